From an optimization exercise on the open Yosys and OpenROAD flow, aimed at small area, a short achievable clock period and few clock cycles; shortcuts taken in it are not production practice. RTL that was checked went through simulation tests only; none was proved equivalent to the original. Order is by start time. A run may have started before the one above it ended, and the first run may already hold edits. Some runs may be left out. An edit can pass the tests and still lose a function that they never use. Only the layout flow was run in runs 2 to 4, 10 to 12, 16 to 19, 21, 23 to 25, 28 to 33, 35, 36, 40, 42 to 44 and 50; the RTL was not checked for function there. Power figures rest on the tool's default switching activity, not on a simulated workload.

<file path="flow/run.sh">
#!/bin/bash
# synth_recipe.tcl (not shown) runs the flow's synth.tcl, then flattens the netlist and writes it again
# the make line also repeats each setting of config.mk as NAME=value (left out here)
make -C /OpenROAD-flow-scripts/flow DESIGN_CONFIG=/design/flow/config.mk WORK_HOME=/design/flow/orfs CLKGATE_MAP_FILE= SYNTH_SCRIPT=/design/flow/synth_recipe.tcl finish
</file>
<file path="flow/config.mk">
export PLATFORM = sky130hd
export DESIGN_NAME = FFT16_stream
export DESIGN_NICKNAME = FFT16_stream
export VERILOG_FILES = /design/flow/design.v
export SDC_FILE = /design/flow/constraint.sdc
export NUM_CORES = 8
export LEC_CHECK = 0
export CAP_MARGIN = 20
export CORE_MARGIN = 2
export CORE_UTILIZATION = 20
export PLACE_DENSITY = 0.3
export SLEW_MARGIN = 20
</file>
<file path="flow/constraint.sdc">
create_clock -name core_clock -period 10.0 [get_ports {i_clk}]
set_input_delay 2.0000 -clock core_clock [delete_from_list [all_inputs] [get_ports {i_clk}]]
set_output_delay 2.0000 -clock core_clock [all_outputs]
set_load 0.01 [all_outputs]
</file>
<file path="flow/design.v">
module get_negative #(parameter WORD_SIZE = 16)
(
	input 	[WORD_SIZE-1:0] in,
	output 	[WORD_SIZE-1:0] out
);
	assign out = ~in + 1'b1;
endmodule
module mux2in1 #( parameter WORD_SIZE = 16)
(
    input       [WORD_SIZE-1:0]    a,
    input       [WORD_SIZE-1:0]    b,
	 input 		 				sel,
    output reg  [WORD_SIZE-1:0]    out
);
	always @ (*) begin
		case (sel)
		1'b0    :   out = a;
		1'b1    :   out = b;
		default :   out = 0;
		endcase
	end
endmodule
module mux4in1 #(parameter WORD_SIZE = 16)
(
    input       [WORD_SIZE-1:0]    a,
    input       [WORD_SIZE-1:0]    b,
	 input       [WORD_SIZE-1:0]    c,
	 input       [WORD_SIZE-1:0]    d,
	 input 		 [1:0]		sel,
    output reg  [WORD_SIZE-1:0]    out
);
	always @ (*) begin
		case (sel)
		2'b00    :   out = a;
		2'b01    :   out = b;
		2'b10    :   out = c;
		2'b11    :   out = d;
		default  :   out = 0;
		endcase
	end
endmodule
module adder3 #(parameter WORD_SIZE = 16)
(
    input                   i_clk,
    input                   i_rst,
    input       [WORD_SIZE-1:0]     i_A,
    input       [WORD_SIZE-1:0]     i_B,
    input       [WORD_SIZE-1:0]     i_C,
    output reg  [WORD_SIZE-1:0]     o_sum
);
    always @(posedge i_clk or posedge i_rst) begin
        if(i_rst) begin
            o_sum <= 0;
        end
        else begin
				o_sum <= i_A + i_B + i_C;
        end
    end
endmodule
module multiplier #(parameter WORD_SIZE = 16, FRACTION = 8)
(
	input 						i_clk,
	input 						i_rst,
	input 		[WORD_SIZE-1:0] 		i_A,
	input 		[WORD_SIZE-1:0] 		i_B,
	output 		[WORD_SIZE-1:0] 		out
);
	reg [2*WORD_SIZE-1:0] 	P;
	reg [WORD_SIZE-1:0]		temp1;
	reg [WORD_SIZE-1:0]		temp2;
	reg [WORD_SIZE-1:0]    temp3;
	reg 						sign1;
	reg 						sign2;
	always @(posedge i_clk or posedge i_rst) begin
		if(i_rst) begin
			temp1 <= 0;
			temp2 <= 0;
			temp3 <= 0;
			P 		<= 0;
			sign1 <= 0;
			sign2 <= 0;
		end
		else begin
			temp1 <= i_A[WORD_SIZE-1] ? ~i_A + 1'b1 : i_A;
			temp2 <= i_B[WORD_SIZE-1] ? ~i_B + 1'b1 : i_B;
			sign1 <= i_A[WORD_SIZE-1] ^ i_B[WORD_SIZE-1];
			P <= temp1 * temp2;
			sign2 <= sign1;
			if(sign2)
				temp3 <= ~(P[WORD_SIZE - 1 + FRACTION:FRACTION]) + 1'b1;
			else
				temp3 <= P[WORD_SIZE - 1 + FRACTION:FRACTION];
		end
	end
	assign out = temp3;
endmodule
module flash #(parameter WORD_SIZE = 16)
(
	input 						i_clk,
	input 						i_we,
	input 			[WORD_SIZE-1:0] 	i_word,
	input				[1:0]		address,
	output 	reg 	[WORD_SIZE-1:0]	o_word0,
	output 	reg 	[WORD_SIZE-1:0]	o_word1,
	output 	reg 	[WORD_SIZE-1:0]	o_word2,
	output 	reg 	[WORD_SIZE-1:0]	o_word3
);
	always @(posedge i_clk) begin
		if(i_we) begin
			case(address)
			2'd0: o_word0 <= i_word;
			2'd1: o_word1 <= i_word;
			2'd2: o_word2 <= i_word;
			2'd3: o_word3 <= i_word;
			endcase
		end
	end
endmodule
module butterfly2 #(parameter WORD_SIZE = 16, FRACTION = 8) 
(
	input 					i_clk,
	input 					i_rst,
	input 					i_start,
	input 	[WORD_SIZE-1:0] 		i_in0_re,
	input 	[WORD_SIZE-1:0] 		i_in0_im,
	input 	[WORD_SIZE-1:0] 		i_in1_re,
	input 	[WORD_SIZE-1:0] 		i_in1_im,
	input 	[WORD_SIZE-1:0] 		i_twiddle_re,
	input 	[WORD_SIZE-1:0] 		i_twiddle_im,
	output 	[WORD_SIZE-1:0]			o_out0_re,
	output 	[WORD_SIZE-1:0]			o_out0_im,
	output 	[WORD_SIZE-1:0]			o_out1_re,
	output 	[WORD_SIZE-1:0]			o_out1_im,
	output 					o_butterfly_done
);
	wire 		[WORD_SIZE-1:0] 		current_factor1;
	wire 		[WORD_SIZE-1:0] 		current_factor2;
	wire		[WORD_SIZE-1:0]     	out_multiplier;
	wire		[WORD_SIZE-1:0]     	out_multiplier_negative;
	wire		[WORD_SIZE-1:0]			w_out_re0, w_out_re1, w_out_im0, w_out_im1;
	wire		[WORD_SIZE-1:0]			w_out_re0_neg, w_out_re1_neg, w_out_im0_neg, w_out_im1_neg;
	reg  						r_butterfly_done;
	reg 						r_busy;
	reg			[2:0]		counter;
	wire		[2:0]		w_flash_counter = counter - 3'd3;
	wire 						w_flash_we = r_busy && (counter >= 3) && (counter <= 6);
	assign o_butterfly_done = r_butterfly_done; 
	always @(posedge i_clk or posedge i_rst) begin
		if(i_rst) begin
			r_butterfly_done <= 0;
			r_busy <= 0;
			counter <= 0;
		end
		else begin
			r_butterfly_done <= 0;
			if(i_start) begin
				r_busy <= 1;
				counter <= 0;
			end
			else if(r_busy) begin
				counter <= counter + 1'b1;
				if(counter == 7) begin
					r_busy <= 0;
					r_butterfly_done <= 1;
				end
			end
		end
	end
	 flash #(.WORD_SIZE(WORD_SIZE)) flash1
	 ( 
		.i_clk(i_clk),
		.i_we(w_flash_we),
		.i_word(out_multiplier),
		.address(w_flash_counter[1:0]),
		.o_word0(w_out_re0),
		.o_word1(w_out_im0),
		.o_word2(w_out_im1),
		.o_word3(w_out_re1)
	 );
	 flash #(.WORD_SIZE(WORD_SIZE)) flash2
	 ( 
		.i_clk(i_clk),
		.i_we(w_flash_we),
		.i_word(out_multiplier_negative),
		.address(w_flash_counter[1:0]),
		.o_word0(w_out_re0_neg),
		.o_word1(w_out_im0_neg),
		.o_word2(w_out_im1_neg),
		.o_word3(w_out_re1_neg)
	 );
	  mux2in1 #(.WORD_SIZE(WORD_SIZE)) mux1
	 (
		  .a(i_in1_re),
		  .b(i_in1_im),
		  .sel(counter[0]),
		  .out(current_factor1)
	  );
     mux2in1 #(.WORD_SIZE(WORD_SIZE)) mux2
	 (
		  .a(i_twiddle_re),
		  .b(i_twiddle_im),
		  .sel(counter[1]),
		  .out(current_factor2)
	  );  
	  multiplier #(.WORD_SIZE(WORD_SIZE), .FRACTION(FRACTION)) M1
    (
        .i_clk(i_clk),
        .i_rst(i_rst),
        .i_A(current_factor1),
        .i_B(current_factor2),
        .out(out_multiplier)
    );
    get_negative #(.WORD_SIZE(WORD_SIZE)) neg1
    (
        .in(out_multiplier),
        .out(out_multiplier_negative)
    );
	 adder3 #(.WORD_SIZE(WORD_SIZE)) Add1
	 (
		.i_clk(i_clk),
		.i_rst(i_rst),
		.i_A(i_in0_re),
		.i_B(w_out_re0),
		.i_C(w_out_re1_neg),
		.o_sum(o_out0_re)
	 );
	 adder3 #(.WORD_SIZE(WORD_SIZE)) Add2
	 (
		.i_clk(i_clk),
		.i_rst(i_rst),
		.i_A(i_in0_im),
		.i_B(w_out_im0),
		.i_C(w_out_im1),
		.o_sum(o_out0_im)
	 );
	 adder3 #(.WORD_SIZE(WORD_SIZE)) Add3
	 (
		.i_clk(i_clk),
		.i_rst(i_rst),
		.i_A(i_in0_re),
		.i_B(w_out_re0_neg),
		.i_C(w_out_re1),
		.o_sum(o_out1_re)
	 );
	 adder3 #(.WORD_SIZE(WORD_SIZE)) Add4
	 (
		.i_clk(i_clk),
		.i_rst(i_rst),
		.i_A(i_in0_im),
		.i_B(w_out_im0_neg),
		.i_C(w_out_im1_neg),
		.o_sum(o_out1_im)
	 );
endmodule
module rom_twiddle #(parameter WORD_SIZE = 16)
(
	input 					i_clk,
	input						i_rst,
	input		  [1:0]		choose_twiddle,
	output reg [WORD_SIZE-1:0]	reg0_re,
	output reg [WORD_SIZE-1:0]	reg0_im,	
	output reg [WORD_SIZE-1:0]	reg1_re,
	output reg [WORD_SIZE-1:0]	reg1_im,
	output reg [WORD_SIZE-1:0]	reg2_re,
	output reg [WORD_SIZE-1:0]	reg2_im,
	output reg [WORD_SIZE-1:0]	reg3_re,
	output reg [WORD_SIZE-1:0]	reg3_im,
	output reg [WORD_SIZE-1:0]	reg4_re,
	output reg [WORD_SIZE-1:0]	reg4_im,
	output reg [WORD_SIZE-1:0]	reg5_re,
	output reg [WORD_SIZE-1:0]	reg5_im,
	output reg [WORD_SIZE-1:0]	reg6_re,
	output reg [WORD_SIZE-1:0]	reg6_im,
	output reg [WORD_SIZE-1:0]	reg7_re,
	output reg [WORD_SIZE-1:0]	reg7_im
);
	always @ (posedge i_clk or posedge i_rst) begin
		if(i_rst) begin
			reg0_re  <= 0;
			reg0_im  <= 0;
			reg1_re  <= 0;
			reg1_im  <= 0;
			reg2_re  <= 0;
			reg2_im  <= 0;
			reg3_re  <= 0;
			reg3_im  <= 0;
			reg4_re  <= 0;
			reg4_im  <= 0;
			reg5_re  <= 0;
			reg5_im  <= 0;
			reg6_re  <= 0;
			reg6_im  <= 0;
			reg7_re  <= 0;
			reg7_im  <= 0;
		end
		else begin
			if(choose_twiddle == 0 || choose_twiddle == 1) begin
				reg0_re  <= 16'b0000000100000000;  
				reg0_im  <= 16'b0000000000000000;  
				reg1_re  <= 16'b0000000011101101;  
				reg1_im  <= 16'b0000000001100010;  
				reg2_re  <= 16'b0000000010110101;  
				reg2_im  <= 16'b0000000010110101;  
				reg3_re  <= 16'b0000000001100010;  
				reg3_im  <= 16'b0000000011101101;  
				reg4_re  <= 16'b0000000000000000;  
				reg4_im  <= 16'b0000000100000000;  
				reg5_re  <= 16'b1111111110011110;  
				reg5_im  <= 16'b0000000011101101;  
				reg6_re  <= 16'b1111111101001011;  
				reg6_im  <= 16'b0000000010110101;  
				reg7_re  <= 16'b1111111100010011;  
				reg7_im  <= 16'b0000000001100010;  
			end
			else if(choose_twiddle == 2) begin
				reg0_re  <= 16'b0000000100000000;  
				reg0_im  <= 16'b0000000000000000;  
				reg1_re  <= 16'b0000000011111011;  
				reg1_im  <= 16'b0000000000110010;  
				reg2_re  <= 16'b0000000011101101;  
				reg2_im  <= 16'b0000000001100010;  
				reg3_re  <= 16'b0000000011010101;  
				reg3_im  <= 16'b0000000010001110;  
				reg4_re  <= 16'b0000000010110101;  
				reg4_im  <= 16'b0000000010110101;  
				reg5_re  <= 16'b0000000010001110;  
				reg5_im  <= 16'b0000000011010101;  
				reg6_re  <= 16'b0000000001100010;  
				reg6_im  <= 16'b0000000011101101;  
				reg7_re  <= 16'b0000000000110010;  
				reg7_im  <= 16'b0000000011111011;  
			end
			else begin
				reg0_re  <= 16'b0000000000000000;  
				reg0_im  <= 16'b0000000100000000;  
				reg1_re  <= 16'b1111111111001110;  
				reg1_im  <= 16'b0000000011111011;  
				reg2_re  <= 16'b1111111110011110;  
				reg2_im  <= 16'b0000000011101101;  
				reg3_re  <= 16'b1111111101110010;  
				reg3_im  <= 16'b0000000011010101;  
				reg4_re  <= 16'b1111111101001011;  
				reg4_im  <= 16'b0000000010110101;  
				reg5_re  <= 16'b1111111100101011;  
				reg5_im  <= 16'b0000000010001110;  
				reg6_re  <= 16'b1111111100010011;  
				reg6_im  <= 16'b0000000001100010;  
				reg7_re  <= 16'b1111111100000101;  
				reg7_im  <= 16'b0000000000110010;  
			end
		end
	end
endmodule
module control_unit
(
	input            i_clk, 
	input            i_rst,
	input            i_start,
	input            i_stage_done,
	input		[2:0]	  STAGES,
	output   [1:0]   o_mux_sel,
	output           o_next_stage,
	output 	        o_cycle_done
);
	reg [4:0] counter;
	reg 				  r_cycle_done;
	reg 				  r_next_stage;
	always @ (posedge i_clk or posedge i_rst) begin
		if(i_rst) begin
			counter <= 0;
			r_cycle_done <= 0;
			r_next_stage <= 0;
		end
		else begin
			r_cycle_done <= 1'b0;
			r_next_stage <= 1'b0;
			if(i_start)
				counter <= 0;
			else if(i_stage_done) begin
				counter <= counter + 1'b1;
				r_next_stage <= 1'b1;
				if(counter == STAGES - 1) begin
					counter <= 0;
					r_cycle_done <= 1'b1;
					r_next_stage <= 1'b0;
				end
			end
		end
	end
	assign o_mux_sel = counter [1:0];
	assign o_next_stage = r_next_stage;
	assign o_cycle_done = r_cycle_done;
endmodule
module ram_16_byte #(parameter WORD_SIZE = 16)
(
	input						i_clk,
	input						we,
	input				[WORD_SIZE-1:0]	in0_re,
	input				[WORD_SIZE-1:0]	in0_im,
	input				[WORD_SIZE-1:0]	in1_re,
	input				[WORD_SIZE-1:0]	in1_im,
	input				[WORD_SIZE-1:0]	in2_re,
	input				[WORD_SIZE-1:0]	in2_im,
	input				[WORD_SIZE-1:0]	in3_re,
	input				[WORD_SIZE-1:0]	in3_im,
	input				[WORD_SIZE-1:0]	in4_re,
	input				[WORD_SIZE-1:0]	in4_im,
	input				[WORD_SIZE-1:0]	in5_re,
	input				[WORD_SIZE-1:0]	in5_im,
	input				[WORD_SIZE-1:0]	in6_re,
	input				[WORD_SIZE-1:0]	in6_im,
	input				[WORD_SIZE-1:0]	in7_re,
	input				[WORD_SIZE-1:0]	in7_im,
	input				[WORD_SIZE-1:0]	in8_re,
	input				[WORD_SIZE-1:0]	in8_im,
	input				[WORD_SIZE-1:0]	in9_re,
	input				[WORD_SIZE-1:0]	in9_im,
	input				[WORD_SIZE-1:0]	in10_re,
	input				[WORD_SIZE-1:0]	in10_im,
	input				[WORD_SIZE-1:0]	in11_re,
	input				[WORD_SIZE-1:0]	in11_im,
	input				[WORD_SIZE-1:0]	in12_re,
	input				[WORD_SIZE-1:0]	in12_im,
	input				[WORD_SIZE-1:0]	in13_re,
	input				[WORD_SIZE-1:0]	in13_im,
	input				[WORD_SIZE-1:0]	in14_re,
	input				[WORD_SIZE-1:0]	in14_im,
	input				[WORD_SIZE-1:0]	in15_re,
	input				[WORD_SIZE-1:0]	in15_im,
	output		reg 	[WORD_SIZE-1:0]	out0_re,
	output		reg 	[WORD_SIZE-1:0]	out0_im,
	output		reg 	[WORD_SIZE-1:0]	out1_re,
	output		reg 	[WORD_SIZE-1:0]	out1_im,
	output		reg 	[WORD_SIZE-1:0]	out2_re,
	output		reg 	[WORD_SIZE-1:0]	out2_im,
	output		reg 	[WORD_SIZE-1:0]	out3_re,
	output		reg 	[WORD_SIZE-1:0]	out3_im,
	output		reg 	[WORD_SIZE-1:0]	out4_re,
	output		reg 	[WORD_SIZE-1:0]	out4_im,
	output		reg 	[WORD_SIZE-1:0]	out5_re,
	output		reg 	[WORD_SIZE-1:0]	out5_im,
	output		reg 	[WORD_SIZE-1:0]	out6_re,
	output		reg 	[WORD_SIZE-1:0]	out6_im,
	output		reg 	[WORD_SIZE-1:0]	out7_re,
	output		reg 	[WORD_SIZE-1:0]	out7_im,
	output		reg 	[WORD_SIZE-1:0]	out8_re,
	output		reg 	[WORD_SIZE-1:0]	out8_im,
	output		reg 	[WORD_SIZE-1:0]	out9_re,
	output		reg 	[WORD_SIZE-1:0]	out9_im,
	output		reg 	[WORD_SIZE-1:0]	out10_re,
	output		reg 	[WORD_SIZE-1:0]	out10_im,
	output		reg 	[WORD_SIZE-1:0]	out11_re,
	output		reg 	[WORD_SIZE-1:0]	out11_im,
	output		reg 	[WORD_SIZE-1:0]	out12_re,
	output		reg 	[WORD_SIZE-1:0]	out12_im,
	output		reg 	[WORD_SIZE-1:0]	out13_re,
	output		reg 	[WORD_SIZE-1:0]	out13_im,
	output		reg 	[WORD_SIZE-1:0]	out14_re,
	output		reg 	[WORD_SIZE-1:0]	out14_im,
	output		reg 	[WORD_SIZE-1:0]	out15_re,
	output		reg 	[WORD_SIZE-1:0]	out15_im
);
	always @(posedge i_clk) if(we) begin
		out0_re 	<= in0_re;
		out0_im 	<= in0_im;
		out1_re 	<= in1_re;
		out1_im 	<= in1_im;
		out2_re 	<= in2_re;
		out2_im 	<= in2_im;
		out3_re 	<= in3_re;
		out3_im 	<= in3_im;
		out4_re 	<= in4_re;
		out4_im 	<= in4_im;
		out5_re 	<= in5_re;
		out5_im 	<= in5_im;
		out6_re 	<= in6_re;
		out6_im 	<= in6_im;
		out7_re 	<= in7_re;
		out7_im 	<= in7_im;
		out8_re 	<= in8_re;
		out8_im 	<= in8_im;
		out9_re 	<= in9_re;
		out9_im 	<= in9_im;
		out10_re 	<= in10_re;
		out10_im 	<= in10_im;
		out11_re 	<= in11_re;
		out11_im 	<= in11_im;
		out12_re 	<= in12_re;
		out12_im 	<= in12_im;
		out13_re 	<= in13_re;
		out13_im 	<= in13_im;
		out14_re 	<= in14_re;
		out14_im 	<= in14_im;
		out15_re 	<= in15_re;
		out15_im 	<= in15_im;
	end
endmodule
module FFT16_top #(parameter WORD_SIZE = 16, parameter FRACTION = 8)
(
	input										  i_clk,
	input 									  i_rst,
	input 									  i_start,
	input				[2:0]					  STAGES,
	input				[1:0]					  choose_twiddle,
	input       	[WORD_SIZE-1:0]     in0_re,
	input       	[WORD_SIZE-1:0]     in0_im,
	input       	[WORD_SIZE-1:0]     in1_re,
	input       	[WORD_SIZE-1:0]     in1_im,
	input       	[WORD_SIZE-1:0]     in2_re,
	input       	[WORD_SIZE-1:0]     in2_im,
	input       	[WORD_SIZE-1:0]     in3_re,
	input       	[WORD_SIZE-1:0]     in3_im,
	input       	[WORD_SIZE-1:0]     in4_re,
	input       	[WORD_SIZE-1:0]     in4_im,
	input       	[WORD_SIZE-1:0]     in5_re,
	input       	[WORD_SIZE-1:0]     in5_im,
	input       	[WORD_SIZE-1:0]     in6_re,
	input       	[WORD_SIZE-1:0]     in6_im,
	input       	[WORD_SIZE-1:0]     in7_re,
	input       	[WORD_SIZE-1:0]     in7_im,
	input       	[WORD_SIZE-1:0]     in8_re,
	input       	[WORD_SIZE-1:0]     in8_im,
	input       	[WORD_SIZE-1:0]     in9_re,
	input       	[WORD_SIZE-1:0]     in9_im,
	input       	[WORD_SIZE-1:0]     in10_re,
	input       	[WORD_SIZE-1:0]     in10_im,
	input       	[WORD_SIZE-1:0]     in11_re,
	input       	[WORD_SIZE-1:0]     in11_im,
	input       	[WORD_SIZE-1:0]     in12_re,
	input       	[WORD_SIZE-1:0]     in12_im,
	input       	[WORD_SIZE-1:0]     in13_re,
	input       	[WORD_SIZE-1:0]     in13_im,
	input       	[WORD_SIZE-1:0]     in14_re,
	input       	[WORD_SIZE-1:0]     in14_im,
	input       	[WORD_SIZE-1:0]     in15_re,
	input       	[WORD_SIZE-1:0]     in15_im,
	output       	[WORD_SIZE-1:0]     out0_re,
	output       	[WORD_SIZE-1:0]     out0_im,
	output       	[WORD_SIZE-1:0]     out1_re,
	output       	[WORD_SIZE-1:0]     out1_im,
	output       	[WORD_SIZE-1:0]     out2_re,
	output       	[WORD_SIZE-1:0]     out2_im,
	output       	[WORD_SIZE-1:0]     out3_re,
	output       	[WORD_SIZE-1:0]     out3_im,
	output       	[WORD_SIZE-1:0]     out4_re,
	output       	[WORD_SIZE-1:0]     out4_im,
	output       	[WORD_SIZE-1:0]     out5_re,
	output       	[WORD_SIZE-1:0]     out5_im,
	output       	[WORD_SIZE-1:0]     out6_re,
	output       	[WORD_SIZE-1:0]     out6_im,
	output       	[WORD_SIZE-1:0]     out7_re,
	output       	[WORD_SIZE-1:0]     out7_im,
	output       	[WORD_SIZE-1:0]     out8_re,
	output       	[WORD_SIZE-1:0]     out8_im,
	output       	[WORD_SIZE-1:0]     out9_re,
	output       	[WORD_SIZE-1:0]     out9_im,
	output       	[WORD_SIZE-1:0]     out10_re,
	output       	[WORD_SIZE-1:0]     out10_im,
	output       	[WORD_SIZE-1:0]     out11_re,
	output       	[WORD_SIZE-1:0]     out11_im,
	output       	[WORD_SIZE-1:0]     out12_re,
	output       	[WORD_SIZE-1:0]     out12_im,
	output       	[WORD_SIZE-1:0]     out13_re,
	output       	[WORD_SIZE-1:0]     out13_im,
	output       	[WORD_SIZE-1:0]     out14_re,
	output       	[WORD_SIZE-1:0]     out14_im,
	output       	[WORD_SIZE-1:0]     out15_re,
	output       	[WORD_SIZE-1:0]     out15_im,
	output 									  o_FFT_cycle_done,
	output 									  o_butterfly_done
);	   
	wire        [WORD_SIZE-1:0]     w_twiddle0_re;
	wire        [WORD_SIZE-1:0]     w_twiddle0_im;
	wire        [WORD_SIZE-1:0]     w_twiddle1_re;
	wire        [WORD_SIZE-1:0]     w_twiddle1_im;
	wire        [WORD_SIZE-1:0]     w_twiddle2_re;
	wire        [WORD_SIZE-1:0]     w_twiddle2_im;
	wire        [WORD_SIZE-1:0]     w_twiddle3_re;
	wire        [WORD_SIZE-1:0]     w_twiddle3_im;
	wire        [WORD_SIZE-1:0]     w_twiddle4_re;
	wire        [WORD_SIZE-1:0]     w_twiddle4_im;
	wire        [WORD_SIZE-1:0]     w_twiddle5_re;
	wire        [WORD_SIZE-1:0]     w_twiddle5_im;
	wire        [WORD_SIZE-1:0]     w_twiddle6_re;
	wire        [WORD_SIZE-1:0]     w_twiddle6_im;
	wire        [WORD_SIZE-1:0]     w_twiddle7_re;
	wire        [WORD_SIZE-1:0]     w_twiddle7_im;
	wire       		[WORD_SIZE-1:0]     	w_Mux0_out0_re_butterfly_in;
	wire       		[WORD_SIZE-1:0]     	w_Mux0_out0_im_butterfly_in;
	wire       		[WORD_SIZE-1:0]     	w_Mux0_out1_re_butterfly_in;
	wire       		[WORD_SIZE-1:0]     	w_Mux0_out1_im_butterfly_in;
	wire       		[WORD_SIZE-1:0]     	w_Mux1_out0_re_butterfly_in;
	wire       		[WORD_SIZE-1:0]     	w_Mux1_out0_im_butterfly_in;
	wire       		[WORD_SIZE-1:0]     	w_Mux1_out1_re_butterfly_in;
	wire       		[WORD_SIZE-1:0]     	w_Mux1_out1_im_butterfly_in;
	wire       		[WORD_SIZE-1:0]     	w_Mux2_out0_re_butterfly_in;
	wire       		[WORD_SIZE-1:0]     	w_Mux2_out0_im_butterfly_in;
	wire       		[WORD_SIZE-1:0]     	w_Mux2_out1_re_butterfly_in;
	wire       		[WORD_SIZE-1:0]     	w_Mux2_out1_im_butterfly_in;
	wire       		[WORD_SIZE-1:0]     	w_Mux3_out0_re_butterfly_in;
	wire       		[WORD_SIZE-1:0]     	w_Mux3_out0_im_butterfly_in;
	wire       		[WORD_SIZE-1:0]     	w_Mux3_out1_re_butterfly_in;
	wire       		[WORD_SIZE-1:0]     	w_Mux3_out1_im_butterfly_in;
	wire       		[WORD_SIZE-1:0]     	w_Mux4_out0_re_butterfly_in;
	wire       		[WORD_SIZE-1:0]     	w_Mux4_out0_im_butterfly_in;
	wire       		[WORD_SIZE-1:0]     	w_Mux4_out1_re_butterfly_in;
	wire       		[WORD_SIZE-1:0]     	w_Mux4_out1_im_butterfly_in;
	wire       		[WORD_SIZE-1:0]     	w_Mux5_out0_re_butterfly_in;
	wire       		[WORD_SIZE-1:0]     	w_Mux5_out0_im_butterfly_in;
	wire       		[WORD_SIZE-1:0]     	w_Mux5_out1_re_butterfly_in;
	wire       		[WORD_SIZE-1:0]     	w_Mux5_out1_im_butterfly_in;
	wire       		[WORD_SIZE-1:0]     	w_Mux6_out0_re_butterfly_in;
	wire       		[WORD_SIZE-1:0]     	w_Mux6_out0_im_butterfly_in;
	wire       		[WORD_SIZE-1:0]     	w_Mux6_out1_re_butterfly_in;
	wire       		[WORD_SIZE-1:0]     	w_Mux6_out1_im_butterfly_in;
	wire       		[WORD_SIZE-1:0]     	w_Mux7_out0_re_butterfly_in;
	wire       		[WORD_SIZE-1:0]     	w_Mux7_out0_im_butterfly_in;
	wire       		[WORD_SIZE-1:0]     	w_Mux7_out1_re_butterfly_in;
	wire       		[WORD_SIZE-1:0]     	w_Mux7_out1_im_butterfly_in;
	wire        	[WORD_SIZE-1:0]     	w_out0_re_butterfly;
	wire        	[WORD_SIZE-1:0]     	w_out0_im_butterfly;
	wire        	[WORD_SIZE-1:0]     	w_out1_re_butterfly;
	wire        	[WORD_SIZE-1:0]     	w_out1_im_butterfly;
	wire        	[WORD_SIZE-1:0]     	w_out2_re_butterfly;
	wire        	[WORD_SIZE-1:0]     	w_out2_im_butterfly;
	wire        	[WORD_SIZE-1:0]     	w_out3_re_butterfly;
	wire        	[WORD_SIZE-1:0]     	w_out3_im_butterfly;
	wire        	[WORD_SIZE-1:0]     	w_out4_re_butterfly;
	wire        	[WORD_SIZE-1:0]     	w_out4_im_butterfly;
	wire        	[WORD_SIZE-1:0]     	w_out5_re_butterfly;
	wire        	[WORD_SIZE-1:0]     	w_out5_im_butterfly;
	wire        	[WORD_SIZE-1:0]     	w_out6_re_butterfly;
	wire        	[WORD_SIZE-1:0]     	w_out6_im_butterfly;
	wire        	[WORD_SIZE-1:0]     	w_out7_re_butterfly;
	wire        	[WORD_SIZE-1:0]     	w_out7_im_butterfly;
	wire        	[WORD_SIZE-1:0]     	w_out8_re_butterfly;
	wire        	[WORD_SIZE-1:0]     	w_out8_im_butterfly;
	wire        	[WORD_SIZE-1:0]     	w_out9_re_butterfly;
	wire        	[WORD_SIZE-1:0]     	w_out9_im_butterfly;
	wire        	[WORD_SIZE-1:0]     	w_out10_re_butterfly;
	wire        	[WORD_SIZE-1:0]     	w_out10_im_butterfly;
	wire        	[WORD_SIZE-1:0]     	w_out11_re_butterfly;
	wire        	[WORD_SIZE-1:0]     	w_out11_im_butterfly;
	wire        	[WORD_SIZE-1:0]     	w_out12_re_butterfly;
	wire        	[WORD_SIZE-1:0]     	w_out12_im_butterfly;
	wire        	[WORD_SIZE-1:0]     	w_out13_re_butterfly;
	wire        	[WORD_SIZE-1:0]     	w_out13_im_butterfly;
	wire        	[WORD_SIZE-1:0]     	w_out14_re_butterfly;
	wire        	[WORD_SIZE-1:0]     	w_out14_im_butterfly;
	wire        	[WORD_SIZE-1:0]     	w_out15_re_butterfly;
	wire        	[WORD_SIZE-1:0]     	w_out15_im_butterfly;
	wire    		[WORD_SIZE-1:0] 		w_Mux0_out_twiddle_re;
	wire    		[WORD_SIZE-1:0] 		w_Mux0_out_twiddle_im;
	wire    		[WORD_SIZE-1:0] 		w_Mux1_out_twiddle_re;
	wire    		[WORD_SIZE-1:0] 		w_Mux1_out_twiddle_im;
	wire    		[WORD_SIZE-1:0] 		w_Mux2_out_twiddle_re;
	wire    		[WORD_SIZE-1:0] 		w_Mux2_out_twiddle_im;
	wire    		[WORD_SIZE-1:0] 		w_Mux3_out_twiddle_re;
	wire    		[WORD_SIZE-1:0] 		w_Mux3_out_twiddle_im;
	wire    		[WORD_SIZE-1:0] 		w_Mux4_out_twiddle_re;
	wire    		[WORD_SIZE-1:0] 		w_Mux4_out_twiddle_im;
	wire    		[WORD_SIZE-1:0] 		w_Mux5_out_twiddle_re;
	wire    		[WORD_SIZE-1:0] 		w_Mux5_out_twiddle_im;
	wire    		[WORD_SIZE-1:0] 		w_Mux6_out_twiddle_re;
	wire    		[WORD_SIZE-1:0] 		w_Mux6_out_twiddle_im;
	wire    		[WORD_SIZE-1:0] 		w_Mux7_out_twiddle_re;
	wire    		[WORD_SIZE-1:0] 		w_Mux7_out_twiddle_im;
	wire 			[1:0]			Mux_switcher_butterfly;
	reg 							buffer;
	wire 							w_FFT_cycle_done;
	assign 						o_FFT_cycle_done = buffer;
	wire w_change_twiddle;
	assign w_change_twiddle = (STAGES == 1 ? 1'b1 : 1'b0);
	always @(posedge i_clk or posedge i_rst)
		if(i_rst)
			buffer <= 1'b0;
		else
			buffer <= w_FFT_cycle_done;
	wire 							w_next_stage;
	wire 							w_butterfly_start = i_start | w_next_stage;
	control_unit my_control_unit 
	(
		.i_clk(i_clk),    
		.i_rst(i_rst),
		.i_start(i_start),
		.i_stage_done(o_butterfly_done),
		.o_next_stage(w_next_stage),
		.STAGES(STAGES),
		.o_mux_sel(Mux_switcher_butterfly),
		.o_cycle_done(w_FFT_cycle_done)
	);
	rom_twiddle #(.WORD_SIZE(WORD_SIZE)) twiddle_rom 
	(
		.i_clk(i_clk),
		.i_rst(i_rst),
		.choose_twiddle(choose_twiddle),
		.reg0_re(w_twiddle0_re),
		.reg0_im(w_twiddle0_im),	
		.reg1_re(w_twiddle1_re),
		.reg1_im(w_twiddle1_im),
		.reg2_re(w_twiddle2_re),
		.reg2_im(w_twiddle2_im),
		.reg3_re(w_twiddle3_re),
		.reg3_im(w_twiddle3_im),
		.reg4_re(w_twiddle4_re),
		.reg4_im(w_twiddle4_im),
		.reg5_re(w_twiddle5_re),
		.reg5_im(w_twiddle5_im),
		.reg6_re(w_twiddle6_re),
		.reg6_im(w_twiddle6_im),
		.reg7_re(w_twiddle7_re),
		.reg7_im(w_twiddle7_im)
	);
	 mux4in1 #(.WORD_SIZE(WORD_SIZE)) mux_butterfly0_in0_re 
	(
		.a(in0_re),
		.b(out0_re),
		.c(out0_re),
		.d(out0_re),
		.sel(Mux_switcher_butterfly),
		.out(w_Mux0_out0_re_butterfly_in)
	);
	mux4in1 #(.WORD_SIZE(WORD_SIZE)) mux_butterfly0_in0_im
	(
		.a(in0_im),
		.b(out0_im),
		.c(out0_im),
		.d(out0_im),
		.sel(Mux_switcher_butterfly),
		.out(w_Mux0_out0_im_butterfly_in)
	);
	mux4in1 #(.WORD_SIZE(WORD_SIZE)) mux_butterfly0_in1_re
	(
		.a(in8_re),
		.b(out2_re),
		.c(out4_re),
		.d(out8_re),
		.sel(Mux_switcher_butterfly),
		.out(w_Mux0_out1_re_butterfly_in)
	);
	mux4in1 #(.WORD_SIZE(WORD_SIZE)) mux_butterfly0_in1_im
	(
		.a(in8_im),
		.b(out2_im),
		.c(out4_im),
		.d(out8_im),
		.sel(Mux_switcher_butterfly),
		.out(w_Mux0_out1_im_butterfly_in)
	);
	mux4in1 #(.WORD_SIZE(WORD_SIZE)) mux_butterfly0_twi_re 
	(
		.a((w_change_twiddle == 1 ? w_twiddle0_re: w_twiddle0_re)),
		.b(w_twiddle0_re),
		.c(w_twiddle0_re),
		.d(w_twiddle0_re),
		.sel(Mux_switcher_butterfly),
		.out(w_Mux0_out_twiddle_re)
	);
	mux4in1 #(.WORD_SIZE(WORD_SIZE)) mux_butterfly0_twi_im
	(
		.a((w_change_twiddle == 1 ? w_twiddle0_im: w_twiddle0_im)),
		.b(w_twiddle0_im),
		.c(w_twiddle0_im),
		.d(w_twiddle0_im),
		.sel(Mux_switcher_butterfly),
		.out(w_Mux0_out_twiddle_im)
	);
	butterfly2 #(.WORD_SIZE(WORD_SIZE), .FRACTION(FRACTION)) butterfly0
	(
		.i_clk(i_clk),
		.i_rst(i_rst),
		.i_start(w_butterfly_start),
		.i_in0_re(w_Mux0_out0_re_butterfly_in),
		.i_in0_im(w_Mux0_out0_im_butterfly_in),
		.i_in1_re(w_Mux0_out1_re_butterfly_in),
		.i_in1_im(w_Mux0_out1_im_butterfly_in),
		.i_twiddle_re(w_Mux0_out_twiddle_re),
		.i_twiddle_im(w_Mux0_out_twiddle_im),
		.o_out0_re(w_out0_re_butterfly),
		.o_out0_im(w_out0_im_butterfly),
		.o_out1_re(w_out1_re_butterfly),
		.o_out1_im(w_out1_im_butterfly),
		.o_butterfly_done(o_butterfly_done)
	);
	 mux4in1 #(.WORD_SIZE(WORD_SIZE)) mux_butterfly1_in0_re 
	(
		.a(in4_re),
		.b(out1_re),
		.c(out2_re),
		.d(out2_re),
		.sel(Mux_switcher_butterfly),
		.out(w_Mux1_out0_re_butterfly_in)
	);
	mux4in1 #(.WORD_SIZE(WORD_SIZE)) mux_butterfly1_in0_im
	(
		.a(in4_im),
		.b(out1_im),
		.c(out2_im),
		.d(out2_im),
		.sel(Mux_switcher_butterfly),
		.out(w_Mux1_out0_im_butterfly_in)
	);
	mux4in1 #(.WORD_SIZE(WORD_SIZE)) mux_butterfly1_in1_re
	(
		.a(in12_re),
		.b(out3_re),
		.c(out6_re),
		.d(out10_re),
		.sel(Mux_switcher_butterfly),
		.out(w_Mux1_out1_re_butterfly_in)
	);
	mux4in1 #(.WORD_SIZE(WORD_SIZE)) mux_butterfly1_in1_im
	(
		.a(in12_im),
		.b(out3_im),
		.c(out6_im),
		.d(out10_im),
		.sel(Mux_switcher_butterfly),
		.out(w_Mux1_out1_im_butterfly_in)
	);
	mux4in1 #(.WORD_SIZE(WORD_SIZE)) mux_butterfly1_twi_re 
	(
		.a((w_change_twiddle == 1 ? w_twiddle1_re: w_twiddle0_re)),
		.b(w_twiddle4_re),
		.c(w_twiddle2_re),
		.d(w_twiddle1_re),
		.sel(Mux_switcher_butterfly),
		.out(w_Mux1_out_twiddle_re)
	);
	mux4in1 #(.WORD_SIZE(WORD_SIZE)) mux_butterfly1_twi_im
	(
		.a((w_change_twiddle == 1 ? w_twiddle1_im: w_twiddle0_im)),
		.b(w_twiddle4_im),
		.c(w_twiddle2_im),
		.d(w_twiddle1_im),
		.sel(Mux_switcher_butterfly),
		.out(w_Mux1_out_twiddle_im)
	);
	butterfly2 #(.WORD_SIZE(WORD_SIZE), .FRACTION(FRACTION)) butterfly1
	(
		.i_clk(i_clk),
		.i_rst(i_rst),
		.i_start(w_butterfly_start),
		.i_in0_re(w_Mux1_out0_re_butterfly_in),
		.i_in0_im(w_Mux1_out0_im_butterfly_in),
		.i_in1_re(w_Mux1_out1_re_butterfly_in),
		.i_in1_im(w_Mux1_out1_im_butterfly_in),
		.i_twiddle_re(w_Mux1_out_twiddle_re),
		.i_twiddle_im(w_Mux1_out_twiddle_im),
		.o_out0_re(w_out2_re_butterfly),
		.o_out0_im(w_out2_im_butterfly),
		.o_out1_re(w_out3_re_butterfly),
		.o_out1_im(w_out3_im_butterfly)
	);
	 mux4in1 #(.WORD_SIZE(WORD_SIZE)) mux_butterfly2_in0_re 
	(
		.a(in2_re),
		.b(out4_re),
		.c(out1_re),
		.d(out4_re),
		.sel(Mux_switcher_butterfly),
		.out(w_Mux2_out0_re_butterfly_in)
	);
	mux4in1 #(.WORD_SIZE(WORD_SIZE)) mux_butterfly2_in0_im
	(
		.a(in2_im),
		.b(out4_im),
		.c(out1_im),
		.d(out4_im),
		.sel(Mux_switcher_butterfly),
		.out(w_Mux2_out0_im_butterfly_in)
	);
	mux4in1 #(.WORD_SIZE(WORD_SIZE)) mux_butterfly2_in1_re
	(
		.a(in10_re),
		.b(out6_re),
		.c(out5_re),
		.d(out12_re),
		.sel(Mux_switcher_butterfly),
		.out(w_Mux2_out1_re_butterfly_in)
	);
	mux4in1 #(.WORD_SIZE(WORD_SIZE)) mux_butterfly2_in1_im
	(
		.a(in10_im),
		.b(out6_im),
		.c(out5_im),
		.d(out12_im),
		.sel(Mux_switcher_butterfly),
		.out(w_Mux2_out1_im_butterfly_in)
	);
	mux4in1 #(.WORD_SIZE(WORD_SIZE)) mux_butterfly2_twi_re 
	(
		.a((w_change_twiddle == 1 ? w_twiddle2_re: w_twiddle0_re)),
		.b(w_twiddle0_re),
		.c(w_twiddle4_re),
		.d(w_twiddle2_re),
		.sel(Mux_switcher_butterfly),
		.out(w_Mux2_out_twiddle_re)
	);
	mux4in1 #(.WORD_SIZE(WORD_SIZE)) mux_butterfly2_twi_im
	(
		.a((w_change_twiddle == 1 ? w_twiddle2_im: w_twiddle0_im)),
		.b(w_twiddle0_im),
		.c(w_twiddle4_im),
		.d(w_twiddle2_im),
		.sel(Mux_switcher_butterfly),
		.out(w_Mux2_out_twiddle_im)
	);
	butterfly2 #(.WORD_SIZE(WORD_SIZE), .FRACTION(FRACTION)) butterfly2
	(
		.i_clk(i_clk),
		.i_rst(i_rst),
		.i_start(w_butterfly_start),
		.i_in0_re(w_Mux2_out0_re_butterfly_in),
		.i_in0_im(w_Mux2_out0_im_butterfly_in),
		.i_in1_re(w_Mux2_out1_re_butterfly_in),
		.i_in1_im(w_Mux2_out1_im_butterfly_in),
		.i_twiddle_re(w_Mux2_out_twiddle_re),
		.i_twiddle_im(w_Mux2_out_twiddle_im),
		.o_out0_re(w_out4_re_butterfly),
		.o_out0_im(w_out4_im_butterfly),
		.o_out1_re(w_out5_re_butterfly),
		.o_out1_im(w_out5_im_butterfly)
	);
	 mux4in1 #(.WORD_SIZE(WORD_SIZE)) mux_butterfly3_in0_re 
	(
		.a(in6_re),
		.b(out5_re),
		.c(out3_re),
		.d(out6_re),
		.sel(Mux_switcher_butterfly),
		.out(w_Mux3_out0_re_butterfly_in)
	);
	mux4in1 #(.WORD_SIZE(WORD_SIZE)) mux_butterfly3_in0_im
	(
		.a(in6_im),
		.b(out5_im),
		.c(out3_im),
		.d(out6_im),
		.sel(Mux_switcher_butterfly),
		.out(w_Mux3_out0_im_butterfly_in)
	);
	mux4in1 #(.WORD_SIZE(WORD_SIZE)) mux_butterfly3_in1_re
	(
		.a(in14_re),
		.b(out7_re),
		.c(out7_re),
		.d(out14_re),
		.sel(Mux_switcher_butterfly),
		.out(w_Mux3_out1_re_butterfly_in)
	);
	mux4in1 #(.WORD_SIZE(WORD_SIZE)) mux_butterfly3_in1_im
	(
		.a(in14_im),
		.b(out7_im),
		.c(out7_im),
		.d(out14_im),
		.sel(Mux_switcher_butterfly),
		.out(w_Mux3_out1_im_butterfly_in)
	);
	mux4in1 #(.WORD_SIZE(WORD_SIZE)) mux_butterfly3_twi_re 
	(
		.a((w_change_twiddle == 1 ? w_twiddle3_re: w_twiddle0_re)),
		.b(w_twiddle4_re),
		.c(w_twiddle6_re),
		.d(w_twiddle3_re),
		.sel(Mux_switcher_butterfly),
		.out(w_Mux3_out_twiddle_re)
	);
	mux4in1 #(.WORD_SIZE(WORD_SIZE)) mux_butterfly3_twi_im
	(
		.a((w_change_twiddle == 1 ? w_twiddle3_im: w_twiddle0_im)),
		.b(w_twiddle4_im),
		.c(w_twiddle6_im),
		.d(w_twiddle3_im),
		.sel(Mux_switcher_butterfly),
		.out(w_Mux3_out_twiddle_im)
	);
	butterfly2 #(.WORD_SIZE(WORD_SIZE), .FRACTION(FRACTION)) butterfly3
	(
		.i_clk(i_clk),
		.i_rst(i_rst),
		.i_start(w_butterfly_start),
		.i_in0_re(w_Mux3_out0_re_butterfly_in),
		.i_in0_im(w_Mux3_out0_im_butterfly_in),
		.i_in1_re(w_Mux3_out1_re_butterfly_in),
		.i_in1_im(w_Mux3_out1_im_butterfly_in),
		.i_twiddle_re(w_Mux3_out_twiddle_re),
		.i_twiddle_im(w_Mux3_out_twiddle_im),
		.o_out0_re(w_out6_re_butterfly),
		.o_out0_im(w_out6_im_butterfly),
		.o_out1_re(w_out7_re_butterfly),
		.o_out1_im(w_out7_im_butterfly)
	);
	 mux4in1 #(.WORD_SIZE(WORD_SIZE)) mux_butterfly4_in0_re 
	(
		.a(in1_re),
		.b(out8_re),
		.c(out8_re),
		.d(out1_re),
		.sel(Mux_switcher_butterfly),
		.out(w_Mux4_out0_re_butterfly_in)
	);
	mux4in1 #(.WORD_SIZE(WORD_SIZE)) mux_butterfly4_in0_im
	(
		.a(in1_im),
		.b(out8_im),
		.c(out8_im),
		.d(out1_im),
		.sel(Mux_switcher_butterfly),
		.out(w_Mux4_out0_im_butterfly_in)
	);
	mux4in1 #(.WORD_SIZE(WORD_SIZE)) mux_butterfly4_in1_re
	(
		.a(in9_re),
		.b(out10_re),
		.c(out12_re),
		.d(out9_re),
		.sel(Mux_switcher_butterfly),
		.out(w_Mux4_out1_re_butterfly_in)
	);
	mux4in1 #(.WORD_SIZE(WORD_SIZE)) mux_butterfly4_in1_im
	(
		.a(in9_im),
		.b(out10_im),
		.c(out12_im),
		.d(out9_im),
		.sel(Mux_switcher_butterfly),
		.out(w_Mux4_out1_im_butterfly_in)
	);
	mux4in1 #(.WORD_SIZE(WORD_SIZE)) mux_butterfly4_twi_re 
	(
		.a((w_change_twiddle == 1 ? w_twiddle4_re: w_twiddle0_re)),
		.b(w_twiddle0_re),
		.c(w_twiddle0_re),
		.d(w_twiddle4_re),
		.sel(Mux_switcher_butterfly),
		.out(w_Mux4_out_twiddle_re)
	);
	mux4in1 #(.WORD_SIZE(WORD_SIZE)) mux_butterfly4_twi_im
	(
		.a((w_change_twiddle == 1 ? w_twiddle4_im: w_twiddle0_im)),
		.b(w_twiddle0_im),
		.c(w_twiddle0_im),
		.d(w_twiddle4_im),
		.sel(Mux_switcher_butterfly),
		.out(w_Mux4_out_twiddle_im)
	);
	butterfly2 #(.WORD_SIZE(WORD_SIZE), .FRACTION(FRACTION)) butterfly4
	(
		.i_clk(i_clk),
		.i_rst(i_rst),
		.i_start(w_butterfly_start),
		.i_in0_re(w_Mux4_out0_re_butterfly_in),
		.i_in0_im(w_Mux4_out0_im_butterfly_in),
		.i_in1_re(w_Mux4_out1_re_butterfly_in),
		.i_in1_im(w_Mux4_out1_im_butterfly_in),
		.i_twiddle_re(w_Mux4_out_twiddle_re),
		.i_twiddle_im(w_Mux4_out_twiddle_im),
		.o_out0_re(w_out8_re_butterfly),
		.o_out0_im(w_out8_im_butterfly),
		.o_out1_re(w_out9_re_butterfly),
		.o_out1_im(w_out9_im_butterfly)
	);
	 mux4in1 #(.WORD_SIZE(WORD_SIZE)) mux_butterfly5_in0_re 
	(
		.a(in5_re),
		.b(out9_re),
		.c(out10_re),
		.d(out3_re),
		.sel(Mux_switcher_butterfly),
		.out(w_Mux5_out0_re_butterfly_in)
	);
	mux4in1 #(.WORD_SIZE(WORD_SIZE)) mux_butterfly5_in0_im
	(
		.a(in5_im),
		.b(out9_im),
		.c(out10_im),
		.d(out3_im),
		.sel(Mux_switcher_butterfly),
		.out(w_Mux5_out0_im_butterfly_in)
	);
	mux4in1 #(.WORD_SIZE(WORD_SIZE)) mux_butterfly5_in1_re
	(
		.a(in13_re),
		.b(out11_re),
		.c(out14_re),
		.d(out11_re),
		.sel(Mux_switcher_butterfly),
		.out(w_Mux5_out1_re_butterfly_in)
	);
	mux4in1 #(.WORD_SIZE(WORD_SIZE)) mux_butterfly5_in1_im
	(
		.a(in13_im),
		.b(out11_im),
		.c(out14_im),
		.d(out11_im),
		.sel(Mux_switcher_butterfly),
		.out(w_Mux5_out1_im_butterfly_in)
	);
	mux4in1 #(.WORD_SIZE(WORD_SIZE)) mux_butterfly5_twi_re 
	(
		.a((w_change_twiddle == 1 ? w_twiddle5_re: w_twiddle0_re)),
		.b(w_twiddle4_re),
		.c(w_twiddle2_re),
		.d(w_twiddle5_re),
		.sel(Mux_switcher_butterfly),
		.out(w_Mux5_out_twiddle_re)
	);
	mux4in1 #(.WORD_SIZE(WORD_SIZE)) mux_butterfly5_twi_im
	(
		.a((w_change_twiddle == 1 ? w_twiddle5_im: w_twiddle0_im)),
		.b(w_twiddle4_im),
		.c(w_twiddle2_im),
		.d(w_twiddle5_im),
		.sel(Mux_switcher_butterfly),
		.out(w_Mux5_out_twiddle_im)
	);
	butterfly2 #(.WORD_SIZE(WORD_SIZE), .FRACTION(FRACTION)) butterfly5
	(
		.i_clk(i_clk),
		.i_rst(i_rst),
		.i_start(w_butterfly_start),
		.i_in0_re(w_Mux5_out0_re_butterfly_in),
		.i_in0_im(w_Mux5_out0_im_butterfly_in),
		.i_in1_re(w_Mux5_out1_re_butterfly_in),
		.i_in1_im(w_Mux5_out1_im_butterfly_in),
		.i_twiddle_re(w_Mux5_out_twiddle_re),
		.i_twiddle_im(w_Mux5_out_twiddle_im),
		.o_out0_re(w_out10_re_butterfly),
		.o_out0_im(w_out10_im_butterfly),
		.o_out1_re(w_out11_re_butterfly),
		.o_out1_im(w_out11_im_butterfly)
	);
	 mux4in1 #(.WORD_SIZE(WORD_SIZE)) mux_butterfly6_in0_re 
	(
		.a(in3_re),
		.b(out12_re),
		.c(out9_re),
		.d(out5_re),
		.sel(Mux_switcher_butterfly),
		.out(w_Mux6_out0_re_butterfly_in)
	);
	mux4in1 #(.WORD_SIZE(WORD_SIZE)) mux_butterfly6_in0_im
	(
		.a(in3_im),
		.b(out12_im),
		.c(out9_im),
		.d(out5_im),
		.sel(Mux_switcher_butterfly),
		.out(w_Mux6_out0_im_butterfly_in)
	);
	mux4in1 #(.WORD_SIZE(WORD_SIZE)) mux_butterfly6_in1_re
	(
		.a(in11_re),
		.b(out14_re),
		.c(out13_re),
		.d(out13_re),
		.sel(Mux_switcher_butterfly),
		.out(w_Mux6_out1_re_butterfly_in)
	);
	mux4in1 #(.WORD_SIZE(WORD_SIZE)) mux_butterfly6_in1_im
	(
		.a(in11_im),
		.b(out14_im),
		.c(out13_im),
		.d(out13_im),
		.sel(Mux_switcher_butterfly),
		.out(w_Mux6_out1_im_butterfly_in)
	);
	mux4in1 #(.WORD_SIZE(WORD_SIZE)) mux_butterfly6_twi_re 
	(
		.a((w_change_twiddle == 1 ? w_twiddle6_re: w_twiddle0_re)),
		.b(w_twiddle0_re),
		.c(w_twiddle4_re),
		.d(w_twiddle6_re),
		.sel(Mux_switcher_butterfly),
		.out(w_Mux6_out_twiddle_re)
	);
	mux4in1 #(.WORD_SIZE(WORD_SIZE)) mux_butterfly6_twi_im
	(
		.a((w_change_twiddle == 1 ? w_twiddle6_im: w_twiddle0_im)),
		.b(w_twiddle0_im),
		.c(w_twiddle4_im),
		.d(w_twiddle6_im),
		.sel(Mux_switcher_butterfly),
		.out(w_Mux6_out_twiddle_im)
	);
	butterfly2 #(.WORD_SIZE(WORD_SIZE), .FRACTION(FRACTION)) butterfly6
	(
		.i_clk(i_clk),
		.i_rst(i_rst),
		.i_start(w_butterfly_start),
		.i_in0_re(w_Mux6_out0_re_butterfly_in),
		.i_in0_im(w_Mux6_out0_im_butterfly_in),
		.i_in1_re(w_Mux6_out1_re_butterfly_in),
		.i_in1_im(w_Mux6_out1_im_butterfly_in),
		.i_twiddle_re(w_Mux6_out_twiddle_re),
		.i_twiddle_im(w_Mux6_out_twiddle_im),
		.o_out0_re(w_out12_re_butterfly),
		.o_out0_im(w_out12_im_butterfly),
		.o_out1_re(w_out13_re_butterfly),
		.o_out1_im(w_out13_im_butterfly)
	);
	 mux4in1 #(.WORD_SIZE(WORD_SIZE)) mux_butterfly7_in0_re 
	(
		.a(in7_re),
		.b(out13_re),
		.c(out11_re),
		.d(out7_re),
		.sel(Mux_switcher_butterfly),
		.out(w_Mux7_out0_re_butterfly_in)
	);
	mux4in1 #(.WORD_SIZE(WORD_SIZE)) mux_butterfly7_in0_im
	(
		.a(in7_im),
		.b(out13_im),
		.c(out11_im),
		.d(out7_im),
		.sel(Mux_switcher_butterfly),
		.out(w_Mux7_out0_im_butterfly_in)
	);
	mux4in1 #(.WORD_SIZE(WORD_SIZE)) mux_butterfly7_in1_re
	(
		.a(in15_re),
		.b(out15_re),
		.c(out15_re),
		.d(out15_re),
		.sel(Mux_switcher_butterfly),
		.out(w_Mux7_out1_re_butterfly_in)
	);
	mux4in1 #(.WORD_SIZE(WORD_SIZE)) mux_butterfly7_in1_im
	(
		.a(in15_im),
		.b(out15_im),
		.c(out15_im),
		.d(out15_im),
		.sel(Mux_switcher_butterfly),
		.out(w_Mux7_out1_im_butterfly_in)
	);
	mux4in1 #(.WORD_SIZE(WORD_SIZE)) mux_butterfly7_twi_re 
	(
		.a((w_change_twiddle == 1 ? w_twiddle7_re: w_twiddle0_re)),
		.b(w_twiddle4_re),
		.c(w_twiddle6_re),
		.d(w_twiddle7_re),
		.sel(Mux_switcher_butterfly),
		.out(w_Mux7_out_twiddle_re)
	);
	mux4in1 #(.WORD_SIZE(WORD_SIZE)) mux_butterfly7_twi_im
	(
		.a((w_change_twiddle == 1 ? w_twiddle7_im: w_twiddle0_im)),
		.b(w_twiddle4_im),
		.c(w_twiddle6_im),
		.d(w_twiddle7_im),
		.sel(Mux_switcher_butterfly),
		.out(w_Mux7_out_twiddle_im)
	);
	butterfly2 #(.WORD_SIZE(WORD_SIZE), .FRACTION(FRACTION)) butterfly7
	(
		.i_clk(i_clk),
		.i_rst(i_rst),
		.i_start(w_butterfly_start),
		.i_in0_re(w_Mux7_out0_re_butterfly_in),
		.i_in0_im(w_Mux7_out0_im_butterfly_in),
		.i_in1_re(w_Mux7_out1_re_butterfly_in),
		.i_in1_im(w_Mux7_out1_im_butterfly_in),
		.i_twiddle_re(w_Mux7_out_twiddle_re),
		.i_twiddle_im(w_Mux7_out_twiddle_im),
		.o_out0_re(w_out14_re_butterfly),
		.o_out0_im(w_out14_im_butterfly),
		.o_out1_re(w_out15_re_butterfly),
		.o_out1_im(w_out15_im_butterfly)
	);
	ram_16_byte #( .WORD_SIZE(WORD_SIZE)) ram_out
	(
		.i_clk(i_clk),
		.we(o_butterfly_done),
		.in0_re(w_out0_re_butterfly),
		.in0_im(w_out0_im_butterfly),
		.in1_re(w_out1_re_butterfly),
		.in1_im(w_out1_im_butterfly),
		.in2_re(w_out2_re_butterfly),
		.in2_im(w_out2_im_butterfly),
		.in3_re(w_out3_re_butterfly),
		.in3_im(w_out3_im_butterfly),
		.in4_re(w_out4_re_butterfly),
		.in4_im(w_out4_im_butterfly),
		.in5_re(w_out5_re_butterfly),
		.in5_im(w_out5_im_butterfly),
		.in6_re(w_out6_re_butterfly),
		.in6_im(w_out6_im_butterfly),
		.in7_re(w_out7_re_butterfly),
		.in7_im(w_out7_im_butterfly),
		.in8_re(w_out8_re_butterfly),
		.in8_im(w_out8_im_butterfly),
		.in9_re(w_out9_re_butterfly),
		.in9_im(w_out9_im_butterfly),
		.in10_re(w_out10_re_butterfly),
		.in10_im(w_out10_im_butterfly),
		.in11_re(w_out11_re_butterfly),
		.in11_im(w_out11_im_butterfly),
		.in12_re(w_out12_re_butterfly),
		.in12_im(w_out12_im_butterfly),
		.in13_re(w_out13_re_butterfly),
		.in13_im(w_out13_im_butterfly),
		.in14_re(w_out14_re_butterfly),
		.in14_im(w_out14_im_butterfly),
		.in15_re(w_out15_re_butterfly),
		.in15_im(w_out15_im_butterfly),
		.out0_re(out0_re),
		.out0_im(out0_im),
		.out1_re(out1_re),
		.out1_im(out1_im),
		.out2_re(out2_re),
		.out2_im(out2_im),
		.out3_re(out3_re),
		.out3_im(out3_im),
		.out4_re(out4_re),
		.out4_im(out4_im),
		.out5_re(out5_re),
		.out5_im(out5_im),
		.out6_re(out6_re),
		.out6_im(out6_im),
		.out7_re(out7_re),
		.out7_im(out7_im),
		.out8_re(out8_re),
		.out8_im(out8_im),
		.out9_re(out9_re),
		.out9_im(out9_im),
		.out10_re(out10_re),
		.out10_im(out10_im),
		.out11_re(out11_re),
		.out11_im(out11_im),
		.out12_re(out12_re),
		.out12_im(out12_im),
		.out13_re(out13_re),
		.out13_im(out13_im),
		.out14_re(out14_re),
		.out14_im(out14_im),
		.out15_re(out15_re),
		.out15_im(out15_im)
	);
endmodule
module FFT16_stream #(parameter WORD_SIZE = 16, FRACTION = 8)
(
	input 							i_clk,
	input 							i_rst,
	input 							i_valid,
	input 		[WORD_SIZE-1:0] 	i_re,
	input 		[WORD_SIZE-1:0] 	i_im,
	output 							o_ready,
	output reg 						o_valid,
	output reg 	[WORD_SIZE-1:0] 	o_re,
	output reg 	[WORD_SIZE-1:0] 	o_im
);
	localparam S_LOAD = 2'd0, S_FFT = 2'd1, S_OUT = 2'd2;
	reg 		[1:0] 			r_state;
	reg 		[3:0] 			r_index;
	reg 							r_start;
	wire 							w_FFT_cycle_done;
	reg 		[WORD_SIZE-1:0] 	r_in_re [0:15];
	reg 		[WORD_SIZE-1:0] 	r_in_im [0:15];
	wire 		[WORD_SIZE-1:0] 	w_out_re [0:15];
	wire 		[WORD_SIZE-1:0] 	w_out_im [0:15];
	assign o_ready = (r_state == S_LOAD);
	always @(posedge i_clk) begin
		if(o_ready && i_valid) begin
			r_in_re[r_index] <= i_re;
			r_in_im[r_index] <= i_im;
		end
	end
	wire 		[3:0] 			w_out_sel = {r_index[2:0], r_index[3]};
	always @(posedge i_clk or posedge i_rst) begin
		if(i_rst) begin
			r_state <= S_LOAD;
			r_index <= 0;
			r_start <= 0;
			o_valid <= 0;
		end
		else begin
			r_start <= 0;
			o_valid <= 0;
			case(r_state)
			S_LOAD: begin
				if(i_valid) begin
					r_index <= r_index + 1'b1;
					if(r_index == 15) begin
						r_start <= 1;
						r_state <= S_FFT;
					end
				end
			end
			S_FFT: begin
				if(w_FFT_cycle_done)
					r_state <= S_OUT;
			end
			default: begin
				o_valid <= 1;
				r_index <= r_index + 1'b1;
				if(r_index == 15)
					r_state <= S_LOAD;
			end
			endcase
		end
	end
	always @(posedge i_clk) begin
		o_re <= w_out_re[w_out_sel];
		o_im <= w_out_im[w_out_sel];
	end
	FFT16_top #(.WORD_SIZE(WORD_SIZE), .FRACTION(FRACTION)) my_FFT16_top
	(
		.i_clk(i_clk),
		.i_rst(i_rst),
		.i_start(r_start),
		.STAGES(3'd4),
		.choose_twiddle(2'd0),
		.in0_re(r_in_re[0]),
		.in0_im(r_in_im[0]),
		.in1_re(r_in_re[1]),
		.in1_im(r_in_im[1]),
		.in2_re(r_in_re[2]),
		.in2_im(r_in_im[2]),
		.in3_re(r_in_re[3]),
		.in3_im(r_in_im[3]),
		.in4_re(r_in_re[4]),
		.in4_im(r_in_im[4]),
		.in5_re(r_in_re[5]),
		.in5_im(r_in_im[5]),
		.in6_re(r_in_re[6]),
		.in6_im(r_in_im[6]),
		.in7_re(r_in_re[7]),
		.in7_im(r_in_im[7]),
		.in8_re(r_in_re[8]),
		.in8_im(r_in_im[8]),
		.in9_re(r_in_re[9]),
		.in9_im(r_in_im[9]),
		.in10_re(r_in_re[10]),
		.in10_im(r_in_im[10]),
		.in11_re(r_in_re[11]),
		.in11_im(r_in_im[11]),
		.in12_re(r_in_re[12]),
		.in12_im(r_in_im[12]),
		.in13_re(r_in_re[13]),
		.in13_im(r_in_im[13]),
		.in14_re(r_in_re[14]),
		.in14_im(r_in_im[14]),
		.in15_re(r_in_re[15]),
		.in15_im(r_in_im[15]),
		.out0_re(w_out_re[0]),
		.out0_im(w_out_im[0]),
		.out1_re(w_out_re[1]),
		.out1_im(w_out_im[1]),
		.out2_re(w_out_re[2]),
		.out2_im(w_out_im[2]),
		.out3_re(w_out_re[3]),
		.out3_im(w_out_im[3]),
		.out4_re(w_out_re[4]),
		.out4_im(w_out_im[4]),
		.out5_re(w_out_re[5]),
		.out5_im(w_out_im[5]),
		.out6_re(w_out_re[6]),
		.out6_im(w_out_im[6]),
		.out7_re(w_out_re[7]),
		.out7_im(w_out_im[7]),
		.out8_re(w_out_re[8]),
		.out8_im(w_out_im[8]),
		.out9_re(w_out_re[9]),
		.out9_im(w_out_im[9]),
		.out10_re(w_out_re[10]),
		.out10_im(w_out_im[10]),
		.out11_re(w_out_re[11]),
		.out11_im(w_out_im[11]),
		.out12_re(w_out_re[12]),
		.out12_im(w_out_im[12]),
		.out13_re(w_out_re[13]),
		.out13_im(w_out_im[13]),
		.out14_re(w_out_re[14]),
		.out14_im(w_out_im[14]),
		.out15_re(w_out_re[15]),
		.out15_im(w_out_im[15]),
		.o_FFT_cycle_done(w_FFT_cycle_done),
		.o_butterfly_done()
	);
endmodule
</file>
==> results of run 1 <==
==> power groups by stage <==
stage          sequential, W  clock (W)  combinational, W
5_1_grt               0.0146     0.0153           0.00313
6_report              0.0145     0.0144           0.00275
4_1_cts               0.0146     0.0148           0.00288
2_1_floorplan         0.0144          0           0.00171
3_3_place_gp          0.0148          0           0.00288
3_5_place_dp          0.0148          0           0.00285
==> Yosys cell counts (120+ instances only) <==
cell type / instances / area, µm²
or3_1: 132 / 826
nand2_1: 921 / 3460
and2_1: 575 / 3600
inv_1: 3070 / 11500
fa_1: 1304 / 26100
ha_1: 1020 / 12800
nand3_1: 120 / 601
dfrtp_1: 1008 / 25200
a21oi_1: 303 / 1520
a22oi_1: 167 / 1250
xnor2_1: 707 / 6190
a222oi_1: 263 / 2630
clkbuf_1: 287 / 1080
edfxtp_1: 2000 / 60100
xor2_1: 211 / 1850
nor3_1: 210 / 1050
nor2_1: 512 / 1920
o21ai_0: 476 / 2380
==> routing by layer <==
metal / GRT usage (%) / vias to the layer above / share of wire (%)
met5: 0 / - / 0.017
met4: 7.26 / 20 / 4.9
met3: 2.85 / 1077 / 6.0
met2: 27.6 / 3980 / 45
met1: 24.1 / 61800 / 44
li1: - / 51600 / -
==> stage by stage <==
stage	std cells	area, µm²
4_1_cts	27600	208000
2_1_floorplan	15100	179000
6_report	27800	209000
3_5_place_dp	26900	196000
3_3_place_gp	26900	196000
5_1_grt	27600	209000
==> final cells by class <==
| cell class | instances | area (µm²) | area share, % |
|---|---|---|---|
| Timing Repair Buffer | 348 | 2910 | 1.39 |
| Multi-Input combinational cell | 8549 | 80500 | 38.6 |
| Sequential cell | 3040 | 85900 | 41.1 |
| Tap cell | 11900 | 14800 | 7.11 |
| Inverter | 3073 | 11500 | 5.53 |
| Clock inverter | 167 | 1740 | 0.835 |
| Antenna cell | 172 | 430 | 0.206 |
| Clock buffer | 550 | 11000 | 5.25 |
==> final timing paths <==
check / from / end / slack [ps] / cells past startpoint
max in group asynchronous: i_rst / my_FFT16_top.butterfly1.Add2.o_sum[13]$_DFF_PP0_ / 6480 / 4
max reg2reg: my_FFT16_top.my_control_unit.counter[0]$_DFFE_PP0P_ / my_FFT16_top.butterfly5.Add4.o_sum[13]$_DFF_PP0_ / 3220 / 18
min reg2reg: my_FFT16_top.butterfly3.Add1.o_sum[5]$_DFF_PP0_ / my_FFT16_top.ram_out.out6_re[5]$_DFFE_PP_ / 320 / 0
min: my_FFT16_top.butterfly3.Add1.o_sum[5]$_DFF_PP0_ / my_FFT16_top.ram_out.out6_re[5]$_DFFE_PP_ / 320 / 0
max: my_FFT16_top.my_control_unit.counter[0]$_DFFE_PP0P_ / my_FFT16_top.butterfly5.Add4.o_sum[13]$_DFF_PP0_ / 3220 / 18
min in group asynchronous: i_rst / my_FFT16_top.butterfly3.M1.P[13]$_DFF_PP0_ / 1490 / 2
==> cells by family (layout without fill, tap and decap cells) <==
| family | count (synthesis) | count (layout) | share of synthesized area (%) |
|---|---|---|---|
| AO/OA/AOI/OAI | 2084 | 2084 | 8.41 |
| XOR/XNOR | 918 | 918 | 4.48 |
| adder cells (fa/ha/maj) | 2324 | 2324 | 21.7 |
| buffers and inverters | 3510 | 4138 | 7.49 |
| flip-flops | 3040 | 3040 | 47.9 |
| multiplexers | 189 | 189 | 1.65 |
| other | 2 | 198 | 0.00419 |
| AND/OR/NAND/NOR | 3008 | 3008 | 8.38 |
==> worst reg2reg max path, delay by kind of cell (launching register included) <==
family | cells | cell delay [ps]
compound gates | 7 | 2360
flops | 1 | 490
buf+inv | 4 | 1680
fa+ha+maj | 3 | 1430
xor+xnor | 1 | 180
simple gates | 3 | 420
==> run_results.csv, run 1 <==
group,metric,value,unit
synthesis,seq_area_frac_synth,47.9,%
sta,min_period,6780,ps
final_layout,area_delta_synth_final,16.5,%
place,dp_slack,3360,ps
grt,grt_pass1_vias,121000,
cts,cts_hold_buffers,0,
power_and_ir_drop,power_density,152,mW/mm²
critical_path,crit_chain,"inv_1 > ha_4 > buf_4 > buf_4 > a222oi_1 > nand2_1 > o21ai_0 > fa_1 > inv_1 > ha_1 > nor2b_1 > o21ai_0 > a21boi_0 > o21ai_0 > a21oi_1 > a2111oi_0 > nor2_1 > xor2_1",
sta,finalCritPeriodShare,67.8,%
route,drc,0,
cts,max-clock-path-buffers,4,
cts,cts_setup_buffers,0,
final_layout,reg_top3,"r_in_im (256), r_in_re (256)",
critical_path,cp_max_fo,52,
floorplanning,num_io_pins,69,
floorplanning,start_util,20.1,%
route,firstDrtPassIters,15,
cts,clk_latency,1140,ps
route,wl,809000,µm
sta,fmaxAchievable,148,MHz
cts,cts_tree,"done",
grt,track_usage,17.6,%
critical_path,worstPathRequired,10900,ps
synthesis,synth_area,0.179,mm²
final_layout,finalNetCount,17800,
power_and_ir_drop,intPower,0.0232,W
cts,cts.sinks,3040,
floorplanning,chipWidth,951,µm
route,num_vias,119000,
synthesis,ys_warn_count,11,
critical_path,worst-path-buf-inv,4,
power_and_ir_drop,vdd_ir_drop_max,0.144,mV
grt,globalRouteOverflowTotal,0,
place,port_buffers,68,
sta,slew_viol_final,0,
floorplanning,dieArea,0.904,mm²
critical_path,crit_arrival,7680,ps
final_layout,fillers,95000,
cts,path_clk_slew,70,ps
sta,hold_violations,0,
power_and_ir_drop,seq_power_share,45.9,%
final_layout,final_common_cell,"inv_1",
place,gp_congestion,0.901,
power_and_ir_drop,power,0.0317,W
synthesis,synth_enable_flop_cells,2000,
route,vias_per_cell,4.27,
floorplanning,coreArea,0.893,mm²
sta,rsz0062_at_grt,"false",
grt,antenna_found_initial,139,
final_layout,final_util,23.4,%
place,hpwlAfterDp,622000,µm
sta,clock_skew,136,ps
critical_path,slowest_stage,"a2111oi_0",
sta,finalSetupViolCount,0,
sta,postLayoutSetupSlackWorst,3220,ps
cts,cts_resized,0,
synthesis,synth_flop_cell,"edfxtp_1",
route,wl_per_cell,29.1,µm
critical_path,crit_path_max_incr_delay,690,ps
sta,slew_headroom,9.84,%
critical_path,path_class,"flop to flop",
critical_path,critPathCaptureType,"flop",
final_layout,final_layout_size_suffix_gt1_share,7.70,%
power_and_ir_drop,p_sw,0.00844,W
cts,cts_buffers,381,
synthesis,async_reset_ff_share,33.2,%
sta,timing.setup.tns,0,ps
worst_hold_path,worstHoldPathType,"flop to flop",
route,ant_nets,0,
critical_path,crit_path_frequent_cell,"o21ai_0",
synthesis,ys_types,92,
critical_path,worstSetupStartpointType,"flop",
final_layout,final_cell_mix,"inv_1, edfxtp_1, fa_1",
synthesis,avgSynthCellArea,11.9,µm²
grt,grt_pass1_wl,1090000,µm
power_and_ir_drop,comb_power_share,8.7,%
floorplanning,die_h,951,µm
power_and_ir_drop,clkPwrFrac,45.4,%
synthesis,synth_cells,15100,
sta,worstMarginPinSlew,1350,ps
floorplanning,rows,347,
cts,h-tree-depth,5,
job,maxCapViolations,0,
power_and_ir_drop,swShare,26.7,%
route,drtIter0Drc,13200,
critical_path,crit_family,"compound AO/OA/AOI/OAI gates",
sta,whs,318,ps
power_and_ir_drop,power.leakage,85.4,nW
cts,cts_root_buffer,"clkbuf_16",
outcome,status,"complete, no violations",
synthesis,ys_ff_latch,3040,
grt,grt_max_degree,142,
Testbench counts, summed over its fixed seeds: cycles 14,216.
==> run 2: too many edits to list; what changed since run 1 <==
flow/design.v: 1485 -> 310 lines; modules unchanged: 0
  FFT16_stream: edited, 141 -> 84 lines, shown in part
  sdf_stage: new, 51 lines, not shown
  cmul3: new, 16 lines, not shown
  cmul_b5: new, 10 lines
  tw2: new, 45 lines, not shown
  tw3: new, 66 lines, not shown
  bit_exchange: new, 38 lines, not shown
  removed: get_negative, mux2in1, mux4in1, adder3, multiplier, flash, butterfly2, rom_twiddle, control_unit, ram_16_byte, FFT16_top
==> module FFT16_stream, changes in run 2, first 15 of 218 lines <==
@@ -1,141 +1,84 @@
-module FFT16_stream #(parameter WORD_SIZE = 16, FRACTION = 8)
-(
-	input 							i_clk,
-	input 							i_rst,
-	input 							i_valid,
-	input 		[WORD_SIZE-1:0] 	i_re,
-	input 		[WORD_SIZE-1:0] 	i_im,
-	output 							o_ready,
-	output reg 						o_valid,
-	output reg 	[WORD_SIZE-1:0] 	o_re,
-	output reg 	[WORD_SIZE-1:0] 	o_im
+module FFT16_stream (
+	input             i_clk,
+	input             i_rst,
==> module cmul_b5 as of run 2 <==
module cmul_b5 (
	input  [15:0] a,
	output [15:0] p
);
	wire signed [24:0] x  = {{9{a[15]}}, a};
	wire signed [24:0] x3 = (x <<< 1) + x;
	wire [24:0] bias = {17'd0, {8{a[15]}}};
	wire [24:0] f = (x3 <<< 6) - (x <<< 3) - x3 + bias;
	assign p = f[23:8];
endmodule
==> run_results.csv, run 2 <==
group,metric,value,unit
outcome,status,"complete, no violations",
critical_path,worstPathRequired,10700,ps
critical_path,crit_path_max_incr_delay,560,ps
final_layout,final_layout_size_suffix_gt1_share,6.77,%
synthesis,seq_area_frac_synth,38.7,%
sta,slew_viol_final,0,
place,port_buffers,68,
sta,worstMarginPinSlew,985,ps
cts,cts_root_buffer,"clkbuf_16",
sta,finalCritPeriodShare,92.6,%
sta,fmaxAchievable,108,MHz
grt,grt_pass1_vias,42600,
critical_path,cp_max_fo,8,
grt,globalRouteOverflowTotal,0,
synthesis,synth_top_area_share,34.4,%
critical_path,critPathCaptureType,"flop",
floorplanning,die_h,542,µm
cts,cts.sinks,1089,
final_layout,reg_top3,"st0.dl_im (128), st0.dl_re (128)",
grt,grt_util_met2,20.4,%
route,drtIter0Drc,2123,
floorplanning,coreArea,0.288,mm²
grt,grt_pass1_wl,265000,µm
grt,met3_usage,1.49,%
route,wl_per_cell,17.2,µm
critical_path,crit_family,"compound AO/OA/AOI/OAI gates",
sta,clock_skew,48.6,ps
cts,clk_latency,800,ps
critical_path,crit_arrival,9950,ps
sta,whs,299,ps
final_layout,fillers,31100,
synthesis,netlist_top_cells_area,"dfxtp_1, ha_1, xnor2_1",
route,vias_per_cell,4.13,
route,drt-met1-wl,81000,µm
synthesis,synth_enable_flop_cells,32,
cts,path_clk_slew,60,ps
cts,max-clock-path-buffers,4,
floorplanning,dieArea,0.294,mm²
critical_path,worst-path-buf-inv,1,
place,hpwlAfterDp,134000,µm
synthesis,synth_area,0.0579,mm²
critical_path,worstSetupStartpointType,"flop",
grt,top_usage_layer,"met2",
cts,cts_buffers,140,
synthesis,synth_top_cell_by_area,"dfxtp_1",
sta,rsz0062_at_grt,"false",
critical_path,slowest_stage,"o41a_1",
final_layout,area_delta_synth_final,17.4,%
floorplanning,start_util,20.1,%
synthesis,yosysMostFrequentCell,"dfxtp_1",
synthesis,async_reset_ff_share,5.79,%
route,wl,174000,µm
worst_hold_path,worstHoldPathType,"flop to flop",
synthesis,ys_warn_count,21,
synthesis,ys_types,99,
route,ant_nets,0,
sta,slew_headroom,33.7,%
grt,track_usage,11.7,%
critical_path,path_class,"flop to flop",
final_layout,ff_latch_area,0.0224,mm²
grt,grt_max_degree,85,
cts,cts_hold_buffers,0,
route,drc,0,
sta,min_period,9260,ps
cts,cts_tree,"done",
final_layout,final_common_cell,"dfxtp_1",
final_layout,finalNetCount,7068,
floorplanning,chipWidth,542,µm
grt,antenna_found_initial,14,
sta,hold_violations,0,
route,top_layer,"met4",
synthesis,synth_flop_cell,"dfxtp_1",
route,num_vias,41800,
synthesis,yosys-top-cells-count,"dfxtp_1, ha_1, inv_1, a21oi_1, nand2_1",
final_layout,final_cell_mix,"dfxtp_1, ha_1, inv_1",
route,firstDrtPassIters,5,
grt,met1_usage,15.0,%
final_layout,multi_input_area,0.0325,mm²
sta,timing.setup.tns,0,ps
floorplanning,num_io_pins,69,
synthesis,ys_ff_latch,1089,
floorplanning,rows,197,
route,wl_met2,83300,µm
sta,finalSetupViolCount,0,
cts,h-tree-depth,4,
route,dr_wl_met3,4950,µm
synthesis,synth_cells,6168,
job,maxCapViolations,0,
synthesis,avgSynthCellArea,9.39,µm²
place,gp_congestion,0.810,
## run 2: cell types whose count changed after synthesis, sizes merged, moves of 555 or more
cell and delta:
dfrtp -946, fa -1183, dfxtp +962, edfxtp -1968, and2 -555, inv -2469
## run 2: final cells by class
| class | instances | share of cell area, % |
|---|---|---|
| flip-flops and latches | 1089 | 33.0 |
| well taps | 3781 | 6.95 |
| repair buffers | 130 | 1.68 |
| clock inverters | 46 | 0.905 |
| inverters | 603 | 3.33 |
| diodes | 1 | 0.00368 |
| clock buffers | 204 | 6.31 |
| multi-input cells | 4277 | 47.8 |
## run 2: stage by stage
stage / setup slack, ps / cells / area (µm²) / utilization [%]
after floorplan: 1880 / 6168 / 57900 / -
after global placement: 704 / 9880 / 63100 / 21.9
after detailed placement: 684 / 9880 / 63100 / 21.9
after CTS: 644 / 10100 / 68000 / 23.6
after global routing: 41.7 / 10100 / 68000 / 23.6
final: 743 / 10100 / 68000 / 23.6
## run 2: final timing paths
path                                          start                        to  slack [ps]  depth (start not counted)
hold reg to reg            st2.dl_re[0][14]$_DFF_P_  st2.dl_re[1][14]$_DFF_P_         300                          0
setup / recovery                st2.o_im[2]$_DFF_P_    u_tw3.o_im[15]$_DFF_P_         740                         37
hold / removal             st2.dl_re[0][14]$_DFF_P_  st2.dl_re[1][14]$_DFF_P_         300                          0
max in group asynchronous                     i_rst       u_tw3.o_v$_DFF_PP0_        7270                          3
min in group asynchronous                     i_rst         wcnt[0]$_DFF_PP0_        1470                          2
setup reg to reg                st2.o_im[2]$_DFF_P_    u_tw3.o_im[15]$_DFF_P_         740                         37
## run 2: what timing repair did
item,in CTS,in global routing
buffers inserted,0,0
endpoints found under the setup margin,0,2
resized for setup,0,1
## run 2: cell families after synthesis
family	after synthesis	share of synthesized area, %
muxes	168	3.07
AOI/OAI and AO/OA	1557	16.9
buffers and inverters	802	5.20
and+or+nand+nor	1316	10.7
xor gates and xnor gates	444	6.74
DFF	1089	38.7
adders and majority gates	792	18.7
## run 2: worst reg2reg max path: cells and delay by family (launching register included)
family                     cells  cell delay [ps]
adders and majority gates      5             1520
buffers and inverters          1              100
and+or+nand+nor                7             1460
AOI/OAI and AO/OA             19             4320
DFF                            1              530
xor gates and xnor gates       4              980
muxes                          1              310
Power of run 2 is not shown: default switching activity piles up to over one toggle a cycle in this logic, so the estimate is an artifact.
--- run 3: outline of the changes from run 2 ---
flow/design.v: 310 -> 308 lines; modules unchanged: 2
  FFT16_stream: edited, 84 -> 85 lines, not shown
  cmul_ed: new, 5 lines, not shown
  cmul_62: new, 5 lines
  cmul_b5: edited, 10 -> 5 lines, not shown
  tw2: edited, 45 -> 47 lines, not shown
  tw3: edited, 66 -> 72 lines, not shown
  removed: cmul3
==> module cmul_62 as of run 3 <==
module cmul_62 (input [15:0] a, output [15:0] p);
	wire [24:0] x = {{9{a[15]}}, a};
	wire [24:0] f = (x << 6) + (x << 5) + (x << 1) + {17'd0, {8{a[15]}}};
	assign p = f[23:8];
endmodule
--- a/flow/config.mk
+++ b/flow/config.mk
@@ -7,6 +7,7 @@
 export LEC_CHECK = 0
 export CAP_MARGIN = 20
 export CORE_MARGIN = 2
-export CORE_UTILIZATION = 20
-export PLACE_DENSITY = 0.3
+export CORE_UTILIZATION = 50
+export PLACE_DENSITY = 0.6
+export SETUP_SLACK_MARGIN = 5
 export SLEW_MARGIN = 20
==> run_results.csv, run 3 <==
group,metric,value,unit
outcome,status,"complete, no violations",
final_layout,fin_cells,8021,
final_layout,area_delta_synth_final,10.6,%
critical_path,crit_family,"adder cells",
route,wl_met2,62900,µm
final_layout,fillers,10700,
synthesis,ys_warn_count,21,
critical_path,slowest_stage,"fa_1",
cts,path_clk_slew,60,ps
route,drt-met1-wl,62000,µm
route,vias_per_cell,5.19,
synthesis,avgSynthCellArea,9.83,µm²
synthesis,yosys-top-cells-count,"dfxtp_1, inv_1, ha_1, nand2_1, a21oi_1",
grt,track_usage,21.4,%
sta,hold_violations,0,
sta,worstMarginPinSlew,1080,ps
grt,grt_util_met2,36.0,%
grt,grt_max_degree,102,
floorplanning,dieArea,0.126,mm²
synthesis,ys_types,85,
cts,clk_latency,760,ps
final_layout,n_antenna_cell,0,
critical_path,worst-path-buf-inv,2,
route,firstDrtPassIters,5,
critical_path,crit_arrival,5280,ps
cts,cts.sinks,1193,
route,wl,134000,µm
synthesis,synth_area,0.0618,mm²
grt,met1_usage,28.4,%
grt,top_usage_layer,"met2",
sta,slew_headroom,28.0,%
cts,cts_buffers,119,
synthesis,yosysMostFrequentCell,"dfxtp_1",
floorplanning,start_util,50.5,%
floorplanning,rows,128,
job,maxCapViolations,0,
sta,clock_skew,88.8,ps
critical_path,path_class,"flop to flop",
sta,finalCritPeriodShare,47.8,%
place,dp_slack,4770,ps
grt,grt_pass1_wl,219000,µm
cts,cts_hold_buffers,0,
critical_path,critPathCaptureType,"flop",
worst_hold_path,worstHoldPathType,"flop to flop",
route,dr_wl_met3,4580,µm
final_layout,final_common_cell,"dfxtp_1",
critical_path,worstPathRequired,10500,ps
cts,cts_tree,"done",
sta,slew_viol_final,0,
cts,max-clock-path-buffers,3,
synthesis,netlist_top_cells_area,"dfxtp_1, ha_1, fa_1",
critical_path,crit_chain,"clkinvlp_4 > fa_1 > inv_1 > fa_1 > fa_1 > ha_1 > a2111o_1 > a31oi_1 > a21oi_2 > o2111ai_2 > a21o_1 > a21oi_1 > o2111a_1 > or3_1 > a21oi_2 > a221oi_1",
sta,whs,255,ps
critical_path,worstSetupStartpointType,"flop",
place,dp_cells,7793,
final_layout,final_layout_size_suffix_gt1_share,6.77,%
route,top_layer,"met4",
sta,postLayoutSetupSlackWorst,5220,ps
synthesis,synth_cells,6286,
sta,fmaxAchievable,209,MHz
place,hpwlAfterDp,101000,µm
synthesis,async_reset_ff_share,5.45,%
synthesis,synth_enable_flop_cells,32,
critical_path,cp_max_fo,6,
final_layout,reg_top3,"st0.dl_im (128), st0.dl_re (128)",
grt,met3_usage,3.02,%
synthesis,synth_flop_cell,"dfxtp_1",
route,wl_per_cell,16.7,µm
floorplanning,die_h,355,µm
critical_path,crit_path_max_incr_delay,610,ps
final_layout,final_cell_mix,"dfxtp_1, inv_1, ha_1",
cts,h-tree-depth,3,
route,drc,0,
synthesis,seq_area_frac_synth,39.7,%
cts,cts_root_buffer,"clkbuf_16",
grt,grt_pass1_vias,41400,
final_layout,finalNetCount,7216,
route,num_vias,41600,
grt,antenna_found_initial,3,
sta,min_period,4780,ps
route,drtIter0Drc,2367,
floorplanning,chipWidth,355,µm
floorplanning,coreArea,0.122,mm²
place,port_buffers,68,
sta,timing.setup.tns,0,ps
grt,globalRouteOverflowTotal,0,
synthesis,ys_ff_latch,1193,
route,ant_nets,0,
synthesis,synth_top_area_share,35.5,%
floorplanning,num_io_pins,69,
sta,finalSetupViolCount,0,
critical_path,crit_path_frequent_cell,"fa_1",
synthesis,synth_top_cell_by_area,"dfxtp_1",
place,gp_congestion,0.903,
sta,rsz0062_at_grt,"true",
-- run 3: cell types whose count changed after synthesis, moves of 27 or more --
| cell | previous run | this run |
|---|---|---|
| fa_1 | 121 | 294 |
| inv_1 | 600 | 725 |
| dfxtp_1 | 994 | 1096 |
| ha_1 | 671 | 593 |
| o21ai_0 | 417 | 361 |
| a21oi_1 | 450 | 397 |
| nand2_1 | 419 | 460 |
| o21bai_1 | 91 | 55 |
| or3_1 | 37 | 66 |
| a22oi_1 | 42 | 15 |
-- run 3: cell families after synthesis --
family | share of synthesized area, %
AO/OA/AOI/OAI | 13.0
buffers and inverters | 5.76
flip-flops | 39.7
XOR/XNOR | 6.20
AND/OR/NAND/NOR | 10.1
adder cells (fa/ha/maj) | 21.5
multiplexers | 3.69
-- run 3: final timing paths --
path                                         from                      to  slack (ps)  cells after the start
max reg2reg                   st2.o_re[0]$_DFF_P_  u_tw3.a_ya[15]$_DFF_P_        5220                     16
min reg2reg                ex0.b_im[2][0]$_DFF_P_  ex0.b_im[3][0]$_DFF_P_         250                      0
max in group asynchronous                   i_rst     ex0.vd[2]$_DFF_PP0_        7750                      4
max                           st2.o_re[0]$_DFF_P_  u_tw3.a_ya[15]$_DFF_P_        5220                     16
min in group asynchronous                   i_rst     u_tw2.a_v$_DFF_PP0_        1650                      3
min                        ex0.b_im[2][0]$_DFF_P_  ex0.b_im[3][0]$_DFF_P_         250                      0
-- run 3: timing repair --
| item | in CTS | in global routing |
|---|---|---|
| pin swaps | 0 | 2 |
| gates resized for setup | 11 | 19 |
| setup endpoints to repair | 11 | 29 |
| setup buffers | 2 | 2 |
-- run 3: final cells by class --
| cell class | instances | area (µm²) | area share [%] |
|---|---|---|---|
| Multi-Input combinational cell | 4149 | 33700 | 49.4 |
| Sequential cell | 1193 | 24600 | 36.0 |
| Clock buffer | 171 | 3550 | 5.20 |
| Inverter | 730 | 2750 | 4.03 |
| Tap cell | 1625 | 2030 | 2.98 |
| Timing Repair Buffer | 101 | 948 | 1.39 |
| Clock inverter | 52 | 712 | 1.04 |
-- run 3: metrics by stage --
step                instance area, µm²  utilization, %
finish                           68300            55.9
CTS                              68200            55.8
detailed placement               63900            52.3
global route                     68300            55.9
floorplan                        61800               -
global placement                 63900            52.3
Power of run 3 is left out for the same reason.
==> inputs of run 4 (changes only) <==
--- a/flow/config.mk
+++ b/flow/config.mk
@@ -7,7 +7,7 @@
 export LEC_CHECK = 0
 export CAP_MARGIN = 20
 export CORE_MARGIN = 2
-export CORE_UTILIZATION = 50
-export PLACE_DENSITY = 0.6
+export CORE_UTILIZATION = 20
+export PLACE_DENSITY = 0.3
 export SETUP_SLACK_MARGIN = 5
 export SLEW_MARGIN = 20
==> run_results.csv, run 4 <==
group,metric,value,unit
outcome,status,"complete, no violations",
route,vias_per_cell,3.94,
synthesis,yosys-top-cells-count,"dfxtp_1, inv_1, ha_1, nand2_1, a21oi_1",
final_layout,postLayoutCellArea,0.0724,mm²
sta,clock_skew,63.5,ps
synthesis,yosys.area_share.adder,21.5,%
route,num_vias,41700,
route,firstDrtPassIters,5,
grt,met3_usage,1.42,%
place,gp_congestion,0.775,
cts,max-clock-path-buffers,4,
final_layout,final_cell_mix,"dfxtp_1, inv_1, ha_1",
grt,grt_pass1_vias,43900,
synthesis,seq_area_frac_synth,39.7,%
synthesis,async_reset_ff_share,5.45,%
sta,finalCritPeriodShare,47.7,%
grt,grt_pass1_wl,269000,µm
cts,path_clk_slew,60,ps
critical_path,crit_chain,"clkinvlp_4 > fa_2 > inv_1 > fa_1 > fa_1 > ha_1 > a2111o_1 > a31oi_2 > a21oi_1 > o2111ai_2 > a21o_1 > a21oi_1 > o2111a_1 > or3_1 > a21oi_2 > a221oi_1",
critical_path,critPathCaptureType,"flop",
cts,clk_latency,810,ps
floorplanning,num_io_pins,69,
cts,cts.sinks,1193,
route,ant_nets,0,
floorplanning,die_h,560,µm
critical_path,path_class,"flop to flop",
synthesis,ys_types,85,
grt,globalRouteOverflowTotal,0,
final_layout,nClkBuffers,211,
place,placed_cell_area,0.0671,mm²
final_layout,bufAreaShareNonClock,1.51,%
sta,slew_viol_final,0,
final_layout,ff_latch_area,0.0246,mm²
cts,h-tree-depth,4,
cts,cts_hold_buffers,0,
route,drc,0,
final_layout,n_all_buffers,122,
final_layout,flops_and_latches,1193,
synthesis,yosysMostFrequentCell,"dfxtp_1",
synthesis,synth_cells,6286,
final_layout,clk_share,6.95,%
sta,worstMarginPinSlew,1050,ps
final_layout,dominant_cells,"multi-input gates",
synthesis,synth_top_cell_by_area,"dfxtp_1",
synthesis,synth_top_area_share,35.5,%
critical_path,worstPathRequired,10570,ps
synthesis,ys_ff_latch,1193,
worst_hold_path,worstHoldPathType,"flop to flop",
final_layout,multi_input_area,0.0338,mm²
job,maxCapViolations,0,
final_layout,n_all_inverters,730,
synthesis,synth_flop_cell,"dfxtp_1",
cts,cts_tree,"done",
final_layout,reg_top3,"st0.dl_im (128), st0.dl_re (128)",
grt,antenna_found_initial,15,
grt,met1_usage,14.8,%
sta,fmaxAchievable,209,MHz
route,wl,173000,µm
place,hpwlAfterDp,131000,µm
route,wl_per_cell,16.3,µm
critical_path,crit_arrival,5340,ps
final_layout,seq_share,33.9,%
synthesis,synth-simple-area-share,10.1,%
floorplanning,rows,204,
final_layout,finalNetCount,7271,
final_layout,final_common_cell,"dfxtp_1",
final_layout,final_layout_size_suffix_gt1_share,7.80,%
floorplanning,nWellTaps,4120,
synthesis,synth_top_family_by_area,"adder cells",
critical_path,crit_family,"compound AO/OA/AOI/OAI gates",
final_layout,final_util,23.5,%
synthesis,synth_enable_flop_cells,32,
synthesis,netlist_top_cells_area,"dfxtp_1, ha_1, fa_1",
sta,min_period,4770,ps
place,port_buffers,68,
floorplanning,chipWidth,560,µm
critical_path,worstSetupStartpointType,"flop",
critical_path,slowest_stage,"fa_2",
critical_path,cp_max_fo,6,
final_layout,area_delta_synth_final,17.2,%
grt,track_usage,11.0,%
synthesis,synth_area,0.0618,mm²
sta,finalSetupViolCount,0,
floorplanning,start_util,20.0,%
synthesis,synth_xor_area_share,6.20,%
cts,cts_root_buffer,"clkbuf_16",
floorplanning,dieArea,0.313,mm²
synthesis,avgSynthCellArea,9.83,µm²
critical_path,worst-path-buf-inv,2,
grt,grt_max_degree,79,
sta,timing.setup.tns,0,ps
synthesis,synth_mux_area_share,3.69,%
final_layout,fillers,33200,
sta,rsz0062_at_grt,"true",
critical_path,crit_path_max_incr_delay,620,ps
final_layout,nMultiInputCombCells,4149,
cts,cts_buffers,153,
grt,top_usage_layer,"met2",
synthesis,ys_warn_count,21,
sta,hold_violations,0,
synthesis,synth_compound_area_share,13.0,%
final_layout,n_antenna_cell,1,
final_layout,multi_input_area_share,46.7,%
grt,grt_util_met2,18.6,%
sta,slew_headroom,29.5,%
floorplanning,coreArea,0.308,mm²
route,drtIter0Drc,1711,
-- run 4: cell counts after synthesis --
Identical to the previous run, type by type.
-- run 4: cells by family (layout without fill, tap and decap cells) --
family | after synthesis | in the layout
and+or+nand+nor | 1344 | 1344
AOI/OAI and AO/OA | 1293 | 1293
DFF | 1193 | 1193
buffers and inverters | 944 | 1119
adders and majority gates | 887 | 887
xor gates and xnor gates | 437 | 437
muxes | 188 | 188
other | 0 | 1
-- run 4: final timing paths --
kind	from	cells past startpoint	end	slack [ps]
min in group asynchronous	i_rst	2	ex1.vd[0]$_DFF_PP0_	1440
max in group asynchronous	i_rst	3	st2.q[1]$_DFFE_PP0P_	7450
worst min-delay path	st1.dl_im[2][2]$_DFF_P_	0	st1.dl_im[3][2]$_DFF_P_	290
worst max-delay path	st2.o_re[0]$_DFF_P_	16	u_tw3.a_ya[15]$_DFF_P_	5230
worst max register to register	st2.o_re[0]$_DFF_P_	16	u_tw3.a_ya[15]$_DFF_P_	5230
worst min register to register	st1.dl_im[2][2]$_DFF_P_	0	st1.dl_im[3][2]$_DFF_P_	290
-- run 4: worst register-to-register path: stages, from the launching register on --
cell        delay, ps
dfxtp_4           410
clkinvlp_4        130
fa_2              620
inv_1             100
fa_1              510
fa_1              410
ha_1              210
a2111o_1          370
a31oi_2           180
a21oi_1           130
o2111ai_2         260
a21o_1            210
a21oi_1           120
o2111a_1          270
or3_1             390
a21oi_2           200
a221oi_1           80
-- run 4: through the flow --
| step | setup slack (ps) | std cells | hold WS [ps] |
|---|---|---|---|
| CTS | 4980 | 10600 | 282 |
| finish | 5230 | 10600 | 288 |
| global route | 4920 | 10600 | 299 |
| floorplan | 5050 | 6286 | 310 |
| detailed placement | 4580 | 10300 | 312 |
| global placement | 4690 | 10300 | 310 |
-- run 4: timing repair --
item | in CTS | in global routing
gates resized for setup | 22 | 23
pin swaps | 0 | 2
setup buffers | 6 | 6
endpoints found under the setup margin | 27 | 32
-- run 4: per-layer routing --
layer	vias up	part of all wire (%)
li1	21200	-
met1	19900	49
met2	417	47
met3	188	2.5
met4	0	1.9
met5	-	0
Power of run 4 is left out for the same reason.
--- run 5: outline of the changes from run 4 ---
flow/design.v: 308 -> 339 lines; modules unchanged: 1
  FFT16_stream: edited, 85 -> 81 lines, not shown
  sdf_stage: edited, 51 -> 72 lines, not shown
  cmul_b5: edited, 5 -> 5 lines, not shown
  cmul_ed_b5: new, 6 lines, not shown
  cmul_62: edited, 5 -> 5 lines, not shown
  tw2: edited, 47 -> 47 lines, not shown
  tw3: edited, 72 -> 85 lines, not shown
  removed: cmul_ed
--- a/flow/config.mk
+++ b/flow/config.mk
@@ -5,9 +5,10 @@
 export SDC_FILE = /design/flow/constraint.sdc
 export NUM_CORES = 8
 export LEC_CHECK = 0
+export ABC_CLOCK_PERIOD_IN_PS = 3500
 export CAP_MARGIN = 20
 export CORE_MARGIN = 2
-export CORE_UTILIZATION = 20
-export PLACE_DENSITY = 0.3
+export CORE_UTILIZATION = 50
+export PLACE_DENSITY = 0.6
 export SETUP_SLACK_MARGIN = 5
 export SLEW_MARGIN = 20
==> run_results.csv, run 5 <==
group,metric,value,unit
outcome,status,"complete, no violations",
synthesis,avgSynthCellArea,9.91,µm²
sta,min_period,4810,ps
cts,cts_buffers,133,
cts,cts_root_buffer,"clkbuf_16",
floorplanning,chipWidth,342,µm
final_layout,ff_latch_area,0.0257,mm²
grt,grt_util_met2,34.5,%
sta,clock_skew,45.1,ps
cts,path_clk_slew,70,ps
grt,grt_max_degree,83,
worst_hold_path,worstHoldPathType,"flop to flop",
sta,rsz0062_at_grt,"true",
final_layout,area_delta_synth_final,11.6,%
critical_path,r2r-end,"u_tw3.o_re[15]$_DFF_P_",
synthesis,synth_top_area_share,40.4,%
place,hpwlAfterDp,87500,µm
synthesis,ys_ff_latch,1249,
critical_path,crit_arrival,5390,ps
route,drtIter0Drc,2035,
cts,h-tree-depth,4,
critical_path,regToRegSetupSlack,5190,ps
route,drt-met1-wl,56600,µm
route,wl_per_cell,16.1,µm
place,gp_congestion,0.874,
route,vias_per_cell,5.08,
sta,finalSetupViolCount,0,
worst_hold_path,worstHoldPathCells,0,
final_layout,final_common_cell,"dfxtp_1",
final_layout,final_layout_size_suffix_gt1_share,6.64,%
cts,cts_hold_buffers,0,
place,port_buffers,68,
sta,slew_headroom,34.8,%
synthesis,async_reset_ff_share,5.20,%
floorplanning,die_h,342,µm
critical_path,r2r-start,"u_tw3.b_k[1]$_DFF_P_",
critical_path,worstPathRequired,10580,ps
grt,antenna_found_initial,0,
synthesis,synth_top_cell_by_area,"dfxtp_1",
final_layout,n_antenna_cell,0,
worst_hold_path,min_to,"st1.dl_re[3][10]$_DFF_P_",
route,wl_met2,55800,µm
final_layout,multi_input_area,0.0283,mm²
floorplanning,start_util,50.5,%
grt,top_usage_layer,"met2",
critical_path,reg2regPathDepth,16,
sta,finalCritPeriodShare,48.1,%
synthesis,netlist_top_cells_area,"dfxtp_1, ha_1, fa_1",
floorplanning,rows,123,
grt,met3_usage,2.46,%
synthesis,ys_types,86,
cts,cts.sinks,1249,
critical_path,slowest_stage,"mux4_2",
grt,globalRouteOverflowTotal,0,
critical_path,critPathCaptureType,"flop",
route,top_layer,"met4",
synthesis,ys_warn_count,21,
cts,clk_latency,730,ps
synthesis,synth_cells,5750,
synthesis,yosysMostFrequentCell,"dfxtp_1",
synthesis,synth_enable_flop_cells,33,
sta,worstMarginPinSlew,978,ps
cts,max-clock-path-buffers,3,
synthesis,yosys-top-cells-count,"dfxtp_1, inv_1, ha_1, nor2_1, nand2_1",
final_layout,reg_top3,"st0.dl_im (128), st0.dl_re (128)",
critical_path,crit_chain,"and2b_2 > buf_6 > mux2i_1 > ha_1 > o21ai_0 > ha_1 > nor2b_1 > o31ai_1 > a21oi_1 > a211oi_1 > nor2_1 > a211o_1 > a21oi_1 > xnor2_1 > mux4_2 > xnor2_1",
floorplanning,coreArea,0.113,mm²
synthesis,seq_area_frac_synth,45.0,%
critical_path,path_class,"flop to flop",
floorplanning,dieArea,0.117,mm²
grt,met1_usage,27.3,%
sta,slew_viol_final,0,
synthesis,synth_flop_cell,"dfxtp_1",
route,num_vias,37400,
worst_hold_path,min_from,"st1.dl_re[2][10]$_DFF_P_",
sta,timing.setup.tns,0,ps
grt,track_usage,20.4,%
critical_path,crit_family,"compound AO/OA/AOI/OAI gates",
sta,fmaxAchievable,208,MHz
route,firstDrtPassIters,5,
critical_path,worst-path-buf-inv,1,
critical_path,cp_max_fo,50,
sta,hold_violations,0,
grt,grt_pass1_wl,192000,µm
final_layout,finalNetCount,6458,
final_layout,final_cell_mix,"dfxtp_1, inv_1, ha_1",
job,maxCapViolations,0,
route,drc,0,
critical_path,worstSetupStartpointType,"flop",
final_layout,fillers,9843,
route,ant_nets,0,
route,wl,118000,µm
cts,cts_tree,"done",
route,dr_wl_met3,3440,µm
synthesis,synth_area,0.0570,mm²
critical_path,crit_path_max_incr_delay,500,ps
floorplanning,num_io_pins,69,
grt,grt_pass1_vias,36600,
==> run 5: cell count changes in the layout (fill, tap and decap cells not counted), sizes merged, moves of 40 or more <==
cell	previous run	this run
a21o	83	43
dfxtp	1096	1151
fa	294	184
ha	593	469
inv	725	604
mux2i	85	173
nand2	460	419
nor2	350	441
o21ai	366	320
xor2	140	86
==> run 5: logic make-up (layout without fill, tap and decap cells) <==
logic type	after synthesis	in the layout	synth area share, %
AOI/OAI and AO/OA	1119	1119	12.0
xor gates and xnor gates	372	372	5.72
adders and majority gates	653	653	16.8
buffers and inverters	805	930	5.33
DFF	1249	1249	45.0
muxes	248	248	4.84
and+or+nand+nor	1304	1304	10.3
==> run 5: through the flow <==
step	hold slack, ps	instances	cell area, µm²	setup WS (ps)	util [%]
after global routing	312	7375	63600	4950	56.3
after global placement	309	7126	58900	5070	52.2
after CTS	301	7372	63500	5130	56.3
final	296	7375	63600	5190	56.3
after detailed placement	312	7126	58900	5060	52.2
after floorplan	310	5750	57000	5070	-
==> run 5: repair_timing <==
item                                    CTS  global route
setup buffers                             6             2
gates resized for setup                   0             5
hold endpoints to repair                  0             0
endpoints found under the setup margin    1            10
==> run 5: how the worst max path moves through the flow <==
stage	startpoint	end	slack, ps	depth (start not counted)
after floorplan	u_tw3.b_k[1]$_DFF_P_	u_tw3.o_re[15]$_DFF_P_	5070	20
after global placement	u_tw3.e_b5$_DFFE_PP_	u_tw3.eo_a[15]$_DFF_P_	5070	16
after detailed placement	u_tw3.e_b5$_DFFE_PP_	u_tw3.eo_a[15]$_DFF_P_	5060	16
after CTS	u_tw3.b_k[1]$_DFF_P_	u_tw3.o_re[15]$_DFF_P_	5130	16
after global routing	u_tw3.b_k[1]$_DFF_P_	u_tw3.o_re[15]$_DFF_P_	4950	16
final	u_tw3.b_k[1]$_DFF_P_	u_tw3.o_re[15]$_DFF_P_	5190	16
==> run 5: layout make-up <==
type,instances,share of cell area (%)
Clock inverter,65,1.26
Inverter,587,3.47
Timing Repair Buffer,103,1.50
Multi-Input combinational cell,3696,44.5
Tap cell,1500,2.95
Sequential cell,1249,40.4
Clock buffer,175,5.90
Testbench counts for the RTL of run 5, summed over its fixed seeds: cycles 3,344.
Power of run 5 is left out for the same reason.
==> inputs of run 6 (changes only) <==
--- a/flow/config.mk
+++ b/flow/config.mk
@@ -5,7 +5,6 @@
 export SDC_FILE = /design/flow/constraint.sdc
 export NUM_CORES = 8
 export LEC_CHECK = 0
-export ABC_CLOCK_PERIOD_IN_PS = 3500
 export CAP_MARGIN = 20
 export CORE_MARGIN = 2
 export CORE_UTILIZATION = 50
==> run_results.csv, run 6 <==
group,metric,value,unit
outcome,status,"complete, no violations",
worst_hold_path,worstHoldPathType,"flop to flop",
sta,clock_skew,45.1,ps
floorplanning,chipWidth,342,µm
critical_path,crit_family,"compound AO/OA/AOI/OAI gates",
critical_path,slowest_stage,"mux4_2",
cts,cts.sinks,1249,
sta,worstMarginPinSlew,978,ps
sta,finalSetupViolCount,0,
sta,slew_viol_final,0,
grt,antenna_found_initial,0,
synthesis,synth_area,0.0570,mm²
synthesis,synth_flop_cell,"dfxtp_1",
synthesis,netlist_top_cells_area,"dfxtp_1, ha_1, fa_1",
cts,clk_latency,730,ps
grt,grt_max_degree,83,
sta,min_period,4810,ps
final_layout,ff_latch_area,0.0257,mm²
floorplanning,coreArea,0.113,mm²
sta,rsz0062_at_grt,"true",
final_layout,final_common_cell,"dfxtp_1",
synthesis,yosysMostFrequentCell,"dfxtp_1",
route,wl_per_cell,16.1,µm
floorplanning,rows,123,
critical_path,crit_arrival,5390,ps
route,vias_per_cell,5.08,
final_layout,n_antenna_cell,0,
grt,grt_pass1_wl,192000,µm
floorplanning,dieArea,0.117,mm²
synthesis,ys_types,86,
critical_path,worstSetupStartpointType,"flop",
grt,grt_pass1_vias,36600,
route,num_vias,37400,
cts,cts_root_buffer,"clkbuf_16",
route,drtIter0Drc,2035,
final_layout,reg_top3,"st0.dl_im (128), st0.dl_re (128)",
place,port_buffers,68,
synthesis,ys_ff_latch,1249,
grt,track_usage,20.4,%
grt,globalRouteOverflowTotal,0,
final_layout,multi_input_area,0.0283,mm²
floorplanning,die_h,342,µm
cts,cts_tree,"done",
route,wl,118000,µm
critical_path,path_class,"flop to flop",
job,maxCapViolations,0,
cts,cts_resized,0,
cts,path_clk_slew,70,ps
sta,fmaxAchievable,208,MHz
final_layout,fillers,9843,
final_layout,final_layout_size_suffix_gt1_share,6.64,%
critical_path,worstPathRequired,10580,ps
cts,cts_setup_buffers,6,
place,hpwlAfterDp,87500,µm
synthesis,yosys-top-cells-count,"dfxtp_1, inv_1, ha_1, nor2_1, nand2_1",
place,gp_congestion,0.874,
final_layout,final_cell_mix,"dfxtp_1, inv_1, ha_1",
synthesis,avgSynthCellArea,9.91,µm²
sta,timing.setup.tns,0,ps
synthesis,seq_area_frac_synth,45.0,%
critical_path,crit_path_max_incr_delay,500,ps
sta,slew_headroom,34.8,%
sta,finalCritPeriodShare,48.1,%
critical_path,critPathCaptureType,"flop",
route,ant_nets,0,
cts,cts_buffers,133,
route,drc,0,
sta,postLayoutSetupSlackWorst,5190,ps
sta,hold_violations,0,
synthesis,synth_top_area_share,40.4,%
synthesis,synth_enable_flop_cells,33,
cts,h-tree-depth,4,
floorplanning,num_io_pins,69,
critical_path,worst-path-buf-inv,1,
floorplanning,start_util,50.5,%
final_layout,area_delta_synth_final,11.6,%
place,dp_slack,5060,ps
cts,cts_hold_buffers,0,
critical_path,cp_max_fo,50,
final_layout,finalNetCount,6458,
route,firstDrtPassIters,5,
synthesis,async_reset_ff_share,5.20,%
cts,max-clock-path-buffers,3,
synthesis,synth_cells,5750,
synthesis,ys_warn_count,21,
critical_path,crit_chain,"and2b_2 > buf_6 > mux2i_1 > ha_1 > o21ai_0 > ha_1 > nor2b_1 > o31ai_1 > a21oi_1 > a211oi_1 > nor2_1 > a211o_1 > a21oi_1 > xnor2_1 > mux4_2 > xnor2_1",
synthesis,synth_top_cell_by_area,"dfxtp_1",
run 6: cell counts after synthesis:
Identical to the previous run, type by type.
run 6: area by class of cell:
| class | count | share of cell area, % |
|---|---|---|
| well taps | 1500 | 2.95 |
| multi-input cells | 3696 | 44.5 |
| inverters | 587 | 3.47 |
| clock buffers | 175 | 5.90 |
| clock inverters | 65 | 1.26 |
| flip-flops and latches | 1249 | 40.4 |
| repair buffers | 103 | 1.50 |
run 6: per-layer routing:
metal | vias to the layer above | GRT usage [%] | share of wire (%)
met3 | 167 | 2.46 | 2.9
met5 | - | 0 | 0
met2 | 485 | 34.5 | 47
met1 | 17600 | 27.3 | 48
li1 | 19200 | - | -
met4 | 0 | 6.01 | 2.2
run 6: final timing paths:
path	from	end	slack, ps	cells past startpoint
hold / removal	st1.dl_re[2][10]$_DFF_P_	st1.dl_re[3][10]$_DFF_P_	300	0
setup / recovery	u_tw3.b_k[1]$_DFF_P_	u_tw3.o_re[15]$_DFF_P_	5190	16
hold reg to reg	st1.dl_re[2][10]$_DFF_P_	st1.dl_re[3][10]$_DFF_P_	300	0
max in group asynchronous	i_rst	st0.q[3]$_DFFE_PP0P_	7410	3
min in group asynchronous	i_rst	ph[0]$_DFF_PP0_	1910	3
setup reg to reg	u_tw3.b_k[1]$_DFF_P_	u_tw3.o_re[15]$_DFF_P_	5190	16
run 6: logic make-up (layout without fill, tap and decap cells):
| logic type | count (synthesis) | in the layout | synth area share, % |
|---|---|---|---|
| AND/OR/NAND/NOR | 1304 | 1304 | 10.3 |
| flip-flops | 1249 | 1249 | 45.0 |
| AO/OA/AOI/OAI | 1119 | 1119 | 12.0 |
| buffers and inverters | 805 | 930 | 5.33 |
| adder cells (fa/ha/maj) | 653 | 653 | 16.8 |
| XOR/XNOR | 372 | 372 | 5.72 |
| multiplexers | 248 | 248 | 4.84 |
run 6: stage by stage:
| stage | hold slack (ps) | std cells | area, µm² | util, % |
|---|---|---|---|---|
| floorplan | 310 | 5750 | 57000 | - |
| global placement | 309 | 7126 | 58900 | 52.2 |
| detailed placement | 312 | 7126 | 58900 | 52.2 |
| CTS | 301 | 7372 | 63500 | 56.3 |
| global route | 312 | 7375 | 63600 | 56.3 |
| finish | 296 | 7375 | 63600 | 56.3 |
Power of run 6 is left out for the same reason.
==> inputs of run 7 (changes only) <==
==> flow/flow/run.sh (new file) <==
#!/bin/bash
# standard flow with a larger setup-slack margin for timing repair
sed 's/SETUP_SLACK_MARGIN=5 /SETUP_SLACK_MARGIN=6.5 /' standard.sh > standard_m.sh
bash standard_m.sh > flow.log 2>&1
==> flow/standard.sh (new file) <==
#!/bin/bash
# synth_recipe.tcl (not shown) runs the flow's synth.tcl, then flattens the netlist and writes it again
# the make line also repeats each setting of config.mk as NAME=value (left out here)
make -C /OpenROAD-flow-scripts/flow DESIGN_CONFIG=/design/flow/config.mk WORK_HOME=/design/flow/orfs CLKGATE_MAP_FILE= SYNTH_SCRIPT=/design/flow/synth_recipe.tcl "${@:-finish}"
removed: flow/run.sh
==> run_results.csv, run 7 <==
group,metric,value,unit
final_layout,finalNetCount,6560,
final_layout,fin_cells,7480,
critical_path,cp_max_fo,6,
floorplanning,start_util,50.5,%
route,firstDrtPassIters,5,
cts,max-clock-path-buffers,3,
sta,finalCritPeriodShare,44.3,%
synthesis,ys_types,86,
synthesis,avgSynthCellArea,9.91,µm²
grt,grt_pass1_wl,197000,µm
sta,slew_headroom,31.2,%
floorplanning,coreArea,0.113,mm²
synthesis,async_reset_ff_share,5.20,%
floorplanning,dieArea,0.117,mm²
synthesis,yosys-top-cells-count,"dfxtp_1, inv_1, ha_1, nor2_1, nand2_1",
worst_hold_path,min_from,"st2.dl_im[0][1]$_DFF_P_",
route,ant_nets,0,
final_layout,postLayoutCellArea,0.0661,mm²
worst_hold_path,worstHoldPathType,"flop to flop",
critical_path,crit_chain,"buf_6 > buf_4 > ha_4 > fa_1 > inv_1 > fa_1 > inv_1 > fa_1 > inv_1 > ha_4 > a21o_1 > nand2_1 > nand2_1 > a41o_1 > o41a_1 > nand4_1 > and4_4 > a21oi_1 > xnor2_1",
critical_path,worstPathRequired,10630,ps
place,dp_slack,5200,ps
synthesis,seq_area_frac_synth,45.0,%
route,vias_per_cell,5.10,
final_layout,ff_latch_area,0.0258,mm²
sta,rsz0062_at_grt,"true",
route,drc,0,
critical_path,r2r-start,"u_tw3.e_b5$_DFFE_PP_",
place,dp_cells,7131,
critical_path,worstSetupStartpointType,"flop",
sta,hold_violations,0,
final_layout,final_cell_mix,"dfxtp_1, inv_1, ha_1",
final_layout,reg_top3,"st0.dl_im (128), st0.dl_re (128)",
cts,clk_latency,750,ps
final_layout,n_antenna_cell,0,
critical_path,reg2regPathDepth,19,
critical_path,path_class,"flop to flop",
route,drt-met1-wl,57400,µm
place,hpwlAfterDp,87800,µm
sta,timing.setup.tns,0,ps
place,placed_cell_area,0.0593,mm²
outcome,status,"complete, no violations",
synthesis,ys_ff_latch,1249,
final_layout,fillers,9576,
route,dr_wl_met3,3770,µm
floorplanning,num_io_pins,69,
sta,clock_skew,45.1,ps
critical_path,regToRegSetupSlack,5570,ps
sta,finalSetupViolCount,0,
final_layout,final_common_cell,"dfxtp_1",
cts,cts_hold_buffers,0,
sta,slew_viol_final,0,
grt,antenna_found_initial,1,
place,gp_congestion,0.868,
synthesis,synth_flop_cell,"dfxtp_1",
sta,worstMarginPinSlew,1030,ps
floorplanning,chipWidth,342,µm
synthesis,synth_top_area_share,40.4,%
route,top_layer,"met4",
final_layout,multi_input_area,0.0298,mm²
place,port_buffers,68,
cts,path_clk_slew,60,ps
final_layout,area_delta_synth_final,16.0,%
floorplanning,rows,123,
critical_path,critPathCaptureType,"flop",
route,wl_met2,57900,µm
grt,grt_max_degree,66,
cts,cts_tree,"done",
synthesis,netlist_top_cells_area,"dfxtp_1, ha_1, fa_1",
critical_path,worst-path-buf-inv,5,
sta,min_period,4430,ps
critical_path,crit_arrival,5060,ps
synthesis,synth_area,0.0570,mm²
worst_hold_path,min_to,"st2.dl_im[1][1]$_DFF_P_",
critical_path,slowest_stage,"fa_1",
cts,cts_root_buffer,"clkbuf_16",
route,wl,122000,µm
critical_path,crit_path_max_incr_delay,500,ps
route,wl_per_cell,16.3,µm
grt,grt_pass1_vias,37300,
cts,cts.sinks,1249,
job,maxCapViolations,0,
synthesis,synth_enable_flop_cells,33,
cts,h-tree-depth,4,
cts,cts_buffers,130,
synthesis,ys_warn_count,21,
floorplanning,die_h,342,µm
critical_path,r2r-end,"u_tw3.eo_a[15]$_DFF_P_",
synthesis,synth_top_cell_by_area,"dfxtp_1",
grt,track_usage,20.9,%
synthesis,synth_cells,5750,
route,drtIter0Drc,2077,
grt,globalRouteOverflowTotal,0,
sta,fmaxAchievable,226,MHz
worst_hold_path,worstHoldPathCells,0,
sta,postLayoutSetupSlackWorst,5570,ps
final_layout,final_layout_size_suffix_gt1_share,12.5,%
route,num_vias,38100,
critical_path,crit_family,"adder cells",
synthesis,yosysMostFrequentCell,"dfxtp_1",
==> run 7: per-layer routing <==
metal,track usage [%],vias to the layer above
met5,0,-
met4,6.03,0
met3,2.78,183
met2,35.4,555
met1,27.9,18000
li1,-,19400
==> run 7: cells by family after synthesis <==
kind of cell               count (synthesis)  share of synthesized area (%)
and+or+nand+nor                         1304                           10.3
xor gates and xnor gates                 372                           5.72
DFF                                     1249                           45.0
adders and majority gates                653                           16.8
AOI/OAI and AO/OA                       1119                           12.0
muxes                                    248                           4.84
buffers and inverters                    805                           5.33
==> run 7: what timing repair did <==
| item | CTS | global route |
|---|---|---|
| setup endpoints to repair | 140 | 113 |
| resized for setup | 192 | 166 |
| pin swaps | 80 | 103 |
| cloned | 3 | 0 |
| setup buffers | 59 | 47 |
==> run 7: worst max path at each step <==
stage	start	endpoint	slack (ps)	depth (start not counted)
6_report	u_tw3.e_b5$_DFFE_PP_	u_tw3.eo_a[15]$_DFF_P_	5570	19
5_1_grt	u_tw3.e_b5$_DFFE_PP_	u_tw3.eo_a[15]$_DFF_P_	5450	19
4_1_cts	u_tw3.e_b5$_DFFE_PP_	u_tw3.eo_a[15]$_DFF_P_	5600	17
3_5_place_dp	u_tw3.e_b5$_DFFE_PP_	u_tw3.eo_a[15]$_DFF_P_	5200	17
3_3_place_gp	u_tw3.e_b5$_DFFE_PP_	u_tw3.eo_a[15]$_DFF_P_	5260	17
2_1_floorplan	u_tw3.e_b5$_DFFE_PP_	u_tw3.eo_a[15]$_DFF_P_	5610	16
==> run 7: final cells by class <==
type                            instances  area share, %
Multi-Input combinational cell       3696           45.1
Sequential cell                      1249           39.0
Clock buffer                          177           5.64
Inverter                              587           3.37
Tap cell                             1500           2.84
Timing Repair Buffer                  208           2.83
Clock inverter                         63           1.26
==> run 7: through the flow <==
step	util (%)	hold WS, ps
2_1_floorplan	-	310
3_3_place_gp	52.6	310
3_5_place_dp	52.6	312
4_1_cts	57.6	277
5_1_grt	58.6	281
6_report	58.6	286
Power of run 7 is left out for the same reason.
==> inputs of run 8 (changes only) <==
==> flow/run.sh (new file) <==
#!/bin/bash
# synth_recipe.tcl (not shown) runs the flow's synth.tcl, then flattens the netlist and writes it again
# the make line also repeats each setting of config.mk as NAME=value (left out here)
make -C /OpenROAD-flow-scripts/flow DESIGN_CONFIG=/design/flow/config.mk WORK_HOME=/design/flow/orfs CLKGATE_MAP_FILE= SYNTH_SCRIPT=/design/flow/synth_recipe.tcl finish
--- a/flow/config.mk
+++ b/flow/config.mk
@@ -7,7 +7,7 @@
 export LEC_CHECK = 0
 export CAP_MARGIN = 20
 export CORE_MARGIN = 2
-export CORE_UTILIZATION = 50
-export PLACE_DENSITY = 0.6
+export CORE_UTILIZATION = 65
+export PLACE_DENSITY = 0.75
 export SETUP_SLACK_MARGIN = 5
 export SLEW_MARGIN = 20
removed: flow/flow/run.sh
removed: flow/standard.sh
==> run_results.csv, run 8 <==
group,metric,value,unit
grt,grt_pass1_vias,37400,
final_layout,postLayoutCellArea,0.0628,mm²
grt,antenna_found_initial,0,
sta,timing.setup.tns,0,ps
final_layout,final_layout_size_suffix_gt1_share,6.35,%
synthesis,synth_top_family_by_area,"adder cells",
sta,slew_headroom,32.2,%
synthesis,synth_top_cell_by_area,"dfxtp_1",
sta,min_period,4760,ps
synthesis,synth_cells,5750,
sta,hold_violations,0,
critical_path,crit_arrival,5320,ps
critical_path,path_class,"flop to flop",
sta,fmaxAchievable,210,MHz
synthesis,ys_warn_count,21,
floorplanning,rows,108,
final_layout,reg_top3,"st0.dl_im (128), st0.dl_re (128)",
floorplanning,chipWidth,300,µm
synthesis,yosys-top-cells-count,"dfxtp_1, inv_1, ha_1, nor2_1, nand2_1",
floorplanning,die_h,300,µm
synthesis,ys_types,86,
worst_hold_path,worstHoldPathType,"flop to flop",
synthesis,yosys.area_share.adder,16.8,%
final_layout,final_cell_mix,"dfxtp_1, inv_1, ha_1",
final_layout,final_util,72.4,%
synthesis,synth_flop_cell,"dfxtp_1",
sta,finalSetupViolCount,0,
final_layout,n_antenna_cell,0,
grt,grt_pass1_wl,191000,µm
synthesis,synth_xor_area_share,5.72,%
synthesis,ys_ff_latch,1249,
place,dp_cells,6780,
synthesis,yosysMostFrequentCell,"dfxtp_1",
route,wl,117000,µm
cts,cts_buffers,117,
synthesis,synth_mux_area_share,4.84,%
cts,cts_tree,"done",
critical_path,worstSetupStartpointType,"flop",
grt,grt_max_degree,89,
sta,whs,282,ps
place,placed_cell_area,0.0585,mm²
critical_path,worstPathRequired,10570,ps
place,dp_slack,4950,ps
sta,finalCritPeriodShare,47.6,%
synthesis,seq_area_frac_synth,45.0,%
route,num_vias,38100,
route,drtIter0Drc,2185,
cts,cts.sinks,1249,
cts,path_clk_slew,70,ps
route,ant_nets,0,
synthesis,synth_enable_flop_cells,33,
floorplanning,coreArea,0.0868,mm²
route,firstDrtPassIters,8,
place,gp_congestion,0.925,
synthesis,avgSynthCellArea,9.91,µm²
outcome,status,"complete, no violations",
final_layout,final_common_cell,"dfxtp_1",
synthesis,netlist_top_cells_area,"dfxtp_1, ha_1, fa_1",
synthesis,synth_top_area_share,40.4,%
place,port_buffers,68,
floorplanning,start_util,65.7,%
critical_path,regToRegSetupSlack,5240,ps
synthesis,synth-simple-area-share,10.3,%
sta,rsz0062_at_grt,"true",
cts,max-clock-path-buffers,3,
final_layout,fin_cells,7010,
synthesis,synth_compound_area_share,12.0,%
cts,clk_latency,700,ps
route,drc,0,
grt,track_usage,26.1,%
sta,worstMarginPinSlew,1020,ps
floorplanning,num_io_pins,69,
cts,h-tree-depth,3,
sta,slew_viol_final,0,
cts,cts_root_buffer,"clkbuf_16",
cts,cts_hold_buffers,0,
grt,globalRouteOverflowTotal,0,
synthesis,synth_area,0.0570,mm²
final_layout,area_delta_synth_final,10.2,%
place,hpwlAfterDp,84800,µm
critical_path,critPathCaptureType,"flop",
route,vias_per_cell,5.44,
synthesis,async_reset_ff_share,5.20,%
sta,postLayoutSetupSlackWorst,5240,ps
critical_path,cp_max_fo,6,
job,maxCapViolations,0,
route,wl_per_cell,16.7,µm
sta,clock_skew,53.5,ps
final_layout,fillers,6220,
floorplanning,dieArea,0.0900,mm²
final_layout,finalNetCount,6440,
[run 8: cell counts after synthesis]
No cell type changed its count.
[run 8: critical path, stage by stage (launching register included)]
cell and delay, ps:
edfxtp_1 500, ha_1 370, fa_1 500, inv_1 50, fa_1 490, fa_1 420
ha_1 320, a21oi_1 180, nand3_1 100, o2111ai_1 290, a31oi_2 200, a41o_1 310
o41a_1 350, nand4_1 100, and4_1 220, a21oi_1 90, xnor2_1 130
[run 8: area by class of cell]
type | instances | area (µm²) | area share (%)
repair buffers | 100 | 921 | 1.47
inverters | 587 | 2210 | 3.52
clock inverters | 60 | 797 | 1.27
well taps | 1155 | 1450 | 2.30
flip-flops and latches | 1249 | 25700 | 40.9
clock buffers | 162 | 3410 | 5.44
multi-input cells | 3697 | 28300 | 45.1
[run 8: routing by layer]
layer	vias up	part of all wire, %	global-route usage, %
met3	182	3.2	3.08
met2	624	50	46.3
met5	-	0	0
met1	18100	45	33.6
met4	0	2.5	7.19
li1	19200	-	-
[run 8: cell families (layout without fill, tap and decap cells)]
group	count (synthesis)	after routing
and+or+nand+nor	1304	1305
DFF	1249	1249
AOI/OAI and AO/OA	1119	1119
buffers and inverters	805	909
adders and majority gates	653	653
xor gates and xnor gates	372	372
muxes	248	248
[run 8: repair_timing]
item / 4_1_cts / 5_1_grt
setup endpoints to repair: 2 / 11
pin swaps: 0 / 0
buffers inserted: 4 / 3
cloned: 0 / 1
resized for setup: 1 / 9
[run 8: path summary, 6_finish.rpt]
kind | from | depth (start not counted) | endpoint
worst max-delay path | u_tw3.e_b5$_DFFE_PP_ | 16 | u_tw3.eo_a[15]$_DFF_P_
worst min-delay path | st1.dl_re[1][3]$_DFF_P_ | 0 | st1.dl_re[2][3]$_DFF_P_
worst max register to register | u_tw3.e_b5$_DFFE_PP_ | 16 | u_tw3.eo_a[15]$_DFF_P_
worst min register to register | st1.dl_re[1][3]$_DFF_P_ | 0 | st1.dl_re[2][3]$_DFF_P_
max in group asynchronous | i_rst | 3 | st1.q[2]$_DFFE_PP0P_
min in group asynchronous | i_rst | 2 | x_v$_DFF_PP0_
Power of run 8 is left out for the same reason.
==> inputs of run 9 (changes only) <==
--- a/flow/config.mk
+++ b/flow/config.mk
@@ -7,7 +7,8 @@
 export LEC_CHECK = 0
 export CAP_MARGIN = 20
 export CORE_MARGIN = 2
-export CORE_UTILIZATION = 65
-export PLACE_DENSITY = 0.75
+export CORE_UTILIZATION = 50
+export CTS_BUF_LIST = sky130_fd_sc_hd__clkbuf_8
+export PLACE_DENSITY = 0.6
 export SETUP_SLACK_MARGIN = 5
 export SLEW_MARGIN = 20
==> run_results.csv, run 9 <==
group,metric,value,unit
cts,path_clk_slew,60,ps
cts,cts_buffers,195,
cts,h-tree-depth,4,
worst_hold_path,worstHoldPathType,"flop to flop",
place,placed_cell_area,0.0589,mm²
critical_path,cp_max_fo,50,
synthesis,synth_cells,5750,
synthesis,yosys-top-cells-count,"dfxtp_1, inv_1, ha_1, nor2_1, nand2_1",
final_layout,area_delta_synth_final,11.1,%
route,num_vias,37800,
synthesis,synth_enable_flop_cells,33,
synthesis,ys_warn_count,21,
critical_path,path_class,"flop to flop",
critical_path,worstSetupStartpointType,"flop",
floorplanning,start_util,50.5,%
cts,cts_hold_buffers,0,
floorplanning,chipWidth,342,µm
critical_path,crit_arrival,5520,ps
critical_path,critPathCaptureType,"flop",
place,gp_congestion,0.874,
final_layout,final_layout_size_suffix_gt1_share,7.77,%
final_layout,final_util,56.1,%
cts,cts_tree,"done",
cts,max-clock-path-buffers,3,
floorplanning,rows,123,
synthesis,synth_area,0.0570,mm²
grt,antenna_found_initial,1,
route,ant_nets,0,
grt,grt_pass1_vias,37100,
grt,track_usage,20.5,%
sta,whs,309,ps
sta,min_period,4800,ps
route,drc,0,
route,wl,119000,µm
floorplanning,dieArea,0.117,mm²
sta,clock_skew,40.8,ps
final_layout,final_common_cell,"dfxtp_1",
sta,slew_headroom,29.1,%
route,vias_per_cell,5.04,
synthesis,ys_ff_latch,1249,
sta,rsz0062_at_grt,"true",
cts,cts_root_buffer,"clkbuf_8",
final_layout,postLayoutCellArea,0.0633,mm²
outcome,status,"complete, no violations",
synthesis,avgSynthCellArea,9.91,µm²
synthesis,yosysMostFrequentCell,"dfxtp_1",
sta,timing.setup.tns,0,ps
synthesis,ys_types,86,
sta,finalSetupViolCount,0,
cts,cts.sinks,1249,
sta,slew_viol_final,0,
synthesis,seq_area_frac_synth,45.0,%
sta,hold_violations,0,
grt,grt_pass1_wl,192000,µm
synthesis,synth_top_area_share,40.4,%
critical_path,worstPathRequired,10730,ps
synthesis,synth_flop_cell,"dfxtp_1",
job,maxCapViolations,0,
final_layout,final_cell_mix,"dfxtp_1, inv_1, ha_1",
cts,clk_latency,880,ps
synthesis,synth_top_cell_by_area,"dfxtp_1",
sta,worstMarginPinSlew,1060,ps
grt,grt_max_degree,83,
place,port_buffers,68,
synthesis,netlist_top_cells_area,"dfxtp_1, ha_1, fa_1",
floorplanning,num_io_pins,69,
floorplanning,die_h,342,µm
synthesis,async_reset_ff_share,5.20,%
place,hpwlAfterDp,87500,µm
final_layout,finalNetCount,6519,
route,drtIter0Drc,1999,
route,firstDrtPassIters,6,
route,wl_per_cell,15.8,µm
sta,finalCritPeriodShare,48.0,%
floorplanning,coreArea,0.113,mm²
sta,fmaxAchievable,209,MHz
grt,globalRouteOverflowTotal,0,
final_layout,reg_top3,"st0.dl_im (128), st0.dl_re (128)",
-- run 9: final timing paths --
path                            cells after the start                      from  slack [ps]                       end
max in group asynchronous                           3                     i_rst        7560       u_tw2.o_v$_DFF_PP0_
worst max register to register                     16      u_tw3.b_k[1]$_DFF_P_        5200    u_tw3.o_re[15]$_DFF_P_
worst min-delay path                                0  st2.dl_im[0][15]$_DFF_P_         310  st2.dl_im[1][15]$_DFF_P_
worst min register to register                      0  st2.dl_im[0][15]$_DFF_P_         310  st2.dl_im[1][15]$_DFF_P_
min in group asynchronous                           3                     i_rst        1730      st3.q[0]$_DFFE_PP0P_
worst max-delay path                               16      u_tw3.b_k[1]$_DFF_P_        5200    u_tw3.o_re[15]$_DFF_P_
-- run 9: repair_timing --
item | 4_1_cts | 5_1_grt
buffers inserted | 6 | 2
endpoints found under the setup margin | 1 | 10
resized for setup | 0 | 6
-- run 9: through the flow --
stage	setup slack, ps	std cells
2_1_floorplan	5070	5750
3_3_place_gp	5070	7126
3_5_place_dp	5060	7126
4_1_cts	5100	7492
5_1_grt	4930	7495
6_report	5200	7496
-- run 9: critical path, cell delays in order, from the launching register on --
cell	delay, ps
dfxtp_1	430
and2b_2	190
buf_6	380
mux2i_1	320
ha_1	270
o21ai_0	280
ha_1	280
nor2b_1	140
o31ai_1	430
a21oi_1	220
a211oi_1	360
nor2_1	130
a211o_1	270
a21oi_1	170
xnor2_1	130
mux4_2	500
xnor2_1	140
-- run 9: cells by family after synthesis --
logic type / share of synthesized area, %
AND/OR/NAND/NOR: 10.3
flip-flops: 45.0
buffers and inverters: 5.33
multiplexers: 4.84
adder cells (fa/ha/maj): 16.8
AO/OA/AOI/OAI: 12.0
XOR/XNOR: 5.72
-- run 9: area by class of cell --
class                           count  area [µm²]
Antenna cell                        2        5.00
Multi-Input combinational cell   3696       28300
Tap cell                         1500        1880
Inverter                          587        2210
Sequential cell                  1249       25700
Fill cell                        9984       49500
Timing Repair Buffer              102         940
Clock buffer                      241        3320
Clock inverter                    119         966
-- run 9: metal layers --
metal / routed length (µm) / up-vias / global-route usage, % / share of wire (%)
li1: - / 19400 / - / -
met1: 56400 / 17700 / 27.2 / 48
met2: 55800 / 563 / 34.3 / 47
met3: 3830 / 167 / 3.08 / 3.2
met4: 2600 / 0 / 6.46 / 2.2
met5: 0 / - / 0 / 0
Power of run 9 is left out for the same reason.
--- run 10: outline of the changes from run 9 ---
flow/design.v: 339 -> 339 lines; modules unchanged: 2
  FFT16_stream: edited, 81 -> 80 lines, not shown
  cmul_a: new, 9 lines, not shown
  cmul_b: new, 6 lines
  tw2: edited, 47 -> 57 lines, not shown
  tw3: edited, 85 -> 77 lines, shown in part
  removed: cmul_b5, cmul_ed_b5, cmul_62
==> module cmul_b as of run 10 <==
module cmul_b (input [15:0] a, input [17:0] a3, input en, output [15:0] p);
	wire [23:0] x  = {{8{a[15]}}, a};
	wire [23:0] x3 = {{6{a3[17]}}, a3};
	wire [23:0] f  = ((x3 << 5) + (x << 1) + {16'd0, {8{a[15]}}}) & {24{en}};
	assign p = f[23:8];
endmodule
==> module tw3, changes in run 10, first 12 of 102 lines <==
@@ -4,8 +4,6 @@
 	input             i_v,
 	input      [15:0] i_re,
 	input      [15:0] i_im,
-	input             i_vn,      
-	input      [15:0] i_ren,
 	output reg        o_v,
 	output reg [15:0] o_re,
 	output reg [15:0] o_im,
@@ -26,39 +24,14 @@
 			o_v <= b_v;
 		end
--- a/flow/config.mk
+++ b/flow/config.mk
@@ -8,7 +8,6 @@
 export CAP_MARGIN = 20
 export CORE_MARGIN = 2
 export CORE_UTILIZATION = 50
-export CTS_BUF_LIST = sky130_fd_sc_hd__clkbuf_8
 export PLACE_DENSITY = 0.6
 export SETUP_SLACK_MARGIN = 5
 export SLEW_MARGIN = 20
==> run_results.csv, run 10 <==
group,metric,value,unit
grt,globalRouteOverflowTotal,0,
synthesis,async_reset_ff_share,5.08,%
worst_hold_path,worstHoldPathCells,0,
critical_path,regToRegSetupSlack,5330,ps
final_layout,ff_latch_area,0.0267,mm²
sta,finalCritPeriodShare,46.7,%
final_layout,multi_input_area,0.0316,mm²
sta,worstMarginPinSlew,1060,ps
floorplanning,start_util,50.5,%
critical_path,crit_family,"compound AO/OA/AOI/OAI gates",
synthesis,ys_types,83,
synthesis,synth_compound_area_share,14.2,%
critical_path,critPathCaptureType,"flop",
sta,finalSetupViolCount,0,
grt,track_usage,20.8,%
sta,rsz0062_at_grt,"true",
critical_path,worstPathRequired,10670,ps
cts,path_clk_slew,60,ps
place,placed_cell_area,0.0629,mm²
final_layout,n_antenna_cell,0,
floorplanning,num_io_pins,69,
floorplanning,dieArea,0.124,mm²
critical_path,slowest_stage,"fa_1",
critical_path,cp_max_fo,39,
final_layout,final_common_cell,"dfxtp_1",
synthesis,yosys.area_share.adder,16.1,%
cts,cts_buffers,136,
place,gp_congestion,0.877,
synthesis,synth-simple-area-share,12.2,%
sta,min_period,4670,ps
synthesis,synth_mux_area_share,3.76,%
synthesis,ys_warn_count,21,
synthesis,synth_xor_area_share,5.70,%
cts,h-tree-depth,4,
synthesis,synth_area,0.0608,mm²
synthesis,yosys-top-cells-count,"dfxtp_1, ha_1, nand2_1, nor2_1, inv_1",
synthesis,synth_top_area_share,39.6,%
worst_hold_path,min_to,"ex0.b_re[1][14]$_DFF_P_",
floorplanning,rows,127,
sta,whs,315,ps
sta,fmaxAchievable,214,MHz
final_layout,postLayoutCellArea,0.0675,mm²
route,drc,0,
synthesis,synth_cells,6235,
grt,antenna_found_initial,4,
critical_path,crit_path_frequent_cell,"a21oi_1",
critical_path,worst-path-buf-inv,2,
critical_path,worstSetupStartpointType,"flop",
final_layout,final_layout_size_suffix_gt1_share,6.22,%
grt,grt_pass1_vias,40200,
sta,slew_headroom,29.2,%
sta,timing.setup.tns,0,ps
critical_path,crit_path_max_incr_delay,520,ps
critical_path,reg2regPathDepth,16,
cts,cts_root_buffer,"clkbuf_16",
cts,cts_tree,"done",
route,wl,131000,µm
synthesis,avgSynthCellArea,9.75,µm²
critical_path,crit_chain,"buf_6 > nor2b_4 > buf_4 > a22oi_1 > fa_1 > fa_1 > ha_1 > a21o_1 > a21o_1 > a21oi_1 > a21boi_0 > o311ai_1 > a21oi_1 > or3_1 > a21oi_1 > xnor2_1",
worst_hold_path,min_from,"ex0.b_re[0][14]$_DFF_P_",
grt,grt_pass1_wl,211000,µm
cts,cts.sinks,1300,
synthesis,synth_enable_flop_cells,32,
route,ant_nets,0,
synthesis,synth_flop_cell,"dfxtp_1",
route,num_vias,41900,
floorplanning,die_h,353,µm
synthesis,synth_top_family_by_area,"adder cells",
final_layout,fin_cells,7978,
sta,slew_viol_final,0,
cts,clk_latency,760,ps
route,firstDrtPassIters,6,
route,wl_per_cell,16.5,µm
route,drtIter0Drc,2499,
critical_path,r2r-start,"u_tw3.a_b5$_DFF_P_",
synthesis,yosysMostFrequentCell,"dfxtp_1",
critical_path,path_class,"flop to flop",
critical_path,r2r-end,"u_tw3.b_ra[14]$_DFF_P_",
floorplanning,coreArea,0.120,mm²
grt,grt_max_degree,113,
critical_path,crit_arrival,5340,ps
cts,max-clock-path-buffers,3,
route,vias_per_cell,5.26,
worst_hold_path,worstHoldPathType,"flop to flop",
final_layout,final_cell_mix,"dfxtp_1, ha_1, nand2_1",
job,maxCapViolations,0,
synthesis,netlist_top_cells_area,"dfxtp_1, ha_1, xnor2_1",
final_layout,reg_top3,"st0.dl_im (128), st0.dl_re (128)",
sta,hold_violations,0,
critical_path,crit_cells,16,
place,hpwlAfterDp,96800,µm
floorplanning,chipWidth,353,µm
place,dp_cells,7719,
final_layout,fillers,10600,
sta,clock_skew,25.4,ps
synthesis,ys_ff_latch,1300,
synthesis,seq_area_frac_synth,43.9,%
synthesis,synth_top_cell_by_area,"dfxtp_1",
outcome,status,"complete, no violations",
final_layout,finalNetCount,7003,
final_layout,area_delta_synth_final,11.1,%
place,port_buffers,68,
## run 10: cells by family after synthesis
kind of cell,count (synthesis)
flops,1300
xor+xnor,396
buf+inv,667
fa+ha+maj,716
simple gates,1588
compound gates,1359
mux,209
## run 10: metal layers
layer	part of all wire, %	global-route usage [%]
met2	46	33.9
met1	48	28.2
met5	0.018	0
met4	3.2	7.53
met3	3.4	2.98
## run 10: worst register-to-register path: stages, from the launching register on
cell and delay, ps:
dfxtp_2 320, buf_6 330, nor2b_4 270, buf_4 230, a22oi_1 120, fa_1 520, fa_1 410, ha_1 300
a21o_1 160, a21o_1 180, a21oi_1 180, a21boi_0 200, o311ai_1 430, a21oi_1 190, or3_1 410, a21oi_1 190
xnor2_1 150
## run 10: area by class of cell
type                            count  share of cell area (%)
Multi-Input combinational cell   4269                    46.9
Sequential cell                  1300                    39.5
Clock buffer                      190                    5.65
Tap cell                         1612                    2.99
Inverter                          443                    2.47
Timing Repair Buffer              101                    1.41
Clock inverter                     62                    1.08
Timing Repair inverter              1                 0.00741
## run 10: worst max-delay path by stage
| stage | from | endpoint | slack, ps |
|---|---|---|---|
| 2_1_floorplan | u_tw3.b_b5$_DFF_P_ | u_tw3.o_re[15]$_DFF_P_ | 5280 |
| 3_3_place_gp | u_tw3.a_b5$_DFF_P_ | u_tw3.b_ra[14]$_DFF_P_ | 4480 |
| 3_5_place_dp | u_tw3.a_b5$_DFF_P_ | u_tw3.b_ra[14]$_DFF_P_ | 4430 |
| 4_1_cts | u_tw3.a_b5$_DFF_P_ | u_tw3.b_ra[14]$_DFF_P_ | 5030 |
| 5_1_grt | u_tw3.a_b5$_DFF_P_ | u_tw3.b_ra[14]$_DFF_P_ | 4970 |
| 6_report | u_tw3.a_b5$_DFF_P_ | u_tw3.b_ra[14]$_DFF_P_ | 5330 |
## run 10: per-stage QoR
| stage | setup slack [ps] | util [%] |
|---|---|---|
| floorplan | 5280 | - |
| global placement | 4480 | 52.3 |
| detailed placement | 4430 | 52.3 |
| CTS | 5030 | 56.1 |
| global route | 4970 | 56.1 |
| finish | 5330 | 56.1 |
## run 10: what timing repair did
item                                    4_1_cts  5_1_grt
hold endpoints to repair                      0        0
gates resized for setup                       3        5
endpoints found under the setup margin        9       10
pin swaps                                     1        0
buffers inserted                              1        4
hold buffers                                  0        0
gates cloned                                  2        0
Power of run 10 is left out for the same reason.
==> inputs of run 11 (changes only) <==
==> flow/flow/run.sh (new file) <==
#!/bin/bash
# standard flow with a larger setup-slack margin for timing repair
sed 's/SETUP_SLACK_MARGIN=5 /SETUP_SLACK_MARGIN=6.7 /' standard.sh > standard_m.sh
bash standard_m.sh > flow.log 2>&1
==> flow/standard.sh (new file) <==
#!/bin/bash
# synth_recipe.tcl (not shown) runs the flow's synth.tcl, then flattens the netlist and writes it again
# the make line also repeats each setting of config.mk as NAME=value (left out here)
make -C /OpenROAD-flow-scripts/flow DESIGN_CONFIG=/design/flow/config.mk WORK_HOME=/design/flow/orfs CLKGATE_MAP_FILE= SYNTH_SCRIPT=/design/flow/synth_recipe.tcl "${@:-finish}"
removed: flow/run.sh
==> run_results.csv, run 11 <==
group,metric,value,unit
floorplanning,dieArea,0.124,mm²
floorplanning,rows,127,
critical_path,crit_path_frequent_cell,"fa_1",
worst_hold_path,worstHoldPathType,"flop to flop",
job,maxCapViolations,0,
synthesis,synth_flop_cell,"dfxtp_1",
critical_path,startpoint,"u_tw2.a_k[0]$_SDFF_PN0_",
sta,min_period,4100,ps
final_layout,final_cell_mix,"dfxtp_1, ha_1, nand2_1",
grt,globalRouteOverflowTotal,0,
grt,grt_pass1_vias,41500,
synthesis,synth_top_cell_by_area,"dfxtp_1",
floorplanning,coreArea,0.120,mm²
cts,cts.sinks,1300,
route,num_vias,42800,
synthesis,ys_ff_latch,1300,
final_layout,final_common_cell,"dfxtp_1",
synthesis,ys_types,83,
synthesis,ys_warn_count,21,
final_layout,reg_top3,"st0.dl_im (128), st0.dl_re (128)",
place,port_buffers,68,
critical_path,path_class,"flop to flop",
grt,track_usage,21.4,%
final_layout,final_layout_size_suffix_gt1_share,13.5,%
cts,cts_buffers,135,
critical_path,crit_arrival,4790,ps
critical_path,crit_path_max_incr_delay,530,ps
critical_path,regToRegSetupSlack,5900,ps
critical_path,worstPathRequired,10690,ps
critical_path,critPathCaptureType,"flop",
synthesis,async_reset_ff_share,5.08,%
critical_path,r2r-start,"u_tw2.a_k[0]$_SDFF_PN0_",
floorplanning,start_util,50.5,%
grt,grt_max_degree,113,
route,drtIter0Drc,2486,
critical_path,reg2regPathDepth,16,
synthesis,synth_area,0.0608,mm²
cts,cts_tree,"done",
cts,max-clock-path-buffers,3,
place,hpwlAfterDp,95500,µm
critical_path,slowest_stage,"fa_1",
sta,timing.setup.tns,0,ps
route,wl_per_cell,16.7,µm
final_layout,fillers,10300,
grt,antenna_found_initial,1,
sta,fmaxAchievable,244,MHz
critical_path,crit_chain,"buf_12 > and2_4 > fa_1 > inv_1 > fa_1 > inv_2 > ha_4 > a21o_1 > a211oi_2 > o21ai_2 > a311oi_4 > nor3_2 > o31a_1 > o41a_1 > or4_1 > nand3_1",
place,gp_congestion,0.859,
synthesis,synth_enable_flop_cells,32,
floorplanning,die_h,353,µm
critical_path,cp-endpoint,"u_tw2.b_re[15]$_DFF_P_",
synthesis,seq_area_frac_synth,43.9,%
route,wl,135000,µm
cts,clk_latency,760,ps
worst_hold_path,min_from,"ex0.b_re[3][14]$_DFF_P_",
critical_path,cp_max_fo,10,
synthesis,yosysMostFrequentCell,"dfxtp_1",
sta,hold_violations,0,
route,firstDrtPassIters,5,
synthesis,synth_top_area_share,39.6,%
sta,finalSetupViolCount,0,
outcome,status,"complete, no violations",
synthesis,avgSynthCellArea,9.75,µm²
critical_path,worstSetupStartpointType,"flop",
floorplanning,num_io_pins,69,
floorplanning,chipWidth,353,µm
cts,h-tree-depth,4,
sta,worstMarginPinSlew,1010,ps
sta,slew_viol_final,0,
route,drc,0,
sta,rsz0062_at_grt,"true",
synthesis,yosys-top-cells-count,"dfxtp_1, ha_1, nand2_1, nor2_1, inv_1",
synthesis,synth_cells,6235,
worst_hold_path,worstHoldPathCells,0,
route,vias_per_cell,5.28,
final_layout,finalNetCount,7142,
final_layout,n_antenna_cell,0,
grt,grt_pass1_wl,218000,µm
cts,cts_root_buffer,"clkbuf_16",
synthesis,netlist_top_cells_area,"dfxtp_1, ha_1, xnor2_1",
cts,cts_hold_buffers,0,
route,ant_nets,0,
worst_hold_path,min_to,"ex0.b_re[4][14]$_DFF_P_",
cts,path_clk_slew,70,ps
sta,clock_skew,22.9,ps
final_layout,area_delta_synth_final,17.0,%
sta,finalCritPeriodShare,41.0,%
critical_path,r2r-end,"u_tw2.b_re[15]$_DFF_P_",
sta,slew_headroom,32.1,%
==> run 11: per-stage QoR <==
stage	setup WS (ps)	hold WS, ps	utilization (%)	instance area, µm²	cells
floorplan	5830	310	-	61200	6235
global placement	4980	310	52.5	63200	7721
detailed placement	4940	312	52.5	63200	7721
CTS	5850	314	58.0	69700	8065
global route	5750	323	59.1	71100	8109
finish	5900	315	59.1	71100	8109
==> run 11: area by class of cell <==
class,count,area [µm²],area share [%]
Multi-Input combinational cell,4269,33600,47.3
Sequential cell,1300,26700,37.6
Clock buffer,187,3970,5.59
Timing Repair Buffer,241,2270,3.20
Tap cell,1612,2020,2.84
Inverter,443,1680,2.36
Clock inverter,56,786,1.11
Timing Repair inverter,1,7.51,0.0106
==> run 11: worst max-delay path: cells and delay by family (launching register included) <==
family / cells / cell delay, ps
AOI/OAI and AO/OA: 6 / 1470
and+or+nand+nor: 4 / 720
buffers and inverters: 3 / 240
adders and majority gates: 3 / 1250
DFF: 1 / 350
==> run 11: timing repair <==
action                                  4_1_cts  5_1_grt
gates resized for setup                     351      216
endpoints found under the setup margin      169      133
setup buffers                                89       40
pin swaps                                   111      127
gates cloned                                 12        4
==> run 11: kinds of logic after synthesis <==
logic type	share of synthesized area, %
XOR/XNOR	5.70
AO/OA/AOI/OAI	14.2
AND/OR/NAND/NOR	12.2
flip-flops	43.9
multiplexers	3.76
buffers and inverters	4.12
adder cells (fa/ha/maj)	16.1
==> run 11: per-layer routing <==
metal,vias to the layer above,part of all wire (%),GRT usage (%)
met4,0,2.1,5.74
li1,21800,-,-
met5,-,0,0
met1,20200,48,28.7
met2,604,47,36.0
met3,189,3.1,2.99
Power of run 11 is left out for the same reason.
==> inputs of run 12 (changes only) <==
==> flow/flow/run.sh (replaced) <==
#!/bin/bash
# standard flow; timing repair aims at a larger setup-slack margin and may resize cells freely
sed 's/SETUP_SLACK_MARGIN=5 /SETUP_SLACK_MARGIN=6.7 MATCH_CELL_FOOTPRINT=0 /' standard.sh > standard_m.sh
bash standard_m.sh > flow.log 2>&1
==> run_results.csv, run 12 <==
group,metric,value,unit
grt,met1_usage,28.3,%
critical_path,worstSetupStartpointType,"flop",
synthesis,yosys-top-cells-count,"dfxtp_1, ha_1, nand2_1, nor2_1, inv_1",
synthesis,avgSynthCellArea,9.75,µm²
route,drtIter0Drc,2223,
final_layout,area_delta_synth_final,15.7,%
route,dr_wl_met3,5250,µm
critical_path,regToRegSetupSlack,5920,ps
grt,antenna_found_initial,2,
synthesis,synth_area,0.0608,mm²
route,num_vias,42900,
worst_hold_path,worstHoldPathType,"flop to flop",
sta,clock_skew,28.3,ps
grt,grt_max_degree,99,
route,ant_nets,0,
grt,grt_util_met2,35.4,%
floorplanning,coreArea,0.120,mm²
synthesis,ys_types,83,
sta,slew_viol_final,0,
sta,finalSetupViolCount,0,
route,top_layer,"met4",
job,maxCapViolations,0,
place,hpwlAfterDp,95900,µm
synthesis,async_reset_ff_share,5.08,%
floorplanning,start_util,50.5,%
route,wl_per_cell,16.6,µm
final_layout,reg_top3,"st0.dl_im (128), st0.dl_re (128)",
route,firstDrtPassIters,5,
grt,globalRouteOverflowTotal,0,
floorplanning,rows,127,
place,port_buffers,68,
route,wl_met2,62400,µm
synthesis,synth_top_area_share,39.6,%
cts,cts_root_buffer,"clkbuf_16",
final_layout,fillers,10400,
cts,max-clock-path-buffers,3,
grt,met3_usage,3.55,%
grt,track_usage,21.4,%
synthesis,netlist_top_cells_area,"dfxtp_1, ha_1, xnor2_1",
cts,path_clk_slew,60,ps
sta,worstMarginPinSlew,943,ps
cts,cts_hold_buffers,0,
sta,rsz0062_at_grt,"true",
outcome,status,"complete, no violations",
sta,timing.setup.tns,0,ps
synthesis,synth_cells,6235,
sta,hold_violations,0,
grt,grt_pass1_wl,217000,µm
route,drt-met1-wl,63000,µm
critical_path,path_class,"flop to flop",
route,wl,135000,µm
sta,finalCritPeriodShare,40.8,%
final_layout,finalNetCount,7140,
synthesis,ys_warn_count,21,
floorplanning,die_h,353,µm
critical_path,critPathCaptureType,"flop",
final_layout,final_layout_size_suffix_gt1_share,12.1,%
critical_path,worstPathRequired,10690,ps
cts,cts_tree,"done",
grt,grt_pass1_vias,41500,
final_layout,n_antenna_cell,0,
route,vias_per_cell,5.30,
synthesis,ys_ff_latch,1300,
final_layout,final_cell_mix,"dfxtp_1, ha_1, nand2_1",
floorplanning,num_io_pins,69,
synthesis,synth_top_cell_by_area,"dfxtp_1",
grt,top_usage_layer,"met2",
cts,cts_buffers,133,
sta,min_period,4080,ps
critical_path,crit_arrival,4770,ps
synthesis,synth_flop_cell,"dfxtp_1",
synthesis,yosysMostFrequentCell,"dfxtp_1",
critical_path,cp_max_fo,12,
route,drc,0,
floorplanning,dieArea,0.124,mm²
cts,h-tree-depth,4,
floorplanning,chipWidth,353,µm
cts,cts.sinks,1300,
sta,fmaxAchievable,245,MHz
sta,slew_headroom,37.0,%
place,gp_congestion,0.857,
synthesis,synth_enable_flop_cells,32,
final_layout,final_common_cell,"dfxtp_1",
synthesis,seq_area_frac_synth,43.9,%
cts,clk_latency,760,ps
## run 12: area by class of cell
cell class / count / area, µm² / area share, %
Multi-Input combinational cell: 4270 / 33200 / 47.2
Sequential cell: 1300 / 26700 / 38.0
Clock buffer: 179 / 3710 / 5.28
Timing Repair Buffer: 240 / 2300 / 3.27
Tap cell: 1612 / 2020 / 2.87
Inverter: 443 / 1670 / 2.38
Clock inverter: 58 / 694 / 0.987
Timing Repair inverter: 1 / 7.51 / 0.0107
## run 12: cells by family after synthesis
logic type      Yosys count  share of synthesized area (%)
fa+ha+maj               716                           16.1
buf+inv                 667                           4.12
compound gates         1359                           14.2
mux                     209                           3.76
flops                  1300                           43.9
xor+xnor                396                           5.70
simple gates           1588                           12.2
## run 12: path summary, 6_finish.rpt
| check | startpoint | end | cells past startpoint |
|---|---|---|---|
| max | u_tw2.a_k[0]$_SDFF_PN0_ | u_tw2.b_re[15]$_DFF_P_ | 16 |
| min | ex0.b_re[1][14]$_DFF_P_ | ex0.b_re[2][14]$_DFF_P_ | 0 |
| max reg2reg | u_tw2.a_k[0]$_SDFF_PN0_ | u_tw2.b_re[15]$_DFF_P_ | 16 |
| min reg2reg | ex0.b_re[1][14]$_DFF_P_ | ex0.b_re[2][14]$_DFF_P_ | 0 |
| max in group asynchronous | i_rst | x_v$_DFF_PP0_ | 3 |
| min in group asynchronous | i_rst | st2.q[1]$_DFFE_PP0P_ | 2 |
## run 12: repair_timing
action	CTS	global route
setup endpoints to repair	152	127
buffers inserted	79	52
gates cloned	11	1
pin swaps	83	101
resized for setup	230	181
## run 12: critical path, stage by stage, from the launching register on
cell and delay (ps):
dfxtp_4 350, buf_12 140, and2_4 140, fa_1 520
inv_1 50, fa_1 490, inv_2 40, ha_4 210
a21o_1 190, a211oi_2 200, o21ai_2 120, a311oi_4 340
nor3_2 90, o31a_1 270, o41a_1 340, or4_1 410
nand3_1 90
## run 12: stage by stage
step / cell area (µm²) / util (%) / setup WS [ps] / cells / hold slack [ps]
final: 70300 / 58.5 / 5920 / 8103 / 313
after global routing: 70300 / 58.5 / 5750 / 8103 / 323
after CTS: 69200 / 57.5 / 5890 / 8049 / 311
after detailed placement: 63200 / 52.5 / 4920 / 7722 / 312
after global placement: 63200 / 52.5 / 4980 / 7722 / 310
after floorplan: 61200 / - / 5870 / 6235 / 310
Power of run 12 is left out for the same reason.
==> inputs of run 13 (changes only) <==
==> flow/design.v: back to that of run 5 <==
==> run_results.csv, run 13 <==
group,metric,value,unit
outcome,status,"complete, no violations",
critical_path,crit_chain,"buf_6 > buf_4 > ha_4 > fa_1 > inv_1 > fa_1 > fa_1 > ha_4 > or3_4 > o21ai_4 > a31oi_4 > a41o_1 > o41a_1 > nand4_1 > and4_4 > a21oi_2 > xnor2_1",
critical_path,regToRegSetupSlack,5600,ps
critical_path,crit_path_frequent_cell,"fa_1",
grt,grt_util_met2,36.0,%
place,dp_cells,7127,
sta,hold_violations,0,
job,maxCapViolations,0,
route,drt-met1-wl,58000,µm
cts,max-clock-path-buffers,3,
grt,met1_usage,28.0,%
sta,slew_viol_final,0,
worst_hold_path,min_from,"st1.dl_im[0][14]$_DFF_P_",
critical_path,worstPathRequired,10590,ps
sta,rsz0062_at_grt,"true",
grt,antenna_found_initial,4,
synthesis,ys_ff_latch,1249,
final_layout,finalNetCount,6601,
cts,path_clk_slew,60,ps
synthesis,synth_area,0.0570,mm²
critical_path,crit_path_max_incr_delay,510,ps
sta,timing.setup.tns,0,ps
critical_path,r2r-start,"u_tw3.e_b5$_DFFE_PP_",
route,dr_wl_met3,3480,µm
sta,finalCritPeriodShare,44.0,%
route,ant_nets,0,
synthesis,yosys-top-cells-count,"dfxtp_1, inv_1, ha_1, nor2_1, nand2_1",
route,top_layer,"met4",
synthesis,ys_warn_count,21,
floorplanning,die_h,342,µm
floorplanning,dieArea,0.117,mm²
critical_path,r2r-end,"u_tw3.eo_a[15]$_DFF_P_",
route,firstDrtPassIters,5,
critical_path,reg2regPathDepth,17,
grt,grt_pass1_wl,200000,µm
grt,track_usage,21.3,%
place,hpwlAfterDp,89300,µm
final_layout,reg_top3,"st0.dl_im (128), st0.dl_re (128)",
synthesis,synth_xor_area_share,5.72,%
sta,finalSetupViolCount,0,
sta,clock_skew,53.3,ps
grt,top_usage_layer,"met2",
grt,met3_usage,2.67,%
final_layout,fillers,9557,
route,drc,0,
sta,slew_headroom,28.7,%
worst_hold_path,worstHoldPathType,"flop to flop",
synthesis,synth_top_cell_by_area,"dfxtp_1",
final_layout,final_layout_size_suffix_gt1_share,14.1,%
final_layout,final_cell_mix,"dfxtp_1, inv_1, ha_1",
place,port_buffers,68,
route,drtIter0Drc,1755,
synthesis,seq_area_frac_synth,45.0,%
sta,fmaxAchievable,227,MHz
critical_path,critPathCaptureType,"flop",
synthesis,synth_cells,5750,
sta,worstMarginPinSlew,1070,ps
route,wl_met2,58900,µm
floorplanning,coreArea,0.113,mm²
synthesis,async_reset_ff_share,5.20,%
worst_hold_path,worstHoldPathCells,0,
route,num_vias,38300,
critical_path,crit_arrival,4990,ps
cts,cts_tree,"done",
synthesis,synth_enable_flop_cells,33,
floorplanning,rows,123,
critical_path,path_class,"flop to flop",
route,vias_per_cell,5.09,
synthesis,ys_types,86,
grt,grt_max_degree,71,
final_layout,final_common_cell,"dfxtp_1",
cts,cts_root_buffer,"clkbuf_16",
route,wl,124000,µm
floorplanning,start_util,50.5,%
synthesis,synth-simple-area-share,10.3,%
synthesis,synth_top_family_by_area,"adder cells",
final_layout,multi_input_area,0.0302,mm²
final_layout,fin_cells,7521,
floorplanning,num_io_pins,69,
critical_path,worstSetupStartpointType,"flop",
grt,globalRouteOverflowTotal,0,
final_layout,area_delta_synth_final,17.6,%
final_layout,n_antenna_cell,0,
worst_hold_path,min_to,"st1.dl_im[1][14]$_DFF_P_",
final_layout,ff_latch_area,0.0258,mm²
floorplanning,chipWidth,342,µm
synthesis,avgSynthCellArea,9.91,µm²
synthesis,yosys.area_share.adder,16.8,%
cts,h-tree-depth,4,
route,wl_per_cell,16.5,µm
synthesis,synth_mux_area_share,4.84,%
critical_path,slowest_stage,"fa_1",
synthesis,synth_compound_area_share,12.0,%
synthesis,yosysMostFrequentCell,"dfxtp_1",
cts,cts.sinks,1249,
cts,clk_latency,750,ps
place,gp_congestion,0.852,
synthesis,synth_top_area_share,40.4,%
critical_path,cp_max_fo,8,
synthesis,synth_flop_cell,"dfxtp_1",
grt,grt_pass1_vias,38000,
sta,min_period,4400,ps
cts,cts_buffers,132,
synthesis,netlist_top_cells_area,"dfxtp_1, ha_1, fa_1",
[run 13: cell types whose count changed after synthesis, sizes merged, moves of 32 or more]
cell | previous run | this run
a21o | 93 | 43
a22oi | 35 | 3
and2 | 57 | 14
dfxtp | 1202 | 1151
fa | 114 | 184
ha | 602 | 469
inv | 438 | 586
mux2i | 135 | 173
nand2 | 482 | 419
nor2 | 473 | 441
nor3 | 150 | 110
[run 13: cell type report]
type	instances	share of cell area, %
multi-input combinational	3696	45.0
sequential	1249	38.5
clock buffer	189	5.77
timing repair buffer	247	3.40
inverter	587	3.32
tap	1500	2.80
clock inverter	53	1.23
[run 13: repair_timing]
| action | 4_1_cts | 5_1_grt |
|---|---|---|
| setup endpoints to repair | 189 | 160 |
| cloned | 2 | 0 |
| gates resized for setup | 258 | 197 |
| pin swaps | 118 | 125 |
| buffers inserted | 93 | 57 |
| hold endpoints to repair | 0 | 0 |
| hold buffers | 0 | 0 |
[run 13: critical path, delay by kind of cell, from the launching register on]
| kind | cells | cell delay, ps |
|---|---|---|
| compound gates | 5 | 790 |
| xor+xnor | 1 | 120 |
| fa+ha+maj | 5 | 1920 |
| buf+inv | 3 | 370 |
| flops | 1 | 370 |
| simple gates | 3 | 710 |
[run 13: how the worst max path moves through the flow]
stage,from,to,slack [ps],cells past startpoint
floorplan,u_tw3.e_b5$_DFFE_PP_,u_tw3.eo_a[15]$_DFF_P_,5610,16
global placement,u_tw3.e_b5$_DFFE_PP_,u_tw3.eo_a[15]$_DFF_P_,5250,16
detailed placement,u_tw3.e_b5$_DFFE_PP_,u_tw3.eo_a[15]$_DFF_P_,5180,16
CTS,u_tw3.e_b5$_DFFE_PP_,u_tw3.eo_a[15]$_DFF_P_,5500,17
global route,u_tw3.e_b5$_DFFE_PP_,u_tw3.eo_a[15]$_DFF_P_,5430,20
finish,u_tw3.e_b5$_DFFE_PP_,u_tw3.eo_a[15]$_DFF_P_,5600,17
[run 13: metrics by stage]
stage          area [µm²]  hold slack (ps)  setup slack (ps)  util, %
6_report            67000              305              5600     59.4
2_1_floorplan       57400              310              5610        -
5_1_grt             67000              313              5430     59.4
3_3_place_gp        59300              309              5250     52.6
3_5_place_dp        59300              312              5180     52.6
4_1_cts             65700              307              5500     58.2
Testbench counts for the RTL of run 13, summed over its fixed seeds: cycles 3,344.
Power of run 13 is left out for the same reason.
--- run 14: outline of the changes from run 13 ---
flow/design.v: 339 -> 382 lines; modules unchanged: 1
  FFT16_stream: edited, 81 -> 80 lines, not shown
  sdf_stage: edited, 72 -> 74 lines, not shown
  cmul_lo: new, 15 lines, not shown
  cmul_a_hi: new, 8 lines, not shown
  cmul_b_hi: new, 6 lines, not shown
  times3: new, 3 lines
  tw2: edited, 47 -> 68 lines, not shown
  tw3: edited, 85 -> 90 lines, shown in part
  removed: cmul_b5, cmul_ed_b5, cmul_62
==> module times3 as of run 14 <==
module times3 (input [15:0] a, output [17:0] a3);
	assign a3 = {{2{a[15]}}, a} + {a[15], a, 1'b0};
endmodule
==> module tw3, changes in run 14, first 12 of 116 lines <==
@@ -4,8 +4,6 @@
 	input             i_v,
 	input      [15:0] i_re,
 	input      [15:0] i_im,
-	input             i_vn,      
-	input      [15:0] i_ren,
 	output reg        o_v,
 	output reg [15:0] o_re,
 	output reg [15:0] o_im,
@@ -26,39 +24,13 @@
 			o_v <= b_v;
 		end
removed: flow/flow/run.sh
removed: flow/standard.sh
==> flow/run.sh (new file) <==
#!/bin/bash
# synth_recipe.tcl (not shown) runs the flow's synth.tcl, then flattens the netlist and writes it again
# the make line also repeats each setting of config.mk as NAME=value (left out here)
make -C /OpenROAD-flow-scripts/flow DESIGN_CONFIG=/design/flow/config.mk WORK_HOME=/design/flow/orfs CLKGATE_MAP_FILE= SYNTH_SCRIPT=/design/flow/synth_recipe.tcl finish
==> run_results.csv, run 14 <==
group,metric,value,unit
cts,cts.sinks,1308,
synthesis,synth_xor_area_share,6.86,%
cts,h-tree-depth,4,
final_layout,final_layout_size_suffix_gt1_share,6.36,%
sta,timing.setup.tns,0,ps
critical_path,cp_max_fo,42,
critical_path,path_class,"flop to flop",
final_layout,fillers,10300,
place,dp_cells,7461,
sta,slew_viol_final,0,
floorplanning,rows,126,
critical_path,worstPathRequired,10680,ps
synthesis,yosysMostFrequentCell,"dfxtp_1",
place,hpwlAfterDp,97600,µm
route,drtIter0Drc,2227,
sta,whs,305,ps
grt,track_usage,21.2,%
final_layout,postLayoutCellArea,0.0664,mm²
critical_path,slowest_stage,"fa_1",
grt,grt_max_degree,81,
sta,hold_violations,0,
cts,clk_latency,780,ps
sta,clock_skew,43.0,ps
cts,cts_root_buffer,"clkbuf_16",
job,maxCapViolations,0,
cts,max-clock-path-buffers,3,
place,placed_cell_area,0.0617,mm²
sta,rsz0062_at_grt,"false",
final_layout,fin_cells,7703,
synthesis,synth_mux_area_share,3.06,%
route,num_vias,39700,
cts,cts_tree,"done",
grt,globalRouteOverflowTotal,0,
synthesis,ys_ff_latch,1308,
final_layout,area_delta_synth_final,11.5,%
synthesis,synth_top_cell_by_area,"dfxtp_1",
final_layout,final_util,56.2,%
floorplanning,dieArea,0.122,mm²
synthesis,yosys.area_share.adder,17.8,%
critical_path,crit_chain,"buf_6 > nor2_1 > buf_4 > or2_2 > fa_1 > fa_1 > inv_1 > ha_1 > fa_1 > a21oi_1 > o21bai_1 > a21oi_1 > o21ai_0 > a41oi_1 > a211oi_1 > a21o_1 > a21oi_1 > xnor2_1",
route,vias_per_cell,5.15,
sta,min_period,4650,ps
synthesis,seq_area_frac_synth,44.5,%
synthesis,synth_cells,6018,
critical_path,worstSetupStartpointType,"flop",
place,dp_slack,4860,ps
final_layout,reg_top3,"st0.dl_im (128), st0.dl_re (128)",
grt,grt_pass1_vias,39300,
synthesis,netlist_top_cells_area,"dfxtp_1, ha_1, xnor2_1",
floorplanning,num_io_pins,69,
synthesis,synth_top_family_by_area,"adder cells",
synthesis,synth_flop_cell,"dfxtp_1",
floorplanning,die_h,349,µm
critical_path,reg2regPathDepth,18,
floorplanning,coreArea,0.118,mm²
critical_path,regToRegSetupSlack,5350,ps
route,firstDrtPassIters,5,
synthesis,synth-simple-area-share,11.0,%
synthesis,synth_area,0.0596,mm²
final_layout,n_antenna_cell,0,
outcome,status,"complete, no violations",
synthesis,synth_top_area_share,41.7,%
worst_hold_path,min_from,"st0.dl_im[6][12]$_DFF_P_",
critical_path,crit_path_max_incr_delay,510,ps
route,ant_nets,0,
sta,fmaxAchievable,215,MHz
final_layout,final_common_cell,"dfxtp_1",
cts,path_clk_slew,70,ps
synthesis,ys_types,92,
synthesis,async_reset_ff_share,5.05,%
sta,slew_headroom,30.3,%
critical_path,crit_arrival,5320,ps
synthesis,synth_compound_area_share,12.4,%
place,gp_congestion,0.876,
cts,cts_buffers,136,
place,port_buffers,68,
critical_path,r2r-start,"u_tw3.a_b5$_DFF_P_",
worst_hold_path,min_to,"st0.dl_im[7][12]$_DFF_P_",
cts,cts_hold_buffers,0,
synthesis,avgSynthCellArea,9.90,µm²
worst_hold_path,worstHoldPathCells,0,
final_layout,finalNetCount,6868,
route,wl_per_cell,16.5,µm
sta,finalCritPeriodShare,46.5,%
worst_hold_path,worstHoldPathType,"flop to flop",
final_layout,final_cell_mix,"dfxtp_1, ha_1, inv_1",
sta,finalSetupViolCount,0,
floorplanning,start_util,50.4,%
synthesis,ys_warn_count,21,
grt,grt_pass1_wl,207000,µm
critical_path,r2r-end,"u_tw3.b_ia[15]$_DFF_P_",
route,drc,0,
floorplanning,chipWidth,349,µm
sta,postLayoutSetupSlackWorst,5350,ps
critical_path,critPathCaptureType,"flop",
synthesis,synth_enable_flop_cells,0,
synthesis,yosys-top-cells-count,"dfxtp_1, ha_1, inv_1, nor2_1, nand2_1",
route,wl,127000,µm
sta,worstMarginPinSlew,1040,ps
grt,antenna_found_initial,4,
-- run 14: cell count changes after synthesis, moves of 36 or more --
cell and delta:
mux2i_1 -66, xnor2_1 +40, xor2_1 +53, dfxtp_1 +91, nand2b_1 +36, nand2_1 +40
fa_1 -54, ha_1 +170, clkbuf_1 -43, nor2b_1 +36, a21oi_1 +79, a31oi_1 -36
o21ai_0 -67, inv_1 -87
-- run 14: kinds of logic after synthesis --
| group | count (synthesis) |
|---|---|
| simple gates | 1433 |
| mux | 172 |
| fa+ha+maj | 769 |
| compound gates | 1180 |
| flops | 1308 |
| buf+inv | 690 |
| xor+xnor | 466 |
-- run 14: timing repair --
action                                  4_1_cts  5_1_grt
gates resized for setup                       1        3
setup buffers                                 0        0
endpoints found under the setup margin        3        3
-- run 14: metal layers --
| metal | share of wire [%] | track usage [%] |
|---|---|---|
| met1 | 48 | 28.4 |
| met4 | 2.5 | 6.68 |
| met5 | 0.010 | 0 |
| met2 | 46 | 35.3 |
| met3 | 3.2 | 3.11 |
-- run 14: final cells by class --
class | instances | area, µm² | share of cell area, %
flip-flops and latches | 1308 | 26500 | 39.9
clock inverters | 69 | 953 | 1.44
inverters | 502 | 1890 | 2.84
well taps | 1536 | 1920 | 2.89
multi-input cells | 4020 | 30500 | 45.9
clock buffers | 172 | 3750 | 5.65
repair buffers | 96 | 911 | 1.37
-- run 14: critical path: cells and delay by family (launching register included) --
kind | cells | cell delay, ps
adder cells (fa/ha/maj) | 4 | 1640
XOR/XNOR | 1 | 130
buffers and inverters | 3 | 610
AND/OR/NAND/NOR | 2 | 410
flip-flops | 1 | 320
AO/OA/AOI/OAI | 8 | 1450
-- run 14: how the worst max path moves through the flow --
stage,startpoint,end,depth (start not counted)
after global routing,u_tw3.a_b5$_DFF_P_,u_tw3.b_ra[15]$_DFF_P_,19
after floorplan,u_tw2.a_k[0]$_DFF_P_,u_tw2.b_re[15]$_DFF_P_,17
after detailed placement,u_tw3.a_b5$_DFF_P_,u_tw3.b_ra[15]$_DFF_P_,19
after global placement,u_tw3.a_b5$_DFF_P_,u_tw3.b_ra[15]$_DFF_P_,19
after CTS,u_tw3.a_b5$_DFF_P_,u_tw3.b_ia[15]$_DFF_P_,17
final,u_tw3.a_b5$_DFF_P_,u_tw3.b_ia[15]$_DFF_P_,18
Testbench counts for the RTL of run 14, summed over its fixed seeds: cycles 3,352.
Power of run 14 is left out for the same reason.
==> inputs of run 15 (changes only) <==
==> flow/flow/run.sh (new file) <==
#!/bin/bash
# standard flow with a larger setup-slack margin for timing repair
sed 's/SETUP_SLACK_MARGIN=5 /SETUP_SLACK_MARGIN=6.7 /' standard.sh > standard_m.sh
bash standard_m.sh > flow.log 2>&1
==> flow/standard.sh (new file) <==
#!/bin/bash
# synth_recipe.tcl (not shown) runs the flow's synth.tcl, then flattens the netlist and writes it again
# the make line also repeats each setting of config.mk as NAME=value (left out here)
make -C /OpenROAD-flow-scripts/flow DESIGN_CONFIG=/design/flow/config.mk WORK_HOME=/design/flow/orfs CLKGATE_MAP_FILE= SYNTH_SCRIPT=/design/flow/synth_recipe.tcl "${@:-finish}"
removed: flow/run.sh
==> run_results.csv, run 15 <==
group,metric,value,unit
critical_path,r2r-start,"u_tw3.a_ed$_DFF_P_",
synthesis,synth_top_family_by_area,"adder cells",
critical_path,crit_chain,"clkinvlp_4 > buf_12 > buf_12 > o22a_1 > fa_2 > fa_1 > inv_2 > ha_4 > fa_2 > a21oi_2 > o21bai_2 > a21oi_2 > o21ai_2 > a41oi_2 > a211oi_2 > a21o_1 > a21oi_2 > xnor2_1",
final_layout,final_cell_mix,"dfxtp_1, ha_1, inv_1",
place,placed_cell_area,0.0619,mm²
place,gp_congestion,0.891,
grt,grt_max_degree,81,
final_layout,final_common_cell,"dfxtp_1",
cts,h-tree-depth,4,
final_layout,postLayoutCellArea,0.0706,mm²
route,wl,137000,µm
floorplanning,start_util,50.4,%
sta,slew_viol_final,0,
floorplanning,rows,126,
grt,grt_pass1_wl,214000,µm
synthesis,synth-simple-area-share,11.0,%
synthesis,netlist_top_cells_area,"dfxtp_1, ha_1, xnor2_1",
route,drc,0,
cts,cts_root_buffer,"clkbuf_16",
sta,fmaxAchievable,255,MHz
final_layout,area_delta_synth_final,18.5,%
sta,worstMarginPinSlew,882,ps
cts,path_clk_slew,70,ps
critical_path,r2r-end,"u_tw3.b_ia[15]$_DFF_P_",
sta,slew_headroom,41.1,%
synthesis,synth_compound_area_share,12.4,%
final_layout,finalNetCount,7056,
grt,antenna_found_initial,3,
cts,max-clock-path-buffers,3,
sta,rsz0062_at_grt,"true",
route,ant_nets,0,
sta,finalSetupViolCount,0,
synthesis,async_reset_ff_share,5.05,%
job,maxCapViolations,0,
critical_path,crit_path_frequent_cell,"a21oi_2",
critical_path,reg2regPathDepth,18,
floorplanning,die_h,349,µm
synthesis,synth_top_cell_by_area,"dfxtp_1",
critical_path,regToRegSetupSlack,6070,ps
route,num_vias,40800,
synthesis,synth_cells,6018,
floorplanning,chipWidth,349,µm
grt,globalRouteOverflowTotal,0,
critical_path,startpoint,"u_tw3.a_ed$_DFF_P_",
sta,min_period,3930,ps
synthesis,synth_flop_cell,"dfxtp_1",
worst_hold_path,min_from,"st1.dl_re[2][7]$_DFF_P_",
floorplanning,dieArea,0.122,mm²
outcome,status,"complete, no violations",
synthesis,synth_enable_flop_cells,0,
critical_path,slowest_stage,"fa_1",
synthesis,yosys-top-cells-count,"dfxtp_1, ha_1, inv_1, nor2_1, nand2_1",
route,vias_per_cell,5.16,
synthesis,ys_warn_count,21,
sta,timing.setup.tns,0,ps
place,hpwlAfterDp,97800,µm
synthesis,synth_xor_area_share,6.86,%
synthesis,ys_ff_latch,1308,
critical_path,crit_path_max_incr_delay,530,ps
route,firstDrtPassIters,5,
critical_path,crit_arrival,4610,ps
grt,grt_pass1_vias,40000,
synthesis,seq_area_frac_synth,44.5,%
cts,clk_latency,780,ps
critical_path,critPathCaptureType,"flop",
route,wl_per_cell,17.3,µm
cts,cts_buffers,136,
synthesis,yosysMostFrequentCell,"dfxtp_1",
worst_hold_path,worstHoldPathCells,0,
synthesis,ys_types,92,
synthesis,synth_top_area_share,41.7,%
place,port_buffers,68,
worst_hold_path,worstHoldPathType,"flop to flop",
final_layout,final_layout_size_suffix_gt1_share,16.1,%
grt,track_usage,22.1,%
sta,finalCritPeriodShare,39.3,%
synthesis,yosys.area_share.adder,17.8,%
synthesis,synth_area,0.0596,mm²
final_layout,reg_top3,"st0.dl_im (128), st0.dl_re (128)",
floorplanning,num_io_pins,69,
floorplanning,coreArea,0.118,mm²
worst_hold_path,min_to,"st1.dl_re[3][7]$_DFF_P_",
synthesis,avgSynthCellArea,9.90,µm²
cts,cts_hold_buffers,0,
sta,hold_violations,0,
critical_path,cp_max_fo,4,
cts,cts_tree,"done",
critical_path,worstPathRequired,10680,ps
cts,cts.sinks,1308,
route,drtIter0Drc,2130,
critical_path,worstSetupStartpointType,"flop",
critical_path,path_class,"flop to flop",
synthesis,synth_mux_area_share,3.06,%
sta,clock_skew,32.3,ps
[run 15: cell counts after synthesis]
No cell type changed its count.
[run 15: worst max path at each step]
stage | endpoint | depth (start not counted)
finish | u_tw3.b_ia[15]$_DFF_P_ | 18
floorplan | u_tw3.b_ra[15]$_DFF_P_ | 19
global route | u_tw3.b_ia[15]$_DFF_P_ | 18
detailed placement | u_tw3.b_ra[15]$_DFF_P_ | 19
global placement | u_tw3.b_ra[15]$_DFF_P_ | 19
CTS | u_tw2.b_re[15]$_DFF_P_ | 16
[run 15: critical path, delay by kind of cell (launching register included)]
family | cells | cell delay (ps)
AO/OA/AOI/OAI | 9 | 1380
adder cells (fa/ha/maj) | 4 | 1420
buffers and inverters | 4 | 540
flip-flops | 1 | 370
XOR/XNOR | 1 | 130
[run 15: layer usage]
layer	global-route usage [%]	share of wire [%]	wire length (µm)
met5	0	0	0
met4	6.98	2.5	3390
met3	2.93	3.3	4520
met2	36.7	46	63200
met1	29.9	48	65500
[run 15: layout make-up]
class	count	area, µm²
multi-input combinational	4022	32800
inverter	502	1900
antenna	2	5.00
timing repair buffer	282	2770
sequential	1308	26600
fill	9975	47500
clock buffer	190	3930
tap	1536	1920
clock inverter	58	674
[run 15: per-stage QoR]
stage	utilization [%]	worst slack, ps	hold WS (ps)	cells
after global routing	59.8	5910	305	7899
after floorplan	-	6200	310	6018
after global placement	52.4	5050	310	7461
final	59.8	6070	304	7900
after detailed placement	52.4	4960	312	7461
after CTS	58.1	6050	308	7828
[run 15: cell families after synthesis]
| logic type | after synthesis |
|---|---|
| XOR/XNOR | 466 |
| AO/OA/AOI/OAI | 1180 |
| adder cells (fa/ha/maj) | 769 |
| AND/OR/NAND/NOR | 1433 |
| multiplexers | 172 |
| flip-flops | 1308 |
| buffers and inverters | 690 |
[run 15: repair_timing]
action	4_1_cts	5_1_grt
resized for setup	385	295
setup endpoints to repair	234	142
pin swaps	128	211
setup buffers	104	67
cloned	15	2
Power of run 15 is left out for the same reason.
==> inputs of run 16 (changes only) <==
--- a/flow/design.v
+++ b/flow/design.v
@@ -58,6 +58,7 @@
 	wire        t3_v, t3_nr;
 	wire [15:0] t3_re, t3_im;
 	tw3 u_tw3 (.i_clk(i_clk), .i_rst(i_rst), .i_v(s2_v), .i_re(s2_re), .i_im(s2_im),
+		.i_vn(s2_vn), .i_ren(s2_ren),
 		.o_v(t3_v), .o_re(t3_re), .o_im(t3_im), .o_nr(t3_nr));
 	wire        s3_v;
 	wire [15:0] s3_re, s3_im;
@@ -258,33 +259,82 @@
 	input             i_v,
 	input      [15:0] i_re,
 	input      [15:0] i_im,
+	input             i_vn,      
+	input      [15:0] i_ren,
 	output reg        o_v,
 	output reg [15:0] o_re,
 	output reg [15:0] o_im,
 	output reg        o_nr
 );
 	reg  [3:0] q;
-	reg        a_v, b_v;
+	reg        a_v, b_v, c_v;
 	always @(posedge i_clk or posedge i_rst) begin
 		if (i_rst) begin
 			q   <= 4'd0;
 			a_v <= 1'b0;
 			b_v <= 1'b0;
+			c_v <= 1'b0;
 			o_v <= 1'b0;
 		end else begin
 			if (i_v) q <= q + 4'd1;
 			a_v <= i_v;
 			b_v <= a_v;
-			o_v <= b_v;
+			c_v <= b_v;
+			o_v <= c_v;
 		end
 	end
-	wire [2:0] k  = {q[1], q[2], q[3]};
-	wire       x1 = q[0];
-	wire       ed = x1 & k[0];
-	wire       b5 = x1 & (k[1:0] == 2'd2);
-	reg        xs, ys, swp, nr;
+	wire [3:0] qn  = i_v ? q + 4'd1 : q;
+	wire [2:0] kn  = {qn[1], qn[2], qn[3]};
+	wire       ntn = i_vn & qn[0] & (kn[1:0] != 2'd0);    
+	wire [2:0] k   = {q[1], q[2], q[3]};
+	wire       x1  = q[0];
+	wire       nt  = i_v & x1 & (k[1:0] != 2'd0);
+	reg  [15:0] e_op;
+	reg         e_ed, e_b5;
+	always @(posedge i_clk) begin
+		e_op <= ntn ? i_ren : i_im;
+		e_ed <= ntn ? kn[0] : e_ed & nt;
+		e_b5 <= ntn ? (kn[1:0] == 2'd2) : e_b5 & nt;
+	end
+	wire [17:0] e3;
+	wire [1:0]  c_ed, c_b5, c_62;
+	times3  u_3 (.a(e_op), .a3(e3));
+	cmul_lo u_l (.a(e_op), .a3(e3), .c_ed(c_ed), .c_b5(c_b5), .c_62(c_62));
+	reg  [15:0] f_op;
+	reg  [17:0] f_3;
+	reg  [1:0]  f_ca, f_cb;
+	reg         f_ed, f_b5;
+	always @(posedge i_clk) begin
+		f_op <= e_op;
+		f_3  <= e3;
+		f_ca <= e_ed ? c_ed : (e_b5 ? c_b5 : 2'd0);
+		f_cb <= c_62;
+		f_ed <= e_ed;
+		f_b5 <= e_b5;
+	end
+	wire [15:0] pa, pb;
+	cmul_a_hi u_a (.a(f_op), .a3(f_3), .ed(f_ed), .b5(f_b5), .c(f_ca), .p(pa));
+	cmul_b_hi u_b (.a(f_op), .a3(f_3), .en(f_ed), .c(f_cb), .p(pb));
+	reg  [15:0] g_a, g_b, h_a, h_b;
+	always @(posedge i_clk) begin
+		g_a <= pa;  g_b <= pb;
+		h_a <= g_a; h_b <= g_b;
+	end
+	reg  [15:0] p1_re, p1_im, p2_re, p2_im, p3_re, p3_im;
+	reg  [2:0]  a_k, b_k, c_k;
+	reg         a_nt, b_nt, c_nt, a_x1, b_x1, c_x1;
+	always @(posedge i_clk) begin
+		p1_re <= i_re;  p1_im <= i_im;
+		p2_re <= p1_re; p2_im <= p1_im;
+		p3_re <= p2_re; p3_im <= p2_im;
+		a_k <= k;   a_nt <= nt;   a_x1 <= x1;
+		b_k <= a_k; b_nt <= a_nt; b_x1 <= a_x1;
+		c_k <= b_k; c_nt <= b_nt; c_x1 <= b_x1;
+	end
+	wire        b5 = (c_k[1:0] == 2'd2);
+	reg         xs, ys, swp, nr;
 	always @(*) begin
-		case (k)
+		case (c_k)
 			3'd1: begin xs = 1; ys = 0; swp = 0; nr = 0; end
 			3'd2: begin xs = 1; ys = 0; swp = 0; nr = 0; end
 			3'd3: begin xs = 0; ys = 1; swp = 1; nr = 0; end
@@ -295,51 +345,18 @@
 			default: begin xs = 0; ys = 0; swp = 0; nr = 0; end
 		endcase
 	end
-	wire [17:0] re3, im3;
-	wire [1:0]  r_ed, r_b5, r_62, i_ed, i_b5, i_62;
-	times3  u_r3 (.a(i_re), .a3(re3));
-	times3  u_i3 (.a(i_im), .a3(im3));
-	cmul_lo u_rl (.a(i_re), .a3(re3), .c_ed(r_ed), .c_b5(r_b5), .c_62(r_62));
-	cmul_lo u_il (.a(i_im), .a3(im3), .c_ed(i_ed), .c_b5(i_b5), .c_62(i_62));
-	reg  [15:0] a_re, a_im;
-	reg  [17:0] a_re3, a_im3;
-	reg  [1:0]  a_rca, a_rcb, a_ica, a_icb;
-	reg         a_ed, a_b5, a_xs, a_ys, a_sw, a_nr;
-	always @(posedge i_clk) begin
-		a_re  <= i_re;
-		a_im  <= i_im;
-		a_re3 <= re3;
-		a_im3 <= im3;
-		a_rca <= ed ? r_ed : (b5 ? r_b5 : 2'd0);
-		a_ica <= ed ? i_ed : (b5 ? i_b5 : 2'd0);
-		a_rcb <= r_62;
-		a_icb <= i_62;
-		a_ed  <= ed;
-		a_b5  <= b5;
-		a_xs  <= x1 & xs;
-		a_ys  <= x1 & ys;
-		a_sw  <= x1 & swp;
-		a_nr  <= x1 & nr;
-	end
-	wire [15:0] ra, rb, ia, ib;
-	cmul_a_hi u_ra (.a(a_re), .a3(a_re3), .ed(a_ed), .b5(a_b5), .c(a_rca), .p(ra));
-	cmul_b_hi u_rb (.a(a_re), .a3(a_re3), .en(a_ed), .c(a_rcb), .p(rb));
-	cmul_a_hi u_ia (.a(a_im), .a3(a_im3), .ed(a_ed), .b5(a_b5), .c(a_ica), .p(ia));
-	cmul_b_hi u_ib (.a(a_im), .a3(a_im3), .en(a_ed), .c(a_icb), .p(ib));
-	reg  [15:0] b_ra, b_rb, b_ia, b_ib;
-	reg         b_b5, b_xs, b_ys, b_sw, b_nr;
-	always @(posedge i_clk) begin
-		b_ra <= ra; b_rb <= rb; b_ia <= ia; b_ib <= ib;
-		b_b5 <= a_b5; b_xs <= a_xs; b_ys <= a_ys; b_sw <= a_sw; b_nr <= a_nr;
-	end
-	wire [15:0] xb = b_b5 ? b_ia : b_ib;
-	wire [15:0] ya = b_b5 ? b_ra : b_rb;
-	wire [15:0] X  = b_xs ? b_ra - xb : b_ra + xb;
-	wire [15:0] Y  = b_ys ? ya - b_ia : ya + b_ia;
+	wire [15:0] xb = b5 ? g_a : g_b;
+	wire [15:0] ya = b5 ? h_a : h_b;
+	wire [15:0] X  = xs ? h_a - xb : h_a + xb;
+	wire [15:0] Y  = ys ? ya - g_a : ya + g_a;
+	wire [15:0] ar = c_nt ? X : p3_re;
+	wire [15:0] ai = c_nt ? Y : p3_im;
+	wire        sw = c_x1 & swp;
+	wire        ng = c_x1 & nr;
 	always @(posedge i_clk) begin
-		o_re <= (b_sw ? Y : X) ^ {16{b_nr}};
-		o_im <= b_sw ? X : Y;
-		o_nr <= b_nr;
+		o_re <= (sw ? ai : ar) ^ {16{ng}};
+		o_im <= sw ? ar : ai;
+		o_nr <= ng;
 	end
 endmodule
 module bit_exchange #(parameter BI = 0, BJ = 3) (
==> run_results.csv, run 16 <==
group,metric,value,unit
place,gp_congestion,0.843,
place,port_buffers,68,
synthesis,synth_cells,5779,
outcome,status,"complete, no violations",
sta,clock_skew,38.7,ps
floorplanning,die_h,346,µm
critical_path,regToRegSetupSlack,6240,ps
synthesis,synth_top_cell_by_area,"dfxtp_1",
final_layout,final_cell_mix,"dfxtp_1, ha_1, inv_1",
cts,h-tree-depth,4,
worst_hold_path,worstHoldPathType,"flop to flop",
grt,track_usage,20.9,%
route,vias_per_cell,5.15,
synthesis,synth_top_family_by_area,"adder cells",
sta,fmaxAchievable,266,MHz
cts,cts_root_buffer,"clkbuf_16",
final_layout,finalNetCount,6727,
floorplanning,dieArea,0.119,mm²
floorplanning,coreArea,0.116,mm²
synthesis,avgSynthCellArea,10.1,µm²
cts,path_clk_slew,60,ps
sta,rsz0062_at_grt,"true",
grt,antenna_found_initial,3,
sta,min_period,3760,ps
cts,cts_hold_buffers,0,
synthesis,netlist_top_cells_area,"dfxtp_1, ha_1, xnor2_1",
final_layout,area_delta_synth_final,19.1,%
critical_path,crit_arrival,4450,ps
cts,cts_tree,"done",
synthesis,ys_types,86,
route,firstDrtPassIters,5,
route,drtIter0Drc,2248,
synthesis,synth_mux_area_share,3.47,%
floorplanning,rows,125,
sta,slew_headroom,26.5,%
route,ant_nets,0,
synthesis,seq_area_frac_synth,48.4,%
route,wl,130000,µm
sta,timing.setup.tns,0,ps
synthesis,yosys.area_share.adder,14.8,%
critical_path,path_class,"flop to flop",
synthesis,synth_compound_area_share,11.9,%
route,num_vias,39700,
critical_path,worstPathRequired,10680,ps
synthesis,synth_flop_cell,"dfxtp_1",
final_layout,final_common_cell,"dfxtp_1",
grt,grt_max_degree,77,
grt,globalRouteOverflowTotal,0,
synthesis,synth_xor_area_share,5.50,%
synthesis,synth_top_area_share,45.5,%
sta,worstMarginPinSlew,1100,ps
grt,grt_pass1_vias,38300,
floorplanning,chipWidth,346,µm
synthesis,async_reset_ff_share,4.81,%
cts,cts.sinks,1394,
cts,max-clock-path-buffers,3,
sta,finalCritPeriodShare,37.6,%
floorplanning,num_io_pins,69,
synthesis,ys_warn_count,21,
sta,whs,311,ps
route,wl_per_cell,16.8,µm
sta,hold_violations,0,
synthesis,synth_area,0.0583,mm²
sta,finalSetupViolCount,0,
sta,slew_viol_final,0,
synthesis,yosys-top-cells-count,"dfxtp_1, ha_1, inv_1, nor2_1, nand2_1",
final_layout,final_layout_size_suffix_gt1_share,17.0,%
cts,clk_latency,760,ps
critical_path,critPathCaptureType,"flop",
synthesis,ys_ff_latch,1394,
final_layout,reg_top3,"st0.dl_im (128), st0.dl_re (128)",
grt,grt_pass1_wl,201000,µm
critical_path,worstSetupStartpointType,"flop",
route,drc,0,
job,maxCapViolations,0,
synthesis,synth-simple-area-share,11.7,%
place,hpwlAfterDp,90500,µm
floorplanning,start_util,50.3,%
synthesis,synth_enable_flop_cells,0,
synthesis,yosysMostFrequentCell,"dfxtp_1",
critical_path,cp_max_fo,3,
cts,cts_buffers,141,
[run 16: layout make-up]
class | count | area (µm²)
antenna | 2 | 5.00
fill | 9628 | 46400
inverter | 463 | 1750
timing repair buffer | 319 | 2860
tap | 1524 | 1910
clock inverter | 62 | 788
sequential | 1394 | 28300
clock buffer | 191 | 4050
multi-input combinational | 3742 | 29800
[run 16: timing repair]
| item | in CTS | in global routing |
|---|---|---|
| setup buffers | 152 | 70 |
| pin swaps | 128 | 173 |
| gates resized for setup | 384 | 276 |
| setup endpoints to repair | 236 | 144 |
| cloned | 7 | 2 |
[run 16: metrics by stage]
step	cells	worst slack, ps	area, µm²	utilization [%]
2_1_floorplan	5779	6160	58700	-
3_3_place_gp	7211	5380	60700	52.4
3_5_place_dp	7211	5380	60700	52.4
4_1_cts	7623	6290	67700	58.4
5_1_grt	7695	6020	69500	59.9
6_report	7697	6240	69500	60.0
[run 16: final timing paths]
path | depth (start not counted) | to | startpoint
setup / recovery | 17 | u_tw2.b_im[15]$_DFF_P_ | u_tw2.a_k[0]$_DFF_P_
hold / removal | 0 | st1.dl_im[3][7]$_DFF_P_ | st1.dl_im[2][7]$_DFF_P_
setup reg to reg | 17 | u_tw2.b_im[15]$_DFF_P_ | u_tw2.a_k[0]$_DFF_P_
hold reg to reg | 0 | st1.dl_im[3][7]$_DFF_P_ | st1.dl_im[2][7]$_DFF_P_
max in group asynchronous | 3 | st0.g_oreg.r_v$_DFF_PP0_ | i_rst
min in group asynchronous | 2 | ex1.vd[0]$_DFF_PP0_ | i_rst
[run 16: layer usage]
metal	part of all wire (%)	global-route usage [%]	vias to the layer above
li1	-	-	20100
met1	51	31.2	18700
met2	43	30.9	673
met3	4.4	3.40	184
met4	2.1	6.36	0
met5	0	0	-
[run 16: critical path: stages (launching register included)]
cell       delay, ps
dfxtp_4          360
buf_12           130
mux2_4           300
fa_1             450
fa_1             490
ha_2             180
inv_2             40
fa_2             360
nor2b_2          130
o21ai_2           70
a21boi_2         190
o21ai_2           90
a21boi_2         170
o2111ai_2        170
a31oi_2          280
buf_4            150
nand4_1           80
nand3_1           80
Power of run 16 is left out for the same reason.
--- run 17: outline of the changes from run 16 ---
flow/design.v: 399 -> 397 lines; modules unchanged: 4
  cmul_lo: edited, 15 -> 15 lines, not shown
  cmul_a_terms: new, 8 lines
  tw2: edited, 68 -> 64 lines, not shown
  tw3: edited, 106 -> 114 lines, not shown
  removed: cmul_a_hi, cmul_b_hi
==> module cmul_a_terms as of run 17 <==
module cmul_a_terms (input [15:0] a, input [17:0] a3, input b5, input id,
	output [15:0] r1, output [15:0] r2, output [15:0] r3);
	wire [23:0] x  = {{8{a[15]}}, a};
	wire [23:0] x3 = {{6{a3[17]}}, a3};
	assign r1 = b5 ? x3[17:2] : a;
	assign r2 = id ? 16'd0 : (b5 ? ~x[20:5] : ~x[19:4]);
	assign r3 = id ? 16'd0 : ~x3[23:8];
endmodule
==> run_results.csv, run 17 <==
group,metric,value,unit
outcome,status,"complete, no violations",
final_layout,postLayoutCellArea,0.0669,mm²
cts,max-clock-path-buffers,3,
floorplanning,chipWidth,344,µm
sta,postLayoutSetupSlackWorst,6470,ps
critical_path,r2r-start,"u_tw3.e_op[1]$_DFF_P_",
floorplanning,start_util,50.5,%
grt,top_usage_layer,"met1",
route,wl,124000,µm
route,ant_nets,0,
route,num_vias,37900,
critical_path,reg2regPathDepth,16,
cts,clk_latency,750,ps
critical_path,critPathCaptureType,"flop",
synthesis,synth_xor_area_share,6.54,%
grt,grt_pass1_vias,36200,
synthesis,synth_top_cell_by_area,"dfxtp_1",
worst_hold_path,worstHoldPathType,"flop to flop",
critical_path,path_class,"flop to flop",
critical_path,worst-path-buf-inv,3,
synthesis,synth-simple-area-share,10.4,%
critical_path,startpoint,"u_tw3.e_op[1]$_DFF_P_",
critical_path,crit_path_frequent_cell,"inv_2",
grt,grt_pass1_wl,194000,µm
final_layout,area_delta_synth_final,15.5,%
grt,met3_usage,4.83,%
sta,worstMarginPinSlew,934,ps
critical_path,cp_max_fo,5,
route,drc,0,
grt,antenna_found_initial,2,
cts,path_clk_slew,60,ps
final_layout,fin_cells,7461,
final_layout,fillers,9733,
critical_path,crit_arrival,4160,ps
cts,cts_root_buffer,"clkbuf_16",
sta,slew_viol_final,0,
floorplanning,dieArea,0.118,mm²
sta,finalSetupViolCount,0,
synthesis,ys_types,101,
synthesis,async_reset_ff_share,4.85,%
grt,track_usage,20.6,%
final_layout,final_util,58.4,%
sta,finalCritPeriodShare,35.3,%
synthesis,seq_area_frac_synth,48.4,%
worst_hold_path,min_from,"st2.dl_im[0][3]$_DFF_P_",
synthesis,synth_top_family_by_area,"adder cells",
critical_path,crit_chain,"ha_4 > inv_2 > fa_2 > inv_2 > a21oi_2 > o21ai_2 > a21o_1 > a21o_4 > xor2_4 > fa_1 > fa_1 > inv_2 > ha_4 > a21oi_4 > xor2_1 > a21oi_1",
cts,cts_tree,"done",
place,port_buffers,68,
grt,grt_max_degree,87,
synthesis,avgSynthCellArea,10.2,µm²
floorplanning,coreArea,0.115,mm²
sta,hold_violations,0,
critical_path,worstPathRequired,10630,ps
critical_path,slowest_stage,"fa_1",
sta,clock_skew,28.3,ps
synthesis,synth_top_area_share,45.4,%
worst_hold_path,worstHoldPathCells,0,
final_layout,final_layout_size_suffix_gt1_share,13.8,%
sta,min_period,3530,ps
final_layout,reg_top3,"st0.dl_im (128), st0.dl_re (128)",
synthesis,synth_cells,5676,
synthesis,yosys-top-cells-count,"dfxtp_1, ha_1, nor2_1, inv_1, nand2_1",
synthesis,netlist_top_cells_area,"dfxtp_1, ha_1, xnor2_1",
synthesis,synth_enable_flop_cells,1,
grt,grt_util_met2,30.2,%
cts,cts.sinks,1381,
sta,timing.setup.tns,0,ps
route,vias_per_cell,5.08,
synthesis,ys_ff_latch,1381,
place,dp_slack,6110,ps
critical_path,crit_path_max_incr_delay,530,ps
synthesis,synth_compound_area_share,11.7,%
cts,h-tree-depth,4,
synthesis,synth_mux_area_share,3.82,%
route,firstDrtPassIters,6,
critical_path,crit_family,"adder cells",
synthesis,synth_area,0.0579,mm²
critical_path,r2r-end,"u_tw3.f_ca[0]$_DFF_P_",
final_layout,final_common_cell,"dfxtp_1",
place,hpwlAfterDp,89400,µm
final_layout,multi_input_area,0.0286,mm²
sta,rsz0062_at_grt,"true",
sta,whs,311,ps
job,maxCapViolations,0,
floorplanning,die_h,344,µm
grt,globalRouteOverflowTotal,0,
synthesis,synth_flop_cell,"dfxtp_1",
cts,cts_buffers,143,
route,drtIter0Drc,2266,
floorplanning,num_io_pins,69,
synthesis,yosys.area_share.adder,14.9,%
sta,fmaxAchievable,283,MHz
sta,slew_headroom,37.8,%
floorplanning,rows,124,
final_layout,finalNetCount,6497,
place,gp_congestion,0.844,
critical_path,worstSetupStartpointType,"flop",
cts,cts_hold_buffers,0,
grt,met1_usage,30.5,%
synthesis,yosysMostFrequentCell,"dfxtp_1",
critical_path,regToRegSetupSlack,6470,ps
final_layout,ff_latch_area,0.0281,mm²
place,placed_cell_area,0.0601,mm²
synthesis,ys_warn_count,21,
final_layout,final_cell_mix,"dfxtp_1, ha_1, nor2_1",
worst_hold_path,min_to,"st2.dl_im[1][3]$_DFF_P_",
place,dp_cells,7103,
route,wl_per_cell,16.6,µm
[run 17: cell types whose count changed in the layout (fill, tap and decap cells not counted), moves of 23 or more]
cell,delta
a21oi_1,+49
nor3_1,-39
o21ai_1,-26
o21ai_0,+35
xor2_1,+37
nor2_1,+55
xnor2_1,+38
nand2_1,-27
nor2b_1,-23
buf_4,-71
buf_6,-41
[run 17: what timing repair did]
action	4_1_cts	5_1_grt
pin swaps	63	134
setup buffers	38	56
gates resized for setup	283	188
cloned	0	2
endpoints found under the setup margin	179	120
[run 17: worst register-to-register path, stage by stage, from the launching register on]
cell	delay, ps
dfxtp_4	380
ha_4	140
inv_2	40
fa_2	410
inv_2	80
a21oi_2	50
o21ai_2	190
a21o_1	150
a21o_4	140
xor2_4	190
fa_1	470
fa_1	530
inv_2	50
ha_4	220
a21oi_4	160
xor2_1	150
a21oi_1	80
[run 17: final cells by class]
| class | count | share of cell area [%] |
|---|---|---|
| clock inverters | 67 | 1.42 |
| flip-flops and latches | 1381 | 42.0 |
| multi-input cells | 3640 | 42.7 |
| diodes | 1 | 0.00374 |
| repair buffers | 195 | 2.44 |
| inverters | 471 | 2.65 |
| well taps | 1512 | 2.83 |
| clock buffers | 194 | 5.96 |
[run 17: per-layer routing]
| metal | vias up | part of all wire [%] |
|---|---|---|
| met5 | - | 0 |
| met4 | 0 | 1.6 |
| met3 | 150 | 5.3 |
| met2 | 611 | 42 |
| met1 | 17800 | 51 |
| li1 | 19300 | - |
[run 17: worst max-delay path by stage]
stage	to	slack (ps)	cells after the start
3_5_place_dp	u_tw3.o_re[14]$_DFF_P_	6110	13
2_1_floorplan	u_tw3.f_ca[1]$_DFF_P_	6450	17
5_1_grt	u_tw3.f_ca[1]$_DFF_P_	6260	17
3_3_place_gp	u_tw3.f_ca[1]$_DFF_P_	6190	17
6_report	u_tw3.f_ca[0]$_DFF_P_	6470	16
4_1_cts	u_tw3.f_ca[0]$_DFF_P_	6430	16
[run 17: kinds of logic (layout without fill, tap and decap cells)]
kind of cell / after synthesis / count (layout)
and+or+nand+nor: 1332 / 1332
AOI/OAI and AO/OA: 1055 / 1055
DFF: 1381 / 1381
muxes: 191 / 191
other: 0 / 1
buffers and inverters: 655 / 927
adders and majority gates: 630 / 630
xor gates and xnor gates: 432 / 432
Power of run 17 is left out for the same reason.
==> run 18: too many edits to list; what changed since run 17 <==
flow/design.v: 397 -> 906 lines; modules unchanged: 7
  cmul_lo: edited, 15 -> 524 lines, not shown
==> run_results.csv, run 18 <==
group,metric,value,unit
outcome,status,"complete, no violations",
synthesis,seq_area_frac_synth,47.4,%
place,hpwlAfterDp,90500,µm
final_layout,finalNetCount,6869,
sta,slew_viol_final,0,
grt,track_usage,21.4,%
synthesis,async_reset_ff_share,4.83,%
floorplanning,dieArea,0.121,mm²
critical_path,cp-endpoint,"u_tw3.c_b5[0]$_DFF_P_",
sta,fmaxAchievable,264,MHz
sta,postLayoutSetupSlackWorst,6210,ps
sta,finalCritPeriodShare,37.9,%
critical_path,cp_max_fo,5,
route,vias_per_cell,5.23,
synthesis,synth_cells,6065,
sta,min_period,3790,ps
cts,cts_hold_buffers,0,
sta,clock_skew,26.2,ps
cts,h-tree-depth,4,
synthesis,synth-simple-area-share,11.7,%
critical_path,crit_arrival,4410,ps
critical_path,r2r-start,"st2.q[1]$_DFFE_PP0P_",
grt,grt_pass1_wl,210000,µm
synthesis,synth_mux_area_share,4.07,%
critical_path,worstPathRequired,10630,ps
final_layout,area_delta_synth_final,18.2,%
sta,worstMarginPinSlew,956,ps
place,gp_congestion,0.881,
floorplanning,coreArea,0.118,mm²
cts,cts_root_buffer,"clkbuf_16",
critical_path,startpoint,"st2.q[1]$_DFFE_PP0P_",
synthesis,synth_top_area_share,44.5,%
synthesis,synth_compound_area_share,13.7,%
route,drtIter0Drc,2180,
final_layout,postLayoutCellArea,0.0701,mm²
synthesis,ys_warn_count,22,
synthesis,avgSynthCellArea,9.78,µm²
synthesis,synth_area,0.0593,mm²
sta,slew_headroom,36.2,%
place,placed_cell_area,0.0615,mm²
floorplanning,start_util,50.3,%
synthesis,yosys-top-cells-count,"dfxtp_1, nor2_1, nand2_1, ha_1, inv_1",
cts,path_clk_slew,60,ps
worst_hold_path,worstHoldPathType,"flop to flop",
critical_path,reg2regPathDepth,18,
route,num_vias,41500,
final_layout,final_common_cell,"dfxtp_1",
grt,antenna_found_initial,1,
cts,cts_setup_buffers,112,
cts,max-clock-path-buffers,3,
final_layout,fin_cells,7926,
grt,globalRouteOverflowTotal,0,
route,wl_per_cell,16.6,µm
place,dp_slack,5320,ps
critical_path,critPathCaptureType,"flop",
sta,whs,312,ps
job,maxCapViolations,0,
critical_path,regToRegSetupSlack,6210,ps
final_layout,final_util,59.5,%
route,drc,0,
route,ant_nets,0,
grt,grt_max_degree,95,
synthesis,synth_top_family_by_area,"compound AO/OA/AOI/OAI gates",
worst_hold_path,worstHoldPathCells,0,
critical_path,path_class,"flop to flop",
route,firstDrtPassIters,7,
route,wl,132000,µm
critical_path,worstSetupStartpointType,"flop",
place,dp_cells,7466,
final_layout,final_layout_size_suffix_gt1_share,16.5,%
sta,rsz0062_at_grt,"true",
critical_path,r2r-end,"u_tw3.c_b5[0]$_DFF_P_",
cts,cts.sinks,1387,
synthesis,synth_enable_flop_cells,1,
synthesis,synth_top_cell_by_area,"dfxtp_1",
floorplanning,num_io_pins,69,
sta,finalSetupViolCount,0,
synthesis,netlist_top_cells_area,"dfxtp_1, ha_1, xnor2_1",
synthesis,ys_types,107,
sta,timing.setup.tns,0,ps
final_layout,n_antenna_cell,0,
floorplanning,die_h,348,µm
cts,cts_tree,"done",
floorplanning,chipWidth,348,µm
cts,cts_resized,334,
synthesis,yosysMostFrequentCell,"dfxtp_1",
cts,cts_buffers,143,
final_layout,final_cell_mix,"dfxtp_1, nor2_1, nand2_1",
grt,grt_pass1_vias,40600,
synthesis,yosys.area_share.adder,12.7,%
synthesis,ys_ff_latch,1387,
cts,clk_latency,760,ps
synthesis,synth_xor_area_share,5.88,%
synthesis,synth_flop_cell,"dfxtp_1",
place,port_buffers,68,
final_layout,reg_top3,"st0.dl_im (128), st0.dl_re (128)",
sta,hold_violations,0,
floorplanning,rows,126,
run 18: changes by cell type in the layout (fill, tap and decap cells not counted), moves of 25 or more:
| cell | change |
|---|---|
| nand2_1 | +80 |
| buf_4 | +79 |
| o211ai_1 | +31 |
| xor2_1 | -37 |
| a21oi_2 | +41 |
| nand3_1 | +26 |
| ha_1 | -61 |
| nor3_1 | +38 |
| nor2_1 | +32 |
| a21o_1 | -25 |
| a211oi_1 | +30 |
run 18: critical path, stage by stage, from the launching register on:
cell and delay, ps:
dfrtp_2 350, and2_4 170, buf_12 130, nand2_8 50, fa_2 400, inv_2 60, fa_2 470, mux2i_4 220
buf_6 150, inv_6 30, ha_4 170, nand2_2 60, nor3_2 40, a311o_1 340, a221o_1 340, a311oi_2 260
a211oi_2 90, nor3_2 240, nor4_2 80
run 18: cells by family (layout without fill, tap and decap cells):
family	after synthesis	count (layout)
mux	205	205
buf+inv	710	1035
flops	1387	1387
fa+ha+maj	556	556
xor+xnor	397	397
compound gates	1270	1270
simple gates	1540	1540
run 18: cell type report:
type | instances | area [µm²]
clock inverters | 63 | 867
flip-flops and latches | 1387 | 28200
well taps | 1536 | 1920
clock buffers | 194 | 4120
inverters | 471 | 1820
multi-input cells | 3968 | 30500
fillers | 9976 | 47700
repair buffers | 307 | 2750
run 18: metal layers:
| metal | routed length (µm) | vias to the layer above | global-route usage, % |
|---|---|---|---|
| li1 | - | 21100 | - |
| met1 | 60500 | 19500 | 27.8 |
| met2 | 62200 | 662 | 35.7 |
| met3 | 5150 | 217 | 3.72 |
| met4 | 3760 | 0 | 7.89 |
| met5 | 0 | - | 0 |
run 18: worst min-delay path by stage:
stage                              endpoint                     from
CTS                 st2.dl_re[1][5]$_DFF_P_  st2.dl_re[0][5]$_DFF_P_
global route         ex0.b_re[3][5]$_DFF_P_   ex0.b_re[2][5]$_DFF_P_
detailed placement   ex0.b_im[3][0]$_DFF_P_   ex0.b_im[2][0]$_DFF_P_
finish                 u_tw2.b_k[0]$_DFF_P_     u_tw2.a_k[0]$_DFF_P_
global placement     ex0.b_im[1][9]$_DFF_P_   ex0.b_im[0][9]$_DFF_P_
floorplan            ex0.b_im[1][0]$_DFF_P_   ex0.b_im[0][0]$_DFF_P_
Power of run 18 is left out for the same reason.
==> inputs of run 19 (changes only) <==
--- a/flow/config.mk
+++ b/flow/config.mk
@@ -7,7 +7,9 @@
 export LEC_CHECK = 0
 export CAP_MARGIN = 20
 export CORE_MARGIN = 2
-export CORE_UTILIZATION = 50
-export PLACE_DENSITY = 0.6
+export CORE_UTILIZATION = 70
+export CTS_CLUSTER_DIAMETER = 80
+export CTS_CLUSTER_SIZE = 25
+export PLACE_DENSITY = 0.8
 export SETUP_SLACK_MARGIN = 5
 export SLEW_MARGIN = 20
==> run_results.csv, run 19 <==
group,metric,value,unit
outcome,status,"complete, no violations",
synthesis,synth_flop_cell,"dfxtp_1",
critical_path,worstPathRequired,10590,ps
synthesis,yosys-top-cells-count,"dfxtp_1, nor2_1, nand2_1, ha_1, inv_1",
synthesis,ys_ff_latch,1387,
critical_path,cp_max_fo,6,
grt,track_usage,29.4,%
synthesis,synth_top_area_share,44.5,%
synthesis,async_reset_ff_share,4.83,%
route,wl_per_cell,18.2,µm
critical_path,crit_path_max_incr_delay,390,ps
route,drc,0,
final_layout,finalNetCount,6799,
synthesis,synth_enable_flop_cells,1,
route,vias_per_cell,5.76,
critical_path,regToRegSetupSlack,6270,ps
floorplanning,num_io_pins,69,
job,maxCapViolations,0,
route,firstDrtPassIters,7,
final_layout,final_layout_size_suffix_gt1_share,13.3,%
floorplanning,start_util,70.7,%
cts,cts_tree,"done",
critical_path,critPathCaptureType,"flop",
critical_path,reg2regPathDepth,17,
synthesis,synth_top_family_by_area,"compound AO/OA/AOI/OAI gates",
sta,finalCritPeriodShare,37.3,%
critical_path,worst-path-buf-inv,4,
sta,rsz0062_at_grt,"true",
route,num_vias,42500,
synthesis,synth_compound_area_share,13.7,%
route,drtIter0Drc,2787,
floorplanning,dieArea,0.0870,mm²
critical_path,crit_cells,17,
place,hpwlAfterDp,90000,µm
sta,worstMarginPinSlew,1140,ps
synthesis,seq_area_frac_synth,47.4,%
sta,slew_viol_final,0,
synthesis,yosysMostFrequentCell,"dfxtp_1",
cts,cts_root_buffer,"clkbuf_16",
cts,h-tree-depth,3,
synthesis,synth_xor_area_share,5.88,%
worst_hold_path,min_from,"ex0.b_re[4][13]$_DFF_P_",
route,ant_nets,0,
final_layout,final_cell_mix,"dfxtp_1, nor2_1, nand2_1",
synthesis,ys_warn_count,22,
place,placed_cell_area,0.0610,mm²
synthesis,avgSynthCellArea,9.78,µm²
floorplanning,rows,106,
cts,clk_latency,670,ps
place,gp_congestion,0.912,
cts,cts.sinks,1387,
sta,slew_headroom,24.2,%
floorplanning,die_h,295,µm
sta,finalSetupViolCount,0,
synthesis,netlist_top_cells_area,"dfxtp_1, ha_1, xnor2_1",
critical_path,r2r-end,"u_tw3.c_ed[1]$_DFF_P_",
critical_path,startpoint,"st2.q[1]$_DFFE_PP0P_",
cts,max-clock-path-buffers,3,
synthesis,yosys.area_share.adder,12.7,%
final_layout,area_delta_synth_final,12.4,%
cts,cts_hold_buffers,0,
critical_path,slowest_stage,"fa_2",
route,wl,134000,µm
worst_hold_path,worstHoldPathType,"flop to flop",
critical_path,worstSetupStartpointType,"flop",
grt,grt_pass1_wl,208000,µm
critical_path,crit_family,"compound AO/OA/AOI/OAI gates",
final_layout,postLayoutCellArea,0.0667,mm²
cts,cts_buffers,69,
grt,grt_max_degree,103,
final_layout,final_common_cell,"dfxtp_1",
synthesis,synth_cells,6065,
final_layout,n_antenna_cell,0,
critical_path,crit_chain,"and2_4 > buf_12 > nand2_8 > fa_2 > buf_4 > or2_4 > a21oi_4 > xnor2_2 > buf_4 > mux2i_4 > buf_6 > mux2_4 > a221oi_2 > nor3_1 > o31a_1 > a311oi_2 > mux2_4",
critical_path,r2r-start,"st2.q[1]$_DFFE_PP0P_",
synthesis,synth_area,0.0593,mm²
sta,timing.setup.tns,0,ps
grt,grt_pass1_vias,41000,
floorplanning,chipWidth,295,µm
critical_path,crit_arrival,4320,ps
sta,min_period,3730,ps
floorplanning,coreArea,0.0838,mm²
synthesis,synth_top_cell_by_area,"dfxtp_1",
critical_path,path_class,"flop to flop",
cts,path_clk_slew,100,ps
sta,clock_skew,38.6,ps
grt,antenna_found_initial,0,
synthesis,synth-simple-area-share,11.7,%
place,port_buffers,68,
final_layout,reg_top3,"st0.dl_im (128), st0.dl_re (128)",
synthesis,synth_mux_area_share,4.07,%
synthesis,ys_types,107,
sta,fmaxAchievable,268,MHz
final_layout,fillers,5329,
sta,hold_violations,0,
critical_path,cp-endpoint,"u_tw3.c_ed[1]$_DFF_P_",
grt,globalRouteOverflowTotal,0,
run 19: cell counts after synthesis:
Identical to the previous run, type by type.
run 19: logic make-up after synthesis:
group | Yosys count
xor+xnor | 397
simple gates | 1540
fa+ha+maj | 556
mux | 205
flops | 1387
compound gates | 1270
buf+inv | 710
run 19: worst min path at each step:
stage,endpoint,depth (start not counted)
after detailed placement,ex0.b_im[6][3]$_DFF_P_,0
after global placement,st2.dl_im[1][14]$_DFF_P_,0
after global routing,ex0.b_re[1][0]$_DFF_P_,0
after floorplan,ex0.b_im[1][0]$_DFF_P_,0
after CTS,ex1.b_re[1][12]$_DFF_P_,0
final,ex0.b_re[5][13]$_DFF_P_,0
run 19: cell type report:
| cell class | count | area (µm²) | area share (%) |
|---|---|---|---|
| Multi-Input combinational cell | 3968 | 30300 | 45.4 |
| Sequential cell | 1387 | 28200 | 42.2 |
| Timing Repair Buffer | 310 | 2870 | 4.30 |
| Clock buffer | 86 | 1850 | 2.78 |
| Inverter | 471 | 1840 | 2.76 |
| Tap cell | 1134 | 1420 | 2.13 |
| Clock inverter | 18 | 264 | 0.396 |
| Timing Repair inverter | 1 | 8.76 | 0.0131 |
run 19: layer usage:
layer	vias up	wire, µm	track usage, %
met3	290	5330	3.06
met1	20300	57800	38.3
met5	-	0	0
li1	20800	-	-
met4	0	4840	9.30
met2	1048	66400	51.6
run 19: metrics by stage:
step | hold slack, ps | std cells | utilization (%) | setup slack (ps)
floorplan | 310 | 6065 | - | 6230
global placement | 310 | 7061 | 72.7 | 5530
detailed placement | 312 | 7061 | 72.7 | 5470
CTS | 317 | 7293 | 77.6 | 6310
global route | 319 | 7375 | 79.5 | 6110
finish | 313 | 7375 | 79.5 | 6270
run 19: timing repair:
action / CTS / global route
cloned: 7 / 2
endpoints found under the setup margin: 224 / 147
setup buffers: 121 / 80
hold endpoints to repair: 0 / 0
resized for setup: 280 / 256
pin swaps: 91 / 183
Power of run 19 is left out for the same reason.
--- run 20: outline of the changes from run 19 ---
flow/design.v: 906 -> 399 lines; modules unchanged: 7
  cmul_lo: edited, 524 -> 17 lines, shown in part
==> module cmul_lo as of run 20, first 9 of 17 lines <==
module cmul_lo (
	input  [15:0] a,
	output [1:0]  c_ed,
	output [1:0]  c_b5,
	output [1:0]  c_62
);
	wire [8:0] i = {a[15], a[7:0]};
	wire [511:0] c_ed0 = 512'hfff8ffc0ff00f800e00007fcffe0ff80fc00f000803efff0ffc0fe00f800c0000007003f00ff07ff1ffff803001f007f03ff0fff7fc1000f003f01ff07ff3ffe;
	wire [511:0] c_ed1 = 512'h0007003f00ff07ff1ffff803001f007f03ff0fff7fc1000f003f01ff07ff3fff0000000000000000000000000000000000000000000000000000000000000001;
--- a/flow/config.mk
+++ b/flow/config.mk
@@ -7,9 +7,7 @@
 export LEC_CHECK = 0
 export CAP_MARGIN = 20
 export CORE_MARGIN = 2
-export CORE_UTILIZATION = 70
-export CTS_CLUSTER_DIAMETER = 80
-export CTS_CLUSTER_SIZE = 25
-export PLACE_DENSITY = 0.8
+export CORE_UTILIZATION = 50
+export PLACE_DENSITY = 0.6
 export SETUP_SLACK_MARGIN = 5
 export SLEW_MARGIN = 20
==> run_results.csv, run 20 <==
group,metric,value,unit
outcome,status,"complete, no violations",
sta,slew_viol_final,0,
place,gp_congestion,0.861,
floorplanning,dieArea,0.121,mm²
sta,worstMarginPinSlew,971,ps
synthesis,synth_compound_area_share,13.3,%
critical_path,critPathCaptureType,"flop",
critical_path,cp_max_fo,2,
place,port_buffers,68,
grt,track_usage,21.2,%
sta,finalCritPeriodShare,34.7,%
final_layout,final_cell_mix,"dfxtp_1, nor2_1, nand2_1",
critical_path,worst-path-buf-inv,2,
critical_path,reg2regPathDepth,15,
sta,rsz0062_at_grt,"true",
synthesis,yosys-top-cells-count,"dfxtp_1, nor2_1, nand2_1, ha_1, inv_1",
critical_path,crit_family,"adder cells",
synthesis,ys_types,88,
critical_path,regToRegSetupSlack,6530,ps
route,wl_per_cell,16.7,µm
critical_path,crit_chain,"inv_2 > fa_1 > inv_1 > fa_2 > ha_4 > fa_2 > a21o_1 > a21oi_2 > o21bai_2 > a211o_1 > a31oi_4 > a21oi_2 > a21o_1 > a21oi_2 > xnor2_1",
synthesis,synth_enable_flop_cells,1,
worst_hold_path,min_to,"ex0.b_im[3][6]$_DFF_P_",
synthesis,avgSynthCellArea,9.73,µm²
sta,fmaxAchievable,288,MHz
final_layout,ff_latch_area,0.0281,mm²
synthesis,seq_area_frac_synth,47.2,%
final_layout,reg_top3,"st0.dl_im (128), st0.dl_re (128)",
final_layout,fillers,10100,
critical_path,crit_arrival,4150,ps
route,num_vias,40900,
route,drc,0,
critical_path,crit_path_frequent_cell,"a21oi_2",
synthesis,yosys.area_share.adder,13.0,%
final_layout,multi_input_area,0.0296,mm²
synthesis,synth_flop_cell,"dfxtp_1",
sta,clock_skew,28.5,ps
synthesis,ys_warn_count,21,
synthesis,synth_top_area_share,44.4,%
critical_path,crit_path_max_incr_delay,520,ps
floorplanning,die_h,348,µm
cts,cts_buffers,142,
cts,path_clk_slew,60,ps
sta,hold_violations,0,
route,ant_nets,0,
job,maxCapViolations,0,
worst_hold_path,worstHoldPathType,"flop to flop",
grt,antenna_found_initial,7,
synthesis,synth_cells,6092,
grt,globalRouteOverflowTotal,0,
sta,finalSetupViolCount,0,
route,vias_per_cell,5.20,
sta,slew_headroom,35.1,%
cts,cts.sinks,1381,
synthesis,netlist_top_cells_area,"dfxtp_1, ha_1, xnor2_1",
final_layout,area_delta_synth_final,15.4,%
final_layout,final_common_cell,"dfxtp_1",
cts,h-tree-depth,4,
worst_hold_path,min_from,"ex0.b_im[2][6]$_DFF_P_",
grt,grt_max_degree,82,
synthesis,synth_area,0.0592,mm²
sta,min_period,3470,ps
grt,grt_pass1_vias,38600,
synthesis,ys_ff_latch,1381,
floorplanning,chipWidth,348,µm
route,drtIter0Drc,2760,
floorplanning,coreArea,0.118,mm²
synthesis,yosysMostFrequentCell,"dfxtp_1",
cts,cts_tree,"done",
cts,cts_root_buffer,"clkbuf_16",
route,dr_wl_met3,4920,µm
critical_path,worstSetupStartpointType,"flop",
critical_path,worstPathRequired,10680,ps
synthesis,synth_top_cell_by_area,"dfxtp_1",
grt,grt_pass1_wl,207000,µm
route,drt-met1-wl,68300,µm
synthesis,synth-simple-area-share,11.6,%
critical_path,r2r-end,"u_tw2.b_re[15]$_DFF_P_",
route,wl_met2,55300,µm
place,hpwlAfterDp,93700,µm
cts,clk_latency,770,ps
synthesis,async_reset_ff_share,4.85,%
critical_path,path_class,"flop to flop",
synthesis,synth_xor_area_share,6.34,%
floorplanning,rows,126,
route,wl,131000,µm
critical_path,slowest_stage,"fa_1",
critical_path,r2r-start,"u_tw2.a_rc[1]$_SDFF_PN0_",
final_layout,finalNetCount,6817,
final_layout,final_layout_size_suffix_gt1_share,12.6,%
route,firstDrtPassIters,6,
sta,timing.setup.tns,0,ps
synthesis,synth_mux_area_share,3.90,%
route,top_layer,"met4",
worst_hold_path,worstHoldPathCells,0,
floorplanning,num_io_pins,69,
cts,max-clock-path-buffers,3,
synthesis,synth_top_family_by_area,"compound AO/OA/AOI/OAI gates",
floorplanning,start_util,50.3,%
-- run 20: layout make-up --
type / instances / share of cell area, %
antenna: 3 / 0.0110
clock buffer: 188 / 5.95
clock inverter: 70 / 1.53
inverter: 469 / 2.60
multi-input combinational: 4003 / 43.3
sequential: 1381 / 41.1
tap: 1536 / 2.81
timing repair buffer: 212 / 2.75
-- run 20: per-stage QoR --
stage               cells  hold WS (ps)  util (%)  setup slack (ps)  area, µm²
finish               7862           313      58.0              6530      68400
global route         7859           321      58.0              6370      68300
CTS                  7809           311      57.1              6510      67200
detailed placement   7488           312      52.0              5750      61300
global placement     7488           310      52.0              5860      61300
floorplan            6092           310         -              6530      59300
-- run 20: timing repair --
item,CTS,global route
endpoints found under the setup margin,222,122
hold buffers,0,0
gates cloned,2,3
pin swaps,47,106
resized for setup,280,188
buffers inserted,61,47
-- run 20: logic make-up after synthesis --
| logic type | count (synthesis) |
|---|---|
| AO/OA/AOI/OAI | 1251 |
| flip-flops | 1381 |
| multiplexers | 197 |
| adder cells (fa/ha/maj) | 574 |
| buffers and inverters | 710 |
| XOR/XNOR | 429 |
| AND/OR/NAND/NOR | 1550 |
-- run 20: worst max path at each step --
stage,startpoint,endpoint,slack [ps],cells past startpoint
final,u_tw2.a_rc[1]$_SDFF_PN0_,u_tw2.b_re[15]$_DFF_P_,6530,15
after global placement,st3.q[0]$_DFFE_PP0P_,o_re[12]$_DFF_P_,5860,14
after CTS,u_tw2.a_rc[1]$_SDFF_PN0_,u_tw2.b_re[15]$_DFF_P_,6510,15
after global routing,u_tw2.a_rc[1]$_SDFF_PN0_,u_tw2.b_re[15]$_DFF_P_,6370,15
after floorplan,st0.q[3]$_DFFE_PP0P_,st0.dl_re[0][14]$_DFF_P_,6530,15
after detailed placement,st3.q[0]$_DFFE_PP0P_,o_re[12]$_DFF_P_,5750,14
-- run 20: metal layers --
| metal | up-vias | GRT usage [%] |
|---|---|---|
| li1 | 20800 | - |
| met1 | 19200 | 32.3 |
| met2 | 705 | 31.1 |
| met3 | 187 | 2.71 |
| met4 | 0 | 5.98 |
| met5 | - | 0 |
Testbench counts for the RTL of run 20, summed over its fixed seeds: cycles 3,360.
Power of run 20 is not shown: the default activity estimate is doubtful for this run.
==> inputs of run 21 (changes only) <==
--- a/flow/design.v
+++ b/flow/design.v
@@ -1,3 +1,47 @@
+module add16 (
+	input  [15:0] a,
+	input  [15:0] b,
+	input         ci,
+	output [15:0] s
+);
+	wire [15:0] p = a ^ b;
+	wire [15:0] g = a & b;
+	wire [7:0] g1, p1;
+	genvar i;
+	generate for (i = 0; i < 8; i = i + 1) begin : l1
+		if (i == 0) begin : z
+			assign g1[0] = g[1] | (p[1] & (g[0] | (p[0] & ci)));
+			assign p1[0] = 1'b0;
+		end else begin : n
+			assign g1[i] = g[2*i+1] | (p[2*i+1] & g[2*i]);
+			assign p1[i] = p[2*i+1] & p[2*i];
+		end
+	end endgenerate
+	wire [3:0] g2, p2;
+	generate for (i = 0; i < 4; i = i + 1) begin : l2
+		assign g2[i] = g1[2*i+1] | (p1[2*i+1] & g1[2*i]);
+		assign p2[i] = p1[2*i+1] & p1[2*i];
+	end endgenerate
+	wire [1:0] g3, p3;
+	generate for (i = 0; i < 2; i = i + 1) begin : l3
+		assign g3[i] = g2[2*i+1] | (p2[2*i+1] & g2[2*i]);
+		assign p3[i] = p2[2*i+1] & p2[2*i];
+	end endgenerate
+	wire [15:0] c;
+	assign c[0]  = ci;
+	assign c[1]  = g[0] | (p[0] & ci);
+	assign c[2]  = g1[0];
+	assign c[4]  = g2[0];
+	assign c[8]  = g3[0];
+	assign c[6]  = g1[2] | (p1[2] & c[4]);
+	assign c[12] = g2[2] | (p2[2] & c[8]);
+	assign c[10] = g1[4] | (p1[4] & c[8]);
+	assign c[14] = g1[6] | (p1[6] & c[12]);
+	generate for (i = 1; i < 8; i = i + 1) begin : odd
+		assign c[2*i+1] = g[2*i] | (p[2*i] & c[2*i]);
+	end endgenerate
+	assign s = p ^ c;
+endmodule
 module cmul_lo (
 	input  [15:0] a,
 	output [1:0]  c_ed,
@@ -136,10 +180,11 @@
 	wire [15:0] t_re  = i_re & {16{comb}};
 	wire [15:0] t_im  = i_im & {16{comb}};
 	wire        t_nr  = i_nr & comb;
-	wire [15:0] u_re  = x0_re + t_re + {15'd0, t_nr};
-	wire [15:0] y1_re = x0_re + ~t_re + {15'd0, ~t_nr};
-	wire [15:0] u_im  = x0_im + t_im;
-	wire [15:0] y1_im = x0_im - t_im;
+	wire [15:0] u_re, y1_re, u_im, y1_im;
+	add16 a0 (.a(x0_re), .b(t_re),  .ci(t_nr),  .s(u_re));
+	add16 a1 (.a(x0_re), .b(~t_re), .ci(~t_nr), .s(y1_re));
+	add16 a2 (.a(x0_im), .b(t_im),  .ci(1'b0),  .s(u_im));
+	add16 a3 (.a(x0_im), .b(~t_im), .ci(1'b1),  .s(y1_im));
 	wire        load  = i_v & ~comb;
 	integer j;
 	always @(posedge i_clk) begin
--- a/flow/config.mk
+++ b/flow/config.mk
@@ -7,7 +7,9 @@
 export LEC_CHECK = 0
 export CAP_MARGIN = 20
 export CORE_MARGIN = 2
-export CORE_UTILIZATION = 50
-export PLACE_DENSITY = 0.6
+export CORE_UTILIZATION = 70
+export CTS_CLUSTER_DIAMETER = 80
+export CTS_CLUSTER_SIZE = 25
+export PLACE_DENSITY = 0.8
 export SETUP_SLACK_MARGIN = 5
 export SLEW_MARGIN = 20
==> run_results.csv, run 21 <==
group,metric,value,unit
outcome,status,"complete, no violations",
place,placed_cell_area,0.0591,mm²
synthesis,netlist_top_cells_area,"dfxtp_1, ha_1, fa_1",
route,ant_nets,0,
critical_path,worstSetupStartpointType,"flop",
synthesis,synth_flop_cell,"dfxtp_1",
cts,h-tree-depth,3,
final_layout,clk_share,3.15,%
cts,cts_buffers,67,
route,wl_per_cell,19.1,µm
final_layout,final_cell_mix,"dfxtp_1, ha_1, nor2_1",
critical_path,slowest_stage,"dfrtp_2",
worst_hold_path,worstHoldPathType,"flop to flop",
cts,clk_latency,660,ps
synthesis,avgSynthCellArea,10.3,µm²
critical_path,cp_max_fo,5,
sta,timing.setup.tns,0,ps
synthesis,synth_cells,5532,
final_layout,seq_share,42.8,%
final_layout,multi_input_area_share,44.1,%
cts,cts_tree,"done",
final_layout,multi_input_area,0.0289,mm²
sta,slew_viol_final,0,
synthesis,synth_top_area_share,45.9,%
critical_path,crit_path_max_incr_delay,430,ps
final_layout,nMultiInputCombCells,3492,
final_layout,fillers,4543,
grt,grt_max_degree,119,
final_layout,final_layout_size_suffix_gt1_share,16.8,%
final_layout,bufAreaShareNonClock,5.32,%
critical_path,worstPathRequired,10550,ps
synthesis,ys_ff_latch,1381,
floorplanning,rows,104,
final_layout,postLayoutCellArea,0.0655,mm²
sta,slew_headroom,24.6,%
synthesis,seq_area_frac_synth,48.9,%
sta,min_period,4010,ps
place,port_buffers,68,
critical_path,critPathCaptureType,"flop",
sta,fmaxAchievable,249,MHz
cts,cts_resized,290,
route,num_vias,39600,
worst_hold_path,min_from,"st0.dl_re[2][9]$_DFF_P_",
grt,grt_pass1_vias,38800,
critical_path,worst-path-buf-inv,2,
critical_path,path_class,"flop to flop",
final_layout,reg_top3,"st0.dl_im (128), st0.dl_re (128)",
critical_path,crit_chain,"and2_4 > nand2_4 > inv_2 > fa_2 > fa_2 > inv_2 > a21oi_2 > o21bai_1 > a21oi_1 > o21bai_1 > a21o_1 > a41o_1 > nor4_2 > o41a_1 > fa_2 > xor2_2 > nand3_1 > o21ai_1 > a21oi_1",
place,hpwlAfterDp,81800,µm
critical_path,r2r-start,"st0.g_oreg.r_v$_DFF_PP0_",
final_layout,n_all_inverters,442,
critical_path,startpoint,"st0.g_oreg.r_v$_DFF_PP0_",
critical_path,crit_family,"compound AO/OA/AOI/OAI gates",
sta,whs,312,ps
final_layout,finalNetCount,6450,
grt,globalRouteOverflowTotal,0,
route,vias_per_cell,5.76,
critical_path,crit_path_frequent_cell,"fa_2",
final_layout,dominant_cells,"multi-input gates",
cts,path_clk_slew,90,ps
synthesis,yosysMostFrequentCell,"dfxtp_1",
cts,max-clock-path-buffers,3,
sta,finalCritPeriodShare,40.1,%
synthesis,synth_top_cell_by_area,"dfxtp_1",
sta,clock_skew,34.5,ps
floorplanning,start_util,70.8,%
cts,cts_setup_buffers,209,
synthesis,synth_area,0.0572,mm²
final_layout,n_antenna_cell,0,
route,drc,0,
synthesis,ys_warn_count,21,
sta,worstMarginPinSlew,1130,ps
final_layout,final_common_cell,"dfxtp_1",
cts,cts_root_buffer,"clkbuf_16",
job,maxCapViolations,0,
floorplanning,die_h,290,µm
synthesis,synth_enable_flop_cells,1,
route,wl,131000,µm
sta,rsz0062_at_grt,"true",
cts,cts.sinks,1381,
grt,grt_pass1_wl,198000,µm
final_layout,flops_and_latches,1381,
grt,antenna_found_initial,2,
final_layout,nClkBuffers,96,
cts,cts_hold_buffers,0,
synthesis,async_reset_ff_share,4.85,%
grt,track_usage,28.8,%
synthesis,ys_types,80,
floorplanning,num_io_pins,69,
final_layout,n_all_buffers,378,
sta,hold_violations,0,
final_layout,area_delta_synth_final,14.3,%
sta,finalSetupViolCount,0,
floorplanning,dieArea,0.0841,mm²
route,drtIter0Drc,2943,
route,firstDrtPassIters,8,
floorplanning,nWellTaps,1060,
synthesis,yosys-top-cells-count,"dfxtp_1, ha_1, nor2_1, a21oi_1, nand2_1",
place,gp_congestion,0.909,
final_layout,ff_latch_area,0.0280,mm²
critical_path,crit_arrival,4560,ps
floorplanning,coreArea,0.0808,mm²
floorplanning,chipWidth,290,µm
run 21: cell types whose count changed after synthesis, moves of 18 or more:
cell / delta
nor2_1: -107
nor3_1: -26
fa_1: +112
ha_1: -32
xnor2_1: -100
nand2b_1: -26
inv_1: -26
clkbuf_1: -20
nand2_1: -64
o21ai_0: -82
o21a_1: -18
o31ai_1: -35
run 21: metal layers:
metal | vias up | GRT usage [%] | share of wire, %
li1 | 18800 | - | -
met1 | 19100 | 36.6 | 41
met2 | 1283 | 50.6 | 50
met3 | 381 | 3.26 | 4.7
met4 | 2 | 10.6 | 4.5
met5 | - | 0 | 0.0061
run 21: path summary, 6_finish.rpt:
path | to | slack, ps | cells after the start
min reg2reg | st0.dl_re[3][9]$_DFF_P_ | 310 | 0
max | st1.dl_re[0][15]$_DFF_P_ | 5990 | 19
min | st0.dl_re[3][9]$_DFF_P_ | 310 | 0
max in group asynchronous | u_tw2.o_v$_DFF_PP0_ | 7570 | 4
max reg2reg | st1.dl_re[0][15]$_DFF_P_ | 5990 | 19
min in group asynchronous | o_valid$_DFF_PP0_ | 1780 | 3
run 21: metrics by stage:
stage / utilization, % / setup WS (ps) / instances
floorplan: - / 6210 / 5532
global placement: 73.2 / 5830 / 6469
detailed placement: 73.2 / 5700 / 6469
CTS: 78.8 / 6160 / 6792
global route: 81.0 / 5880 / 6863
finish: 81.0 / 5990 / 6863
run 21: cells by family (layout without fill, tap and decap cells):
kind of cell,count (synthesis),in the layout,synth area share [%]
flip-flops,1381,1381,48.9
AND/OR/NAND/NOR,1255,1258,9.57
AO/OA/AOI/OAI,1041,1041,11.1
buffers and inverters,662,930,4.40
adder cells (fa/ha/maj),653,653,16.7
XOR/XNOR,342,342,5.23
multiplexers,198,198,4.07
run 21: worst reg2reg max path, cell delays in order (launching register included):
cell and delay [ps]:
dfrtp_2 430, and2_4 200, nand2_4 80, inv_2 40, fa_2 360, fa_2 370
inv_2 90, a21oi_2 50, o21bai_1 230, a21oi_1 130, o21bai_1 210, a21o_1 210
a41o_1 270, nor4_2 70, o41a_1 340, fa_2 390, xor2_2 160, nand3_1 90
o21ai_1 100, a21oi_1 80
Power of run 21 is left out: the tool's default activity adds up to more than one toggle a clock period on the data nets, which glitch-free logic cannot reach.
==> inputs of run 22 (changes only) <==
--- a/flow/design.v
+++ b/flow/design.v
@@ -1,47 +1,3 @@
-module add16 (
-	input  [15:0] a,
-	input  [15:0] b,
-	input         ci,
-	output [15:0] s
-);
-	wire [15:0] p = a ^ b;
-	wire [15:0] g = a & b;
-	wire [7:0] g1, p1;
-	genvar i;
-	generate for (i = 0; i < 8; i = i + 1) begin : l1
-		if (i == 0) begin : z
-			assign g1[0] = g[1] | (p[1] & (g[0] | (p[0] & ci)));
-			assign p1[0] = 1'b0;
-		end else begin : n
-			assign g1[i] = g[2*i+1] | (p[2*i+1] & g[2*i]);
-			assign p1[i] = p[2*i+1] & p[2*i];
-		end
-	end endgenerate
-	wire [3:0] g2, p2;
-	generate for (i = 0; i < 4; i = i + 1) begin : l2
-		assign g2[i] = g1[2*i+1] | (p1[2*i+1] & g1[2*i]);
-		assign p2[i] = p1[2*i+1] & p1[2*i];
-	end endgenerate
-	wire [1:0] g3, p3;
-	generate for (i = 0; i < 2; i = i + 1) begin : l3
-		assign g3[i] = g2[2*i+1] | (p2[2*i+1] & g2[2*i]);
-		assign p3[i] = p2[2*i+1] & p2[2*i];
-	end endgenerate
-	wire [15:0] c;
-	assign c[0]  = ci;
-	assign c[1]  = g[0] | (p[0] & ci);
-	assign c[2]  = g1[0];
-	assign c[4]  = g2[0];
-	assign c[8]  = g3[0];
-	assign c[6]  = g1[2] | (p1[2] & c[4]);
-	assign c[12] = g2[2] | (p2[2] & c[8]);
-	assign c[10] = g1[4] | (p1[4] & c[8]);
-	assign c[14] = g1[6] | (p1[6] & c[12]);
-	generate for (i = 1; i < 8; i = i + 1) begin : odd
-		assign c[2*i+1] = g[2*i] | (p[2*i] & c[2*i]);
-	end endgenerate
-	assign s = p ^ c;
-endmodule
 module cmul_lo (
 	input  [15:0] a,
 	output [1:0]  c_ed,
@@ -180,11 +136,10 @@
 	wire [15:0] t_re  = i_re & {16{comb}};
 	wire [15:0] t_im  = i_im & {16{comb}};
 	wire        t_nr  = i_nr & comb;
-	wire [15:0] u_re, y1_re, u_im, y1_im;
-	add16 a0 (.a(x0_re), .b(t_re),  .ci(t_nr),  .s(u_re));
-	add16 a1 (.a(x0_re), .b(~t_re), .ci(~t_nr), .s(y1_re));
-	add16 a2 (.a(x0_im), .b(t_im),  .ci(1'b0),  .s(u_im));
-	add16 a3 (.a(x0_im), .b(~t_im), .ci(1'b1),  .s(y1_im));
+	wire [15:0] u_re  = x0_re + t_re + {15'd0, t_nr};
+	wire [15:0] y1_re = x0_re + ~t_re + {15'd0, ~t_nr};
+	wire [15:0] u_im  = x0_im + t_im;
+	wire [15:0] y1_im = x0_im - t_im;
 	wire        load  = i_v & ~comb;
 	integer j;
 	always @(posedge i_clk) begin
==> run_results.csv, run 22 <==
group,metric,value,unit
critical_path,worstPathRequired,10540,ps
route,num_vias,41600,
route,drc,0,
final_layout,n_antenna_cell,0,
synthesis,netlist_top_cells_area,"dfxtp_1, ha_1, xnor2_1",
sta,postLayoutSetupSlackWorst,6510,ps
synthesis,synth_flop_cell,"dfxtp_1",
floorplanning,coreArea,0.0837,mm²
critical_path,r2r-start,"u_tw3.f_b1[6]$_DFF_P_",
sta,min_period,3490,ps
synthesis,synth_top_cell_by_area,"dfxtp_1",
critical_path,crit_path_max_incr_delay,530,ps
sta,slew_headroom,30.4,%
sta,timing.setup.tns,0,ps
critical_path,slowest_stage,"fa_1",
sta,slew_viol_final,0,
synthesis,ys_ff_latch,1381,
sta,fmaxAchievable,287,MHz
worst_hold_path,min_from,"ex1.b_re[0][7]$_DFF_P_",
critical_path,cp_max_fo,2,
floorplanning,num_io_pins,69,
worst_hold_path,min_to,"ex1.b_re[1][7]$_DFF_P_",
synthesis,synth_cells,6092,
floorplanning,chipWidth,295,µm
synthesis,ys_types,88,
critical_path,critPathCaptureType,"flop",
worst_hold_path,worstHoldPathCells,0,
cts,cts_buffers,69,
route,wl,131000,µm
critical_path,reg2regPathDepth,14,
place,dp_slack,5960,ps
route,drtIter0Drc,3125,
floorplanning,dieArea,0.0870,mm²
final_layout,final_common_cell,"dfxtp_1",
grt,grt_pass1_vias,39100,
grt,globalRouteOverflowTotal,0,
place,gp_congestion,0.922,
critical_path,startpoint,"u_tw3.f_b1[6]$_DFF_P_",
sta,whs,313,ps
final_layout,final_layout_size_suffix_gt1_share,9.86,%
route,vias_per_cell,5.72,
route,ant_nets,0,
cts,cts_tree,"done",
synthesis,synth_area,0.0592,mm²
synthesis,seq_area_frac_synth,47.2,%
sta,hold_violations,0,
grt,track_usage,29.1,%
critical_path,crit_path_frequent_cell,"fa_2",
final_layout,final_cell_mix,"dfxtp_1, nor2_1, nand2_1",
final_layout,area_delta_synth_final,9.13,%
route,firstDrtPassIters,6,
critical_path,r2r-end,"u_tw3.g_a[15]$_DFF_P_",
cts,clk_latency,670,ps
floorplanning,rows,106,
job,maxCapViolations,0,
place,hpwlAfterDp,91700,µm
floorplanning,die_h,295,µm
final_layout,finalNetCount,6709,
sta,clock_skew,38.9,ps
critical_path,crit_arrival,4030,ps
grt,grt_max_degree,93,
cts,cts.sinks,1381,
synthesis,yosys-top-cells-count,"dfxtp_1, nor2_1, nand2_1, ha_1, inv_1",
place,port_buffers,68,
synthesis,synth_top_area_share,44.4,%
grt,grt_pass1_wl,204000,µm
critical_path,crit_family,"adder cells",
grt,antenna_found_initial,5,
cts,h-tree-depth,3,
floorplanning,start_util,70.8,%
cts,max-clock-path-buffers,3,
cts,cts_hold_buffers,0,
sta,rsz0062_at_grt,"true",
synthesis,yosysMostFrequentCell,"dfxtp_1",
cts,cts_root_buffer,"clkbuf_16",
sta,worstMarginPinSlew,1040,ps
critical_path,crit_chain,"inv_2 > fa_1 > fa_2 > ha_4 > fa_2 > a21o_1 > a21oi_2 > o21bai_2 > a211o_1 > nand2_2 > o2111ai_2 > a41oi_2 > o21bai_1 > xnor2_1",
cts,path_clk_slew,100,ps
outcome,status,"complete, no violations",
sta,finalCritPeriodShare,34.9,%
critical_path,regToRegSetupSlack,6510,ps
synthesis,ys_warn_count,21,
worst_hold_path,worstHoldPathType,"flop to flop",
sta,finalSetupViolCount,0,
final_layout,reg_top3,"st0.dl_im (128), st0.dl_re (128)",
synthesis,avgSynthCellArea,9.73,µm²
synthesis,async_reset_ff_share,4.85,%
critical_path,worst-path-buf-inv,1,
critical_path,path_class,"flop to flop",
synthesis,synth_enable_flop_cells,1,
critical_path,worstSetupStartpointType,"flop",
route,wl_per_cell,18.0,µm
==> run 22: cell types whose count changed after synthesis, sizes merged, moves of 18 or more <==
cell    delta
clkbuf    +20
fa       -112
ha        +32
inv       +26
nand2     +64
nand2b    +26
nor2     +105
nor3      +27
o21a      +18
o21ai     +83
o31ai     +34
xnor2    +100
==> run 22: repair_timing <==
| item | CTS | global route |
|---|---|---|
| endpoints found under the setup margin | 205 | 123 |
| resized for setup | 166 | 219 |
| pin swaps | 34 | 101 |
| cloned | 2 | 1 |
| buffers inserted | 36 | 44 |
==> run 22: routing by layer <==
layer  up-vias  share of wire (%)  global-route usage (%)
met2      1118                 45                    46.1
met4         2                2.1                    6.61
met5         -             0.0099                       0
met3       206                5.3                    3.59
met1     19800                 47                    42.7
li1      20500                  -                       -
==> run 22: area by class of cell <==
cell class	instances	area [µm²]
well taps	1134	1420
multi-input cells	4002	29700
repair buffers	178	1620
flip-flops and latches	1381	28100
fillers	5602	19000
clock buffers	89	1930
inverters	469	1780
clock inverters	14	186
==> run 22: cell families after synthesis <==
family                   after synthesis  share of synthesized area, %
flip-flops                          1381                          47.2
buffers and inverters                710                          4.53
multiplexers                         197                          3.90
AO/OA/AOI/OAI                       1251                          13.3
adder cells (fa/ha/maj)              574                          13.0
AND/OR/NAND/NOR                     1550                          11.6
XOR/XNOR                             429                          6.34
==> run 22: worst max-delay path by stage <==
stage                                     to  slack [ps]  cells after the start
floorplan           st0.dl_re[0][14]$_DFF_P_        6530                     15
global placement     ex1.b_re[0][15]$_DFF_P_        6090                     13
detailed placement   ex1.b_re[0][15]$_DFF_P_        5960                     13
CTS                   u_tw2.b_re[15]$_DFF_P_        6500                     15
global route          u_tw2.b_im[14]$_DFF_P_        6390                     14
finish                 u_tw3.g_a[15]$_DFF_P_        6510                     14
==> run 22: stage by stage <==
step | area (µm²) | utilization (%) | cells
6_report | 64700 | 77.3 | 7267
5_1_grt | 64700 | 77.3 | 7267
4_1_cts | 63400 | 75.8 | 7222
3_5_place_dp | 60700 | 72.6 | 7081
3_3_place_gp | 60700 | 72.6 | 7081
2_1_floorplan | 59300 | - | 6092
Testbench counts for the RTL of run 22, summed over its fixed seeds: cycles 3,360.
Power of run 22 is left out for the same reason.
--- run 23: outline of the changes from run 22 ---
flow/design.v: 399 -> 385 lines; modules unchanged: 2
  FFT16_stream: edited, 81 -> 82 lines, not shown
  cmul_p: new, 8 lines, not shown
  cmul_q: new, 5 lines
  cmul_62: new, 6 lines, not shown
  tw2: edited, 64 -> 62 lines, not shown
  tw3: edited, 114 -> 110 lines, not shown
  removed: cmul_lo, times3, cmul_a_terms
==> module cmul_q as of run 23 <==
module cmul_q (input [23:0] p, input [17:0] a3, input id, output [15:0] q);
	wire [23:0] t = id ? 24'd0 : {{6{a3[17]}}, a3};
	wire [23:0] f = p - t;
	assign q = f[23:8];
endmodule
==> run_results.csv, run 23 <==
group,metric,value,unit
outcome,status,"complete, no violations",
critical_path,worst-path-buf-inv,4,
worst_hold_path,min_from,"u_tw3.a_k[1]$_DFF_P_",
grt,grt_pass1_wl,198000,µm
route,drc,0,
worst_hold_path,worstHoldPathCells,0,
sta,hold_violations,0,
synthesis,yosysMostFrequentCell,"dfxtp_1",
final_layout,reg_top3,"st0.dl_im (128), st0.dl_re (128)",
synthesis,ys_warn_count,21,
critical_path,crit_arrival,4050,ps
synthesis,synth_enable_flop_cells,1,
sta,finalSetupViolCount,0,
route,num_vias,39900,
final_layout,postLayoutCellArea,0.0645,mm²
job,maxCapViolations,0,
cts,cts_buffers,68,
place,gp_congestion,0.904,
floorplanning,num_io_pins,69,
final_layout,fin_cells,7051,
route,ant_nets,0,
synthesis,synth_flop_cell,"dfxtp_1",
final_layout,final_common_cell,"dfxtp_1",
synthesis,netlist_top_cells_area,"dfxtp_1, ha_1, xnor2_1",
sta,postLayoutSetupSlackWorst,6520,ps
cts,path_clk_slew,100,ps
cts,max-clock-path-buffers,3,
critical_path,crit_chain,"and2_4 > buf_12 > inv_16 > buf_12 > nor2_4 > fa_1 > inv_2 > ha_4 > a21o_1 > a21o_1 > and2_4 > nor4_4 > a221oi_2 > o21ai_2 > a21boi_2 > o41a_1 > a21oi_2 > xnor2_1",
grt,track_usage,28.7,%
cts,cts.sinks,1393,
critical_path,r2r-start,"u_tw2.q[1]$_DFFE_PP0P_",
cts,cts_root_buffer,"clkbuf_16",
critical_path,crit_family,"compound AO/OA/AOI/OAI gates",
sta,rsz0062_at_grt,"true",
critical_path,reg2regPathDepth,18,
floorplanning,rows,105,
grt,grt_max_degree,89,
route,wl,128000,µm
worst_hold_path,min_to,"u_tw3.b_k[1]$_DFF_P_",
critical_path,regToRegSetupSlack,6520,ps
sta,min_period,3480,ps
floorplanning,dieArea,0.0856,mm²
final_layout,final_util,78.4,%
grt,globalRouteOverflowTotal,0,
grt,antenna_found_initial,5,
critical_path,worstPathRequired,10580,ps
sta,finalCritPeriodShare,34.8,%
synthesis,ys_types,81,
synthesis,synth_top_cell_by_area,"dfxtp_1",
route,drtIter0Drc,2656,
critical_path,cp_max_fo,8,
synthesis,avgSynthCellArea,10.0,µm²
grt,grt_pass1_vias,38000,
synthesis,synth_top_area_share,45.5,%
final_layout,fillers,5386,
critical_path,critPathCaptureType,"flop",
cts,cts_tree,"done",
critical_path,path_class,"flop to flop",
cts,h-tree-depth,3,
synthesis,async_reset_ff_share,4.81,%
cts,cts_hold_buffers,0,
final_layout,final_layout_size_suffix_gt1_share,10.7,%
sta,slew_headroom,30.7,%
synthesis,synth_area,0.0583,mm²
critical_path,crit_path_max_incr_delay,510,ps
final_layout,finalNetCount,6596,
floorplanning,chipWidth,293,µm
place,dp_slack,5630,ps
synthesis,synth_cells,5829,
critical_path,r2r-end,"u_tw2.a_rp[23]$_DFF_P_",
final_layout,area_delta_synth_final,10.6,%
sta,timing.setup.tns,0,ps
worst_hold_path,worstHoldPathType,"flop to flop",
route,firstDrtPassIters,5,
place,dp_cells,6811,
sta,clock_skew,24.5,ps
synthesis,ys_ff_latch,1393,
critical_path,slowest_stage,"fa_1",
synthesis,yosys-top-cells-count,"dfxtp_1, ha_1, nor2_1, inv_1, a21oi_1",
synthesis,seq_area_frac_synth,48.4,%
route,wl_per_cell,18.1,µm
sta,worstMarginPinSlew,1040,ps
final_layout,final_cell_mix,"dfxtp_1, ha_1, nor2_1",
cts,clk_latency,650,ps
floorplanning,start_util,70.9,%
sta,slew_viol_final,0,
sta,whs,315,ps
floorplanning,coreArea,0.0822,mm²
place,placed_cell_area,0.0600,mm²
place,port_buffers,68,
critical_path,worstSetupStartpointType,"flop",
floorplanning,die_h,293,µm
place,hpwlAfterDp,90700,µm
sta,fmaxAchievable,287,MHz
route,vias_per_cell,5.65,
[run 23: cell count changes after synthesis, moves of 43 or more]
| cell | before | now |
|---|---|---|
| o21ai_0 | 295 | 203 |
| nand2_1 | 501 | 410 |
| nor2_1 | 558 | 495 |
| xnor2_1 | 292 | 341 |
| clkbuf_1 | 200 | 154 |
| a211oi_1 | 57 | 14 |
[run 23: what timing repair did]
action | 4_1_cts | 5_1_grt
cloned | 6 | 1
buffers inserted | 63 | 70
gates resized for setup | 204 | 218
pin swaps | 63 | 117
endpoints found under the setup margin | 234 | 136
[run 23: logic make-up after synthesis]
kind of cell             synth area share [%]
buffers and inverters                    4.29
XOR/XNOR                                 7.26
adder cells (fa/ha/maj)                  14.0
AND/OR/NAND/NOR                          10.7
multiplexers                             3.18
AO/OA/AOI/OAI                            12.2
flip-flops                               48.4
[run 23: how the worst max path moves through the flow]
stage | start | to | slack [ps] | cells past startpoint
6_report | u_tw2.q[1]$_DFFE_PP0P_ | u_tw2.a_rp[23]$_DFF_P_ | 6520 | 18
2_1_floorplan | u_tw2.q[3]$_DFFE_PP0P_ | u_tw2.a_rp[23]$_DFF_P_ | 6450 | 18
5_1_grt | u_tw2.q[1]$_DFFE_PP0P_ | u_tw2.a_rp[23]$_DFF_P_ | 6380 | 17
4_1_cts | u_tw2.q[1]$_DFFE_PP0P_ | u_tw2.a_ip[22]$_DFF_P_ | 6560 | 17
3_5_place_dp | u_tw2.q[1]$_DFFE_PP0P_ | u_tw2.a_rp[23]$_DFF_P_ | 5630 | 16
3_3_place_gp | u_tw2.q[1]$_DFFE_PP0P_ | u_tw2.a_ip[22]$_DFF_P_ | 5720 | 15
[run 23: per-layer routing]
layer  vias up  wire length, µm  global-route usage, %
li1      19700                -                      -
met5         -               20                      0
met1     19100            60700                   42.2
met4         2             2670                   6.58
met2       858            58300                   45.9
met3       179             6200                   2.83
[run 23: final cells by class]
cell class	count	area (µm²)	share of cell area, %
tap	1070	1340	2.08
clock inverter	13	151	0.235
clock buffer	86	1830	2.84
timing repair inverter	2	13.8	0.0213
antenna	1	2.50	0.00388
sequential	1393	28300	43.8
timing repair buffer	225	1980	3.06
multi-input combinational	3775	29100	45.0
inverter	486	1860	2.88
Power of run 23 is left out for the same reason.
==> inputs of run 24 (changes only) <==
--- a/flow/design.v
+++ b/flow/design.v
@@ -59,7 +59,6 @@
 	wire        t3_v, t3_nr;
 	wire [15:0] t3_re, t3_im;
 	tw3 u_tw3 (.i_clk(i_clk), .i_rst(i_rst), .i_v(s2_v), .i_re(s2_re), .i_im(s2_im),
-		.i_vn(s2_vn), .i_ren(s2_ren),
 		.o_v(t3_v), .o_re(t3_re), .o_im(t3_im), .o_nr(t3_nr));
 	wire        s3_v;
 	wire [15:0] s3_re, s3_im;
@@ -241,8 +240,6 @@
 	input             i_v,
 	input      [15:0] i_re,
 	input      [15:0] i_im,
-	input             i_vn,      
-	input      [15:0] i_ren,
 	output reg        o_v,
 	output reg [15:0] o_re,
 	output reg [15:0] o_im,
@@ -265,18 +262,20 @@
 			o_v <= c_v;
 		end
 	end
-	wire [3:0] qn  = i_v ? q + 4'd1 : q;
-	wire [2:0] kn  = {qn[1], qn[2], qn[3]};
-	wire       ntn = i_vn & qn[0] & (kn[1:0] != 2'd0);    
 	wire [2:0] k   = {q[1], q[2], q[3]};
 	wire       x1  = q[0];
-	wire       nt  = i_v & x1 & (k[1:0] != 2'd0);
-	reg  [15:0] e_op;
-	reg         e_b5;
+	wire       nt  = i_v & x1 & (k[1:0] != 2'd0);    
+	reg  [15:0] p1_re, p1_im, p2_re, p2_im;
+	reg  [2:0]  a_k, b_k;
+	reg         a_nt, b_nt, a_x1, b_x1;
 	always @(posedge i_clk) begin
-		e_op <= ntn ? i_ren : i_im;
-		e_b5 <= ntn ? (kn[1:0] == 2'd2) : e_b5;
+		p1_re <= i_re;  p1_im <= i_im;
+		p2_re <= p1_re; p2_im <= p1_im;
+		a_k <= k;   a_nt <= nt;   a_x1 <= x1;
+		b_k <= a_k; b_nt <= a_nt; b_x1 <= a_x1;
 	end
+	wire [15:0] e_op = a_nt ? p1_im : i_re;
+	wire        e_b5 = a_nt ? (a_k[1:0] == 2'd2) : (k[1:0] == 2'd2);
 	wire [23:0] ep;
 	wire [17:0] e3;
 	cmul_p u_p (.a(e_op), .b5(e_b5), .id(1'b0), .p(ep), .a3(e3));
@@ -296,15 +295,6 @@
 		g_a <= qa;
 		g_b <= qb;
 	end
-	reg  [15:0] p1_re, p1_im, p2_re, p2_im;
-	reg  [2:0]  a_k, b_k;
-	reg         a_nt, b_nt, a_x1, b_x1;
-	always @(posedge i_clk) begin
-		p1_re <= i_re;  p1_im <= i_im;
-		p2_re <= p1_re; p2_im <= p1_im;
-		a_k <= k;   a_nt <= nt;   a_x1 <= x1;
-		b_k <= a_k; b_nt <= a_nt; b_x1 <= a_x1;
-	end
 	reg         xs, ys, swp, nr;
 	always @(*) begin
 		case (b_k)
==> run_results.csv, run 24 <==
group,metric,value,unit
outcome,status,"complete, no violations",
cts,cts_hold_buffers,0,
grt,track_usage,29.6,%
route,drc,0,
final_layout,reg_top3,"st0.dl_im (128), st0.dl_re (128)",
sta,min_period,3710,ps
critical_path,r2r-start,"u_tw3.a_nt$_DFF_P_",
job,maxCapViolations,0,
floorplanning,die_h,292,µm
critical_path,crit_arrival,4300,ps
synthesis,synth_enable_flop_cells,0,
place,hpwlAfterDp,90100,µm
synthesis,avgSynthCellArea,10.0,µm²
critical_path,startpoint,"u_tw3.a_nt$_DFF_P_",
critical_path,reg2regPathDepth,18,
sta,slew_viol_final,0,
synthesis,ys_types,86,
place,port_buffers,68,
cts,cts.sinks,1376,
synthesis,yosys-top-cells-count,"dfxtp_1, ha_1, nor2_1, a21oi_1, nand2_1",
cts,clk_latency,670,ps
synthesis,async_reset_ff_share,4.87,%
critical_path,crit_path_frequent_cell,"buf_12",
route,num_vias,40500,
sta,hold_violations,0,
synthesis,synth_top_cell_by_area,"dfxtp_1",
grt,grt_max_degree,92,
floorplanning,coreArea,0.0820,mm²
synthesis,netlist_top_cells_area,"dfxtp_1, ha_1, xnor2_1",
floorplanning,rows,105,
sta,rsz0062_at_grt,"true",
grt,grt_pass1_vias,38500,
route,wl_per_cell,18.6,µm
sta,clock_skew,32.1,ps
synthesis,ys_ff_latch,1376,
worst_hold_path,worstHoldPathCells,0,
critical_path,crit_path_max_incr_delay,450,ps
synthesis,synth_flop_cell,"dfxtp_1",
final_layout,final_layout_size_suffix_gt1_share,11.9,%
critical_path,crit_family,"compound AO/OA/AOI/OAI gates",
synthesis,ys_warn_count,21,
final_layout,area_delta_synth_final,12.1,%
route,ant_nets,0,
floorplanning,start_util,70.6,%
critical_path,critPathCaptureType,"flop",
synthesis,seq_area_frac_synth,48.2,%
critical_path,worstPathRequired,10590,ps
critical_path,cp_max_fo,6,
sta,fmaxAchievable,269,MHz
route,vias_per_cell,5.76,
cts,path_clk_slew,100,ps
grt,globalRouteOverflowTotal,0,
grt,grt_pass1_wl,202000,µm
synthesis,yosysMostFrequentCell,"dfxtp_1",
route,drtIter0Drc,2840,
route,firstDrtPassIters,6,
final_layout,final_cell_mix,"dfxtp_1, nor2_1, ha_1",
cts,cts_buffers,69,
synthesis,synth_cells,5791,
cts,max-clock-path-buffers,3,
sta,worstMarginPinSlew,1080,ps
critical_path,path_class,"flop to flop",
synthesis,synth_area,0.0579,mm²
final_layout,n_antenna_cell,0,
floorplanning,dieArea,0.0850,mm²
critical_path,crit_chain,"buf_12 > nor2_4 > a32oi_4 > buf_12 > buf_12 > mux2i_4 > fa_1 > inv_2 > ha_4 > a21oi_4 > o21a_1 > o31a_1 > o21bai_2 > a21boi_2 > o31ai_4 > o41a_1 > a21oi_2 > xor2_1",
sta,finalSetupViolCount,0,
cts,cts_tree,"done",
critical_path,slowest_stage,"fa_1",
place,gp_congestion,0.902,
synthesis,synth_top_area_share,45.3,%
final_layout,finalNetCount,6588,
critical_path,crit_cells,18,
critical_path,worstSetupStartpointType,"flop",
final_layout,final_common_cell,"dfxtp_1",
floorplanning,num_io_pins,69,
sta,slew_headroom,27.5,%
grt,antenna_found_initial,6,
cts,cts_root_buffer,"clkbuf_16",
route,wl,131000,µm
cts,h-tree-depth,3,
sta,timing.setup.tns,0,ps
worst_hold_path,min_from,"ex0.b_re[5][6]$_DFF_P_",
floorplanning,chipWidth,292,µm
sta,finalCritPeriodShare,37.1,%
critical_path,worst-path-buf-inv,4,
worst_hold_path,worstHoldPathType,"flop to flop",
run 24: changes by cell type in the layout (fill, tap and decap cells not counted), moves of 15 or more:
cell,before,now
a21o_1,91,62
buf_4,133,153
dfxtp_1,1307,1287
inv_1,468,385
inv_2,11,26
mux2i_1,91,111
nand2_1,386,401
nor2_1,482,515
o21ai_0,178,126
o21ai_1,44,97
xnor2_1,337,312
xor2_1,142,161
run 24: layer usage:
layer  wire (µm)  share of wire (%)  global-route usage [%]
met2       59100                 45                    46.6
met5           0                  0                       0
met4        3680                2.8                    9.15
met3        7770                5.9                    3.60
met1       60500                 46                    42.9
run 24: worst paths after layout:
path	end	slack (ps)
worst min register to register	ex0.b_re[6][6]$_DFF_P_	320
min in group asynchronous	u_tw3.o_v$_DFF_PP0_	1990
worst max-delay path	u_tw3.f_p[23]$_DFF_P_	6290
worst min-delay path	ex0.b_re[6][6]$_DFF_P_	320
worst max register to register	u_tw3.f_p[23]$_DFF_P_	6290
max in group asynchronous	st2.q[1]$_DFFE_PP0P_	7270
run 24: stage by stage:
stage	instances	worst slack [ps]	area [µm²]	utilization (%)	hold WS (ps)
2_1_floorplan	5791	6420	58300	-	310
3_3_place_gp	6777	5540	59700	72.8	309
3_5_place_dp	6777	5510	59700	72.8	312
4_1_cts	6988	6390	63600	77.6	319
5_1_grt	7042	6150	64900	79.2	326
6_report	7042	6290	64900	79.2	323
run 24: cell families after synthesis:
family | Yosys count | share of synthesized area (%)
flops | 1376 | 48.2
fa+ha+maj | 613 | 14.2
mux | 188 | 3.68
buf+inv | 599 | 3.90
xor+xnor | 480 | 7.26
compound gates | 1116 | 11.7
simple gates | 1419 | 11.0
run 24: layout make-up:
| class | count | area, µm² |
|---|---|---|
| flip-flops and latches | 1376 | 27900 |
| multi-input cells | 3819 | 29600 |
| well taps | 1070 | 1340 |
| clock inverters | 20 | 277 |
| inverters | 422 | 1600 |
| fillers | 5272 | 17100 |
| repair buffers | 253 | 2410 |
| clock buffers | 82 | 1800 |
run 24: what timing repair did:
item,CTS,global route
resized for setup,243,208
buffers inserted,100,54
cloned,9,0
pin swaps,66,123
setup endpoints to repair,224,128
Power of run 24 is left out for the same reason.
==> inputs of run 25 (changes only) <==
--- a/flow/design.v
+++ b/flow/design.v
@@ -199,29 +199,27 @@
 		end
 	end
 	wire [1:0]  k = q[1] ? {q[2], q[3]} : 2'd0;    
-	wire        b5 = k[0];
 	wire [23:0] rp, ip;
 	wire [17:0] r3, i3;
-	cmul_p u_rp (.a(i_re), .b5(1'b1), .id(~b5), .p(rp), .a3(r3));
-	cmul_p u_ip (.a(i_im), .b5(1'b1), .id(~b5), .p(ip), .a3(i3));
+	cmul_p u_rp (.a(i_re), .b5(1'b1), .id(1'b0), .p(rp), .a3(r3));
+	cmul_p u_ip (.a(i_im), .b5(1'b1), .id(1'b0), .p(ip), .a3(i3));
 	reg  [1:0]  a_k, b_k;
 	reg  [23:0] a_rp, a_ip;
 	reg  [17:0] a_r3, a_i3;
-	reg         a_id;
+	reg  [15:0] a_re, a_im;
 	always @(posedge i_clk) begin
 		a_k  <= k;
-		a_id <= ~b5;
-		a_rp <= rp;  a_r3 <= r3;
-		a_ip <= ip;  a_i3 <= i3;
+		a_rp <= rp;  a_r3 <= r3;  a_re <= i_re;
+		a_ip <= ip;  a_i3 <= i3;  a_im <= i_im;
 	end
 	wire [15:0] mr, mi;
-	cmul_q u_rq (.p(a_rp), .a3(a_r3), .id(a_id), .q(mr));
-	cmul_q u_iq (.p(a_ip), .a3(a_i3), .id(a_id), .q(mi));
+	cmul_q u_rq (.p(a_rp), .a3(a_r3), .id(1'b0), .q(mr));
+	cmul_q u_iq (.p(a_ip), .a3(a_i3), .id(1'b0), .q(mi));
 	reg  [15:0] b_re, b_im;
 	always @(posedge i_clk) begin
 		b_k  <= a_k;
-		b_re <= mr;
-		b_im <= mi;
+		b_re <= a_k[0] ? mr : a_re;
+		b_im <= a_k[0] ? mi : a_im;
 	end
 	wire [15:0] msum = b_re + b_im;
 	wire [15:0] mdif = b_re - b_im;
==> run_results.csv, run 25 <==
group,metric,value,unit
grt,track_usage,29.0,%
route,ant_nets,0,
critical_path,r2r-start,"u_tw3.a_nt$_DFF_P_",
critical_path,worst-path-buf-inv,6,
grt,met1_usage,43.2,%
sta,finalSetupViolCount,0,
floorplanning,die_h,293,µm
outcome,status,"complete, no violations",
floorplanning,nWellTaps,1080,
grt,globalRouteOverflowTotal,0,
grt,top_usage_layer,"met2",
grt,grt_max_degree,73,
sta,clock_skew,29.4,ps
cts,max-clock-path-buffers,3,
synthesis,avgSynthCellArea,10.0,µm²
final_layout,multi_input_area,0.0298,mm²
synthesis,yosysMostFrequentCell,"dfxtp_1",
synthesis,yosys-top-cells-count,"dfxtp_1, ha_1, nor2_1, inv_1, a21oi_1",
final_layout,final_cell_mix,"dfxtp_1, nor2_1, ha_1",
final_layout,reg_top3,"st0.dl_im (128), st0.dl_re (128)",
cts,path_clk_slew,100,ps
critical_path,critPathCaptureType,"flop",
floorplanning,rows,106,
final_layout,n_all_buffers,317,
final_layout,fillers,5178,
critical_path,r2r-end,"u_tw3.f_p[22]$_DFF_P_",
synthesis,synth_top_cell_by_area,"dfxtp_1",
critical_path,startpoint,"u_tw3.a_nt$_DFF_P_",
critical_path,worstSetupStartpointType,"flop",
synthesis,synth_flop_cell,"dfxtp_1",
floorplanning,coreArea,0.0833,mm²
critical_path,slowest_stage,"dfxtp_4",
critical_path,regToRegSetupSlack,6350,ps
place,hpwlAfterDp,91100,µm
floorplanning,dieArea,0.0860,mm²
final_layout,ff_latch_area,0.0285,mm²
final_layout,finalNetCount,6710,
final_layout,bufAreaShareNonClock,4.40,%
sta,fmaxAchievable,274,MHz
cts,clk_latency,650,ps
floorplanning,start_util,70.3,%
final_layout,area_delta_synth_final,13.3,%
critical_path,crit_cells,20,
synthesis,netlist_top_cells_area,"dfxtp_1, ha_1, xnor2_1",
job,maxCapViolations,0,
critical_path,path_class,"flop to flop",
critical_path,crit_path_max_incr_delay,440,ps
synthesis,ys_types,87,
cts,cts.sinks,1401,
final_layout,final_layout_size_suffix_gt1_share,14.4,%
cts,cts_buffers,68,
synthesis,seq_area_frac_synth,48.4,%
sta,finalCritPeriodShare,36.5,%
sta,slew_headroom,26.9,%
cts,cts_tree,"done",
final_layout,nMultiInputCombCells,3762,
critical_path,crit_family,"compound AO/OA/AOI/OAI gates",
worst_hold_path,worstHoldPathType,"flop to flop",
final_layout,n_all_inverters,509,
final_layout,flops_and_latches,1401,
place,gp_congestion,0.940,
route,firstDrtPassIters,5,
grt,grt_util_met2,45.5,%
critical_path,reg2regPathDepth,20,
synthesis,synth_cells,5847,
critical_path,crit_arrival,4230,ps
sta,timing.setup.tns,0,ps
route,num_vias,40400,
critical_path,crit_chain,"buf_12 > buf_12 > mux2i_4 > inv_2 > nand2b_4 > inv_1 > ha_1 > inv_1 > ha_4 > a21o_1 > a21oi_2 > o21ai_2 > a211o_1 > o211ai_1 > buf_4 > a211o_1 > nand3b_1 > a31o_2 > a21oi_2 > xnor2_1",
synthesis,synth_area,0.0586,mm²
final_layout,clk_share,2.94,%
sta,slew_viol_final,0,
route,drtIter0Drc,2586,
route,wl,131000,µm
route,wl_per_cell,18.3,µm
final_layout,nClkBuffers,86,
synthesis,async_reset_ff_share,4.78,%
grt,grt_pass1_vias,37900,
final_layout,final_common_cell,"dfxtp_1",
sta,hold_violations,0,
synthesis,synth_enable_flop_cells,0,
final_layout,n_antenna_cell,0,
sta,min_period,3650,ps
critical_path,cp-endpoint,"u_tw3.f_p[22]$_DFF_P_",
synthesis,synth_top_area_share,45.6,%
cts,cts_root_buffer,"clkbuf_16",
floorplanning,chipWidth,293,µm
grt,grt_pass1_wl,199000,µm
final_layout,dominant_cells,"multi-input gates",
route,drc,0,
sta,worstMarginPinSlew,1090,ps
critical_path,worstPathRequired,10590,ps
final_layout,seq_share,42.9,%
grt,antenna_found_initial,7,
critical_path,cp_max_fo,5,
sta,rsz0062_at_grt,"true",
cts,cts_hold_buffers,0,
synthesis,ys_warn_count,21,
final_layout,multi_input_area_share,44.8,%
route,vias_per_cell,5.63,
floorplanning,num_io_pins,69,
synthesis,ys_ff_latch,1401,
cts,h-tree-depth,3,
grt,met3_usage,3.89,%
place,port_buffers,68,
run 25: worst reg2reg max path, cell delays in order, from the launching register on:
cell	delay [ps]
dfxtp_4	440
buf_12	130
buf_12	100
mux2i_4	290
inv_2	120
nand2b_4	100
inv_1	40
ha_1	190
inv_1	100
ha_4	220
a21o_1	170
a21oi_2	220
o21ai_2	110
a211o_1	270
o211ai_1	160
buf_4	180
a211o_1	130
nand3b_1	110
a31o_2	270
a21oi_2	130
xnor2_1	120
run 25: worst min path at each step:
stage | from | endpoint | slack (ps) | depth (start not counted)
floorplan | ex0.b_im[0][0]$_DFF_P_ | ex0.b_im[1][0]$_DFF_P_ | 310 | 0
global placement | ex1.b_re[0][1]$_DFF_P_ | ex1.b_re[1][1]$_DFF_P_ | 310 | 0
detailed placement | ex0.b_re[5][12]$_DFF_P_ | ex0.b_re[6][12]$_DFF_P_ | 310 | 0
CTS | st0.dl_im[5][2]$_DFF_P_ | st0.dl_im[6][2]$_DFF_P_ | 310 | 0
global route | st1.dl_im[1][1]$_DFF_P_ | st1.dl_im[2][1]$_DFF_P_ | 310 | 0
finish | st0.dl_im[5][2]$_DFF_P_ | st0.dl_im[6][2]$_DFF_P_ | 310 | 0
run 25: layer usage:
layer	vias to the layer above	routed length [µm]
met3	147	7610
met2	957	59100
li1	19900	-
met5	-	13
met1	19400	62600
met4	2	2110
run 25: logic make-up after synthesis:
group | count (synthesis) | share of synthesized area (%)
and+or+nand+nor | 1338 | 10.1
muxes | 205 | 4.02
xor gates and xnor gates | 465 | 6.95
AOI/OAI and AO/OA | 1134 | 11.9
buffers and inverters | 685 | 4.40
adders and majority gates | 619 | 14.2
DFF | 1401 | 48.4
run 25: what timing repair did:
action	CTS	global route
cloned	4	0
buffers inserted	143	76
gates resized for setup	268	375
pin swaps	107	176
setup endpoints to repair	246	159
run 25: per-stage QoR:
stage	worst slack, ps	utilization, %	cell area, µm²	hold WS, ps	cells
after floorplan	6460	-	59000	310	5847
after global placement	5670	72.6	60500	310	6846
after detailed placement	5600	72.6	60500	312	6846
after CTS	6410	77.2	64300	312	7093
after global routing	6190	79.7	66400	314	7169
final	6350	79.7	66400	308	7169
Power of run 25 is left out for the same reason.
==> inputs of run 26 (changes only) <==
--- a/flow/design.v
+++ b/flow/design.v
@@ -59,6 +59,7 @@
 	wire        t3_v, t3_nr;
 	wire [15:0] t3_re, t3_im;
 	tw3 u_tw3 (.i_clk(i_clk), .i_rst(i_rst), .i_v(s2_v), .i_re(s2_re), .i_im(s2_im),
+		.i_vn(s2_vn), .i_ren(s2_ren),
 		.o_v(t3_v), .o_re(t3_re), .o_im(t3_im), .o_nr(t3_nr));
 	wire        s3_v;
 	wire [15:0] s3_re, s3_im;
@@ -238,6 +239,8 @@
 	input             i_v,
 	input      [15:0] i_re,
 	input      [15:0] i_im,
+	input             i_vn,      
+	input      [15:0] i_ren,
 	output reg        o_v,
 	output reg [15:0] o_re,
 	output reg [15:0] o_im,
@@ -260,20 +263,18 @@
 			o_v <= c_v;
 		end
 	end
+	wire [3:0] qn  = i_v ? q + 4'd1 : q;
+	wire [2:0] kn  = {qn[1], qn[2], qn[3]};
+	wire       ntn = i_vn & qn[0] & (kn[1:0] != 2'd0);    
 	wire [2:0] k   = {q[1], q[2], q[3]};
 	wire       x1  = q[0];
-	wire       nt  = i_v & x1 & (k[1:0] != 2'd0);    
-	reg  [15:0] p1_re, p1_im, p2_re, p2_im;
-	reg  [2:0]  a_k, b_k;
-	reg         a_nt, b_nt, a_x1, b_x1;
+	wire       nt  = i_v & x1 & (k[1:0] != 2'd0);
+	reg  [15:0] e_op;
+	reg         e_b5;
 	always @(posedge i_clk) begin
-		p1_re <= i_re;  p1_im <= i_im;
-		p2_re <= p1_re; p2_im <= p1_im;
-		a_k <= k;   a_nt <= nt;   a_x1 <= x1;
-		b_k <= a_k; b_nt <= a_nt; b_x1 <= a_x1;
+		e_op <= ntn ? i_ren : i_im;
+		e_b5 <= ntn ? (kn[1:0] == 2'd2) : e_b5;
 	end
-	wire [15:0] e_op = a_nt ? p1_im : i_re;
-	wire        e_b5 = a_nt ? (a_k[1:0] == 2'd2) : (k[1:0] == 2'd2);
 	wire [23:0] ep;
 	wire [17:0] e3;
 	cmul_p u_p (.a(e_op), .b5(e_b5), .id(1'b0), .p(ep), .a3(e3));
@@ -293,6 +294,15 @@
 		g_a <= qa;
 		g_b <= qb;
 	end
+	reg  [15:0] p1_re, p1_im, p2_re, p2_im;
+	reg  [2:0]  a_k, b_k;
+	reg         a_nt, b_nt, a_x1, b_x1;
+	always @(posedge i_clk) begin
+		p1_re <= i_re;  p1_im <= i_im;
+		p2_re <= p1_re; p2_im <= p1_im;
+		a_k <= k;   a_nt <= nt;   a_x1 <= x1;
+		b_k <= a_k; b_nt <= a_nt; b_x1 <= a_x1;
+	end
 	reg         xs, ys, swp, nr;
 	always @(*) begin
 		case (b_k)
--- a/flow/config.mk
+++ b/flow/config.mk
@@ -7,9 +7,9 @@
 export LEC_CHECK = 0
 export CAP_MARGIN = 20
 export CORE_MARGIN = 2
-export CORE_UTILIZATION = 70
-export CTS_CLUSTER_DIAMETER = 80
-export CTS_CLUSTER_SIZE = 25
-export PLACE_DENSITY = 0.8
+export CORE_UTILIZATION = 80
+export CTS_CLUSTER_DIAMETER = 100
+export CTS_CLUSTER_SIZE = 30
+export PLACE_DENSITY = 0.85
 export SETUP_SLACK_MARGIN = 5
 export SLEW_MARGIN = 20
==> run_results.csv, run 26 <==
group,metric,value,unit
floorplanning,start_util,80.8,%
cts,clk_latency,690,ps
cts,cts_buffers,53,
final_layout,ff_latch_area,0.0288,mm²
grt,grt_pass1_wl,220000,µm
synthesis,synth_top_cell_by_area,"dfxtp_1",
final_layout,final_layout_size_suffix_gt1_share,9.59,%
final_layout,bufAreaShareNonClock,2.75,%
final_layout,flops_and_latches,1418,
floorplanning,die_h,278,µm
worst_hold_path,worstHoldPathType,"flop to flop",
route,wl,145000,µm
final_layout,n_all_buffers,199,
cts,cts_hold_buffers,0,
critical_path,critPathCaptureType,"flop",
sta,clock_skew,30.9,ps
grt,track_usage,35.4,%
sta,finalSetupViolCount,0,
critical_path,worstSetupStartpointType,"flop",
floorplanning,coreArea,0.0743,mm²
synthesis,ys_warn_count,21,
critical_path,startpoint,"u_tw3.e_b5$_DFFE_PP_",
cts,h-tree-depth,2,
critical_path,r2r-start,"u_tw3.e_b5$_DFFE_PP_",
synthesis,avgSynthCellArea,10.0,µm²
synthesis,synth_cells,5997,
synthesis,yosys-top-cells-count,"dfxtp_1, ha_1, nor2_1, inv_1, nand2_1",
grt,grt_max_degree,75,
final_layout,clk_share,2.25,%
synthesis,synth_compound_area_share,12.2,%
critical_path,r2r-end,"u_tw3.f_p[23]$_DFF_P_",
cts,cts_root_buffer,"clkbuf_16",
final_layout,nClkBuffers,71,
grt,grt_pass1_vias,42000,
sta,fmaxAchievable,293,MHz
grt,globalRouteOverflowTotal,0,
place,hpwlAfterDp,102000,µm
sta,timing.setup.tns,0,ps
synthesis,synth_xor_area_share,6.64,%
final_layout,final_common_cell,"dfxtp_1",
final_layout,n_all_inverters,491,
synthesis,seq_area_frac_synth,47.9,%
route,num_vias,43300,
floorplanning,nWellTaps,969,
critical_path,crit_arrival,4030,ps
final_layout,final_cell_mix,"dfxtp_1, ha_1, nor2_1",
final_layout,fillers,3699,
synthesis,yosysMostFrequentCell,"dfxtp_1",
place,gp_congestion,0.958,
floorplanning,dieArea,0.0773,mm²
sta,slew_viol_final,0,
cts,path_clk_slew,110,ps
final_layout,dominant_cells,"multi-input gates",
route,firstDrtPassIters,6,
synthesis,synth_enable_flop_cells,1,
route,drtIter0Drc,4111,
sta,worstMarginPinSlew,1060,ps
sta,slew_headroom,29.1,%
synthesis,synth_flop_cell,"dfxtp_1",
grt,antenna_found_initial,3,
synthesis,synth-simple-area-share,11.4,%
synthesis,synth_top_family_by_area,"adder cells",
floorplanning,chipWidth,278,µm
final_layout,finalNetCount,6748,
synthesis,synth_top_area_share,45.0,%
synthesis,ys_types,80,
route,ant_nets,0,
synthesis,ys_ff_latch,1418,
final_layout,n_antenna_cell,0,
final_layout,seq_share,44.3,%
sta,rsz0062_at_grt,"true",
cts,cts_tree,"done",
sta,finalCritPeriodShare,34.2,%
synthesis,synth_mux_area_share,3.77,%
cts,max-clock-path-buffers,3,
final_layout,area_delta_synth_final,8.25,%
floorplanning,rows,100,
critical_path,cp_max_fo,8,
final_layout,nMultiInputCombCells,3926,
cts,cts.sinks,1418,
synthesis,netlist_top_cells_area,"dfxtp_1, ha_1, xnor2_1",
critical_path,worstPathRequired,10620,ps
critical_path,path_class,"flop to flop",
route,drc,0,
job,maxCapViolations,0,
final_layout,multi_input_area_share,46.0,%
sta,hold_violations,0,
critical_path,regToRegSetupSlack,6580,ps
sta,min_period,3420,ps
critical_path,reg2regPathDepth,15,
final_layout,reg_top3,"st0.dl_im (128), st0.dl_re (128)",
synthesis,synth_area,0.0600,mm²
synthesis,async_reset_ff_share,4.72,%
critical_path,cp-endpoint,"u_tw3.f_p[23]$_DFF_P_",
floorplanning,num_io_pins,69,
route,wl_per_cell,20.4,µm
outcome,status,"complete, no violations",
final_layout,multi_input_area,0.0299,mm²
route,vias_per_cell,6.12,
place,port_buffers,68,
synthesis,yosys.area_share.adder,14.0,%
[run 26: changes by cell type in the layout (fill, tap and decap cells not counted), sizes merged, moves of 17 or more]
cell | previous run | this run
buf | 249 | 137
nor2 | 524 | 501
nand3 | 54 | 90
xor2 | 154 | 131
inv | 512 | 488
nand2 | 402 | 435
a21oi | 452 | 383
nor3 | 90 | 145
o211ai | 9 | 29
mux2i | 124 | 100
dlygate4sd2 | 18 | 1
o21a | 33 | 60
[run 26: repair_timing]
action,CTS,global route
resized for setup,199,198
pin swaps,27,94
gates cloned,1,3
hold endpoints to repair,0,0
buffers inserted,49,51
endpoints found under the setup margin,253,130
[run 26: worst min-delay path by stage]
| stage | startpoint | to | slack, ps | cells past startpoint |
|---|---|---|---|---|
| floorplan | ex0.b_im[0][0]$_DFF_P_ | ex0.b_im[1][0]$_DFF_P_ | 310 | 0 |
| finish | st0.dl_re[6][15]$_DFF_P_ | st0.dl_re[7][15]$_DFF_P_ | 310 | 0 |
| global route | st0.dl_re[6][10]$_DFF_P_ | st0.dl_re[7][10]$_DFF_P_ | 330 | 0 |
| detailed placement | ex0.b_im[1][15]$_DFF_P_ | ex0.b_im[2][15]$_DFF_P_ | 310 | 0 |
| global placement | st1.dl_im[1][11]$_DFF_P_ | st1.dl_im[2][11]$_DFF_P_ | 310 | 0 |
| CTS | u_tw3.p1_re[11]$_DFF_P_ | u_tw3.p2_re[11]$_DFF_P_ | 310 | 0 |
[run 26: per-layer routing]
layer,track usage [%],vias up,routed length (µm)
met2,59.4,1738,68300
met4,12.6,6,5990
met1,47.5,20800,60700
met5,0,-,34
met3,4.38,451,9650
li1,-,20400,-
[run 26: stage by stage]
stage                     instance area (µm²)  worst slack, ps  hold WS, ps  cells  utilization (%)
after CTS                               63700             6490          315   7023             85.8
after global placement                  61600             6050          309   6898             82.9
final                                   65000             6580          313   7078             87.4
after detailed placement                61600             5910          312   6898             82.9
after floorplan                         60100             6700          310   5997                -
after global routing                    65000             6460          328   7078             87.4
[run 26: worst max-delay path: stages, from the launching register on]
cell and delay, ps:
edfxtp_1 530, buf_6 200, nand2_1 140, o21ai_1 140
fa_1 530, inv_1 40, ha_1 200, a21o_1 210
a221oi_4 290, a21oi_2 120, o21ai_2 150, o211ai_1 150
nand3_1 150, nand3b_1 180, a21oi_2 190, xnor2_1 130
Testbench counts for the RTL of run 26, summed over its fixed seeds: cycles 3,360.
Power of run 26 is left out for the same reason.
==> inputs of run 27 (changes only) <==
--- a/flow/config.mk
+++ b/flow/config.mk
@@ -7,9 +7,9 @@
 export LEC_CHECK = 0
 export CAP_MARGIN = 20
 export CORE_MARGIN = 2
-export CORE_UTILIZATION = 80
-export CTS_CLUSTER_DIAMETER = 100
-export CTS_CLUSTER_SIZE = 30
-export PLACE_DENSITY = 0.85
+export CORE_UTILIZATION = 70
+export CTS_CLUSTER_DIAMETER = 80
+export CTS_CLUSTER_SIZE = 25
+export PLACE_DENSITY = 0.8
 export SETUP_SLACK_MARGIN = 5
 export SLEW_MARGIN = 20
==> run_results.csv, run 27 <==
group,metric,value,unit
outcome,status,"complete, no violations",
cts,cts_buffers,71,
route,wl_per_cell,18.0,µm
job,maxCapViolations,0,
sta,slew_headroom,27.6,%
route,num_vias,41300,
final_layout,reg_top3,"st0.dl_im (128), st0.dl_re (128)",
grt,antenna_found_initial,7,
worst_hold_path,min_to,"ex0.b_re[1][6]$_DFF_P_",
route,drc,0,
critical_path,slowest_stage,"or4b_4",
synthesis,synth_cells,5997,
critical_path,crit_cells,13,
synthesis,avgSynthCellArea,10.0,µm²
final_layout,multi_input_area,0.0297,mm²
synthesis,synth_enable_flop_cells,1,
cts,cts_root_buffer,"clkbuf_16",
synthesis,seq_area_frac_synth,47.9,%
final_layout,final_layout_size_suffix_gt1_share,9.06,%
synthesis,netlist_top_cells_area,"dfxtp_1, ha_1, xnor2_1",
synthesis,async_reset_ff_share,4.72,%
critical_path,path_class,"flop to flop",
cts,max-clock-path-buffers,3,
sta,worstMarginPinSlew,1080,ps
critical_path,critPathCaptureType,"flop",
floorplanning,chipWidth,297,µm
worst_hold_path,worstHoldPathCells,0,
critical_path,regToRegSetupSlack,6660,ps
cts,h-tree-depth,3,
floorplanning,die_h,297,µm
critical_path,crit_chain,"mux2i_4 > nor2_2 > mux2_4 > fa_2 > a21o_1 > a21oi_2 > o21bai_1 > a21o_1 > a21oi_2 > o21ai_2 > o41ai_2 > or4b_4 > o211ai_1",
synthesis,synth_area,0.0600,mm²
grt,track_usage,28.9,%
floorplanning,dieArea,0.0881,mm²
place,port_buffers,68,
critical_path,crit_family,"compound AO/OA/AOI/OAI gates",
final_layout,fillers,5571,
synthesis,ys_ff_latch,1418,
critical_path,r2r-start,"u_tw3.h_selr$_DFF_P_",
critical_path,reg2regPathDepth,13,
final_layout,final_common_cell,"dfxtp_1",
grt,grt_pass1_vias,39500,
synthesis,synth_top_cell_by_area,"dfxtp_1",
synthesis,ys_types,80,
route,firstDrtPassIters,6,
route,wl,131000,µm
floorplanning,start_util,70.6,%
grt,globalRouteOverflowTotal,0,
sta,clock_skew,26.4,ps
route,vias_per_cell,5.68,
floorplanning,coreArea,0.0850,mm²
route,drtIter0Drc,3214,
final_layout,ff_latch_area,0.0288,mm²
critical_path,crit_arrival,3920,ps
sta,whs,313,ps
cts,cts.sinks,1418,
sta,slew_viol_final,0,
cts,path_clk_slew,90,ps
sta,hold_violations,0,
sta,timing.setup.tns,0,ps
place,hpwlAfterDp,95600,µm
sta,rsz0062_at_grt,"true",
grt,grt_max_degree,78,
synthesis,yosys-top-cells-count,"dfxtp_1, ha_1, nor2_1, inv_1, nand2_1",
final_layout,area_delta_synth_final,9.08,%
synthesis,synth_flop_cell,"dfxtp_1",
critical_path,cp_max_fo,3,
sta,finalCritPeriodShare,33.4,%
worst_hold_path,worstHoldPathType,"flop to flop",
floorplanning,num_io_pins,69,
synthesis,ys_warn_count,21,
cts,cts_hold_buffers,0,
critical_path,startpoint,"u_tw3.h_selr$_DFF_P_",
sta,finalSetupViolCount,0,
final_layout,final_cell_mix,"dfxtp_1, ha_1, nor2_1",
critical_path,worst-path-buf-inv,0,
final_layout,postLayoutCellArea,0.0655,mm²
cts,clk_latency,650,ps
final_layout,finalNetCount,6749,
critical_path,worstSetupStartpointType,"flop",
route,ant_nets,0,
floorplanning,rows,107,
sta,min_period,3340,ps
place,placed_cell_area,0.0618,mm²
final_layout,n_antenna_cell,0,
place,gp_congestion,0.935,
sta,fmaxAchievable,299,MHz
synthesis,synth_top_area_share,45.0,%
critical_path,worstPathRequired,10580,ps
critical_path,r2r-end,"u_tw3.o_re[14]$_DFF_P_",
critical_path,crit_path_max_incr_delay,490,ps
worst_hold_path,min_from,"ex0.b_re[0][6]$_DFF_P_",
grt,grt_pass1_wl,207000,µm
synthesis,yosysMostFrequentCell,"dfxtp_1",
cts,cts_tree,"done",
[run 27: cell counts after synthesis]
No cell type changed its count.
[run 27: routing by layer]
metal	share of wire, %	GRT usage (%)	vias up
met5	0.020	0	-
met4	1.7	5.89	4
met3	5.4	3.34	176
met2	45	45.7	985
met1	48	42.9	19800
li1	-	-	20400
[run 27: how the worst max path moves through the flow]
| stage | endpoint | slack, ps |
|---|---|---|
| final | u_tw3.o_re[14]$_DFF_P_ | 6660 |
| after detailed placement | u_tw3.o_re[14]$_DFF_P_ | 5920 |
| after floorplan | u_tw3.f_p[23]$_DFF_P_ | 6700 |
| after global routing | u_tw3.o_re[14]$_DFF_P_ | 6520 |
| after global placement | u_tw3.o_re[14]$_DFF_P_ | 6040 |
| after CTS | st1.dl_im[0][15]$_DFF_P_ | 6650 |
[run 27: kinds of logic (layout without fill, tap and decap cells)]
group,after synthesis,count (layout),share of synthesized area (%)
fa+ha+maj,624,624,14.0
buf+inv,653,780,4.12
xor+xnor,455,455,6.64
mux,192,192,3.77
compound gates,1150,1150,12.2
flops,1418,1418,47.9
simple gates,1505,1505,11.4
[run 27: cell type report]
cell class	instances	share of cell area, %
multi-input combinational	3926	45.3
clock inverter	16	0.300
sequential	1418	44.0
inverter	491	2.85
tap	1144	2.19
timing repair buffer	182	2.48
clock buffer	91	2.89
[run 27: what timing repair did]
item,CTS,global route
gates cloned,2,1
setup endpoints to repair,206,135
pin swaps,21,87
buffers inserted,39,47
gates resized for setup,168,163
[run 27: through the flow]
stage / setup WS (ps) / utilization [%] / instances
floorplan: 6700 / - / 5997
global placement: 6040 / 72.7 / 7072
detailed placement: 5920 / 72.7 / 7072
CTS: 6650 / 75.9 / 7220
global route: 6520 / 77.0 / 7268
finish: 6660 / 77.0 / 7268
Power of run 27 is left out for the same reason.
==> inputs of run 28 (changes only) <==
--- a/flow/design.v
+++ b/flow/design.v
@@ -185,18 +185,16 @@
 	output reg        o_nr
 );
 	reg [3:0] q;
-	reg       a_v, b_v;
+	reg       a_v;
 	always @(posedge i_clk or posedge i_rst) begin
 		if (i_rst) begin
 			q   <= 4'd0;
 			a_v <= 1'b0;
-			b_v <= 1'b0;
 			o_v <= 1'b0;
 		end else begin
 			if (i_v) q <= q + 4'd1;
 			a_v <= i_v;
-			b_v <= a_v;
-			o_v <= b_v;
+			o_v <= a_v;
 		end
 	end
 	wire [1:0]  k = q[1] ? {q[2], q[3]} : 2'd0;    
@@ -204,32 +202,25 @@
 	wire [17:0] r3, i3;
 	cmul_p u_rp (.a(i_re), .b5(1'b1), .id(1'b0), .p(rp), .a3(r3));
 	cmul_p u_ip (.a(i_im), .b5(1'b1), .id(1'b0), .p(ip), .a3(i3));
-	reg  [1:0]  a_k, b_k;
-	reg  [23:0] a_rp, a_ip;
-	reg  [17:0] a_r3, a_i3;
-	reg  [15:0] a_re, a_im;
+	reg  [1:0]  a_k;
+	reg  [15:0] a_rp, a_ip, a_re, a_im;
+	reg  [9:0]  a_r3, a_i3;
+	reg         a_rb, a_ib;
 	always @(posedge i_clk) begin
 		a_k  <= k;
-		a_rp <= rp;  a_r3 <= r3;  a_re <= i_re;
-		a_ip <= ip;  a_i3 <= i3;  a_im <= i_im;
+		a_rp <= rp[23:8];  a_r3 <= r3[17:8];  a_rb <= (rp[7:0] < r3[7:0]);  a_re <= i_re;
+		a_ip <= ip[23:8];  a_i3 <= i3[17:8];  a_ib <= (ip[7:0] < i3[7:0]);  a_im <= i_im;
 	end
-	wire [15:0] mr, mi;
-	cmul_q u_rq (.p(a_rp), .a3(a_r3), .id(1'b0), .q(mr));
-	cmul_q u_iq (.p(a_ip), .a3(a_i3), .id(1'b0), .q(mi));
-	reg  [15:0] b_re, b_im;
+	wire [15:0] rt = {{6{a_r3[9]}}, a_r3};
+	wire [15:0] it = {{6{a_i3[9]}}, a_i3};
+	wire [15:0] msum = a_rp + a_ip + ~rt + ~it + {15'd0, ~a_rb} + {15'd0, ~a_ib};
+	wire [15:0] mdif = a_rp + ~a_ip + ~rt + it + {15'd0, ~a_rb} + {15'd0, a_ib} + 16'd1;
 	always @(posedge i_clk) begin
-		b_k  <= a_k;
-		b_re <= a_k[0] ? mr : a_re;
-		b_im <= a_k[0] ? mi : a_im;
-	end
-	wire [15:0] msum = b_re + b_im;
-	wire [15:0] mdif = b_re - b_im;
-	always @(posedge i_clk) begin
-		case (b_k)
+		case (a_k)
 			2'd1: begin o_re <= mdif;  o_im <= msum; o_nr <= 1'b0; end
-			2'd2: begin o_re <= ~b_im; o_im <= b_re; o_nr <= 1'b1; end
+			2'd2: begin o_re <= ~a_im; o_im <= a_re; o_nr <= 1'b1; end
 			2'd3: begin o_re <= ~msum; o_im <= mdif; o_nr <= 1'b1; end
-			default: begin o_re <= b_re; o_im <= b_im; o_nr <= 1'b0; end
+			default: begin o_re <= a_re; o_im <= a_im; o_nr <= 1'b0; end
 		endcase
 	end
 endmodule
==> run_results.csv, run 28 <==
group,metric,value,unit
synthesis,synth_xor_area_share,6.56,%
worst_hold_path,worstHoldPathType,"flop to flop",
worst_hold_path,worstHoldPathCells,0,
floorplanning,die_h,292,µm
place,port_buffers,68,
sta,min_period,3770,ps
sta,slew_viol_final,0,
final_layout,fillers,5377,
grt,antenna_found_initial,4,
synthesis,synth_top_area_share,44.6,%
route,num_vias,39100,
place,gp_congestion,0.906,
job,maxCapViolations,0,
critical_path,worstSetupStartpointType,"flop",
worst_hold_path,min_from,"st2.dl_im[0][0]$_DFF_P_",
route,wl_per_cell,18.0,µm
sta,postLayoutSetupSlackWorst,6230,ps
synthesis,synth_cells,5745,
critical_path,cp_max_fo,2,
outcome,status,"complete, no violations",
route,drt-met1-wl,58500,µm
cts,cts.sinks,1361,
floorplanning,rows,105,
grt,globalRouteOverflowTotal,0,
grt,grt_max_degree,80,
sta,worstMarginPinSlew,1030,ps
floorplanning,chipWidth,292,µm
synthesis,ys_warn_count,21,
final_layout,final_cell_mix,"dfxtp_1, ha_1, inv_1",
final_layout,ff_latch_area,0.0277,mm²
final_layout,finalNetCount,6483,
critical_path,worst-path-buf-inv,3,
sta,rsz0062_at_grt,"true",
synthesis,ys_ff_latch,1361,
sta,fmaxAchievable,265,MHz
cts,path_clk_slew,100,ps
synthesis,synth_top_family_by_area,"adder cells",
sta,hold_violations,0,
grt,grt_pass1_wl,197000,µm
floorplanning,dieArea,0.0853,mm²
synthesis,synth_mux_area_share,3.43,%
sta,finalSetupViolCount,0,
critical_path,critPathCaptureType,"flop",
grt,track_usage,28.8,%
cts,cts_buffers,67,
cts,clk_latency,660,ps
critical_path,r2r-end,"u_tw2.o_re[14]$_DFF_P_",
place,dp_slack,5910,ps
synthesis,async_reset_ff_share,4.85,%
synthesis,yosysMostFrequentCell,"dfxtp_1",
route,dr_wl_met3,6250,µm
sta,slew_headroom,31.3,%
final_layout,fin_cells,6908,
critical_path,crit_arrival,4300,ps
critical_path,crit_path_max_incr_delay,490,ps
synthesis,synth_compound_area_share,11.6,%
critical_path,slowest_stage,"fa_1",
synthesis,seq_area_frac_synth,47.5,%
synthesis,ys_types,89,
critical_path,reg2regPathDepth,15,
cts,cts_root_buffer,"clkbuf_16",
critical_path,crit_chain,"inv_2 > fa_2 > buf_4 > fa_1 > inv_2 > fa_2 > a21o_1 > a21o_1 > a2111oi_4 > nor3_2 > o31ai_2 > o21ai_1 > xor2_1 > nand2_1 > o2bb2ai_1",
route,wl_met2,55900,µm
final_layout,final_common_cell,"dfxtp_1",
cts,max-clock-path-buffers,3,
final_layout,area_delta_synth_final,8.91,%
route,top_layer,"met4",
sta,whs,317,ps
route,ant_nets,0,
route,vias_per_cell,5.66,
synthesis,synth_area,0.0581,mm²
critical_path,crit_family,"adder cells",
synthesis,synth_flop_cell,"dfxtp_1",
route,drtIter0Drc,2970,
floorplanning,coreArea,0.0821,mm²
synthesis,avgSynthCellArea,10.1,µm²
synthesis,synth_top_cell_by_area,"dfxtp_1",
place,hpwlAfterDp,91300,µm
critical_path,path_class,"flop to flop",
floorplanning,start_util,70.8,%
route,drc,0,
place,dp_cells,6725,
critical_path,worstPathRequired,10530,ps
synthesis,yosys.area_share.adder,15.7,%
route,firstDrtPassIters,7,
floorplanning,num_io_pins,69,
synthesis,yosys-top-cells-count,"dfxtp_1, ha_1, inv_1, nor2_1, a21oi_1",
worst_hold_path,min_to,"st2.dl_im[1][0]$_DFF_P_",
sta,timing.setup.tns,0,ps
cts,cts_tree,"done",
final_layout,multi_input_area,0.0288,mm²
critical_path,r2r-start,"u_tw2.a_i3[1]$_DFF_P_",
place,placed_cell_area,0.0598,mm²
route,wl,125000,µm
synthesis,synth_enable_flop_cells,1,
critical_path,regToRegSetupSlack,6230,ps
sta,finalCritPeriodShare,37.7,%
final_layout,final_layout_size_suffix_gt1_share,9.05,%
sta,clock_skew,27.5,ps
cts,h-tree-depth,3,
final_layout,final_util,77.1,%
final_layout,postLayoutCellArea,0.0633,mm²
synthesis,netlist_top_cells_area,"dfxtp_1, ha_1, fa_1",
final_layout,reg_top3,"st0.dl_im (128), st0.dl_re (128)",
synthesis,synth-simple-area-share,10.7,%
grt,grt_pass1_vias,37700,
==> run 28: cell types whose count changed after synthesis, sizes merged, moves of 37 or more <==
cell | previous run | this run
ha | 547 | 509
fa | 77 | 137
o21ai | 245 | 197
a21oi | 383 | 441
nand2 | 435 | 398
dfxtp | 1350 | 1294
==> run 28: layout make-up <==
| class | count | area share (%) |
|---|---|---|
| Antenna cell | 4 | 0.0158 |
| Clock inverter | 16 | 0.364 |
| Inverter | 505 | 3.02 |
| Tap cell | 1070 | 2.12 |
| Sequential cell | 1361 | 43.7 |
| Clock buffer | 85 | 2.77 |
| Multi-Input combinational cell | 3697 | 45.5 |
| Timing Repair Buffer | 170 | 2.46 |
==> run 28: timing repair <==
action | CTS | global route
setup endpoints to repair | 181 | 103
gates cloned | 3 | 1
resized for setup | 174 | 137
buffers inserted | 39 | 34
pin swaps | 35 | 75
hold buffers | 0 | 0
==> run 28: worst register-to-register path, stage by stage (launching register included) <==
cell and delay, ps:
dfxtp_2 330, inv_2 50, fa_2 460, buf_4 160
fa_1 490, inv_2 60, fa_2 390, a21o_1 160
a21o_1 210, a2111oi_4 340, nor3_2 100, o31ai_2 290
o21ai_1 130, xor2_1 240, nand2_1 90, o2bb2ai_1 150
==> run 28: how the worst max path moves through the flow <==
stage / from / to / slack (ps) / cells after the start
3_5_place_dp: u_tw3.e_b5$_DFFE_PP_ / u_tw3.f_p[23]$_DFF_P_ / 5910 / 13
2_1_floorplan: u_tw2.a_i3[1]$_DFF_P_ / u_tw2.o_im[15]$_DFF_P_ / 6540 / 14
4_1_cts: u_tw2.a_r3[0]$_DFF_P_ / u_tw2.o_im[14]$_DFF_P_ / 6270 / 14
3_3_place_gp: i_valid / rdy_n$_DFF_PP0_ / 5990 / 5
5_1_grt: u_tw2.a_i3[1]$_DFF_P_ / u_tw2.o_re[15]$_DFF_P_ / 6090 / 14
6_report: u_tw2.a_i3[1]$_DFF_P_ / u_tw2.o_re[14]$_DFF_P_ / 6230 / 15
==> run 28: metal layers <==
| layer | GRT usage (%) | vias up |
|---|---|---|
| met2 | 45.4 | 968 |
| li1 | - | 19300 |
| met3 | 2.80 | 218 |
| met4 | 9.59 | 0 |
| met1 | 41.7 | 18600 |
| met5 | 0 | - |
Power of run 28 is left out for the same reason.
==> inputs of run 29 (changes only) <==
--- a/flow/design.v
+++ b/flow/design.v
@@ -269,21 +269,26 @@
 	wire [23:0] ep;
 	wire [17:0] e3;
 	cmul_p u_p (.a(e_op), .b5(e_b5), .id(1'b0), .p(ep), .a3(e3));
-	reg  [23:0] f_p;
-	reg  [17:0] f_3;
-	reg  [15:0] f_op;
+	wire [9:0]  l62 = {2'b0, e3[2:0], 5'd0} + {2'b0, e_op[6:0], 1'b0} + {2'b0, {8{e_op[15]}}};
+	reg  [15:0] f_p;
+	reg  [14:0] f_3;      
+	reg  [8:0]  f_a;      
+	reg         f_b;
+	reg  [1:0]  f_c;
 	always @(posedge i_clk) begin
-		f_p  <= ep;
-		f_3  <= e3;
-		f_op <= e_op;
+		f_p <= ep[23:8];
+		f_3 <= e3[17:3];
+		f_a <= e_op[15:7];
+		f_b <= (ep[7:0] < e3[7:0]);
+		f_c <= l62[9:8];
 	end
-	wire [15:0] qa, qb;
-	cmul_q  u_q  (.p(f_p), .a3(f_3), .id(1'b0), .q(qa));
-	cmul_62 u_62 (.a(f_op), .a3(f_3), .q(qb));
+	wire [15:0] t_hi = {{6{f_3[14]}}, f_3[14:5]};      
+	wire [15:0] t_62 = {f_3[14], f_3};                  
+	wire [15:0] a_62 = {{7{f_a[8]}}, f_a};              
 	reg  [15:0] g_a, g_b;
 	always @(posedge i_clk) begin
-		g_a <= qa;
-		g_b <= qb;
+		g_a <= f_p + ~t_hi + {15'd0, ~f_b};
+		g_b <= t_62 + a_62 + {14'd0, f_c};
 	end
 	reg  [15:0] p1_re, p1_im, p2_re, p2_im;
 	reg  [2:0]  a_k, b_k;
==> run_results.csv, run 29 <==
group,metric,value,unit
sta,slew_viol_final,0,
synthesis,synth_top_area_share,44.3,%
sta,min_period,3830,ps
critical_path,crit_path_max_incr_delay,600,ps
cts,cts_tree,"done",
sta,finalSetupViolCount,0,
critical_path,slowest_stage,"fa_2",
floorplanning,num_io_pins,69,
route,wl_met2,57400,µm
route,ant_nets,0,
floorplanning,start_util,70.7,%
grt,top_usage_layer,"met2",
worst_hold_path,min_from,"ex0.b_im[3][4]$_DFF_P_",
route,wl,131000,µm
sta,hold_violations,0,
critical_path,r2r-end,"u_tw2.o_im[13]$_DFF_P_",
cts,max-clock-path-buffers,3,
final_layout,final_layout_size_suffix_gt1_share,11.8,%
final_layout,finalNetCount,6566,
place,hpwlAfterDp,93400,µm
critical_path,startpoint,"u_tw2.a_ip[1]$_DFF_P_",
synthesis,async_reset_ff_share,4.89,%
final_layout,reg_top3,"st0.dl_im (128), st0.dl_re (128)",
cts,h-tree-depth,3,
route,wl_per_cell,18.7,µm
synthesis,synth_cells,5754,
synthesis,avgSynthCellArea,10.1,µm²
critical_path,reg2regPathDepth,12,
place,gp_congestion,0.934,
critical_path,r2r-start,"u_tw2.a_ip[1]$_DFF_P_",
route,firstDrtPassIters,8,
synthesis,ys_ff_latch,1350,
sta,finalCritPeriodShare,38.3,%
synthesis,synth_top_cell_by_area,"dfxtp_1",
sta,rsz0062_at_grt,"true",
synthesis,ys_types,77,
synthesis,yosysMostFrequentCell,"dfxtp_1",
critical_path,worst-path-buf-inv,2,
grt,grt_util_met2,44.9,%
critical_path,critPathCaptureType,"flop",
floorplanning,chipWidth,292,µm
route,drtIter0Drc,3304,
final_layout,final_cell_mix,"dfxtp_1, nor2_1, inv_1",
critical_path,cp-endpoint,"u_tw2.o_im[13]$_DFF_P_",
grt,antenna_found_initial,9,
sta,clock_skew,29.8,ps
grt,globalRouteOverflowTotal,0,
synthesis,synth_area,0.0580,mm²
route,num_vias,40000,
critical_path,regToRegSetupSlack,6170,ps
critical_path,worstSetupStartpointType,"flop",
critical_path,crit_cells,12,
worst_hold_path,worstHoldPathType,"flop to flop",
synthesis,yosys-top-cells-count,"dfxtp_1, nor2_1, ha_1, inv_1, nand2_1",
grt,grt_max_degree,81,
critical_path,cp_max_fo,2,
grt,grt_pass1_vias,38000,
critical_path,crit_path_frequent_cell,"a211oi_2",
job,maxCapViolations,0,
outcome,status,"complete, no violations",
synthesis,synth_enable_flop_cells,1,
sta,fmaxAchievable,261,MHz
place,port_buffers,68,
synthesis,seq_area_frac_synth,47.2,%
synthesis,ys_warn_count,21,
cts,cts_hold_buffers,0,
critical_path,worstPathRequired,10550,ps
cts,path_clk_slew,100,ps
cts,cts_buffers,67,
sta,timing.setup.tns,0,ps
sta,worstMarginPinSlew,1270,ps
floorplanning,coreArea,0.0820,mm²
synthesis,netlist_top_cells_area,"dfxtp_1, ha_1, fa_1",
sta,postLayoutSetupSlackWorst,6170,ps
route,top_layer,"met5",
critical_path,crit_family,"adder cells",
critical_path,crit_arrival,4380,ps
route,drt-met1-wl,60800,µm
sta,slew_headroom,14.8,%
route,vias_per_cell,5.74,
floorplanning,rows,105,
floorplanning,dieArea,0.0851,mm²
grt,track_usage,29.5,%
cts,clk_latency,670,ps
grt,met1_usage,43.7,%
cts,cts_root_buffer,"clkbuf_16",
final_layout,area_delta_synth_final,11.0,%
synthesis,synth_flop_cell,"dfxtp_1",
place,dp_slack,6080,ps
grt,grt_pass1_wl,201000,µm
floorplanning,die_h,292,µm
route,drc,0,
critical_path,crit_chain,"fa_2 > fa_1 > inv_2 > ha_4 > a211oi_2 > nor2_2 > o211a_1 > o41a_1 > a211oi_2 > buf_4 > xnor2_2 > mux4_2",
critical_path,path_class,"flop to flop",
cts,cts.sinks,1350,
final_layout,final_common_cell,"dfxtp_1",
grt,met3_usage,5.37,%
route,dr_wl_met3,9590,µm
==> run 29: cell types whose count changed after synthesis, sizes merged, moves of 17 or more <==
cell,previous run,this run
a21oi,441,407
nor2,472,510
o211ai,15,32
o21ai,197,226
or3,58,31
xor2,129,146
==> run 29: final cells by class <==
type	count	area (µm²)
Antenna cell	1	2.50
Clock buffer	77	1760
Clock inverter	19	231
Fill cell	5324	17600
Inverter	506	1920
Multi-Input combinational cell	3741	29600
Sequential cell	1350	27500
Tap cell	1070	1340
Timing Repair Buffer	216	1980
==> run 29: worst min path at each step <==
stage	slack [ps]	endpoint	depth (start not counted)
detailed placement	310	ex0.b_im[1][11]$_DFF_P_	0
floorplan	310	ex0.b_im[1][0]$_DFF_P_	0
finish	320	ex0.b_im[4][4]$_DFF_P_	0
global route	330	st0.dl_re[7][14]$_DFF_P_	0
global placement	310	st0.dl_im[1][5]$_DFF_P_	0
CTS	310	st1.dl_im[2][8]$_DFF_P_	0
==> run 29: worst register-to-register path: cells and delay by family (launching register included) <==
family / cells / cell delay [ps]
XOR/XNOR: 1 / 70
multiplexers: 1 / 460
buffers and inverters: 2 / 270
flip-flops: 1 / 340
adder cells (fa/ha/maj): 3 / 1270
AND/OR/NAND/NOR: 1 / 80
AO/OA/AOI/OAI: 4 / 1220
==> run 29: per-stage QoR <==
stage	std cells	cell area, µm²	hold WS [ps]	utilization, %
final	6980	64300	324	78.5
after global routing	6979	64300	327	78.5
after CTS	6927	62800	312	76.7
after detailed placement	6760	59700	312	72.9
after global placement	6760	59700	310	72.9
after floorplan	5754	58100	310	-
==> run 29: repair_timing <==
| item | 4_1_cts | 5_1_grt |
|---|---|---|
| setup endpoints to repair | 202 | 146 |
| buffers inserted | 68 | 50 |
| pin swaps | 67 | 109 |
| resized for setup | 232 | 255 |
| cloned | 3 | 2 |
==> run 29: cells by family (layout without fill, tap and decap cells) <==
logic type	after synthesis	count (layout)	synth area share [%]
muxes	167	167	3.40
buffers and inverters	663	818	4.31
xor gates and xnor gates	436	436	6.59
AOI/OAI and AO/OA	1070	1070	11.6
other	0	1	0
adders and majority gates	649	649	15.9
and+or+nand+nor	1419	1419	11.0
DFF	1350	1350	47.2
Power of run 29 is left out for the same reason.
==> inputs of run 30 (changes only) <==
--- a/flow/design.v
+++ b/flow/design.v
@@ -1,3 +1,45 @@
+module add16 (
+	input  [15:0] a,
+	input  [15:0] b,
+	input         ci,
+	output [15:0] s
+);
+	wire [15:0] p = a ^ b;
+	wire [15:0] g0 = a & b;
+	wire [15:0] gl0 = {g0[15:1], g0[0] | (p[0] & ci)};
+	wire [15:0] pl0 = {p[15:1], 1'b0};
+	wire [15:0] gl1, pl1, gl2, pl2, gl3, pl3, gl4;
+	genvar i;
+	generate for (i = 0; i < 16; i = i + 1) begin : lv
+		if (i % 2 == 1) begin : a1
+			assign gl1[i] = gl0[i] | (pl0[i] & gl0[i-1]);
+			assign pl1[i] = pl0[i] & pl0[i-1];
+		end else begin : b1
+			assign gl1[i] = gl0[i];
+			assign pl1[i] = pl0[i];
+		end
+		if (i % 4 >= 2) begin : a2
+			assign gl2[i] = gl1[i] | (pl1[i] & gl1[(i/4)*4+1]);
+			assign pl2[i] = pl1[i] & pl1[(i/4)*4+1];
+		end else begin : b2
+			assign gl2[i] = gl1[i];
+			assign pl2[i] = pl1[i];
+		end
+		if (i % 8 >= 4) begin : a3
+			assign gl3[i] = gl2[i] | (pl2[i] & gl2[(i/8)*8+3]);
+			assign pl3[i] = pl2[i] & pl2[(i/8)*8+3];
+		end else begin : b3
+			assign gl3[i] = gl2[i];
+			assign pl3[i] = pl2[i];
+		end
+		if (i >= 8) begin : a4
+			assign gl4[i] = gl3[i] | (pl3[i] & gl3[7]);
+		end else begin : b4
+			assign gl4[i] = gl3[i];
+		end
+	end endgenerate
+	assign s = p ^ {gl4[14:0], ci};
+endmodule
 module FFT16_stream (
 	input             i_clk,
 	input             i_rst,
@@ -120,10 +162,11 @@
 	wire [15:0] t_re  = i_re & {16{comb}};
 	wire [15:0] t_im  = i_im & {16{comb}};
 	wire        t_nr  = i_nr & comb;
-	wire [15:0] u_re  = x0_re + t_re + {15'd0, t_nr};
-	wire [15:0] y1_re = x0_re + ~t_re + {15'd0, ~t_nr};
-	wire [15:0] u_im  = x0_im + t_im;
-	wire [15:0] y1_im = x0_im - t_im;
+	wire [15:0] u_re, y1_re, u_im, y1_im;
+	add16 a0 (.a(x0_re), .b(t_re),  .ci(t_nr),  .s(u_re));
+	add16 a1 (.a(x0_re), .b(~t_re), .ci(~t_nr), .s(y1_re));
+	add16 a2 (.a(x0_im), .b(t_im),  .ci(1'b0),  .s(u_im));
+	add16 a3 (.a(x0_im), .b(~t_im), .ci(1'b1),  .s(y1_im));
 	wire        load  = i_v & ~comb;
 	integer j;
 	always @(posedge i_clk) begin
==> run_results.csv, run 30 <==
group,metric,value,unit
synthesis,synth_top_area_share,45.5,%
grt,track_usage,28.8,%
cts,clk_latency,640,ps
synthesis,yosysMostFrequentCell,"dfxtp_1",
cts,path_clk_slew,100,ps
grt,top_usage_layer,"met2",
synthesis,synth_mux_area_share,3.34,%
floorplanning,coreArea,0.0802,mm²
route,dr_wl_met3,7300,µm
route,firstDrtPassIters,8,
final_layout,reg_top3,"st0.dl_im (128), st0.dl_re (128)",
route,wl_per_cell,18.6,µm
critical_path,path_class,"flop to flop",
route,vias_per_cell,5.59,
route,wl_met2,54100,µm
sta,slew_headroom,29.8,%
final_layout,final_cell_mix,"dfxtp_1, ha_1, inv_1",
place,gp_congestion,0.944,
sta,slew_viol_final,0,
final_layout,final_common_cell,"dfxtp_1",
synthesis,yosys-top-cells-count,"dfxtp_1, ha_1, inv_1, nor2_1, nand2_1",
synthesis,yosys.area_share.adder,17.9,%
sta,hold_violations,0,
final_layout,area_delta_synth_final,10.6,%
grt,globalRouteOverflowTotal,0,
cts,cts_tree,"done",
floorplanning,rows,104,
floorplanning,chipWidth,288,µm
sta,finalCritPeriodShare,35.1,%
synthesis,async_reset_ff_share,4.89,%
route,top_layer,"met5",
outcome,status,"complete, no violations",
route,wl,122000,µm
grt,grt_pass1_wl,189000,µm
route,drtIter0Drc,2450,
grt,grt_pass1_vias,35500,
sta,worstMarginPinSlew,1050,ps
job,maxCapViolations,0,
sta,timing.setup.tns,0,ps
route,drt-met1-wl,58000,µm
sta,min_period,3510,ps
floorplanning,die_h,288,µm
floorplanning,dieArea,0.0830,mm²
floorplanning,num_io_pins,69,
critical_path,crit_arrival,4030,ps
sta,finalSetupViolCount,0,
route,num_vias,36800,
sta,fmaxAchievable,285,MHz
synthesis,synth_xor_area_share,6.40,%
critical_path,cp_max_fo,6,
grt,met3_usage,3.77,%
worst_hold_path,worstHoldPathType,"flop to flop",
place,hpwlAfterDp,87600,µm
grt,grt_max_degree,108,
synthesis,netlist_top_cells_area,"dfxtp_1, ha_1, fa_1",
synthesis,synth_compound_area_share,11.1,%
grt,met1_usage,43.0,%
final_layout,finalNetCount,6219,
final_layout,final_util,77.9,%
cts,max-clock-path-buffers,3,
sta,rsz0062_at_grt,"true",
cts,h-tree-depth,3,
synthesis,synth_area,0.0565,mm²
synthesis,synth_enable_flop_cells,1,
route,ant_nets,0,
critical_path,worstPathRequired,10520,ps
synthesis,synth_top_family_by_area,"adder cells",
synthesis,avgSynthCellArea,10.6,µm²
floorplanning,start_util,70.5,%
synthesis,synth_top_cell_by_area,"dfxtp_1",
synthesis,synth_cells,5335,
synthesis,ys_warn_count,21,
route,drc,0,
critical_path,worstSetupStartpointType,"flop",
synthesis,synth-simple-area-share,8.76,%
cts,cts_hold_buffers,0,
synthesis,ys_ff_latch,1350,
synthesis,synth_flop_cell,"dfxtp_1",
sta,clock_skew,29.2,ps
grt,antenna_found_initial,3,
cts,cts_root_buffer,"clkbuf_16",
final_layout,final_layout_size_suffix_gt1_share,10.7,%
synthesis,seq_area_frac_synth,48.4,%
critical_path,critPathCaptureType,"flop",
grt,grt_util_met2,44.5,%
cts,cts_buffers,67,
synthesis,ys_types,86,
cts,cts.sinks,1350,
place,port_buffers,68,
## run 30: changes by cell type after synthesis, moves of 39 or more
cell     delta
nor2_1     -66
o21ai_0    -59
inv_1      -39
a21oi_1    -49
nand3_1    -49
nor3_1     -83
fa_1       +48
## run 30: metrics by stage
stage                     hold slack [ps]  cell area [µm²]  setup WS [ps]  cells
after floorplan                       310            56600           6540   5335
after global placement                309            58300           6010   6361
after detailed placement              312            58300           5900   6361
after CTS                             325            61100           6560   6516
after global routing                  321            62500           6380   6579
final                                 322            62500           6490   6582
## run 30: final timing paths
path                                             to  cells after the start                     start  slack, ps
max                          u_tw2.o_re[12]$_DFF_P_                     11     u_tw2.a_i3[7]$_DFF_P_       6490
min                        st2.dl_im[1][13]$_DFF_P_                      0  st2.dl_im[0][13]$_DFF_P_        320
max reg2reg                  u_tw2.o_re[12]$_DFF_P_                     11     u_tw2.a_i3[7]$_DFF_P_       6490
min reg2reg                st2.dl_im[1][13]$_DFF_P_                      0  st2.dl_im[0][13]$_DFF_P_        320
max in group asynchronous       u_tw2.o_v$_DFF_PP0_                      3                     i_rst       7300
min in group asynchronous       wcnt[1]$_DFFE_PP0P_                      3                     i_rst       2000
## run 30: critical path: stages (launching register included)
cell and delay [ps]:
dfxtp_2 360, inv_1 50, fa_1 550, fa_1 450, inv_1 130, ha_2 330
and3_1 230, a221o_1 350, a31oi_4 210, o21bai_1 120, xor2_1 160, mux4_2 460
## run 30: kinds of logic after synthesis
kind of cell,Yosys count
AO/OA/AOI/OAI,992
XOR/XNOR,413
adder cells (fa/ha/maj),695
buffers and inverters,596
flip-flops,1350
multiplexers,162
AND/OR/NAND/NOR,1127
## run 30: what timing repair did
item,CTS,global route
hold endpoints to repair,0,0
gates cloned,1,3
gates resized for setup,196,181
setup buffers,55,60
pin swaps,64,88
setup endpoints to repair,216,124
## run 30: area by class of cell
cell class                 instances  area, µm²
antenna                            3       7.51
clock buffer                      83       1750
clock inverter                    16        211
fill                            5156      17700
inverter                         469       1780
multi-input combinational       3389      28100
sequential                      1350      27500
tap                             1060       1330
timing repair buffer             212       1890
Power of run 30 is left out for the same reason.
--- run 31: outline of the changes from run 30 ---
flow/design.v: 422 -> 432 lines; modules unchanged: 5
  addsk: new, 28 lines, not shown
  add16: edited, 42 -> 3 lines
  cmul_p: edited, 8 -> 11 lines, not shown
  tw2: edited, 51 -> 61 lines, not shown
  tw3: edited, 115 -> 123 lines, not shown
==> module add16 as of run 31 <==
module add16 (input [15:0] a, input [15:0] b, input ci, output [15:0] s);
	addsk #(.W(16)) u (.a(a), .b(b), .ci(ci), .s(s));
endmodule
==> run_results.csv, run 31 <==
group,metric,value,unit
outcome,status,"complete, no violations",
sta,fmaxAchievable,293,MHz
critical_path,crit_arrival,3950,ps
route,wl_per_cell,17.9,µm
critical_path,cp_max_fo,7,
critical_path,worst-path-buf-inv,3,
synthesis,ys_types,77,
critical_path,slowest_stage,"dfrtp_2",
critical_path,reg2regPathDepth,15,
floorplanning,die_h,287,µm
synthesis,seq_area_frac_synth,50.1,%
critical_path,r2r-start,"u_tw2.o_v$_DFF_PP0_",
route,drt-met1-wl,54200,µm
final_layout,multi_input_area,0.0270,mm²
grt,globalRouteOverflowTotal,0,
critical_path,regToRegSetupSlack,6590,ps
synthesis,ys_ff_latch,1385,
synthesis,synth_flop_cell,"dfxtp_1",
final_layout,final_cell_mix,"dfxtp_1, ha_1, inv_1",
final_layout,reg_top3,"st0.dl_im (128), st0.dl_re (128)",
critical_path,path_class,"flop to flop",
route,drc,0,
route,num_vias,35100,
sta,slew_viol_final,0,
synthesis,async_reset_ff_share,4.84,%
sta,slew_headroom,26.8,%
critical_path,startpoint,"u_tw2.o_v$_DFF_PP0_",
grt,grt_pass1_wl,179000,µm
floorplanning,rows,103,
synthesis,netlist_top_cells_area,"dfxtp_1, ha_1, fa_1",
cts,cts_tree,"done",
cts,max-clock-path-buffers,3,
grt,grt_max_degree,73,
cts,path_clk_slew,100,ps
route,top_layer,"met5",
grt,antenna_found_initial,8,
final_layout,ff_latch_area,0.0282,mm²
critical_path,crit_chain,"buf_6 > buf_4 > buf_4 > and3_4 > ha_4 > fa_2 > nor2b_2 > o211ai_1 > and3_4 > o31ai_4 > a41o_1 > o41ai_4 > xnor2_2 > nand2b_4 > a31o_2",
cts,cts.sinks,1385,
floorplanning,chipWidth,287,µm
critical_path,crit_family,"compound AO/OA/AOI/OAI gates",
route,ant_nets,0,
synthesis,ys_warn_count,24,
floorplanning,dieArea,0.0824,mm²
sta,finalSetupViolCount,0,
final_layout,final_layout_size_suffix_gt1_share,11.6,%
synthesis,yosysMostFrequentCell,"dfxtp_1",
synthesis,yosys-top-cells-count,"dfxtp_1, ha_1, inv_1, nor2_1, nand2_1",
synthesis,synth_top_area_share,47.0,%
cts,cts_buffers,67,
job,maxCapViolations,0,
place,hpwlAfterDp,81300,µm
cts,clk_latency,640,ps
sta,worstMarginPinSlew,1100,ps
place,port_buffers,68,
synthesis,synth_area,0.0561,mm²
cts,cts_root_buffer,"clkbuf_16",
final_layout,fillers,4950,
route,vias_per_cell,5.48,
synthesis,synth_top_cell_by_area,"dfxtp_1",
critical_path,worstPathRequired,10540,ps
worst_hold_path,worstHoldPathCells,0,
route,wl_met2,51700,µm
route,firstDrtPassIters,5,
final_layout,area_delta_synth_final,10.4,%
route,drtIter0Drc,2046,
sta,rsz0062_at_grt,"true",
critical_path,crit_cells,15,
worst_hold_path,worstHoldPathType,"flop to flop",
final_layout,finalNetCount,6037,
sta,timing.setup.tns,0,ps
floorplanning,start_util,70.9,%
grt,track_usage,27.2,%
synthesis,avgSynthCellArea,10.8,µm²
critical_path,worstSetupStartpointType,"flop",
route,wl,114000,µm
sta,clock_skew,33.5,ps
synthesis,synth_enable_flop_cells,1,
critical_path,crit_path_max_incr_delay,430,ps
sta,finalCritPeriodShare,34.1,%
worst_hold_path,min_from,"st1.dl_im[2][3]$_DFF_P_",
critical_path,critPathCaptureType,"flop",
synthesis,synth_cells,5182,
sta,hold_violations,0,
grt,grt_pass1_vias,34400,
floorplanning,coreArea,0.0791,mm²
place,gp_congestion,0.852,
route,dr_wl_met3,6410,µm
floorplanning,num_io_pins,69,
sta,min_period,3410,ps
final_layout,final_common_cell,"dfxtp_1",
cts,h-tree-depth,3,
run 31: cell count changes after synthesis, moves of 30 or more:
cell     previous run  this run
a21oi_1           358       314
nor3_1             47        83
a21o_1             77        42
dfxtp_1          1283      1317
o21a_1             84        51
nor2_1            444       412
mux2_2             43        73
o21ai_1            36         6
run 31: worst paths after layout:
path / to
setup / recovery: st2.dl_im[0][15]$_DFF_P_
hold / removal: st1.dl_im[3][3]$_DFF_P_
setup reg to reg: st2.dl_im[0][15]$_DFF_P_
hold reg to reg: st1.dl_im[3][3]$_DFF_P_
max in group asynchronous: u_tw3.o_v$_DFF_PP0_
min in group asynchronous: wcnt[1]$_DFFE_PP0P_
run 31: routing by layer:
| metal | GRT usage [%] | vias up |
|---|---|---|
| li1 | - | 17300 |
| met1 | 39.9 | 16900 |
| met2 | 42.2 | 737 |
| met3 | 4.80 | 168 |
| met4 | 6.39 | 4 |
| met5 | 0 | - |
run 31: timing repair:
action | in CTS | in global routing
buffers inserted | 52 | 50
gates cloned | 3 | 1
hold buffers | 0 | 0
gates resized for setup | 182 | 202
hold endpoints to repair | 0 | 0
pin swaps | 48 | 106
setup endpoints to repair | 198 | 120
run 31: final cells by class:
| type | count | share of cell area (%) |
|---|---|---|
| multi-input cells | 3210 | 43.6 |
| flip-flops and latches | 1385 | 45.5 |
| repair buffers | 202 | 2.95 |
| clock inverters | 13 | 0.239 |
| well taps | 1050 | 2.12 |
| diodes | 1 | 0.00404 |
| clock buffers | 87 | 2.88 |
| inverters | 450 | 2.76 |
run 31: cells by family after synthesis:
group / count (synthesis) / synth area share, %
compound gates: 786 / 8.69
mux: 196 / 4.36
other cells: 2 / 0.0134
fa+ha+maj: 686 / 17.7
flops: 1385 / 50.1
simple gates: 1151 / 9.22
xor+xnor: 387 / 6.04
buf+inv: 589 / 3.95
run 31: metrics by stage:
step / cells / worst slack [ps] / cell area (µm²) / hold WS [ps] / utilization, %
2_1_floorplan: 5183 / 6520 / 56200 / 310 / -
3_3_place_gp: 6191 / 6030 / 57800 / 310 / 73.1
3_5_place_dp: 6191 / 5990 / 57800 / 312 / 73.1
4_1_cts: 6346 / 6580 / 60600 / 310 / 76.6
5_1_grt: 6397 / 6440 / 61900 / 325 / 78.2
6_report: 6398 / 6590 / 61900 / 305 / 78.2
Power of run 31 is left out for the same reason.
==> inputs of run 32 (changes only) <==
--- a/flow/config.mk
+++ b/flow/config.mk
@@ -7,9 +7,9 @@
 export LEC_CHECK = 0
 export CAP_MARGIN = 20
 export CORE_MARGIN = 2
-export CORE_UTILIZATION = 70
+export CORE_UTILIZATION = 75
 export CTS_CLUSTER_DIAMETER = 80
 export CTS_CLUSTER_SIZE = 25
-export PLACE_DENSITY = 0.8
+export PLACE_DENSITY = 0.85
 export SETUP_SLACK_MARGIN = 5
 export SLEW_MARGIN = 20
==> run_results.csv, run 32 <==
group,metric,value,unit
route,drtIter0Drc,2889,
final_layout,seq_share,45.4,%
cts,h-tree-depth,3,
synthesis,netlist_top_cells_area,"dfxtp_1, ha_1, fa_1",
cts,path_clk_slew,100,ps
final_layout,final_cell_mix,"dfxtp_1, ha_1, inv_1",
cts,clk_latency,650,ps
cts,max-clock-path-buffers,3,
critical_path,path_class,"flop to flop",
sta,timing.setup.tns,0,ps
floorplanning,num_io_pins,69,
cts,cts_buffers,66,
synthesis,synth_area,0.0561,mm²
final_layout,clk_share,3.10,%
cts,cts_tree,"done",
floorplanning,die_h,277,µm
final_layout,n_antenna_cell,3,
final_layout,multi_input_area_share,43.5,%
final_layout,dominant_cells,"registers",
critical_path,crit_arrival,4020,ps
synthesis,synth_top_cell_by_area,"dfxtp_1",
place,port_buffers,68,
critical_path,crit_path_max_incr_delay,530,ps
grt,antenna_found_initial,3,
grt,globalRouteOverflowTotal,0,
grt,grt_pass1_vias,36400,
synthesis,avgSynthCellArea,10.8,µm²
synthesis,yosysMostFrequentCell,"dfxtp_1",
critical_path,r2r-start,"u_tw3.e_b5$_DFFE_PP_",
critical_path,worst-path-buf-inv,2,
floorplanning,rows,100,
worst_hold_path,min_to,"ex0.b_im[1][5]$_DFF_P_",
final_layout,finalNetCount,6048,
synthesis,synth_top_area_share,47.0,%
final_layout,ff_latch_area,0.0282,mm²
route,vias_per_cell,5.77,
sta,hold_violations,0,
final_layout,nMultiInputCombCells,3210,
job,maxCapViolations,0,
place,dp_cells,6102,
sta,min_period,3450,ps
critical_path,crit_chain,"buf_12 > and2_4 > fa_1 > inv_2 > ha_4 > o211ai_1 > a21o_1 > a31oi_4 > a211oi_2 > o21ai_2 > or3_4 > a21oi_4 > o21ba_2 > xnor2_1",
place,hpwlAfterDp,83200,µm
final_layout,flops_and_latches,1385,
route,num_vias,36500,
cts,cts_hold_buffers,0,
sta,finalCritPeriodShare,34.5,%
sta,finalSetupViolCount,0,
sta,fmaxAchievable,290,MHz
critical_path,slowest_stage,"fa_1",
critical_path,cp_max_fo,5,
sta,clock_skew,33.7,ps
final_layout,n_all_buffers,214,
final_layout,final_common_cell,"dfxtp_1",
grt,grt_pass1_wl,189000,µm
worst_hold_path,worstHoldPathType,"flop to flop",
final_layout,fillers,3913,
place,gp_congestion,0.892,
sta,rsz0062_at_grt,"true",
floorplanning,nWellTaps,969,
critical_path,worstSetupStartpointType,"flop",
route,wl,124000,µm
sta,slew_headroom,29.3,%
synthesis,synth_cells,5182,
worst_hold_path,worstHoldPathCells,0,
final_layout,n_all_inverters,450,
synthesis,yosys-top-cells-count,"dfxtp_1, ha_1, inv_1, nor2_1, nand2_1",
floorplanning,chipWidth,277,µm
worst_hold_path,min_from,"ex0.b_im[0][5]$_DFF_P_",
synthesis,async_reset_ff_share,4.84,%
critical_path,regToRegSetupSlack,6550,ps
floorplanning,dieArea,0.0770,mm²
floorplanning,coreArea,0.0742,mm²
grt,grt_max_degree,87,
synthesis,seq_area_frac_synth,50.1,%
cts,cts.sinks,1385,
critical_path,crit_family,"compound AO/OA/AOI/OAI gates",
final_layout,fin_cells,6328,
final_layout,area_delta_synth_final,10.5,%
synthesis,synth_enable_flop_cells,1,
sta,worstMarginPinSlew,1060,ps
final_layout,multi_input_area,0.0270,mm²
outcome,status,"complete, no violations",
critical_path,r2r-end,"u_tw3.f_p[15]$_DFF_P_",
route,ant_nets,0,
final_layout,nClkBuffers,87,
sta,slew_viol_final,0,
final_layout,bufAreaShareNonClock,3.19,%
cts,cts_root_buffer,"clkbuf_16",
critical_path,reg2regPathDepth,14,
synthesis,ys_ff_latch,1385,
floorplanning,start_util,75.6,%
synthesis,ys_types,77,
route,wl_per_cell,19.5,µm
final_layout,final_layout_size_suffix_gt1_share,11.8,%
final_layout,reg_top3,"st0.dl_im (128), st0.dl_re (128)",
route,firstDrtPassIters,5,
synthesis,ys_warn_count,24,
critical_path,critPathCaptureType,"flop",
critical_path,worstPathRequired,10580,ps
synthesis,synth_flop_cell,"dfxtp_1",
grt,track_usage,30.8,%
route,drc,0,
run 32: cell types whose count changed in the layout (fill, tap and decap cells not counted), sizes merged, moves of 2 or more:
cell	change
clkinvlp	+3
buf	+14
clkdlybuf4s15	-4
inv	-6
diode	+2
run 32: kinds of logic after synthesis:
family | after synthesis | synth area share, %
fa+ha+maj | 686 | 17.7
other cells | 2 | 0.0134
buf+inv | 589 | 3.95
flops | 1385 | 50.1
simple gates | 1151 | 9.22
compound gates | 786 | 8.69
xor+xnor | 387 | 6.04
mux | 196 | 4.36
run 32: stage by stage:
step / util (%) / hold WS [ps] / setup slack (ps) / instance area [µm²]
3_3_place_gp: 77.7 / 310 / 6010 / 57700
2_1_floorplan: - / 310 / 6520 / 56200
3_5_place_dp: 77.7 / 312 / 5840 / 57700
6_report: 83.5 / 315 / 6550 / 62000
4_1_cts: 81.7 / 314 / 6550 / 60600
5_1_grt: 83.5 / 311 / 6430 / 62000
run 32: worst max path at each step:
| stage | start | end | slack (ps) | depth (start not counted) |
|---|---|---|---|---|
| after floorplan | st0.g_oreg.r_v$_DFF_PP0_ | st1.dl_re[0][15]$_DFF_P_ | 6520 | 17 |
| after global routing | u_tw3.e_b5$_DFFE_PP_ | u_tw3.f_p[15]$_DFF_P_ | 6430 | 15 |
| after CTS | st0.g_oreg.r_v$_DFF_PP0_ | st1.dl_re[0][15]$_DFF_P_ | 6550 | 14 |
| after detailed placement | u_tw3.e_b5$_DFFE_PP_ | u_tw3.f_p[15]$_DFF_P_ | 5840 | 14 |
| after global placement | u_tw3.e_b5$_DFFE_PP_ | u_tw3.f_p[15]$_DFF_P_ | 6010 | 14 |
| final | u_tw3.e_b5$_DFFE_PP_ | u_tw3.f_p[15]$_DFF_P_ | 6550 | 14 |
run 32: what timing repair did:
item	CTS	global route
pin swaps	50	77
setup buffers	60	60
resized for setup	192	195
gates cloned	4	1
endpoints found under the hold margin	0	0
endpoints found under the setup margin	210	129
run 32: metal layers:
| layer | up-vias | GRT usage, % | part of all wire (%) |
|---|---|---|---|
| li1 | 17300 | - | - |
| met1 | 17900 | 44.1 | 44 |
| met2 | 1111 | 50.1 | 47 |
| met3 | 276 | 3.39 | 5.8 |
| met4 | 0 | 8.24 | 2.7 |
| met5 | - | 0 | 0 |
Power of run 32 is left out for the same reason.
==> inputs of run 33 (changes only) <==
==> flow/flow/run.sh (replaced) <==
#!/bin/bash
# standard flow with a larger setup-slack margin for timing repair
sed 's/SETUP_SLACK_MARGIN=5 /SETUP_SLACK_MARGIN=7.0 /' standard.sh > standard_m.sh
bash standard_m.sh > flow.log 2>&1
--- a/flow/config.mk
+++ b/flow/config.mk
@@ -7,9 +7,9 @@
 export LEC_CHECK = 0
 export CAP_MARGIN = 20
 export CORE_MARGIN = 2
-export CORE_UTILIZATION = 75
-export CTS_CLUSTER_DIAMETER = 80
-export CTS_CLUSTER_SIZE = 25
-export PLACE_DENSITY = 0.85
+export CORE_UTILIZATION = 70
+export CTS_CLUSTER_DIAMETER = 70
+export CTS_CLUSTER_SIZE = 30
+export PLACE_DENSITY = 0.8
 export SETUP_SLACK_MARGIN = 5
 export SLEW_MARGIN = 20
==> run_results.csv, run 33 <==
group,metric,value,unit
outcome,status,"complete, no violations",
final_layout,n_antenna_cell,0,
sta,timing.setup.tns,0,ps
synthesis,synth-simple-area-share,9.22,%
grt,grt_pass1_vias,35200,
cts,max-clock-path-buffers,3,
floorplanning,die_h,287,µm
synthesis,yosysMostFrequentCell,"dfxtp_1",
critical_path,regToRegSetupSlack,6640,ps
synthesis,synth_flop_cell,"dfxtp_1",
critical_path,cp_max_fo,8,
sta,clock_skew,41.6,ps
synthesis,yosys-top-cells-count,"dfxtp_1, ha_1, inv_1, nor2_1, nand2_1",
floorplanning,rows,103,
worst_hold_path,worstHoldPathType,"flop to flop",
cts,cts_buffers,59,
floorplanning,num_io_pins,69,
critical_path,reg2regPathDepth,14,
route,firstDrtPassIters,6,
cts,clk_latency,700,ps
synthesis,yosys.area_share.adder,17.7,%
job,maxCapViolations,0,
route,wl_per_cell,18.7,µm
synthesis,synth_area,0.0561,mm²
synthesis,async_reset_ff_share,4.84,%
place,port_buffers,68,
cts,cts_hold_buffers,0,
floorplanning,coreArea,0.0791,mm²
place,hpwlAfterDp,81200,µm
sta,rsz0062_at_grt,"true",
synthesis,synth_xor_area_share,6.04,%
critical_path,cp-endpoint,"o_re[15]$_DFF_P_",
synthesis,synth_top_cell_by_area,"dfxtp_1",
critical_path,critPathCaptureType,"flop",
grt,grt_pass1_wl,182000,µm
synthesis,ys_ff_latch,1385,
cts,path_clk_slew,110,ps
final_layout,fillers,4349,
final_layout,finalNetCount,6134,
grt,grt_max_degree,87,
route,num_vias,36300,
synthesis,avgSynthCellArea,10.8,µm²
route,vias_per_cell,5.58,
critical_path,worstPathRequired,10590,ps
cts,cts_root_buffer,"clkbuf_16",
synthesis,synth_mux_area_share,4.36,%
cts,h-tree-depth,2,
route,drc,0,
critical_path,path_class,"flop to flop",
grt,track_usage,27.6,%
floorplanning,dieArea,0.0824,mm²
cts,cts.sinks,1385,
sta,finalSetupViolCount,0,
synthesis,synth_compound_area_share,8.69,%
sta,finalCritPeriodShare,33.6,%
route,drtIter0Drc,2465,
place,gp_congestion,0.857,
synthesis,netlist_top_cells_area,"dfxtp_1, ha_1, fa_1",
sta,worstMarginPinSlew,1130,ps
sta,slew_viol_final,0,
synthesis,synth_top_area_share,47.0,%
critical_path,crit_arrival,3950,ps
route,ant_nets,0,
synthesis,synth_top_family_by_area,"adder cells",
final_layout,final_common_cell,"dfxtp_1",
grt,globalRouteOverflowTotal,0,
sta,hold_violations,0,
synthesis,ys_warn_count,24,
critical_path,r2r-end,"o_re[15]$_DFF_P_",
critical_path,worstSetupStartpointType,"flop",
critical_path,startpoint,"u_tw3.o_v$_DFF_PP0_",
synthesis,synth_cells,5182,
grt,antenna_found_initial,10,
cts,cts_resized,497,
critical_path,r2r-start,"u_tw3.o_v$_DFF_PP0_",
sta,slew_headroom,24.9,%
synthesis,synth_enable_flop_cells,1,
cts,cts_tree,"done",
cts,cts_setup_buffers,130,
final_layout,final_cell_mix,"dfxtp_1, ha_1, inv_1",
sta,min_period,3360,ps
sta,fmaxAchievable,297,MHz
synthesis,seq_area_frac_synth,50.1,%
final_layout,area_delta_synth_final,14.9,%
floorplanning,start_util,70.9,%
final_layout,reg_top3,"st0.dl_im (128), st0.dl_re (128)",
floorplanning,chipWidth,287,µm
route,wl,121000,µm
synthesis,ys_types,77,
final_layout,final_layout_size_suffix_gt1_share,18.8,%
-- run 33: cell counts after synthesis --
Identical to the previous run, type by type.
-- run 33: per-layer routing --
layer	vias to the layer above	part of all wire, %	GRT usage, %
li1	17500	-	-
met1	17800	47	40.7
met2	831	47	43.6
met3	154	5.1	4.00
met4	2	1.6	5.43
met5	-	0.011	0
-- run 33: area by class of cell --
cell class	instances	area [µm²]	area share, %
clock buffer	76	1560	2.42
clock inverter	23	360	0.559
inverter	450	1730	2.69
multi-input combinational	3211	28500	44.2
sequential	1385	28200	43.8
tap	1050	1310	2.04
timing repair buffer	306	2740	4.26
-- run 33: worst min-delay path by stage --
stage / from / slack (ps) / cells past startpoint / end
after CTS: ex0.b_im[1][2]$_DFF_P_ / 310 / 0 / ex0.b_im[2][2]$_DFF_P_
after global placement: st0.dl_im[1][0]$_DFF_P_ / 310 / 0 / st0.dl_im[2][0]$_DFF_P_
final: ex0.b_im[1][2]$_DFF_P_ / 310 / 0 / ex0.b_im[2][2]$_DFF_P_
after floorplan: ex0.b_im[0][0]$_DFF_P_ / 310 / 0 / ex0.b_im[1][0]$_DFF_P_
after detailed placement: st0.dl_im[0][4]$_DFF_P_ / 310 / 0 / st0.dl_im[1][4]$_DFF_P_
after global routing: ex0.b_im[1][2]$_DFF_P_ / 310 / 0 / ex0.b_im[2][2]$_DFF_P_
-- run 33: through the flow --
stage	utilization [%]	cell area, µm²	hold WS (ps)	setup slack, ps	cells
floorplan	-	56400	310	6620	5183
global placement	73.2	57900	310	6150	6180
detailed placement	73.2	57900	312	6100	6180
CTS	78.5	62100	311	6680	6411
global route	81.4	64400	312	6520	6501
finish	81.4	64400	313	6640	6501
-- run 33: cells by family (layout without fill, tap and decap cells) --
group                      Yosys count  in the layout
and+or+nand+nor                   1151           1153
AOI/OAI and AO/OA                  786            786
xor gates and xnor gates           387            387
buffers and inverters              589            855
muxes                              196            196
DFF                               1385           1385
other                                2              3
adders and majority gates          686            686
-- run 33: worst max-delay path, cell delays in order (launching register included) --
cell and delay [ps]:
dfrtp_2 430, and2_4 220, buf_4 120, buf_4 110, buf_4 160, nand2_1 120
ha_4 370, inv_1 100, a21oi_2 320, o21ai_4 100, a211o_1 350, a311oi_2 280
xnor2_1 140, and2_4 190, o31ai_1 220
Power of run 33 is left out for the same reason.
==> inputs of run 34 (changes only) <==
--- a/flow/design.v
+++ b/flow/design.v
@@ -1,33 +1,44 @@
-module addsk #(parameter W = 16) (
-	input  [W-1:0] a,
-	input  [W-1:0] b,
-	input          ci,
-	output [W-1:0] s
+module add16 (
+	input  [15:0] a,
+	input  [15:0] b,
+	input         ci,
+	output [15:0] s
 );
-	localparam L = $clog2(W);
-	wire [W-1:0] p = a ^ b;
-	wire [W-1:0] g = a & b;
-	wire [W-1:0] gg [0:L];
-	wire [W-1:0] pp [0:L];
-	assign gg[0] = {g[W-1:1], g[0] | (p[0] & ci)};
-	assign pp[0] = {p[W-1:1], 1'b0};
-	genvar l, i;
-	generate for (l = 1; l <= L; l = l + 1) begin : lv
-		for (i = 0; i < W; i = i + 1) begin : bt
-			if ((i % (1 << l)) >= (1 << (l - 1))) begin : cmb
-				localparam integer J = (i / (1 << l)) * (1 << l) + (1 << (l - 1)) - 1;
-				assign gg[l][i] = gg[l-1][i] | (pp[l-1][i] & gg[l-1][J]);
-				assign pp[l][i] = pp[l-1][i] & pp[l-1][J];
-			end else begin : pas
-				assign gg[l][i] = gg[l-1][i];
-				assign pp[l][i] = pp[l-1][i];
-			end
+	wire [15:0] p = a ^ b;
+	wire [15:0] g0 = a & b;
+	wire [15:0] gl0 = {g0[15:1], g0[0] | (p[0] & ci)};
+	wire [15:0] pl0 = {p[15:1], 1'b0};
+	wire [15:0] gl1, pl1, gl2, pl2, gl3, pl3, gl4;
+	genvar i;
+	generate for (i = 0; i < 16; i = i + 1) begin : lv
+		if (i % 2 == 1) begin : a1
+			assign gl1[i] = gl0[i] | (pl0[i] & gl0[i-1]);
+			assign pl1[i] = pl0[i] & pl0[i-1];
+		end else begin : b1
+			assign gl1[i] = gl0[i];
+			assign pl1[i] = pl0[i];
+		end
+		if (i % 4 >= 2) begin : a2
+			assign gl2[i] = gl1[i] | (pl1[i] & gl1[(i/4)*4+1]);
+			assign pl2[i] = pl1[i] & pl1[(i/4)*4+1];
+		end else begin : b2
+			assign gl2[i] = gl1[i];
+			assign pl2[i] = pl1[i];
+		end
+		if (i % 8 >= 4) begin : a3
+			assign gl3[i] = gl2[i] | (pl2[i] & gl2[(i/8)*8+3]);
+			assign pl3[i] = pl2[i] & pl2[(i/8)*8+3];
+		end else begin : b3
+			assign gl3[i] = gl2[i];
+			assign pl3[i] = pl2[i];
+		end
+		if (i >= 8) begin : a4
+			assign gl4[i] = gl3[i] | (pl3[i] & gl3[7]);
+		end else begin : b4
+			assign gl4[i] = gl3[i];
 		end
 	end endgenerate
-	assign s = p ^ {gg[L][W-2:0], ci};
-endmodule
-module add16 (input [15:0] a, input [15:0] b, input ci, output [15:0] s);
-	addsk #(.W(16)) u (.a(a), .b(b), .ci(ci), .s(s));
+	assign s = p ^ {gl4[14:0], ci};
 endmodule
 module FFT16_stream (
 	input             i_clk,
@@ -191,11 +202,8 @@
 	wire [23:0] m1 = id ? 24'd0 : (b5 ? (x << 6) : (x << 4));
 	wire [23:0] m2 = (b5 & ~id) ? (x << 3) : 24'd0;
 	wire [7:0]  bias = {8{a[15] & ~id}};
-	wire [23:0] r0 = {a, bias};
-	wire [23:0] cs = r0 ^ ~m1 ^ ~m2;
-	wire [23:0] cc = (r0 & ~m1) | (r0 & ~m2) | (~m1 & ~m2);
-	addsk #(.W(24)) u_p (.a(cs), .b({cc[22:0], 1'b1}), .ci(1'b1), .s(p));
-	addsk #(.W(18)) u_3 (.a({{2{a[15]}}, a}), .b({a[15], a, 1'b0}), .ci(1'b0), .s(a3));
+	assign p  = {a, bias} - m1 - m2;
+	assign a3 = {{2{a[15]}}, a} + {a[15], a, 1'b0};
 endmodule
 module cmul_q (input [23:0] p, input [17:0] a3, input id, output [15:0] q);
 	wire [23:0] t = id ? 24'd0 : {{6{a3[17]}}, a3};
@@ -248,18 +256,16 @@
 		a_rp <= rp[23:8];  a_r3 <= r3[17:8];  a_rb <= (rp[7:0] < r3[7:0]);  a_re <= i_re;
 		a_ip <= ip[23:8];  a_i3 <= i3[17:8];  a_ib <= (ip[7:0] < i3[7:0]);  a_im <= i_im;
 	end
-	wire [15:0] mr, mi;
-	add16 u_mr (.a(a_rp), .b(~{{6{a_r3[9]}}, a_r3}), .ci(~a_rb), .s(mr));
-	add16 u_mi (.a(a_ip), .b(~{{6{a_i3[9]}}, a_i3}), .ci(~a_ib), .s(mi));
+	wire [15:0] mr = a_rp + ~{{6{a_r3[9]}}, a_r3} + {15'd0, ~a_rb};
+	wire [15:0] mi = a_ip + ~{{6{a_i3[9]}}, a_i3} + {15'd0, ~a_ib};
 	reg  [15:0] b_re, b_im;
 	always @(posedge i_clk) begin
 		b_k  <= a_k;
 		b_re <= a_k[0] ? mr : a_re;
 		b_im <= a_k[0] ? mi : a_im;
 	end
-	wire [15:0] msum, mdif;
-	add16 u_ms (.a(b_re), .b(b_im),  .ci(1'b0), .s(msum));
-	add16 u_md (.a(b_re), .b(~b_im), .ci(1'b1), .s(mdif));
+	wire [15:0] msum = b_re + b_im;
+	wire [15:0] mdif = b_re - b_im;
 	always @(posedge i_clk) begin
 		case (b_k)
 			2'd1: begin o_re <= mdif;  o_im <= msum; o_nr <= 1'b0; end
@@ -331,14 +337,9 @@
 	wire [15:0] t_62 = {f_3[14], f_3};                  
 	wire [15:0] a_62 = {{7{f_a[8]}}, f_a};              
 	reg  [15:0] g_a, g_b;
-	wire [15:0] qa, qb;
-	wire [15:0] bs = t_62 ^ a_62 ^ {14'd0, f_c};
-	wire [15:0] bc = (t_62 & a_62) | (t_62 & {14'd0, f_c}) | (a_62 & {14'd0, f_c});
-	addsk #(.W(16)) u_qb (.a(bs), .b({bc[14:0], 1'b0}), .ci(1'b0), .s(qb));
-	add16 u_qa (.a(f_p), .b(~t_hi), .ci(~f_b), .s(qa));
 	always @(posedge i_clk) begin
-		g_a <= qa;
-		g_b <= qb;
+		g_a <= f_p + ~t_hi + {15'd0, ~f_b};
+		g_b <= t_62 + a_62 + {14'd0, f_c};
 	end
 	reg  [15:0] p1_re, p1_im, p2_re, p2_im;
 	reg  [2:0]  a_k, b_k;
@@ -383,12 +384,9 @@
 	end
 	wire [15:0] br = (h_selr ? g_a : g_b) & {16{~h_zr}};
 	wire [15:0] bi = (h_seli ? g_a : g_b) & {16{~h_zi}};
-	wire [15:0] sr, si;
-	add16 u_sr (.a(h_re), .b(br ^ {16{h_cr}}), .ci(h_cr), .s(sr));
-	add16 u_si (.a(h_im), .b(bi ^ {16{h_ci}}), .ci(h_ci), .s(si));
 	always @(posedge i_clk) begin
-		o_re <= sr;
-		o_im <= si;
+		o_re <= h_re + (br ^ {16{h_cr}}) + {15'd0, h_cr};
+		o_im <= h_im + (bi ^ {16{h_ci}}) + {15'd0, h_ci};
 		o_nr <= ng_d;
 	end
 endmodule
==> flow/flow/run.sh (replaced) <==
#!/bin/bash
# standard flow with a larger setup-slack margin for timing repair
sed 's/SETUP_SLACK_MARGIN=5 /SETUP_SLACK_MARGIN=6.7 /' standard.sh > standard_m.sh
bash standard_m.sh > flow.log 2>&1
--- a/flow/config.mk
+++ b/flow/config.mk
@@ -8,8 +8,8 @@
 export CAP_MARGIN = 20
 export CORE_MARGIN = 2
 export CORE_UTILIZATION = 70
-export CTS_CLUSTER_DIAMETER = 70
-export CTS_CLUSTER_SIZE = 30
+export CTS_CLUSTER_DIAMETER = 80
+export CTS_CLUSTER_SIZE = 25
 export PLACE_DENSITY = 0.8
 export SETUP_SLACK_MARGIN = 5
 export SLEW_MARGIN = 20
==> run_results.csv, run 34 <==
group,metric,value,unit
outcome,status,"complete, no violations",
critical_path,regToRegSetupSlack,6670,ps
sta,hold_violations,0,
route,drc,0,
synthesis,yosys-top-cells-count,"dfxtp_1, ha_1, inv_1, nor2_1, nand2_1",
place,hpwlAfterDp,81000,µm
route,num_vias,37200,
floorplanning,start_util,70.4,%
sta,min_period,3330,ps
synthesis,ys_types,76,
place,dp_slack,6100,ps
critical_path,slowest_stage,"dfxtp_1",
grt,globalRouteOverflowTotal,0,
route,firstDrtPassIters,8,
route,ant_nets,0,
sta,clock_skew,28.9,ps
synthesis,ys_warn_count,21,
cts,max-clock-path-buffers,3,
worst_hold_path,worstHoldPathType,"flop to flop",
cts,path_clk_slew,100,ps
floorplanning,chipWidth,291,µm
cts,cts_hold_buffers,0,
final_layout,n_antenna_cell,0,
critical_path,cp_max_fo,5,
place,gp_congestion,0.877,
final_layout,fillers,5455,
critical_path,worstPathRequired,10520,ps
sta,postLayoutSetupSlackWorst,6670,ps
sta,whs,318,ps
critical_path,r2r-start,"u_tw3.e_op[7]$_DFF_P_",
place,port_buffers,68,
place,placed_cell_area,0.0592,mm²
sta,finalCritPeriodShare,33.3,%
final_layout,reg_top3,"st0.dl_im (128), st0.dl_re (128)",
cts,clk_latency,640,ps
critical_path,startpoint,"u_tw3.e_op[7]$_DFF_P_",
final_layout,final_cell_mix,"dfxtp_1, ha_1, inv_1",
sta,timing.setup.tns,0,ps
floorplanning,die_h,291,µm
grt,track_usage,26.2,%
grt,grt_pass1_vias,37400,
sta,worstMarginPinSlew,1040,ps
sta,rsz0062_at_grt,"true",
synthesis,avgSynthCellArea,10.3,µm²
worst_hold_path,worstHoldPathCells,0,
synthesis,synth_cells,5583,
cts,cts_buffers,68,
sta,slew_viol_final,0,
synthesis,synth_enable_flop_cells,1,
final_layout,final_common_cell,"dfxtp_1",
floorplanning,num_io_pins,69,
floorplanning,rows,105,
sta,slew_headroom,30.4,%
synthesis,synth_top_area_share,45.8,%
final_layout,postLayoutCellArea,0.0625,mm²
cts,cts_tree,"done",
worst_hold_path,min_to,"u_tw3.b_x1$_DFF_P_",
critical_path,path_class,"flop to flop",
route,wl,113000,µm
critical_path,critPathCaptureType,"flop",
synthesis,synth_area,0.0575,mm²
grt,grt_pass1_wl,182000,µm
sta,finalSetupViolCount,0,
floorplanning,coreArea,0.0817,mm²
route,wl_per_cell,16.7,µm
final_layout,final_layout_size_suffix_gt1_share,8.69,%
critical_path,crit_arrival,3850,ps
synthesis,synth_flop_cell,"dfxtp_1",
synthesis,ys_ff_latch,1385,
cts,cts.sinks,1385,
critical_path,r2r-end,"u_tw3.f_p[14]$_DFF_P_",
route,drtIter0Drc,2099,
grt,antenna_found_initial,0,
cts,h-tree-depth,3,
synthesis,netlist_top_cells_area,"dfxtp_1, ha_1, fa_1",
critical_path,worstSetupStartpointType,"flop",
floorplanning,dieArea,0.0845,mm²
cts,cts_root_buffer,"clkbuf_16",
route,vias_per_cell,5.50,
synthesis,synth_top_cell_by_area,"dfxtp_1",
worst_hold_path,min_from,"u_tw3.a_x1$_DFF_P_",
synthesis,seq_area_frac_synth,48.8,%
synthesis,async_reset_ff_share,4.84,%
grt,grt_max_degree,94,
critical_path,crit_chain,"inv_1 > nor2_1 > a21oi_2 > fa_1 > ha_4 > and3_4 > nand3_2 > a21oi_2 > nor2_1 > a211o_1 > o21ai_2 > o21ai_2 > xnor2_1",
sta,fmaxAchievable,300,MHz
critical_path,reg2regPathDepth,13,
critical_path,crit_path_max_incr_delay,580,ps
job,maxCapViolations,0,
synthesis,yosysMostFrequentCell,"dfxtp_1",
final_layout,finalNetCount,6351,
final_layout,area_delta_synth_final,8.74,%
==> run 34: logic make-up (layout without fill, tap and decap cells) <==
| group | count (synthesis) | count (layout) | synth area share, % |
|---|---|---|---|
| AND/OR/NAND/NOR | 1376 | 1377 | 10.8 |
| AO/OA/AOI/OAI | 936 | 936 | 10.1 |
| flip-flops | 1385 | 1385 | 48.8 |
| adder cells (fa/ha/maj) | 654 | 654 | 16.0 |
| buffers and inverters | 617 | 729 | 4.07 |
| XOR/XNOR | 424 | 424 | 6.46 |
| multiplexers | 191 | 191 | 3.88 |
==> run 34: final cells by class <==
class	instances	area, µm²	area share (%)
Tap cell	1070	1340	2.14
Clock buffer	89	1800	2.88
Inverter	468	1780	2.84
Multi-Input combinational cell	3582	27900	44.6
Timing Repair inverter	1	7.51	0.0120
Timing Repair Buffer	156	1400	2.24
Clock inverter	15	170	0.272
Sequential cell	1385	28100	45.0
==> run 34: critical path: cells and delay by family (launching register included) <==
kind | cells | cell delay, ps
simple gates | 4 | 580
flops | 1 | 580
compound gates | 5 | 910
buf+inv | 1 | 170
xor+xnor | 1 | 120
fa+ha+maj | 2 | 860
==> run 34: timing repair <==
item	4_1_cts	5_1_grt
gates cloned	2	1
buffers inserted	41	26
endpoints found under the setup margin	188	116
pin swaps	18	66
gates resized for setup	113	187
==> run 34: worst max path at each step <==
| stage | to | slack, ps | cells past startpoint |
|---|---|---|---|
| 6_report | u_tw3.f_p[14]$_DFF_P_ | 6670 | 13 |
| 5_1_grt | u_tw3.f_p[14]$_DFF_P_ | 6560 | 13 |
| 4_1_cts | u_tw3.o_re[14]$_DFF_P_ | 6650 | 13 |
| 3_5_place_dp | u_tw3.f_p[14]$_DFF_P_ | 6100 | 14 |
| 3_3_place_gp | u_tw3.f_p[14]$_DFF_P_ | 6230 | 14 |
| 2_1_floorplan | ex1.b_re[0][15]$_DFF_P_ | 6700 | 16 |
==> run 34: through the flow <==
stage	std cells	utilization, %
after floorplan	5583	-
after global placement	6592	72.4
after detailed placement	6592	72.4
after CTS	6739	75.4
after global routing	6766	76.5
final	6766	76.5
==> run 34: layer usage <==
layer,vias up,global-route usage (%),part of all wire [%]
li1,18600,-,-
met1,17600,32.7,43
met2,705,47.0,50
met3,245,2.92,3.4
met4,0,9.48,3.7
met5,-,0,0
Testbench counts for the RTL of run 34, summed over its fixed seeds: cycles 3,360.
Power of run 34 is left out for the same reason.
==> inputs of run 35 (changes only) <==
--- a/flow/design.v
+++ b/flow/design.v
@@ -1,44 +1,33 @@
-module add16 (
-	input  [15:0] a,
-	input  [15:0] b,
-	input         ci,
-	output [15:0] s
+module addsk #(parameter W = 16) (
+	input  [W-1:0] a,
+	input  [W-1:0] b,
+	input          ci,
+	output [W-1:0] s
 );
-	wire [15:0] p = a ^ b;
-	wire [15:0] g0 = a & b;
-	wire [15:0] gl0 = {g0[15:1], g0[0] | (p[0] & ci)};
-	wire [15:0] pl0 = {p[15:1], 1'b0};
-	wire [15:0] gl1, pl1, gl2, pl2, gl3, pl3, gl4;
-	genvar i;
-	generate for (i = 0; i < 16; i = i + 1) begin : lv
-		if (i % 2 == 1) begin : a1
-			assign gl1[i] = gl0[i] | (pl0[i] & gl0[i-1]);
-			assign pl1[i] = pl0[i] & pl0[i-1];
-		end else begin : b1
-			assign gl1[i] = gl0[i];
-			assign pl1[i] = pl0[i];
-		end
-		if (i % 4 >= 2) begin : a2
-			assign gl2[i] = gl1[i] | (pl1[i] & gl1[(i/4)*4+1]);
-			assign pl2[i] = pl1[i] & pl1[(i/4)*4+1];
-		end else begin : b2
-			assign gl2[i] = gl1[i];
-			assign pl2[i] = pl1[i];
-		end
-		if (i % 8 >= 4) begin : a3
-			assign gl3[i] = gl2[i] | (pl2[i] & gl2[(i/8)*8+3]);
-			assign pl3[i] = pl2[i] & pl2[(i/8)*8+3];
-		end else begin : b3
-			assign gl3[i] = gl2[i];
-			assign pl3[i] = pl2[i];
-		end
-		if (i >= 8) begin : a4
-			assign gl4[i] = gl3[i] | (pl3[i] & gl3[7]);
-		end else begin : b4
-			assign gl4[i] = gl3[i];
+	localparam L = $clog2(W);
+	wire [W-1:0] p = a ^ b;
+	wire [W-1:0] g = a & b;
+	wire [W-1:0] gg [0:L];
+	wire [W-1:0] pp [0:L];
+	assign gg[0] = {g[W-1:1], g[0] | (p[0] & ci)};
+	assign pp[0] = {p[W-1:1], 1'b0};
+	genvar l, i;
+	generate for (l = 1; l <= L; l = l + 1) begin : lv
+		for (i = 0; i < W; i = i + 1) begin : bt
+			if ((i % (1 << l)) >= (1 << (l - 1))) begin : cmb
+				localparam integer J = (i / (1 << l)) * (1 << l) + (1 << (l - 1)) - 1;
+				assign gg[l][i] = gg[l-1][i] | (pp[l-1][i] & gg[l-1][J]);
+				assign pp[l][i] = pp[l-1][i] & pp[l-1][J];
+			end else begin : pas
+				assign gg[l][i] = gg[l-1][i];
+				assign pp[l][i] = pp[l-1][i];
+			end
 		end
 	end endgenerate
-	assign s = p ^ {gl4[14:0], ci};
+	assign s = p ^ {gg[L][W-2:0], ci};
+endmodule
+module add16 (input [15:0] a, input [15:0] b, input ci, output [15:0] s);
+	addsk #(.W(16)) u (.a(a), .b(b), .ci(ci), .s(s));
 endmodule
 module FFT16_stream (
 	input             i_clk,
@@ -202,19 +191,11 @@
 	wire [23:0] m1 = id ? 24'd0 : (b5 ? (x << 6) : (x << 4));
 	wire [23:0] m2 = (b5 & ~id) ? (x << 3) : 24'd0;
 	wire [7:0]  bias = {8{a[15] & ~id}};
-	assign p  = {a, bias} - m1 - m2;
-	assign a3 = {{2{a[15]}}, a} + {a[15], a, 1'b0};
-endmodule
-module cmul_q (input [23:0] p, input [17:0] a3, input id, output [15:0] q);
-	wire [23:0] t = id ? 24'd0 : {{6{a3[17]}}, a3};
-	wire [23:0] f = p - t;
-	assign q = f[23:8];
-endmodule
-module cmul_62 (input [15:0] a, input [17:0] a3, output [15:0] q);
-	wire [23:0] x  = {{8{a[15]}}, a};
-	wire [23:0] x3 = {{6{a3[17]}}, a3};
-	wire [23:0] f  = (x3 << 5) + (x << 1) + {16'd0, {8{a[15]}}};
-	assign q = f[23:8];
+	wire [23:0] r0 = {a, bias};
+	wire [23:0] cs = r0 ^ ~m1 ^ ~m2;
+	wire [23:0] cc = (r0 & ~m1) | (r0 & ~m2) | (~m1 & ~m2);
+	addsk #(.W(24)) u_p (.a(cs), .b({cc[22:0], 1'b1}), .ci(1'b1), .s(p));
+	addsk #(.W(18)) u_3 (.a({{2{a[15]}}, a}), .b({a[15], a, 1'b0}), .ci(1'b0), .s(a3));
 endmodule
 module tw2 (
 	input             i_clk,
@@ -256,16 +237,18 @@
 		a_rp <= rp[23:8];  a_r3 <= r3[17:8];  a_rb <= (rp[7:0] < r3[7:0]);  a_re <= i_re;
 		a_ip <= ip[23:8];  a_i3 <= i3[17:8];  a_ib <= (ip[7:0] < i3[7:0]);  a_im <= i_im;
 	end
-	wire [15:0] mr = a_rp + ~{{6{a_r3[9]}}, a_r3} + {15'd0, ~a_rb};
-	wire [15:0] mi = a_ip + ~{{6{a_i3[9]}}, a_i3} + {15'd0, ~a_ib};
+	wire [15:0] mr, mi;
+	add16 u_mr (.a(a_rp), .b(~{{6{a_r3[9]}}, a_r3}), .ci(~a_rb), .s(mr));
+	add16 u_mi (.a(a_ip), .b(~{{6{a_i3[9]}}, a_i3}), .ci(~a_ib), .s(mi));
 	reg  [15:0] b_re, b_im;
 	always @(posedge i_clk) begin
 		b_k  <= a_k;
 		b_re <= a_k[0] ? mr : a_re;
 		b_im <= a_k[0] ? mi : a_im;
 	end
-	wire [15:0] msum = b_re + b_im;
-	wire [15:0] mdif = b_re - b_im;
+	wire [15:0] msum, mdif;
+	add16 u_ms (.a(b_re), .b(b_im),  .ci(1'b0), .s(msum));
+	add16 u_md (.a(b_re), .b(~b_im), .ci(1'b1), .s(mdif));
 	always @(posedge i_clk) begin
 		case (b_k)
 			2'd1: begin o_re <= mdif;  o_im <= msum; o_nr <= 1'b0; end
@@ -315,7 +298,7 @@
 	reg         e_b5;
 	always @(posedge i_clk) begin
 		e_op <= ntn ? i_ren : i_im;
-		e_b5 <= ntn ? (kn[1:0] == 2'd2) : e_b5;
+		e_b5 <= ntn ? (kn[1:0] == 2'd2) : (k[1:0] == 2'd2);
 	end
 	wire [23:0] ep;
 	wire [17:0] e3;
@@ -337,9 +320,14 @@
 	wire [15:0] t_62 = {f_3[14], f_3};                  
 	wire [15:0] a_62 = {{7{f_a[8]}}, f_a};              
 	reg  [15:0] g_a, g_b;
+	wire [15:0] qa, qb;
+	wire [15:0] bs = t_62 ^ a_62 ^ {14'd0, f_c};
+	wire [15:0] bc = (t_62 & a_62) | (t_62 & {14'd0, f_c}) | (a_62 & {14'd0, f_c});
+	addsk #(.W(16)) u_qb (.a(bs), .b({bc[14:0], 1'b0}), .ci(1'b0), .s(qb));
+	add16 u_qa (.a(f_p), .b(~t_hi), .ci(~f_b), .s(qa));
 	always @(posedge i_clk) begin
-		g_a <= f_p + ~t_hi + {15'd0, ~f_b};
-		g_b <= t_62 + a_62 + {14'd0, f_c};
+		g_a <= qa;
+		g_b <= qb;
 	end
 	reg  [15:0] p1_re, p1_im, p2_re, p2_im;
 	reg  [2:0]  a_k, b_k;
@@ -384,9 +372,12 @@
 	end
 	wire [15:0] br = (h_selr ? g_a : g_b) & {16{~h_zr}};
 	wire [15:0] bi = (h_seli ? g_a : g_b) & {16{~h_zi}};
+	wire [15:0] sr, si;
+	add16 u_sr (.a(h_re), .b(br ^ {16{h_cr}}), .ci(h_cr), .s(sr));
+	add16 u_si (.a(h_im), .b(bi ^ {16{h_ci}}), .ci(h_ci), .s(si));
 	always @(posedge i_clk) begin
-		o_re <= h_re + (br ^ {16{h_cr}}) + {15'd0, h_cr};
-		o_im <= h_im + (bi ^ {16{h_ci}}) + {15'd0, h_ci};
+		o_re <= sr;
+		o_im <= si;
 		o_nr <= ng_d;
 	end
 endmodule
==> run_results.csv, run 35 <==
group,metric,value,unit
outcome,status,"complete, no violations",
synthesis,synth-simple-area-share,9.52,%
cts,cts_buffers,68,
critical_path,cp_max_fo,1,
place,hpwlAfterDp,83300,µm
synthesis,avgSynthCellArea,10.8,µm²
cts,cts_tree,"done",
critical_path,crit_family,"flip-flops",
grt,grt_max_degree,80,
synthesis,yosys.area_share.adder,17.5,%
critical_path,reg2regPathDepth,12,
sta,finalCritPeriodShare,32.9,%
job,maxCapViolations,0,
synthesis,synth_flop_cell,"dfxtp_1",
synthesis,synth_mux_area_share,3.82,%
floorplanning,die_h,288,µm
synthesis,synth_top_cell_by_area,"dfxtp_1",
route,wl_per_cell,17.8,µm
sta,worstMarginPinSlew,1100,ps
route,wl,115000,µm
synthesis,synth_top_area_share,46.6,%
sta,finalSetupViolCount,0,
final_layout,multi_input_area,0.0270,mm²
synthesis,synth_compound_area_share,9.80,%
critical_path,r2r-start,"u_tw3.e_op[0]$_DFF_P_",
sta,timing.setup.tns,0,ps
critical_path,r2r-end,"u_tw3.f_p[15]$_DFF_P_",
critical_path,worstPathRequired,8000,ps
final_layout,area_delta_synth_final,8.81,%
place,gp_congestion,0.884,
critical_path,path_class,"flop to output port",
sta,hold_violations,0,
final_layout,final_layout_size_suffix_gt1_share,8.71,%
critical_path,crit_chain,"clkdlybuf4s15_2",
place,port_buffers,68,
synthesis,yosys-top-cells-count,"dfxtp_1, ha_1, inv_1, nand2_1, nor2_1",
synthesis,yosysMostFrequentCell,"dfxtp_1",
floorplanning,rows,104,
synthesis,ys_ff_latch,1385,
final_layout,final_cell_mix,"dfxtp_1, ha_1, inv_1",
critical_path,crit_cells,1,
synthesis,synth_xor_area_share,5.91,%
cts,clk_latency,650,ps
synthesis,seq_area_frac_synth,49.6,%
route,firstDrtPassIters,8,
grt,antenna_found_initial,6,
cts,h-tree-depth,3,
cts,cts_hold_buffers,0,
grt,grt_pass1_vias,34600,
floorplanning,chipWidth,288,µm
critical_path,slowest_stage,"dfxtp_2",
route,num_vias,35500,
floorplanning,coreArea,0.0803,mm²
sta,min_period,3290,ps
grt,track_usage,27.3,%
synthesis,synth_enable_flop_cells,0,
sta,slew_headroom,26.5,%
critical_path,crit_arrival,1290,ps
critical_path,regToRegSetupSlack,6720,ps
synthesis,ys_types,91,
worst_hold_path,worstHoldPathType,"flop to flop",
final_layout,final_common_cell,"dfxtp_1",
cts,max-clock-path-buffers,3,
sta,fmaxAchievable,304,MHz
final_layout,ff_latch_area,0.0281,mm²
route,drc,0,
sta,rsz0062_at_grt,"true",
critical_path,worstSetupStartpointType,"flop",
synthesis,synth_top_family_by_area,"adder cells",
cts,cts.sinks,1385,
cts,cts_root_buffer,"clkbuf_16",
sta,clock_skew,32.1,ps
synthesis,netlist_top_cells_area,"dfxtp_1, ha_1, fa_1",
route,drtIter0Drc,2226,
sta,slew_viol_final,0,
synthesis,async_reset_ff_share,4.84,%
synthesis,synth_cells,5261,
synthesis,ys_warn_count,24,
floorplanning,num_io_pins,69,
route,ant_nets,0,
final_layout,reg_top3,"st0.dl_im (128), st0.dl_re (128)",
floorplanning,start_util,70.5,%
critical_path,crit_path_max_incr_delay,390,ps
critical_path,critPathCaptureType,"output port",
worst_hold_path,min_to,"ex0.b_re[6][9]$_DFF_P_",
cts,path_clk_slew,90,ps
grt,globalRouteOverflowTotal,0,
floorplanning,dieArea,0.0831,mm²
route,vias_per_cell,5.50,
critical_path,startpoint,"o_re[9]$_DFF_P_",
critical_path,worst-path-buf-inv,1,
final_layout,fillers,5180,
grt,grt_pass1_wl,181000,µm
worst_hold_path,worstHoldPathCells,0,
synthesis,synth_area,0.0566,mm²
final_layout,finalNetCount,6075,
worst_hold_path,min_from,"ex0.b_re[5][9]$_DFF_P_",
-- run 35: cell types whose count changed after synthesis, sizes merged, moves of 21 or more --
cell / previous run / this run
a21oi: 348 / 285
xnor2: 274 / 215
nor2: 447 / 395
nor3: 119 / 73
fa: 134 / 176
nand3: 76 / 35
inv: 467 / 433
o21ai: 212 / 183
nand2: 442 / 420
o21a: 52 / 73
-- run 35: metrics by stage --
stage | setup WS, ps | cells | cell area (µm²) | utilization, % | hold WS [ps]
after floorplan | 6670 | 5262 | 56700 | - | 310
after global placement | 6060 | 6278 | 58300 | 72.7 | 310
after detailed placement | 5940 | 6278 | 58300 | 72.7 | 312
after CTS | 6680 | 6411 | 60800 | 75.8 | 325
after global routing | 6550 | 6445 | 61500 | 76.7 | 328
final | 6710 | 6449 | 61600 | 76.7 | 318
-- run 35: area by class of cell --
| cell class | count | area share (%) |
|---|---|---|
| repair buffers | 158 | 2.21 |
| flip-flops and latches | 1385 | 45.7 |
| clock buffers | 84 | 2.93 |
| multi-input cells | 3308 | 43.9 |
| diodes | 4 | 0.0163 |
| clock inverters | 17 | 0.445 |
| well taps | 1060 | 2.15 |
| inverters | 433 | 2.68 |
-- run 35: worst max-delay path by stage --
stage,slack [ps],endpoint
floorplan,6670,st1.dl_re[0][13]$_DFF_P_
global placement,6060,st1.g_oreg.r_im[15]$_DFF_P_
detailed placement,5940,st1.g_oreg.r_im[15]$_DFF_P_
CTS,6680,st1.g_oreg.r_im[15]$_DFF_P_
global route,6550,u_tw3.f_p[15]$_DFF_P_
finish,6710,o_re[9]
-- run 35: repair_timing --
| action | CTS | global route |
|---|---|---|
| pin swaps | 20 | 59 |
| setup buffers | 30 | 34 |
| endpoints found under the hold margin | 0 | 0 |
| gates cloned | 2 | 0 |
| gates resized for setup | 116 | 105 |
| endpoints found under the setup margin | 190 | 106 |
-- run 35: per-layer routing --
metal / vias to the layer above / part of all wire, % / global-route usage (%)
met2: 671 / 44 / 41.7
met5: - / 0.018 / 0
met3: 140 / 5.2 / 4.01
met1: 17100 / 49 / 41.4
li1: 17600 / - / -
met4: 4 / 1.7 / 5.67
Power of run 35 is left out for the same reason.
==> inputs of run 36 (changes only) <==
--- a/flow/config.mk
+++ b/flow/config.mk
@@ -8,8 +8,8 @@
 export CAP_MARGIN = 20
 export CORE_MARGIN = 2
 export CORE_UTILIZATION = 70
-export CTS_CLUSTER_DIAMETER = 80
-export CTS_CLUSTER_SIZE = 25
+export CTS_CLUSTER_DIAMETER = 70
+export CTS_CLUSTER_SIZE = 30
 export PLACE_DENSITY = 0.8
 export SETUP_SLACK_MARGIN = 5
 export SLEW_MARGIN = 20
==> run_results.csv, run 36 <==
group,metric,value,unit
final_layout,reg_top3,"st0.dl_im (128), st0.dl_re (128)",
synthesis,ys_types,91,
grt,grt_max_degree,80,
job,maxCapViolations,0,
synthesis,synth_flop_cell,"dfxtp_1",
cts,cts.sinks,1385,
outcome,status,"complete, no violations",
floorplanning,rows,104,
route,firstDrtPassIters,5,
synthesis,async_reset_ff_share,4.84,%
sta,finalSetupViolCount,0,
place,dp_cells,6278,
floorplanning,chipWidth,288,µm
final_layout,final_cell_mix,"dfxtp_1, ha_1, inv_1",
sta,worstMarginPinSlew,1090,ps
final_layout,final_common_cell,"dfxtp_1",
grt,track_usage,27.0,%
cts,clk_latency,690,ps
route,ant_nets,0,
final_layout,fillers,5163,
synthesis,netlist_top_cells_area,"dfxtp_1, ha_1, fa_1",
synthesis,avgSynthCellArea,10.8,µm²
floorplanning,start_util,70.5,%
sta,min_period,3290,ps
sta,postLayoutSetupSlackWorst,6710,ps
critical_path,crit_chain,"buf_6 > and3_4 > fa_2 > fa_2 > nand2b_4 > a221oi_2 > o211ai_1 > a31oi_2 > a221o_1 > a21oi_2 > xor2_2 > mux2_4",
synthesis,ys_ff_latch,1385,
critical_path,path_class,"flop to flop",
final_layout,area_delta_synth_final,8.53,%
sta,rsz0062_at_grt,"true",
route,num_vias,35400,
cts,path_clk_slew,110,ps
cts,max-clock-path-buffers,3,
floorplanning,dieArea,0.0831,mm²
cts,cts_tree,"done",
synthesis,yosys-top-cells-count,"dfxtp_1, ha_1, inv_1, nand2_1, nor2_1",
route,drtIter0Drc,2248,
critical_path,crit_family,"compound AO/OA/AOI/OAI gates",
final_layout,fin_cells,6442,
place,dp_slack,5940,ps
cts,cts_root_buffer,"clkbuf_16",
cts,h-tree-depth,2,
critical_path,worstPathRequired,10530,ps
synthesis,seq_area_frac_synth,49.6,%
sta,slew_headroom,27.4,%
sta,timing.setup.tns,0,ps
cts,cts_hold_buffers,0,
critical_path,cp_max_fo,3,
synthesis,ys_warn_count,24,
final_layout,final_layout_size_suffix_gt1_share,9.04,%
critical_path,worstSetupStartpointType,"flop",
place,hpwlAfterDp,83300,µm
grt,grt_pass1_vias,34400,
critical_path,critPathCaptureType,"flop",
route,wl,115000,µm
grt,grt_pass1_wl,179000,µm
sta,fmaxAchievable,304,MHz
route,vias_per_cell,5.50,
synthesis,synth_enable_flop_cells,0,
floorplanning,num_io_pins,69,
floorplanning,coreArea,0.0803,mm²
sta,hold_violations,0,
route,drc,0,
grt,globalRouteOverflowTotal,0,
cts,cts_buffers,59,
sta,whs,309,ps
synthesis,synth_top_cell_by_area,"dfxtp_1",
worst_hold_path,worstHoldPathType,"flop to flop",
critical_path,crit_path_frequent_cell,"fa_2",
final_layout,finalNetCount,6067,
synthesis,synth_cells,5261,
critical_path,crit_path_max_incr_delay,450,ps
floorplanning,die_h,288,µm
critical_path,worst-path-buf-inv,1,
final_layout,multi_input_area,0.0270,mm²
place,gp_congestion,0.884,
synthesis,synth_area,0.0566,mm²
critical_path,crit_arrival,3820,ps
sta,finalCritPeriodShare,32.9,%
sta,slew_viol_final,0,
route,wl_per_cell,17.8,µm
place,port_buffers,68,
final_layout,ff_latch_area,0.0281,mm²
grt,antenna_found_initial,11,
synthesis,synth_top_area_share,46.6,%
synthesis,yosysMostFrequentCell,"dfxtp_1",
critical_path,slowest_stage,"dfrtp_2",
sta,clock_skew,42.7,ps
run 36: final timing paths:
check	from	end	slack (ps)	depth (start not counted)
max	st2.q[1]$_DFFE_PP0P_	u_tw3.e_op[15]$_DFF_P_	6710	12
min in group asynchronous	i_rst	st0.pend[1]$_DFFE_PP0P_	1730	2
min	u_tw3.p1_im[8]$_DFF_P_	u_tw3.p2_im[8]$_DFF_P_	310	0
max in group asynchronous	i_rst	ex0.vd[5]$_DFF_PP0_	7190	3
max reg2reg	st2.q[1]$_DFFE_PP0P_	u_tw3.e_op[15]$_DFF_P_	6710	12
min reg2reg	u_tw3.p1_im[8]$_DFF_P_	u_tw3.p2_im[8]$_DFF_P_	310	0
run 36: per-layer routing:
metal | vias to the layer above | global-route usage, % | wire length [µm] | share of wire, %
li1 | 17600 | - | - | -
met1 | 17000 | 40.2 | 55200 | 48
met2 | 718 | 41.3 | 50600 | 44
met3 | 134 | 5.33 | 6910 | 6.0
met4 | 0 | 5.14 | 1850 | 1.6
met5 | - | 0 | 0 | 0
run 36: layout make-up:
class / count / share of cell area [%]
Antenna cell: 4 / 0.0163
Clock buffer: 70 / 2.49
Clock inverter: 23 / 0.524
Inverter: 433 / 2.68
Multi-Input combinational cell: 3308 / 44.0
Sequential cell: 1385 / 45.8
Tap cell: 1060 / 2.16
Timing Repair Buffer: 159 / 2.28
run 36: kinds of logic (layout without fill, tap and decap cells):
kind of cell / count (synthesis) / after routing / share of synthesized area, %
other: 2 / 7 / 0.0133
AND/OR/NAND/NOR: 1197 / 1199 / 9.52
XOR/XNOR: 382 / 382 / 5.91
multiplexers: 188 / 188 / 3.82
buffers and inverters: 571 / 685 / 3.81
flip-flops: 1385 / 1385 / 49.6
adder cells (fa/ha/maj): 686 / 686 / 17.5
AO/OA/AOI/OAI: 850 / 850 / 9.80
run 36: through the flow:
step	cell area [µm²]	util, %
6_report	61400	76.5
2_1_floorplan	56700	-
4_1_cts	60600	75.5
5_1_grt	61400	76.5
3_3_place_gp	58300	72.7
3_5_place_dp	58300	72.7
run 36: timing repair:
| action | CTS | global route |
|---|---|---|
| endpoints found under the setup margin | 190 | 105 |
| gates resized for setup | 160 | 117 |
| buffers inserted | 30 | 35 |
| pin swaps | 17 | 60 |
| gates cloned | 2 | 0 |
Power of run 36 is left out for the same reason.
==> inputs of run 37 (changes only) <==
--- a/flow/design.v
+++ b/flow/design.v
@@ -1,10 +1,9 @@
-module addsk #(parameter W = 16) (
+module addsk #(parameter W = 16, L = 4) (    
 	input  [W-1:0] a,
 	input  [W-1:0] b,
 	input          ci,
 	output [W-1:0] s
 );
-	localparam L = $clog2(W);
 	wire [W-1:0] p = a ^ b;
 	wire [W-1:0] g = a & b;
 	wire [W-1:0] gg [0:L];
@@ -27,7 +26,7 @@
 	assign s = p ^ {gg[L][W-2:0], ci};
 endmodule
 module add16 (input [15:0] a, input [15:0] b, input ci, output [15:0] s);
-	addsk #(.W(16)) u (.a(a), .b(b), .ci(ci), .s(s));
+	addsk #(.W(16), .L(4)) u (.a(a), .b(b), .ci(ci), .s(s));
 endmodule
 module FFT16_stream (
 	input             i_clk,
@@ -194,8 +193,8 @@
 	wire [23:0] r0 = {a, bias};
 	wire [23:0] cs = r0 ^ ~m1 ^ ~m2;
 	wire [23:0] cc = (r0 & ~m1) | (r0 & ~m2) | (~m1 & ~m2);
-	addsk #(.W(24)) u_p (.a(cs), .b({cc[22:0], 1'b1}), .ci(1'b1), .s(p));
-	addsk #(.W(18)) u_3 (.a({{2{a[15]}}, a}), .b({a[15], a, 1'b0}), .ci(1'b0), .s(a3));
+	addsk #(.W(24), .L(5)) u_p (.a(cs), .b({cc[22:0], 1'b1}), .ci(1'b1), .s(p));
+	addsk #(.W(18), .L(5)) u_3 (.a({{2{a[15]}}, a}), .b({a[15], a, 1'b0}), .ci(1'b0), .s(a3));
 endmodule
 module tw2 (
 	input             i_clk,
@@ -323,7 +322,7 @@
 	wire [15:0] qa, qb;
 	wire [15:0] bs = t_62 ^ a_62 ^ {14'd0, f_c};
 	wire [15:0] bc = (t_62 & a_62) | (t_62 & {14'd0, f_c}) | (a_62 & {14'd0, f_c});
-	addsk #(.W(16)) u_qb (.a(bs), .b({bc[14:0], 1'b0}), .ci(1'b0), .s(qb));
+	addsk #(.W(16), .L(4)) u_qb (.a(bs), .b({bc[14:0], 1'b0}), .ci(1'b0), .s(qb));
 	add16 u_qa (.a(f_p), .b(~t_hi), .ci(~f_b), .s(qa));
 	always @(posedge i_clk) begin
 		g_a <= qa;
--- a/flow/config.mk
+++ b/flow/config.mk
@@ -8,8 +8,8 @@
 export CAP_MARGIN = 20
 export CORE_MARGIN = 2
 export CORE_UTILIZATION = 70
-export CTS_CLUSTER_DIAMETER = 70
-export CTS_CLUSTER_SIZE = 30
+export CTS_CLUSTER_DIAMETER = 80
+export CTS_CLUSTER_SIZE = 25
 export PLACE_DENSITY = 0.8
 export SETUP_SLACK_MARGIN = 5
 export SLEW_MARGIN = 20
==> run_results.csv, run 37 <==
group,metric,value,unit
final_layout,finalNetCount,6075,
final_layout,fillers,5180,
synthesis,avgSynthCellArea,10.8,µm²
final_layout,final_cell_mix,"dfxtp_1, ha_1, inv_1",
cts,max-clock-path-buffers,3,
place,port_buffers,68,
synthesis,synth_enable_flop_cells,0,
route,ant_nets,0,
critical_path,cp_max_fo,1,
cts,path_clk_slew,90,ps
grt,grt_max_degree,80,
sta,worstMarginPinSlew,1100,ps
synthesis,async_reset_ff_share,4.84,%
cts,clk_latency,650,ps
route,firstDrtPassIters,8,
critical_path,worst-path-buf-inv,1,
cts,cts_buffers,68,
final_layout,final_common_cell,"dfxtp_1",
place,dp_slack,5940,ps
synthesis,seq_area_frac_synth,49.6,%
route,num_vias,35500,
critical_path,regToRegSetupSlack,6720,ps
route,wl,115000,µm
synthesis,synth_cells,5261,
final_layout,final_layout_size_suffix_gt1_share,8.71,%
synthesis,netlist_top_cells_area,"dfxtp_1, ha_1, fa_1",
floorplanning,dieArea,0.0831,mm²
sta,slew_viol_final,0,
sta,postLayoutSetupSlackWorst,6710,ps
cts,cts_tree,"done",
critical_path,crit_path_max_incr_delay,390,ps
floorplanning,die_h,288,µm
grt,antenna_found_initial,6,
cts,cts_root_buffer,"clkbuf_16",
sta,finalCritPeriodShare,32.9,%
critical_path,path_class,"flop to output port",
synthesis,yosysMostFrequentCell,"dfxtp_1",
cts,h-tree-depth,3,
critical_path,critPathCaptureType,"output port",
final_layout,final_util,76.7,%
route,drtIter0Drc,2226,
critical_path,crit_chain,"clkdlybuf4s15_2",
place,hpwlAfterDp,83300,µm
final_layout,reg_top3,"st0.dl_im (128), st0.dl_re (128)",
place,gp_congestion,0.884,
sta,whs,318,ps
grt,grt_pass1_vias,34600,
grt,track_usage,27.3,%
floorplanning,start_util,70.5,%
synthesis,yosys-top-cells-count,"dfxtp_1, ha_1, inv_1, nand2_1, nor2_1",
grt,globalRouteOverflowTotal,0,
job,maxCapViolations,0,
sta,slew_headroom,26.5,%
sta,min_period,3290,ps
cts,cts_hold_buffers,0,
grt,grt_pass1_wl,181000,µm
final_layout,area_delta_synth_final,8.81,%
worst_hold_path,worstHoldPathType,"flop to flop",
sta,timing.setup.tns,0,ps
synthesis,ys_warn_count,24,
synthesis,synth_top_area_share,46.6,%
outcome,status,"complete, no violations",
critical_path,worstSetupStartpointType,"flop",
cts,cts.sinks,1385,
route,vias_per_cell,5.50,
sta,finalSetupViolCount,0,
floorplanning,num_io_pins,69,
critical_path,slowest_stage,"dfxtp_2",
route,drc,0,
floorplanning,coreArea,0.0803,mm²
synthesis,synth_area,0.0566,mm²
sta,rsz0062_at_grt,"true",
sta,hold_violations,0,
synthesis,synth_flop_cell,"dfxtp_1",
critical_path,crit_family,"flip-flops",
sta,fmaxAchievable,304,MHz
synthesis,ys_ff_latch,1385,
sta,clock_skew,32.1,ps
critical_path,worstPathRequired,8000,ps
synthesis,synth_top_cell_by_area,"dfxtp_1",
critical_path,crit_arrival,1290,ps
floorplanning,rows,104,
route,wl_per_cell,17.8,µm
floorplanning,chipWidth,288,µm
synthesis,ys_types,91,
-- run 37: cell count changes in the layout (fill, tap and decap cells not counted), moves of 4 or more --
cell and change:
clkinv_8 -5, buf_2 -5, dlygate4sd2_1 +21, clkbuf_1 +4, clkdlybuf4s15_2 -5, inv_16 -4, clkdlybuf4s15_1 -11, dfxtp_1 +5
nand2_2 -5, clkbuf_16 +11
-- run 37: layer usage --
metal  global-route usage, %  part of all wire, %  vias to the layer above
li1                        -                    -                    17600
met1                    41.4                   49                    17100
met2                    41.7                   44                      671
met3                    4.01                  5.2                      140
met4                    5.67                  1.7                        4
met5                       0                0.018                        -
-- run 37: area by class of cell --
cell class	count	area [µm²]	area share, %
clock inverter	17	274	0.445
antenna	4	10.0	0.0163
tap	1060	1330	2.15
inverter	433	1650	2.68
clock buffer	84	1800	2.93
timing repair buffer	158	1360	2.21
sequential	1385	28100	45.7
multi-input combinational	3308	27000	43.9
-- run 37: final timing paths --
kind / from / end / cells after the start
max: o_re[9]$_DFF_P_ / o_re[9] / 1
min: ex0.b_re[5][9]$_DFF_P_ / ex0.b_re[6][9]$_DFF_P_ / 0
max reg2reg: u_tw3.e_op[0]$_DFF_P_ / u_tw3.f_p[15]$_DFF_P_ / 12
min reg2reg: ex0.b_re[5][9]$_DFF_P_ / ex0.b_re[6][9]$_DFF_P_ / 0
max in group asynchronous: i_rst / ex0.vd[3]$_DFF_PP0_ / 3
min in group asynchronous: i_rst / st0.pend[1]$_DFFE_PP0P_ / 2
-- run 37: what timing repair did --
item	in CTS	in global routing
setup buffers	30	34
endpoints found under the setup margin	190	106
cloned	2	0
pin swaps	20	59
gates resized for setup	116	105
-- run 37: logic make-up (layout without fill, tap and decap cells) --
kind of cell / after synthesis / in the layout / synth area share [%]
DFF: 1385 / 1385 / 49.6
and+or+nand+nor: 1197 / 1199 / 9.52
AOI/OAI and AO/OA: 850 / 850 / 9.80
adders and majority gates: 686 / 686 / 17.5
buffers and inverters: 571 / 692 / 3.81
xor gates and xnor gates: 382 / 382 / 5.91
muxes: 188 / 188 / 3.82
other: 2 / 7 / 0.0133
-- run 37: through the flow --
step / std cells / area (µm²)
final: 6449 / 61600
after global routing: 6445 / 61500
after CTS: 6411 / 60800
after detailed placement: 6278 / 58300
after global placement: 6278 / 58300
after floorplan: 5262 / 56700
Testbench counts for the RTL of run 37, summed over its fixed seeds: cycles 3,360.
Power of run 37 is left out for the same reason.
==> inputs of run 38 (changes only) <==
==> flow/flow/run.sh (replaced) <==
#!/bin/bash
# standard flow with a larger setup-slack margin for timing repair
sed 's/SETUP_SLACK_MARGIN=5 /SETUP_SLACK_MARGIN=6.85 /' standard.sh > standard_m.sh
bash standard_m.sh > flow.log 2>&1
--- a/flow/config.mk
+++ b/flow/config.mk
@@ -8,8 +8,8 @@
 export CAP_MARGIN = 20
 export CORE_MARGIN = 2
 export CORE_UTILIZATION = 70
-export CTS_CLUSTER_DIAMETER = 80
-export CTS_CLUSTER_SIZE = 25
+export CTS_CLUSTER_DIAMETER = 70
+export CTS_CLUSTER_SIZE = 30
 export PLACE_DENSITY = 0.8
 export SETUP_SLACK_MARGIN = 5
 export SLEW_MARGIN = 20
==> run_results.csv, run 38 <==
group,metric,value,unit
critical_path,r2r-start,"u_tw2.o_v$_DFF_PP0_",
synthesis,avgSynthCellArea,10.8,µm²
route,wl,116000,µm
grt,grt_pass1_vias,34400,
synthesis,async_reset_ff_share,4.84,%
route,ant_nets,0,
floorplanning,num_io_pins,69,
cts,path_clk_slew,110,ps
synthesis,synth_flop_cell,"dfxtp_1",
synthesis,ys_ff_latch,1385,
sta,timing.setup.tns,0,ps
route,wl_met2,51400,µm
route,drt-met1-wl,55200,µm
cts,clk_latency,700,ps
synthesis,ys_types,91,
place,gp_congestion,0.867,
synthesis,seq_area_frac_synth,49.6,%
route,firstDrtPassIters,5,
cts,cts_hold_buffers,0,
cts,cts_root_buffer,"clkbuf_16",
cts,cts.sinks,1385,
critical_path,path_class,"flop to output port",
critical_path,r2r-end,"u_tw3.e_op[15]$_DFF_P_",
synthesis,netlist_top_cells_area,"dfxtp_1, ha_1, fa_1",
sta,fmaxAchievable,305,MHz
grt,grt_max_degree,80,
synthesis,synth_cells,5261,
sta,whs,301,ps
grt,track_usage,27.1,%
grt,grt_pass1_wl,180000,µm
sta,hold_violations,0,
synthesis,synth_top_cell_by_area,"dfxtp_1",
synthesis,synth_area,0.0566,mm²
cts,max-clock-path-buffers,3,
sta,rsz0062_at_grt,"true",
final_layout,area_delta_synth_final,10.4,%
place,port_buffers,68,
critical_path,worstPathRequired,8000,ps
grt,antenna_found_initial,7,
route,drtIter0Drc,2264,
route,vias_per_cell,5.50,
cts,cts_buffers,60,
cts,cts_tree,"done",
sta,slew_headroom,23.6,%
route,drc,0,
critical_path,critPathCaptureType,"output port",
worst_hold_path,worstHoldPathType,"flop to flop",
final_layout,final_layout_size_suffix_gt1_share,11.9,%
floorplanning,start_util,70.5,%
floorplanning,chipWidth,288,µm
sta,finalSetupViolCount,0,
final_layout,final_cell_mix,"dfxtp_1, ha_1, inv_1",
final_layout,postLayoutCellArea,0.0625,mm²
sta,worstMarginPinSlew,1140,ps
synthesis,synth_enable_flop_cells,0,
floorplanning,coreArea,0.0803,mm²
place,placed_cell_area,0.0584,mm²
floorplanning,dieArea,0.0831,mm²
critical_path,crit_arrival,1280,ps
critical_path,cp_max_fo,2,
job,maxCapViolations,0,
sta,clock_skew,47.9,ps
synthesis,yosysMostFrequentCell,"dfxtp_1",
grt,globalRouteOverflowTotal,0,
outcome,status,"complete, no violations",
synthesis,synth_top_area_share,46.6,%
route,dr_wl_met3,6980,µm
critical_path,regToRegSetupSlack,6730,ps
sta,slew_viol_final,0,
sta,finalCritPeriodShare,32.8,%
critical_path,cp-endpoint,"o_ready",
place,hpwlAfterDp,82500,µm
critical_path,reg2regPathDepth,12,
critical_path,startpoint,"rdy_n$_DFF_PP0_",
route,num_vias,35600,
route,top_layer,"met4",
final_layout,finalNetCount,6099,
synthesis,yosys-top-cells-count,"dfxtp_1, ha_1, inv_1, nand2_1, nor2_1",
sta,min_period,3280,ps
floorplanning,rows,104,
route,wl_per_cell,17.9,µm
cts,h-tree-depth,2,
floorplanning,die_h,288,µm
synthesis,ys_warn_count,24,
final_layout,final_common_cell,"dfxtp_1",
final_layout,reg_top3,"st0.dl_im (128), st0.dl_re (128)",
critical_path,worstSetupStartpointType,"flop",
==> run 38: metal layers <==
layer,up-vias,GRT usage [%]
li1,17600,-
met1,17100,40.5
met2,724,41.4
met3,152,4.69
met4,0,5.93
met5,-,0
==> run 38: cells by family (layout without fill, tap and decap cells) <==
family / after synthesis / after routing / share of synthesized area (%)
flip-flops: 1385 / 1385 / 49.6
AND/OR/NAND/NOR: 1197 / 1200 / 9.52
AO/OA/AOI/OAI: 850 / 850 / 9.80
adder cells (fa/ha/maj): 686 / 686 / 17.5
buffers and inverters: 571 / 720 / 3.81
XOR/XNOR: 382 / 382 / 5.91
multiplexers: 188 / 188 / 3.82
other: 2 / 5 / 0.0133
==> run 38: repair_timing <==
item                                    CTS  global route
endpoints found under the setup margin  258           152
gates cloned                              4             1
endpoints found under the hold margin     0             0
buffers inserted                         38            58
pin swaps                                28           106
gates resized for setup                 267           201
==> run 38: how the worst min path moves through the flow <==
stage                                  start  slack [ps]                        to  cells after the start
detailed placement   st0.dl_re[0][2]$_DFF_P_         310   st0.dl_re[1][2]$_DFF_P_                      0
global placement     st1.dl_im[2][1]$_DFF_P_         310   st1.dl_im[3][1]$_DFF_P_                      0
finish              st2.dl_im[0][10]$_DFF_P_         300  st2.dl_im[1][10]$_DFF_P_                      0
floorplan             ex0.b_im[0][0]$_DFF_P_         310    ex0.b_im[1][0]$_DFF_P_                      0
CTS                 st2.dl_im[0][10]$_DFF_P_         300  st2.dl_im[1][10]$_DFF_P_                      0
global route        st2.dl_im[0][10]$_DFF_P_         300  st2.dl_im[1][10]$_DFF_P_                      0
==> run 38: cell type report <==
cell class / instances / area, µm²
flip-flops and latches: 1385 / 28200
fillers: 5127 / 17800
inverters: 433 / 1650
repair buffers: 189 / 1650
clock inverters: 25 / 389
diodes: 2 / 5.00
multi-input cells: 3309 / 27700
clock buffers: 73 / 1590
well taps: 1060 / 1330
==> run 38: critical path: stages, from the launching register on <==
cell and delay [ps]:
dfrtp_1 430, inv_1 60, buf_2 120
==> run 38: through the flow <==
step	util [%]	setup slack, ps	cells
after floorplan	-	6730	5262
after global placement	72.7	6060	6274
after CTS	76.0	6700	6414
after global routing	77.8	6600	6474
after detailed placement	72.7	5900	6274
final	77.8	6720	6476
Power of run 38 is left out for the same reason.
==> inputs of run 39 (changes only) <==
==> flow/flow/run.sh (replaced) <==
#!/bin/bash
# standard flow; timing repair aims at a larger setup-slack margin, and the
# port buffers are plain buffers
sed 's/SETUP_SLACK_MARGIN=5 /SETUP_SLACK_MARGIN=6.7 BUFFER_PORTS_ARGS="-buffer_cell sky130_fd_sc_hd__buf_2" /' standard.sh > standard_m.sh
bash standard_m.sh > flow.log 2>&1
==> run_results.csv, run 39 <==
group,metric,value,unit
worst_hold_path,worstHoldPathType,"flop to flop",
floorplanning,rows,104,
grt,met1_usage,40.7,%
synthesis,ys_ff_latch,1385,
sta,rsz0062_at_grt,"true",
sta,timing.setup.tns,0,ps
final_layout,final_cell_mix,"dfxtp_1, ha_1, inv_1",
critical_path,reg2regPathDepth,12,
final_layout,area_delta_synth_final,8.19,%
synthesis,ys_warn_count,24,
sta,finalCritPeriodShare,33.4,%
sta,fmaxAchievable,299,MHz
synthesis,synth_top_cell_by_area,"dfxtp_1",
cts,cts_tree,"done",
place,hpwlAfterDp,83200,µm
sta,hold_violations,0,
sta,clock_skew,46.1,ps
critical_path,crit_arrival,3880,ps
final_layout,final_util,76.2,%
cts,cts_hold_buffers,0,
synthesis,seq_area_frac_synth,49.6,%
final_layout,fillers,5193,
sta,slew_viol_final,0,
grt,track_usage,27.1,%
synthesis,synth_cells,5261,
synthesis,synth_area,0.0566,mm²
critical_path,cp_max_fo,5,
floorplanning,die_h,288,µm
route,wl_per_cell,17.7,µm
synthesis,netlist_top_cells_area,"dfxtp_1, ha_1, fa_1",
route,drtIter0Drc,2521,
route,vias_per_cell,5.53,
cts,cts_root_buffer,"clkbuf_16",
route,wl,114000,µm
cts,max-clock-path-buffers,3,
synthesis,yosysMostFrequentCell,"dfxtp_1",
grt,top_usage_layer,"met2",
floorplanning,chipWidth,288,µm
synthesis,synth_top_area_share,46.6,%
critical_path,path_class,"flop to flop",
sta,finalSetupViolCount,0,
synthesis,async_reset_ff_share,4.84,%
route,firstDrtPassIters,7,
route,num_vias,35700,
synthesis,synth_flop_cell,"dfxtp_1",
synthesis,synth_enable_flop_cells,0,
grt,met3_usage,4.42,%
final_layout,final_common_cell,"dfxtp_1",
floorplanning,num_io_pins,69,
route,top_layer,"met5",
critical_path,r2r-start,"u_tw3.e_op[4]$_DFF_P_",
route,dr_wl_met3,6900,µm
floorplanning,coreArea,0.0803,mm²
grt,grt_pass1_wl,179000,µm
place,port_buffers,68,
final_layout,reg_top3,"st0.dl_im (128), st0.dl_re (128)",
sta,postLayoutSetupSlackWorst,6660,ps
sta,worstMarginPinSlew,1110,ps
sta,slew_headroom,26.1,%
cts,path_clk_slew,110,ps
cts,cts_resized,62,
synthesis,avgSynthCellArea,10.8,µm²
route,drc,0,
floorplanning,start_util,70.5,%
final_layout,fin_cells,6447,
outcome,status,"complete, no violations",
cts,cts_buffers,60,
critical_path,critPathCaptureType,"flop",
place,dp_slack,5900,ps
worst_hold_path,min_to,"ex0.b_re[5][8]$_DFF_P_",
route,wl_met2,50200,µm
cts,cts.sinks,1385,
synthesis,ys_types,91,
grt,grt_max_degree,80,
sta,whs,312,ps
cts,h-tree-depth,2,
floorplanning,dieArea,0.0831,mm²
sta,min_period,3340,ps
critical_path,worstPathRequired,10540,ps
grt,globalRouteOverflowTotal,0,
route,ant_nets,0,
job,maxCapViolations,0,
final_layout,postLayoutCellArea,0.0612,mm²
critical_path,regToRegSetupSlack,6660,ps
final_layout,final_layout_size_suffix_gt1_share,10.0,%
grt,grt_util_met2,41.4,%
place,dp_cells,6278,
final_layout,finalNetCount,6074,
grt,antenna_found_initial,10,
place,gp_congestion,0.902,
grt,grt_pass1_vias,34600,
worst_hold_path,worstHoldPathCells,0,
critical_path,worstSetupStartpointType,"flop",
synthesis,yosys-top-cells-count,"dfxtp_1, ha_1, inv_1, nand2_1, nor2_1",
cts,clk_latency,700,ps
worst_hold_path,min_from,"ex0.b_re[4][8]$_DFF_P_",
critical_path,r2r-end,"u_tw3.f_p[15]$_DFF_P_",
cts,cts_setup_buffers,30,
place,placed_cell_area,0.0580,mm²
route,drt-met1-wl,55000,µm
## run 39: changes by cell type in the layout (fill, tap and decap cells not counted), moves of 9 or more
cell | before | now
clkdlybuf4s50_1 | 34 | 0
buf_2 | 17 | 68
nand2_1 | 402 | 415
a21oi_1 | 263 | 273
dfxtp_1 | 1273 | 1295
buf_6 | 25 | 8
buf_4 | 107 | 85
nand2_2 | 13 | 4
dfxtp_2 | 29 | 13
ha_1 | 489 | 504
## run 39: worst max path at each step
stage	startpoint	end	slack [ps]
detailed placement	st0.g_oreg.r_v$_DFF_PP0_	st1.g_oreg.r_im[15]$_DFF_P_	5900
finish	u_tw3.e_op[4]$_DFF_P_	u_tw3.f_p[15]$_DFF_P_	6660
floorplan	st0.g_oreg.r_v$_DFF_PP0_	st1.dl_re[0][13]$_DFF_P_	6670
global placement	x_v$_DFF_PP0_	st0.dl_re[0][14]$_DFF_P_	6010
CTS	st1.q[2]$_DFFE_PP0P_	st1.g_oreg.r_im[15]$_DFF_P_	6670
global route	u_tw3.e_op[4]$_DFF_P_	u_tw3.f_p[15]$_DFF_P_	6530
## run 39: cells by family after synthesis
| group | count (synthesis) | synth area share [%] |
|---|---|---|
| xor+xnor | 382 | 5.91 |
| compound gates | 850 | 9.80 |
| simple gates | 1197 | 9.52 |
| other cells | 2 | 0.0133 |
| mux | 188 | 3.82 |
| buf+inv | 571 | 3.81 |
| fa+ha+maj | 686 | 17.5 |
| flops | 1385 | 49.6 |
## run 39: layout make-up
cell class | count | area, µm² | area share (%)
Tap cell | 1060 | 1330 | 2.17
Timing Repair Buffer | 165 | 1150 | 1.88
Clock inverter | 22 | 353 | 0.577
Clock buffer | 72 | 1580 | 2.58
Antenna cell | 2 | 5.00 | 0.00818
Sequential cell | 1385 | 28100 | 46.0
Inverter | 433 | 1650 | 2.69
Multi-Input combinational cell | 3308 | 27000 | 44.1
## run 39: worst max-delay path, cell delays in order (launching register included)
cell        delay [ps]
dfxtp_4            410
clkinvlp_4         160
nor2_4             160
a21oi_1             70
fa_1               490
ha_1               350
and3_1             210
a211o_1            290
a21o_1             210
a31oi_4            200
o211ai_1           180
a2111oi_2          400
a211oi_1            80
Power of run 39 is left out for the same reason.
==> inputs of run 40 (changes only) <==
--- a/flow/design.v
+++ b/flow/design.v
@@ -58,19 +58,12 @@
 			rdy_n <= acc ? (ph_n != wcnt_p1[2:0]) : (ph_n != wcnt[2:0]);
 		end
 	end
-	reg        x_v;
-	reg [15:0] x_re, x_im;
-	always @(posedge i_clk or posedge i_rst) begin
-		if (i_rst) x_v <= 1'b0;
-		else       x_v <= acc;
-	end
-	always @(posedge i_clk) begin
-		x_re <= i_re;
-		x_im <= i_im;
-	end
+	wire        x_v  = acc;
+	wire [15:0] x_re = i_re;
+	wire [15:0] x_im = i_im;
 	wire        s0_v, s0_nr;
 	wire [15:0] s0_re, s0_im;
-	sdf_stage #(.LD(3), .JOUT(1), .OREG(1)) st0 (.i_clk(i_clk), .i_rst(i_rst), .i_v(x_v), .i_re(x_re), .i_im(x_im),
+	sdf_stage #(.LD(3), .JOUT(1), .OREG(1), .LATEV(1)) st0 (.i_clk(i_clk), .i_rst(i_rst), .i_v(x_v), .i_re(x_re), .i_im(x_im),
 		.i_nr(1'b0), .o_v(s0_v), .o_re(s0_re), .o_im(s0_im), .o_nr(s0_nr));
 	wire        s1_v;
 	wire [15:0] s1_re, s1_im;
@@ -110,7 +103,7 @@
 		o_im <= r1_im;
 	end
 endmodule
-module sdf_stage #(parameter LD = 0, JOUT = 0, OREG = 1) (
+module sdf_stage #(parameter LD = 0, JOUT = 0, OREG = 1, LATEV = 0) (
 	input             i_clk,
 	input             i_rst,
 	input             i_v,
@@ -147,19 +140,22 @@
 	reg  [15:0] dl_im [0:D-1];
 	wire [15:0] x0_re = dl_re[D-1];
 	wire [15:0] x0_im = dl_im[D-1];
-	wire [15:0] t_re  = i_re & {16{comb}};
-	wire [15:0] t_im  = i_im & {16{comb}};
-	wire        t_nr  = i_nr & comb;
+	wire        gt    = LATEV ? q[LD] : comb;
+	wire [15:0] t_re  = i_re & {16{gt}};
+	wire [15:0] t_im  = i_im & {16{gt}};
+	wire        t_nr  = i_nr & gt;
 	wire [15:0] u_re, y1_re, u_im, y1_im;
 	add16 a0 (.a(x0_re), .b(t_re),  .ci(t_nr),  .s(u_re));
 	add16 a1 (.a(x0_re), .b(~t_re), .ci(~t_nr), .s(y1_re));
 	add16 a2 (.a(x0_im), .b(t_im),  .ci(1'b0),  .s(u_im));
 	add16 a3 (.a(x0_im), .b(~t_im), .ci(1'b1),  .s(y1_im));
 	wire        load  = i_v & ~comb;
+	wire [15:0] n_re  = LATEV ? (i_v ? (q[LD] ? y1_re : i_re) : x0_re) : (load ? i_re : y1_re);
+	wire [15:0] n_im  = LATEV ? (i_v ? (q[LD] ? y1_im : i_im) : x0_im) : (load ? i_im : y1_im);
 	integer j;
 	always @(posedge i_clk) begin
-		dl_re[0] <= load ? i_re : y1_re;
-		dl_im[0] <= load ? i_im : y1_im;
+		dl_re[0] <= n_re;
+		dl_im[0] <= n_im;
 		for (j = 1; j < D; j = j + 1) begin
 			dl_re[j] <= dl_re[j-1];
 			dl_im[j] <= dl_im[j-1];
==> run_results.csv, run 40 <==
group,metric,value,unit
outcome,status,"complete, no violations",
synthesis,ys_types,79,
critical_path,critPathCaptureType,"flop",
synthesis,avgSynthCellArea,10.7,µm²
floorplanning,num_io_pins,69,
cts,clk_latency,690,ps
cts,cts_buffers,58,
final_layout,area_delta_synth_final,11.0,%
final_layout,finalNetCount,6074,
grt,antenna_found_initial,11,
critical_path,slowest_stage,"o41ai_4",
cts,cts_root_buffer,"clkbuf_16",
final_layout,final_common_cell,"dfxtp_1",
critical_path,worstSetupStartpointType,"input port",
route,drc,0,
job,maxCapViolations,0,
floorplanning,rows,103,
critical_path,startpoint,"i_im[0]",
synthesis,synth_top_area_share,46.4,%
final_layout,reg_top3,"st0.dl_im (128), st0.dl_re (128)",
route,drtIter0Drc,2158,
route,firstDrtPassIters,5,
synthesis,async_reset_ff_share,4.88,%
route,vias_per_cell,5.51,
synthesis,ys_ff_latch,1352,
sta,slew_headroom,33.8,%
grt,grt_max_degree,79,
sta,timing.setup.tns,0,ps
floorplanning,dieArea,0.0816,mm²
synthesis,netlist_top_cells_area,"dfxtp_1, ha_1, fa_1",
route,wl_per_cell,18.1,µm
critical_path,crit_family,"compound AO/OA/AOI/OAI gates",
critical_path,worstPathRequired,10630,ps
final_layout,fillers,4822,
floorplanning,coreArea,0.0787,mm²
synthesis,seq_area_frac_synth,49.3,%
cts,h-tree-depth,2,
route,ant_nets,0,
critical_path,crit_path_max_incr_delay,410,ps
grt,track_usage,27.5,%
cts,max-clock-path-buffers,3,
critical_path,r2r-start,"st0.q[3]$_DFFE_PP0P_",
route,num_vias,35500,
synthesis,yosys-top-cells-count,"dfxtp_1, ha_1, inv_1, nor2_1, nand2_1",
sta,slew_viol_final,0,
floorplanning,chipWidth,286,µm
cts,cts_tree,"done",
critical_path,crit_arrival,4640,ps
synthesis,yosysMostFrequentCell,"dfxtp_1",
synthesis,synth_enable_flop_cells,0,
cts,cts.sinks,1352,
synthesis,synth_flop_cell,"dfxtp_1",
sta,fmaxAchievable,249,MHz
worst_hold_path,worstHoldPathType,"flop to flop",
critical_path,worst-path-buf-inv,2,
sta,clock_skew,39.8,ps
place,port_buffers,68,
sta,finalCritPeriodShare,40.1,%
critical_path,cp_max_fo,3,
critical_path,crit_chain,"buf_8 > and2_4 > ha_4 > fa_2 > nor2b_2 > o21ai_2 > a21boi_2 > o221ai_2 > o211a_4 > o41ai_4 > buf_4 > xor2_1 > nand2_1 > a21oi_1",
grt,grt_pass1_vias,34700,
sta,min_period,4010,ps
cts,path_clk_slew,110,ps
route,wl,117000,µm
synthesis,synth_top_cell_by_area,"dfxtp_1",
place,hpwlAfterDp,80700,µm
synthesis,synth_area,0.0555,mm²
floorplanning,start_util,70.5,%
final_layout,final_cell_mix,"dfxtp_1, ha_1, inv_1",
grt,globalRouteOverflowTotal,0,
sta,finalSetupViolCount,0,
synthesis,synth_cells,5198,
grt,grt_pass1_wl,180000,µm
critical_path,path_class,"input port to flop",
sta,hold_violations,0,
sta,worstMarginPinSlew,993,ps
floorplanning,die_h,286,µm
worst_hold_path,min_from,"st0.dl_re[2][7]$_DFF_P_",
sta,rsz0062_at_grt,"true",
synthesis,ys_warn_count,24,
final_layout,final_layout_size_suffix_gt1_share,13.8,%
place,gp_congestion,0.870,
[run 40: worst paths after layout]
check                                      endpoint  slack (ps)  cells past startpoint
max                        st0.dl_im[0][14]$_DFF_P_        5990                     14
min                         st0.dl_re[3][7]$_DFF_P_         320                      0
max reg2reg                 st0.dl_re[0][9]$_DFF_P_        6440                     16
min reg2reg                 st0.dl_re[3][7]$_DFF_P_         320                      0
max in group asynchronous         o_valid$_DFF_PP0_        7900                      4
min in group asynchronous      st0.q[0]$_DFFE_PP0P_        1470                      3
[run 40: cells by family (layout without fill, tap and decap cells)]
kind of cell	after synthesis	count (layout)	share of synthesized area, %
adder cells (fa/ha/maj)	686	686	17.8
AND/OR/NAND/NOR	1110	1111	8.78
XOR/XNOR	398	398	6.28
buffers and inverters	589	777	3.99
other	2	9	0.0135
multiplexers	212	212	4.35
AO/OA/AOI/OAI	849	849	9.41
flip-flops	1352	1352	49.3
[run 40: cell type report]
class                   count  area [µm²]  share of cell area, %
clock buffers              72        1530                   2.47
diodes                      6        15.0                 0.0244
well taps                1050        1310                   2.13
multi-input cells        3259       27500                   44.6
inverters                 454        1730                   2.80
flip-flops and latches   1352       27500                   44.6
repair buffers            228        1790                   2.91
clock inverters            23         308                  0.499
[run 40: what timing repair did]
action / in CTS / in global routing
pin swaps: 88 / 130
gates resized for setup: 155 / 212
setup buffers: 76 / 58
gates cloned: 3 / 1
hold buffers: 0 / 0
endpoints found under the setup margin: 239 / 166
[run 40: stage by stage]
step	util [%]	instance area, µm²	worst slack, ps	instances	hold WS [ps]
after CTS	76.5	60200	6080	6377	324
after detailed placement	72.6	57200	5120	6203	312
final	78.3	61600	5990	6444	319
after floorplan	-	55900	5640	5199	310
after global placement	72.6	57200	5220	6203	310
after global routing	78.3	61600	5900	6443	320
[run 40: routing by layer]
metal	share of wire (%)	vias up	GRT usage [%]	wire, µm
met5	0.022	-	0	26
met4	2.0	4	6.37	2380
met3	5.2	170	4.45	6020
met2	46	716	43.4	53200
met1	47	17300	39.9	54900
li1	-	17300	-	-
Power of run 40 is left out for the same reason.
==> inputs of run 41 (changes only) <==
--- a/flow/design.v
+++ b/flow/design.v
@@ -58,12 +58,19 @@
 			rdy_n <= acc ? (ph_n != wcnt_p1[2:0]) : (ph_n != wcnt[2:0]);
 		end
 	end
-	wire        x_v  = acc;
-	wire [15:0] x_re = i_re;
-	wire [15:0] x_im = i_im;
+	reg        x_v;
+	reg [15:0] x_re, x_im;
+	always @(posedge i_clk or posedge i_rst) begin
+		if (i_rst) x_v <= 1'b0;
+		else       x_v <= acc;
+	end
+	always @(posedge i_clk) begin
+		x_re <= i_re;
+		x_im <= i_im;
+	end
 	wire        s0_v, s0_nr;
 	wire [15:0] s0_re, s0_im;
-	sdf_stage #(.LD(3), .JOUT(1), .OREG(1), .LATEV(1)) st0 (.i_clk(i_clk), .i_rst(i_rst), .i_v(x_v), .i_re(x_re), .i_im(x_im),
+	sdf_stage #(.LD(3), .JOUT(1), .OREG(1)) st0 (.i_clk(i_clk), .i_rst(i_rst), .i_v(x_v), .i_re(x_re), .i_im(x_im),
 		.i_nr(1'b0), .o_v(s0_v), .o_re(s0_re), .o_im(s0_im), .o_nr(s0_nr));
 	wire        s1_v;
 	wire [15:0] s1_re, s1_im;
@@ -103,7 +110,7 @@
 		o_im <= r1_im;
 	end
 endmodule
-module sdf_stage #(parameter LD = 0, JOUT = 0, OREG = 1, LATEV = 0) (
+module sdf_stage #(parameter LD = 0, JOUT = 0, OREG = 1) (
 	input             i_clk,
 	input             i_rst,
 	input             i_v,
@@ -140,22 +147,19 @@
 	reg  [15:0] dl_im [0:D-1];
 	wire [15:0] x0_re = dl_re[D-1];
 	wire [15:0] x0_im = dl_im[D-1];
-	wire        gt    = LATEV ? q[LD] : comb;
-	wire [15:0] t_re  = i_re & {16{gt}};
-	wire [15:0] t_im  = i_im & {16{gt}};
-	wire        t_nr  = i_nr & gt;
+	wire [15:0] t_re  = i_re & {16{comb}};
+	wire [15:0] t_im  = i_im & {16{comb}};
+	wire        t_nr  = i_nr & comb;
 	wire [15:0] u_re, y1_re, u_im, y1_im;
 	add16 a0 (.a(x0_re), .b(t_re),  .ci(t_nr),  .s(u_re));
 	add16 a1 (.a(x0_re), .b(~t_re), .ci(~t_nr), .s(y1_re));
 	add16 a2 (.a(x0_im), .b(t_im),  .ci(1'b0),  .s(u_im));
 	add16 a3 (.a(x0_im), .b(~t_im), .ci(1'b1),  .s(y1_im));
 	wire        load  = i_v & ~comb;
-	wire [15:0] n_re  = LATEV ? (i_v ? (q[LD] ? y1_re : i_re) : x0_re) : (load ? i_re : y1_re);
-	wire [15:0] n_im  = LATEV ? (i_v ? (q[LD] ? y1_im : i_im) : x0_im) : (load ? i_im : y1_im);
 	integer j;
 	always @(posedge i_clk) begin
-		dl_re[0] <= n_re;
-		dl_im[0] <= n_im;
+		dl_re[0] <= load ? i_re : y1_re;
+		dl_im[0] <= load ? i_im : y1_im;
 		for (j = 1; j < D; j = j + 1) begin
 			dl_re[j] <= dl_re[j-1];
 			dl_im[j] <= dl_im[j-1];
==> flow/flow/run.sh (replaced) <==
#!/bin/bash
# standard flow with a larger setup-slack margin for timing repair
sed 's/SETUP_SLACK_MARGIN=5 /SETUP_SLACK_MARGIN=6.7 /' standard.sh > standard_m.sh
bash standard_m.sh > flow.log 2>&1
==> flow/config.mk (replaced) <==
export PLATFORM = sky130hd
export DESIGN_NAME = FFT16_stream
export DESIGN_NICKNAME = FFT16_stream
export VERILOG_FILES = /design/flow/design.v
export SDC_FILE = /design/flow/constraint.sdc
export NUM_CORES = 8
export LEC_CHECK = 0
export CAP_MARGIN = 5
export CORE_MARGIN = 2
export CORE_UTILIZATION = 70
export CTS_CLUSTER_DIAMETER = 80
export CTS_CLUSTER_SIZE = 25
export PLACE_DENSITY = 0.8
export SETUP_SLACK_MARGIN = 5
export SLEW_MARGIN = 5
==> run_results.csv, run 41 <==
group,metric,value,unit
worst_hold_path,worstHoldPathType,"flop to flop",
floorplanning,num_io_pins,69,
critical_path,path_class,"flop to output port",
synthesis,avgSynthCellArea,10.8,µm²
place,port_buffers,68,
sta,slew_viol_final,0,
sta,clock_skew,31.3,ps
critical_path,worstPathRequired,8000,ps
synthesis,synth_xor_area_share,5.91,%
sta,worstMarginPinSlew,1210,ps
cts,cts_hold_buffers,0,
route,drc,0,
route,wl_per_cell,17.8,µm
synthesis,seq_area_frac_synth,49.6,%
sta,finalCritPeriodShare,32.8,%
route,ant_nets,0,
route,num_vias,35500,
final_layout,fillers,5177,
floorplanning,coreArea,0.0803,mm²
grt,track_usage,27.3,%
synthesis,yosys.area_share.adder,17.5,%
sta,fmaxAchievable,305,MHz
final_layout,reg_top3,"st0.dl_im (128), st0.dl_re (128)",
synthesis,ys_types,91,
cts,max-clock-path-buffers,3,
floorplanning,start_util,70.5,%
sta,hold_violations,0,
synthesis,ys_warn_count,24,
critical_path,worst-path-buf-inv,1,
critical_path,crit_arrival,1280,ps
synthesis,synth_area,0.0566,mm²
critical_path,regToRegSetupSlack,6730,ps
grt,grt_pass1_wl,181000,µm
sta,finalSetupViolCount,0,
synthesis,synth-simple-area-share,9.52,%
synthesis,synth_flop_cell,"dfxtp_1",
grt,grt_pass1_vias,34600,
synthesis,synth_compound_area_share,9.80,%
synthesis,yosysMostFrequentCell,"dfxtp_1",
cts,clk_latency,650,ps
final_layout,area_delta_synth_final,8.81,%
synthesis,yosys-top-cells-count,"dfxtp_1, ha_1, inv_1, nand2_1, nor2_1",
cts,cts_tree,"done",
cts,cts.sinks,1385,
critical_path,crit_path_max_incr_delay,380,ps
sta,timing.setup.tns,0,ps
floorplanning,rows,104,
place,gp_congestion,0.884,
critical_path,slowest_stage,"dfxtp_2",
grt,globalRouteOverflowTotal,0,
critical_path,crit_family,"flip-flops",
route,firstDrtPassIters,6,
route,wl,115000,µm
synthesis,async_reset_ff_share,4.84,%
job,maxCapViolations,0,
final_layout,final_common_cell,"dfxtp_1",
synthesis,netlist_top_cells_area,"dfxtp_1, ha_1, fa_1",
synthesis,synth_cells,5261,
synthesis,synth_top_area_share,46.6,%
route,drtIter0Drc,2318,
sta,slew_headroom,18.9,%
synthesis,ys_ff_latch,1385,
cts,path_clk_slew,90,ps
grt,grt_max_degree,80,
cts,cts_root_buffer,"clkbuf_16",
final_layout,finalNetCount,6075,
sta,min_period,3280,ps
synthesis,synth_enable_flop_cells,0,
critical_path,cp_max_fo,1,
synthesis,synth_mux_area_share,3.82,%
floorplanning,die_h,288,µm
sta,rsz0062_at_grt,"true",
cts,cts_buffers,68,
floorplanning,dieArea,0.0831,mm²
critical_path,worstSetupStartpointType,"flop",
route,vias_per_cell,5.50,
outcome,status,"complete, no violations",
final_layout,final_cell_mix,"dfxtp_1, ha_1, inv_1",
synthesis,synth_top_cell_by_area,"dfxtp_1",
final_layout,final_util,76.7,%
cts,h-tree-depth,3,
critical_path,critPathCaptureType,"output port",
final_layout,final_layout_size_suffix_gt1_share,8.71,%
synthesis,synth_top_family_by_area,"adder cells",
place,hpwlAfterDp,83300,µm
critical_path,crit_chain,"clkdlybuf4s15_2",
grt,antenna_found_initial,6,
floorplanning,chipWidth,288,µm
run 41: worst paths after layout:
check                                            start                       to  cells after the start
worst max-delay path                   o_re[9]$_DFF_P_                  o_re[9]                      1
worst min-delay path            ex0.b_re[5][9]$_DFF_P_   ex0.b_re[6][9]$_DFF_P_                      0
worst max register to register   u_tw3.e_op[0]$_DFF_P_    u_tw3.f_p[15]$_DFF_P_                     12
worst min register to register  ex0.b_re[5][9]$_DFF_P_   ex0.b_re[6][9]$_DFF_P_                      0
max in group asynchronous                        i_rst      ex0.vd[3]$_DFF_PP0_                      3
min in group asynchronous                        i_rst  st0.pend[1]$_DFFE_PP0P_                      2
run 41: worst reg2reg max path, delay by kind of cell (launching register included):
kind,cells,cell delay (ps)
AO/OA/AOI/OAI,8,1740
adder cells (fa/ha/maj),2,780
buffers and inverters,1,50
flip-flops,1,380
AND/OR/NAND/NOR,1,160
run 41: repair_timing:
item / in CTS / in global routing
pin swaps: 20 / 57
setup buffers: 30 / 34
cloned: 2 / 0
endpoints found under the setup margin: 190 / 104
gates resized for setup: 116 / 106
run 41: area by class of cell:
class | count | area, µm² | share of cell area (%)
tap | 1060 | 1330 | 2.15
timing repair buffer | 158 | 1360 | 2.21
clock buffer | 84 | 1800 | 2.93
clock inverter | 17 | 274 | 0.445
multi-input combinational | 3308 | 27000 | 43.9
sequential | 1385 | 28100 | 45.7
antenna | 6 | 15.0 | 0.0244
inverter | 433 | 1650 | 2.68
run 41: metal layers:
| metal | track usage (%) | vias to the layer above | wire (µm) |
|---|---|---|---|
| met2 | 41.7 | 714 | 50600 |
| met5 | 0 | - | 21 |
| li1 | - | 17600 | - |
| met4 | 5.67 | 4 | 2050 |
| met1 | 41.4 | 17100 | 56200 |
| met3 | 4.01 | 144 | 6220 |
run 41: through the flow:
stage	hold slack, ps	cell area [µm²]	setup slack [ps]	cells
after floorplan	310	56700	6670	5262
after global placement	310	58300	6060	6278
after detailed placement	312	58300	5940	6278
after CTS	325	60800	6680	6411
after global routing	329	61500	6550	6445
final	319	61600	6720	6451
run 41: cells by family after synthesis:
logic type | Yosys count
buffers and inverters | 571
other | 2
AO/OA/AOI/OAI | 850
multiplexers | 188
XOR/XNOR | 382
adder cells (fa/ha/maj) | 686
flip-flops | 1385
AND/OR/NAND/NOR | 1197
Testbench counts for the RTL of run 41, summed over its fixed seeds: cycles 3,360.
Power of run 41 is left out for the same reason.
==> inputs of run 42 (changes only) <==
--- a/flow/design.v
+++ b/flow/design.v
@@ -227,14 +227,19 @@
 	wire [17:0] r3, i3;
 	cmul_p u_rp (.a(i_re), .b5(1'b1), .id(1'b0), .p(rp), .a3(r3));
 	cmul_p u_ip (.a(i_im), .b5(1'b1), .id(1'b0), .p(ip), .a3(i3));
+	wire        pass = ~k[0];
 	reg  [1:0]  a_k, b_k;
-	reg  [15:0] a_rp, a_ip, a_re, a_im;
+	reg  [15:0] a_rp, a_ip;
 	reg  [9:0]  a_r3, a_i3;
 	reg         a_rb, a_ib;
 	always @(posedge i_clk) begin
 		a_k  <= k;
-		a_rp <= rp[23:8];  a_r3 <= r3[17:8];  a_rb <= (rp[7:0] < r3[7:0]);  a_re <= i_re;
-		a_ip <= ip[23:8];  a_i3 <= i3[17:8];  a_ib <= (ip[7:0] < i3[7:0]);  a_im <= i_im;
+		a_rp <= pass ? i_re : rp[23:8];
+		a_ip <= pass ? i_im : ip[23:8];
+		a_r3 <= pass ? 10'd0 : r3[17:8];
+		a_i3 <= pass ? 10'd0 : i3[17:8];
+		a_rb <= ~pass & (rp[7:0] < r3[7:0]);
+		a_ib <= ~pass & (ip[7:0] < i3[7:0]);
 	end
 	wire [15:0] mr, mi;
 	add16 u_mr (.a(a_rp), .b(~{{6{a_r3[9]}}, a_r3}), .ci(~a_rb), .s(mr));
@@ -242,8 +247,8 @@
 	reg  [15:0] b_re, b_im;
 	always @(posedge i_clk) begin
 		b_k  <= a_k;
-		b_re <= a_k[0] ? mr : a_re;
-		b_im <= a_k[0] ? mi : a_im;
+		b_re <= mr;
+		b_im <= mi;
 	end
 	wire [15:0] msum, mdif;
 	add16 u_ms (.a(b_re), .b(b_im),  .ci(1'b0), .s(msum));
--- a/flow/config.mk
+++ b/flow/config.mk
@@ -5,11 +5,11 @@
 export SDC_FILE = /design/flow/constraint.sdc
 export NUM_CORES = 8
 export LEC_CHECK = 0
-export CAP_MARGIN = 5
+export CAP_MARGIN = 20
 export CORE_MARGIN = 2
 export CORE_UTILIZATION = 70
 export CTS_CLUSTER_DIAMETER = 80
 export CTS_CLUSTER_SIZE = 25
 export PLACE_DENSITY = 0.8
 export SETUP_SLACK_MARGIN = 5
-export SLEW_MARGIN = 5
+export SLEW_MARGIN = 20
==> run_results.csv, run 42 <==
group,metric,value,unit
route,drtIter0Drc,2164,
grt,antenna_found_initial,7,
grt,grt_util_met2,43.6,%
synthesis,synth_top_cell_by_area,"dfxtp_1",
sta,clock_skew,34.8,ps
cts,h-tree-depth,3,
synthesis,avgSynthCellArea,10.6,µm²
grt,met3_usage,4.30,%
route,vias_per_cell,5.50,
critical_path,regToRegSetupSlack,6470,ps
floorplanning,die_h,286,µm
floorplanning,num_io_pins,69,
cts,cts.sinks,1355,
floorplanning,rows,103,
place,dp_slack,5910,ps
place,port_buffers,68,
job,maxCapViolations,0,
sta,timing.setup.tns,0,ps
route,wl_per_cell,17.7,µm
synthesis,synth_top_area_share,46.4,%
sta,finalCritPeriodShare,35.3,%
critical_path,crit_family,"compound AO/OA/AOI/OAI gates",
sta,slew_viol_final,0,
final_layout,fin_cells,6429,
sta,min_period,3530,ps
grt,track_usage,27.4,%
sta,fmaxAchievable,283,MHz
sta,worstMarginPinSlew,1070,ps
synthesis,synth_area,0.0556,mm²
grt,top_usage_layer,"met2",
cts,clk_latency,660,ps
critical_path,worstSetupStartpointType,"flop",
final_layout,final_common_cell,"dfxtp_1",
worst_hold_path,worstHoldPathType,"flop to flop",
final_layout,n_antenna_cell,0,
synthesis,ys_ff_latch,1355,
cts,cts_root_buffer,"clkbuf_16",
critical_path,worstPathRequired,10520,ps
route,wl,114000,µm
final_layout,area_delta_synth_final,9.48,%
synthesis,async_reset_ff_share,4.94,%
synthesis,yosys-top-cells-count,"dfxtp_1, ha_1, inv_1, nor2_1, nand2_1",
synthesis,ys_warn_count,24,
critical_path,path_class,"flop to flop",
critical_path,crit_arrival,4060,ps
final_layout,finalNetCount,6065,
cts,cts_hold_buffers,0,
route,ant_nets,0,
route,firstDrtPassIters,5,
outcome,status,"complete, no violations",
synthesis,seq_area_frac_synth,49.4,%
critical_path,slowest_stage,"fa_1",
sta,slew_headroom,28.7,%
critical_path,crit_path_max_incr_delay,560,ps
synthesis,yosysMostFrequentCell,"dfxtp_1",
critical_path,worst-path-buf-inv,2,
route,num_vias,35300,
final_layout,reg_top3,"st0.dl_im (128), st0.dl_re (128)",
synthesis,netlist_top_cells_area,"dfxtp_1, ha_1, fa_1",
place,hpwlAfterDp,81800,µm
worst_hold_path,min_to,"st2.dl_re[1][0]$_DFF_P_",
floorplanning,dieArea,0.0817,mm²
cts,path_clk_slew,100,ps
grt,grt_pass1_wl,179000,µm
synthesis,synth_cells,5253,
critical_path,reg2regPathDepth,13,
final_layout,final_layout_size_suffix_gt1_share,9.05,%
critical_path,critPathCaptureType,"flop",
sta,finalSetupViolCount,0,
critical_path,r2r-start,"u_tw3.e_b5$_DFF_P_",
route,drc,0,
floorplanning,coreArea,0.0789,mm²
grt,grt_max_degree,94,
grt,met1_usage,39.2,%
floorplanning,start_util,70.5,%
critical_path,r2r-end,"u_tw3.f_p[15]$_DFF_P_",
worst_hold_path,min_from,"st2.dl_re[0][0]$_DFF_P_",
cts,max-clock-path-buffers,3,
final_layout,final_cell_mix,"dfxtp_1, ha_1, inv_1",
grt,grt_pass1_vias,34800,
critical_path,crit_chain,"and2_4 > fa_1 > inv_1 > ha_1 > o21a_1 > o21a_4 > o2111ai_4 > a21boi_2 > a221o_2 > a221o_1 > o41ai_4 > buf_4 > a211oi_2",
sta,rsz0062_at_grt,"true",
floorplanning,chipWidth,286,µm
grt,globalRouteOverflowTotal,0,
synthesis,ys_types,79,
cts,cts_tree,"done",
place,dp_cells,6243,
synthesis,synth_flop_cell,"dfxtp_1",
cts,cts_buffers,66,
sta,postLayoutSetupSlackWorst,6470,ps
place,gp_congestion,0.865,
critical_path,cp_max_fo,6,
worst_hold_path,worstHoldPathCells,0,
sta,hold_violations,0,
synthesis,synth_enable_flop_cells,0,
-- run 42: kinds of logic (layout without fill, tap and decap cells) --
group	Yosys count	after routing	share of synthesized area, %
other	1	3	0.00675
buffers and inverters	632	755	4.28
xor gates and xnor gates	395	395	6.22
DFF	1355	1355	49.4
muxes	176	176	3.65
and+or+nand+nor	1171	1172	9.36
AOI/OAI and AO/OA	837	837	9.27
adders and majority gates	686	686	17.8
-- run 42: per-stage QoR --
stage                     hold WS, ps  instance area [µm²]  util (%)
after global routing              315                60900      77.2
after global placement            310                57300      72.6
after detailed placement          312                57300      72.6
after floorplan                   310                55800         -
final                             306                60900      77.2
after CTS                         303                60100      76.2
-- run 42: per-layer routing --
| metal | vias to the layer above | share of wire, % |
|---|---|---|
| met1 | 17000 | 47 |
| met2 | 762 | 45 |
| met3 | 209 | 5.3 |
| met5 | - | 0 |
| li1 | 17400 | - |
| met4 | 0 | 2.6 |
-- run 42: what timing repair did --
action / in CTS / in global routing
cloned: 3 / 0
endpoints found under the setup margin: 213 / 141
pin swaps: 31 / 66
resized for setup: 166 / 138
buffers inserted: 47 / 33
-- run 42: worst max path at each step --
stage / startpoint / end / slack, ps / cells past startpoint
after global placement: st2.q[1]$_DFFE_PP0P_ / u_tw3.e_op[15]$_DFF_P_ / 6040 / 15
after global routing: u_tw3.e_b5$_DFF_P_ / u_tw3.f_p[14]$_DFF_P_ / 6330 / 13
final: u_tw3.e_b5$_DFF_P_ / u_tw3.f_p[15]$_DFF_P_ / 6470 / 13
after floorplan: u_tw3.e_b5$_DFF_P_ / u_tw3.f_p[14]$_DFF_P_ / 6450 / 14
after detailed placement: st2.q[1]$_DFFE_PP0P_ / u_tw3.e_op[15]$_DFF_P_ / 5910 / 15
after CTS: u_tw3.e_b5$_DFF_P_ / u_tw3.f_p[14]$_DFF_P_ / 6350 / 13
-- run 42: layout make-up --
cell class	count	area [µm²]
sequential	1355	27500
multi-input combinational	3269	26600
fill	5091	18000
inverter	481	1820
clock buffer	89	1760
timing repair buffer	171	1570
tap	1050	1310
clock inverter	14	260
Power of run 42 is left out for the same reason.
==> inputs of run 43 (changes only) <==
--- a/flow/config.mk
+++ b/flow/config.mk
@@ -8,8 +8,8 @@
 export CAP_MARGIN = 20
 export CORE_MARGIN = 2
 export CORE_UTILIZATION = 70
-export CTS_CLUSTER_DIAMETER = 80
-export CTS_CLUSTER_SIZE = 25
+export CTS_CLUSTER_DIAMETER = 70
+export CTS_CLUSTER_SIZE = 30
 export PLACE_DENSITY = 0.8
 export SETUP_SLACK_MARGIN = 5
 export SLEW_MARGIN = 20
==> run_results.csv, run 43 <==
group,metric,value,unit
grt,grt_max_degree,94,
critical_path,worstPathRequired,10540,ps
floorplanning,rows,103,
synthesis,ys_ff_latch,1355,
floorplanning,num_io_pins,69,
cts,cts_buffers,58,
grt,top_usage_layer,"met2",
sta,rsz0062_at_grt,"true",
synthesis,synth_top_cell_by_area,"dfxtp_1",
critical_path,cp_max_fo,3,
synthesis,ys_types,79,
critical_path,path_class,"flop to flop",
critical_path,critPathCaptureType,"flop",
grt,grt_pass1_vias,34500,
grt,met3_usage,2.80,%
grt,met1_usage,39.8,%
critical_path,crit_path_max_incr_delay,560,ps
sta,finalSetupViolCount,0,
final_layout,reg_top3,"st0.dl_im (128), st0.dl_re (128)",
synthesis,synth-simple-area-share,9.36,%
cts,cts_tree,"done",
synthesis,synth_top_family_by_area,"adder cells",
synthesis,async_reset_ff_share,4.94,%
route,num_vias,35300,
outcome,status,"complete, no violations",
job,maxCapViolations,0,
critical_path,slowest_stage,"fa_1",
cts,path_clk_slew,110,ps
sta,finalCritPeriodShare,35.6,%
route,wl,113000,µm
grt,antenna_found_initial,7,
floorplanning,dieArea,0.0817,mm²
place,port_buffers,68,
critical_path,worstSetupStartpointType,"flop",
sta,slew_headroom,26.5,%
synthesis,synth_flop_cell,"dfxtp_1",
final_layout,area_delta_synth_final,9.67,%
sta,hold_violations,0,
synthesis,synth_enable_flop_cells,0,
final_layout,fin_cells,6431,
final_layout,fillers,5103,
cts,cts_root_buffer,"clkbuf_16",
synthesis,yosys.area_share.adder,17.8,%
route,ant_nets,0,
floorplanning,coreArea,0.0789,mm²
synthesis,yosysMostFrequentCell,"dfxtp_1",
sta,slew_viol_final,0,
synthesis,synth_top_area_share,46.4,%
synthesis,yosys-top-cells-count,"dfxtp_1, ha_1, inv_1, nor2_1, nand2_1",
synthesis,avgSynthCellArea,10.6,µm²
synthesis,netlist_top_cells_area,"dfxtp_1, ha_1, fa_1",
synthesis,synth_compound_area_share,9.27,%
place,dp_cells,6243,
final_layout,final_util,77.3,%
cts,clk_latency,690,ps
final_layout,n_antenna_cell,0,
grt,globalRouteOverflowTotal,0,
floorplanning,die_h,286,µm
cts,max-clock-path-buffers,3,
sta,timing.setup.tns,0,ps
sta,worstMarginPinSlew,1100,ps
grt,grt_pass1_wl,179000,µm
route,drc,0,
final_layout,final_layout_size_suffix_gt1_share,9.96,%
critical_path,crit_arrival,4100,ps
critical_path,r2r-start,"u_tw3.e_op[0]$_DFF_P_",
synthesis,seq_area_frac_synth,49.4,%
cts,cts.sinks,1355,
route,firstDrtPassIters,5,
cts,h-tree-depth,2,
synthesis,ys_warn_count,24,
grt,track_usage,27.1,%
final_layout,final_common_cell,"dfxtp_1",
place,hpwlAfterDp,81800,µm
synthesis,synth_cells,5253,
floorplanning,chipWidth,286,µm
synthesis,synth_area,0.0556,mm²
critical_path,startpoint,"u_tw3.e_op[0]$_DFF_P_",
worst_hold_path,min_from,"st1.dl_re[1][12]$_DFF_P_",
place,gp_congestion,0.865,
route,wl_per_cell,17.6,µm
route,vias_per_cell,5.49,
grt,grt_util_met2,43.7,%
worst_hold_path,worstHoldPathType,"flop to flop",
floorplanning,start_util,70.5,%
synthesis,synth_mux_area_share,3.65,%
sta,fmaxAchievable,281,MHz
sta,clock_skew,51.2,ps
critical_path,crit_chain,"nor2b_4 > fa_1 > inv_1 > ha_1 > o21a_1 > o21a_4 > o2111ai_4 > a21boi_2 > a221o_2 > a221o_1 > o41ai_4 > buf_4 > a211oi_2",
sta,min_period,3560,ps
route,drtIter0Drc,2219,
final_layout,final_cell_mix,"dfxtp_1, ha_1, inv_1",
final_layout,finalNetCount,6068,
synthesis,synth_xor_area_share,6.22,%
==> run 43: cell counts after synthesis <==
Identical to the previous run, type by type.
==> run 43: cell families after synthesis <==
family,count (synthesis)
compound gates,837
xor+xnor,395
fa+ha+maj,686
buf+inv,632
flops,1355
mux,176
other cells,1
simple gates,1171
==> run 43: final cells by class <==
type	instances	area (µm²)	area share [%]
flip-flops and latches	1355	27600	45.2
multi-input cells	3269	26700	43.8
inverters	481	1840	3.01
repair buffers	182	1650	2.71
clock buffers	71	1510	2.48
well taps	1050	1310	2.15
clock inverters	23	380	0.624
==> run 43: worst paths after layout <==
| kind | to | slack, ps | cells past startpoint |
|---|---|---|---|
| worst min-delay path | st1.dl_re[2][12]$_DFF_P_ | 310 | 0 |
| worst min register to register | st1.dl_re[2][12]$_DFF_P_ | 310 | 0 |
| worst max-delay path | u_tw3.f_p[15]$_DFF_P_ | 6440 | 13 |
| max in group asynchronous | u_tw3.o_v$_DFF_PP0_ | 7530 | 3 |
| worst max register to register | u_tw3.f_p[15]$_DFF_P_ | 6440 | 13 |
| min in group asynchronous | ph[2]$_DFF_PP0_ | 1830 | 3 |
==> run 43: worst max-delay path, delay by kind of cell, from the launching register on <==
kind | cells | cell delay [ps]
buf+inv | 2 | 260
flops | 1 | 370
compound gates | 8 | 1820
simple gates | 1 | 120
fa+ha+maj | 2 | 860
==> run 43: routing by layer <==
layer | part of all wire, % | vias up
met4 | 2.0 | 2
met2 | 46 | 752
met5 | 0.0062 | -
li1 | - | 17400
met1 | 47 | 17000
met3 | 4.8 | 168
==> run 43: metrics by stage <==
step	cell area, µm²	worst slack [ps]	hold slack, ps
2_1_floorplan	55800	6450	310
3_3_place_gp	57300	6040	310
3_5_place_dp	57300	5910	312
4_1_cts	60100	6360	288
5_1_grt	61000	6310	311
6_report	61000	6440	308
==> run 43: what timing repair did <==
item | CTS | global route
gates resized for setup | 218 | 156
setup buffers | 52 | 39
hold buffers | 0 | 0
endpoints found under the setup margin | 216 | 147
cloned | 3 | 0
pin swaps | 37 | 75
Power of run 43 is left out for the same reason.
==> inputs of run 44 (changes only) <==
==> flow/config.mk (replaced) <==
export PLATFORM = sky130hd
export DESIGN_NAME = FFT16_stream
export DESIGN_NICKNAME = FFT16_stream
export VERILOG_FILES = /design/flow/design.v
export SDC_FILE = /design/flow/constraint.sdc
export NUM_CORES = 8
export LEC_CHECK = 0
export CAP_MARGIN = 5
export CORE_MARGIN = 2
export CORE_UTILIZATION = 70
export CTS_CLUSTER_DIAMETER = 80
export CTS_CLUSTER_SIZE = 25
export PLACE_DENSITY = 0.8
export SETUP_SLACK_MARGIN = 5
export SLEW_MARGIN = 5
==> run_results.csv, run 44 <==
group,metric,value,unit
worst_hold_path,worstHoldPathCells,0,
sta,fmaxAchievable,283,MHz
grt,track_usage,27.4,%
grt,grt_pass1_wl,179000,µm
sta,finalSetupViolCount,0,
final_layout,n_antenna_cell,0,
place,hpwlAfterDp,81800,µm
job,maxCapViolations,0,
floorplanning,start_util,70.5,%
cts,cts.sinks,1355,
final_layout,reg_top3,"st0.dl_im (128), st0.dl_re (128)",
floorplanning,chipWidth,286,µm
floorplanning,rows,103,
outcome,status,"complete, no violations",
critical_path,r2r-start,"u_tw3.e_b5$_DFF_P_",
critical_path,cp_max_fo,6,
grt,met3_usage,4.30,%
grt,grt_util_met2,43.6,%
critical_path,critPathCaptureType,"flop",
sta,hold_violations,0,
cts,cts_buffers,66,
route,firstDrtPassIters,5,
worst_hold_path,min_from,"st2.dl_re[0][0]$_DFF_P_",
cts,max-clock-path-buffers,3,
synthesis,synth_enable_flop_cells,0,
sta,min_period,3530,ps
final_layout,final_common_cell,"dfxtp_1",
synthesis,netlist_top_cells_area,"dfxtp_1, ha_1, fa_1",
grt,globalRouteOverflowTotal,0,
synthesis,synth_area,0.0556,mm²
sta,postLayoutSetupSlackWorst,6470,ps
synthesis,avgSynthCellArea,10.6,µm²
synthesis,ys_types,79,
sta,slew_viol_final,0,
cts,cts_tree,"done",
grt,met1_usage,39.2,%
cts,path_clk_slew,100,ps
sta,clock_skew,35.6,ps
cts,cts_root_buffer,"clkbuf_16",
final_layout,fillers,5098,
final_layout,final_layout_size_suffix_gt1_share,9.04,%
final_layout,multi_input_area,0.0266,mm²
critical_path,regToRegSetupSlack,6470,ps
route,dr_wl_met3,6150,µm
critical_path,crit_arrival,4060,ps
cts,cts_hold_buffers,0,
sta,timing.setup.tns,0,ps
floorplanning,coreArea,0.0789,mm²
final_layout,finalNetCount,6065,
synthesis,synth_top_cell_by_area,"dfxtp_1",
worst_hold_path,worstHoldPathType,"flop to flop",
place,port_buffers,68,
route,ant_nets,0,
sta,slew_headroom,13.5,%
sta,worstMarginPinSlew,1300,ps
synthesis,ys_warn_count,24,
final_layout,final_util,77.2,%
route,wl_met2,51800,µm
synthesis,synth_cells,5253,
critical_path,reg2regPathDepth,13,
floorplanning,num_io_pins,69,
route,num_vias,35300,
synthesis,synth_top_area_share,46.4,%
place,dp_slack,5910,ps
final_layout,final_cell_mix,"dfxtp_1, ha_1, inv_1",
critical_path,worstSetupStartpointType,"flop",
cts,clk_latency,660,ps
floorplanning,dieArea,0.0817,mm²
worst_hold_path,min_to,"st2.dl_re[1][0]$_DFF_P_",
route,top_layer,"met4",
route,drc,0,
floorplanning,die_h,286,µm
synthesis,synth_flop_cell,"dfxtp_1",
synthesis,yosysMostFrequentCell,"dfxtp_1",
sta,finalCritPeriodShare,35.3,%
synthesis,ys_ff_latch,1355,
critical_path,path_class,"flop to flop",
route,drt-met1-wl,53200,µm
synthesis,seq_area_frac_synth,49.4,%
cts,h-tree-depth,3,
final_layout,ff_latch_area,0.0275,mm²
critical_path,r2r-end,"u_tw3.f_p[15]$_DFF_P_",
grt,grt_pass1_vias,34800,
sta,rsz0062_at_grt,"true",
route,wl,114000,µm
synthesis,async_reset_ff_share,4.94,%
grt,top_usage_layer,"met2",
route,drtIter0Drc,2201,
grt,antenna_found_initial,7,
synthesis,yosys-top-cells-count,"dfxtp_1, ha_1, inv_1, nor2_1, nand2_1",
critical_path,worstPathRequired,10520,ps
grt,grt_max_degree,94,
route,vias_per_cell,5.49,
route,wl_per_cell,17.7,µm
final_layout,area_delta_synth_final,9.46,%
place,gp_congestion,0.865,
run 44: cell count changes in the layout (fill, tap and decap cells not counted), moves of 7 or more:
cell           previous run  this run
buf_2                    10         3
buf_4                    92        84
clkbuf_1                 12        21
clkbuf_16                58        66
dlygate4sd2_1             2        12
run 44: worst max path at each step:
stage	startpoint	to	slack, ps
4_1_cts	u_tw3.e_b5$_DFF_P_	u_tw3.f_p[14]$_DFF_P_	6350
2_1_floorplan	u_tw3.e_b5$_DFF_P_	u_tw3.f_p[14]$_DFF_P_	6450
6_report	u_tw3.e_b5$_DFF_P_	u_tw3.f_p[15]$_DFF_P_	6470
3_3_place_gp	st2.q[1]$_DFFE_PP0P_	u_tw3.e_op[15]$_DFF_P_	6040
3_5_place_dp	st2.q[1]$_DFFE_PP0P_	u_tw3.e_op[15]$_DFF_P_	5910
5_1_grt	u_tw3.e_b5$_DFF_P_	u_tw3.f_p[14]$_DFF_P_	6330
run 44: metrics by stage:
step                      cell area (µm²)  hold WS, ps  instances
final                               60900          305       6429
after global routing                60900          315       6429
after CTS                           60100          303       6396
after detailed placement            57300          312       6243
after global placement              57300          310       6243
after floorplan                     55800          310       5255
run 44: cell families (layout without fill, tap and decap cells):
family	count (synthesis)	count (layout)	share of synthesized area [%]
compound gates	837	837	9.27
xor+xnor	395	395	6.22
fa+ha+maj	686	686	17.8
buf+inv	632	755	4.28
flops	1355	1355	49.4
mux	176	176	3.65
other cells	1	3	0.00675
simple gates	1171	1172	9.36
run 44: area by class of cell:
class	count	share of cell area, %
Tap cell	1050	2.16
Inverter	481	2.99
Timing Repair Buffer	171	2.57
Clock buffer	89	2.89
Clock inverter	14	0.428
Multi-Input combinational cell	3269	43.7
Sequential cell	1355	45.3
run 44: critical path, cell delays in order, from the launching register on:
cell and delay [ps]:
dfxtp_4 390, and2_4 150, fa_1 560, inv_1 50, ha_1 270, o21a_1 200, o21a_4 210, o2111ai_4 190
a21boi_2 100, a221o_2 370, a221o_1 380, o41ai_4 290, buf_4 200, a211oi_2 60
run 44: repair_timing:
item                                    in CTS  in global routing
setup buffers                               47                 33
gates cloned                                 3                  0
resized for setup                          166                138
endpoints found under the setup margin     213                141
pin swaps                                   31                 65
Power of run 44 is left out for the same reason.
==> inputs of run 45 (changes only) <==
--- a/flow/design.v
+++ b/flow/design.v
@@ -227,19 +227,14 @@
 	wire [17:0] r3, i3;
 	cmul_p u_rp (.a(i_re), .b5(1'b1), .id(1'b0), .p(rp), .a3(r3));
 	cmul_p u_ip (.a(i_im), .b5(1'b1), .id(1'b0), .p(ip), .a3(i3));
-	wire        pass = ~k[0];
 	reg  [1:0]  a_k, b_k;
-	reg  [15:0] a_rp, a_ip;
+	reg  [15:0] a_rp, a_ip, a_re, a_im;
 	reg  [9:0]  a_r3, a_i3;
 	reg         a_rb, a_ib;
 	always @(posedge i_clk) begin
 		a_k  <= k;
-		a_rp <= pass ? i_re : rp[23:8];
-		a_ip <= pass ? i_im : ip[23:8];
-		a_r3 <= pass ? 10'd0 : r3[17:8];
-		a_i3 <= pass ? 10'd0 : i3[17:8];
-		a_rb <= ~pass & (rp[7:0] < r3[7:0]);
-		a_ib <= ~pass & (ip[7:0] < i3[7:0]);
+		a_rp <= rp[23:8];  a_r3 <= r3[17:8];  a_rb <= (rp[7:0] < r3[7:0]);  a_re <= i_re;
+		a_ip <= ip[23:8];  a_i3 <= i3[17:8];  a_ib <= (ip[7:0] < i3[7:0]);  a_im <= i_im;
 	end
 	wire [15:0] mr, mi;
 	add16 u_mr (.a(a_rp), .b(~{{6{a_r3[9]}}, a_r3}), .ci(~a_rb), .s(mr));
@@ -247,8 +242,8 @@
 	reg  [15:0] b_re, b_im;
 	always @(posedge i_clk) begin
 		b_k  <= a_k;
-		b_re <= mr;
-		b_im <= mi;
+		b_re <= a_k[0] ? mr : a_re;
+		b_im <= a_k[0] ? mi : a_im;
 	end
 	wire [15:0] msum, mdif;
 	add16 u_ms (.a(b_re), .b(b_im),  .ci(1'b0), .s(msum));
@@ -304,21 +299,30 @@
 		e_op <= ntn ? i_ren : i_im;
 		e_b5 <= ntn ? (kn[1:0] == 2'd2) : (k[1:0] == 2'd2);
 	end
-	wire [23:0] ep;
+	wire [23:0] ex  = {{8{e_op[15]}}, e_op};
+	wire [23:0] nm1 = ~(e_b5 ? (ex << 6) : (ex << 4));
+	wire [23:0] nm2 = ~(e_b5 ? (ex << 3) : 24'd0);
+	wire [9:0]  pl  = {2'b0, {8{e_op[15]}}} + {2'b0, nm1[7:0]} + {2'b0, nm2[7:0]} + 10'd2;
+	wire [15:0] hs  = e_op ^ nm1[23:8] ^ nm2[23:8];
+	wire [15:0] hc  = (e_op & nm1[23:8]) | (e_op & nm2[23:8]) | (nm1[23:8] & nm2[23:8]);
+	wire [15:0] eh;
+	addsk #(.W(16), .L(4)) u_h (.a(hs), .b({hc[14:0], 1'b0}), .ci(1'b0), .s(eh));
 	wire [17:0] e3;
-	cmul_p u_p (.a(e_op), .b5(e_b5), .id(1'b0), .p(ep), .a3(e3));
+	addsk #(.W(18), .L(5)) u_3 (.a({{2{e_op[15]}}, e_op}), .b({e_op[15], e_op, 1'b0}), .ci(1'b0), .s(e3));
+	wire        eb  = (pl[7:0] < e3[7:0]);
+	wire [1:0]  ecc = pl[9:8] + 2'd1 - {1'b0, eb};
 	wire [9:0]  l62 = {2'b0, e3[2:0], 5'd0} + {2'b0, e_op[6:0], 1'b0} + {2'b0, {8{e_op[15]}}};
-	reg  [15:0] f_p;
+	reg  [15:0] f_h;
 	reg  [14:0] f_3;      
 	reg  [8:0]  f_a;      
-	reg         f_b;
+	reg  [1:0]  f_cc;
 	reg  [1:0]  f_c;
 	always @(posedge i_clk) begin
-		f_p <= ep[23:8];
-		f_3 <= e3[17:3];
-		f_a <= e_op[15:7];
-		f_b <= (ep[7:0] < e3[7:0]);
-		f_c <= l62[9:8];
+		f_h  <= eh;
+		f_3  <= e3[17:3];
+		f_a  <= e_op[15:7];
+		f_cc <= ecc;
+		f_c  <= l62[9:8];
 	end
 	wire [15:0] t_hi = {{6{f_3[14]}}, f_3[14:5]};      
 	wire [15:0] t_62 = {f_3[14], f_3};                  
@@ -328,7 +332,10 @@
 	wire [15:0] bs = t_62 ^ a_62 ^ {14'd0, f_c};
 	wire [15:0] bc = (t_62 & a_62) | (t_62 & {14'd0, f_c}) | (a_62 & {14'd0, f_c});
 	addsk #(.W(16), .L(4)) u_qb (.a(bs), .b({bc[14:0], 1'b0}), .ci(1'b0), .s(qb));
-	add16 u_qa (.a(f_p), .b(~t_hi), .ci(~f_b), .s(qa));
+	wire [15:0] t_n = ~t_hi;
+	wire [15:0] as = f_h ^ t_n ^ {14'd0, f_cc};
+	wire [15:0] ac = (f_h & t_n) | (f_h & {14'd0, f_cc}) | (t_n & {14'd0, f_cc});
+	addsk #(.W(16), .L(4)) u_qa (.a(as), .b({ac[14:0], 1'b0}), .ci(1'b0), .s(qa));
 	always @(posedge i_clk) begin
 		g_a <= qa;
 		g_b <= qb;
==> flow/flow/run.sh (replaced) <==
#!/bin/bash
# standard flow; timing repair aims at a larger setup-slack margin, and the
# port buffers are plain buffers
sed 's/SETUP_SLACK_MARGIN=5 /SETUP_SLACK_MARGIN=6.7 BUFFER_PORTS_ARGS="-buffer_cell sky130_fd_sc_hd__buf_2" /' standard.sh > standard_m.sh
bash standard_m.sh > flow.log 2>&1
--- a/flow/config.mk
+++ b/flow/config.mk
@@ -5,11 +5,11 @@
 export SDC_FILE = /design/flow/constraint.sdc
 export NUM_CORES = 8
 export LEC_CHECK = 0
-export CAP_MARGIN = 5
+export CAP_MARGIN = 20
 export CORE_MARGIN = 2
 export CORE_UTILIZATION = 70
 export CTS_CLUSTER_DIAMETER = 80
 export CTS_CLUSTER_SIZE = 25
 export PLACE_DENSITY = 0.8
 export SETUP_SLACK_MARGIN = 5
-export SLEW_MARGIN = 5
+export SLEW_MARGIN = 20
==> run_results.csv, run 45 <==
group,metric,value,unit
outcome,status,"complete, no violations",
critical_path,startpoint,"st0.q[3]$_DFFE_PP0P_",
synthesis,synth_cells,5281,
final_layout,final_cell_mix,"dfxtp_1, ha_1, inv_1",
grt,antenna_found_initial,6,
grt,globalRouteOverflowTotal,0,
worst_hold_path,worstHoldPathType,"flop to flop",
sta,min_period,3280,ps
critical_path,worstPathRequired,10470,ps
place,gp_congestion,0.891,
synthesis,yosysMostFrequentCell,"dfxtp_1",
place,port_buffers,68,
sta,timing.setup.tns,0,ps
sta,slew_viol_final,0,
final_layout,fin_cells,6501,
route,vias_per_cell,5.54,
final_layout,final_common_cell,"dfxtp_1",
grt,grt_pass1_vias,35100,
route,firstDrtPassIters,6,
sta,rsz0062_at_grt,"true",
synthesis,synth_top_area_share,46.6,%
synthesis,yosys-top-cells-count,"dfxtp_1, ha_1, inv_1, nor2_1, nand2_1",
critical_path,critPathCaptureType,"flop",
route,ant_nets,0,
place,dp_slack,6140,ps
floorplanning,rows,104,
critical_path,r2r-start,"st0.q[3]$_DFFE_PP0P_",
floorplanning,coreArea,0.0803,mm²
place,placed_cell_area,0.0581,mm²
route,drtIter0Drc,2342,
cts,cts_hold_buffers,0,
critical_path,path_class,"flop to flop",
synthesis,seq_area_frac_synth,49.5,%
sta,finalSetupViolCount,0,
sta,slew_headroom,25.2,%
critical_path,crit_arrival,3750,ps
synthesis,avgSynthCellArea,10.7,µm²
synthesis,synth_flop_cell,"dfxtp_1",
synthesis,async_reset_ff_share,4.83,%
synthesis,synth_enable_flop_cells,0,
synthesis,ys_ff_latch,1386,
critical_path,worstSetupStartpointType,"flop",
floorplanning,dieArea,0.0833,mm²
sta,clock_skew,32.2,ps
cts,cts.sinks,1386,
critical_path,cp_max_fo,15,
grt,grt_max_degree,88,
place,hpwlAfterDp,83000,µm
cts,cts_tree,"done",
sta,worstMarginPinSlew,1120,ps
sta,postLayoutSetupSlackWorst,6720,ps
critical_path,crit_family,"compound AO/OA/AOI/OAI gates",
sta,finalCritPeriodShare,32.8,%
worst_hold_path,min_from,"st2.g_oreg.r_re[6]$_DFF_P_",
cts,max-clock-path-buffers,3,
synthesis,synth_area,0.0567,mm²
final_layout,final_util,76.9,%
floorplanning,die_h,289,µm
synthesis,ys_types,81,
route,wl_per_cell,17.8,µm
critical_path,crit_chain,"and2_4 > buf_12 > nand2_1 > ha_1 > nand2b_1 > a21oi_2 > o21ba_2 > o211ai_1 > buf_4 > a2111o_1 > a31oi_4 > xor2_1 > mux2i_1",
critical_path,regToRegSetupSlack,6720,ps
route,wl,116000,µm
floorplanning,chipWidth,289,µm
critical_path,worst-path-buf-inv,2,
final_layout,reg_top3,"st0.dl_im (128), st0.dl_re (128)",
grt,grt_pass1_wl,181000,µm
sta,whs,308,ps
synthesis,synth_top_cell_by_area,"dfxtp_1",
floorplanning,start_util,70.6,%
critical_path,slowest_stage,"a2111o_1",
cts,cts_buffers,69,
floorplanning,num_io_pins,69,
grt,track_usage,27.3,%
route,num_vias,36000,
final_layout,area_delta_synth_final,8.95,%
route,drc,0,
sta,fmaxAchievable,305,MHz
cts,clk_latency,660,ps
final_layout,finalNetCount,6147,
job,maxCapViolations,0,
sta,hold_violations,0,
critical_path,crit_path_max_incr_delay,520,ps
place,dp_cells,6294,
final_layout,final_layout_size_suffix_gt1_share,10.1,%
final_layout,postLayoutCellArea,0.0618,mm²
cts,path_clk_slew,100,ps
synthesis,ys_warn_count,24,
cts,h-tree-depth,3,
synthesis,netlist_top_cells_area,"dfxtp_1, ha_1, fa_1",
cts,cts_root_buffer,"clkbuf_16",
==> run 45: cell count changes after synthesis, sizes merged, moves of 8 or more <==
cell / previous run / this run
dfxtp: 1288 / 1319
nand3: 50 / 35
nand2b: 30 / 59
o21bai: 50 / 41
o21a: 50 / 72
and2: 29 / 17
o21ai: 186 / 175
nand3b: 5 / 13
mux2i: 105 / 115
nand2: 379 / 347
inv: 481 / 463
ha: 510 / 538
==> run 45: cell type report <==
cell class | instances | area [µm²]
fill | 5089 | 18500
timing repair buffer | 185 | 1380
clock buffer | 91 | 1850
tap | 1060 | 1330
multi-input combinational | 3297 | 27000
inverter | 463 | 1760
clock inverter | 17 | 240
antenna | 2 | 5.00
sequential | 1386 | 28200
==> run 45: worst paths after layout <==
kind | end | cells past startpoint
max | st0.g_oreg.r_im[15]$_DFF_P_ | 13
min | u_tw3.p1_re[6]$_DFF_P_ | 0
max reg2reg | st0.g_oreg.r_im[15]$_DFF_P_ | 13
min reg2reg | u_tw3.p1_re[6]$_DFF_P_ | 0
max in group asynchronous | st1.q[2]$_DFFE_PP0P_ | 3
min in group asynchronous | st2.pend[1]$_DFFE_PP0P_ | 2
==> run 45: timing repair <==
| action | CTS | global route |
|---|---|---|
| setup endpoints to repair | 153 | 112 |
| pin swaps | 19 | 60 |
| cloned | 3 | 3 |
| buffers inserted | 36 | 55 |
| resized for setup | 85 | 116 |
==> run 45: logic make-up after synthesis <==
kind of cell    count (synthesis)  share of synthesized area [%]
compound gates                854                           9.35
xor+xnor                      387                           5.98
fa+ha+maj                     710                           18.0
buf+inv                       600                           3.98
flops                        1386                           49.5
mux                           197                           4.08
other cells                     1                        0.00662
simple gates                 1146                           9.11
==> run 45: metal layers <==
layer,part of all wire [%],track usage (%),vias up
met4,1.7,5.95,2
li1,-,-,17700
met2,45,42.9,750
met3,5.1,2.88,138
met1,48,41.0,17500
met5,0.011,0,-
==> run 45: worst register-to-register path: stages (launching register included) <==
cell and delay, ps:
dfrtp_2 450, and2_4 200, buf_12 150, nand2_1 130
ha_1 320, nand2b_1 170, a21oi_2 160, o21ba_2 190
o211ai_1 110, buf_4 160, a2111o_1 520, a31oi_4 210
xor2_1 190, mux2i_1 130
Testbench counts for the RTL of run 45, summed over its fixed seeds: cycles 3,360.
Power of run 45 is left out for the same reason.
==> inputs of run 46 (changes only) <==
==> flow/flow/run.sh (replaced) <==
#!/bin/bash
# standard flow with a larger setup-slack margin for timing repair
sed 's/SETUP_SLACK_MARGIN=5 /SETUP_SLACK_MARGIN=6.7 /' standard.sh > standard_m.sh
bash standard_m.sh > flow.log 2>&1
==> run_results.csv, run 46 <==
group,metric,value,unit
outcome,status,"complete, no violations",
cts,clk_latency,660,ps
synthesis,synth_cells,5281,
sta,slew_viol_final,0,
critical_path,r2r-start,"st1.g_oreg.r_re[15]$_DFF_P_",
critical_path,path_class,"flop to output port",
sta,fmaxAchievable,304,MHz
worst_hold_path,min_from,"st0.dl_re[5][12]$_DFF_P_",
route,wl,116000,µm
sta,timing.setup.tns,0,ps
critical_path,cp_max_fo,1,
floorplanning,coreArea,0.0803,mm²
floorplanning,rows,104,
cts,path_clk_slew,100,ps
sta,finalCritPeriodShare,32.9,%
sta,worstMarginPinSlew,1100,ps
final_layout,reg_top3,"st0.dl_im (128), st0.dl_re (128)",
route,vias_per_cell,5.56,
final_layout,final_layout_size_suffix_gt1_share,8.36,%
route,drtIter0Drc,2329,
critical_path,startpoint,"o_im[0]$_DFF_P_",
final_layout,final_cell_mix,"dfxtp_1, ha_1, inv_1",
final_layout,area_delta_synth_final,8.80,%
floorplanning,chipWidth,289,µm
grt,grt_pass1_vias,35400,
place,gp_congestion,0.886,
floorplanning,dieArea,0.0833,mm²
final_layout,fillers,5210,
synthesis,yosys-top-cells-count,"dfxtp_1, ha_1, inv_1, nor2_1, nand2_1",
synthesis,seq_area_frac_synth,49.5,%
floorplanning,num_io_pins,69,
final_layout,ff_latch_area,0.0282,mm²
final_layout,multi_input_area,0.0270,mm²
synthesis,ys_warn_count,24,
critical_path,worstPathRequired,8000,ps
grt,globalRouteOverflowTotal,0,
critical_path,worst-path-buf-inv,1,
route,wl_per_cell,17.9,µm
synthesis,avgSynthCellArea,10.7,µm²
critical_path,crit_path_max_incr_delay,390,ps
sta,rsz0062_at_grt,"true",
synthesis,netlist_top_cells_area,"dfxtp_1, ha_1, fa_1",
critical_path,crit_arrival,1290,ps
synthesis,synth_top_cell_by_area,"dfxtp_1",
critical_path,worstSetupStartpointType,"flop",
cts,cts.sinks,1386,
route,ant_nets,0,
grt,antenna_found_initial,12,
synthesis,synth_top_area_share,46.6,%
sta,slew_headroom,26.4,%
route,drc,0,
route,firstDrtPassIters,5,
floorplanning,die_h,289,µm
floorplanning,start_util,70.6,%
sta,finalSetupViolCount,0,
cts,cts_tree,"done",
synthesis,synth_area,0.0567,mm²
final_layout,finalNetCount,6119,
synthesis,ys_ff_latch,1386,
place,hpwlAfterDp,84100,µm
grt,grt_pass1_wl,182000,µm
grt,track_usage,27.5,%
sta,hold_violations,0,
critical_path,crit_family,"flip-flops",
worst_hold_path,worstHoldPathType,"flop to flop",
cts,max-clock-path-buffers,3,
place,port_buffers,68,
cts,cts_buffers,68,
critical_path,crit_chain,"clkdlybuf4s15_1",
sta,min_period,3290,ps
critical_path,critPathCaptureType,"output port",
synthesis,async_reset_ff_share,4.83,%
route,num_vias,36000,
cts,h-tree-depth,3,
synthesis,synth_flop_cell,"dfxtp_1",
synthesis,synth_enable_flop_cells,0,
critical_path,slowest_stage,"dfxtp_1",
final_layout,final_common_cell,"dfxtp_1",
sta,clock_skew,32.0,ps
synthesis,yosysMostFrequentCell,"dfxtp_1",
synthesis,ys_types,81,
job,maxCapViolations,0,
grt,grt_max_degree,88,
cts,cts_root_buffer,"clkbuf_16",
run 46: cell counts after synthesis:
No cell type changed its count.
run 46: final timing paths:
path,cells past startpoint,slack (ps),endpoint
worst max register to register,11,6760,u_tw2.a_rp[9]$_DFF_P_
max in group asynchronous,3,7080,x_v$_DFF_PP0_
worst min-delay path,0,300,st0.dl_re[6][12]$_DFF_P_
min in group asynchronous,2,1690,o_valid$_DFF_PP0_
worst max-delay path,1,6710,o_im[0]
worst min register to register,0,300,st0.dl_re[6][12]$_DFF_P_
run 46: layout make-up:
type,instances,share of cell area [%]
inverter,463,2.85
clock buffer,87,2.88
antenna,2,0.00812
clock inverter,17,0.408
sequential,1386,45.7
multi-input combinational,3298,43.7
tap,1060,2.15
timing repair buffer,157,2.28
run 46: per-stage QoR:
stage / area [µm²] / instances / utilization [%] / hold WS [ps] / setup WS (ps)
floorplan: 56800 / 5282 / - / 310 / 6680
global placement: 58400 / 6293 / 72.7 / 310 / 6210
detailed placement: 58400 / 6293 / 72.7 / 312 / 6100
CTS: 60900 / 6427 / 75.9 / 311 / 6680
global route: 61700 / 6468 / 76.8 / 317 / 6600
finish: 61700 / 6470 / 76.8 / 303 / 6710
run 46: kinds of logic (layout without fill, tap and decap cells):
family / after synthesis / in the layout / synth area share (%)
xor+xnor: 387 / 387 / 5.98
compound gates: 854 / 854 / 9.35
mux: 197 / 197 / 4.08
simple gates: 1146 / 1148 / 9.11
fa+ha+maj: 710 / 710 / 18.0
buf+inv: 600 / 724 / 3.98
flops: 1386 / 1386 / 49.5
other cells: 1 / 4 / 0.00662
run 46: repair_timing:
| action | 4_1_cts | 5_1_grt |
|---|---|---|
| pin swaps | 14 | 37 |
| resized for setup | 141 | 110 |
| gates cloned | 2 | 1 |
| hold buffers | 0 | 0 |
| buffers inserted | 28 | 40 |
| setup endpoints to repair | 189 | 116 |
run 46: layer usage:
| metal | wire length (µm) | global-route usage (%) | vias to the layer above |
|---|---|---|---|
| met5 | 40 | 0 | - |
| met4 | 2100 | 6.22 | 6 |
| met3 | 6410 | 4.01 | 171 |
| met2 | 51800 | 42.3 | 783 |
| met1 | 55600 | 41.1 | 17400 |
| li1 | - | - | 17600 |
Power of run 46 is left out for the same reason.
==> inputs of run 47 (changes only) <==
--- a/flow/design.v
+++ b/flow/design.v
@@ -227,14 +227,19 @@
 	wire [17:0] r3, i3;
 	cmul_p u_rp (.a(i_re), .b5(1'b1), .id(1'b0), .p(rp), .a3(r3));
 	cmul_p u_ip (.a(i_im), .b5(1'b1), .id(1'b0), .p(ip), .a3(i3));
+	wire        pass = ~k[0];
 	reg  [1:0]  a_k, b_k;
-	reg  [15:0] a_rp, a_ip, a_re, a_im;
+	reg  [15:0] a_rp, a_ip;
 	reg  [9:0]  a_r3, a_i3;
 	reg         a_rb, a_ib;
 	always @(posedge i_clk) begin
 		a_k  <= k;
-		a_rp <= rp[23:8];  a_r3 <= r3[17:8];  a_rb <= (rp[7:0] < r3[7:0]);  a_re <= i_re;
-		a_ip <= ip[23:8];  a_i3 <= i3[17:8];  a_ib <= (ip[7:0] < i3[7:0]);  a_im <= i_im;
+		a_rp <= pass ? i_re : rp[23:8];
+		a_ip <= pass ? i_im : ip[23:8];
+		a_r3 <= pass ? 10'd0 : r3[17:8];
+		a_i3 <= pass ? 10'd0 : i3[17:8];
+		a_rb <= ~pass & (rp[7:0] < r3[7:0]);
+		a_ib <= ~pass & (ip[7:0] < i3[7:0]);
 	end
 	wire [15:0] mr, mi;
 	add16 u_mr (.a(a_rp), .b(~{{6{a_r3[9]}}, a_r3}), .ci(~a_rb), .s(mr));
@@ -242,8 +247,8 @@
 	reg  [15:0] b_re, b_im;
 	always @(posedge i_clk) begin
 		b_k  <= a_k;
-		b_re <= a_k[0] ? mr : a_re;
-		b_im <= a_k[0] ? mi : a_im;
+		b_re <= mr;
+		b_im <= mi;
 	end
 	wire [15:0] msum, mdif;
 	add16 u_ms (.a(b_re), .b(b_im),  .ci(1'b0), .s(msum));
--- a/flow/config.mk
+++ b/flow/config.mk
@@ -13,3 +13,4 @@
 export PLACE_DENSITY = 0.8
 export SETUP_SLACK_MARGIN = 5
 export SLEW_MARGIN = 20
+export TNS_END_PERCENT = 0
==> run_results.csv, run 47 <==
group,metric,value,unit
outcome,status,"complete, no violations",
grt,grt_pass1_wl,176000,µm
route,vias_per_cell,5.49,
critical_path,cp_max_fo,1,
synthesis,ys_warn_count,24,
critical_path,worstPathRequired,8000,ps
cts,cts_root_buffer,"clkbuf_16",
synthesis,yosys-top-cells-count,"dfxtp_1, ha_1, inv_1, nor2_1, nand2_1",
floorplanning,coreArea,0.0790,mm²
final_layout,reg_top3,"st0.dl_im (128), st0.dl_re (128)",
cts,max-clock-path-buffers,3,
critical_path,worstSetupStartpointType,"flop",
sta,slew_viol_final,0,
critical_path,crit_family,"buffers and inverters",
synthesis,synth_mux_area_share,3.40,%
worst_hold_path,worstHoldPathCells,0,
route,drtIter0Drc,2097,
critical_path,regToRegSetupSlack,6500,ps
cts,path_clk_slew,100,ps
worst_hold_path,min_to,"st1.dl_re[1][5]$_DFF_P_",
final_layout,final_cell_mix,"dfxtp_1, ha_1, inv_1",
synthesis,yosys.area_share.adder,18.2,%
final_layout,fin_cells,6400,
floorplanning,start_util,70.7,%
critical_path,crit_chain,"clkdlybuf4s50_1",
floorplanning,die_h,287,µm
synthesis,synth_xor_area_share,6.49,%
sta,hold_violations,0,
synthesis,synth_cells,5278,
route,wl,110000,µm
critical_path,r2r-end,"u_tw3.e_op[14]$_DFF_P_",
place,gp_congestion,0.878,
synthesis,ys_ff_latch,1356,
synthesis,synth_enable_flop_cells,0,
floorplanning,num_io_pins,69,
floorplanning,chipWidth,287,µm
synthesis,synth-simple-area-share,9.16,%
cts,cts_tree,"done",
final_layout,final_common_cell,"dfxtp_1",
critical_path,crit_arrival,1570,ps
floorplanning,dieArea,0.0821,mm²
cts,h-tree-depth,3,
sta,clock_skew,28.5,ps
synthesis,synth_area,0.0559,mm²
final_layout,finalNetCount,6062,
final_layout,fillers,5313,
place,dp_slack,5970,ps
synthesis,synth_compound_area_share,9.31,%
critical_path,worst-path-buf-inv,1,
critical_path,reg2regPathDepth,15,
job,maxCapViolations,0,
route,wl_met2,49100,µm
synthesis,seq_area_frac_synth,49.2,%
critical_path,path_class,"flop to output port",
synthesis,async_reset_ff_share,4.94,%
sta,slew_headroom,28.2,%
cts,cts_buffers,66,
sta,min_period,3570,ps
place,dp_cells,6272,
grt,globalRouteOverflowTotal,0,
critical_path,crit_path_max_incr_delay,560,ps
synthesis,yosysMostFrequentCell,"dfxtp_1",
synthesis,synth_top_family_by_area,"adder cells",
sta,finalSetupViolCount,0,
synthesis,synth_flop_cell,"dfxtp_1",
route,ant_nets,0,
synthesis,synth_top_cell_by_area,"dfxtp_1",
sta,finalCritPeriodShare,35.7,%
final_layout,final_layout_size_suffix_gt1_share,6.02,%
worst_hold_path,worstHoldPathType,"flop to flop",
grt,track_usage,26.7,%
cts,cts.sinks,1356,
grt,antenna_found_initial,10,
synthesis,avgSynthCellArea,10.6,µm²
critical_path,critPathCaptureType,"output port",
sta,rsz0062_at_grt,"true",
worst_hold_path,min_from,"st1.dl_re[0][5]$_DFF_P_",
place,hpwlAfterDp,81200,µm
synthesis,netlist_top_cells_area,"dfxtp_1, ha_1, fa_1",
critical_path,slowest_stage,"clkdlybuf4s50_1",
sta,fmaxAchievable,280,MHz
route,drc,0,
synthesis,ys_types,82,
route,top_layer,"met4",
route,firstDrtPassIters,5,
grt,grt_pass1_vias,34300,
route,wl_per_cell,17.2,µm
place,port_buffers,68,
route,num_vias,35100,
route,drt-met1-wl,53000,µm
synthesis,synth_top_area_share,46.2,%
route,dr_wl_met3,5400,µm
final_layout,final_util,76.0,%
floorplanning,rows,103,
final_layout,area_delta_synth_final,7.45,%
sta,postLayoutSetupSlackWorst,6430,ps
grt,grt_max_degree,84,
sta,timing.setup.tns,0,ps
sta,worstMarginPinSlew,1080,ps
critical_path,r2r-start,"st2.q[1]$_DFFE_PP0P_",
cts,clk_latency,660,ps
-- run 47: changes by cell type after synthesis, sizes merged, moves of 12 or more --
cell    change
o21a       -27
xor2       +24
nand2      +34
inv        +19
dfxtp      -30
nand2b     -14
a21oi      +31
buf        +14
a21o       -12
nor3       -15
mux2       -17
-- run 47: final cells by class --
cell class              instances  area (µm²)  share of cell area [%]
diodes                          1        2.50                 0.00417
clock inverters                15         230                   0.384
inverters                     482        1820                    3.04
flip-flops and latches       1356       27500                    45.9
clock buffers                  85        1750                    2.92
repair buffers                114        1100                    1.83
multi-input cells            3297       26300                    43.8
well taps                    1050        1310                    2.19
-- run 47: layer usage --
layer | GRT usage, % | up-vias
li1 | - | 17300
met1 | 40.1 | 16900
met2 | 41.3 | 724
met3 | 2.72 | 155
met4 | 6.99 | 0
met5 | 0 | -
-- run 47: cell families after synthesis --
family,Yosys count
AND/OR/NAND/NOR,1158
XOR/XNOR,414
other,1
multiplexers,164
AO/OA/AOI/OAI,849
adder cells (fa/ha/maj),710
buffers and inverters,626
flip-flops,1356
-- run 47: timing repair --
action                     4_1_cts  5_1_grt
pin swaps                        4       22
hold buffers                     0        0
setup endpoints to repair      224      264
setup buffers                    4       21
resized for setup               45       68
gates cloned                     0        2
-- run 47: worst max-delay path by stage --
stage / startpoint / endpoint / slack [ps] / cells after the start
2_1_floorplan: u_tw2.o_v$_DFF_PP0_ / u_tw3.e_op[9]$_DFF_P_ / 6340 / 16
3_3_place_gp: u_tw3.e_b5$_DFF_P_ / u_tw3.f_h[15]$_DFF_P_ / 6070 / 13
4_1_cts: o_im[4]$_DFF_P_ / o_im[4] / 6410 / 1
5_1_grt: x_v$_DFF_PP0_ / st0.g_oreg.r_re[14]$_DFF_P_ / 6360 / 13
3_5_place_dp: u_tw3.e_b5$_DFF_P_ / u_tw3.f_h[15]$_DFF_P_ / 5970 / 13
6_report: o_im[4]$_DFF_P_ / o_im[4] / 6430 / 1
-- run 47: through the flow --
step	area (µm²)	hold WS [ps]
2_1_floorplan	55900	310
3_3_place_gp	57500	310
3_5_place_dp	57500	312
4_1_cts	59600	312
5_1_grt	60000	321
6_report	60000	308
Testbench counts for the RTL of run 47, summed over its fixed seeds: cycles 3,360.
Power of run 47 is left out for the same reason.
==> inputs of run 48 (changes only) <==
--- a/flow/config.mk
+++ b/flow/config.mk
@@ -13,4 +13,4 @@
 export PLACE_DENSITY = 0.8
 export SETUP_SLACK_MARGIN = 5
 export SLEW_MARGIN = 20
-export TNS_END_PERCENT = 0
+export TNS_END_PERCENT = 30
==> run_results.csv, run 48 <==
group,metric,value,unit
outcome,status,"complete, no violations",
synthesis,synth_mux_area_share,3.40,%
cts,path_clk_slew,100,ps
critical_path,r2r-end,"st0.g_oreg.r_im[8]$_DFF_P_",
critical_path,cp-endpoint,"o_im[7]",
grt,globalRouteOverflowTotal,0,
critical_path,startpoint,"o_im[7]$_DFF_P_",
critical_path,crit_arrival,1480,ps
sta,fmaxAchievable,287,MHz
sta,finalSetupViolCount,0,
cts,cts_tree,"done",
cts,max-clock-path-buffers,3,
sta,min_period,3480,ps
synthesis,synth_compound_area_share,9.31,%
critical_path,path_class,"flop to output port",
floorplanning,num_io_pins,69,
synthesis,ys_types,82,
grt,grt_pass1_vias,34600,
cts,clk_latency,660,ps
synthesis,synth_area,0.0559,mm²
final_layout,fillers,5172,
critical_path,cp_max_fo,1,
sta,timing.setup.tns,0,ps
critical_path,worstSetupStartpointType,"flop",
critical_path,reg2regPathDepth,11,
route,wl,112000,µm
final_layout,final_layout_size_suffix_gt1_share,7.88,%
sta,worstMarginPinSlew,1070,ps
synthesis,avgSynthCellArea,10.6,µm²
cts,cts.sinks,1356,
grt,grt_max_degree,84,
critical_path,regToRegSetupSlack,6630,ps
worst_hold_path,worstHoldPathCells,0,
sta,clock_skew,29.2,ps
floorplanning,rows,103,
critical_path,r2r-start,"x_v$_DFF_PP0_",
synthesis,synth_top_area_share,46.2,%
critical_path,crit_cells,1,
route,firstDrtPassIters,5,
critical_path,critPathCaptureType,"output port",
synthesis,yosysMostFrequentCell,"dfxtp_1",
final_layout,finalNetCount,6103,
floorplanning,die_h,287,µm
final_layout,area_delta_synth_final,8.66,%
synthesis,synth_flop_cell,"dfxtp_1",
place,gp_congestion,0.878,
cts,cts_buffers,66,
floorplanning,chipWidth,287,µm
synthesis,seq_area_frac_synth,49.2,%
synthesis,synth_enable_flop_cells,0,
synthesis,ys_ff_latch,1356,
synthesis,synth_cells,5278,
critical_path,worst-path-buf-inv,1,
critical_path,crit_family,"buffers and inverters",
grt,grt_pass1_wl,178000,µm
cts,h-tree-depth,3,
final_layout,final_cell_mix,"dfxtp_1, ha_1, inv_1",
route,wl_per_cell,17.4,µm
place,port_buffers,68,
synthesis,netlist_top_cells_area,"dfxtp_1, ha_1, fa_1",
synthesis,synth-simple-area-share,9.16,%
floorplanning,start_util,70.7,%
critical_path,crit_path_max_incr_delay,530,ps
floorplanning,dieArea,0.0821,mm²
route,vias_per_cell,5.49,
synthesis,synth_top_cell_by_area,"dfxtp_1",
place,hpwlAfterDp,81200,µm
sta,finalCritPeriodShare,34.8,%
critical_path,slowest_stage,"clkdlybuf4s50_1",
final_layout,final_common_cell,"dfxtp_1",
sta,slew_viol_final,0,
sta,hold_violations,0,
final_layout,reg_top3,"st0.dl_im (128), st0.dl_re (128)",
synthesis,synth_top_family_by_area,"adder cells",
sta,rsz0062_at_grt,"true",
critical_path,crit_chain,"clkdlybuf4s50_1",
synthesis,yosys-top-cells-count,"dfxtp_1, ha_1, inv_1, nor2_1, nand2_1",
route,drc,0,
worst_hold_path,worstHoldPathType,"flop to flop",
cts,cts_root_buffer,"clkbuf_16",
grt,track_usage,27.0,%
synthesis,ys_warn_count,24,
sta,slew_headroom,28.7,%
synthesis,synth_xor_area_share,6.49,%
floorplanning,coreArea,0.0790,mm²
synthesis,yosys.area_share.adder,18.2,%
grt,antenna_found_initial,6,
route,ant_nets,0,
route,drtIter0Drc,2338,
critical_path,worstPathRequired,8000,ps
job,maxCapViolations,0,
route,num_vias,35400,
synthesis,async_reset_ff_share,4.94,%
-- run 48: worst min path at each step --
stage | from | endpoint | slack (ps)
floorplan | ex0.b_im[0][0]$_DFF_P_ | ex0.b_im[1][0]$_DFF_P_ | 310
detailed placement | st2.dl_im[0][14]$_DFF_P_ | st2.dl_im[1][14]$_DFF_P_ | 310
global route | ex1.b_im[0][10]$_DFF_P_ | ex1.b_im[1][10]$_DFF_P_ | 320
global placement | ex0.b_re[1][8]$_DFF_P_ | ex0.b_re[2][8]$_DFF_P_ | 310
CTS | st1.dl_re[2][1]$_DFF_P_ | st1.dl_re[3][1]$_DFF_P_ | 310
finish | st1.dl_re[0][5]$_DFF_P_ | st1.dl_re[1][5]$_DFF_P_ | 310
-- run 48: logic make-up (layout without fill, tap and decap cells) --
family / Yosys count / after routing
buffers and inverters: 626 / 736
xor gates and xnor gates: 414 / 414
adders and majority gates: 710 / 710
DFF: 1356 / 1356
other: 1 / 4
and+or+nand+nor: 1158 / 1159
AOI/OAI and AO/OA: 849 / 849
muxes: 164 / 164
-- run 48: layer usage --
metal | vias to the layer above | wire length [µm] | GRT usage, %
li1 | 17400 | - | -
met1 | 17100 | 54300 | 40.5
met2 | 738 | 50400 | 42.2
met3 | 168 | 4910 | 2.70
met4 | 0 | 2580 | 7.00
met5 | - | 0 | 0
-- run 48: timing repair --
action	4_1_cts	5_1_grt
gates cloned	3	1
buffers inserted	28	35
endpoints found under the setup margin	224	198
pin swaps	31	26
hold buffers	0	0
resized for setup	133	116
-- run 48: final cells by class --
| cell class | count | area [µm²] | area share (%) |
|---|---|---|---|
| well taps | 1050 | 1310 | 2.16 |
| flip-flops and latches | 1356 | 27600 | 45.4 |
| diodes | 2 | 5.00 | 0.00824 |
| multi-input cells | 3298 | 26500 | 43.6 |
| clock inverters | 15 | 230 | 0.379 |
| repair buffers | 154 | 1520 | 2.50 |
| inverters | 482 | 1830 | 3.01 |
| clock buffers | 85 | 1750 | 2.89 |
-- run 48: stage by stage --
step           hold slack (ps)  area (µm²)  instances  utilization (%)  setup slack, ps
5_1_grt                    321       60700       6440             76.8             6460
3_5_place_dp               312       57500       6272             72.8             5970
4_1_cts                    312       60100       6403             76.1             6410
2_1_floorplan              310       55900       5279                -             6340
6_report                   307       60700       6442             76.8             6520
3_3_place_gp               310       57500       6272             72.8             6070
Power of run 48 is left out for the same reason.
==> inputs of run 49 (changes only) <==
--- a/flow/config.mk
+++ b/flow/config.mk
@@ -13,4 +13,3 @@
 export PLACE_DENSITY = 0.8
 export SETUP_SLACK_MARGIN = 5
 export SLEW_MARGIN = 20
-export TNS_END_PERCENT = 30
==> run_results.csv, run 49 <==
group,metric,value,unit
synthesis,synth_compound_area_share,9.31,%
cts,h-tree-depth,3,
cts,max-clock-path-buffers,3,
route,vias_per_cell,5.47,
sta,rsz0062_at_grt,"true",
grt,antenna_found_initial,4,
place,gp_congestion,0.883,
route,drt-met1-wl,53000,µm
synthesis,yosys-top-cells-count,"dfxtp_1, ha_1, inv_1, nor2_1, nand2_1",
sta,whs,318,ps
route,wl,112000,µm
synthesis,seq_area_frac_synth,49.2,%
synthesis,synth_area,0.0559,mm²
cts,cts.sinks,1356,
critical_path,crit_arrival,1270,ps
sta,finalSetupViolCount,0,
synthesis,synth_cells,5278,
sta,timing.setup.tns,0,ps
final_layout,final_layout_size_suffix_gt1_share,9.12,%
synthesis,ys_warn_count,24,
cts,cts_tree,"done",
grt,globalRouteOverflowTotal,0,
synthesis,synth_enable_flop_cells,0,
critical_path,cp_max_fo,1,
grt,grt_pass1_wl,178000,µm
cts,cts_buffers,66,
sta,finalCritPeriodShare,32.7,%
final_layout,multi_input_area,0.0269,mm²
grt,grt_pass1_vias,34900,
final_layout,finalNetCount,6102,
job,maxCapViolations,0,
route,wl_met2,51000,µm
critical_path,worstSetupStartpointType,"flop",
cts,clk_latency,650,ps
grt,grt_max_degree,83,
route,drtIter0Drc,2175,
cts,cts_root_buffer,"clkbuf_16",
outcome,status,"complete, no violations",
cts,path_clk_slew,100,ps
floorplanning,dieArea,0.0821,mm²
synthesis,synth-simple-area-share,9.16,%
critical_path,crit_chain,"clkdlybuf4s15_2",
final_layout,fin_cells,6443,
synthesis,synth_xor_area_share,6.49,%
route,wl_per_cell,17.5,µm
route,ant_nets,0,
route,drc,0,
place,port_buffers,68,
final_layout,area_delta_synth_final,9.11,%
critical_path,regToRegSetupSlack,6750,ps
synthesis,ys_ff_latch,1356,
final_layout,fillers,5031,
place,dp_cells,6269,
grt,track_usage,27.1,%
floorplanning,die_h,287,µm
synthesis,synth_mux_area_share,3.40,%
synthesis,yosys.area_share.adder,18.2,%
sta,clock_skew,27.9,ps
synthesis,synth_top_family_by_area,"adder cells",
sta,hold_violations,0,
critical_path,worst-path-buf-inv,1,
critical_path,crit_family,"flip-flops",
synthesis,async_reset_ff_share,4.94,%
floorplanning,coreArea,0.0790,mm²
sta,fmaxAchievable,306,MHz
worst_hold_path,worstHoldPathType,"flop to flop",
critical_path,slowest_stage,"dfxtp_4",
synthesis,avgSynthCellArea,10.6,µm²
route,dr_wl_met3,5480,µm
route,num_vias,35200,
critical_path,crit_path_max_incr_delay,390,ps
route,firstDrtPassIters,5,
sta,worstMarginPinSlew,1070,ps
sta,min_period,3270,ps
synthesis,ys_types,82,
critical_path,path_class,"flop to output port",
synthesis,synth_flop_cell,"dfxtp_1",
sta,slew_viol_final,0,
synthesis,yosysMostFrequentCell,"dfxtp_1",
floorplanning,chipWidth,287,µm
floorplanning,num_io_pins,69,
critical_path,critPathCaptureType,"output port",
critical_path,worstPathRequired,8000,ps
final_layout,reg_top3,"st0.dl_im (128), st0.dl_re (128)",
route,top_layer,"met5",
place,hpwlAfterDp,81500,µm
synthesis,synth_top_area_share,46.2,%
final_layout,final_cell_mix,"dfxtp_1, ha_1, inv_1",
floorplanning,rows,103,
synthesis,synth_top_cell_by_area,"dfxtp_1",
final_layout,ff_latch_area,0.0276,mm²
final_layout,final_common_cell,"dfxtp_1",
synthesis,netlist_top_cells_area,"dfxtp_1, ha_1, fa_1",
sta,slew_headroom,28.4,%
floorplanning,start_util,70.7,%
final_layout,final_util,77.2,%
## run 49: kinds of logic (layout without fill, tap and decap cells)
kind of cell,Yosys count,count (layout)
AOI/OAI and AO/OA,849,849
other,1,3
and+or+nand+nor,1158,1160
xor gates and xnor gates,414,414
muxes,164,164
buffers and inverters,626,737
adders and majority gates,710,710
DFF,1356,1356
## run 49: final timing paths
| kind | cells after the start | to | startpoint |
|---|---|---|---|
| max in group asynchronous | 3 | u_tw3.o_v$_DFF_PP0_ | i_rst |
| worst min register to register | 0 | st2.dl_re[1][6]$_DFF_P_ | st2.dl_re[0][6]$_DFF_P_ |
| worst max-delay path | 1 | o_im[5] | o_im[5]$_DFF_P_ |
| min in group asynchronous | 3 | st0.q[3]$_DFFE_PP0P_ | i_rst |
| worst max register to register | 12 | st0.g_oreg.r_re[8]$_DFF_P_ | x_v$_DFF_PP0_ |
| worst min-delay path | 0 | st2.dl_re[1][6]$_DFF_P_ | st2.dl_re[0][6]$_DFF_P_ |
## run 49: layout make-up
| type | instances | area share (%) |
|---|---|---|
| sequential | 1356 | 45.2 |
| multi-input combinational | 3299 | 44.1 |
| inverter | 482 | 3.00 |
| clock buffer | 88 | 2.91 |
| timing repair buffer | 151 | 2.23 |
| tap | 1050 | 2.16 |
| clock inverter | 15 | 0.343 |
| timing repair inverter | 1 | 0.0123 |
| antenna | 1 | 0.00411 |
## run 49: layer usage
layer  up-vias  track usage, %
met4         2            7.57
met3       190            4.80
met2       653            42.8
met1     17000            38.6
li1      17400               -
met5         -               0
## run 49: what timing repair did
action | CTS | global route
pin swaps | 18 | 74
hold buffers | 0 | 0
cloned | 3 | 2
buffers inserted | 37 | 28
endpoints found under the setup margin | 193 | 136
resized for setup | 156 | 164
## run 49: worst reg2reg max path: stages, from the launching register on
cell and delay (ps):
dfrtp_2 470, buf_6 150, buf_4 160, and3_4 170
ha_2 190, fa_2 350, nor2b_1 140, o21bai_1 190
a21oi_2 100, or2_2 300, o21ai_2 140, fa_1 470
mux2_2 290
## run 49: metrics by stage
stage | area (µm²) | worst slack [ps]
floorplan | 56000 | 6700
global placement | 57500 | 6210
detailed placement | 57500 | 6030
CTS | 60100 | 6660
global route | 61000 | 6620
finish | 61000 | 6730
Power of run 49 is left out for the same reason.
==> inputs of run 50 (changes only) <==
--- a/flow/design.v
+++ b/flow/design.v
@@ -93,7 +93,7 @@
 		.o_v(t3_v), .o_re(t3_re), .o_im(t3_im), .o_nr(t3_nr));
 	wire        s3_v;
 	wire [15:0] s3_re, s3_im;
-	sdf_stage #(.LD(0), .JOUT(0), .OREG(0)) st3 (.i_clk(i_clk), .i_rst(i_rst), .i_v(t3_v), .i_re(t3_re), .i_im(t3_im),
+	sdf_stage #(.LD(0), .JOUT(0), .OREG(1)) st3 (.i_clk(i_clk), .i_rst(i_rst), .i_v(t3_v), .i_re(t3_re), .i_im(t3_im),
 		.i_nr(t3_nr), .o_v(s3_v), .o_re(s3_re), .o_im(s3_im), .o_nr());
 	wire        r0_v, r1_v;
 	wire [15:0] r0_re, r0_im, r1_re, r1_im;
==> flow/flow/run.sh (replaced) <==
#!/bin/bash
# standard flow; timing repair aims at a larger setup-slack margin, and the
# port buffers are plain buffers
sed 's/SETUP_SLACK_MARGIN=5 /SETUP_SLACK_MARGIN=6.7 BUFFER_PORTS_ARGS="-buffer_cell sky130_fd_sc_hd__buf_2" /' standard.sh > standard_m.sh
bash standard_m.sh > flow.log 2>&1
==> run_results.csv, run 50 <==
group,metric,value,unit
grt,antenna_found_initial,2,
final_layout,area_delta_synth_final,7.42,%
sta,timing.setup.tns,0,ps
sta,clock_skew,24.7,ps
final_layout,final_cell_mix,"dfxtp_1, ha_1, inv_1",
synthesis,synth_top_family_by_area,"adder cells",
route,num_vias,35100,
synthesis,synth_enable_flop_cells,0,
cts,h-tree-depth,3,
critical_path,worstPathRequired,8000,ps
sta,fmaxAchievable,301,MHz
critical_path,r2r-start,"x_v$_DFF_PP0_",
synthesis,ys_warn_count,24,
job,maxCapViolations,0,
critical_path,crit_family,"flip-flops",
grt,globalRouteOverflowTotal,0,
worst_hold_path,min_to,"ex0.b_im[6][5]$_DFF_P_",
sta,slew_viol_final,0,
sta,min_period,3320,ps
sta,slew_headroom,25.2,%
place,placed_cell_area,0.0580,mm²
route,wl_per_cell,17.1,µm
final_layout,finalNetCount,6053,
floorplanning,start_util,70.6,%
critical_path,slowest_stage,"dfrtp_1",
critical_path,crit_path_max_incr_delay,490,ps
synthesis,yosys.area_share.adder,17.8,%
critical_path,path_class,"flop to output port",
floorplanning,die_h,289,µm
sta,finalCritPeriodShare,33.2,%
cts,cts_hold_buffers,0,
route,drc,0,
critical_path,crit_chain,"buf_2",
cts,path_clk_slew,100,ps
sta,worstMarginPinSlew,1120,ps
critical_path,reg2regPathDepth,12,
synthesis,yosysMostFrequentCell,"dfxtp_1",
sta,hold_violations,0,
outcome,status,"complete, no violations",
cts,cts_buffers,67,
grt,track_usage,26.1,%
grt,grt_pass1_vias,34400,
synthesis,synth_top_cell_by_area,"dfxtp_1",
critical_path,critPathCaptureType,"output port",
worst_hold_path,worstHoldPathType,"flop to flop",
sta,whs,323,ps
synthesis,synth_cells,5247,
place,port_buffers,68,
critical_path,worst-path-buf-inv,1,
synthesis,seq_area_frac_synth,49.7,%
synthesis,synth_area,0.0567,mm²
synthesis,avgSynthCellArea,10.8,µm²
final_layout,final_util,75.8,%
place,gp_congestion,0.876,
floorplanning,rows,104,
critical_path,worstSetupStartpointType,"flop",
critical_path,regToRegSetupSlack,6760,ps
synthesis,synth-simple-area-share,8.85,%
route,drtIter0Drc,2025,
route,wl,109000,µm
cts,max-clock-path-buffers,3,
final_layout,reg_top3,"st0.dl_im (128), st0.dl_re (128)",
cts,cts_tree,"done",
grt,grt_pass1_wl,175000,µm
synthesis,synth_flop_cell,"dfxtp_1",
synthesis,netlist_top_cells_area,"dfxtp_1, ha_1, fa_1",
worst_hold_path,min_from,"ex0.b_im[5][5]$_DFF_P_",
synthesis,async_reset_ff_share,4.90,%
final_layout,fillers,5274,
floorplanning,chipWidth,289,µm
synthesis,ys_types,85,
route,ant_nets,0,
critical_path,crit_arrival,1320,ps
sta,finalSetupViolCount,0,
synthesis,synth_mux_area_share,4.50,%
final_layout,final_common_cell,"dfxtp_1",
cts,cts.sinks,1389,
synthesis,yosys-top-cells-count,"dfxtp_1, ha_1, inv_1, nor2_1, nand2_1",
final_layout,postLayoutCellArea,0.0609,mm²
floorplanning,dieArea,0.0833,mm²
cts,clk_latency,650,ps
worst_hold_path,worstHoldPathCells,0,
route,vias_per_cell,5.47,
synthesis,synth_top_area_share,46.7,%
floorplanning,coreArea,0.0803,mm²
synthesis,synth_compound_area_share,9.05,%
final_layout,final_layout_size_suffix_gt1_share,8.84,%
floorplanning,num_io_pins,69,
synthesis,synth_xor_area_share,6.18,%
critical_path,cp_max_fo,1,
cts,cts_root_buffer,"clkbuf_16",
route,firstDrtPassIters,5,
critical_path,r2r-end,"st0.g_oreg.r_re[15]$_DFF_P_",
grt,grt_max_degree,113,
synthesis,ys_ff_latch,1389,
sta,rsz0062_at_grt,"true",
place,hpwlAfterDp,80500,µm
-- run 50: cell types whose count changed in the layout (fill, tap and decap cells not counted), moves of 34 or more --
cell             delta
mux2_2             +38
dfxtp_1            +42
nor2_1             -50
buf_2              +65
nand2_1            -35
clkdlybuf4s50_1    -34
-- run 50: cells by family after synthesis --
kind of cell               after synthesis
other                                    1
and+or+nand+nor                       1102
muxes                                  222
AOI/OAI and AO/OA                      832
DFF                                   1389
xor gates and xnor gates               400
adders and majority gates              702
buffers and inverters                  599
-- run 50: layout make-up --
| class | instances | area, µm² | area share [%] |
|---|---|---|---|
| flip-flops and latches | 1389 | 28200 | 46.3 |
| diodes | 1 | 2.50 | 0.00411 |
| inverters | 468 | 1780 | 2.92 |
| well taps | 1060 | 1330 | 2.18 |
| multi-input cells | 3260 | 26700 | 43.9 |
| repair buffers | 130 | 870 | 1.43 |
| clock buffers | 90 | 1810 | 2.97 |
| clock inverters | 12 | 180 | 0.296 |
-- run 50: timing repair --
action	in CTS	in global routing
pin swaps	6	27
setup buffers	14	31
resized for setup	45	94
gates cloned	1	0
endpoints found under the hold margin	0	0
endpoints found under the setup margin	138	91
-- run 50: worst max path at each step --
stage	startpoint	to	slack, ps	cells past startpoint
after floorplan	st2.q[1]$_DFFE_PP0P_	u_tw3.e_op[15]$_DFF_P_	6710	15
after global placement	u_tw3.o_v$_DFF_PP0_	st3.g_oreg.r_im[15]$_DFF_P_	6200	12
after detailed placement	u_tw3.o_v$_DFF_PP0_	st3.g_oreg.r_im[15]$_DFF_P_	6100	12
after CTS	u_tw3.o_v$_DFF_PP0_	st3.g_oreg.r_im[15]$_DFF_P_	6690	13
after global routing	st1.q[2]$_DFFE_PP0P_	st1.dl_im[0][15]$_DFF_P_	6580	13
final	o_valid$_DFF_PP0_	o_valid	6680	1
-- run 50: routing by layer --
metal	part of all wire (%)	track usage (%)	vias up	routed length (µm)
li1	-	-	17400	-
met1	48	38.0	16900	53100
met2	45	42.0	601	49700
met3	4.0	3.05	159	4420
met4	2.1	5.89	2	2250
met5	0.012	0	-	13
-- run 50: stage by stage --
step / cells / setup WS [ps]
CTS: 6378 / 6690
floorplan: 5248 / 6710
global placement: 6261 / 6200
detailed placement: 6261 / 6100
global route: 6409 / 6580
finish: 6410 / 6680
Power of run 50 is left out for the same reason.

-- re-timing with driven ports --
Ports are ideal in the flow. The routed layouts listed here were re-timed in OpenROAD.
Step 1, drivers: a clkbuf_16 drives i_clk and a buf_2 each remaining input, both assumed.
Step 2 also shifts input and output timing later by t, the mid clock arrival at the registers, as if the neighbouring blocks saw the same clock.
Three values: no drivers, after step 1, after step 2; two values: the first two.
run	shift t [ns]	setup WS [ns]	worst hold slack (ns)	clock arrival spread, ns
run 1	1.218	3.221 / 3.221 / 3.221	0.318 / 0.318 / 0.318	0.136 / 0.137
run 2	0.863	0.743 / 0.743 / 0.743	0.299 / 0.299 / 0.299	0.053 / 0.053
run 3	0.786	5.215 / 5.215 / 5.215	0.255 / 0.255 / 0.255	0.101 / 0.101
run 4	0.876	5.226 / 5.226 / 5.226	0.288 / 0.288 / 0.288	0.069 / 0.070
run 5	0.780	5.188 / 5.188 / 5.188	0.296 / 0.296 / 0.296	0.049 / 0.048
run 6	0.780	5.188 / 5.188 / 5.188	0.296 / 0.296 / 0.296	0.049 / 0.048
run 7	0.798	5.567 / 5.567 / 5.567	0.286 / 0.286 / 0.286	0.048 / 0.048
run 8	0.742	5.245 / 5.245 / 5.245	0.282 / 0.282 / 0.282	0.057 / 0.056
run 9	0.936	5.204 / 5.204 / 5.204	0.309 / 0.309 / 0.309	0.051 / 0.051
run 10	0.810	5.333 / 5.333 / 5.333	0.315 / 0.315 / 0.315	0.028 / 0.028
run 11	0.824	5.897 / 5.897 / 5.897	0.315 / 0.315 / 0.315	0.029 / 0.030
run 12	0.810	5.922 / 5.922 / 5.922	0.313 / 0.313 / 0.313	0.029 / 0.030
run 13	0.794	5.596 / 5.596 / 5.596	0.305 / 0.305 / 0.305	0.055 / 0.055
run 14	0.829	5.354 / 5.354 / 5.354	0.305 / 0.305 / 0.305	0.046 / 0.046
run 15	0.842	6.073 / 6.073 / 6.073	0.304 / 0.304 / 0.304	0.040 / 0.040
run 16	0.812	6.236 / 6.236 / 6.236	0.311 / 0.311 / 0.311	0.040 / 0.040
run 17	0.809	6.465 / 6.465 / 6.465	0.311 / 0.311 / 0.311	0.035 / 0.034
run 18	0.817	6.214 / 6.214 / 6.214	0.312 / 0.312 / 0.312	0.031 / 0.031
run 19	0.713	6.270 / 6.270 / 6.270	0.313 / 0.313 / 0.313	0.044 / 0.044
run 20	0.831	6.532 / 6.532 / 6.434	0.313 / 0.313 / 0.313	0.031 / 0.031
run 21	0.715	5.990 / 5.990 / 5.990	0.312 / 0.312 / 0.312	0.044 / 0.044
run 22	0.718	6.513 / 6.513 / 6.513	0.313 / 0.313 / 0.313	0.048 / 0.048
run 23	0.707	6.521 / 6.521 / 6.247	0.315 / 0.315 / 0.315	0.027 / 0.028
run 24	0.731	6.289 / 6.289 / 6.289	0.323 / 0.323 / 0.323	0.040 / 0.040
run 25	0.704	6.353 / 6.353 / 6.185	0.308 / 0.308 / 0.308	0.036 / 0.036
run 26	0.742	6.582 / 6.582 / 6.151	0.313 / 0.313 / 0.313	0.037 / 0.037
run 27	0.712	6.657 / 6.657 / 6.337	0.313 / 0.313 / 0.313	0.028 / 0.028
run 28	0.715	6.230 / 6.230 / 6.212	0.317 / 0.317 / 0.317	0.033 / 0.032
run 29	0.716	6.168 / 6.168 / 6.168	0.324 / 0.324 / 0.324	0.034 / 0.033
run 30	0.703	6.489 / 6.489 / 6.403	0.322 / 0.322 / 0.322	0.035 / 0.035
run 31	0.693	6.591 / 6.591 / 6.396	0.305 / 0.305 / 0.305	0.037 / 0.037
run 32	0.698	6.555 / 6.555 / 6.445	0.315 / 0.315 / 0.315	0.035 / 0.035
run 33	0.744	6.639 / 6.639 / 6.473	0.313 / 0.313 / 0.313	0.043 / 0.044
run 34	0.691	6.671 / 6.671 / 6.473	0.318 / 0.318 / 0.318	0.034 / 0.033
run 35	0.708	6.713 / 6.642 / 6.361	0.318 / 0.318 / 0.318	0.032 / 0.032
run 36	0.736	6.714 / 6.657 / 6.400	0.309 / 0.309 / 0.309	0.046 / 0.046
run 37	0.708	6.713 / 6.642 / 6.361	0.318 / 0.318 / 0.318	0.032 / 0.032
run 38	0.738	6.722 / 6.658 / 6.364	0.301 / 0.301 / 0.301	0.048 / 0.048
run 39	0.747	6.658 / 6.658 / 6.450	0.312 / 0.312 / 0.312	0.046 / 0.046
run 40	0.735	5.992 / 6.023 / 5.288	0.319 / 0.319 / 0.319	0.058 / 0.058
run 41	0.706	6.716 / 6.645 / 6.363	0.319 / 0.319 / 0.319	0.032 / 0.031
run 42	0.706	6.468 / 6.468 / 6.453	0.306 / 0.306 / 0.306	0.042 / 0.043
run 43	0.740	6.440 / 6.440 / 6.440	0.308 / 0.308 / 0.308	0.054 / 0.054
run 44	0.705	6.469 / 6.469 / 6.453	0.305 / 0.305 / 0.305	0.041 / 0.042
run 45	0.710	6.718 / 6.658 / 6.344	0.308 / 0.308 / 0.308	0.041 / 0.041
run 46	0.711	6.708 / 6.638 / 6.292	0.303 / 0.303 / 0.303	0.040 / 0.040
run 47	0.708	6.431 / 6.363 / 6.359	0.308 / 0.308 / 0.308	0.030 / 0.029
run 48	0.707	6.518 / 6.452 / 6.360	0.307 / 0.307 / 0.307	0.032 / 0.032
run 49	0.712	6.730 / 6.660 / 6.315	0.318 / 0.318 / 0.318	0.033 / 0.033
run 50	0.713	6.679 / 6.608 / 6.403	0.323 / 0.323 / 0.323	0.032 / 0.032
After both steps every run listed still meets setup and hold. For run 40, which loses most, drivers alone change the setup slack by +0.031 ns; drivers and shift together by -0.704 ns. Setup slack includes reset recovery checks.
